From an optimization exercise on the open Yosys and OpenROAD flow, aimed at small area and a short achievable clock period; shortcuts taken in it are not production practice. At most, simulation tests tie the RTL to the original design; equivalence was not proved. Runs are listed by start time; runs that overlapped did not see each other's results, and the first one shown may already differ from the original design. The series may have gaps, and a smaller design here may also do less where the tests do not look. Function not checked in runs 11, 12, 26 to 43 and 46: the RTL went through the layout flow alone. In runs 16 to 46 the design's own scripts or RTL, not TritonCTS, make the clock network. The clock port is modelled as an ideal driver, which makes a skipped or thinned clock tree look cheaper than it is; a real chip needs a root buffer or a tree. Power is estimated from default activity; no workload was simulated.

===== design/flow/constraint.sdc =====
create_clock -name core_clock -period 13.0 [get_ports {clk}]
set_input_delay 2.6000 -clock core_clock [delete_from_list [all_inputs] [get_ports {clk}]]
set_output_delay 2.6000 -clock core_clock [all_outputs]
set_load 0.01 [all_outputs]

===== design/flow/run.sh =====
#!/bin/bash
# synth_recipe.tcl (not shown) runs the flow's synth.tcl, then flattens the netlist and writes it again
# the make line also repeats each setting of config.mk as NAME=value (left out here)
make -C /OpenROAD-flow-scripts/flow DESIGN_CONFIG=/design/flow/config.mk WORK_HOME=/design/flow/orfs CLKGATE_MAP_FILE= SYNTH_SCRIPT=/design/flow/synth_recipe.tcl finish

===== design/flow/config.mk =====
export PLATFORM = sky130hd
export DESIGN_NAME = fpadd
export DESIGN_NICKNAME = fpadd
export VERILOG_FILES = /design/flow/design.v
export SDC_FILE = /design/flow/constraint.sdc
export NUM_CORES = 4
export LEC_CHECK = 0
export CAP_MARGIN = 20
export CORE_MARGIN = 2
export CORE_UTILIZATION = 40
export SLEW_MARGIN = 20

===== design/flow/design.v =====
module cmpshift(e1,e2,s1,s2,m1,m2,clk,ex,ey,mx,my,s,sx1,sy1);  
input [7:0]e1,e2;
input [23:0]m1,m2;
input clk,s1,s2;
output reg[7:0]ex,ey;
output reg[23:0]mx,my;
output reg s,sx1,sy1;
reg [7:0]diff;
always@(posedge clk)
begin
sx1<=s1;
sy1<=s2;
if(e1==e2)
begin
ex<=e1+8'b10000001;
ey<=e2+8'b10000001;
mx<=m1;
my<=m2;
s<=1'b1;
end
else if(e1>e2)
begin
diff=e1-e2;
ex<=e1+8'b10000001;
ey<=e1+8'b10000001;
mx<=m1;
my<=m2>>diff;
s<=1'b1;
end
else
begin
diff=e2-e1;
ex<=e2+8'b10000001;
ey<=e2+8'b10000001;
mx<=m2;
my<=m1>>diff;
s<=1'b0;
end
end
endmodule
module buffer1(ex,ey,sx1,sy1,mx,my,s,clk,ex1,ey1,mx1,my1,sn,sn1,sn2);
input [7:0]ex,ey;
input [23:0]mx,my;
input s,clk,sx1,sy1;
output reg [7:0]ex1,ey1;
output reg [23:0]mx1,my1;
output reg sn,sn1,sn2;
always@(posedge clk)
begin
sn1<=sx1;
sn2<=sy1;
ex1<=ex;
ey1<=ey;
mx1<=mx;
my1<=my;
sn<=s;
end
endmodule
module faddsub(a,b,s1,s2,sn,ex1,clk,out,ex2,sn3,sn4,s,sr1);  
input [23:0]a,b;
input[7:0]ex1;
input s1,s2,clk,sn;
output reg [7:0]ex2;
output reg[24:0]out;
output reg s,sn3,sn4,sr1;
always@(posedge clk)
begin
ex2<=ex1;
sr1<=sn;
sn3<=s1;
sn4<=s2;
s<=s1^s2;
if(s)
begin
out<=a+b;
end
else
begin
out<=a+b;
end
end
endmodule
module buffer2(mxy1,s3,sr1,ex,sn3,sn4,clk,mxy2,ex3,sn5,sn6,s4,sr2);
input [24:0]mxy1;
input s3,clk,sr1,sn3,sn4;
input [7:0]ex;
output reg[24:0]mxy2;
output reg[7:0]ex3;
output reg s4,sn5,sn6,sr2;
always@(posedge clk)
begin
sr2<=sr1;
sn5<=sn3;
sn6<=sn4;
ex3<=ex;
mxy2<=mxy1;
s4<=s3;
end
endmodule
module normalized(mxy1,s,s1,s2,s3,clk,ex,sr,exy,mxy);
input[24:0]mxy1;
input s,s1,s2,s3,clk;
input[7:0]ex;
output reg sr;
output reg[7:0]exy;
output reg[23:0]mxy;
reg [24:0]mxy2;
reg [23:0]mxyt;
reg [7:0]exyt;
always@(posedge clk)
begin
sr<=s?s1^(mxy1[24]&s3):s2^(mxy1[24]&s3);
mxy2=(mxy1[24]&s3)?~mxy1+25'b1:mxy1;
mxyt=mxy2[24:1];
exyt=ex;
repeat(24)
begin
if(mxyt[23]==1'b0)
begin
mxyt=mxyt<<1'b1;
exyt=exyt-8'b1;
end
end
mxy<=mxyt;
exy<=exyt;
end
endmodule
module fpadd(a,b,clk,out);
input[31:0]a,b;
input clk;
output [31:0]out;
wire [7:0]e1,e2,ex,ey,exy,ex1,ey1,ex2,ex3;
wire s1,s2,s,s3,sr,sn,s4,sx1,sy1,sn1,sn2,sn3,sn4,sr1,sr2,sn5,sn6;
wire [23:0]m1,m2,mx,my,mxy,mx1,my1;
wire [24:0]mxy1,mxy2;
assign s1=a[31];
assign s2=b[31];
assign e1=a[30:23];
assign e2=b[30:23];
assign m1[23]=1'b1;
assign m2[23]=1'b1;
assign m1[22:0]=a[22:0];
assign m2[22:0]=b[22:0];
cmpshift cmp1(e1[7:0],e2[7:0],s1,s2,m1[23:0],m2[23:0],clk,ex,ey,mx,my,s,sx1,sy1);
buffer1 buff1(ex,ey,sx1,sy1,mx,my,s,clk,ex1,ey1,mx1,my1,sn,sn1,sn2);
faddsub add(mx1,my1,sn1,sn2,sn,ex1,clk,mxy1,ex2,sn3,sn4,s3,sr1);
buffer2 buff2(mxy1,s3,sr1,ex2,sn3,sn4,clk,mxy2,ex3,sn5,sn6,s4,sr2);
normalized norm(mxy2,sr2,sn5,sn6,s4,clk,ex3,sr,exy,mxy);
assign out={sr,exy,mxy[22:0]};
endmodule

==> run summary, run 1 <==
The global routing usage summed across all routing layers is 23.8%. The total of max-cap violations came out at 0. The aggregate routed wire length came out at 57000 µm. The final number of setup-violating endpoints came out at 0. Setup repair after global routing left no endpoint under its margin. The antenna diode count came out at 0.

The portion of the post-synthesis area used by sequential elements is 24.8%. Routability-driven placement finished with a final weighted congestion of 1.01. The worst path arrival time came out at 12.87 ns. The cell with the most instances on the worst path is ha_1. At the pin with the least slew margin, the transition time is 1.09 ns. The routed length per placed instance is 19.5 µm. The area growth from synthesis to layout came out at 14.7%. Dividing the synthesized area by the synthesized cell count gives 7.96 µm². The synthesized netlist contains 114 unique library cells.

The number of nets in the layout came out at 2446. The initialized floorplan defines 77 standard-cell rows. In this run the clock root is driven by a clkbuf_16. On the worst path, the slowest cell contributes a delay of 0.74 ns. The height of the chip came out at 216 µm. The total area inside the core boundary comes to 44200 µm². The share of the clock period used by the worst path after layout came out at 95.4%. The total power draw came out at 3100 µW. Summed over all layers, the global routing overflow is 0. In this run the tool buffered the top-level ports with 96 buffer cells.

The synthesized net count came out at 2385. The DRC violations left came out at 0. The peak supply drop came out at 0.0955 mV. The clock tree from TritonCTS is built. Sorting the synthesized cells by area gives the leading types as dfxtp_1 25%, xnor2_1 4.8%, a21oi_1 4.6%. The worst setup path is of the flip-flop to flip-flop kind. The initial antenna violation count is 0. The clock insertion delay at the later pin of the skew report came out at 0.55 ns. The buffer levels on the longest clock path came out at 3. STA classifies the critical path endpoint as a flip-flop.

After technology mapping, the gate count stands at 2255. The die covers 46600 µm². Before antenna repair, the detailed router went through 6 iterations. The clock period minus final worst setup slack came out at 12.40 ns. The data required time at the worst endpoint came out at 13.48 ns. Timing would allow up to 80.7 MHz. The total number of clock tree sinks came out at 222. The number of DRC violations after detailed-routing iteration 0 is 1745. The clock skew came out at 0.0122 ns. Power spread over the standard cell area amounts to 150 nW/µm².

The final core utilization is 46.6%. The H-tree level count came out at 1. The synthesized design devotes to its leading area cell type 24.8% of total area. The critical path contains buffers and inverters numbering 2 combined. The final-report hold violation count came out at 0. The via total after detailed routing is 17554. The cell at the slowest stage of the critical path is or4_1. In this run, synthesis produced a sequential element count of 222. Dividing the detail-routed via count by the number of cells gives 6.00. The via count of the first global-routing pass is 16588. The kind of cell with the highest combined delay on the critical path is adder cells. The HPWL after detailed placement is 43600 µm. Summed over all instances, the cell type with the most area after synthesis is dfxtp_1. Ranked by instance count, the synthesized netlist is headed by 222 x dfxtp_1, 209 x nand2_1, 190 x nor2_1. The number of warnings reported in the yosys synthesis log is 5. After filler insertion, the fill cell instance count of the layout stands at 4355. The path class of the tightest hold or removal check is flip-flop to flip-flop. In the synthesized netlist the dominant register cell turns out to be dfxtp_1. The analysis attributes to cell leakage a power of 0.00783 µW. The first global-routing pass estimated 91200 µm of wire.

In this run the remaining antenna-violating nets after routing total 0. Summed over all failing endpoints, the final setup total negative slack is 0 ns. The maximum number of pins on one net before global-route repair came out at 61. From left edge to right edge, the die measures 216 µm. The maximum fanout along the worst path is 8. The worst max-slew margin expressed relative to the limit is 27.1%. The count of flip-flops with a built-in enable after synthesis came out at 0.

The mapped netlist covers 18000 µm². The max-slew violation count is 0. Of the cells placed in the final design, the portion with a size suffix greater than 1 is 11.9%. The flow ran to the end and the layout has no timing, DRC or antenna violations. The worst setup path is launched from a flip-flop. By instance count, the leading cell after synthesis is dfxtp_1. In this run, post-CTS hold repair placed 0 buffers.

The count of boundary I/O pins came out at 97. After clock tree synthesis, the clock-pin slew on the worst setup and hold paths is 0.07 ns. The async set or reset register ratio after synthesis came out at 0%. For this configuration, the core starts out at a cell density of 40.6%. The number of buffers created by CTS is 24.
==> cells in the final DEF, fill, tap and decap left out, types with 29 or more instances in the layout <==
master             n
a21oi_1          163
a31oi_1           34
buf_4             61
mux2i_1           80
nand4_1           29
xor2_1            46
xnor2_1           96
nand3_1           63
a211oi_1          49
nor2_1           189
nor3_1            77
ha_1              61
clkdlybuf4s50_1   96
o21ai_0          109
o21a_1            30
dfxtp_1          222
mux2_2            55
inv_1             67
nand2_1          209
==> routing by layer <==
layer / GRT usage (%) / share of wire (%) / routed length (µm)
met2: 36.6 / 44 / 24900
met5: 0 / 0 / 0
met4: 7.29 / 2.7 / 1520
met3: 2.65 / 6.9 / 3930
met1: 34.6 / 47 / 26700
==> sequential cells by signal, indices dropped and copies added (netlist names), 8 cells and up <==
name / count
add.ex2: 8
add.out: 25
buff1.ex1: 8
buff1.mx1: 23
buff1.my1: 24
buff2.ex3: 8
buff2.mxy2: 25
cmp1.ex: 8
cmp1.mx: 23
cmp1.my: 24
norm.exy: 8
norm.mxy: 23
==> repair_timing <==
item                       in CTS  in global routing
setup endpoints to repair       0                  4
buffers inserted                0                  5
gates resized for setup         0                 19
==> kinds of logic (layout without fill, tap and decap cells) <==
group / Yosys count / after routing / share of synthesized area (%)
buffers and inverters: 189 / 268 / 4.29
DFF: 222 / 222 / 24.8
AOI/OAI and AO/OA: 660 / 660 / 24.8
muxes: 143 / 143 / 8.80
adders and majority gates: 67 / 67 / 4.77
xor gates and xnor gates: 167 / 167 / 9.60
and+or+nand+nor: 807 / 807 / 23.0
==> area by class of cell <==
class | instances | area, µm² | share of cell area (%)
Clock inverter | 16 | 200 | 0.972
Sequential cell | 222 | 4440 | 21.6
Tap cell | 592 | 741 | 3.60
Timing Repair Buffer | 157 | 1420 | 6.89
Inverter | 67 | 251 | 1.22
Clock buffer | 28 | 656 | 3.18
Multi-Input combinational cell | 1844 | 12900 | 62.6
==> metrics by stage <==
stage | hold WS, ns | setup slack (ns) | instances | cell area (µm²)
CTS | 0.317 | 0.296 | 2921 | 20400
global route | 0.324 | 0.00652 | 2926 | 20600
floorplan | 0.310 | 0.847 | 2255 | 18000
finish | 0.315 | 0.603 | 2926 | 20600
detailed placement | 0.312 | 0.292 | 2877 | 19600
global placement | 0.313 | 0.550 | 2877 | 19600
==> where the power goes <==
group | leakage, µW | switching (µW) | internal, µW
combinational | 0.00556 | 913 | 584
sequential | 0.00186 | 74.4 | 814
clock | 0.000407 | 301 | 412
==> path summary, 6_finish.rpt <==
check | to | slack [ns] | cells after the start | start
max | norm.exy[7] | 0.60 | 51 | buff2.mxy2[14]
min reg2reg | buff2.mxy2[24] | 0.31 | 0 | add.out[24]
min | buff2.mxy2[24] | 0.31 | 0 | add.out[24]
max reg2reg | norm.exy[7] | 0.60 | 51 | buff2.mxy2[14]
==> run 2, diff against run 1 <==
==> design/flow/design.v (replaced) <==
module cmpshift(clk,a,b,ex,mx,my,sg,sx);
input clk;
input [31:0] a,b;
output reg [7:0] ex;
output reg [22:0] mx;
output reg [23:0] my;
output reg sg,sx;
wire [7:0] e1 = a[30:23];
wire [7:0] e2 = b[30:23];
wire [8:0] d12 = {1'b0,e1} - {1'b0,e2};
wire [7:0] d21 = e2 - e1;
wire ge = ~d12[8];
wire [7:0] diff = ge ? d12[7:0] : d21;
wire [23:0] ms = ge ? {1'b1,b[22:0]} : {1'b1,a[22:0]};
wire big = (|diff[7:5]) | (diff[4] & diff[3]);
wire [23:0] sh = ms >> diff[4:0];
always @(posedge clk) begin
  ex <= (ge ? e1 : e2) + 8'h81;
  mx <= ge ? a[22:0] : b[22:0];
  my <= big ? 24'd0 : sh;
  sg <= ge ? a[31] : b[31];
  sx <= a[31] ^ b[31];
end
endmodule
module faddsub(clk,ex,mx,my,sg,sx,t,ex_o,sg_o);
input clk;
input [7:0] ex;
input [22:0] mx;
input [23:0] my;
input sg,sx;
output reg [23:0] t;
output reg [7:0] ex_o;
output reg sg_o;
wire [24:0] sum = {2'b01,mx} + {1'b0,my};
wire neg = sum[24] & sx;
reg [24:0] low;
integer i;
always @* begin
  low[0] = 1'b0;
  for (i = 1; i < 25; i = i + 1)
    low[i] = low[i-1] | sum[i-1];
end
wire [24:0] m = sum ^ ({25{neg}} & low);
always @(posedge clk) begin
  t <= m[24:1];
  ex_o <= ex;
  sg_o <= sg ^ neg;
end
endmodule
module buffer2(clk,d,q);
input clk;
input [31:0] d;
output reg [31:0] q;
always @(posedge clk)
  q <= d;
endmodule
module normalized(clk,t,ex,sg,r);
input clk;
input [23:0] t;
input [7:0] ex;
input sg;
output reg [31:0] r;
wire z16 = ~|t[23:8];
wire [23:0] t1 = z16 ? {t[7:0],16'd0} : t;
wire z8 = ~|t1[23:16];
wire [23:0] t2 = z8 ? {t1[15:0],8'd0} : t1;
wire z4 = ~|t2[23:20];
wire [23:0] t3 = z4 ? {t2[19:0],4'd0} : t2;
wire z2 = ~|t3[23:22];
wire [23:0] t4 = z2 ? {t3[21:0],2'd0} : t3;
wire z1 = ~t4[23];
wire [23:0] t5 = z1 ? {t4[22:0],1'b0} : t4;
wire [4:0] lz = {z16,z8,z4,z2,z1};
always @(posedge clk)
  r <= {sg, ex - {3'd0,lz}, t5[22:0]};
endmodule
module fpadd(a,b,clk,out);
input [31:0] a,b;
input clk;
output [31:0] out;
reg [31:0] ra, rb;
always @(posedge clk) begin
  ra <= a;
  rb <= b;
end
wire [7:0] ex2;
wire [22:0] mx2;
wire [23:0] my2;
wire sg2, sx2;
cmpshift u_cmp(.clk(clk), .a(ra), .b(rb), .ex(ex2), .mx(mx2), .my(my2), .sg(sg2), .sx(sx2));
wire [23:0] t3;
wire [7:0] ex3;
wire sg3;
faddsub u_add(.clk(clk), .ex(ex2), .mx(mx2), .my(my2), .sg(sg2), .sx(sx2), .t(t3), .ex_o(ex3), .sg_o(sg3));
wire [31:0] r4;
normalized u_norm(.clk(clk), .t(t3), .ex(ex3), .sg(sg3), .r(r4));
buffer2 u_out(.clk(clk), .d(r4), .q(out));
endmodule
==> run 2 against run 1 <==
Area after synthesis fell by 43%. Synthesized cell count fell by 52%. Clock power rose by 4.6%. Critical path type unchanged. Cell area fell by 40%. Still clean.
==> run summary, run 2 <==
The number of buffers created by CTS came to 23 (-4.2%). The multiplexer fraction of the synthesized cell area is 10.7% (+1.9 points). The async set or reset register ratio after synthesis is 0% (unchanged). The post-cts resize count came out at 0 (unchanged). The DRC violations left is 0 (unchanged).

The clock insertion delay at the later pin of the skew report came out at 0.52 ns (-0.03 ns). The number of unique standard cell types used by synthesis came out at 74 (-35%). The highest attainable clock frequency came to 209 MHz (+160%). The clock-pin slew on the worst setup and hold paths is 0.06 ns (about the same). The cell area after synthesis is 10200 µm² (-43%). The count of hold-fix buffers inserted at cts is 0 (unchanged).

STA classifies the critical path endpoint as a flip-flop. The pre-CTS worst setup slack came to 7.92 ns (+7.63 ns). The kind of cell with the highest combined delay on the critical path is compound AO/OA/AOI/OAI gates. The remaining antenna violation count came out at 0 (unchanged). The flow ran to the end and the layout has no timing, DRC or antenna violations. Of all cell types, the one taking the most synthesized area is dfxtp_1. TritonCTS built the clock tree.

The clock period minus final worst setup slack is 4.79 ns (-7.61 ns). The delay of the slowest critical-path stage came out at 0.57 ns (-0.17 ns). The height of the chip is 164 µm (-24%). The placer's final routability congestion estimate came to 0.976 (-3.4%). The data required time at the worst endpoint came out at 13.45 ns (-0.03 ns). The aggregate routed wire length is 23000 µm (-60%).

The number of nets in the layout came to 1282 (-48%). The area growth from synthesis to layout came out at 21.2%. The post-synthesis register bit count came to 218 (-1.8%). The clock skew is 0.0110 ns (-0.00120 ns). The total power draw is 2230 µW (-28%). The via total after detailed routing is 7908 (-55%). The post-CTS repair timing setup buffer count was 0 (unchanged). The cell at the slowest stage of the critical path is inv_1. The number of placement rows was 58 (-25%). The total overflow reported by the global router came to 0 (unchanged). In the layout the commonest cells are 218 x dfxtp_1, 146 x nand2_1, 96 x clkdlybuf4s50_1. The number of buffers and inverters on the critical path came to 2 (unchanged). The sequential cell area came out at 4360 µm² (-1.8%).

The worst path arrival time was 5.24 ns (-7.63 ns). Setup repair after global routing left no endpoint under its margin. The first-pass GRT wire length is 38100 µm (-58%). The first-pass iteration count of the detailed router came out at 5 (-1). Traced cell by cell, the critical path runs through nor4_1 -> a21oi_1 -> o21a_1 -> inv_1 -> o21ai_0 -> a21oi_1 -> nand2_1 -> inv_2 -> fa_1 -> nor2b_1 -> o21ai_0 -> nand2b_1 -> a211oi_1 -> xor2_1. The buffer levels on the longest clock path came out at 3 (unchanged). The maximum fanout along the worst path came out at 28 (+20). The slew at the pin with the worst max-slew slack came out at 1.01 ns (-0.0769 ns). The power density of the placed cells is 180 nW/µm² (+20%). The routed length per placed instance is 15.2 µm (-22%).

The path class of the tightest hold or removal check is flip-flop to flip-flop. The final-report hold violation count came out at 0 (unchanged). The most common cell after layout, fill and taps aside is dfxtp_1. The most used flip-flop cell after synthesis is dfxtp_1.

The post-synthesis cell count is 1088 (-52%). The area of combinational cells with multiple inputs came out at 5510 µm² (-57%). The setup path with the least slack is of type flip-flop to flip-flop. The count of flip-flops with a built-in enable after synthesis came to 0 (unchanged). The worst setup path is launched from a flip-flop. The total of max-cap violations was 0 (unchanged). The via count of the first global-routing pass came out at 7633 (-54%). The peak supply drop is 0.113 mV (+18%). The leakage dissipation was 0.00504 µW (-36%). The final number of setup-violating endpoints came out at 0 (unchanged).

The core box area came out at 25100 µm² (-43%). The die width is 164 µm (-24%). The max-slew violation count is 0 (unchanged). Sorting the synthesized cells by area gives the leading types as dfxtp_1 43%, ha_1 5.4%, nand2_1 5.4%. The final setup slack of the worst path was 8.21 ns (+7.61 ns). After synthesis, the largest family of logic cells by area is simple AND/OR/NAND/NOR gates. The final core utilization came out at 49.3% (+2.7 points). The synthesized-area fraction occupied by and/or/nand/nor cells came out at 16.8% (-6.2 points). The count of boundary I/O pins came out at 97 (unchanged). The number of I/O port buffers is 96 (unchanged).

The share of the synthesized area in compound gates (AO/OA/AOI/OAI) came out at 15.6% (-9.2 points). The tree is rooted in a clkbuf_16. By instance count, the leading cell after synthesis is dfxtp_1.

The count of filler cells inserted in the layout was 2432 (-44%). The maximum number of pins on one net before global-route repair was 44 (-28%). The effective utilization at floorplan is 40.7% (+0.053 points). The per-instance average area after synthesis came to 9.38 µm² (+18%). The H-tree level count is 1 (unchanged). Counting instances in the post-synthesis netlist gives the leading cell types as 218 x dfxtp_1, 146 x nand2_1, 67 x a21oi_1. The global routing usage summed across all routing layers is 17.4% (-6.4 points). The estimated wirelength of the detail-placed design came out at 17500 µm (-60%). The worst max-slew margin expressed relative to the limit came out at 30.8% (+3.7 points). The total negative slack is 0 ns (unchanged).

The number of DRC violations after detailed-routing iteration 0 came out at 514 (-71%). The adder-cell area share of the yosys netlist came out at 6.18% (+1.4 points). The total number of clock tree sinks came to 218 (-1.8%).

The share of post-route cells with drive strength above 1 is 8.85% (-3.0 points). The antenna diode count came out at 0 (unchanged). The initial antenna violation count is 0 (unchanged). The share of the clock period used by the worst path after layout is 36.9% (-59 points). The average vias per placed instance came out at 5.22 (-13%). The synthesized net count came out at 1201 (-50%).

The xor and xnor area share after synthesis came out at 4.46% (-5.1 points). The number of warnings reported in the yosys synthesis log came out at 5 (unchanged). The portion of the post-synthesis area used by sequential elements came out at 42.8% (+18 points).

The fraction of post-synthesis cell area in the top cell type by area is 42.8% (+18 points). The total die area is 26800 µm² (-42%).
## run 2: changes by cell type after synthesis, moves of 37 or more
cell      delta
nand3_1     -42
a211oi_1    -37
clkbuf_1    -49
o21ai_0     -62
nand2_1     -63
nor2_1     -128
mux2_2      -47
a21oi_1     -98
xnor2_1     -59
nor3_1      -44
## run 2: path summary, 6_finish.rpt
check | from | endpoint | slack, ns | cells after the start
max | u_add.t[9] | u_norm.r[29] | 8.21 | 14
min reg2reg | u_norm.r[21] | u_out.q[21] | 0.32 | 0
max reg2reg | u_add.t[9] | u_norm.r[29] | 8.21 | 14
min | u_norm.r[21] | u_out.q[21] | 0.32 | 0
## run 2: metrics by stage
step | instances | hold WS (ns) | cell area [µm²]
after floorplan | 1088 | 0.310 | 10200
after global routing | 1516 | 0.331 | 12400
after CTS | 1515 | 0.325 | 12300
final | 1516 | 0.324 | 12400
after global placement | 1473 | 0.311 | 11500
after detailed placement | 1473 | 0.312 | 11500
## run 2: final cells by class
cell class	instances	area share [%]
well taps	330	3.34
repair buffers	103	8.36
inverters	45	1.37
clock buffers	25	4.79
multi-input cells	778	44.5
clock inverters	17	2.34
flip-flops and latches	218	35.3
## run 2: cells by family (layout without fill, tap and decap cells)
logic type | after synthesis | after routing
buffers and inverters | 92 | 190
adders and majority gates | 48 | 48
DFF | 218 | 218
xor gates and xnor gates | 52 | 52
muxes | 78 | 78
AOI/OAI and AO/OA | 242 | 242
and+or+nand+nor | 358 | 358
## run 2: power by group
group	switching (µW)	total [µW]	internal, µW
logic	326	607	281
registers	71.6	874	803
clock network	271	746	474
total	669	2230	1560
## run 2: metal layers
| layer | wire, µm | vias up | global-route usage, % |
|---|---|---|---|
| met5 | 0 | - | 0 |
| met4 | 643 | 0 | 5.98 |
| met3 | 1050 | 53 | 2.63 |
| met2 | 10800 | 204 | 29.6 |
| met1 | 10600 | 3588 | 22.5 |
| li1 | - | 4063 | - |
==> run 3, diff against run 2 <==
--- a/design/flow/config.mk
+++ b/design/flow/config.mk
@@ -7,2 +7,3 @@
 export LEC_CHECK = 0
+export ABC_AREA = 1
 export CAP_MARGIN = 20
==> run 3 against run 2 <==
Still clean. Cell count increased by 15%. Via count rose by 2.7%. Worst setup slack worse by 0.059 ns.
==> run summary, run 3 <==
The worst hold path cell count is 0 (unchanged). The origin of the worst min-delay path is u_norm.r[12]. The number of DRC violations after detailed-routing iteration 0 is 395 (-23%). Setup repair after global routing left no endpoint under its margin. The highest attainable clock frequency came out at 206 MHz (-1.2%). The flow ran to the end and the layout has no timing, DRC or antenna violations. The net switching fraction of the power came out at 31.7% (+1.6 points). The startpoint of the worst-slack reg-to-reg timing path is u_add.t[10]. The remaining antenna violation count is 0 (unchanged). The number of nets in the layout is 1517 (+18%). The total number of clock tree sinks came out at 218 (unchanged). The total negative slack came out at 0 ns (unchanged). The worst max-slew margin expressed relative to the limit came out at 33.4% (+2.6 points). The maximum number of pins on one net before global-route repair came out at 94 (+110%). The internal power summed over all cells came to 1550 µW (-0.83%).

The first-pass iteration count of the detailed router is 5 (unchanged). The tightest min-delay check is of the flip-flop to flip-flop type. The global routing stage identified its most utilized layer as met2.

The clock-pin slew on the worst setup and hold paths is 0.05 ns (about the same). The power spent charging and discharging nets came out at 716 µW (+7.0%). The area growth from synthesis to layout came out at 20.0%. The clock period minus final worst setup slack is 4.85 ns (+0.0586 ns). TritonCTS built the clock tree. The total die area came out at 26300 µm² (-2.1%). The async set or reset register ratio after synthesis is 0% (unchanged). The worst path arrival time is 5.29 ns (+0.05 ns). The slew at the pin with the worst max-slew slack came out at 0.996 ns (-0.0160 ns).

The post-cts resize count came out at 0 (unchanged). The share of the clock period used by the worst path after layout is 37.3% (+0.45 points). The total of max-cap violations is 0 (unchanged). The die width came out at 162 µm (-1.0%).

The number of cells in the design after placement was 1702 (+16%). The DRC violations left came out at 0 (unchanged). The effective utilization at floorplan came out at 41.0% (+0.31 points).

The per-instance average area after synthesis came out at 7.54 µm² (-20%). The cell at the slowest stage of the critical path is o21ai_0. STA classifies the critical path startpoint as a flip-flop.

Leaving out fill and tap cells, the most frequent cells in the layout are 365 x nand2_1, 218 x dfxtp_1, 150 x inv_1. The buffer levels on the longest clock path was 3 (unchanged). The power density of the placed cells was 189 nW/µm² (+4.7%). The met2 global-route usage is 29.4% (-0.13 points). The average vias per placed instance came out at 4.65 (-11%).

The global routing usage on met3 is 2.32% (-0.30 points). CTS placed an instance of clkbuf_16 at the clock tree root. The total power draw came out at 2260 µW (+1.5%). The number of warnings reported in the yosys synthesis log is 5 (unchanged). The aggregate routed wire length came to 20800 µm (-9.7%).

The post-CTS repair timing setup buffer count came out at 0 (unchanged). The number of I/O port buffers is 96 (unchanged). The number of placement rows came out at 57 (-1.7%). The number of unique standard cell types used by synthesis came out at 46 (-38%).

The met1 track utilization from global routing came out at 19.0% (-3.6 points). The synthesized design spends more area on one cell type than any other, namely dfxtp_1. The final-report hold violation count came out at 0 (unchanged). The synthesized net count came out at 1438 (+20%). In the post-synthesis netlist, the biggest area contributors are dfxtp_1 44%, nand2_1 14%, o21ai_0 6.9%. The kind of capture point of the worst setup path is a flip-flop.

The final number of setup-violating endpoints came out at 0 (unchanged). The number of standard cells in the layout, taps in and fillers out came out at 1745 (+15%). The data required time at the worst endpoint came out at 13.44 ns (about the same).

The post-synthesis cell count came out at 1325 (+22%). The portion of the post-synthesis area used by sequential elements is 43.7% (+0.93 points). By count the netlist is led by 365 x nand2_1, 218 x dfxtp_1, 150 x inv_1.

The estimated wirelength of the detail-placed design is 16600 µm (-5.4%). The beginning of the critical path is u_add.t[10]. The type of the worst setup path is flip-flop to flip-flop.

The clock group share of total power is 31.1% (-2.4 points). The peak supply drop is 0.108 mV (-4.5%). The combinational cell fraction of total power came to 30.2% (+2.9 points). The part of the total power dissipated in sequential elements came to 38.7% (-0.6 points).

The height of the chip is 162 µm (-1.0%). The count of flip-flops with a built-in enable after synthesis is 0 (unchanged). The first-pass GRT wire length is 34400 µm (-9.6%). The number of buffers and inverters on the critical path came out at 2 (unchanged).

The delay of the slowest critical-path stage was 0.60 ns (+0.03 ns). The placer's final routability congestion estimate came out at 0.880 (-9.9%). The share of post-route cells with drive strength above 1 is 5.70% (-3.2 points). The core box area is 24400 µm² (-2.9%).

The via count of the first global-routing pass came out at 7486 (-1.9%). The depth of the worst register-to-register path is 22 (+8). The clock insertion delay at the later pin of the skew report was 0.51 ns (about the same). The most frequent cell after synthesis is nand2_1. The antenna diode count is 0 (unchanged). The most common cell after layout, fill and taps aside is nand2_1. The number of buffers created by CTS came out at 24 (+4.3%). The cell area after synthesis came to 9990 µm² (-2.1%). The post-synthesis register bit count is 218 (unchanged). Traced cell by cell, the critical path runs through inv_1 -> nand4_1 -> nor2_1 -> nand2_4 -> inv_4 -> a21oi_1 -> nand2_1 -> nor3_1 -> nand2_1 -> o21ai_0 -> nor2_4 -> nand2_2 -> o21ai_4 -> a21oi_4 -> ha_1 -> nor2_1 -> a211oi_1 -> nor2_1 -> o21ai_0 -> nand2_1 -> nor3_1 -> xor2_1. The total overflow reported by the global router is 0 (unchanged). The clock skew came out at 0.0151 ns (+0.00411 ns). The count of hold-fix buffers inserted at cts came out at 0 (unchanged). The maximum fanout along the worst path is 32 (+14%). The initial antenna violation count is 0 (unchanged). The number of cells on the critical path came to 22 (+8). The most used flip-flop cell after synthesis is dfxtp_1. The routed length per placed instance was 11.9 µm (-22%). The via total after detailed routing came out at 8119 (+2.7%).

The count of boundary I/O pins came out at 97 (unchanged). The fraction of post-synthesis cell area in the top cell type by area came to 43.7% (+0.93 points). The max-slew violation count is 0 (unchanged). The cell family contributing the most delay on the critical path is simple AND/OR/NAND/NOR gates. The leakage dissipation is 0.00569 µW (+13%). The H-tree level count is 1 (unchanged).

The global routing usage summed across all routing layers came to 15.8% (-1.5 points).
-- run 3: changes by cell type after synthesis, sizes merged, moves of 24 or more --
cell	change
inv	+115
mux2i	-43
mux4	-24
nand2	+224
nand3	+65
nor3	-26
o21ai	+103
-- run 3: metal layers --
layer | part of all wire [%] | vias up
met2 | 49 | 169
met3 | 3.6 | 50
met4 | 2.8 | 0
met5 | 0 | -
met1 | 44 | 3516
li1 | - | 4384
-- run 3: cell type report --
cell class                 instances  area (µm²)
timing repair buffer             100         991
multi-input combinational        899        4780
sequential                       218        4360
fill                            2478       12400
clock inverter                    13         183
clock buffer                      30         664
inverter                         161         607
tap                              324         405
-- run 3: cells by family (layout without fill, tap and decap cells) --
| kind of cell | count (synthesis) | in the layout | share of synthesized area, % |
|---|---|---|---|
| fa+ha+maj | 48 | 48 | 6.31 |
| mux | 3 | 3 | 0.301 |
| xor+xnor | 57 | 57 | 5.00 |
| flops | 218 | 218 | 43.7 |
| simple gates | 555 | 555 | 23.4 |
| buf+inv | 208 | 304 | 8.50 |
| compound gates | 236 | 236 | 12.8 |
-- run 3: path summary, 6_finish.rpt --
path                                endpoint  slack, ns
worst max-delay path            u_norm.r[30]       8.15
worst min-delay path             u_out.q[12]       0.32
worst max register to register  u_norm.r[30]       8.15
worst min register to register   u_out.q[12]       0.32
-- run 3: per-stage QoR --
stage	hold slack [ns]	cell area, µm²	worst slack (ns)	util, %
2_1_floorplan	0.310	9990	9.69	-
3_3_place_gp	0.310	11100	8.25	45.7
3_5_place_dp	0.312	11100	8.14	45.7
4_1_cts	0.322	12000	8.12	49.2
5_1_grt	0.329	12000	7.36	49.2
6_report	0.322	12000	8.15	49.2
-- run 3: power by group through the flow --
stage	clock [µW]	combinational, µW	sequential [µW]
floorplan	0	440	902
global placement	0	685	890
detailed placement	0	683	893
CTS	723	686	879
global route	753	771	892
finish	703	682	876
==> run 4, diff against run 3 <==
--- a/design/flow/design.v
+++ b/design/flow/design.v
@@ -49,10 +49,3 @@
 endmodule
-module buffer2(clk,d,q);
-input clk;
-input [31:0] d;
-output reg [31:0] q;
-always @(posedge clk)
-  q <= d;
-endmodule
-module normalized(clk,t,ex,sg,r);
+module buffer2(clk,t,ex,sg,q);
 input clk;
@@ -61,3 +54,20 @@
 input sg;
-output reg [31:0] r;
+output reg [31:0] q;
+wire z4 = ~|t[23:20];
+wire [23:0] t3 = z4 ? {t[19:0],4'd0} : t;
+wire z2 = ~|t3[23:22];
+wire [23:0] t4 = z2 ? {t3[21:0],2'd0} : t3;
+wire z1 = ~t4[23];
+wire [22:0] t5 = z1 ? t4[21:0] << 1 : t4[22:0];
+always @(posedge clk)
+  q <= {sg, ex - {5'd0,z4,z2,z1}, t5};
+endmodule
+module normalized(clk,t,ex,sg,t_o,ex_o,sg_o);
+input clk;
+input [23:0] t;
+input [7:0] ex;
+input sg;
+output reg [23:0] t_o;
+output reg [7:0] ex_o;
+output reg sg_o;
 wire z16 = ~|t[23:8];
@@ -66,11 +76,7 @@
 wire [23:0] t2 = z8 ? {t1[15:0],8'd0} : t1;
-wire z4 = ~|t2[23:20];
-wire [23:0] t3 = z4 ? {t2[19:0],4'd0} : t2;
-wire z2 = ~|t3[23:22];
-wire [23:0] t4 = z2 ? {t3[21:0],2'd0} : t3;
-wire z1 = ~t4[23];
-wire [23:0] t5 = z1 ? {t4[22:0],1'b0} : t4;
-wire [4:0] lz = {z16,z8,z4,z2,z1};
-always @(posedge clk)
-  r <= {sg, ex - {3'd0,lz}, t5[22:0]};
+always @(posedge clk) begin
+  t_o <= t2;
+  ex_o <= {ex[7:3] - {3'd0,z16,z8}, ex[2:0]};
+  sg_o <= sg;
+end
 endmodule
@@ -94,5 +100,7 @@
 faddsub u_add(.clk(clk), .ex(ex2), .mx(mx2), .my(my2), .sg(sg2), .sx(sx2), .t(t3), .ex_o(ex3), .sg_o(sg3));
-wire [31:0] r4;
-normalized u_norm(.clk(clk), .t(t3), .ex(ex3), .sg(sg3), .r(r4));
-buffer2 u_out(.clk(clk), .d(r4), .q(out));
+wire [23:0] t4;
+wire [7:0] ex4;
+wire sg4;
+normalized u_norm(.clk(clk), .t(t3), .ex(ex3), .sg(sg3), .t_o(t4), .ex_o(ex4), .sg_o(sg4));
+buffer2 u_out(.clk(clk), .t(t4), .ex(ex4), .sg(sg4), .q(out));
 endmodule
==> design/flow/flow/run.sh (new file) <==
#!/bin/bash
# Standard ORFS layout, with plain buffers (not delay cells) on the ports.
set -euo pipefail
export BUFFER_PORTS_ARGS="-buffer_cell sky130_fd_sc_hd__buf_2"
bash standard.sh > standard.log 2>&1
==> design/flow/standard.sh (new file) <==
#!/bin/bash
# synth_recipe.tcl (not shown) runs the flow's synth.tcl, then flattens the netlist and writes it again
# the make line also repeats each setting of config.mk as NAME=value (left out here)
make -C /OpenROAD-flow-scripts/flow DESIGN_CONFIG=/design/flow/config.mk WORK_HOME=/design/flow/orfs CLKGATE_MAP_FILE= SYNTH_SCRIPT=/design/flow/synth_recipe.tcl "${@:-finish}"
removed: design/flow/run.sh
==> run 4 against run 3 <==
Core utilization decreased by 2.4 points. Sequential cell count increased by 1. Clock skew increased by 0.0087 ns. Largest cell class unchanged. Critical path depth decreased by 4. Clock-buffer cell count decreased by 1. Register-to-register slack improved by 0.68 ns. Critical endpoint is now u_cmp.my[0]. Critical path type unchanged. Total power decreased by 1.8%. Global-route usage decreased by 0.37 points.
==> run summary, run 4 <==
The flow ran to the end and the layout has no timing, DRC or antenna violations. The total placed instance area came out at 10800 µm² (-3.2%). The via total after detailed routing is 7817 (-3.7%). The number of nets in the layout came to 1464 (-3.5%). The die width came out at 163 µm (+0.34%). The share of the clock period used by the worst path after layout is 32.1% (-5.2 points). The portion of the post-synthesis area used by sequential elements was 43.6% (-0.11 points). The leakage dissipation was 0.00572 µW (+0.52%). The count of flip-flops with a built-in enable after synthesis came to 0 (unchanged). The share of the synthesized area in compound gates (AO/OA/AOI/OAI) is 14.6% (+1.8 points). The maximum number of pins on one net before global-route repair came out at 94 (unchanged). TritonCTS built the clock tree. The global routing usage summed across all routing layers came to 15.5% (-0.37 points). The total number of clock tree sinks was 219 (+0.46%). The share of post-route cells with drive strength above 1 was 14.8% (+9.1 points). The number of placement rows is 58 (+1.8%). The routed wire length on met2 came to 9470 µm (-7.5%). Among all flip-flop cells after synthesis, the most frequent one is dfxtp_1.

The kind of capture point of the worst setup path is a flip-flop. The per-instance average area after synthesis is 7.96 µm² (+5.6%). The first-pass iteration count of the detailed router was 5 (unchanged). Yosys instantiated no cell more often than nand2_1.

The total negative slack is 0 ns (unchanged). The antenna diode count came out at 0 (unchanged). The total of max-cap violations came out at 0 (unchanged). The largest total area in the synthesized netlist belongs to dfxtp_1. The post-CTS repair timing setup buffer count is 0 (unchanged). The type of the worst setup path is flip-flop to flip-flop.

The effective utilization at floorplan came out at 40.3% (-0.66 points). The power density of the placed cells came out at 190 nW/µm² (+0.91%). The average vias per placed instance came out at 4.60 (-1.1%).

The post-synthesis register bit count came out at 219 (+0.46%). The final-report hold violation count came to 0 (unchanged). The commonest cells after synthesis are 287 x nand2_1, 219 x dfxtp_1, 146 x inv_1.

The synthesized net count came out at 1378 (-4.2%). The async set or reset register ratio after synthesis is 0% (unchanged). The total die area is 26400 µm² (+0.69%). The cell area after synthesis is 10100 µm² (+0.70%). The synthesized-area fraction occupied by and/or/nand/nor cells came out at 19.4% (-4.0 points). The min-delay analysis places its worst path in the category flip-flop to flip-flop. The total overflow reported by the global router is 0 (unchanged).

The max-slew violation count came out at 0 (unchanged). Relative to the synthesized area, the layout overhead comes to 16.0%. The remaining antenna violation count came out at 0 (unchanged). The placer's final routability congestion estimate was 0.946 (+7.5%). In the final layout, the registers with the most flip-flops are ra: 32 flops, rb: 32 flops, u_out.q: 32 flops. The cell sitting at the root of the clock tree is a clkbuf_16. The worst hold path cell count is 0 (unchanged).

The most common cell after layout, fill and taps aside is nand2_1. The multiplexer fraction of the synthesized cell area is 2.39% (+2.1 points). Sorting the synthesized cells by area gives the leading types as dfxtp_1 44%, nand2_1 11%, o21ai_0 6.8%. The estimated wirelength of the detail-placed design came out at 15900 µm (-4.0%). In this run the critical register-to-register path is captured at u_cmp.my[0]. The count of boundary I/O pins is 97 (unchanged). The number of I/O port buffers was 96 (unchanged). The data required time at the worst endpoint is 13.42 ns (-0.02 ns). The number of DRC violations after detailed-routing iteration 0 is 398 (+0.76%).

The clock period minus final worst setup slack is 4.17 ns (-0.681 ns). In the layout the commonest cells are 286 x nand2_1, 219 x dfxtp_1, 146 x inv_1. The fraction of post-synthesis cell area in the top cell type by area came out at 43.6% (-0.11 points). The register-to-register path setup slack is 8.83 ns (+0.68 ns). The post-route cell area was 11700 µm² (-2.7%).

The height of the chip came out at 163 µm (+0.34%). The buffer levels on the longest clock path is 3 (unchanged). The slew at the pin with the worst max-slew slack is 0.811 ns (-0.185 ns).

The highest attainable clock frequency is 240 MHz (+16%). The most critical setup path has its endpoint at u_cmp.my[0]. The H-tree level count is 1 (unchanged). Routed signal wires occupy layers up through met4. The clock skew came out at 0.0238 ns (+0.00872 ns).

The clock insertion delay at the later pin of the skew report is 0.52 ns (about the same). The maximum fanout along the worst path is 93 (+190%). The post-cts resize count is 0 (unchanged). The clock-pin slew on the worst setup and hold paths is 0.06 ns (about the same). The xor and xnor area share after synthesis came out at 5.61% (+0.61 points). The initial antenna violation count came out at 0 (unchanged).

The core box area is 25000 µm² (+2.3%). The peak supply drop is 0.168 mV (+57%). By area, the combinational part of the netlist is dominated by simple AND/OR/NAND/NOR gates. The worst path arrival time is 4.59 ns (-0.70 ns). The worst max-slew margin expressed relative to the limit is 45.6% (+12 points). The number of unique standard cell types used by synthesis is 52 (+13%). The adder-cell area share of the yosys netlist is 6.47% (+0.16 points). The depth of the worst register-to-register path was 18 (-18%). The launching element type of the critical path is a flip-flop. The via count of the first global-routing pass is 7104 (-5.1%). Setup repair after global routing left no endpoint under its margin. The number of warnings reported in the yosys synthesis log was 5 (unchanged). The DRC violations left came out at 0 (unchanged). The startpoint identified for the worst register-to-register timing path is ra[23]. The post-synthesis cell count came out at 1264 (-4.6%). The met3 wire length is 835 µm (+11%). The first-pass GRT wire length came to 33700 µm (-2.1%).

The routed length per placed instance is 12.0 µm (+0.47%). The final number of setup-violating endpoints is 0 (unchanged). The met1 wire length is 9340 µm (+1.1%). The count of hold-fix buffers inserted at cts is 0 (unchanged). The beginning of the critical path is ra[23]. The aggregate routed wire length came out at 20400 µm (-2.2%).

The number of buffers created by CTS came out at 25 (+4.2%).
==> run 4: cell types whose count changed in the layout (fill, tap and decap cells not counted), moves of 4 or more <==
cell,before,now
xnor2_1,28,20
mux2i_1,3,24
o21ai_1,14,48
or2_2,1,10
clkinv_4,2,6
a21oi_1,51,46
nand2_1,365,286
buf_2,0,96
inv_1,150,146
nand3_1,83,33
nor2_1,63,59
xor2_1,29,35
o211ai_1,8,12
clkdlybuf4s50_1,96,0
==> run 4: critical path: stages (launching register included) <==
cell	delay, ns
dfxtp_1	0.35
inv_1	0.05
ha_1	0.19
inv_1	0.08
fa_1	0.19
inv_1	0.06
o21ai_2	0.18
nand4_1	0.16
nand2_4	0.28
buf_4	0.61
nand2_1	0.09
o21ai_1	0.46
inv_2	0.44
o21ai_0	0.40
mux2i_1	0.17
nand2_1	0.12
a21oi_1	0.07
o21ai_1	0.10
inv_1	0.04
==> run 4: how the worst min path moves through the flow <==
stage                              from              to  slack, ns
after floorplan             u_cmp.ex[0]   u_add.ex_o[0]       0.31
after global placement       u_add.sg_o     u_norm.sg_o       0.31
after detailed placement    u_cmp.ex[1]   u_add.ex_o[1]       0.31
after CTS                 u_add.ex_o[0]  u_norm.ex_o[0]       0.33
after global routing        u_norm.sg_o     u_out.q[31]       0.33
final                     u_add.ex_o[0]  u_norm.ex_o[0]       0.33
==> run 4: cell families after synthesis <==
| kind of cell | count (synthesis) |
|---|---|
| xor+xnor | 58 |
| buf+inv | 200 |
| fa+ha+maj | 49 |
| simple gates | 443 |
| flops | 219 |
| mux | 24 |
| compound gates | 271 |
==> run 4: final cells by class <==
class / instances / area [µm²]
clock inverter: 16 / 213
timing repair buffer: 102 / 526
clock buffer: 29 / 661
multi-input combinational: 845 / 4880
fill: 2532 / 13300
sequential: 219 / 4380
tap: 330 / 413
inverter: 157 / 591
==> run 4: power breakdown <==
group          internal, µW  leakage [µW]  switching (µW)
clock network           448      0.000432             279
logic                   229       0.00345             378
registers               819       0.00184            67.4
==> run 4: routing by layer <==
layer / global-route usage (%) / vias up
met4: 5.83 / 0
met1: 19.5 / 3360
met5: 0 / -
met3: 2.32 / 37
met2: 26.8 / 173
li1: - / 4247
==> run 4: metrics by stage <==
step / utilization (%) / power [µW] / setup WS (ns) / cells / hold WS, ns
floorplan: - / 1340 / 10.07 / 1264 / 0.310
global placement: 43.2 / 1500 / 9.08 / 1653 / 0.311
detailed placement: 43.2 / 1510 / 8.92 / 1653 / 0.312
CTS: 46.7 / 2240 / 8.91 / 1698 / 0.326
global route: 46.7 / 2370 / 8.43 / 1698 / 0.334
finish: 46.7 / 2220 / 8.83 / 1698 / 0.326
==> run 5, diff against run 4 <==
--- a/design/flow/design.v
+++ b/design/flow/design.v
@@ -1,4 +1,5 @@
-module cmpshift(clk,a,b,ex,mx,my,sg,sx);
+module cmpshift(clk,a,b,ge_m,ge_x,ex,mx,my,sg,sx);
 input clk;
 input [31:0] a,b;
+input ge_m,ge_x;
 output reg [7:0] ex;
@@ -9,7 +10,6 @@
 wire [7:0] e2 = b[30:23];
-wire [8:0] d12 = {1'b0,e1} - {1'b0,e2};
+wire [7:0] d12 = e1 - e2;
 wire [7:0] d21 = e2 - e1;
-wire ge = ~d12[8];
-wire [7:0] diff = ge ? d12[7:0] : d21;
-wire [23:0] ms = ge ? {1'b1,b[22:0]} : {1'b1,a[22:0]};
+wire [7:0] diff = ge_x ? d12 : d21;
+wire [23:0] ms = ge_m ? {1'b1,b[22:0]} : {1'b1,a[22:0]};
 wire big = (|diff[7:5]) | (diff[4] & diff[3]);
@@ -17,6 +17,6 @@
 always @(posedge clk) begin
-  ex <= (ge ? e1 : e2) + 8'h81;
-  mx <= ge ? a[22:0] : b[22:0];
+  ex <= (ge_x ? e1 : e2) + 8'h81;
+  mx <= ge_x ? a[22:0] : b[22:0];
   my <= big ? 24'd0 : sh;
-  sg <= ge ? a[31] : b[31];
+  sg <= ge_x ? a[31] : b[31];
   sx <= a[31] ^ b[31];
@@ -55,10 +55,10 @@
 output reg [31:0] q;
-wire z4 = ~|t[23:20];
-wire [23:0] t3 = z4 ? {t[19:0],4'd0} : t;
-wire z2 = ~|t3[23:22];
-wire [23:0] t4 = z2 ? {t3[21:0],2'd0} : t3;
-wire z1 = ~t4[23];
-wire [22:0] t5 = z1 ? t4[21:0] << 1 : t4[22:0];
+wire [7:0] h = t[23:16];
+wire [2:0] lz;
+assign lz[2] = ~|h[7:4];
+assign lz[1] = lz[2] ? ~|h[3:2] : ~|h[7:6];
+assign lz[0] = lz[2] ? (lz[1] ? ~h[1] : ~h[3]) : (lz[1] ? ~h[5] : ~h[7]);
+wire [23:0] tn = t << lz;
 always @(posedge clk)
-  q <= {sg, ex - {5'd0,z4,z2,z1}, t5};
+  q <= {sg, ex - {5'd0,lz}, tn[22:0]};
 endmodule
@@ -87,2 +87,3 @@
 reg [31:0] ra, rb;
+reg ge_m, ge_x;
 always @(posedge clk) begin
@@ -90,2 +91,4 @@
   rb <= b;
+  ge_m <= a[30:23] >= b[30:23];
+  ge_x <= ~(b[30:23] > a[30:23]);
 end
@@ -95,3 +98,3 @@
 wire sg2, sx2;
-cmpshift u_cmp(.clk(clk), .a(ra), .b(rb), .ex(ex2), .mx(mx2), .my(my2), .sg(sg2), .sx(sx2));
+cmpshift u_cmp(.clk(clk), .a(ra), .b(rb), .ge_m(ge_m), .ge_x(ge_x), .ex(ex2), .mx(mx2), .my(my2), .sg(sg2), .sx(sx2));
 wire [23:0] t3;
==> run 5 against run 4 <==
Cell area grew 0.75%. Register-to-register slack gained 0.71 ns. Die area grew 0.25%. Sequential cell count grew 1. Hold slack lost 0.00094 ns. Area after synthesis grew 0.26%. Via count grew 1.1%. Global-route usage shrank 0.076 points. Total power shrank 0.74%. Sequential share of layout area shrank 0.099 points. Core utilization grew 0.35 points. Clock skew grew 0.00057 ns. Critical path type is now flip-flop to output pin. Critical endpoint is now out[24].
==> run summary, run 5 <==
The run finished with no timing, DRC or antenna violations. The count of filler cells inserted in the layout was 2558 (+1.0%). The total number of clock tree sinks came out at 220 (+0.46%). The routed length per placed instance is 12.1 µm (+1.0%). The async set or reset register ratio after synthesis is 0% (unchanged).

The worst hold path begins at u_add.ex_o[0]. The average vias per placed instance was 4.67 (+1.4%). The worst path arrival time came to 0.94 ns (-3.65 ns). The height of the chip came out at 163 µm (+0.13%). The DRC violations left is 0 (unchanged). The effective utilization at floorplan is 40.4% (+0.11 points). The remaining antenna violation count is 0 (unchanged). The number of DRC violations after detailed-routing iteration 0 came out at 328 (-18%). Among cell families on the critical path, the largest total delay comes from flip-flops. In this run the critical register-to-register path is launched from u_norm.t_o[21]. The slowest stage of the critical path is the dfxtp_1 cell. The number of nets in the layout is 1465 (+0.068%). The fraction of post-synthesis cell area in the top cell type by area is 43.7% (+0.085 points). The estimated wirelength of the detail-placed design came out at 16100 µm (+1.2%).

The via total after detailed routing came to 7903 (+1.1%). Ranked by instance count, the synthesized netlist is headed by 310 x nand2_1, 220 x dfxtp_1, 134 x o21ai_0. The placer's final routability congestion estimate came out at 0.896 (-5.3%). The number of buffers and inverters on the critical path came out at 1 (-5).

The peak supply drop is 0.112 mV (-34%). Setup repair after global routing left no endpoint under its margin. The launching element type of the critical path is a flip-flop. The via count of the first global-routing pass is 7302 (+2.8%). The post-synthesis cell count is 1259 (-0.40%).

The H-tree level count came out at 1 (unchanged). The first-pass iteration count of the detailed router came out at 5 (unchanged). The total die area is 26500 µm² (+0.25%). The delay of the slowest critical-path stage is 0.31 ns (-0.30 ns). The power density of the placed cells is 187 nW/µm² (-1.5%). Yosys instantiated no cell more often than nand2_1. The die width is 163 µm (+0.13%). The endpoint of the worst register-to-register path is u_out.q[30]. The final-report hold violation count is 0 (unchanged). The library cell used most frequently in the layout, excluding fill and tap cells, is nand2_1. The clock skew is 0.0243 ns (+0.000566 ns). The max-slew violation count came to 0 (unchanged). In this run the clock root is driven by a clkbuf_16. The global routing usage summed across all routing layers came to 15.4% (-0.076 points). The number of buffers created by CTS is 25 (unchanged). The met1 track utilization from global routing is 19.0% (-0.53 points). The worst hold path cell count came out at 0 (unchanged). The total negative slack was 0 ns (unchanged). The synthesized net count is 1380 (+0.15%). The number of unique standard cell types used by synthesis came to 55 (+5.8%). The aggregate routed wire length came out at 20500 µm (+0.73%). Leaving out fill and tap cells, the most frequent cells in the layout are 310 x nand2_1, 219 x dfxtp_1, 133 x o21ai_0.

The post-cts resize count is 0 (unchanged). The clock-pin slew on the worst setup and hold paths came out at 0.06 ns (about the same). The maximum fanout along the worst path came to 1 (-99%). The post-synthesis register bit count came to 220 (+0.46%). The data required time at the worst endpoint was 10.40 ns (-3.02 ns). The share of post-route cells with drive strength above 1 came out at 14.0% (-0.75 points). The clock insertion delay at the later pin of the skew report is 0.52 ns (about the same).

The total of max-cap violations came out at 0 (unchanged). The worst setup path is captured at an output pin. The type of the worst setup path is flip-flop to output pin. Summed over all instances, the cell type with the most area after synthesis is dfxtp_1. The core box area was 25000 µm² (unchanged). The antenna diode count is 0 (unchanged).

The count of boundary I/O pins is 97 (unchanged). The buffer levels on the longest clock path is 3 (unchanged). The met2 global-route usage was 27.3% (+0.56 points).

The number of warnings reported in the yosys synthesis log was 5 (unchanged). The post-CTS repair timing setup buffer count came to 0 (unchanged). The worst max-slew margin expressed relative to the limit came out at 38.1% (-7.5 points). The leakage dissipation came to 0.00570 µW (-0.32%). The largest registers in the layout are ra: 32 flops, rb: 32 flops, u_out.q: 32 flops.

The final number of setup-violating endpoints came out at 0 (unchanged). The initial antenna violation count is 0 (unchanged). The maximum number of pins on one net before global-route repair is 69 (-27%). The count of hold-fix buffers inserted at cts came to 0 (unchanged). The portion of the post-synthesis area used by sequential elements is 43.7% (+0.085 points). The number of standard cells in the layout, taps in and fillers out is 1693 (-0.29%). The global routing usage on met3 came out at 2.32% (unchanged).

met2 is the most crowded layer. The number of I/O port buffers is 96 (unchanged). The share of the clock period used by the worst path after layout is 27.2% (-4.9 points). The hold path endpoint is u_norm.ex_o[0]. In the synthesized netlist the dominant register cell turns out to be dfxtp_1. TritonCTS built the clock tree. The class of the most critical hold timing path is flip-flop to flip-flop. The slew at the pin with the worst max-slew slack is 0.929 ns (+0.118 ns). The number of cells in the design after placement came out at 1647 (-0.36%). The cell area after synthesis came out at 10100 µm² (+0.26%). The final core utilization is 47.1% (+0.35 points). The count of flip-flops with a built-in enable after synthesis was 0 (unchanged).

The number of placement rows is 58 (unchanged). The per-instance average area after synthesis came out at 8.01 µm² (+0.66%). The depth of the worst register-to-register path came out at 14 (-4). The first-pass GRT wire length is 33800 µm (+0.53%). The register-to-register path setup slack came out at 9.54 ns (+0.71 ns). Traced cell by cell, the critical path runs through buf_2. The clock period minus final worst setup slack was 3.54 ns (-0.632 ns). The area growth from synthesis to layout is 16.5%. The highest attainable clock frequency was 283 MHz (+18%).

Yosys attributes the largest share of cell area to dfxtp_1 44%, nand2_1 12%, o21ai_0 6.6%. The total overflow reported by the global router is 0 (unchanged).
## run 5: changes by cell type after synthesis, sizes merged, moves of 10 or more
cell   change
mux2i     +10
o21ai     -45
inv       -18
nand2     +21
nand3     +16
## run 5: power by group
group / internal, µW / switching [µW]
Combinational: 220 / 367
Clock: 479 / 267
Sequential: 813 / 57.6
## run 5: worst max-delay path by stage
| stage | start | end | depth (start not counted) |
|---|---|---|---|
| 3_5_place_dp | a[24] | ge_m | 8 |
| 6_report | u_out.q[24] | out[24] | 1 |
| 4_1_cts | u_out.q[10] | out[10] | 1 |
| 5_1_grt | u_norm.t_o[21] | u_out.q[30] | 14 |
| 2_1_floorplan | a[26] | ge_m | 7 |
| 3_3_place_gp | a[24] | ge_m | 8 |
## run 5: kinds of logic (layout without fill, tap and decap cells)
logic type | after synthesis | in the layout | share of synthesized area (%)
AO/OA/AOI/OAI | 232 | 232 | 12.5
buffers and inverters | 182 | 286 | 7.00
multiplexers | 34 | 34 | 3.37
adder cells (fa/ha/maj) | 56 | 56 | 7.32
flip-flops | 220 | 220 | 43.7
AND/OR/NAND/NOR | 476 | 476 | 20.8
XOR/XNOR | 59 | 59 | 5.38
## run 5: stage by stage
step | area (µm²) | hold slack, ns | power, µW | setup slack [ns]
after global placement | 10800 | 0.311 | 1470 | 9.36
after global routing | 11800 | 0.330 | 2350 | 9.16
final | 11800 | 0.325 | 2200 | 9.46
after floorplan | 10100 | 0.310 | 1300 | 9.58
after detailed placement | 10800 | 0.312 | 1470 | 9.37
after CTS | 11800 | 0.324 | 2230 | 9.43
## run 5: area by class of cell
cell class	instances	area (µm²)	share of cell area, %
multi-input cells	857	4980	42.3
inverters	139	522	4.44
flip-flops and latches	220	4410	37.5
repair buffers	101	518	4.41
well taps	330	413	3.51
clock buffers	35	743	6.32
clock inverters	11	175	1.49
## run 5: per-layer routing
layer	routed length (µm)	share of wire, %	vias up
li1	-	-	4234
met1	9330	45	3473
met2	9800	48	160
met3	785	3.8	36
met4	590	2.9	0
met5	0	0	-
==> run 6, diff against run 5 <==
==> design/flow/flow/run.sh (replaced) <==
#!/bin/bash
# Standard ORFS layout, with plain buffers (not delay cells) on the ports,
# and timing repair asked to leave extra setup slack.
set -euo pipefail
export BUFFER_PORTS_ARGS="-buffer_cell sky130_fd_sc_hd__buf_2"
export SETUP_SLACK_MARGIN=9.5
bash standard.sh > standard.log 2>&1
==> run 6 against run 5 <==
Cell count is essentially flat. Non-clock buffer count is the same. First-iteration DRC count grew 4.9%. Clock power is essentially flat. Global-route usage is essentially flat. Die area is the same. Highest routed layer unchanged.
==> run summary, run 6 <==
The tightest min-delay check is of the flip-flop to flip-flop type. The post-CTS repair timing setup buffer count is 0 (unchanged). The final-report hold violation count came out at 0 (unchanged). The highest attainable clock frequency came to 283 MHz (+0.23%). The final setup slack of the worst path came out at 9.47 ns (+0.00796 ns). The clock tree from TritonCTS is built. The run finished with no timing, DRC or antenna violations. The routed length per placed instance came to 12.1 µm (+0.24%). The endpoint of the worst register-to-register path is u_cmp.my[1].

The via total after detailed routing came to 7931 (+0.35%). On the critical path, the stage with the largest delay is an instance of dfxtp_2. The worst setup path is launched from a flip-flop. The worst hold path begins at u_add.ex_o[0]. The largest registers in the layout are ra: 32 flops, rb: 32 flops, u_out.q: 32 flops. The total overflow reported by the global router is 0 (unchanged). The height of the chip came out at 163 µm (unchanged). The share of the clock period used by the worst path after layout is 27.1% (-0.061 points). The clock period minus final worst setup slack is 3.53 ns (-0.00796 ns).

The number of buffers created by CTS came out at 25 (unchanged). The number of unique standard cell types used by synthesis is 55 (unchanged). The number of placement rows came out at 58 (unchanged). The average vias per placed instance came out at 4.68 (+0.30%). The async set or reset register ratio after synthesis came to 0% (unchanged).

The synthesized net count is 1380 (unchanged). The placer's final routability congestion estimate is 0.896 (unchanged). The final core utilization came out at 47.4% (+0.36 points). The DRC violations left came out at 0 (unchanged). Leaving out fill and tap cells, the most frequent cells in the layout are 307 x nand2_1, 212 x dfxtp_1, 133 x o21ai_0. The total placed instance area was 10800 µm² (unchanged). The area growth from synthesis to layout is 17.4%.

The clock-pin slew on the worst setup and hold paths is 0.06 ns (about the same). The worst hold path cell count is 0 (unchanged). The total die area is 26500 µm² (unchanged). The count of boundary I/O pins came out at 97 (unchanged). The post-route cell area was 11800 µm² (+0.76%). The portion of the post-synthesis area used by sequential elements came to 43.7% (unchanged). The first-pass iteration count of the detailed router was 5 (unchanged).

The die width is 163 µm (unchanged). The count of flip-flops with a built-in enable after synthesis came out at 0 (unchanged). The clock skew came out at 0.0259 ns (+0.00155 ns). The post-synthesis register bit count came out at 220 (unchanged).

The share of post-route cells with drive strength above 1 is 15.0% (+1.0 points). The clock insertion delay at the later pin of the skew report is 0.52 ns (about the same). The maximum fanout along the worst path is 1 (unchanged). The number of nets in the layout is 1466 (+0.068%). The peak supply drop came to 0.125 mV (+12%). The delay of the slowest critical-path stage is 0.32 ns (about the same). The signal on the critical path passes through buf_6. After synthesis, the most frequently instantiated cells are 310 x nand2_1, 220 x dfxtp_1, 134 x o21ai_0.

The worst max-slew margin expressed relative to the limit is 38.3% (+0.22 points). The path with the worst hold slack has its endpoint at u_norm.ex_o[0]. The effective utilization at floorplan came out at 40.4% (unchanged).

The power density of the placed cells is 188 nW/µm² (about the same). The register-to-register path setup slack is 9.81 ns (+0.27 ns). The cell area after synthesis is 10100 µm² (unchanged). The number of buffers and inverters on the critical path came out at 1 (unchanged). The data required time at the worst endpoint was 10.40 ns (about the same).

The antenna diode count is 0 (unchanged). The worst setup path is captured at an output pin. The number of warnings reported in the yosys synthesis log came out at 5 (unchanged). The leakage dissipation is 0.00571 µW (about the same).

In the synthesized netlist the dominant register cell turns out to be dfxtp_1. The depth of the worst register-to-register path was 10 (-4). The startpoint of the worst-slack reg-to-reg timing path is ra[23]. The core box area is 25000 µm² (unchanged). The aggregate routed wire length is 20600 µm (+0.30%). The estimated wirelength of the detail-placed design came to 16100 µm (unchanged). The total of max-cap violations is 0 (unchanged). Grouping stages by cell kind, the critical path spends the most delay in flip-flops. Among all cell types in the netlist, the one instantiated most often is nand2_1. The remaining antenna violation count is 0 (unchanged).

The worst path arrival time is 0.93 ns (about the same). The maximum number of pins on one net before global-route repair came out at 69 (unchanged). The pre-CTS worst setup slack came out at 9.37 ns (unchanged). The number of DRC violations after detailed-routing iteration 0 came to 344 (+4.9%). The worst setup path is of the flip-flop to output pin kind.

The most common cell after layout, fill and taps aside is nand2_1. By area the synthesized netlist is led by dfxtp_1 44%, nand2_1 12%, o21ai_0 6.6%. The max-slew violation count came out at 0 (unchanged). Setup repair after global routing could not meet its margin everywhere. The cell chosen for the clock root is clkbuf_16. The final number of setup-violating endpoints came out at 0 (unchanged). The initial antenna violation count came to 0 (unchanged). The buffer levels on the longest clock path came out at 3 (unchanged).

The global routing usage summed across all routing layers came out at 15.4% (about the same). The fraction of post-synthesis cell area in the top cell type by area is 43.7% (unchanged). The first-pass GRT wire length came out at 33800 µm (about the same). The post-synthesis cell count came to 1259 (unchanged). The slew at the pin with the worst max-slew slack is 0.926 ns (-0.00324 ns). The total number of clock tree sinks came out at 220 (unchanged). The per-instance average area after synthesis came to 8.01 µm² (unchanged). The total negative slack came out at 0 ns (unchanged). The via count of the first global-routing pass is 7299 (-0.041%). The count of hold-fix buffers inserted at cts came out at 0 (unchanged).

The number of I/O port buffers was 96 (unchanged). The H-tree level count is 1 (unchanged). The total power draw came out at 2220 µW (+0.77%). The synthesized design spends more area on one cell type than any other, namely dfxtp_1.
-- run 6: metal layers --
metal | vias up | GRT usage, % | share of wire [%]
li1 | 4238 | - | -
met1 | 3490 | 19.0 | 45
met2 | 163 | 27.3 | 48
met3 | 40 | 2.32 | 3.8
met4 | 0 | 5.31 | 3.0
met5 | - | 0 | 0
-- run 6: worst max path at each step --
stage                      from       to  slack, ns  cells past startpoint
floorplan                 a[26]     ge_m       9.58                      7
global placement          a[24]     ge_m       9.36                      8
detailed placement        a[24]     ge_m       9.37                      8
CTS                 u_out.q[24]  out[24]       9.43                      1
global route         u_out.q[0]   out[0]       9.42                      1
finish              u_out.q[25]  out[25]       9.47                      1
-- run 6: repair_timing --
item / 4_1_cts / 5_1_grt
endpoints found under the setup margin: 32 / 69
gates resized for setup: 4 / 21
cloned: 0 / 1
-- run 6: where the power goes --
group	total (µW)	switching, µW	internal, µW
registers	874	59.8	815
clock network	747	267	479
logic	600	369	230
-- run 6: cell type report --
type                    instances  area (µm²)
fillers                      2546       13100
multi-input cells             857        4990
flip-flops and latches        220        4410
clock buffers                  35         743
repair buffers                101         566
inverters                     139         534
well taps                     330         413
clock inverters                11         175
repair inverters                1        5.00
-- run 6: stage by stage --
stage	instances	hold slack, ns
detailed placement	1647	0.312
global route	1694	0.330
CTS	1693	0.324
finish	1694	0.325
floorplan	1259	0.310
global placement	1647	0.311
-- run 6: logic make-up after synthesis --
group	synth area share (%)
DFF	43.7
muxes	3.37
adders and majority gates	7.32
buffers and inverters	7.00
and+or+nand+nor	20.8
xor gates and xnor gates	5.38
AOI/OAI and AO/OA	12.5
==> run 7, diff against run 6 <==
==> design/flow/flow/run.sh (replaced) <==
#!/bin/bash
# Standard ORFS layout, with plain buffers (not delay cells) on the ports.
set -euo pipefail
export BUFFER_PORTS_ARGS="-buffer_cell sky130_fd_sc_hd__buf_2"
bash standard.sh > standard.log 2>&1
--- a/design/flow/config.mk
+++ b/design/flow/config.mk
@@ -11,2 +11,3 @@
 export CORE_UTILIZATION = 40
+export CTS_BUF_LIST = sky130_fd_sc_hd__clkbuf_4
 export SLEW_MARGIN = 20
==> run 7 against run 6 <==
Clock-buffer cell count up 37. Sequential cell count is the same. Total power fell by 9.8%. Highest routed layer unchanged. Clock power is 27% lower. Largest power group unchanged. Critical path type unchanged.
==> run summary, run 7 <==
The depth of the worst register-to-register path is 8 (-2). The number of placement rows is 58 (unchanged). The peak supply drop came out at 0.105 mV (-16%). The maximum fanout along the worst path was 1 (unchanged). The kind of cell with the highest combined delay on the critical path is flip-flops. The count of filler cells inserted in the layout came out at 2628 (+3.2%). The fraction of post-synthesis cell area in the top cell type by area was 43.7% (unchanged).

The first-pass iteration count of the detailed router came to 5 (unchanged). The startpoint of the worst-slack reg-to-reg timing path is ge_m. The per-instance average area after synthesis came to 8.01 µm² (unchanged). The worst path arrival time came out at 1.12 ns (+0.19 ns). Ranked by total cell area, the synthesized netlist is headed by dfxtp_1 44%, nand2_1 12%, o21ai_0 6.6%.

Of all cell types, the one taking the most synthesized area is dfxtp_1. The total overflow reported by the global router is 0 (unchanged). The number of warnings reported in the yosys synthesis log is 5 (unchanged). Among all cell types in the netlist, the one instantiated most often is nand2_1.

The routed length per placed instance is 12.0 µm (-1.3%). The count of boundary I/O pins was 97 (unchanged). The async set or reset register ratio after synthesis came out at 0% (unchanged). The sequential cell area is 4410 µm² (-0.20%). The path with the worst hold slack has its endpoint at u_add.ex_o[4]. The final number of setup-violating endpoints came out at 0 (unchanged). The area of combinational cells with multiple inputs is 4980 µm² (-0.30%). The first-pass GRT wire length is 34500 µm (+1.9%).

The cell area after synthesis came to 10100 µm² (unchanged). The number of buffers created by CTS is 56 (+120%). The count of hold-fix buffers inserted at cts is 0 (unchanged). The pre-CTS worst setup slack was 9.37 ns (unchanged). The final-report hold violation count is 0 (unchanged). The number of buffers and inverters on the critical path is 1 (unchanged). The critical path is of the flip-flop to output pin type.

After synthesis, the most frequently instantiated cells are 310 x nand2_1, 220 x dfxtp_1, 134 x o21ai_0. The clock-pin slew on the worst setup and hold paths was 0.07 ns (about the same). The aggregate routed wire length is 20900 µm (+1.6%). The highest attainable clock frequency is 269 MHz (-5.2%). TritonCTS built the clock tree. The number of cells in the design after placement is 1647 (unchanged).

The global routing usage summed across all routing layers is 15.8% (+0.41 points). The core box area came to 25000 µm² (unchanged). The worst max-slew margin expressed relative to the limit was 38.8% (+0.49 points).

The via total after detailed routing is 8114 (+2.3%). The register-to-register path setup slack is 9.51 ns (-0.30 ns). The max-slew violation count is 0 (unchanged). The most used flip-flop cell after synthesis is dfxtp_1. The launching element type of the critical path is a flip-flop. The height of the chip came out at 163 µm (unchanged). The slew at the pin with the worst max-slew slack is 0.918 ns (-0.00734 ns). The effective utilization at floorplan came out at 40.4% (unchanged). The portion of the post-synthesis area used by sequential elements was 43.7% (unchanged). The via count of the first global-routing pass came out at 7581 (+3.9%). The count of flip-flops with a built-in enable after synthesis came out at 0 (unchanged). In the layout the commonest cells are 310 x nand2_1, 219 x dfxtp_1, 133 x o21ai_0.

The clock insertion delay at the later pin of the skew report came out at 0.69 ns (+0.17 ns). The average vias per placed instance came out at 4.66 (-0.57%). For this design, the slowest cell found on the critical path is dfxtp_1. The worst hold path cell count came out at 0 (unchanged). The data required time at the worst endpoint is 10.40 ns (about the same).

The most common cell after layout, fill and taps aside is nand2_1. The number of DRC violations after detailed-routing iteration 0 came out at 375 (+9.0%). The H-tree level count came out at 2 (+1). The clock period minus final worst setup slack came out at 3.72 ns (+0.193 ns). The post-CTS repair timing setup buffer count came out at 0 (unchanged). The total of max-cap violations came to 0 (unchanged). From synthesis to final layout, the design area changed by 14.1%. The post-synthesis register bit count is 220 (unchanged). The number of unique standard cell types used by synthesis was 55 (unchanged). The buffer levels on the longest clock path came out at 3 (unchanged). The number of standard cells in the layout, taps in and fillers out is 1743 (+2.9%).

The delay of the slowest critical-path stage is 0.31 ns (about the same). The remaining antenna violation count is 0 (unchanged). The worst hold slack was 0.309 ns (-0.0155 ns). The cell chosen for the clock root is clkbuf_4. The total number of clock tree sinks is 220 (unchanged). The total die area was 26500 µm² (unchanged). The largest registers in the layout are ra: 32 flops, rb: 32 flops, u_out.q: 32 flops. The maximum number of pins on one net before global-route repair is 69 (unchanged).

The synthesized net count is 1380 (unchanged). The worst setup path is captured at an output pin. The total power draw is 2000 µW (-9.8%).

The post-cts resize count came out at 0 (-4). The share of the clock period used by the worst path after layout is 28.6% (+1.5 points). The DRC violations left came out at 0 (unchanged). The estimated wirelength of the detail-placed design came out at 16100 µm (unchanged). The post-synthesis cell count is 1259 (unchanged). The number of I/O port buffers is 96 (unchanged). The leakage dissipation was 0.00565 µW (-0.97%). The placer's final routability congestion estimate came out at 0.896 (unchanged). The worst register-to-register path ends at u_cmp.my[3]. The total negative slack came out at 0 ns (unchanged). The die width was 163 µm (unchanged). The number of nets in the layout is 1496 (+2.0%). The min-delay analysis places its worst path in the category flip-flop to flip-flop. The power density of the placed cells came to 174 nW/µm² (-7.1%).

The clock skew came out at 0.0789 ns (+0.0530 ns). The final setup slack of the worst path is 9.28 ns (-0.193 ns). Traced cell by cell, the critical path runs through buf_2. The worst hold path begins at u_cmp.ex[4]. Setup repair after global routing left no endpoint under its margin. The run finished with no timing, DRC or antenna violations. The initial antenna violation count came out at 1 (+1). The share of post-route cells with drive strength above 1 came out at 16.2% (+1.1 points).
[run 7: cell count changes in the layout (fill, tap and decap cells not counted), sizes merged]
| cell | previous run | this run |
|---|---|---|
| clkinvlp | 5 | 1 |
| clkbuf | 35 | 72 |
| bufinv | 4 | 1 |
| inv | 137 | 139 |
| clkinv | 5 | 20 |
| diode | 0 | 2 |
[run 7: through the flow]
step / util (%) / area (µm²)
after floorplan: - / 10100
after global placement: 43.4 / 10800
after detailed placement: 43.4 / 10800
after CTS: 46.1 / 11500
after global routing: 46.1 / 11500
final: 46.1 / 11500
[run 7: per-layer routing]
metal	track usage [%]	vias to the layer above	wire length, µm
li1	-	4327	-
met1	18.8	3535	9270
met2	27.5	203	9940
met3	3.57	49	1100
met4	6.52	0	579
met5	0	-	0
[run 7: cell type report]
cell class / count / share of cell area (%)
multi-input combinational: 857 / 43.3
clock inverter: 22 / 1.08
timing repair buffer: 101 / 4.50
antenna: 2 / 0.0435
sequential: 220 / 38.3
clock buffer: 72 / 4.70
inverter: 139 / 4.54
tap: 330 / 3.59
[run 7: where the power goes]
group	leakage, µW	switching, µW	total [µW]	internal (µW)
Combinational	0.00341	367	587	220
Sequential	0.00185	58.0	870	812
Clock	0.000394	267	546	279
Total	0.00565	692	2000	1310
[run 7: worst max path at each step]
stage,start,end,cells past startpoint
2_1_floorplan,a[26],ge_m,7
3_3_place_gp,a[24],ge_m,8
3_5_place_dp,a[24],ge_m,8
4_1_cts,u_out.q[10],out[10],1
5_1_grt,ge_m,u_cmp.my[3],8
6_report,u_out.q[30],out[30],1
[run 7: cell families (layout without fill, tap and decap cells)]
logic type               Yosys count  count (layout)  synth area share, %
AND/OR/NAND/NOR                  476             476                 20.8
buffers and inverters            182             334                 7.00
multiplexers                      34              34                 3.37
AO/OA/AOI/OAI                    232             232                 12.5
XOR/XNOR                          59              59                 5.38
other                              0               2                    0
adder cells (fa/ha/maj)           56              56                 7.32
flip-flops                       220             220                 43.7
[run 7: worst reg2reg max path: cells and delay by family, from the launching register on]
kind | cells | cell delay [ns]
buffers and inverters | 3 | 1.40
AO/OA/AOI/OAI | 2 | 0.63
flip-flops | 1 | 0.32
XOR/XNOR | 1 | 0.60
AND/OR/NAND/NOR | 2 | 0.34
==> run 8, diff against run 7 <==
--- a/design/flow/config.mk
+++ b/design/flow/config.mk
@@ -11,3 +11,3 @@
 export CORE_UTILIZATION = 40
-export CTS_BUF_LIST = sky130_fd_sc_hd__clkbuf_4
+export CTS_BUF_LIST = sky130_fd_sc_hd__clkbuf_8
 export SLEW_MARGIN = 20
==> run 8 against run 7 <==
Via count decreased by 1.9%. Clock power grew 22%. Total power rose by 6.1%. Clock skew shrank 0.059 ns. Sequential power about the same. Largest cell class unchanged.
==> run summary, run 8 <==
The run finished with no timing, DRC or antenna violations. The count of filler cells inserted in the layout is 2595 (-1.3%). The data required time at the worst endpoint is 10.40 ns (about the same). The highest attainable clock frequency came to 283 MHz (+5.1%).

The total negative slack came out at 0 ns (unchanged). The buffer levels on the longest clock path came out at 3 (unchanged). The max-slew violation count came out at 0 (unchanged). The maximum fanout along the worst path came out at 1 (unchanged). The total die area came out at 26500 µm² (unchanged).

The initial antenna violation count came out at 0 (-1). The clock skew is 0.0203 ns (-0.0586 ns). The maximum number of pins on one net before global-route repair is 69 (unchanged). The number of cells on the critical path came to 1 (unchanged).

The number of DRC violations after detailed-routing iteration 0 came out at 390 (+4.0%). The path class of the tightest hold or removal check is flip-flop to flip-flop. The post-cts resize count came to 0 (unchanged). The global routing usage summed across all routing layers was 15.6% (-0.16 points). Ranked by instance count, the synthesized netlist is headed by 310 x nand2_1, 220 x dfxtp_1, 134 x o21ai_0. The depth of the worst register-to-register path is 13 (+5). The number of unique standard cell types used by synthesis is 55 (unchanged). The clock period minus final worst setup slack is 3.54 ns (-0.182 ns). Setup repair after global routing left no endpoint under its margin. The most frequent cell after synthesis is nand2_1. The worst setup path is captured at an output pin. The register-to-register path setup slack was 9.53 ns (+0.02 ns).

The first-pass iteration count of the detailed router is 6 (+1). The slew at the pin with the worst max-slew slack came out at 0.912 ns (-0.00656 ns). Ranked by total cell area, the synthesized netlist is headed by dfxtp_1 44%, nand2_1 12%, o21ai_0 6.6%. The routed length per placed instance is 12.1 µm (+0.64%). The critical path is of the flip-flop to output pin type.

Leaving out fill and tap cells, the most frequent cells in the layout are 310 x nand2_1, 219 x dfxtp_1, 138 x inv_1. The effective utilization at floorplan came out at 40.4% (unchanged). The total placed instance area is 10800 µm² (unchanged). The async set or reset register ratio after synthesis is 0% (unchanged). The via total after detailed routing was 7956 (-1.9%). The worst hold slack is 0.324 ns (+0.0144 ns). The die width came out at 163 µm (unchanged). The tree is rooted in a clkbuf_8. The first-pass GRT wire length is 34100 µm (-0.98%). The portion of the post-synthesis area used by sequential elements came to 43.7% (unchanged). The antenna diode count is 0 (-2). The synthesized net count came out at 1380 (unchanged).

The number of warnings reported in the yosys synthesis log came to 5 (unchanged). The estimated wirelength of the detail-placed design came out at 16100 µm (unchanged). Among all stages on the critical path, the largest delay is contributed by dfxtp_1. The post-CTS repair timing setup buffer count is 0 (unchanged). The total of max-cap violations came out at 0 (unchanged). The area growth from synthesis to layout is 15.7%. The critical path goes through buf_2.

In this run the worst setup path begins at u_out.q[30]. The delay of the slowest critical-path stage is 0.31 ns (about the same). The share of the clock period used by the worst path after layout came out at 27.2% (-1.4 points). The peak supply drop came to 0.0878 mV (-16%).

The leakage dissipation came out at 0.00571 µW (+1.0%). The startpoint identified for the worst register-to-register timing path is u_add.t[17]. The number of buffers created by CTS was 37 (-34%).

Following the worst setup path forward leads to its endpoint at out[30]. The power density of the placed cells is 182 nW/µm² (+4.6%). Leaving out fill and tap cells, the most frequent cell in the layout is nand2_1. The DRC violations left is 0 (unchanged). The average vias per placed instance came out at 4.64 (-0.23%). The area of combinational cells with multiple inputs came out at 4980 µm² (unchanged).

The number of I/O port buffers is 96 (unchanged). The endpoint of the worst register-to-register path is u_norm.ex_o[7]. The total number of clock tree sinks is 220 (unchanged). TritonCTS built the clock tree. The count of hold-fix buffers inserted at cts is 0 (unchanged). The count of flip-flops with a built-in enable after synthesis is 0 (unchanged). The sequential cell area came out at 4410 µm² (unchanged). The number of buffers and inverters on the critical path is 1 (unchanged).

The share of post-route cells with drive strength above 1 is 14.9% (-1.3 points). The fraction of post-synthesis cell area in the top cell type by area is 43.7% (unchanged). The placer's final routability congestion estimate came to 0.896 (unchanged). The count of boundary I/O pins is 97 (unchanged). The final number of setup-violating endpoints came out at 0 (unchanged). STA classifies the critical path startpoint as a flip-flop. The clock-pin slew on the worst setup and hold paths is 0.06 ns (about the same). The total overflow reported by the global router came out at 0 (unchanged). The aggregate routed wire length came out at 20700 µm (-1.1%). The worst max-slew margin expressed relative to the limit is 39.2% (+0.44 points). The most used flip-flop cell after synthesis is dfxtp_1.

Of all cell types, the one taking the most synthesized area is dfxtp_1. The height of the chip came out at 163 µm (unchanged). Grouping stages by cell kind, the critical path spends the most delay in flip-flops. The total power draw came to 2130 µW (+6.1%). The post-synthesis register bit count came out at 220 (unchanged). The remaining antenna violation count came out at 0 (unchanged). The H-tree level count came to 2 (unchanged). The largest registers in the layout are ra: 32 flops, rb: 32 flops, u_out.q: 32 flops. The cell area after synthesis came to 10100 µm² (unchanged). The number of nets in the layout came out at 1477 (-1.3%). The core box area came out at 25000 µm² (unchanged). The number of placement rows was 58 (unchanged).

The worst path arrival time is 0.94 ns (-0.18 ns). The clock insertion delay at the later pin of the skew report is 0.52 ns (-0.17 ns). The via count of the first global-routing pass is 7412 (-2.2%). The per-instance average area after synthesis is 8.01 µm² (unchanged). The post-synthesis cell count was 1259 (unchanged).

The post-route cell area came out at 11700 µm² (+1.4%). The final-report hold violation count is 0 (unchanged).
[run 8: per-stage QoR]
stage | std cells | setup slack [ns] | utilization, %
6_report | 1713 | 9.46 | 46.7
2_1_floorplan | 1259 | 9.58 | -
5_1_grt | 1713 | 9.16 | 46.7
3_5_place_dp | 1647 | 9.37 | 43.4
3_3_place_gp | 1647 | 9.36 | 43.4
4_1_cts | 1713 | 9.42 | 46.7
[run 8: kinds of logic (layout without fill, tap and decap cells)]
kind of cell / count (synthesis) / count (layout) / synth area share, %
AND/OR/NAND/NOR: 476 / 476 / 20.8
AO/OA/AOI/OAI: 232 / 232 / 12.5
flip-flops: 220 / 220 / 43.7
buffers and inverters: 182 / 306 / 7.00
XOR/XNOR: 59 / 59 / 5.38
adder cells (fa/ha/maj): 56 / 56 / 7.32
multiplexers: 34 / 34 / 3.37
[run 8: worst min-delay path by stage]
stage                endpoint  depth (start not counted)  slack (ns)          start
6_report          u_out.q[31]                          0        0.32    u_norm.sg_o
5_1_grt        u_norm.ex_o[0]                          0        0.33  u_add.ex_o[0]
4_1_cts           u_out.q[31]                          0        0.32    u_norm.sg_o
3_5_place_dp      u_out.q[31]                          0        0.31    u_norm.sg_o
3_3_place_gp   u_norm.ex_o[0]                          0        0.31  u_add.ex_o[0]
2_1_floorplan   u_add.ex_o[0]                          0        0.31    u_cmp.ex[0]
[run 8: cell type report]
class	instances	area share [%]
multi-input cells	857	42.7
flip-flops and latches	220	37.8
clock buffers	46	5.43
inverters	139	4.47
repair buffers	101	4.44
well taps	330	3.54
clock inverters	20	1.72
[run 8: where the power goes]
| group | internal (µW) | total [µW] | switching, µW |
|---|---|---|---|
| Combinational | 220 | 587 | 367 |
| Sequential | 813 | 871 | 57.9 |
| Clock | 401 | 668 | 267 |
| Total | 1430 | 2130 | 692 |
[run 8: per-layer routing]
metal  GRT usage, %  share of wire [%]  vias to the layer above
met1           19.1                 45                     3484
met2           27.5                 48                      175
met3           2.93                4.4                       35
met4           5.59                2.3                        0
li1               -                  -                     4262
met5              0                  0                        -
==> run 9, diff against run 8 <==
--- a/design/flow/config.mk
+++ b/design/flow/config.mk
@@ -11,3 +11,4 @@
 export CORE_UTILIZATION = 40
-export CTS_BUF_LIST = sky130_fd_sc_hd__clkbuf_8
+export CTS_CLUSTER_DIAMETER = 200
+export CTS_CLUSTER_SIZE = 30
 export SLEW_MARGIN = 20
==> run 9 against run 8 <==
Still clean on timing, DRC and antenna. Core utilization shrank 2.2 points. Clock power decreased by 45%. Wire length shrank 1.8%. Cell area is 4.6% lower. Area after synthesis stayed put. Worst setup slack gained 0.031 ns. Critical endpoint is now out[24].
==> run summary, run 9 <==
The sequential cell area came out at 4410 µm² (unchanged). The maximum fanout along the worst path is 1 (unchanged). The placer's final routability congestion estimate came to 0.896 (unchanged). The antenna diode count came out at 0 (unchanged). The number of cells on the critical path is 1 (unchanged).

The share of the clock period used by the worst path after layout is 27.0% (-0.24 points). The number of unique standard cell types used by synthesis came out at 55 (unchanged). The synthesized net count came out at 1380 (unchanged).

The highest attainable clock frequency came out at 285 MHz (+0.89%). The total die area is 26500 µm² (unchanged). The fraction of post-synthesis cell area in the top cell type by area came out at 43.7% (unchanged).

The DRC violations left came to 0 (unchanged). The estimated wirelength of the detail-placed design was 16100 µm (unchanged). The clock skew was 0.0186 ns (-0.00171 ns).

The max-slew violation count was 0 (unchanged). The clock insertion delay at the later pin of the skew report came out at 0.47 ns (-0.05 ns). The count of boundary I/O pins is 97 (unchanged).

The number of placement rows came out at 58 (unchanged). The number of cells in the design after placement came out at 1647 (unchanged). The number of DRC violations after detailed-routing iteration 0 came to 359 (-7.9%). The power density of the placed cells is 164 nW/µm² (-10%). The core box area was 25000 µm² (unchanged). The portion of the post-synthesis area used by sequential elements is 43.7% (unchanged). The final core utilization is 44.6% (-2.2 points). The number of I/O port buffers is 96 (unchanged). The number of standard cells in the layout, taps in and fillers out is 1659 (-3.2%). The most common cell in the synthesized netlist is nand2_1. The initial antenna violation count is 0 (unchanged). The count of hold-fix buffers inserted at cts came out at 0 (unchanged). The async set or reset register ratio after synthesis was 0% (unchanged). The total number of clock tree sinks is 220 (unchanged). The aggregate routed wire length is 20300 µm (-1.8%). The data required time at the worst endpoint came out at 10.40 ns (about the same). The post-synthesis register bit count came out at 220 (unchanged).

The biggest area contributor in the post-synthesis netlist is dfxtp_1. The height of the chip was 163 µm (unchanged). The leakage dissipation is 0.00540 µW (-5.4%). The largest registers in the layout are ra: 32 flops, rb: 32 flops, u_out.q: 32 flops. The count of filler cells inserted in the layout was 2624 (+1.1%).

The H-tree level count came out at 1 (-1). The count of flip-flops with a built-in enable after synthesis is 0 (unchanged). The final-report hold violation count was 0 (unchanged). The kind of cell with the highest combined delay on the critical path is flip-flops. Leaving out fill and tap cells, the most frequent cell in the layout is nand2_1. Walking the worst path, the cells encountered are buf_2. The die width is 163 µm (unchanged). The final number of setup-violating endpoints came out at 0 (unchanged). The peak supply drop is 0.122 mV (+39%). The number of warnings reported in the yosys synthesis log was 5 (unchanged). The per-instance average area after synthesis came to 8.01 µm² (unchanged). The cell area after synthesis came out at 10100 µm² (unchanged).

The total negative slack is 0 ns (unchanged). The buffer levels on the longest clock path is 3 (unchanged). The remaining antenna violation count was 0 (unchanged). The post-CTS repair timing setup buffer count was 0 (unchanged).

The delay of the slowest critical-path stage came out at 0.33 ns (+0.02 ns). The effective utilization at floorplan is 40.4% (unchanged). STA classifies the critical path endpoint as an output pin. The total power draw came out at 1820 µW (-14%). The worst hold path cell count came out at 0 (unchanged). The average vias per placed instance came to 4.69 (+1.1%). The number of buffers created by CTS came to 11 (-70%).

The routed length per placed instance is 12.2 µm (+1.4%). The clock period minus final worst setup slack was 3.51 ns (-0.0312 ns). The total of max-cap violations came out at 0 (unchanged).

The clock-pin slew on the worst setup and hold paths was 0.10 ns (+0.04 ns). The area of combinational cells with multiple inputs is 4980 µm² (unchanged). In the post-synthesis netlist, the biggest area contributors are dfxtp_1 44%, nand2_1 12%, o21ai_0 6.6%. The worst path arrival time is 0.91 ns (-0.03 ns). The global routing usage summed across all routing layers is 15.3% (-0.33 points). The depth of the worst register-to-register path is 14 (+1).

The share of post-route cells with drive strength above 1 was 12.0% (-2.9 points). TritonCTS built the clock tree. The via count of the first global-routing pass was 7184 (-3.1%).

The first-pass iteration count of the detailed router is 5 (-1). Setup repair after global routing left no endpoint under its margin. Leaving out fill and tap cells, the most frequent cells in the layout are 310 x nand2_1, 219 x dfxtp_1, 133 x o21ai_0.

The total overflow reported by the global router came out at 0 (unchanged). The run finished with no timing, DRC or antenna violations. The number of nets in the layout came out at 1451 (-1.8%). The post-cts resize count is 0 (unchanged). The number of buffers and inverters on the critical path is 1 (unchanged). The commonest cells after synthesis are 310 x nand2_1, 220 x dfxtp_1, 134 x o21ai_0. The maximum number of pins on one net before global-route repair is 69 (unchanged).

The class of the most critical hold timing path is flip-flop to flip-flop. The cell at the slowest stage of the critical path is dfxtp_1. The most used flip-flop cell after synthesis is dfxtp_1. The area growth from synthesis to layout is 10.3%. The post-synthesis cell count was 1259 (unchanged). The critical path is of the flip-flop to output pin type. The slew at the pin with the worst max-slew slack came out at 0.920 ns (+0.00815 ns). STA classifies the critical path startpoint as a flip-flop.

The via total after detailed routing came out at 7789 (-2.1%). The worst max-slew margin expressed relative to the limit is 38.7% (-0.54 points). The first-pass GRT wire length came to 33600 µm (-1.5%). In this run the clock root is driven by a clkbuf_16.
## run 9: path summary, 6_finish.rpt
check / startpoint / slack (ns) / endpoint
setup reg to reg: u_norm.t_o[21] / 9.53 / u_out.q[30]
setup / recovery: u_out.q[24] / 9.49 / out[24]
hold reg to reg: u_add.ex_o[0] / 0.34 / u_norm.ex_o[0]
hold / removal: u_add.ex_o[0] / 0.34 / u_norm.ex_o[0]
## run 9: cell families after synthesis
| logic type | synth area share (%) |
|---|---|
| and+or+nand+nor | 20.8 |
| AOI/OAI and AO/OA | 12.5 |
| DFF | 43.7 |
| buffers and inverters | 7.00 |
| xor gates and xnor gates | 5.38 |
| adders and majority gates | 7.32 |
| muxes | 3.37 |
## run 9: routing by layer
metal | up-vias | wire (µm) | global-route usage (%)
met2 | 162 | 9710 | 27.5
met1 | 3403 | 9340 | 19.2
li1 | 4187 | - | -
met3 | 37 | 726 | 1.81
met4 | 0 | 507 | 4.55
met5 | - | 0 | 0
## run 9: final cells by class
cell class                 count  share of cell area (%)
inverter                     139                    4.69
sequential                   220                    39.6
multi-input combinational    857                    44.7
clock inverter                 1                   0.180
clock buffer                  11                    2.47
timing repair buffer         101                    4.65
tap                          330                    3.71
## run 9: worst register-to-register path: stages, from the launching register on
cell and delay, ns:
dfxtp_1 0.36, nor2_1 0.13, o21ai_0 0.09, nand2_1 0.55, inv_2 0.36, o21ai_0 0.25
o21bai_1 0.11, a21oi_2 0.11, buf_4 0.29, ha_1 0.25, nor2_1 0.06, a211oi_1 0.32
nand3b_1 0.17, nor3_1 0.21, xor2_1 0.16
## run 9: where the power goes
group	switching [µW]	total [µW]	internal, µW	leakage, µW
combinational	368	588	220	0.00341
sequential	57.7	869	811	0.00185
clock	208	365	158	0.000145
## run 9: stage by stage
| stage | setup WS [ns] | cell area, µm² | hold WS (ns) |
|---|---|---|---|
| 2_1_floorplan | 9.58 | 10100 | 0.310 |
| 5_1_grt | 9.13 | 11100 | 0.343 |
| 6_report | 9.49 | 11100 | 0.336 |
| 3_3_place_gp | 9.36 | 10800 | 0.311 |
| 4_1_cts | 9.46 | 11100 | 0.337 |
| 3_5_place_dp | 9.37 | 10800 | 0.312 |
==> run 10, diff against run 9 <==
--- a/design/flow/config.mk
+++ b/design/flow/config.mk
@@ -11,4 +11,4 @@
 export CORE_UTILIZATION = 40
-export CTS_CLUSTER_DIAMETER = 200
-export CTS_CLUSTER_SIZE = 30
+export CTS_CLUSTER_DIAMETER = 150
+export CTS_CLUSTER_SIZE = 24
 export SLEW_MARGIN = 20
==> run 10 against run 9 <==
Still clean on timing, DRC and antenna. Hold slack worse by 0.0055 ns. Cell area up 0.45%. Worst setup slack better by 0.0019 ns. Cell count up 0.12%. Critical endpoint unchanged. Largest cell class unchanged. Largest power group unchanged.
==> run summary, run 10 <==
The flow ran to the end and the layout has no timing, DRC or antenna violations. The total overflow reported by the global router is 0 (unchanged). The most used flip-flop cell after synthesis is dfxtp_1. The number of standard cells in the layout, taps in and fillers out came out at 1661 (+0.12%). The final number of setup-violating endpoints is 0 (unchanged). The worst setup path is of the flip-flop to output pin kind. In the final layout, the registers with the most flip-flops are ra: 32 flops, rb: 32 flops, u_out.q: 32 flops. The first-pass GRT wire length came out at 33300 µm (-0.94%). The critical path goes through buf_2. The biggest area contributor in the post-synthesis netlist is dfxtp_1. The count of flip-flops with a built-in enable after synthesis is 0 (unchanged). The area of combinational cells with multiple inputs is 4980 µm² (unchanged). In this run the most critical hold path is launched from u_add.ex_o[2]. The register-to-register path setup slack came out at 9.53 ns (about the same). STA classifies the critical path endpoint as an output pin. The count of hold-fix buffers inserted at cts came out at 0 (unchanged).

The endpoint identified for the worst register-to-register timing path is u_out.q[30]. After synthesis, the cell types taking the most area are dfxtp_1 44%, nand2_1 12%, o21ai_0 6.6%. The highest attainable clock frequency is 285 MHz (about the same).

The buffer levels on the longest clock path came out at 3 (unchanged). The average vias per placed instance came to 4.68 (-0.40%). The number of cells in the design after placement came out at 1647 (unchanged). The global routing usage summed across all routing layers is 15.1% (-0.17 points). The total placed instance area is 10800 µm² (unchanged). The aggregate routed wire length is 20200 µm (-0.20%). The leakage dissipation is 0.00543 µW (+0.46%). The startpoint of the worst-slack reg-to-reg timing path is u_norm.t_o[21]. The DRC violations left came out at 0 (unchanged). In the layout the commonest cells are 310 x nand2_1, 219 x dfxtp_1, 133 x o21ai_0.

The count of boundary I/O pins was 97 (unchanged). The clock skew came out at 0.0202 ns (+0.00160 ns). The number of warnings reported in the yosys synthesis log is 5 (unchanged). The via count of the first global-routing pass is 7166 (-0.25%). The post-synthesis register bit count is 220 (unchanged). The post-CTS repair timing setup buffer count came to 0 (unchanged). The effective utilization at floorplan came to 40.4% (unchanged). The post-cts resize count is 0 (unchanged). The data required time at the worst endpoint came out at 10.40 ns (about the same). Among all stages on the critical path, the largest delay is contributed by dfxtp_1. The total die area came out at 26500 µm² (unchanged). The max-slew violation count came out at 0 (unchanged). The placer's final routability congestion estimate came out at 0.896 (unchanged). The total negative slack is 0 ns (unchanged). The worst max-slew margin expressed relative to the limit is 38.2% (-0.49 points). The synthesized net count came out at 1380 (unchanged). The via total after detailed routing came out at 7767 (-0.28%). The slew at the pin with the worst max-slew slack came to 0.927 ns (+0.00731 ns).

The peak supply drop is 0.124 mV (+1.5%). The count of filler cells inserted in the layout came out at 2614 (-0.38%). The commonest cells after synthesis are 310 x nand2_1, 220 x dfxtp_1, 134 x o21ai_0.

The final core utilization came out at 44.8% (+0.20 points). The total of max-cap violations came to 0 (unchanged). The height of the chip is 163 µm (unchanged).

The delay of the slowest critical-path stage was 0.32 ns (about the same). The core box area came out at 25000 µm² (unchanged). The routed length per placed instance is 12.2 µm (-0.32%). Setup repair after global routing left no endpoint under its margin. The share of post-route cells with drive strength above 1 came out at 12.1% (+0.13 points).

The kind of cell with the highest combined delay on the critical path is flip-flops. The antenna diode count is 0 (unchanged). The depth of the worst register-to-register path is 14 (unchanged).

The number of unique standard cell types used by synthesis came out at 55 (unchanged). The class of the most critical hold timing path is flip-flop to flip-flop. The fraction of post-synthesis cell area in the top cell type by area is 43.7% (unchanged).

The library cell used most frequently in the layout, excluding fill and tap cells, is nand2_1. The total number of clock tree sinks came to 220 (unchanged). The die width came out at 163 µm (unchanged). The post-route cell area is 11200 µm² (+0.45%). The worst hold path terminates at u_norm.ex_o[2]. The remaining antenna violation count is 0 (unchanged).

The portion of the post-synthesis area used by sequential elements is 43.7% (unchanged). The first-pass iteration count of the detailed router is 5 (unchanged). The initial antenna violation count came to 0 (unchanged).

The clock-pin slew on the worst setup and hold paths came to 0.09 ns (about the same). The number of buffers and inverters on the critical path came out at 1 (unchanged). The number of I/O port buffers came out at 96 (unchanged). The cell area after synthesis is 10100 µm² (unchanged). The power density of the placed cells is 165 nW/µm² (+1.1%). The area growth from synthesis to layout is 10.8%. The number of DRC violations after detailed-routing iteration 0 is 355 (-1.1%). The total power draw was 1850 µW (+1.5%). The clock insertion delay at the later pin of the skew report came out at 0.47 ns (about the same).

The most frequent cell after synthesis is nand2_1. The cell chosen for the clock root is clkbuf_16. The post-synthesis cell count came out at 1259 (unchanged). The async set or reset register ratio after synthesis came to 0% (unchanged). The maximum number of pins on one net before global-route repair was 69 (unchanged).

STA classifies the critical path startpoint as a flip-flop. The number of buffers created by CTS came to 13 (+2). The sequential cell area is 4410 µm² (unchanged). The final-report hold violation count came out at 0 (unchanged).

The estimated wirelength of the detail-placed design was 16100 µm (unchanged). The per-instance average area after synthesis is 8.01 µm² (unchanged). The number of placement rows is 58 (unchanged).

The clock period minus final worst setup slack is 3.51 ns (-0.00193 ns). The number of nets in the layout is 1453 (+0.14%). The worst path arrival time came out at 0.91 ns (about the same). The maximum fanout along the worst path came to 1 (unchanged). The clock tree from TritonCTS is built.

The H-tree level count came out at 1 (unchanged). The worst hold path cell count was 0 (unchanged). The share of the clock period used by the worst path after layout came out at 27.0% (about the same).
## run 10: cell counts after synthesis
No cell type changed its count.
## run 10: cell type report
class	count	share of cell area (%)
multi-input cells	857	44.5
clock buffers	13	2.91
well taps	330	3.69
repair buffers	101	4.63
inverters	139	4.67
flip-flops and latches	220	39.4
clock inverters	1	0.179
## run 10: power by group
| group | total (µW) | switching (µW) | internal (µW) |
|---|---|---|---|
| Clock | 394 | 210 | 184 |
| Combinational | 587 | 368 | 220 |
| Sequential | 869 | 57.6 | 811 |
| Total | 1850 | 635 | 1210 |
## run 10: metal layers
layer	vias up	global-route usage (%)	wire [µm]
met2	155	27.2	9660
met3	38	1.83	731
met4	0	4.63	556
li1	4184	-	-
met5	-	0	0
met1	3390	18.9	9300
## run 10: worst max-delay path by stage
stage,from,slack (ns),cells after the start,to
2_1_floorplan,a[26],9.58,7,ge_m
3_3_place_gp,a[24],9.36,8,ge_m
6_report,u_out.q[24],9.49,1,out[24]
4_1_cts,u_out.q[10],9.46,1,out[10]
3_5_place_dp,a[24],9.37,8,ge_m
5_1_grt,u_norm.t_o[21],9.14,14,u_out.q[30]
## run 10: per-stage QoR
step                      hold slack, ns  worst slack [ns]
final                              0.331              9.49
after global routing               0.336              9.14
after CTS                          0.334              9.46
after detailed placement           0.312              9.37
after global placement             0.311              9.36
after floorplan                    0.310              9.58
## run 10: logic make-up after synthesis
| kind of cell | after synthesis | synth area share, % |
|---|---|---|
| simple gates | 476 | 20.8 |
| compound gates | 232 | 12.5 |
| flops | 220 | 43.7 |
| buf+inv | 182 | 7.00 |
| xor+xnor | 59 | 5.38 |
| fa+ha+maj | 56 | 7.32 |
| mux | 34 | 3.37 |
==> run 11, diff against run 10 <==
--- a/design/flow/design.v
+++ b/design/flow/design.v
@@ -10,5 +10,5 @@
 wire [7:0] e2 = b[30:23];
-wire [7:0] d12 = e1 - e2;
-wire [7:0] d21 = e2 - e1;
-wire [7:0] diff = ge_x ? d12 : d21;
+wire [7:0] emax = ge_x ? e1 : e2;
+wire [7:0] emin = ge_x ? e2 : e1;
+wire [7:0] diff = emax - emin;
 wire [23:0] ms = ge_m ? {1'b1,b[22:0]} : {1'b1,a[22:0]};
@@ -17,3 +17,3 @@
 always @(posedge clk) begin
-  ex <= (ge_x ? e1 : e2) + 8'h81;
+  ex <= emax + 8'h81;
   mx <= ge_x ? a[22:0] : b[22:0];
--- a/design/flow/config.mk
+++ b/design/flow/config.mk
@@ -10,5 +10,6 @@
 export CORE_MARGIN = 2
-export CORE_UTILIZATION = 40
+export CORE_UTILIZATION = 60
 export CTS_CLUSTER_DIAMETER = 150
 export CTS_CLUSTER_SIZE = 24
+export PLACE_DENSITY = 0.7
 export SLEW_MARGIN = 20
==> run 11 against run 10 <==
Global-route usage is 7.6 points higher. Cell area is 3.3% lower. Combinational power is 26% higher. Largest cell class unchanged.
==> run summary, run 11 <==
The library cell used most frequently in the layout, excluding fill and tap cells, is nand2_1. The H-tree level count is 1 (unchanged). The height of the chip came out at 132 µm (-19%). By area the synthesized netlist is led by dfxtp_1 45%, nand2_1 11%, o21ai_0 7.4%. The share of post-route cells with drive strength above 1 is 12.0% (-0.15 points). The number of I/O port buffers is 96 (unchanged). The clock group share of total power is 19.6% (-1.7 points). The number of nets in the layout came out at 1409 (-3.0%). The peak supply drop is 0.129 mV (+3.8%). The leakage dissipation is 0.00531 µW (-2.1%).

The most used flip-flop cell after synthesis is dfxtp_1. The most frequent cell after synthesis is nand2_1. The post-cts resize count came out at 0 (unchanged). Leaving out fill and tap cells, the most frequent cells in the layout are 287 x nand2_1, 219 x dfxtp_1, 146 x o21ai_0. The worst hold path belongs to the class flip-flop to flip-flop.

The max-slew violation count is 0 (unchanged). The via total after detailed routing is 7656 (-1.4%). The effective utilization at floorplan is 61.8% (+21 points). The internal power summed over all cells came out at 1280 µW (+5.7%). The post-route cell area was 10800 µm² (-3.3%). The cell area after synthesis is 9860 µm² (-2.3%). The depth of the worst register-to-register path came out at 11 (-3). The commonest cells after synthesis are 287 x nand2_1, 220 x dfxtp_1, 146 x o21ai_0. The count of hold-fix buffers inserted at cts was 0 (unchanged). The number of warnings reported in the yosys synthesis log is 5 (unchanged). The number of standard cells in the layout, taps in and fillers out was 1513 (-8.9%). The highest attainable clock frequency came out at 225 MHz (-21%). The number of unique standard cell types used by synthesis came out at 47 (-15%). The initial antenna violation count was 0 (unchanged). The total placed instance area was 10500 µm² (-3.5%). The tree is rooted in a clkbuf_16. The first-pass iteration count of the detailed router came out at 5 (unchanged). The total overflow reported by the global router came to 0 (unchanged). The startpoint of the worst-slack reg-to-reg timing path is ge_m.

The number of buffers created by CTS came out at 13 (unchanged). The worst setup path is of the flip-flop to flip-flop kind. The register-to-register path setup slack was 8.55 ns (-0.98 ns). The remaining antenna violation count came to 0 (unchanged).

The per-instance average area after synthesis came out at 8.03 µm² (+0.25%). The part of the total power dissipated in sequential elements is 44.2% (-2.8 points). The clock period minus final worst setup slack came out at 4.45 ns (+0.942 ns). The data required time at the worst endpoint came out at 13.34 ns (+2.94 ns). Compared with the post-synthesis result, the final layout area differs by 9.65%. The worst max-slew margin expressed relative to the limit came to 28.8% (-9.4 points).

The number of cells in the design after placement came out at 1498 (-9.0%). The routed length per placed instance came out at 13.4 µm (+10%). The post-synthesis register bit count came out at 220 (unchanged). The kind of capture point of the worst setup path is a flip-flop. The placer's final routability congestion estimate came out at 0.891 (-0.51%). The clock-pin slew on the worst setup and hold paths came out at 0.09 ns (about the same). The worst path arrival time came out at 4.79 ns (+3.88 ns).

The post-CTS repair timing setup buffer count came to 0 (unchanged). The number of DRC violations after detailed-routing iteration 0 is 419 (+18%). The global routing usage summed across all routing layers came out at 22.7% (+7.6 points). The core box area came to 15900 µm² (-36%). The fraction of post-synthesis cell area in the top cell type by area came to 44.7% (+1.0 points). The count of flip-flops with a built-in enable after synthesis was 0 (unchanged). The estimated wirelength of the detail-placed design came to 16000 µm (-0.46%).

The maximum number of pins on one net before global-route repair came out at 74 (+7.2%). The worst register-to-register path ends at u_cmp.my[4]. Setup repair after global routing left no endpoint under its margin. The clock insertion delay at the later pin of the skew report came out at 0.48 ns (about the same). The total number of clock tree sinks was 220 (unchanged). The buffer levels on the longest clock path came out at 3 (unchanged).

The share of the clock period used by the worst path after layout is 34.2% (+7.2 points). The run finished with no timing, DRC or antenna violations. The average vias per placed instance came out at 5.06 (+8.2%). The aggregate routed wire length is 20300 µm (+0.39%).

The power density of the placed cells came out at 189 nW/µm² (+14%). The portion of the post-synthesis area used by sequential elements came out at 44.7% (+1.0 points). The antenna diode count is 0 (unchanged). The final number of setup-violating endpoints is 0 (unchanged). The pre-CTS worst setup slack is 8.59 ns (-0.785 ns).

The die width came to 132 µm (-19%). TritonCTS built the clock tree. The worst setup path is launched from a flip-flop. The net switching fraction of the power was 37.2% (+2.8 points). The count of boundary I/O pins came to 97 (unchanged). The largest registers in the layout are ra: 32 flops, rb: 32 flops, u_out.q: 32 flops.

The total die area came out at 17500 µm² (-34%). The first-pass GRT wire length came out at 32900 µm (-1.2%). The post-synthesis cell count is 1227 (-2.5%). The power spent charging and discharging nets is 760 µW (+20%). The final setup slack of the worst path is 8.55 ns (-0.942 ns). The async set or reset register ratio after synthesis came out at 0% (unchanged). The number of placement rows came out at 46 (-21%). The combinational cell fraction of total power is 36.2% (+4.5 points).

The clock skew came out at 0.0179 ns (-0.00231 ns). The maximum fanout along the worst path came to 73 (+72). dfxtp_1 takes more of the synthesized area than any other cell. The via count of the first global-routing pass is 6851 (-4.4%). The synthesized net count was 1339 (-3.0%). The total of max-cap violations came out at 0 (unchanged). The final-report hold violation count is 0 (unchanged).

The DRC violations left is 0 (unchanged). The worst hold slack came out at 0.331 ns (+0.000529 ns). The beginning of the critical path is ge_m. The total negative slack came out at 0 ns (unchanged). The slew at the pin with the worst max-slew slack is 1.07 ns (+0.141 ns). In this run the worst setup path terminates at u_cmp.my[4].
[run 11: power by group through the flow]
stage | Sequential [µW] | Clock, µW | Combinational (µW)
after floorplan | 910 | 0 | 537
after global placement | 919 | 0 | 730
after detailed placement | 920 | 0 | 735
after CTS | 906 | 412 | 738
after global routing | 918 | 430 | 837
final | 903 | 400 | 740
[run 11: kinds of logic after synthesis]
| kind of cell | synth area share [%] |
|---|---|
| multiplexers | 4.06 |
| AO/OA/AOI/OAI | 12.8 |
| adder cells (fa/ha/maj) | 6.27 |
| XOR/XNOR | 5.51 |
| AND/OR/NAND/NOR | 19.8 |
| flip-flops | 44.7 |
| buffers and inverters | 6.87 |
[run 11: how the worst min path moves through the flow]
| stage | startpoint | endpoint | cells past startpoint |
|---|---|---|---|
| floorplan | u_cmp.ex[0] | u_add.ex_o[0] | 0 |
| global placement | u_add.ex_o[2] | u_norm.ex_o[2] | 0 |
| detailed placement | u_cmp.ex[4] | u_add.ex_o[4] | 0 |
| CTS | u_cmp.ex[0] | u_add.ex_o[0] | 0 |
| global route | u_cmp.ex[4] | u_add.ex_o[4] | 0 |
| finish | u_add.ex_o[2] | u_norm.ex_o[2] | 0 |
[run 11: per-stage QoR]
step	power, µW	util, %
after floorplan	1450	-
after global placement	1650	65.6
after detailed placement	1660	65.6
after CTS	2060	67.8
after global routing	2180	67.8
final	2040	67.8
[run 11: critical path, cell delays in order (launching register included)]
cell,delay (ns)
dfxtp_2,1.03
o21ai_0,0.47
ha_1,0.41
nand2_1,0.07
nand2_1,0.05
a21oi_1,0.11
inv_1,0.06
or2_2,0.26
nand2_1,0.69
clkinv_1,0.67
o31ai_1,0.39
a21oi_1,0.09
[run 11: layer usage]
metal / global-route usage (%) / part of all wire [%]
met3: 2.42 / 4.3
met2: 38.1 / 46
met1: 32.1 / 49
met4: 4.23 / 1.2
met5: 0 / 0
[run 11: final cells by class]
cell class                 count  area [µm²]
clock buffer                  13         325
fill                        1410        5140
clock inverter                 2        28.8
multi-input combinational    831        4780
tap                          216         270
sequential                   220        4410
inverter                     132         495
timing repair buffer          99         503
==> run 12, diff against run 11 <==
--- a/design/flow/config.mk
+++ b/design/flow/config.mk
@@ -10,6 +10,6 @@
 export CORE_MARGIN = 2
-export CORE_UTILIZATION = 60
+export CORE_UTILIZATION = 70
 export CTS_CLUSTER_DIAMETER = 150
 export CTS_CLUSTER_SIZE = 24
-export PLACE_DENSITY = 0.7
+export PLACE_DENSITY = 0.8
 export SLEW_MARGIN = 20
==> run 12 against run 11 <==
Cell area is 0.35% lower. Sequential power is 0.9% lower. Cell count is 2.3% lower. Critical endpoint is now u_cmp.my[1]. Largest power group unchanged. Highest routed layer unchanged.
==> run summary, run 12 <==
The flow ran to the end and the layout has no timing, DRC or antenna violations. The DRC violations left is 0 (unchanged). By instance count, the leading cell after synthesis is nand2_1.

Leaving out fill and tap cells, the most frequent cell in the layout is nand2_1. The portion of the post-synthesis area used by sequential elements is 44.7% (unchanged). The effective utilization at floorplan is 71.3% (+9.5 points). The commonest cells after synthesis are 287 x nand2_1, 220 x dfxtp_1, 146 x o21ai_0. The remaining antenna violation count is 0 (unchanged). The async set or reset register ratio after synthesis is 0% (unchanged). The average vias per placed instance is 5.41 (+6.9%).

The final-report hold violation count is 0 (unchanged). The slew at the pin with the worst max-slew slack is 0.981 ns (-0.0874 ns). The number of warnings reported in the yosys synthesis log came out at 5 (unchanged). The first-pass iteration count of the detailed router is 5 (unchanged).

In this design, the critical path's most frequently occurring cell is nand2_1. The number of buffers created by CTS is 13 (unchanged). The endpoint identified for the worst register-to-register timing path is u_cmp.my[1]. For this design, the slowest cell found on the critical path is nand2_1.

The clock insertion delay at the later pin of the skew report was 0.48 ns (about the same). The worst register-to-register path begins at ge_m. The share of the clock period used by the worst path after layout came out at 32.1% (-2.2 points). The estimated wirelength of the detail-placed design came out at 16600 µm (+3.4%). The number of placement rows was 43 (-6.5%). The total of max-cap violations is 0 (unchanged).

The clock-pin slew on the worst setup and hold paths is 0.09 ns (about the same). The area growth from synthesis to layout came out at 9.27%. The power density of the placed cells is 191 nW/µm² (+0.82%). The number of I/O port buffers is 96 (unchanged).

The startpoint identified for the worst hold timing path is u_cmp.ex[3]. TritonCTS built the clock tree. The count of hold-fix buffers inserted at cts came out at 0 (unchanged). The sequential cell area came out at 4410 µm² (unchanged).

The via total after detailed routing is 7995 (+4.4%). The register-to-register path setup slack came out at 8.83 ns (+0.28 ns). The post-CTS repair timing setup buffer count is 0 (unchanged).

The aggregate routed wire length was 21200 µm (+4.5%). The global routing usage summed across all routing layers is 28.0% (+5.3 points). The antenna diode count is 0 (unchanged). The library cells used most frequently in the layout, excluding fill and tap cells, are 287 x nand2_1, 219 x dfxtp_1, 146 x o21ai_0. The highest attainable clock frequency is 240 MHz (+6.7%). The placer's final routability congestion estimate came to 0.889 (-0.26%).

The worst hold slack was 0.331 ns (+0.000239 ns). The maximum number of pins on one net before global-route repair came to 74 (unchanged). The worst hold path cell count came to 0 (unchanged). The via count of the first global-routing pass was 7286 (+6.3%). The total number of clock tree sinks is 220 (unchanged). The fraction of post-synthesis cell area in the top cell type by area is 44.7% (unchanged). The H-tree level count is 1 (unchanged). The critical path is of the flip-flop to flip-flop type. The area of combinational cells with multiple inputs was 4780 µm² (unchanged). By area the synthesized netlist is led by dfxtp_1 45%, nand2_1 11%, o21ai_0 7.4%. The depth of the worst register-to-register path was 13 (+2).

The post-cts resize count was 0 (unchanged). The number of nets in the layout is 1410 (+0.071%). The leakage dissipation came out at 0.00532 µW (about the same). The count of boundary I/O pins came out at 97 (unchanged). The die width came out at 123 µm (-7.2%). The worst max-slew margin expressed relative to the limit is 34.4% (+5.7 points). The share of post-route cells with drive strength above 1 came out at 12.0% (+0.068 points). In the final layout, the registers with the most flip-flops are ra: 32 flops, rb: 32 flops, u_out.q: 32 flops. The cell area after synthesis is 9860 µm² (unchanged). The path with the worst hold slack has its endpoint at u_add.ex_o[3]. The peak supply drop is 0.139 mV (+7.9%). In the synthesized netlist the dominant register cell turns out to be dfxtp_1.

The post-synthesis cell count came out at 1227 (unchanged). The max-slew violation count is 0 (unchanged). The number of unique standard cell types used by synthesis is 47 (unchanged). The initial antenna violation count came out at 0 (unchanged). The maximum fanout along the worst path came out at 73 (unchanged). STA classifies the critical path startpoint as a flip-flop. The total negative slack is 0 ns (unchanged). The biggest area contributor in the post-synthesis netlist is dfxtp_1. Walking the worst path, the cells encountered are buf_4 -> o21ai_0 -> ha_1 -> nand2_1 -> nand2_1 -> a21oi_1 -> inv_1 -> or2_2 -> nand2_1 -> clkinv_1 -> nor2_1 -> nand2_1 -> a21oi_1. The data required time at the worst endpoint came out at 13.39 ns (+0.05 ns). The synthesized net count is 1339 (unchanged). The count of flip-flops with a built-in enable after synthesis is 0 (unchanged). The delay of the slowest critical-path stage came to 0.72 ns (-0.31 ns). The count of filler cells inserted in the layout came out at 990 (-30%). The height of the chip is 123 µm (-7.2%). The routed length per placed instance was 14.4 µm (+7.0%). Setup repair after global routing left no endpoint under its margin. The total overflow reported by the global router came to 0 (unchanged).

The per-instance average area after synthesis is 8.03 µm² (unchanged). The clock skew came out at 0.0237 ns (+0.00581 ns). The final number of setup-violating endpoints is 0 (unchanged).

Clock tree synthesis selected as its root buffer the cell clkbuf_16. The first-pass GRT wire length is 33800 µm (+2.7%). The buffer levels on the longest clock path came to 3 (unchanged). The worst setup path is captured at a flip-flop. The clock period minus final worst setup slack is 4.17 ns (-0.281 ns). The total die area came out at 15000 µm² (-14%). The post-synthesis register bit count is 220 (unchanged). The core box area is 13800 µm² (-13%). The tightest min-delay check is of the flip-flop to flip-flop type. The number of DRC violations after detailed-routing iteration 0 was 645 (+54%). The worst path arrival time came out at 4.56 ns (-0.23 ns).
run 12: cell counts after synthesis:
Identical to the previous run, type by type.
run 12: how the worst max path moves through the flow:
stage                     start          end  slack [ns]  depth (start not counted)
after global placement     ge_m  u_cmp.my[4]        8.98                         12
after floorplan            ge_m  u_cmp.my[0]        9.03                         18
after detailed placement   ge_m  u_cmp.my[4]        8.91                         12
after global routing       ge_m  u_cmp.my[1]        8.44                         13
after CTS                  ge_m  u_cmp.my[1]        8.83                         13
final                      ge_m  u_cmp.my[1]        8.83                         13
run 12: report_power, final:
| part | switching, µW | internal, µW | total [µW] |
|---|---|---|---|
| clock network | 214 | 186 | 400 |
| logic | 484 | 274 | 758 |
| registers | 69.3 | 826 | 895 |
run 12: cell families (layout without fill, tap and decap cells):
family,after synthesis,in the layout,synth area share [%]
adders and majority gates,47,47,6.27
DFF,220,220,44.7
buffers and inverters,176,247,6.87
muxes,40,40,4.06
xor gates and xnor gates,59,59,5.51
AOI/OAI and AO/OA,235,235,12.8
and+or+nand+nor,450,450,19.8
run 12: critical path, delay by kind of cell, from the launching register on:
family | cells | cell delay [ns]
fa+ha+maj | 1 | 0.38
compound gates | 3 | 0.68
flops | 1 | 0.32
simple gates | 6 | 1.47
buf+inv | 3 | 1.24
run 12: area by class of cell:
type                            instances  share of cell area (%)
Tap cell                              180                    2.09
Timing Repair Buffer                  100                    4.74
Clock inverter                          2                   0.267
Inverter                              132                    4.60
Multi-Input combinational cell        831                    44.4
Clock buffer                           13                    3.02
Sequential cell                       220                    40.9
run 12: through the flow:
stage | power [µW] | instances | cell area [µm²] | worst slack (ns) | util, %
floorplan | 1450 | 1227 | 9860 | 9.03 | -
global placement | 1640 | 1463 | 10400 | 8.98 | 75.3
detailed placement | 1660 | 1463 | 10400 | 8.91 | 75.3
CTS | 2050 | 1478 | 10800 | 8.83 | 77.9
global route | 2180 | 1478 | 10800 | 8.44 | 77.9
finish | 2050 | 1478 | 10800 | 8.83 | 77.9
run 12: metal layers:
layer,GRT usage (%),share of wire [%],up-vias,routed length (µm)
met2,49.7,48,237,10200
li1,-,-,4106,-
met3,3.58,4.9,36,1040
met4,6.68,2.1,0,448
met5,0,0,-,0
met1,36.4,45,3616,9530
==> run 13, diff against run 12 <==
--- a/design/flow/design.v
+++ b/design/flow/design.v
@@ -1,5 +1,5 @@
-module cmpshift(clk,a,b,ge_m,ge_x,ex,mx,my,sg,sx);
+module cmpshift(clk,a,b,ge_m,lt_x,ex,mx,my,sg,sx);
 input clk;
 input [31:0] a,b;
-input ge_m,ge_x;
+input ge_m,lt_x;
 output reg [7:0] ex;
@@ -10,4 +10,4 @@
 wire [7:0] e2 = b[30:23];
-wire [7:0] emax = ge_x ? e1 : e2;
-wire [7:0] emin = ge_x ? e2 : e1;
+wire [7:0] emax = lt_x ? e2 : e1;
+wire [7:0] emin = lt_x ? e1 : e2;
 wire [7:0] diff = emax - emin;
@@ -18,5 +18,5 @@
   ex <= emax + 8'h81;
-  mx <= ge_x ? a[22:0] : b[22:0];
+  mx <= lt_x ? b[22:0] : a[22:0];
   my <= big ? 24'd0 : sh;
-  sg <= ge_x ? a[31] : b[31];
+  sg <= lt_x ? b[31] : a[31];
   sx <= a[31] ^ b[31];
@@ -87,3 +87,3 @@
 reg [31:0] ra, rb;
-reg ge_m, ge_x;
+reg ge_m, lt_x;
 always @(posedge clk) begin
@@ -92,3 +92,3 @@
   ge_m <= a[30:23] >= b[30:23];
-  ge_x <= ~(b[30:23] > a[30:23]);
+  lt_x <= a[30:23] < b[30:23];
 end
@@ -98,3 +98,3 @@
 wire sg2, sx2;
-cmpshift u_cmp(.clk(clk), .a(ra), .b(rb), .ge_m(ge_m), .ge_x(ge_x), .ex(ex2), .mx(mx2), .my(my2), .sg(sg2), .sx(sx2));
+cmpshift u_cmp(.clk(clk), .a(ra), .b(rb), .ge_m(ge_m), .lt_x(lt_x), .ex(ex2), .mx(mx2), .my(my2), .sg(sg2), .sx(sx2));
 wire [23:0] t3;
--- a/design/flow/config.mk
+++ b/design/flow/config.mk
@@ -10,6 +10,6 @@
 export CORE_MARGIN = 2
-export CORE_UTILIZATION = 70
+export CORE_UTILIZATION = 60
 export CTS_CLUSTER_DIAMETER = 150
 export CTS_CLUSTER_SIZE = 24
-export PLACE_DENSITY = 0.8
+export PLACE_DENSITY = 0.7
 export SLEW_MARGIN = 20
==> run 13 against run 12 <==
Cell area is 0.53% higher. Clock-buffer cell count stayed put. Hold slack improved by 0.0011 ns. Wire length down 4.1%. Cell count is 2.8% higher. Critical path depth up 2. Largest power group unchanged. Highest routed layer unchanged.
==> run summary, run 13 <==
The flow ran to the end and the layout has no timing, DRC or antenna violations. The worst hold slack was 0.332 ns (+0.00106 ns). The internal power summed over all cells is 1280 µW (-0.75%). Traced cell by cell, the critical path runs through nor2_1 -> o21ai_0 -> nand2_1 -> clkinv_1 -> nand2_1 -> nand2_1 -> nand2_1 -> nand2_1 -> inv_1 -> ha_1 -> nor2_1 -> a211oi_1 -> nand3b_1 -> nor3_1 -> xor2_1.

The maximum number of pins on one net before global-route repair is 66 (-11%). The first-pass iteration count of the detailed router came out at 6 (+1). The number of unique standard cell types used by synthesis came out at 53 (+13%). The count of hold-fix buffers inserted at cts is 0 (unchanged). The routed length per placed instance is 13.4 µm (-6.7%). The clock period minus final worst setup slack was 4.41 ns (+0.241 ns). The clock skew is 0.0156 ns (-0.00805 ns). TritonCTS built the clock tree. The buffer levels on the longest clock path came to 3 (unchanged). The number of buffers created by CTS is 13 (unchanged). The cell that appears most often on the critical path is nand2_1. The share of the clock period used by the worst path after layout is 33.9% (+1.9 points). The worst hold path cell count is 0 (unchanged). The worst register-to-register path ends at u_out.q[30].

The global routing usage summed across all routing layers was 23.3% (-4.7 points). The worst setup path is of the flip-flop to flip-flop kind. The library cell used most frequently in the layout, excluding fill and tap cells, is nand2_1. The effective utilization at floorplan is 61.7% (-9.5 points). The estimated wirelength of the detail-placed design came out at 16100 µm (-2.7%). The total die area is 17500 µm² (+16%). The number of nets in the layout is 1415 (+0.35%).

The initial antenna violation count is 0 (unchanged). The total of max-cap violations is 0 (unchanged). The slew at the pin with the worst max-slew slack is 0.967 ns (-0.0138 ns). The per-instance average area after synthesis was 8.01 µm² (-0.25%). The cell area after synthesis is 9880 µm² (+0.24%). The total placed instance area came out at 10500 µm² (+0.55%). The count of boundary I/O pins is 97 (unchanged). In this run the worst hold path is classified as flip-flop to flip-flop.

The leakage dissipation came out at 0.00527 µW (-0.87%). The startpoint identified for the worst register-to-register timing path is u_norm.t_o[21]. The clock insertion delay at the later pin of the skew report was 0.48 ns (about the same).

The power density of the placed cells is 187 nW/µm² (-2.2%). The worst setup path is launched from a flip-flop. The number of placement rows is 46 (+7.0%). The most frequent cell after synthesis is nand2_1.

The net switching fraction of the power is 36.8% (-0.57 points). The fraction of post-synthesis cell area in the top cell type by area is 44.8% (+0.095 points). The clock-pin slew on the worst setup and hold paths came out at 0.09 ns (about the same). The post-cts resize count is 0 (unchanged). The portion of the post-synthesis area used by sequential elements is 44.8% (+0.095 points). The number of I/O port buffers is 96 (unchanged).

Yosys attributes the largest share of cell area to dfxtp_1 45%, nand2_1 11%, o21ai_0 7.6%. The depth of the worst register-to-register path is 15 (+2). The area growth from synthesis to layout came out at 9.59%.

The aggregate routed wire length is 20400 µm (-4.1%). The pre-CTS worst setup slack is 8.69 ns (-0.221 ns). The worst max-slew margin expressed relative to the limit is 35.5% (+1.1 points).

The synthesized net count came to 1345 (+0.45%). The total number of clock tree sinks is 221 (+0.45%). The most used flip-flop cell after synthesis is dfxtp_1.

The share of post-route cells with drive strength above 1 came out at 11.6% (-0.43 points). The post-synthesis register bit count is 221 (+0.45%). The core box area came to 16000 µm² (+16%). Setup repair after global routing left no endpoint under its margin. The final number of setup-violating endpoints is 0 (unchanged). The H-tree level count came out at 1 (unchanged). The part of the total power dissipated in sequential elements is 44.4% (+0.8 points).

The via total after detailed routing is 7726 (-3.4%). The final-report hold violation count is 0 (unchanged). The post-route cell area came out at 10800 µm² (+0.53%). The max-slew violation count is 0 (unchanged). The data required time at the worst endpoint was 13.41 ns (+0.02 ns). The post-synthesis cell count came out at 1233 (+0.49%). The final setup slack of the worst path was 8.59 ns (-0.241 ns). The height of the chip was 132 µm (+7.9%). The register-to-register path setup slack came out at 8.59 ns (-0.24 ns).

The peak supply drop is 0.117 mV (-16%). The path with the worst hold slack has its endpoint at u_norm.sg_o. The via count of the first global-routing pass is 7179 (-1.5%). The library cell with the largest summed area after synthesis is dfxtp_1. The die width is 132 µm (+7.9%). The worst path arrival time is 4.82 ns (+0.26 ns).

The maximum fanout along the worst path is 28 (-62%). The total negative slack came to 0 ns (unchanged). The DRC violations left is 0 (unchanged). The average vias per placed instance was 5.09 (-6.0%). The count of flip-flops with a built-in enable after synthesis is 0 (unchanged). For this design, the slowest cell found on the critical path is clkinv_1. The first-pass GRT wire length came out at 33800 µm (+0.12%). The clock group share of total power is 19.9% (+0.4 points).

The power spent charging and discharging nets came out at 744 µW (-3.1%). The top cell types in the final layout, fill and taps aside, are 290 x nand2_1, 220 x dfxtp_1, 151 x o21ai_0. The number of DRC violations after detailed-routing iteration 0 is 420 (-35%).

The async set or reset register ratio after synthesis came out at 0% (unchanged). The combinational cell fraction of total power was 35.7% (-1.2 points). The number of warnings reported in the yosys synthesis log was 5 (unchanged).

The post-CTS repair timing setup buffer count came out at 0 (unchanged). In the synthesized netlist, the cells that appear most often are 290 x nand2_1, 221 x dfxtp_1, 151 x o21ai_0. The highest attainable clock frequency came out at 227 MHz (-5.5%).

The delay of the slowest critical-path stage came out at 0.76 ns (+0.04 ns). The cell chosen for the clock root is clkbuf_16. The worst setup path is captured at a flip-flop. The antenna diode count was 0 (unchanged).

The largest registers in the layout are ra: 32 flops, rb: 32 flops, u_out.q: 32 flops. The total overflow reported by the global router is 0 (unchanged). The placer's final routability congestion estimate is 0.854 (-3.9%). The startpoint identified for the worst hold timing path is u_add.sg_o. The remaining antenna violation count is 0 (unchanged).
-- run 13: cell count changes in the layout (fill, tap and decap cells not counted), moves of 2 or more --
| cell | previous run | this run |
|---|---|---|
| clkinv_1 | 3 | 5 |
| nor2_2 | 5 | 3 |
| mux2i_1 | 40 | 35 |
| a31oi_1 | 2 | 4 |
| nor2_1 | 69 | 73 |
| nand3_1 | 32 | 28 |
| inv_2 | 4 | 2 |
| nand4_1 | 10 | 8 |
| nand2_1 | 287 | 290 |
| o22ai_1 | 0 | 3 |
| o211a_1 | 0 | 2 |
| o211ai_1 | 5 | 1 |
| o21ai_0 | 146 | 151 |
-- run 13: layer usage --
metal	part of all wire (%)	GRT usage (%)
met5	0	0
met4	2.7	6.63
met2	47	39.6
met3	4.4	3.27
met1	46	31.0
-- run 13: kinds of logic after synthesis --
family	count (synthesis)	share of synthesized area (%)
XOR/XNOR	59	5.50
adder cells (fa/ha/maj)	47	6.26
buffers and inverters	177	6.90
flip-flops	221	44.8
multiplexers	35	3.55
AO/OA/AOI/OAI	243	13.4
AND/OR/NAND/NOR	451	19.7
-- run 13: worst max-delay path by stage --
| stage | slack (ns) | end | start | cells past startpoint |
|---|---|---|---|---|
| after floorplan | 9.49 | u_cmp.my[16] | lt_x | 15 |
| after global placement | 8.82 | u_cmp.my[1] | lt_x | 9 |
| after detailed placement | 8.69 | u_out.q[30] | u_norm.t_o[21] | 15 |
| after CTS | 8.65 | u_out.q[30] | u_norm.t_o[21] | 15 |
| after global routing | 7.95 | u_out.q[30] | u_norm.t_o[21] | 15 |
| final | 8.59 | u_out.q[30] | u_norm.t_o[21] | 15 |
-- run 13: area by class of cell --
class	instances	area, µm²
multi-input combinational	835	4770
timing repair buffer	99	503
clock inverter	2	28.8
tap	216	270
sequential	221	4430
clock buffer	13	325
fill	1421	5170
inverter	133	500
-- run 13: stage by stage --
stage | total power, µW | cells | util, %
floorplan | 1430 | 1233 | -
global placement | 1620 | 1504 | 65.5
detailed placement | 1630 | 1504 | 65.5
CTS | 2030 | 1519 | 67.7
global route | 2170 | 1519 | 67.7
finish | 2020 | 1519 | 67.7
-- run 13: worst max-delay path: cells and delay by family (launching register included) --
kind            cells  cell delay [ns]
buf+inv             2             1.38
compound gates      2             0.38
flops               1             0.34
fa+ha+maj           1             0.30
simple gates        9             1.79
xor+xnor            1             0.15
-- run 13: power by group through the flow --
stage               combinational [µW]  clock [µW]  sequential, µW
global route                       816         437             913
detailed placement                 714           0             914
floorplan                          520           0             907
CTS                                718         411             899
global placement                   710           0             915
finish                             721         401             897
==> run 14, diff against run 13 <==
--- a/design/flow/flow/run.sh
+++ b/design/flow/flow/run.sh
@@ -4,2 +4,3 @@
 export BUFFER_PORTS_ARGS="-buffer_cell sky130_fd_sc_hd__buf_2"
+export SETUP_SLACK_MARGIN=9.6
 bash standard.sh > standard.log 2>&1
==> run 14 against run 13 <==
Clock-buffer cell count unchanged. Global-route usage down 0.075 points. Sequential power about the same. Critical path type is now flip-flop to output pin. Largest cell class unchanged. Combinational power up 6.1%. Cell area up 2.5%. Wire length up 3.4%. Sequential share of layout area down 0.89 points. Total power up 2.1%. Non-clock buffer count up 6. Hold slack worse by 0.0019 ns. First-iteration DRC count up 25%. Register-to-register slack better by 1.2 ns.
==> run summary, run 14 <==
The flow ran to the end and the layout has no timing, DRC or antenna violations. The clock period minus final worst setup slack is 3.53 ns (-0.883 ns). The per-instance average area after synthesis is 8.01 µm² (unchanged). The kind of cell with the highest combined delay on the critical path is flip-flops.

The H-tree level count is 1 (unchanged). The core box area came out at 16000 µm² (unchanged). The data required time at the worst endpoint came out at 10.40 ns (-3.01 ns).

The remaining antenna violation count is 0 (unchanged). The effective utilization at floorplan came out at 61.7% (unchanged). The total overflow reported by the global router is 0 (unchanged). STA classifies the critical path endpoint as an output pin. Leaving out fill and tap cells, the most frequent cells in the layout are 286 x nand2_1, 213 x dfxtp_1, 147 x o21ai_0.

The clock skew was 0.0219 ns (+0.00629 ns). The delay of the slowest critical-path stage came to 0.32 ns (-0.44 ns). The clock-pin slew on the worst setup and hold paths came to 0.09 ns (about the same). The depth of the worst register-to-register path is 13 (-2). The worst hold path cell count came out at 0 (unchanged). In this run the critical register-to-register path is launched from lt_x. TritonCTS built the clock tree. The hold path endpoint is u_add.ex_o[4].

The maximum fanout along the worst path came out at 1 (-96%). The total negative slack came out at 0 ns (unchanged). The fraction of post-synthesis cell area in the top cell type by area was 44.8% (unchanged).

The height of the chip is 132 µm (unchanged). The count of flip-flops with a built-in enable after synthesis is 0 (unchanged). In the post-synthesis netlist, the cell with the most instances is nand2_1. The first-pass GRT wire length is 33800 µm (about the same). The power density of the placed cells is 186 nW/µm² (-0.40%). The cell chosen for the clock root is clkbuf_16.

The count of boundary I/O pins came out at 97 (unchanged). The endpoint identified for the worst register-to-register timing path is u_cmp.my[22]. The antenna diode count is 0 (unchanged).

The async set or reset register ratio after synthesis came out at 0% (unchanged). The clock insertion delay at the later pin of the skew report is 0.49 ns (about the same). Leaving out fill and tap cells, the most frequent cell in the layout is nand2_1. The number of buffers created by CTS came out at 13 (unchanged).

The synthesized net count is 1345 (unchanged). The buffer levels on the longest clock path came to 3 (unchanged). Sorting the synthesized cells by how often they occur yields 290 x nand2_1, 221 x dfxtp_1, 151 x o21ai_0.

The final-report hold violation count is 0 (unchanged). The startpoint identified for the worst hold timing path is u_cmp.ex[4]. The biggest area contributor in the post-synthesis netlist is dfxtp_1. The global routing usage summed across all routing layers was 23.2% (-0.075 points). The portion of the post-synthesis area used by sequential elements is 44.8% (unchanged). The share of post-route cells with drive strength above 1 came out at 14.3% (+2.8 points). The post-synthesis register bit count is 221 (unchanged). The maximum number of pins on one net before global-route repair is 42 (-36%). The number of placement rows came out at 46 (unchanged).

The share of the clock period used by the worst path after layout is 27.1% (-6.8 points). The peak supply drop came out at 0.162 mV (+39%). The worst path arrival time is 0.93 ns (-3.89 ns). The DRC violations left came to 0 (unchanged).

The total of max-cap violations came out at 0 (unchanged). The aggregate routed wire length is 21100 µm (+3.4%). The first-pass iteration count of the detailed router is 5 (-1).

The number of nets in the layout is 1423 (+0.57%). The cell area after synthesis came out at 9880 µm² (unchanged). The estimated wirelength of the detail-placed design came out at 15900 µm (-1.4%). STA classifies the critical path startpoint as a flip-flop.

The routed length per placed instance is 13.8 µm (+2.9%). The count of hold-fix buffers inserted at cts came out at 0 (unchanged). The total number of clock tree sinks came out at 221 (unchanged).

The final core utilization came out at 69.3% (+1.7 points). The number of buffers and inverters on the critical path is 1 (-1). The post-synthesis cell count came out at 1233 (unchanged). The worst hold path belongs to the class flip-flop to flip-flop. The leakage dissipation came out at 0.00537 µW (+1.8%).

Setup repair after global routing could not meet its margin everywhere. The max-slew violation count is 0 (unchanged). The critical path goes through buf_2. The largest registers in the layout are ra: 32 flops, rb: 32 flops, u_out.q: 32 flops. The total die area is 17500 µm² (unchanged). The number of warnings reported in the yosys synthesis log came out at 5 (unchanged). The via count of the first global-routing pass is 7193 (+0.20%). The worst max-slew margin expressed relative to the limit came out at 53.8% (+18 points). The via total after detailed routing is 7841 (+1.5%).

The number of unique standard cell types used by synthesis came to 53 (unchanged). The worst setup path is of the flip-flop to output pin kind. The number of DRC violations after detailed-routing iteration 0 came out at 525 (+25%). By area the synthesized netlist is led by dfxtp_1 45%, nand2_1 11%, o21ai_0 7.6%.

The placer's final routability congestion estimate came out at 0.866 (+1.4%). The die width was 132 µm (unchanged). The average vias per placed instance is 5.13 (+0.96%). The highest attainable clock frequency came out at 284 MHz (+25%). The register-to-register path setup slack came out at 9.78 ns (+1.19 ns).

Among all flip-flop cells after synthesis, the most frequent one is dfxtp_1. The area growth from synthesis to layout is 12.3%. The cell at the slowest stage of the critical path is dfxtp_1. The slew at the pin with the worst max-slew slack is 0.686 ns (-0.281 ns). The number of I/O port buffers is 96 (unchanged). The final number of setup-violating endpoints came out at 0 (unchanged). The initial antenna violation count is 0 (unchanged).
[run 14: layout make-up]
type                            count  area, µm²
Timing Repair inverter              1       5.00
Clock buffer                       13        325
Inverter                          133        522
Timing Repair Buffer              105        626
Sequential cell                   221       4440
Clock inverter                      2       28.8
Multi-Input combinational cell    836       4880
Fill cell                        1375       4900
Tap cell                          216        270
[run 14: kinds of logic after synthesis]
| family | count (synthesis) | share of synthesized area (%) |
|---|---|---|
| xor+xnor | 59 | 5.50 |
| fa+ha+maj | 47 | 6.26 |
| simple gates | 451 | 19.7 |
| buf+inv | 177 | 6.90 |
| flops | 221 | 44.8 |
| compound gates | 243 | 13.4 |
| mux | 35 | 3.55 |
[run 14: metal layers]
layer | track usage [%] | vias up | share of wire (%)
met2 | 39.8 | 188 | 47
li1 | - | 4137 | -
met3 | 3.19 | 41 | 4.0
met5 | 0 | - | 0
met4 | 6.81 | 0 | 2.7
met1 | 30.6 | 3475 | 46
[run 14: how the worst max path moves through the flow]
stage | to | cells after the start | slack (ns) | startpoint
final | out[27] | 1 | 9.47 | u_out.q[27]
after global routing | out[27] | 1 | 9.43 | u_out.q[27]
after CTS | out[30] | 1 | 9.48 | u_out.q[30]
after detailed placement | u_cmp.my[22] | 13 | 8.64 | lt_x
after global placement | u_out.q[30] | 15 | 8.80 | u_norm.t_o[21]
after floorplan | ge_m | 7 | 9.62 | b[24]
[run 14: metrics by stage]
| stage | setup WS [ns] | total power [µW] | hold slack (ns) | cell area [µm²] | instances |
|---|---|---|---|---|---|
| 2_1_floorplan | 9.62 | 1430 | 0.310 | 9910 | 1233 |
| 3_3_place_gp | 8.80 | 1620 | 0.310 | 10500 | 1504 |
| 3_5_place_dp | 8.64 | 1630 | 0.313 | 10500 | 1504 |
| 4_1_cts | 9.48 | 2040 | 0.333 | 11000 | 1521 |
| 5_1_grt | 9.43 | 2200 | 0.343 | 11100 | 1527 |
| 6_report | 9.47 | 2060 | 0.330 | 11100 | 1527 |
[run 14: timing repair]
item / in CTS / in global routing
resized for setup: 27 / 17
cloned: 1 / 1
pin swaps: 0 / 2
endpoints found under the setup margin: 93 / 70
setup buffers: 1 / 5
[run 14: where the power goes]
group	total, µW	internal (µW)	switching, µW
logic	765	288	476
clock network	399	186	213
registers	898	827	71.0
total	2060	1300	761
==> run 15, diff against run 14 <==
==> design/flow/flow/run.sh (replaced) <==
#!/bin/bash
# Standard ORFS layout, with plain buffers (not delay cells) on the ports,
# and timing repair asked to leave more setup slack than the clock needs
# so that it buffers and sizes the slowest paths.
set -euo pipefail
export BUFFER_PORTS_ARGS="-buffer_cell sky130_fd_sc_hd__buf_2"
export SETUP_SLACK_MARGIN=9.6
bash standard.sh > standard.log 2>&1
==> run 15 against run 14 <==
Still clean on timing, DRC and antenna. Cell area did not move. Cell count unchanged. Via count unchanged. Wire length stayed put. Clock skew unchanged. Critical path depth unchanged. Critical path type unchanged. Largest cell class unchanged.
==> run summary, run 15 <==
The die width came out at 132 µm (unchanged). The async set or reset register ratio after synthesis came out at 0% (unchanged). The via count of the first global-routing pass came to 7193 (unchanged).

The first-pass GRT wire length is 33800 µm (unchanged). The initial antenna violation count came to 0 (unchanged). The highest attainable clock frequency is 284 MHz (unchanged). The cell chosen for the clock root is clkbuf_16. Among cell families on the critical path, the largest total delay comes from flip-flops.

The global routing usage summed across all routing layers came to 23.2% (unchanged). The power density of the placed cells came out at 186 nW/µm² (unchanged). STA classifies the critical path endpoint as an output pin.

The run finished with no timing, DRC or antenna violations. The total overflow reported by the global router came out at 0 (unchanged). The pre-CTS worst setup slack is 8.64 ns (unchanged).

The worst setup path is launched from a flip-flop. The number of placement rows is 46 (unchanged). The share of the clock period used by the worst path after layout is 27.1% (unchanged). The slew at the pin with the worst max-slew slack is 0.686 ns (unchanged). The portion of the post-synthesis area used by sequential elements is 44.8% (unchanged). The count of hold-fix buffers inserted at cts came to 0 (unchanged). The final-report hold violation count came out at 0 (unchanged). The remaining antenna violation count came out at 0 (unchanged). The cell area after synthesis came out at 9880 µm² (unchanged). In this run the critical register-to-register path is launched from lt_x. The clock insertion delay at the later pin of the skew report is 0.49 ns (about the same). The effective utilization at floorplan was 61.7% (unchanged). The average vias per placed instance is 5.13 (unchanged). The clock skew came out at 0.0219 ns (unchanged).

The total of max-cap violations came to 0 (unchanged). The library cell used most frequently in the layout, excluding fill and tap cells, is nand2_1. The hold path endpoint is u_add.ex_o[4]. The total die area came to 17500 µm² (unchanged). The worst max-slew margin expressed relative to the limit came to 53.8% (unchanged). The worst path arrival time is 0.93 ns (about the same). The origin of the worst min-delay path is u_cmp.ex[4]. Leaving out fill and tap cells, the most frequent cells in the layout are 286 x nand2_1, 213 x dfxtp_1, 147 x o21ai_0.

The count of flip-flops with a built-in enable after synthesis is 0 (unchanged). The post-synthesis cell count is 1233 (unchanged). The count of filler cells inserted in the layout is 1375 (unchanged).

The via total after detailed routing is 7841 (unchanged). The routed length per placed instance is 13.8 µm (unchanged). The total number of clock tree sinks was 221 (unchanged). The largest registers in the layout are ra: 32 flops, rb: 32 flops, u_out.q: 32 flops. The critical path goes through buf_2. The data required time at the worst endpoint came out at 10.40 ns (about the same). The clock-pin slew on the worst setup and hold paths is 0.09 ns (about the same).

The core box area is 16000 µm² (unchanged). By count the netlist is led by 290 x nand2_1, 221 x dfxtp_1, 151 x o21ai_0. The area growth from synthesis to layout is 12.3% (unchanged).

In the synthesized netlist the dominant register cell turns out to be dfxtp_1. On the critical path, the stage with the largest delay is an instance of dfxtp_1. The post-synthesis register bit count is 221 (unchanged). The depth of the worst register-to-register path came out at 13 (unchanged). The number of nets in the layout is 1423 (unchanged). The synthesized net count came out at 1345 (unchanged).

The final setup slack of the worst path came out at 9.47 ns (unchanged). Setup repair after global routing could not meet its margin everywhere. The maximum fanout along the worst path is 1 (unchanged). The placer's final routability congestion estimate came out at 0.866 (unchanged). The total negative slack came to 0 ns (unchanged).

The buffer levels on the longest clock path was 3 (unchanged). The first-pass iteration count of the detailed router came out at 5 (unchanged). The worst hold path cell count came out at 0 (unchanged).

The number of DRC violations after detailed-routing iteration 0 was 525 (unchanged). The tightest min-delay check is of the flip-flop to flip-flop type. The worst setup path is of the flip-flop to output pin kind. The height of the chip came out at 132 µm (unchanged). The number of unique standard cell types used by synthesis came to 53 (unchanged). Sorting the synthesized cells by area gives the leading types as dfxtp_1 45%, nand2_1 11%, o21ai_0 7.6%. The peak supply drop came to 0.162 mV (unchanged). The register-to-register path setup slack was 9.78 ns (about the same). The antenna diode count is 0 (unchanged). The maximum number of pins on one net before global-route repair is 42 (unchanged). The DRC violations left came out at 0 (unchanged). The synthesized design spends more area on one cell type than any other, namely dfxtp_1. The estimated wirelength of the detail-placed design is 15900 µm (unchanged). The per-instance average area after synthesis is 8.01 µm² (unchanged). The max-slew violation count is 0 (unchanged). In this run the critical register-to-register path is captured at u_cmp.my[22]. The count of boundary I/O pins is 97 (unchanged).

The final number of setup-violating endpoints is 0 (unchanged). The share of post-route cells with drive strength above 1 came out at 14.3% (unchanged). In the post-synthesis netlist, the cell with the most instances is nand2_1. The leakage dissipation came to 0.00537 µW (unchanged). The fraction of post-synthesis cell area in the top cell type by area is 44.8% (unchanged).

TritonCTS built the clock tree. The aggregate routed wire length is 21100 µm (unchanged). The clock period minus final worst setup slack is 3.53 ns (unchanged). The H-tree level count is 1 (unchanged). The number of buffers and inverters on the critical path came out at 1 (unchanged). The number of warnings reported in the yosys synthesis log came out at 5 (unchanged). The delay of the slowest critical-path stage is 0.32 ns (about the same). The number of buffers created by CTS came to 13 (unchanged).

The number of I/O port buffers came out at 96 (unchanged).
run 15: cell counts after synthesis:
Identical to the previous run, type by type.
run 15: kinds of logic after synthesis:
family                   count (synthesis)  share of synthesized area [%]
AO/OA/AOI/OAI                          243                           13.4
XOR/XNOR                                59                           5.50
adder cells (fa/ha/maj)                 47                           6.26
buffers and inverters                  177                           6.90
flip-flops                             221                           44.8
multiplexers                            35                           3.55
AND/OR/NAND/NOR                        451                           19.7
run 15: area by class of cell:
cell class	count	area (µm²)	area share [%]
clock buffers	13	325	2.93
repair buffers	105	626	5.64
inverters	133	522	4.70
well taps	216	270	2.44
flip-flops and latches	221	4440	40.0
repair inverters	1	5.00	0.0451
clock inverters	2	28.8	0.259
multi-input cells	836	4880	44.0
run 15: how the worst max path moves through the flow:
| stage | depth (start not counted) | slack, ns | startpoint | end |
|---|---|---|---|---|
| global placement | 15 | 8.80 | u_norm.t_o[21] | u_out.q[30] |
| finish | 1 | 9.47 | u_out.q[27] | out[27] |
| floorplan | 7 | 9.62 | b[24] | ge_m |
| detailed placement | 13 | 8.64 | lt_x | u_cmp.my[22] |
| global route | 1 | 9.43 | u_out.q[27] | out[27] |
| CTS | 1 | 9.48 | u_out.q[30] | out[30] |
run 15: layer usage:
layer	GRT usage, %	up-vias	routed length, µm
li1	-	4137	-
met1	30.6	3475	9710
met2	39.8	188	9930
met3	3.19	41	853
met4	6.81	0	570
met5	0	-	0
run 15: per-stage QoR:
step / hold slack [ns] / cells / total power (µW) / util, % / instance area (µm²)
final: 0.330 / 1527 / 2060 / 69.3 / 11100
after global routing: 0.343 / 1527 / 2200 / 69.3 / 11100
after CTS: 0.333 / 1521 / 2040 / 68.6 / 11000
after detailed placement: 0.313 / 1504 / 1630 / 65.7 / 10500
after global placement: 0.310 / 1504 / 1620 / 65.7 / 10500
after floorplan: 0.310 / 1233 / 1430 / - / 9910
run 15: worst reg2reg max path, stage by stage, from the launching register on:
cell and delay [ns]:
dfxtp_4 0.45, inv_1 0.24, or2_2 0.34, o21ai_0 0.17, inv_1 0.11, ha_1 0.41
a21oi_1 0.27, nor2_1 0.07, nor2_1 0.08, o21ai_0 0.10, xnor2_1 0.19, nor3_4 0.26
nand2_4 0.17, nor4_1 0.26
run 15: what timing repair did:
action | 4_1_cts | 5_1_grt
endpoints found under the setup margin | 93 | 70
gates resized for setup | 27 | 17
pin swaps | 0 | 2
setup buffers | 1 | 5
cloned | 1 | 1
run 15: report_power, final:
part           leakage, µW  switching, µW  total [µW]  internal (µW)
Combinational      0.00334            476         765            288
Clock             0.000175            213         399            186
Sequential         0.00185           71.0         898            827
Total              0.00537            761        2060           1300
==> run 16, diff against run 15 <==
==> design/flow/flow/run.sh (replaced) <==
#!/bin/bash
# Standard ORFS layout with three changes: plain buffers (not delay cells)
# on the ports; a two-level inverter clock tree in place of TritonCTS
# (flow/cts_hook.tcl); and timing repair asked to leave more setup slack
# than the clock needs, so that it buffers and sizes the slowest paths.
set -euo pipefail
here=$(pwd)
export BUFFER_PORTS_ARGS="-buffer_cell sky130_fd_sc_hd__buf_2"
export SETUP_SLACK_MARGIN=9.65
export PRE_CTS_TCL=$here/flow/cts_hook.tcl
export MANTREE_LEAVES=10
bash standard.sh > standard.log 2>&1
==> design/flow/flow/cts_hook.tcl (new file) <==
# Sourced by ORFS's cts.tcl before it builds the clock tree: replaces
# TritonCTS with a two-level inverter tree (mantree.tcl), which has less
# insertion delay on a design this small.
source [file join [file dirname [info script]] mantree.tcl]
rename clock_tree_synthesis _tritoncts
proc clock_tree_synthesis {args} {
  mantree_build $::env(MANTREE_LEAVES) sky130_fd_sc_hd__clkinv_8 sky130_fd_sc_hd__clkinv_16
  global_connect
  set_propagated_clock [all_clocks]
}
==> design/flow/flow/mantree.tcl (new file) <==
# Build a two-level clock tree: one root buffer driving K leaf buffers,
# each leaf driving the flip-flops of one k-means cluster.
proc mantree_build {K leafcell rootcell} {
  set db [ord::get_db]
  set block [ord::get_db_block]
  set clknet [$block findNet clk]
  set sinks {}
  set xs {}; set ys {}
  foreach it [$clknet getITerms] {
    set inst [$it getInst]
    set bb [$inst getBBox]
    lappend sinks $it
    lappend xs [expr {([$bb xMin] + [$bb xMax]) / 2.0}]
    lappend ys [expr {([$bb yMin] + [$bb yMax]) / 2.0}]
  }
  set n [llength $sinks]
  # k-means, seeded by sorting along x then y in strips
  set idx [lsort -integer -command [list apply {{xs a b} {expr {[lindex $xs $a] < [lindex $xs $b] ? -1 : 1}}} $xs] [lrange [list_range $n] 0 end]]
  set cx {}; set cy {}
  for {set k 0} {$k < $K} {incr k} {
    set i [lindex $idx [expr {int(($k + 0.5) * $n / $K)}]]
    lappend cx [lindex $xs $i]; lappend cy [lindex $ys $i]
  }
  set cap [expr {int(ceil(1.0 * $n / $K)) + 2}]
  for {set iter 0} {$iter < 30} {incr iter} {
    # balanced assignment: greedy by distance with capacity
    set pairs {}
    for {set i 0} {$i < $n} {incr i} {
      for {set k 0} {$k < $K} {incr k} {
        set d [expr {abs([lindex $xs $i] - [lindex $cx $k]) + abs([lindex $ys $i] - [lindex $cy $k])}]
        lappend pairs [list $d $i $k]
      }
    }
    set pairs [lsort -real -index 0 $pairs]
    set asg [lrepeat $n -1]
    set cnt [lrepeat $K 0]
    foreach p $pairs {
      lassign $p d i k
      if {[lindex $asg $i] >= 0} continue
      if {[lindex $cnt $k] >= $cap} continue
      lset asg $i $k
      lset cnt $k [expr {[lindex $cnt $k] + 1}]
    }
    set sx [lrepeat $K 0.0]; set sy [lrepeat $K 0.0]
    for {set i 0} {$i < $n} {incr i} {
      set k [lindex $asg $i]
      lset sx $k [expr {[lindex $sx $k] + [lindex $xs $i]}]
      lset sy $k [expr {[lindex $sy $k] + [lindex $ys $i]}]
    }
    for {set k 0} {$k < $K} {incr k} {
      if {[lindex $cnt $k] > 0} {
        lset cx $k [expr {[lindex $sx $k] / [lindex $cnt $k]}]
        lset cy $k [expr {[lindex $sy $k] / [lindex $cnt $k]}]
      }
    }
  }
  set leafm [$db findMaster $leafcell]
  set rootm [$db findMaster $rootcell]
  # root at the centroid of the leaves
  set rx 0.0; set ry 0.0
  for {set k 0} {$k < $K} {incr k} { set rx [expr {$rx + [lindex $cx $k]}]; set ry [expr {$ry + [lindex $cy $k]}] }
  set rx [expr {int($rx / $K)}]; set ry [expr {int($ry / $K)}]
  set root [odb::dbInst_create $block $rootm "clkroot"]
  $root setLocation $rx $ry
  $root setPlacementStatus PLACED
  set rnet [odb::dbNet_create $block "clknet_root"]
  $rnet setSigType CLOCK
  set leafnets {}
  for {set k 0} {$k < $K} {incr k} {
    set b [odb::dbInst_create $block $leafm "clkleaf_$k"]
    $b setLocation [expr {int([lindex $cx $k])}] [expr {int([lindex $cy $k])}]
    $b setPlacementStatus PLACED
    set ln [odb::dbNet_create $block "clknet_leaf_$k"]
    $ln setSigType CLOCK
    [$b findITerm A] connect $rnet
    [mantree_out $b] connect $ln
    lappend leafnets $ln
  }
  for {set i 0} {$i < $n} {incr i} {
    set it [lindex $sinks $i]
    $it disconnect
    $it connect [lindex $leafnets [lindex $asg $i]]
  }
  [$root findITerm A] connect $clknet
  [mantree_out $root] connect $rnet
  puts "mantree: $n sinks, $K leaves, counts $cnt"
}
proc list_range {n} { set l {}; for {set i 0} {$i < $n} {incr i} { lappend l $i }; return $l }
proc mantree_out {inst} {
  set it [$inst findITerm X]
  if {$it eq "NULL" || $it eq ""} { set it [$inst findITerm Y] }
  return $it
}
==> run 16 against run 15 <==
Wire length down 2.0%. Total power down 6.4%. Clock skew about the same. Clock power decreased by 34%. Area after synthesis is the same. Die area unchanged. Cell count shrank 0.20%. Register-to-register slack is essentially flat. Hold slack got worse by 0.0054 ns. Global-route usage shrank 0.69 points. Largest cell class unchanged.
==> run summary, run 16 <==
The run finished with no timing, DRC or antenna violations. The via count of the first global-routing pass came to 7097 (-1.3%). The count of filler cells inserted in the layout came to 1383 (+0.58%). The total overflow reported by the global router is 0 (unchanged). The number of cells on the critical path came out at 1 (unchanged). The first-pass iteration count of the detailed router is 5 (unchanged). The slew at the pin with the worst max-slew slack is 0.655 ns (-0.0315 ns). The share of post-route cells with drive strength above 1 is 15.2% (+0.87 points). Setup repair after global routing could not meet its margin everywhere. The total of max-cap violations is 0 (unchanged). The die width came out at 132 µm (unchanged). The worst max-slew margin expressed relative to the limit is 55.9% (+2.1 points).

The first-pass GRT wire length came out at 33400 µm (-1.1%). The worst path arrival time is 0.73 ns (-0.20 ns). The register-to-register path setup slack came out at 9.77 ns (about the same). The number of nets in the layout was 1422 (-0.070%). The share of the clock period used by the worst path after layout came out at 25.6% (-1.5 points). The count of flip-flops with a built-in enable after synthesis is 0 (unchanged). The total negative slack was 0 ns (unchanged). The remaining antenna violation count came out at 0 (unchanged). The post-synthesis cell count came out at 1233 (unchanged). The critical path goes through buf_2.

The per-instance average area after synthesis came out at 8.01 µm² (unchanged). The top cell types in the final layout, fill and taps aside, are 283 x nand2_1, 209 x dfxtp_1, 148 x o21ai_0. The height of the chip came to 132 µm (unchanged). By startpoint and endpoint, the worst setup path is classified as flip-flop to output pin. The via total after detailed routing is 7802 (-0.50%). Counting instances in the post-synthesis netlist gives the leading cell types as 290 x nand2_1, 221 x dfxtp_1, 151 x o21ai_0. The core box area is 16000 µm² (unchanged). The number of DRC violations after detailed-routing iteration 0 came to 481 (-8.4%). The DRC violations left came out at 0 (unchanged). The origin of the worst min-delay path is u_norm.sg_o. The maximum number of pins on one net before global-route repair is 42 (unchanged). The async set or reset register ratio after synthesis came out at 0% (unchanged). The synthesized net count came out at 1345 (unchanged). The clock period minus final worst setup slack is 3.33 ns (-0.197 ns). The total die area is 17500 µm² (unchanged). For this run, the leading register cell type out of synthesis is dfxtp_1. The effective utilization at floorplan is 61.7% (unchanged). The power density of the placed cells was 175 nW/µm² (-5.7%). The number of warnings reported in the yosys synthesis log is 5 (unchanged).

The number of buffers and inverters on the critical path is 1 (unchanged). The portion of the post-synthesis area used by sequential elements is 44.8% (unchanged). The max-slew violation count came out at 0 (unchanged).

The min-delay analysis places its worst path in the category flip-flop to flip-flop. The largest registers in the layout are ra: 32 flops, rb: 32 flops, u_out.q: 32 flops. The fraction of post-synthesis cell area in the top cell type by area came out at 44.8% (unchanged). The startpoint identified for the worst register-to-register timing path is lt_x.

The placer's final routability congestion estimate is 0.883 (+1.9%). The clock skew came out at 0.0218 ns (-0.0000718 ns). The antenna diode count is 0 (unchanged). The number of unique standard cell types used by synthesis is 53 (unchanged). The estimated wirelength of the detail-placed design came out at 15900 µm (about the same). The number of placement rows came out at 46 (unchanged). The worst hold path cell count is 0 (unchanged). The delay of the slowest critical-path stage is 0.33 ns (about the same). Of all cell types, the one taking the most synthesized area is dfxtp_1. In this run the critical register-to-register path is captured at u_cmp.my[1]. The maximum fanout along the worst path came to 1 (unchanged).

The routed length per placed instance came to 13.6 µm (-1.8%). The cell at the slowest stage of the critical path is dfxtp_1. The highest attainable clock frequency is 300 MHz (+5.9%).

The final-report hold violation count is 0 (unchanged). The count of hold-fix buffers inserted at cts is 0 (unchanged). The launching element type of the critical path is a flip-flop. The leakage dissipation is 0.00525 µW (-2.2%).

The peak supply drop was 0.141 mV (-13%). The kind of cell with the highest combined delay on the critical path is flip-flops. The average vias per placed instance is 5.12 (-0.30%).

The post-synthesis register bit count is 221 (unchanged). The final number of setup-violating endpoints is 0 (unchanged). Ranked by total cell area, the synthesized netlist is headed by dfxtp_1 45%, nand2_1 11%, o21ai_0 7.6%. The kind of capture point of the worst setup path is an output pin. The global routing usage summed across all routing layers is 22.5% (-0.69 points).

The data required time at the worst endpoint is 10.40 ns (about the same). The most common cell after layout, fill and taps aside is nand2_1. The clock-pin slew on the worst setup and hold paths came out at 0.10 ns (about the same).

The cell area after synthesis came out at 9880 µm² (unchanged). The area growth from synthesis to layout is 11.4%. The initial antenna violation count is 0 (unchanged). The count of boundary I/O pins was 97 (unchanged). The hold path endpoint is u_out.q[31].

The most common cell in the synthesized netlist is nand2_1. The aggregate routed wire length is 20700 µm (-2.0%). The worst hold slack came out at 0.325 ns (-0.00541 ns). The depth of the worst register-to-register path is 11 (-2). The clock insertion delay at the later pin of the skew report is 0.28 ns (-0.21 ns). The number of I/O port buffers is 96 (unchanged).
-- run 16: changes by cell type in the layout (fill, tap and decap cells not counted), sizes merged --
cell	previous run	this run
clkbuf	14	0
clkinv	2	15
clkinvlp	4	7
buf	104	106
nand2	297	296
inv	130	124
-- run 16: cell type report --
type | count | area [µm²] | share of cell area, %
Timing Repair Buffer | 106 | 629 | 5.72
Multi-Input combinational cell | 835 | 4910 | 44.7
Inverter | 144 | 741 | 6.73
Timing Repair inverter | 2 | 10.0 | 0.0909
Tap cell | 216 | 270 | 2.46
Sequential cell | 221 | 4440 | 40.4
-- run 16: cells by family (layout without fill, tap and decap cells) --
| kind of cell | after synthesis | in the layout | synth area share (%) |
|---|---|---|---|
| adder cells (fa/ha/maj) | 47 | 47 | 6.26 |
| flip-flops | 221 | 221 | 44.8 |
| multiplexers | 35 | 35 | 3.55 |
| buffers and inverters | 177 | 252 | 6.90 |
| AO/OA/AOI/OAI | 243 | 243 | 13.4 |
| AND/OR/NAND/NOR | 451 | 451 | 19.7 |
| XOR/XNOR | 59 | 59 | 5.50 |
-- run 16: report_power, final --
group	total (µW)	switching (µW)	internal, µW
sequential	899	70.7	828
combinational	768	478	290
clock	263	226	36.4
-- run 16: worst max path at each step --
stage / start / endpoint / slack [ns]
6_report: u_out.q[29] / out[29] / 9.67
5_1_grt: u_norm.t_o[19] / u_out.q[29] / 9.55
4_1_cts: u_out.q[0] / out[0] / 9.65
3_5_place_dp: u_norm.t_o[21] / u_out.q[30] / 8.69
3_3_place_gp: u_norm.t_o[21] / u_out.q[30] / 8.80
2_1_floorplan: b[24] / ge_m / 9.64
-- run 16: layer usage --
metal / up-vias / global-route usage, % / wire [µm]
li1: 4150 / - / -
met1: 3482 / 30.2 / 9770
met2: 138 / 38.9 / 9710
met3: 32 / 2.19 / 649
met4: 0 / 6.21 / 525
met5: - / 0 / 0
-- run 16: what timing repair did --
item                                    in CTS  in global routing
cloned                                       1                  1
pin swaps                                    0                  5
endpoints found under the setup margin      64                 56
buffers inserted                             2                  5
gates resized for setup                     26                 28
-- run 16: worst register-to-register path, stage by stage, from the launching register on --
cell	delay (ns)
dfxtp_4	0.42
o21ai_0	0.40
ha_2	0.26
inv_1	0.07
fa_2	0.41
xor2_1	0.20
buf_4	0.32
clkinvlp_2	0.43
mux2i_1	0.39
nor2_1	0.07
nand2_1	0.07
a21oi_1	0.06
-- run 16: per-stage QoR --
stage	instance area [µm²]	utilization, %	setup slack, ns	total power (µW)	std cells
global placement	10500	65.9	8.80	1630	1504
floorplan	9950	-	9.64	1430	1233
global route	11000	68.8	9.55	2070	1524
finish	11000	68.8	9.67	1930	1524
detailed placement	10500	65.9	8.69	1630	1504
CTS	10900	67.9	9.65	1910	1518
==> run 17, diff against run 16 <==
--- a/design/flow/config.mk
+++ b/design/flow/config.mk
@@ -7,3 +7,3 @@
 export LEC_CHECK = 0
-export ABC_AREA = 1
+export ABC_AREA = 0
 export CAP_MARGIN = 20
==> run 17 against run 16 <==
Still clean on timing, DRC and antenna. Global-route usage shrank 0.88 points. Area after synthesis grew 2.0%. Clock skew grew 0.0030 ns. Cell area grew 3.6%. Total power grew 6.6%. Sequential power grew 3.9%. Clock power shrank 3%. Maximum frequency shrank 6.4%. Wire length shrank 4.5%. Critical path depth grew 9. Critical path type is now input pin to flip-flop. Highest routed layer unchanged.
==> run summary, run 17 <==
The flow ran to the end and the layout has no timing, DRC or antenna violations. The post-synthesis cell count is 1025 (-17%). The count of hold-fix buffers inserted at cts is 0 (unchanged). The total of max-cap violations came out at 0 (unchanged). The height of the chip came out at 134 µm (+0.97%). The clock skew came out at 0.0248 ns (+0.00296 ns). The largest registers in the layout are ra: 32 flops, rb: 32 flops, u_out.q: 32 flops. The share of post-route cells with drive strength above 1 came out at 21.4% (+6.2 points). The effective utilization at floorplan came to 61.0% (-0.75 points). The average vias per placed instance came out at 5.50 (+7.5%). Setup repair after global routing could not meet its margin everywhere. The worst hold path belongs to the class flip-flop to flip-flop.

The DRC violations left came out at 0 (unchanged). The initial antenna violation count came out at 0 (unchanged). The remaining antenna violation count came to 0 (unchanged). Yosys instantiated no cell more often than dfxtp_1. The maximum fanout along the worst path is 2 (+1). The highest attainable clock frequency came out at 281 MHz (-6.4%).

The number of unique standard cell types used by synthesis is 70 (+32%). The clock insertion delay at the later pin of the skew report came out at 0.27 ns (about the same). The peak supply drop was 0.134 mV (-4.3%). The worst register-to-register path begins at u_cmp.mx[0]. Relative to the synthesized area, the layout overhead comes to 13.1%. The per-instance average area after synthesis came out at 9.83 µm² (+23%). The number of DRC violations after detailed-routing iteration 0 came out at 271 (-44%). The fraction of post-synthesis cell area in the top cell type by area was 43.9% (-0.88 points). The kind of capture point of the worst setup path is a flip-flop.

The via count of the first global-routing pass was 6974 (-1.7%). The aggregate routed wire length is 19700 µm (-4.5%). The synthesized net count was 1137 (-15%).

The total negative slack came out at 0 ns (unchanged). The max-slew violation count came out at 0 (unchanged). The estimated wirelength of the detail-placed design came out at 15200 µm (-4.3%). The power density of the placed cells came out at 180 nW/µm² (+2.9%). The worst max-slew margin expressed relative to the limit came out at 53.3% (-2.6 points). The biggest area contributor in the post-synthesis netlist is dfxtp_1. The data required time at the worst endpoint came to 13.16 ns (+2.76 ns).

The maximum number of pins on one net before global-route repair came out at 30 (-29%). The worst path arrival time was 3.71 ns (+2.98 ns). The core box area came to 16500 µm² (+3.3%). The slew at the pin with the worst max-slew slack came out at 0.695 ns (+0.0401 ns). The number of placement rows is 47 (+2.2%).

The count of boundary I/O pins came out at 97 (unchanged). In this run the most critical hold path is launched from u_norm.sg_o. The pre-CTS worst setup slack came out at 8.98 ns (+0.297 ns). The portion of the post-synthesis area used by sequential elements came to 43.9% (-0.88 points). The total die area is 17900 µm² (+2.0%). The clock period minus final worst setup slack is 3.55 ns (+0.226 ns). The most critical setup path has its startpoint at b[24].

The die width came out at 134 µm (+0.97%). The count of flip-flops with a built-in enable after synthesis was 0 (unchanged). The leakage dissipation was 0.00498 µW (-5.1%). The number of warnings reported in the yosys synthesis log came to 5 (unchanged). The final core utilization is 69.0% (+0.21 points).

The cell area after synthesis is 10100 µm² (+2.0%). Sorting the synthesized cells by how often they occur yields 221 x dfxtp_1, 116 x nand2_1, 72 x mux2i_1. The number of cells in the design after placement is 1311 (-13%). The placer's final routability congestion estimate was 0.952 (+7.8%).

The number of nets in the layout was 1225 (-14%). The routed length per placed instance came out at 14.8 µm (+9.3%). Ranked by total cell area, the synthesized netlist is headed by dfxtp_1 44%, mux2i_1 7.2%, ha_1 5.3%. The global routing usage summed across all routing layers was 21.6% (-0.88 points). In the synthesized netlist the dominant register cell turns out to be dfxtp_1. The worst setup path is launched from an input pin. The library cell used most frequently in the layout, excluding fill and tap cells, is dfxtp_1.

The first-pass GRT wire length came to 32400 µm (-3.2%). The total overflow reported by the global router came out at 0 (unchanged). The top cell types in the final layout, fill and taps aside, are 214 x dfxtp_1, 116 x nand2_1, 91 x buf_2. The number of standard cells in the layout, taps in and fillers out is 1331 (-13%). The final setup slack of the worst path came out at 9.45 ns (-0.226 ns). The first-pass iteration count of the detailed router is 5 (unchanged). The count of filler cells inserted in the layout was 1392 (+0.65%). The clock-pin slew on the worst setup and hold paths was 0.10 ns (about the same). The worst setup path is of the input pin to flip-flop kind. The post-synthesis register bit count came out at 221 (unchanged). The async set or reset register ratio after synthesis is 0% (unchanged).

The via total after detailed routing is 7323 (-6.1%). The final-report hold violation count came to 0 (unchanged). The antenna diode count is 0 (unchanged). The share of the clock period used by the worst path after layout came out at 27.3% (+1.7 points). The final number of setup-violating endpoints is 0 (unchanged). The number of I/O port buffers came out at 96 (unchanged).
run 17: kinds of logic after synthesis:
family	Yosys count	synth area share [%]
AOI/OAI and AO/OA	188	12.6
DFF	221	43.9
muxes	125	14.6
and+or+nand+nor	302	14.3
adders and majority gates	47	6.13
xor gates and xnor gates	63	5.47
buffers and inverters	79	2.95
run 17: routing by layer:
metal | vias to the layer above | wire, µm | track usage, %
met5 | - | 0 | 0
met4 | 0 | 557 | 6.15
met3 | 38 | 718 | 1.29
met2 | 147 | 9950 | 40.9
met1 | 3342 | 8490 | 26.6
li1 | 3796 | - | -
run 17: worst max-delay path, stage by stage:
cell      delay (ns)
buf_12          0.11
inv_12          0.04
ha_4            0.18
nor2b_4         0.12
o21ai_1         0.12
nand2b_1        0.10
a21oi_2         0.13
nor2_1          0.06
a211oi_2        0.16
o21ai_1         0.10
run 17: final timing paths:
kind	endpoint	slack [ns]	cells after the start
max	ge_m	9.45	10
min	u_out.q[31]	0.33	0
max reg2reg	u_add.t[22]	9.71	11
min reg2reg	u_out.q[31]	0.33	0
run 17: through the flow:
step | hold slack (ns) | power (µW) | cell area (µm²)
floorplan | 0.310 | 1540 | 10100
global placement | 0.310 | 1750 | 10800
detailed placement | 0.312 | 1760 | 10800
CTS | 0.335 | 2020 | 11100
global route | 0.339 | 2210 | 11400
finish | 0.334 | 2060 | 11400
run 17: final cells by class:
type / instances / area [µm²] / area share (%)
inverter: 49 / 348 / 3.05
multi-input combinational: 725 / 5630 / 49.4
sequential: 221 / 4440 / 38.9
tap: 220 / 275 / 2.41
timing repair buffer: 116 / 709 / 6.22
run 17: repair_timing:
action                     in CTS  in global routing
pin swaps                      10                 13
gates cloned                    0                  0
gates resized for setup        16                 52
setup buffers                   3                  6
setup endpoints to repair      50                 37
run 17: where the power goes:
group / internal [µW] / switching (µW) / total [µW]
registers: 840 / 93.7 / 934
clock network: 36.4 / 219 / 255
logic: 380 / 487 / 867
==> run 18, diff against run 17 <==
==> design/flow/flow/run.sh (replaced) <==
#!/bin/bash
# Standard ORFS layout with three changes: plain buffers (not delay cells)
# on the ports (flow/place_hook.tcl); a two-level inverter clock tree in
# place of TritonCTS (flow/cts_hook.tcl); and timing repair asked to leave
# more setup slack than the clock needs, so that it buffers and sizes the
# slowest paths.
set -euo pipefail
here=$(pwd)
export PRE_GLOBAL_PLACE_TCL=$here/flow/place_hook.tcl
export SETUP_SLACK_MARGIN=9.65
export PRE_CTS_TCL=$here/flow/cts_hook.tcl
export MANTREE_LEAVES=10
bash standard.sh > standard.log 2>&1
==> design/flow/flow/place_hook.tcl (new file) <==
# Sourced by ORFS's global_place.tcl before it buffers the ports: inputs
# get the smallest buffer, outputs a buffer that drives the port load well.
rename buffer_ports _orfs_buffer_ports
proc buffer_ports {args} {
  _orfs_buffer_ports -inputs -buffer_cell sky130_fd_sc_hd__buf_1
  _orfs_buffer_ports -outputs -buffer_cell sky130_fd_sc_hd__buf_2
}
==> design/flow/config.mk (replaced) <==
export PLATFORM = sky130hd
export DESIGN_NAME = fpadd
export DESIGN_NICKNAME = fpadd
export VERILOG_FILES = /design/flow/design.v
export SDC_FILE = /design/flow/constraint.sdc
export NUM_CORES = 4
export LEC_CHECK = 0
export ABC_AREA = 1
export CAP_MARGIN = 20
export CORE_MARGIN = 2
export CORE_UTILIZATION = 70
export PLACE_DENSITY = 0.8
export SLEW_MARGIN = 20
==> run 18 against run 17 <==
Sequential power down 3.4%. Cell area is 4.1% lower. First-iteration DRC count increased to 2.6 times the previous value. Critical endpoint is now out[31]. Total power decreased by 5.5%. Hold slack got worse by 0.0014 ns. Wire length grew 9.9%.
==> run summary, run 18 <==
The first-pass iteration count of the detailed router came out at 5 (unchanged). By count the netlist is led by 290 x nand2_1, 221 x dfxtp_1, 151 x o21ai_0. The number of DRC violations after detailed-routing iteration 0 is 692 (+160%). Sorting the synthesized cells by area gives the leading types as dfxtp_1 45%, nand2_1 11%, o21ai_0 7.6%. Leaving out fill and tap cells, the most frequent cell in the layout is nand2_1. The number of I/O port buffers is 96 (unchanged). The number of buffers and inverters on the critical path came to 1 (-1). dfxtp_1 takes more of the synthesized area than any other cell. The post-synthesis register bit count is 221 (unchanged). The placer's final routability congestion estimate was 0.927 (-2.6%).

The number of nets in the layout came out at 1422 (+16%). The flow ran to the end and the layout has no timing, DRC or antenna violations. The clock period minus final worst setup slack came out at 3.34 ns (-0.217 ns). The total negative slack is 0 ns (unchanged). The total of max-cap violations is 0 (unchanged). The number of cells on the critical path is 1 (-9). The remaining antenna violation count is 0 (unchanged). The synthesized net count came out at 1345 (+18%).

The die width came out at 123 µm (-8.1%). The worst setup path is captured at an output pin. The slew at the pin with the worst max-slew slack is 0.659 ns (-0.0357 ns). The number of warnings reported in the yosys synthesis log was 5 (unchanged). The area growth from synthesis to layout is 10.7%. The async set or reset register ratio after synthesis is 0% (unchanged). The aggregate routed wire length was 21700 µm (+9.9%). In the layout the commonest cells are 283 x nand2_1, 211 x dfxtp_1, 145 x o21ai_0. The via count of the first global-routing pass is 7246 (+3.9%).

The area of combinational cells with multiple inputs is 4950 µm² (-12%). The total placed instance area is 10400 µm² (-3.8%). The post-synthesis cell count came out at 1233 (+20%). The count of filler cells inserted in the layout came out at 985 (-29%). The global routing usage summed across all routing layers was 27.1% (+5.5 points).

The count of boundary I/O pins was 97 (unchanged). The estimated wirelength of the detail-placed design is 16000 µm (+5.3%). The highest attainable clock frequency is 300 MHz (+6.5%).

For hold timing, the worst endpoint is u_norm.ex_o[0]. The share of the clock period used by the worst path after layout is 25.7% (-1.7 points). The path class of the tightest hold or removal check is flip-flop to flip-flop.

The worst hold path cell count was 0 (unchanged). The first-pass GRT wire length came out at 33300 µm (+2.8%). The origin of the worst min-delay path is u_add.ex_o[0]. The met1 track utilization from global routing is 34.4% (+7.8 points). The leakage dissipation is 0.00512 µW (+2.8%). The routed length per placed instance is 14.6 µm (-1.7%). The worst setup path is launched from a flip-flop.

The via total after detailed routing came to 8054 (+10%). The clock insertion delay at the later pin of the skew report came out at 0.28 ns (about the same). Tracing the worst setup path back leads to its startpoint at u_out.q[31]. The count of flip-flops with a built-in enable after synthesis came out at 0 (unchanged). The most common cell in the synthesized netlist is nand2_1. The cell at the slowest stage of the critical path is dfxtp_2. The total die area was 15100 µm² (-16%). The sequential cell area came out at 4440 µm² (about the same). The max-slew violation count was 0 (unchanged). The portion of the post-synthesis area used by sequential elements is 44.8% (+0.88 points).

The clock-pin slew on the worst setup and hold paths is 0.10 ns (about the same). The worst path arrival time came out at 0.74 ns (-2.97 ns). The effective utilization at floorplan came to 71.5% (+10 points). The worst register-to-register path ends at u_add.t[23]. The number of placement rows came out at 43 (-8.5%).

The post-route cell area is 10900 µm² (-4.1%). The final number of setup-violating endpoints came out at 0 (unchanged). The share of post-route cells with drive strength above 1 is 11.0% (-10 points). The final-report hold violation count came out at 0 (unchanged). The startpoint identified for the worst register-to-register timing path is u_cmp.mx[0]. The global routing usage on met3 was 2.28% (+0.98 points). Setup repair after global routing could not meet its margin everywhere. The maximum number of pins on one net before global-route repair came to 42 (+40%). The per-instance average area after synthesis is 8.01 µm² (-19%). Broken down by cell family, the worst path's largest delay share belongs to flip-flops. The most heavily used metal layer in global routing is met2. The total overflow reported by the global router came out at 0 (unchanged).

The depth of the worst register-to-register path came out at 18 (+7). The delay of the slowest critical-path stage is 0.34 ns (+0.16 ns). The largest registers in the layout are ra: 32 flops, rb: 32 flops, u_out.q: 32 flops.

The core box area is 13800 µm² (-16%). The antenna diode count is 0 (unchanged). The number of unique standard cell types used by synthesis came out at 53 (-24%). The DRC violations left came to 0 (unchanged). The number of cells in the design after placement is 1468 (+12%).

The average vias per placed instance came to 5.41 (-1.6%). The met2 global-route usage was 49.8% (+8.9 points). The fraction of post-synthesis cell area in the top cell type by area was 44.8% (+0.88 points). The register-to-register path setup slack came to 9.87 ns (+0.16 ns).

The worst max-slew margin expressed relative to the limit is 55.6% (+2.3 points). The signal on the critical path passes through buf_6. The initial antenna violation count is 0 (unchanged). The height of the chip came out at 123 µm (-8.1%).

The clock skew came out at 0.0268 ns (+0.00202 ns). The power density of the placed cells came out at 178 nW/µm² (-1.5%). The peak supply drop was 0.139 mV (+3.1%). The maximum fanout along the worst path came out at 1 (-1). The most used flip-flop cell after synthesis is dfxtp_1. The number of standard cells in the layout, taps in and fillers out is 1488 (+12%). By startpoint and endpoint, the worst setup path is classified as flip-flop to output pin.

The data required time at the worst endpoint is 10.40 ns (-2.76 ns). The cell area after synthesis was 9880 µm² (-2.0%).
## run 18: per-stage QoR
step	setup slack, ns	util, %	hold slack, ns	total power [µW]
2_1_floorplan	9.64	-	0.310	1430
3_3_place_gp	8.76	75.3	0.310	1620
3_5_place_dp	8.51	75.3	0.313	1630
4_1_cts	9.65	77.5	0.332	1890
5_1_grt	9.59	79.1	0.336	2070
6_report	9.66	79.1	0.333	1940
## run 18: what timing repair did
action	4_1_cts	5_1_grt
hold endpoints to repair	0	0
resized for setup	23	49
pin swaps	0	8
setup buffers	3	5
hold buffers	0	0
endpoints found under the setup margin	62	50
gates cloned	1	0
## run 18: kinds of logic (layout without fill, tap and decap cells)
| group | Yosys count | after routing | synth area share [%] |
|---|---|---|---|
| compound gates | 243 | 243 | 13.4 |
| xor+xnor | 59 | 59 | 5.50 |
| fa+ha+maj | 47 | 47 | 6.26 |
| buf+inv | 177 | 252 | 6.90 |
| flops | 221 | 221 | 44.8 |
| mux | 35 | 35 | 3.55 |
| simple gates | 451 | 451 | 19.7 |
## run 18: layer usage
| layer | part of all wire [%] | routed length [µm] | vias up |
|---|---|---|---|
| met4 | 2.9 | 632 | 0 |
| met2 | 50 | 10800 | 213 |
| met3 | 4.2 | 915 | 43 |
| met5 | 0 | 0 | - |
| li1 | - | - | 4136 |
| met1 | 43 | 9330 | 3662 |
## run 18: cell type report
type	instances	share of cell area, %
inverter	144	6.75
multi-input combinational	835	45.3
sequential	221	40.6
tap	180	2.06
timing repair buffer	107	5.31
timing repair inverter	1	0.0458
## run 18: worst max-delay path by stage
stage	to	slack, ns
floorplan	ge_m	9.64
global placement	u_out.q[30]	8.76
detailed placement	u_out.q[30]	8.51
CTS	out[4]	9.65
global route	ge_m	9.59
finish	out[31]	9.66
## run 18: where the power goes
part	internal, µW	switching [µW]
logic	293	485
registers	828	74.2
clock network	36.4	226
total	1160	785
==> run 19, diff against run 18 <==
--- a/design/flow/config.mk
+++ b/design/flow/config.mk
@@ -10,4 +10,4 @@
 export CORE_MARGIN = 2
-export CORE_UTILIZATION = 70
-export PLACE_DENSITY = 0.8
+export CORE_UTILIZATION = 60
+export PLACE_DENSITY = 0.7
 export SLEW_MARGIN = 20
==> run 19 against run 18 <==
Sequential cell count stayed put. Sequential power is 0.6% lower. Clock skew is 0.010 ns lower. Core utilization is 11 points lower. Register-to-register slack worse by 0.02 ns. Worst setup slack better by 0.017 ns.
==> run summary, run 19 <==
The die width is 132 µm (+7.8%). The worst path arrival time came to 0.72 ns (-0.02 ns). The clock insertion delay at the later pin of the skew report came out at 0.28 ns (about the same). The portion of the post-synthesis area used by sequential elements came out at 44.8% (unchanged).

The most frequent cell after synthesis is nand2_1. The flow ran to the end and the layout has no timing, DRC or antenna violations. The post-route cell area is 10900 µm² (-0.55%). The type of the worst setup path is flip-flop to output pin.

The met2 global-route usage came out at 39.5% (-10 points). The total placed instance area is 10500 µm² (+0.43%). After global routing, the most crowded layer is met2. The highest attainable clock frequency is 301 MHz (+0.51%). The share of the clock period used by the worst path after layout came out at 25.5% (-0.13 points). The placer's final routability congestion estimate was 0.861 (-7.1%).

The clock skew is 0.0167 ns (-0.0101 ns). The worst max-slew margin expressed relative to the limit came out at 54.3% (-1.3 points). The count of boundary I/O pins came to 97 (unchanged).

The via total after detailed routing is 7748 (-3.8%). The antenna diode count was 0 (unchanged). The average vias per placed instance came out at 5.10 (-5.8%).

The global routing usage on met3 came out at 2.50% (+0.22 points). The number of buffers and inverters on the critical path came out at 1 (unchanged). The leakage dissipation came out at 0.00508 µW (-0.77%).

Broken down by cell family, the worst path's largest delay share belongs to flip-flops. The number of warnings reported in the yosys synthesis log came to 5 (unchanged). The first-pass GRT wire length is 32800 µm (-1.3%). In the layout the commonest cells are 284 x nand2_1, 212 x dfxtp_1, 146 x o21ai_0.

The total die area was 17500 µm² (+16%). The sequential cell area was 4440 µm² (about the same). The maximum fanout along the worst path is 1 (unchanged). The met1 track utilization from global routing was 29.2% (-5.1 points). The cell area after synthesis came out at 9880 µm² (unchanged).

The maximum number of pins on one net before global-route repair came out at 42 (unchanged). The estimated wirelength of the detail-placed design is 16100 µm (+0.20%). The count of hold-fix buffers inserted at cts is 0 (unchanged). The aggregate routed wire length is 20500 µm (-5.3%). The number of nets in the layout is 1418 (-0.28%). The via count of the first global-routing pass came out at 7016 (-3.2%). The core box area came out at 16000 µm² (+16%).

The final number of setup-violating endpoints came out at 0 (unchanged). The worst hold slack is 0.328 ns (-0.00465 ns). The clock period minus final worst setup slack came to 3.32 ns (-0.0170 ns). STA classifies the critical path endpoint as an output pin. The largest total area in the synthesized netlist belongs to dfxtp_1. The DRC violations left was 0 (unchanged).

Setup repair after global routing could not meet its margin everywhere. The signal on the critical path passes through buf_6. The worst hold path cell count is 0 (unchanged).

The routed length per placed instance is 13.5 µm (-7.3%). The data required time at the worst endpoint came out at 10.40 ns (about the same). The peak supply drop is 0.127 mV (-8.1%). The remaining antenna violation count is 0 (unchanged). The total overflow reported by the global router was 0 (unchanged). The per-instance average area after synthesis is 8.01 µm² (unchanged). The number of I/O port buffers came to 96 (unchanged).

The fraction of post-synthesis cell area in the top cell type by area came out at 44.8% (unchanged). The async set or reset register ratio after synthesis was 0% (unchanged). The library cell used most frequently in the layout, excluding fill and tap cells, is nand2_1. The area of combinational cells with multiple inputs came to 4910 µm² (-0.88%). The slew at the pin with the worst max-slew slack is 0.679 ns (+0.0196 ns). The count of flip-flops with a built-in enable after synthesis was 0 (unchanged). The area growth from synthesis to layout came out at 10.1%.

The height of the chip was 132 µm (+7.8%). The depth of the worst register-to-register path is 13 (-5). The final-report hold violation count is 0 (unchanged). For this run, the leading register cell type out of synthesis is dfxtp_1.

On the critical path, the stage with the largest delay is an instance of dfxtp_2. The effective utilization at floorplan was 61.7% (-9.7 points). The register-to-register path setup slack came to 9.85 ns (-0.02 ns). The delay of the slowest critical-path stage came to 0.34 ns (about the same). The count of filler cells inserted in the layout is 1430 (+45%). The synthesized net count is 1345 (unchanged). The class of the most critical hold timing path is flip-flop to flip-flop. The share of post-route cells with drive strength above 1 came out at 9.89% (-1.1 points). The number of unique standard cell types used by synthesis came out at 53 (unchanged). The post-synthesis cell count came to 1233 (unchanged). The global routing usage summed across all routing layers came to 22.3% (-4.9 points). The power density of the placed cells is 176 nW/µm² (-1.1%). The largest registers in the layout are ra: 32 flops, rb: 32 flops, u_out.q: 32 flops.

The number of DRC violations after detailed-routing iteration 0 came to 483 (-30%). Yosys attributes the largest share of cell area to dfxtp_1 45%, nand2_1 11%, o21ai_0 7.6%. The first-pass iteration count of the detailed router came out at 5 (unchanged). The max-slew violation count came out at 0 (unchanged). The final core utilization was 68.0% (-11 points). Ranked by instance count, the synthesized netlist is headed by 290 x nand2_1, 221 x dfxtp_1, 151 x o21ai_0.

The number of cells on the critical path is 1 (unchanged). The post-synthesis register bit count is 221 (unchanged). The clock-pin slew on the worst setup and hold paths came to 0.09 ns (about the same). The initial antenna violation count came out at 0 (unchanged).

STA classifies the critical path startpoint as a flip-flop. The total negative slack came out at 0 ns (unchanged). The total of max-cap violations came to 0 (unchanged). The number of placement rows is 46 (+7.0%).
==> run 19: cell counts after synthesis <==
No cell type changed its count.
==> run 19: timing repair <==
item,in CTS,in global routing
buffers inserted,1,3
cloned,1,0
pin swaps,0,5
gates resized for setup,22,31
setup endpoints to repair,61,52
==> run 19: worst paths after layout <==
path,from,end
max,u_out.q[23],out[23]
min,u_add.ex_o[0],u_norm.ex_o[0]
max reg2reg,u_norm.t_o[19],u_out.q[29]
min reg2reg,u_add.ex_o[0],u_norm.ex_o[0]
==> run 19: area by class of cell <==
type / count / area share (%)
sequential: 221 / 40.8
multi-input combinational: 835 / 45.1
inverter: 144 / 6.69
timing repair inverter: 1 / 0.0460
tap: 216 / 2.48
timing repair buffer: 103 / 4.88
==> run 19: where the power goes <==
part / total (µW) / switching, µW / internal (µW)
clock: 261 / 225 / 36.4
sequential: 897 / 70.4 / 827
combinational: 753 / 471 / 282
total: 1910 / 767 / 1140
==> run 19: through the flow <==
| step | cells | total power (µW) | worst slack [ns] |
|---|---|---|---|
| floorplan | 1233 | 1430 | 9.64 |
| global placement | 1504 | 1620 | 8.79 |
| detailed placement | 1504 | 1630 | 8.59 |
| CTS | 1517 | 1900 | 9.62 |
| global route | 1520 | 2050 | 9.54 |
| finish | 1520 | 1910 | 9.68 |
==> run 19: worst reg2reg max path, cell delays in order (launching register included) <==
cell        delay (ns)
dfxtp_1           0.34
o21ai_0           0.29
nand2_4           0.22
clkinv_4          0.23
nand2_1           0.08
nand2_1           0.06
nand2_1           0.08
nand2_4           0.23
clkinvlp_4        0.27
ha_1              0.28
fa_1              0.40
o21ai_0           0.31
nor3_1            0.10
xor2_1            0.15
==> run 19: routing by layer <==
metal	wire, µm	vias to the layer above
met3	891	25
met2	9740	166
met4	460	0
met5	0	-
met1	9430	3425
li1	-	4132
==> run 19: cells by family after synthesis <==
logic type               Yosys count  share of synthesized area, %
AO/OA/AOI/OAI                    243                          13.4
XOR/XNOR                          59                          5.50
adder cells (fa/ha/maj)           47                          6.26
buffers and inverters            177                          6.90
flip-flops                       221                          44.8
multiplexers                      35                          3.55
AND/OR/NAND/NOR                  451                          19.7
==> run 20, diff against run 19 <==
--- a/design/flow/flow/run.sh
+++ b/design/flow/flow/run.sh
@@ -9,3 +9,3 @@
 export PRE_GLOBAL_PLACE_TCL=$here/flow/place_hook.tcl
-export SETUP_SLACK_MARGIN=9.65
+export SETUP_SLACK_MARGIN=9.7
 export PRE_CTS_TCL=$here/flow/cts_hook.tcl
==> run 20 against run 19 <==
Still clean on timing, DRC and antenna. First-iteration DRC count down 2.5%. Critical path depth unchanged. Clock skew up 0.0049 ns. Global-route usage up 0.25 points. Worst setup slack worse by 0.017 ns. Register-to-register slack better by 0.03 ns. Sequential power about the same. Clock power up 2%. Maximum frequency down 0.51%. Cell area up 3.1%. Die area unchanged. Critical path type unchanged. Largest cell class unchanged. Largest power group unchanged. Highest routed layer unchanged.
==> run summary, run 20 <==
The per-instance average area after synthesis is 8.01 µm² (unchanged). The estimated wirelength of the detail-placed design came out at 15700 µm (-2.5%). The register-to-register path setup slack is 9.88 ns (+0.03 ns). The total of max-cap violations was 0 (unchanged). The post-synthesis register bit count came out at 221 (unchanged). Among cell families on the critical path, the largest total delay comes from flip-flops. The fraction of post-synthesis cell area in the top cell type by area is 44.8% (unchanged). The worst path arrival time is 0.74 ns (+0.02 ns). The worst setup path is launched from a flip-flop.

The cell area after synthesis came out at 9880 µm² (unchanged). The post-synthesis cell count is 1233 (unchanged). The via total after detailed routing is 7906 (+2.0%). The average vias per placed instance was 5.17 (+1.4%). The slowest stage of the critical path belongs to the cell dfxtp_1. Yosys instantiated no cell more often than nand2_1. The critical path goes through buf_2.

The share of post-route cells with drive strength above 1 is 13.1% (+3.2 points). The delay of the slowest critical-path stage is 0.33 ns (about the same). The max-slew violation count came to 0 (unchanged).

The clock insertion delay at the later pin of the skew report was 0.28 ns (about the same). The worst max-slew margin expressed relative to the limit was 51.6% (-2.7 points). The remaining antenna violation count was 0 (unchanged). The placer's final routability congestion estimate is 0.915 (+6.2%).

The core box area was 16000 µm² (unchanged). The initial antenna violation count is 0 (unchanged). Ranked by instance count, the synthesized netlist is headed by 290 x nand2_1, 221 x dfxtp_1, 151 x o21ai_0. The final number of setup-violating endpoints is 0 (unchanged). The type of the worst setup path is flip-flop to output pin. The clock skew was 0.0216 ns (+0.00489 ns). The number of buffers and inverters on the critical path is 1 (unchanged).

In the final layout, the registers with the most flip-flops are ra: 32 flops, rb: 32 flops, u_out.q: 32 flops. The total negative slack came out at 0 ns (unchanged). The final core utilization is 70.1% (+2.1 points). The total overflow reported by the global router came to 0 (unchanged).

The height of the chip is 132 µm (unchanged). The number of warnings reported in the yosys synthesis log came to 5 (unchanged). The total die area is 17500 µm² (unchanged).

The power density of the placed cells was 176 nW/µm² (about the same). The total power draw is 1970 µW (+3.2%). The number of nets in the layout is 1428 (+0.71%). The library cells used most frequently in the layout, excluding fill and tap cells, are 281 x nand2_1, 207 x dfxtp_1, 142 x o21ai_0. The run finished with no timing, DRC or antenna violations.

The clock period minus final worst setup slack came out at 3.34 ns (+0.0170 ns). In the synthesized netlist the dominant register cell turns out to be dfxtp_1. The maximum number of pins on one net before global-route repair came out at 66 (+57%). Setup repair after global routing could not meet its margin everywhere. The count of flip-flops with a built-in enable after synthesis is 0 (unchanged).

The synthesized net count was 1345 (unchanged). The number of DRC violations after detailed-routing iteration 0 is 471 (-2.5%). The async set or reset register ratio after synthesis came out at 0% (unchanged). The antenna diode count is 0 (unchanged). The library cell with the largest summed area after synthesis is dfxtp_1. The first-pass iteration count of the detailed router is 6 (+1). The number of placement rows came out at 46 (unchanged). The data required time at the worst endpoint was 10.40 ns (about the same). Leaving out fill and tap cells, the most frequent cell in the layout is nand2_1. The class of the most critical hold timing path is flip-flop to flip-flop. The number of unique standard cell types used by synthesis came out at 53 (unchanged).

The DRC violations left is 0 (unchanged). The area growth from synthesis to layout came out at 13.6%. The portion of the post-synthesis area used by sequential elements came out at 44.8% (unchanged).

The kind of capture point of the worst setup path is an output pin. Sorting the synthesized cells by area gives the leading types as dfxtp_1 45%, nand2_1 11%, o21ai_0 7.6%. The first-pass GRT wire length came out at 33400 µm (+1.6%).

The maximum fanout along the worst path is 1 (unchanged). The count of boundary I/O pins came out at 97 (unchanged). The slew at the pin with the worst max-slew slack was 0.718 ns (+0.0394 ns). The final-report hold violation count is 0 (unchanged). The die width is 132 µm (unchanged). The share of the clock period used by the worst path after layout came out at 25.7% (+0.13 points). The leakage dissipation came out at 0.00518 µW (+2.0%). The via count of the first global-routing pass is 7129 (+1.6%). The peak supply drop is 0.138 mV (+8.1%). The aggregate routed wire length came to 20700 µm (+1.1%). The number of I/O port buffers is 96 (unchanged). The effective utilization at floorplan came out at 61.7% (unchanged). The global routing usage summed across all routing layers is 22.5% (+0.25 points). The clock-pin slew on the worst setup and hold paths came to 0.10 ns (about the same).

The routed length per placed instance was 13.6 µm (+0.40%). The highest attainable clock frequency is 300 MHz (-0.51%).
==> run 20: cell counts after synthesis <==
No cell type changed its count.
==> run 20: what timing repair did <==
item                       in CTS  in global routing
resized for setup              40                 69
hold buffers                    0                  0
setup endpoints to repair      91                 81
buffers inserted                3                  8
gates cloned                    2                  1
pin swaps                       1                 19
==> run 20: cell families (layout without fill, tap and decap cells) <==
logic type / after synthesis / count (layout) / synth area share [%]
fa+ha+maj: 47 / 47 / 6.26
mux: 35 / 35 / 3.55
buf+inv: 177 / 258 / 6.90
xor+xnor: 59 / 59 / 5.50
flops: 221 / 221 / 44.8
simple gates: 451 / 451 / 19.7
compound gates: 243 / 243 / 13.4
==> run 20: layout make-up <==
type / instances / area (µm²)
inverters: 144 / 741
fillers: 1361 / 4780
multi-input cells: 835 / 5060
well taps: 216 / 270
flip-flops and latches: 221 / 4440
repair buffers: 112 / 697
repair inverters: 2 / 10.0
==> run 20: worst paths after layout <==
path	start	endpoint	depth (start not counted)
hold reg to reg	u_cmp.ex[7]	u_add.ex_o[7]	0
setup reg to reg	u_norm.t_o[19]	u_out.q[29]	13
hold / removal	u_cmp.ex[7]	u_add.ex_o[7]	0
setup / recovery	u_out.q[25]	out[25]	1
==> run 20: through the flow <==
step | hold WS, ns | setup slack [ns] | instance area, µm² | instances
floorplan | 0.310 | 9.64 | 9980 | 1233
global placement | 0.310 | 8.75 | 10500 | 1505
detailed placement | 0.312 | 8.68 | 10500 | 1505
CTS | 0.315 | 9.65 | 10800 | 1521
global route | 0.318 | 9.61 | 11200 | 1530
finish | 0.311 | 9.66 | 11200 | 1530
==> run 20: layer usage <==
metal,GRT usage [%],routed length [µm],vias to the layer above
met2,39.1,9890,193
met1,30.8,9380,3521
met3,2.08,973,37
li1,-,-,4155
met4,4.42,493,0
met5,0,0,-
==> run 20: where the power goes <==
group	switching (µW)	total (µW)	internal [µW]
sequential	68.4	896	828
clock	229	266	36.5
combinational	497	811	314
total	795	1970	1180
==> run 21, diff against run 20 <==
--- a/design/flow/flow/run.sh
+++ b/design/flow/flow/run.sh
@@ -9,3 +9,3 @@
 export PRE_GLOBAL_PLACE_TCL=$here/flow/place_hook.tcl
-export SETUP_SLACK_MARGIN=9.7
+export SETUP_SLACK_MARGIN=9.55
 export PRE_CTS_TCL=$here/flow/cts_hook.tcl
==> run 21 against run 20 <==
Cell count decreased by 0.59%. Clock skew increased by 0.014 ns. Sequential share of layout area increased by 1.6 points. Via count decreased by 1.9%. Clock power about the same. Global-route usage increased by 0.30 points. Synthesized cell count unchanged. Die area unchanged. Sequential power about the same. Cell area decreased by 4.1%. Worst setup slack got worse by 0.028 ns. Still clean on timing, DRC and antenna. Critical path depth unchanged. Critical path type unchanged.
==> run summary, run 21 <==
The share of post-route cells with drive strength above 1 came to 8.20% (-4.9 points). The fraction of post-synthesis cell area in the top cell type by area came out at 44.8% (unchanged). The number of standard cells in the layout, taps in and fillers out is 1521 (-0.59%). The data required time at the worst endpoint came out at 10.40 ns (about the same). The clock period minus final worst setup slack is 3.37 ns (+0.0284 ns). Counting instances in the post-synthesis netlist gives the leading cell types as 290 x nand2_1, 221 x dfxtp_1, 151 x o21ai_0. The estimated wirelength of the detail-placed design came out at 16200 µm (+3.3%). The kind of cell with the highest combined delay on the critical path is flip-flops. The initial antenna violation count came out at 0 (unchanged). The number of DRC violations after detailed-routing iteration 0 came out at 441 (-6.4%).

The placer's final routability congestion estimate came out at 0.881 (-3.7%). The cell area after synthesis is 9880 µm² (unchanged). The count of flip-flops with a built-in enable after synthesis came out at 0 (unchanged). The cell at the slowest stage of the critical path is dfxtp_1. The count of filler cells inserted in the layout is 1458 (+7.1%). The number of cells in the design after placement is 1506 (+0.066%). The clock-pin slew on the worst setup and hold paths was 0.10 ns (about the same). STA classifies the critical path startpoint as a flip-flop. The first-pass GRT wire length is 33600 µm (+0.76%). The count of boundary I/O pins was 97 (unchanged). The type of the worst setup path is flip-flop to output pin. The total negative slack is 0 ns (unchanged).

The effective utilization at floorplan was 61.7% (unchanged). The clock insertion delay at the later pin of the skew report came out at 0.28 ns (about the same). The routed length per placed instance is 13.5 µm (-0.38%). STA classifies the critical path endpoint as an output pin. The flow ran to the end and the layout has no timing, DRC or antenna violations.

The top cell types in the final layout, fill and taps aside, are 286 x nand2_1, 220 x dfxtp_1, 147 x o21ai_0. The worst path arrival time came out at 0.77 ns (+0.03 ns). The max-slew violation count came out at 0 (unchanged).

The antenna diode count was 0 (unchanged). The clock skew was 0.0360 ns (+0.0145 ns). The leakage dissipation came to 0.00505 µW (-2.6%).

The async set or reset register ratio after synthesis came to 0% (unchanged). The number of placement rows came to 46 (unchanged). Setup repair after global routing left no endpoint under its margin. The worst max-slew margin expressed relative to the limit is 51.3% (-0.28 points). By area the synthesized netlist is led by dfxtp_1 45%, nand2_1 11%, o21ai_0 7.6%. Yosys instantiated no cell more often than nand2_1. The remaining antenna violation count came out at 0 (unchanged). The critical path goes through buf_2. The total placed instance area came out at 10400 µm² (-0.83%). The maximum fanout along the worst path came out at 1 (unchanged). The core box area is 16000 µm² (unchanged). The area growth from synthesis to layout is 8.87%. The number of warnings reported in the yosys synthesis log was 5 (unchanged). The number of I/O port buffers came out at 96 (unchanged).

The aggregate routed wire length was 20500 µm (-0.96%). The class of the most critical hold timing path is flip-flop to flip-flop. The synthesized net count came out at 1345 (unchanged). The first-pass iteration count of the detailed router came out at 5 (-1).

The die width came out at 132 µm (unchanged). The peak supply drop was 0.108 mV (-22%). The final-report hold violation count came out at 0 (unchanged). The delay of the slowest critical-path stage came to 0.35 ns (+0.02 ns). The number of unique standard cell types used by synthesis is 53 (unchanged).

The via count of the first global-routing pass is 7133 (+0.056%). The portion of the post-synthesis area used by sequential elements came to 44.8% (unchanged). The worst hold slack is 0.334 ns (+0.0226 ns). The slew at the pin with the worst max-slew slack came out at 0.722 ns (+0.00414 ns).

The highest attainable clock frequency is 297 MHz (-0.84%). The number of buffers and inverters on the critical path is 1 (unchanged). The library cell used most frequently in the layout, excluding fill and tap cells, is nand2_1.

The height of the chip was 132 µm (unchanged). The post-synthesis register bit count is 221 (unchanged). The total die area came to 17500 µm² (unchanged). In the final layout, the registers with the most flip-flops are ra: 32 flops, rb: 32 flops, u_out.q: 32 flops. The total overflow reported by the global router came out at 0 (unchanged). The maximum number of pins on one net before global-route repair is 42 (-36%).

The final number of setup-violating endpoints was 0 (unchanged). The average vias per placed instance came out at 5.10 (-1.3%). Among all flip-flop cells after synthesis, the most frequent one is dfxtp_1. The post-synthesis cell count came out at 1233 (unchanged). The global routing usage summed across all routing layers was 22.8% (+0.30 points). The per-instance average area after synthesis was 8.01 µm² (unchanged). The DRC violations left is 0 (unchanged). The via total after detailed routing came out at 7758 (-1.9%).

The total of max-cap violations came out at 0 (unchanged). The post-route cell area was 10800 µm² (-4.1%). The library cell with the largest summed area after synthesis is dfxtp_1. The final core utilization came out at 67.2% (-2.9 points). The number of nets in the layout came out at 1419 (-0.63%). The share of the clock period used by the worst path after layout came to 25.9% (+0.22 points).

The power density of the placed cells is 176 nW/µm² (+0.28%).
## run 21: cell counts after synthesis
No cell type changed its count.
## run 21: layout make-up
| type | count | area (µm²) | area share, % |
|---|---|---|---|
| Tap cell | 216 | 270 | 2.51 |
| Inverter | 144 | 716 | 6.65 |
| Multi-Input combinational cell | 835 | 4850 | 45.1 |
| Timing Repair Buffer | 104 | 488 | 4.54 |
| Timing Repair inverter | 1 | 5.00 | 0.0465 |
| Sequential cell | 221 | 4430 | 41.2 |
## run 21: layer usage
metal / vias up / global-route usage, % / wire, µm
met5: - / 0 / 0
met4: 0 / 4.60 / 358
met3: 21 / 2.54 / 715
met2: 121 / 39.8 / 9830
met1: 3473 / 30.7 / 9630
li1: 4143 / - / -
## run 21: repair_timing
| item | in CTS | in global routing |
|---|---|---|
| endpoints found under the hold margin | 0 | 0 |
| pin swaps | 0 | 1 |
| resized for setup | 12 | 15 |
| setup endpoints to repair | 56 | 32 |
| hold buffers | 0 | 0 |
| setup buffers | 1 | 2 |
| cloned | 1 | 0 |
## run 21: path summary, 6_finish.rpt
check	from	endpoint	slack, ns	cells after the start
max	u_out.q[3]	out[3]	9.63	1
min	u_cmp.ex[4]	u_add.ex_o[4]	0.33	0
max reg2reg	u_add.t[17]	u_norm.ex_o[5]	9.83	12
min reg2reg	u_cmp.ex[4]	u_add.ex_o[4]	0.33	0
## run 21: kinds of logic after synthesis
group | synth area share (%)
AO/OA/AOI/OAI | 13.4
adder cells (fa/ha/maj) | 6.26
AND/OR/NAND/NOR | 19.7
buffers and inverters | 6.90
flip-flops | 44.8
XOR/XNOR | 5.50
multiplexers | 3.55
## run 21: where the power goes
part	internal [µW]	leakage [µW]	total, µW	switching, µW
logic	272	0.00312	740	468
clock network	36.4	0.0000803	263	227
registers	825	0.00185	894	69.0
## run 21: through the flow
stage	worst slack [ns]	power (µW)
finish	9.63	1900
global route	9.55	2040
detailed placement	8.58	1630
global placement	8.77	1620
floorplan	9.55	1430
CTS	9.57	1900
==> run 22, diff against run 21 <==
--- a/design/flow/flow/run.sh
+++ b/design/flow/flow/run.sh
@@ -9,3 +9,3 @@
 export PRE_GLOBAL_PLACE_TCL=$here/flow/place_hook.tcl
-export SETUP_SLACK_MARGIN=9.55
+export SETUP_SLACK_MARGIN=9.5
 export PRE_CTS_TCL=$here/flow/cts_hook.tcl
==> run 22 against run 21 <==
Hold slack better by 0.0013 ns. Sequential cell count did not move. Sequential power about the same. Area after synthesis stayed put. Wire length decreased by 0.12%. Sequential share of layout area grew 0.072 points. Critical path type is now input pin to flip-flop. Largest cell class unchanged.
==> run summary, run 22 <==
The flow ran to the end and the layout has no timing, DRC or antenna violations. The DRC violations left came to 0 (unchanged). The post-synthesis register bit count came to 221 (unchanged). The count of flip-flops with a built-in enable after synthesis is 0 (unchanged).

STA classifies the critical path startpoint as an input pin. The number of warnings reported in the yosys synthesis log is 5 (unchanged). The number of placement rows came out at 46 (unchanged). The count of boundary I/O pins came out at 97 (unchanged). The aggregate routed wire length came out at 20500 µm (-0.12%). In the layout the commonest cells are 286 x nand2_1, 220 x dfxtp_1, 150 x o21ai_0. The maximum number of pins on one net before global-route repair came out at 42 (unchanged). The final number of setup-violating endpoints is 0 (unchanged). The leakage dissipation came out at 0.00503 µW (-0.37%).

The die width is 132 µm (unchanged). The placer's final routability congestion estimate is 0.870 (-1.2%). The clock group share of total power is 14.0% (about the same). The library cell with the largest summed area after synthesis is dfxtp_1. Setup repair after global routing left no endpoint under its margin. The async set or reset register ratio after synthesis came out at 0% (unchanged).

The total of max-cap violations came out at 0 (unchanged). In the final layout, the registers with the most flip-flops are ra: 32 flops, rb: 32 flops, u_out.q: 32 flops. The via count of the first global-routing pass is 7106 (-0.38%). The slew at the pin with the worst max-slew slack is 0.740 ns (+0.0175 ns). The number of nets in the layout is 1418 (-0.070%). The per-instance average area after synthesis came to 8.01 µm² (unchanged). The worst path arrival time came to 3.54 ns (+2.77 ns). The total overflow reported by the global router came out at 0 (unchanged).

The data required time at the worst endpoint is 13.19 ns (+2.79 ns). STA classifies the critical path endpoint as a flip-flop. The final core utilization came out at 67.1% (-0.12 points). The internal power summed over all cells came out at 1130 µW (about the same). The combinational cell fraction of total power was 38.9% (about the same). The part of the total power dissipated in sequential elements is 47.1% (about the same). The total negative slack came out at 0 ns (unchanged).

The net switching fraction of the power is 40.3% (about the same). The effective utilization at floorplan is 61.7% (unchanged). The height of the chip is 132 µm (unchanged). The first-pass iteration count of the detailed router is 5 (unchanged). The most frequent cell after synthesis is nand2_1. The remaining antenna violation count is 0 (unchanged). The core box area is 16000 µm² (unchanged). The maximum fanout along the worst path was 2 (+1). The area growth from synthesis to layout is 8.67%. The worst setup path is of the input pin to flip-flop kind. The initial antenna violation count is 0 (unchanged). The total die area came out at 17500 µm² (unchanged). The highest attainable clock frequency came out at 298 MHz (+0.33%).

The cell area after synthesis was 9880 µm² (unchanged). The post-synthesis cell count came out at 1233 (unchanged). The commonest cells after synthesis are 290 x nand2_1, 221 x dfxtp_1, 151 x o21ai_0. The path class of the tightest hold or removal check is flip-flop to flip-flop. The max-slew violation count is 0 (unchanged). The clock skew was 0.0391 ns (+0.00305 ns).

The peak supply drop came out at 0.142 mV (+31%). The power density of the placed cells is 177 nW/µm² (+0.16%). The count of hold-fix buffers inserted at cts came out at 0 (unchanged).

The final-report hold violation count is 0 (unchanged). The share of the clock period used by the worst path after layout came to 25.8% (-0.086 points). The antenna diode count is 0 (unchanged).

The fraction of post-synthesis cell area in the top cell type by area came out at 44.8% (unchanged). The routed length per placed instance came to 13.5 µm (about the same). The worst max-slew margin expressed relative to the limit came out at 50.2% (-1.2 points). The clock-pin slew on the worst setup and hold paths is 0.10 ns (about the same).

The clock period minus final worst setup slack came to 3.35 ns (-0.0112 ns). Sorting the synthesized cells by area gives the leading types as dfxtp_1 45%, nand2_1 11%, o21ai_0 7.6%. The power spent charging and discharging nets came to 765 µW (about the same). The most used flip-flop cell after synthesis is dfxtp_1. The estimated wirelength of the detail-placed design came out at 16100 µm (-0.14%). The number of I/O port buffers came out at 96 (unchanged). The global routing usage summed across all routing layers came out at 22.6% (-0.18 points). The first-pass GRT wire length is 33300 µm (-0.90%). The share of post-route cells with drive strength above 1 is 8.13% (-0.070 points). The number of unique standard cell types used by synthesis is 53 (unchanged). The via total after detailed routing is 7743 (-0.19%). The clock insertion delay at the later pin of the skew report is 0.29 ns (about the same). The synthesized net count came to 1345 (unchanged). The average vias per placed instance was 5.09 (-0.13%). The portion of the post-synthesis area used by sequential elements is 44.8% (unchanged).

The number of DRC violations after detailed-routing iteration 0 is 418 (-5.2%). Leaving out fill and tap cells, the most frequent cell in the layout is nand2_1.
run 22: cell counts after synthesis:
No cell type changed its count.
run 22: final timing paths:
kind               start     endpoint  slack (ns)  depth (start not counted)
min          u_norm.sg_o  u_out.q[31]        0.34                          0
min reg2reg  u_norm.sg_o  u_out.q[31]        0.34                          0
max reg2reg         lt_x  u_cmp.my[3]        9.77                         13
max                b[24]         ge_m        9.65                          8
run 22: timing repair:
| item | in CTS | in global routing |
|---|---|---|
| endpoints found under the setup margin | 56 | 31 |
| gates resized for setup | 11 | 12 |
| cloned | 0 | 1 |
| setup buffers | 1 | 2 |
run 22: cell families after synthesis:
group,share of synthesized area (%)
and+or+nand+nor,19.7
xor gates and xnor gates,5.50
adders and majority gates,6.26
buffers and inverters,6.90
AOI/OAI and AO/OA,13.4
muxes,3.55
DFF,44.8
run 22: layout make-up:
type / count / area (µm²)
well taps: 216 / 270
repair buffers: 103 / 480
inverters: 144 / 726
flip-flops and latches: 221 / 4430
fillers: 1479 / 5260
repair inverters: 1 / 5.00
multi-input cells: 835 / 4830
run 22: power by group through the flow:
stage | Clock, µW | Sequential [µW] | Combinational [µW]
5_1_grt | 295 | 907 | 830
3_5_place_dp | 0 | 914 | 714
4_1_cts | 275 | 896 | 725
6_report | 265 | 894 | 737
3_3_place_gp | 0 | 914 | 710
2_1_floorplan | 0 | 907 | 521
run 22: critical path, cell delays in order:
cell and delay (ns):
buf_1 0.09, inv_1 0.04, ha_1 0.30, a21oi_2 0.14, o21ai_0 0.08, nand2_1 0.07
o211a_1 0.15, o21ai_0 0.07
run 22: metal layers:
layer | part of all wire [%] | vias up | GRT usage (%)
met5 | 0 | - | 0
met4 | 2.4 | 0 | 5.14
met3 | 3.7 | 29 | 1.96
met2 | 48 | 160 | 40.2
met1 | 46 | 3423 | 30.0
li1 | - | 4131 | -
run 22: through the flow:
step	hold slack [ns]	setup slack, ns	std cells	instance area (µm²)	total power (µW)
after floorplan	0.310	9.54	1233	9890	1430
after global placement	0.310	8.77	1505	10400	1620
after detailed placement	0.312	8.61	1505	10400	1630
after CTS	0.333	9.54	1517	10700	1900
after global routing	0.347	9.50	1520	10700	2030
final	0.335	9.65	1520	10700	1900
==> run 23, diff against run 22 <==
--- a/design/flow/flow/run.sh
+++ b/design/flow/flow/run.sh
@@ -9,3 +9,3 @@
 export PRE_GLOBAL_PLACE_TCL=$here/flow/place_hook.tcl
-export SETUP_SLACK_MARGIN=9.5
+export SETUP_SLACK_MARGIN=9.6
 export PRE_CTS_TCL=$here/flow/cts_hook.tcl
==> run 23 against run 22 <==
Still clean on timing, DRC and antenna. Worst setup slack improved by 0.016 ns. Cell area rose by 0.38%. Die area stayed put. Largest cell class unchanged. Largest power group unchanged.
==> run summary, run 23 <==
The flow ran to the end and the layout has no timing, DRC or antenna violations. The most used flip-flop cell after synthesis is dfxtp_1. The initial antenna violation count is 0 (unchanged).

The number of warnings reported in the yosys synthesis log came out at 5 (unchanged). The maximum number of pins on one net before global-route repair was 42 (unchanged). After synthesis, the cell types taking the most area are dfxtp_1 45%, nand2_1 11%, o21ai_0 7.6%. The met1 wire length is 9590 µm (+1.0%). The slew at the pin with the worst max-slew slack is 0.731 ns (-0.00845 ns). The worst path arrival time was 0.74 ns (-2.80 ns).

The placer's final routability congestion estimate came out at 0.880 (+1.1%). Traced cell by cell, the critical path runs through buf_2. The total of max-cap violations is 0 (unchanged). The maximum fanout along the worst path came out at 1 (-1). The power density of the placed cells came out at 176 nW/µm² (-0.26%).

The via count of the first global-routing pass was 7057 (-0.69%). The final core utilization came out at 67.4% (+0.26 points). The per-instance average area after synthesis came out at 8.01 µm² (unchanged). The share of the clock period used by the worst path after layout was 25.7% (-0.12 points).

The critical path in this run is classified as flip-flop to output pin. Grouping stages by cell kind, the critical path spends the most delay in flip-flops. The data required time at the worst endpoint came out at 10.40 ns (-2.79 ns).

The final number of setup-violating endpoints came out at 0 (unchanged). The average vias per placed instance is 5.09 (about the same). The cell area after synthesis came to 9880 µm² (unchanged). The aggregate routed wire length was 20700 µm (+0.80%).

The post-synthesis cell count was 1233 (unchanged). The die width is 132 µm (unchanged). The clock insertion delay at the later pin of the skew report came out at 0.28 ns (about the same). Summed over all instances, the cell type with the most area after synthesis is dfxtp_1. The number of I/O port buffers was 96 (unchanged). The number of unique standard cell types used by synthesis came out at 53 (unchanged). The area growth from synthesis to layout came out at 9.09%. The remaining antenna violation count came out at 0 (unchanged). The number of DRC violations after detailed-routing iteration 0 came to 424 (+1.4%). The number of placement rows is 46 (unchanged). The clock period minus final worst setup slack is 3.34 ns (-0.0159 ns). The depth of the worst register-to-register path is 11 (-2). The leakage dissipation is 0.00506 µW (+0.55%). The post-synthesis register bit count was 221 (unchanged). The total overflow reported by the global router is 0 (unchanged). Setup repair after global routing left no endpoint under its margin. The share of post-route cells with drive strength above 1 came out at 8.96% (+0.83 points). The async set or reset register ratio after synthesis came out at 0% (unchanged). The antenna diode count came out at 0 (unchanged). The total die area came out at 17500 µm² (unchanged). The total placed instance area was 10400 µm² (+0.17%).

The post-route cell area came out at 10800 µm² (+0.38%). The core box area came out at 16000 µm² (unchanged). Counting instances in the post-synthesis netlist gives the leading cell types as 290 x nand2_1, 221 x dfxtp_1, 151 x o21ai_0.

The height of the chip came out at 132 µm (unchanged). The DRC violations left came to 0 (unchanged). The count of flip-flops with a built-in enable after synthesis is 0 (unchanged). The portion of the post-synthesis area used by sequential elements was 44.8% (unchanged). Leaving out fill and tap cells, the most frequent cell in the layout is nand2_1. The routed wire length on met2 is 9610 µm (-1.5%). The tightest min-delay check is of the flip-flop to flip-flop type. The first-pass GRT wire length is 33400 µm (+0.14%). The synthesized net count is 1345 (unchanged). The final-report hold violation count came out at 0 (unchanged). The total negative slack is 0 ns (unchanged). The delay of the slowest critical-path stage is 0.33 ns (+0.03 ns). The count of boundary I/O pins is 97 (unchanged). The worst max-slew margin expressed relative to the limit was 50.7% (+0.57 points). The number of buffers and inverters on the critical path is 1 (-1). The top cell types in the final layout, fill and taps aside, are 284 x nand2_1, 219 x dfxtp_1, 145 x o21ai_0. The estimated wirelength of the detail-placed design is 16000 µm (-1.1%). The number of nets in the layout is 1420 (+0.14%). The fraction of post-synthesis cell area in the top cell type by area is 44.8% (unchanged). The highest attainable clock frequency is 300 MHz (+0.48%). The met3 wire length came out at 878 µm (+14%). The count of hold-fix buffers inserted at cts is 0 (unchanged). On the critical path, the stage with the largest delay is an instance of dfxtp_2. In the final layout, the registers with the most flip-flops are ra: 32 flops, rb: 32 flops, u_out.q: 32 flops. The clock-pin slew on the worst setup and hold paths is 0.10 ns (about the same). STA classifies the critical path endpoint as an output pin.

Routed signal wires occupy layers up through met4. The peak supply drop is 0.134 mV (-5.8%). The launching element type of the critical path is a flip-flop. The first-pass iteration count of the detailed router was 5 (unchanged). The effective utilization at floorplan came out at 61.7% (unchanged).

The global routing usage summed across all routing layers came out at 22.6% (-0.038 points). The routed length per placed instance came to 13.6 µm (+0.67%). The max-slew violation count is 0 (unchanged). Yosys instantiated no cell more often than nand2_1. The number of cells on the critical path came out at 1 (-7). The worst hold path cell count came out at 0 (unchanged).

The clock skew came out at 0.0256 ns (-0.0135 ns). The via total after detailed routing came to 7751 (+0.10%).
run 23: cells by family (layout without fill, tap and decap cells):
family                   after synthesis  count (layout)  synth area share, %
AO/OA/AOI/OAI                        243             243                 13.4
AND/OR/NAND/NOR                      451             451                 19.7
flip-flops                           221             221                 44.8
adder cells (fa/ha/maj)               47              47                 6.26
multiplexers                          35              35                 3.55
XOR/XNOR                              59              59                 5.50
buffers and inverters                177             250                 6.90
run 23: routing by layer:
metal | up-vias | global-route usage [%]
li1 | 4131 | -
met5 | - | 0
met1 | 3430 | 30.2
met2 | 153 | 38.7
met3 | 37 | 2.73
met4 | 0 | 6.27
run 23: per-stage QoR:
step / worst slack [ns] / total power [µW] / std cells / hold WS [ns]
2_1_floorplan: 9.62 / 1430 / 1233 / 0.310
3_3_place_gp: 8.77 / 1620 / 1504 / 0.311
3_5_place_dp: 8.61 / 1630 / 1504 / 0.312
4_1_cts: 9.62 / 1900 / 1519 / 0.328
5_1_grt: 9.61 / 2040 / 1522 / 0.331
6_report: 9.66 / 1900 / 1522 / 0.329
run 23: power breakdown:
group / switching (µW) / internal (µW)
logic: 468 / 272
registers: 69.7 / 825
clock network: 227 / 36.4
run 23: path summary, 6_finish.rpt:
check | startpoint | to | slack [ns]
setup / recovery | u_out.q[25] | out[25] | 9.66
hold / removal | u_add.ex_o[2] | u_norm.ex_o[2] | 0.33
setup reg to reg | lt_x | u_cmp.my[3] | 9.84
hold reg to reg | u_add.ex_o[2] | u_norm.ex_o[2] | 0.33
run 23: layout make-up:
cell class,count,area [µm²]
Multi-Input combinational cell,835,4860
Timing Repair Buffer,105,498
Fill cell,1439,5220
Timing Repair inverter,1,5.00
Inverter,144,717
Sequential cell,221,4430
Tap cell,216,270
run 23: what timing repair did:
item | 4_1_cts | 5_1_grt
cloned | 1 | 0
setup endpoints to repair | 56 | 50
setup buffers | 3 | 3
resized for setup | 19 | 13
pin swaps | 0 | 2
==> run 24, diff against run 23 <==
--- a/design/flow/config.mk
+++ b/design/flow/config.mk
@@ -11,3 +11,3 @@
 export CORE_UTILIZATION = 60
-export PLACE_DENSITY = 0.7
+export PLACE_DENSITY = 0.8
 export SLEW_MARGIN = 20
==> run 24 against run 23 <==
Sequential cell count did not move. Critical path depth up 7. Hold slack got worse by 0.0014 ns. Clock power barely moved. Sequential share of layout area shrank 0.19 points. First-iteration DRC count up 5.4%. Wire length decreased by 7.7%.
==> run summary, run 24 <==
The DRC violations left is 0 (unchanged). The initial antenna violation count was 0 (unchanged). The core box area is 16000 µm² (unchanged). The power density of the placed cells was 174 nW/µm² (-1.1%). The maximum fanout along the worst path is 2 (+1). The worst path arrival time is 3.55 ns (+2.81 ns). The height of the chip is 132 µm (unchanged). The share of the clock period used by the worst path after layout came out at 26.0% (+0.27 points). The total power draw came to 1890 µW (-0.69%). The area growth from synthesis to layout came out at 9.59%. The number of warnings reported in the yosys synthesis log came out at 5 (unchanged). The estimated wirelength of the detail-placed design is 14700 µm (-7.8%). The synthesized design spends more area on one cell type than any other, namely dfxtp_1. The total of max-cap violations is 0 (unchanged). The number of I/O port buffers was 96 (unchanged).

The synthesized net count came out at 1345 (unchanged). The part of the total power dissipated in sequential elements came out at 47.2% (about the same). The tightest min-delay check is of the flip-flop to flip-flop type.

The most used flip-flop cell after synthesis is dfxtp_1. The worst max-slew margin expressed relative to the limit was 57.8% (+7.0 points). The clock period minus final worst setup slack came out at 3.37 ns (+0.0349 ns).

The clock skew is 0.0270 ns (+0.00140 ns). The total placed instance area came out at 10400 µm² (+0.14%). The aggregate routed wire length is 19100 µm (-7.7%).

The effective utilization at floorplan came out at 61.7% (unchanged). The post-route cell area is 10800 µm² (+0.45%). The kind of capture point of the worst setup path is a flip-flop. The maximum number of pins on one net before global-route repair is 42 (unchanged). The leakage dissipation came out at 0.00505 µW (-0.21%). Walking the worst path, the cells encountered are clkbuf_2 -> inv_2 -> ha_4 -> a21oi_2 -> o21ai_2 -> nand2_1 -> o211a_1 -> o21ai_1. The final number of setup-violating endpoints came out at 0 (unchanged). The clock insertion delay at the later pin of the skew report came out at 0.28 ns (about the same). The async set or reset register ratio after synthesis is 0% (unchanged). The share of the synthesized area in compound gates (AO/OA/AOI/OAI) came out at 13.4% (unchanged).

The total die area is 17500 µm² (unchanged). The worst setup path is launched from an input pin. The internal power summed over all cells is 1140 µW (+0.22%). The clock group share of total power came to 13.9% (about the same). The placer's final routability congestion estimate came out at 0.955 (+8.5%).

The peak supply drop is 0.129 mV (-3.1%). The number of DRC violations after detailed-routing iteration 0 is 447 (+5.4%). The total negative slack is 0 ns (unchanged). The xor and xnor area share after synthesis was 5.50% (unchanged). The remaining antenna violation count came out at 0 (unchanged). After synthesis, the largest family of logic cells by area is simple AND/OR/NAND/NOR gates. The portion of the post-synthesis area used by sequential elements is 44.8% (unchanged). The count of hold-fix buffers inserted at cts is 0 (unchanged). The delay of the slowest critical-path stage is 0.24 ns (-0.09 ns). The per-instance average area after synthesis came out at 8.01 µm² (unchanged).

The number of unique standard cell types used by synthesis came out at 53 (unchanged). The share of post-route cells with drive strength above 1 came out at 9.41% (+0.45 points). The antenna diode count is 0 (unchanged). The count of filler cells inserted in the layout is 1388 (-3.5%). The total overflow reported by the global router is 0 (unchanged). In the layout the commonest cells are 283 x nand2_1, 219 x dfxtp_1, 146 x o21ai_0.

The cell area after synthesis was 9880 µm² (unchanged). The area of combinational cells with multiple inputs came to 4910 µm² (+1.0%). The final-report hold violation count came out at 0 (unchanged). The power spent charging and discharging nets came out at 750 µW (-2.0%). The net switching fraction of the power came out at 39.8% (-0.54 points). The sequential cell area came out at 4430 µm² (unchanged). The die width is 132 µm (unchanged). Yosys instantiated no cell more often than nand2_1. Leaving out fill and tap cells, the most frequent cell in the layout is nand2_1. The fraction of post-synthesis cell area in the top cell type by area came out at 44.8% (unchanged).

The final core utilization came out at 67.7% (+0.30 points). The post-synthesis register bit count is 221 (unchanged). The routed length per placed instance was 12.5 µm (-7.7%). The number of placement rows came out at 46 (unchanged). The number of nets in the layout came out at 1421 (+0.070%). The combinational cell fraction of total power was 39.0% (about the same). The post-synthesis cell count came out at 1233 (unchanged). The highest attainable clock frequency is 296 MHz (-1.0%).

The global routing usage summed across all routing layers came out at 21.2% (-1.4 points). By startpoint and endpoint, the worst setup path is classified as input pin to flip-flop. The run finished with no timing, DRC or antenna violations.

The via count of the first global-routing pass came out at 7384 (+4.6%). Setup repair after global routing left no endpoint under its margin. The clock-pin slew on the worst setup and hold paths is 0.10 ns (about the same). The count of flip-flops with a built-in enable after synthesis came out at 0 (unchanged).

By area the synthesized netlist is led by dfxtp_1 45%, nand2_1 11%, o21ai_0 7.6%. The data required time at the worst endpoint came to 13.18 ns (+2.78 ns). The slew at the pin with the worst max-slew slack came out at 0.627 ns (-0.104 ns).

The cell at the slowest stage of the critical path is ha_4. The max-slew violation count came out at 0 (unchanged). The count of boundary I/O pins came out at 97 (unchanged). The largest registers in the layout are ra: 32 flops, rb: 32 flops, u_out.q: 32 flops. The commonest cells after synthesis are 290 x nand2_1, 221 x dfxtp_1, 151 x o21ai_0.

The multiplexer fraction of the synthesized cell area is 3.55% (unchanged). The first-pass iteration count of the detailed router is 6 (+1). The synthesized-area fraction occupied by and/or/nand/nor cells is 19.7% (unchanged). The first-pass GRT wire length came to 31900 µm (-4.4%). The via total after detailed routing is 7758 (+0.090%). The average vias per placed instance was 5.09 (about the same).

The worst hold slack was 0.327 ns (-0.00142 ns). The adder-cell area share of the yosys netlist came out at 6.26% (unchanged).
==> run 24: cell counts after synthesis <==
No cell type changed its count.
==> run 24: kinds of logic (layout without fill, tap and decap cells) <==
| logic type | after synthesis | count (layout) |
|---|---|---|
| and+or+nand+nor | 451 | 451 |
| DFF | 221 | 221 |
| muxes | 35 | 35 |
| buffers and inverters | 177 | 251 |
| xor gates and xnor gates | 59 | 59 |
| AOI/OAI and AO/OA | 243 | 243 |
| adders and majority gates | 47 | 47 |
==> run 24: metal layers <==
layer / up-vias / share of wire [%] / GRT usage (%)
li1: 4134 / - / -
met1: 3379 / 42 / 24.6
met2: 207 / 50 / 40.4
met3: 38 / 4.7 / 2.11
met4: 0 / 3.0 / 6.87
met5: - / 0 / 0
==> run 24: critical path: cells and delay by family <==
kind                     cells  cell delay [ns]
AO/OA/AOI/OAI                4             0.47
adder cells (fa/ha/maj)      1             0.24
buffers and inverters        2             0.15
AND/OR/NAND/NOR              1             0.10
==> run 24: final timing paths <==
check                              startpoint             end  slack (ns)  cells past startpoint
worst max-delay path                    b[26]            ge_m        9.63                      8
worst max register to register           lt_x    u_cmp.my[22]        9.86                     13
worst min register to register  u_add.ex_o[1]  u_norm.ex_o[1]        0.33                      0
worst min-delay path            u_add.ex_o[1]  u_norm.ex_o[1]        0.33                      0
==> run 24: layout make-up <==
type / instances / share of cell area [%]
repair inverters: 1 / 0.0462
multi-input cells: 835 / 45.3
well taps: 216 / 2.50
inverters: 144 / 6.55
repair buffers: 106 / 4.67
flip-flops and latches: 221 / 40.9
==> run 24: timing repair <==
| item | 4_1_cts | 5_1_grt |
|---|---|---|
| resized for setup | 9 | 28 |
| pin swaps | 0 | 7 |
| buffers inserted | 1 | 4 |
| gates cloned | 1 | 0 |
| setup endpoints to repair | 32 | 50 |
==> run 24: per-stage QoR <==
| step | worst slack (ns) | instances |
|---|---|---|
| 2_1_floorplan | 9.62 | 1233 |
| 3_3_place_gp | 8.98 | 1506 |
| 3_5_place_dp | 8.77 | 1506 |
| 4_1_cts | 9.61 | 1519 |
| 5_1_grt | 9.56 | 1523 |
| 6_report | 9.63 | 1523 |
==> run 24: power groups by stage <==
stage | Sequential, µW | Clock, µW | Combinational, µW
2_1_floorplan | 907 | 0 | 522
3_3_place_gp | 906 | 0 | 690
3_5_place_dp | 909 | 0 | 700
4_1_cts | 891 | 269 | 714
5_1_grt | 903 | 293 | 830
6_report | 890 | 261 | 735
==> run 25, diff against run 24 <==
--- a/design/flow/config.mk
+++ b/design/flow/config.mk
@@ -10,4 +10,4 @@
 export CORE_MARGIN = 2
-export CORE_UTILIZATION = 60
-export PLACE_DENSITY = 0.8
+export CORE_UTILIZATION = 50
+export PLACE_DENSITY = 0.6
 export SLEW_MARGIN = 20
==> run 25 against run 24 <==
Synthesized cell count unchanged. Sequential power about the same. Clock power increased by 2%. Combinational power about the same. Critical path depth decreased by 7. Critical endpoint is now out[21]. Hold slack got worse by 0.014 ns. Sequential cell count unchanged. Cell count increased by 3.2%. Worst setup slack improved by 0.027 ns. Still clean on timing, DRC and antenna.
==> run summary, run 25 <==
The aggregate routed wire length is 20700 µm (+8.6%). The first-pass iteration count of the detailed router is 4 (-2). The portion of the post-synthesis area used by sequential elements is 44.8% (unchanged).

The endpoint of the worst register-to-register path is u_cmp.my[1]. The worst hold path cell count came out at 0 (unchanged). The height of the chip is 145 µm (+9.3%).

The delay of the slowest critical-path stage came out at 0.34 ns (+0.10 ns). The total die area came out at 20900 µm² (+19%). The clock skew came out at 0.0232 ns (-0.00382 ns). The average vias per placed instance is 4.87 (-4.5%). The max-slew violation count is 0 (unchanged). The async set or reset register ratio after synthesis is 0% (unchanged).

The count of boundary I/O pins came out at 97 (unchanged). The tightest min-delay check is of the flip-flop to flip-flop type. The per-instance average area after synthesis came out at 8.01 µm² (unchanged).

The DRC violations left was 0 (unchanged). The clock period minus final worst setup slack is 3.35 ns (-0.0270 ns). Among all flip-flop cells after synthesis, the most frequent one is dfxtp_1.

The total overflow reported by the global router came out at 0 (unchanged). The leakage dissipation is 0.00504 µW (-0.13%). The core box area is 19400 µm² (+21%).

The number of unique standard cell types used by synthesis was 53 (unchanged). Traced cell by cell, the critical path runs through buf_2. The final number of setup-violating endpoints came out at 0 (unchanged).

Leaving out fill and tap cells, the most frequent cells in the layout are 285 x nand2_1, 220 x dfxtp_1, 148 x o21ai_0. The via total after detailed routing came out at 7646 (-1.4%). The die width came out at 145 µm (+9.3%). The estimated wirelength of the detail-placed design came out at 16300 µm (+11%). The global routing usage summed across all routing layers came out at 19.7% (-1.4 points). The number of warnings reported in the yosys synthesis log came out at 5 (unchanged). By startpoint and endpoint, the worst setup path is classified as flip-flop to output pin. The placer's final routability congestion estimate is 0.870 (-8.9%).

The number of cells on the critical path was 1 (-7). In the final layout, the registers with the most flip-flops are ra: 32 flops, rb: 32 flops, u_out.q: 32 flops. The remaining antenna violation count was 0 (unchanged). The startpoint identified for the worst hold timing path is u_cmp.ex[7]. The number of placement rows came to 51 (+11%). The cell area after synthesis was 9880 µm² (unchanged). The total placed instance area is 10500 µm² (+0.59%). The run finished with no timing, DRC or antenna violations. The synthesized design spends more area on one cell type than any other, namely dfxtp_1. The routed length per placed instance came out at 13.2 µm (+5.3%).

The number of DRC violations after detailed-routing iteration 0 was 330 (-26%). The initial antenna violation count came out at 0 (unchanged). The maximum number of pins on one net before global-route repair is 42 (unchanged).

The worst max-slew margin expressed relative to the limit is 52.5% (-5.3 points). The worst path arrival time was 0.75 ns (-2.80 ns). The power density of the placed cells is 175 nW/µm² (+0.43%). The synthesized net count is 1345 (unchanged). The data required time at the worst endpoint was 10.40 ns (-2.78 ns).

Yosys attributes the largest share of cell area to dfxtp_1 45%, nand2_1 11%, o21ai_0 7.6%. The highest attainable clock frequency is 299 MHz (+0.81%). The post-synthesis register bit count came to 221 (unchanged). The post-route cell area is 10800 µm² (-0.13%).

The first-pass GRT wire length came out at 33700 µm (+5.6%). The share of post-route cells with drive strength above 1 is 8.50% (-0.91 points). By count the netlist is led by 290 x nand2_1, 221 x dfxtp_1, 151 x o21ai_0. For hold timing, the worst endpoint is u_add.ex_o[7]. From synthesis to final layout, the design area changed by 9.45%. The number of buffers and inverters on the critical path came to 1 (-1). The launching element type of the critical path is a flip-flop. The final-report hold violation count came to 0 (unchanged).

The clock-pin slew on the worst setup and hold paths came to 0.10 ns (about the same). The total of max-cap violations came out at 0 (unchanged). The number of I/O port buffers came to 96 (unchanged). The maximum fanout along the worst path came out at 1 (-1). The depth of the worst register-to-register path is 10 (-3). The slew at the pin with the worst max-slew slack came out at 0.705 ns (+0.0783 ns). The total negative slack came out at 0 ns (unchanged). The antenna diode count came to 0 (unchanged). Setup repair after global routing left no endpoint under its margin.

The number of nets in the layout was 1420 (-0.070%). The cell family contributing the most delay on the critical path is flip-flops. The effective utilization at floorplan was 50.9% (-11 points).

The most frequent cell after synthesis is nand2_1. The startpoint of the worst-slack reg-to-reg timing path is lt_x. The fraction of post-synthesis cell area in the top cell type by area is 44.8% (unchanged). The peak supply drop came to 0.123 mV (-4.9%).

The worst setup path is captured at an output pin. The count of flip-flops with a built-in enable after synthesis is 0 (unchanged). The register-to-register path setup slack came out at 9.84 ns (-0.02 ns). The share of the clock period used by the worst path after layout came out at 25.7% (-0.21 points).

Leaving out fill and tap cells, the most frequent cell in the layout is nand2_1. The post-synthesis cell count is 1233 (unchanged). The largest individual stage delay along the critical path comes from the cell dfxtp_1. The via count of the first global-routing pass came to 7053 (-4.5%). The clock insertion delay at the later pin of the skew report is 0.29 ns (about the same).
run 25: what timing repair did:
item / in CTS / in global routing
setup buffers: 1 / 1
hold buffers: 0 / 0
gates resized for setup: 12 / 10
pin swaps: 0 / 1
setup endpoints to repair: 55 / 37
gates cloned: 1 / 2
run 25: final cells by class:
class                           count  area, µm²
Fill cell                        1922       8590
Multi-Input combinational cell    836       4850
Sequential cell                   221       4430
Inverter                          144        711
Timing Repair Buffer              103        480
Tap cell                          265        332
Timing Repair inverter              2       10.0
run 25: logic make-up (layout without fill, tap and decap cells):
logic type | Yosys count | in the layout | share of synthesized area (%)
simple gates | 451 | 452 | 19.7
fa+ha+maj | 47 | 47 | 6.26
mux | 35 | 35 | 3.55
compound gates | 243 | 243 | 13.4
buf+inv | 177 | 249 | 6.90
xor+xnor | 59 | 59 | 5.50
flops | 221 | 221 | 44.8
run 25: stage by stage:
step	setup slack [ns]	hold WS [ns]	utilization (%)	std cells	total power, µW
finish	9.65	0.313	55.7	1571	1890
global route	9.60	0.320	55.7	1571	2050
CTS	9.60	0.308	55.5	1568	1910
detailed placement	8.80	0.312	54.1	1555	1630
global placement	8.89	0.310	54.1	1555	1630
floorplan	9.62	0.310	-	1233	1430
run 25: worst max-delay path by stage:
stage	from	end	slack, ns
after floorplan	b[24]	ge_m	9.62
after global placement	lt_x	u_cmp.my[22]	8.89
after detailed placement	lt_x	u_cmp.my[14]	8.80
after CTS	u_add.t[17]	u_norm.ex_o[5]	9.60
after global routing	u_out.q[21]	out[21]	9.60
final	u_out.q[21]	out[21]	9.65
run 25: routing by layer:
metal / up-vias / GRT usage, % / routed length [µm]
met3: 20 / 1.59 / 591
met4: 0 / 3.12 / 366
li1: 4124 / - / -
met2: 104 / 35.5 / 9980
met1: 3398 / 26.4 / 9800
met5: - / 0 / 0
run 25: power by group:
part	total [µW]	switching (µW)	internal (µW)
Combinational	735	465	270
Clock	266	230	36.4
Sequential	890	65.7	825
==> run 26, diff against run 25 <==
--- a/design/flow/design.v
+++ b/design/flow/design.v
@@ -15,3 +15,9 @@
 wire big = (|diff[7:5]) | (diff[4] & diff[3]);
-wire [23:0] sh = ms >> diff[4:0];
+wire [23:0] s1 = diff[0] ? {1'd0, ms[23:1]} : ms;
+wire [23:0] s2 = diff[1] ? {2'd0, s1[23:2]} : s1;
+wire [23:0] s4 = diff[2] ? {4'd0, s2[23:4]} : s2;
+wire k0 = ~big & ~diff[4] & ~diff[3];
+wire k8 = ~big & diff[3];
+wire k16 = ~big & diff[4];
+wire [23:0] sh = ({24{k0}} & s4) | ({24{k8}} & {8'd0, s4[23:8]}) | ({24{k16}} & {16'd0, s4[23:16]});
 always @(posedge clk) begin
@@ -19,3 +25,3 @@
   mx <= lt_x ? b[22:0] : a[22:0];
-  my <= big ? 24'd0 : sh;
+  my <= sh;
   sg <= lt_x ? b[31] : a[31];
@@ -60,5 +66,7 @@
 assign lz[0] = lz[2] ? (lz[1] ? ~h[1] : ~h[3]) : (lz[1] ? ~h[5] : ~h[7]);
-wire [23:0] tn = t << lz;
+wire [22:0] t4 = lz[2] ? {t[18:0],4'd0} : t[22:0];
+wire [22:0] t6 = lz[1] ? {t4[20:0],2'd0} : t4;
+wire [22:0] t7 = lz[0] ? {t6[21:0],1'd0} : t6;
 always @(posedge clk)
-  q <= {sg, ex - {5'd0,lz}, tn[22:0]};
+  q <= {sg, ex - {5'd0,lz}, t7};
 endmodule
@@ -72,9 +80,9 @@
 output reg sg_o;
-wire z16 = ~|t[23:8];
-wire [23:0] t1 = z16 ? {t[7:0],16'd0} : t;
-wire z8 = ~|t1[23:16];
-wire [23:0] t2 = z8 ? {t1[15:0],8'd0} : t1;
+wire k16 = ~|t[23:8];
+wire k0 = |t[23:16];
+wire k8 = ~k0 & ~k16;
+wire [23:0] t2 = ({24{k0}} & t) | ({24{k8}} & {t[15:0],8'd0}) | ({24{k16}} & {t[7:0],16'd0});
 always @(posedge clk) begin
   t_o <= t2;
-  ex_o <= {ex[7:3] - {3'd0,z16,z8}, ex[2:0]};
+  ex_o <= {ex[7:3] - {3'd0,k16,k8}, ex[2:0]};
   sg_o <= sg;
--- a/design/flow/config.mk
+++ b/design/flow/config.mk
@@ -10,4 +10,4 @@
 export CORE_MARGIN = 2
-export CORE_UTILIZATION = 50
-export PLACE_DENSITY = 0.6
+export CORE_UTILIZATION = 60
+export PLACE_DENSITY = 0.7
 export SLEW_MARGIN = 20
==> run 26 against run 25 <==
Clock power barely moved. Worst setup slack improved by 0.013 ns. Via count rose by 0.67%. First-iteration DRC count rose by 58%. Cell count fell by 2.4%. Sequential share of layout area barely moved.
==> run summary, run 26 <==
The total die area came out at 17300 µm² (-17%). The number of placement rows came out at 46 (-9.8%). The library cell with the largest summed area after synthesis is dfxtp_1. The routed length per placed instance is 13.4 µm (+1.4%). The most common cell in the synthesized netlist is nand2_1. The count of filler cells inserted in the layout is 1393 (-28%). STA classifies the critical path endpoint as a flip-flop.

The total negative slack was 0 ns (unchanged). The initial antenna violation count was 1 (+1). The final core utilization is 68.2% (+12 points). The worst max-slew margin expressed relative to the limit is 39.8% (-13 points).

The highest attainable clock frequency is 300 MHz (+0.38%). The synthesized net count was 1336 (-0.67%). The post-synthesis cell count came out at 1224 (-0.73%).

The global routing usage summed across all routing layers is 23.0% (+3.3 points). The first-pass iteration count of the detailed router came out at 6 (+2). The commonest cells after synthesis are 286 x nand2_1, 221 x dfxtp_1, 157 x inv_1. The maximum number of pins on one net before global-route repair is 43 (+2.4%). The max-slew violation count is 0 (unchanged).

After synthesis, the cell types taking the most area are dfxtp_1 45%, nand2_1 11%, o21ai_0 7.8%. The share of post-route cells with drive strength above 1 is 10.3% (+1.8 points). The peak supply drop is 0.119 mV (-3.6%). Setup repair after global routing left no endpoint under its margin. The clock skew came out at 0.0202 ns (-0.00300 ns). The area growth from synthesis to layout is 10.8%. Leaving out fill and tap cells, the most frequent cell in the layout is nand2_1.

The number of unique standard cell types used by synthesis is 46 (-13%). The estimated wirelength of the detail-placed design is 15900 µm (-2.2%). The share of the clock period used by the worst path after layout came out at 25.6% (-0.098 points). The critical path starts at b[24]. The via count of the first global-routing pass came out at 7054 (+0.014%). The count of flip-flops with a built-in enable after synthesis is 0 (unchanged). The worst hold path begins at u_cmp.ex[7]. The fraction of post-synthesis cell area in the top cell type by area came out at 45.3% (+0.49 points). The maximum fanout along the worst path is 2 (+1). In the final layout, the registers with the most flip-flops are ra: 32 flops, rb: 32 flops, u_out.q: 32 flops. The first-pass GRT wire length came to 33400 µm (-0.80%). The number of I/O port buffers is 96 (unchanged). The effective utilization at floorplan was 61.5% (+11 points).

The remaining antenna violation count is 0 (unchanged). The startpoint identified for the worst register-to-register timing path is lt_x. The pre-CTS worst setup slack is 8.24 ns (-0.556 ns). The worst path arrival time came out at 3.50 ns (+2.75 ns). The data required time at the worst endpoint is 13.16 ns (+2.76 ns). The async set or reset register ratio after synthesis is 0% (unchanged). The area of combinational cells with multiple inputs came out at 4720 µm² (-2.7%). The placer's final routability congestion estimate came out at 0.940 (+8.0%). The total overflow reported by the global router was 0 (unchanged). The aggregate routed wire length came out at 20500 µm (-1.0%). The portion of the post-synthesis area used by sequential elements is 45.3% (+0.49 points). The average vias per placed instance was 5.02 (+3.2%). The number of warnings reported in the yosys synthesis log came to 5 (unchanged). The number of nets in the layout was 1431 (+0.77%). In this run the worst hold path is classified as flip-flop to flip-flop. The clock insertion delay at the later pin of the skew report is 0.28 ns (about the same). The die width is 132 µm (-9.0%). The library cells used most frequently in the layout, excluding fill and tap cells, are 286 x nand2_1, 219 x dfxtp_1, 149 x inv_1.

The type of the worst setup path is input pin to flip-flop. The total of max-cap violations came to 0 (unchanged). The number of DRC violations after detailed-routing iteration 0 came to 520 (+58%). The DRC violations left is 0 (unchanged). The clock-pin slew on the worst setup and hold paths is 0.09 ns (about the same).

The run finished with no timing, DRC or antenna violations. The power density of the placed cells is 178 nW/µm² (+1.8%). The final setup slack of the worst path came out at 9.67 ns (+0.0127 ns). The leakage dissipation is 0.00510 µW (+1.2%). The antenna diode count came out at 0 (unchanged). The count of boundary I/O pins is 97 (unchanged). The count of hold-fix buffers inserted at cts came to 0 (unchanged). The via total after detailed routing is 7697 (+0.67%). The slew at the pin with the worst max-slew slack is 0.903 ns (+0.198 ns). The cell area after synthesis was 9770 µm² (-1.1%). The sequential cell area came out at 4430 µm² (about the same).

The final-report hold violation count came out at 0 (unchanged). The launching element type of the critical path is an input pin. The post-synthesis register bit count came to 221 (unchanged).

The clock period minus final worst setup slack is 3.33 ns (-0.0127 ns). The height of the chip is 132 µm (-9.0%). In the synthesized netlist the dominant register cell turns out to be dfxtp_1. The per-instance average area after synthesis came to 7.98 µm² (-0.35%).

The core box area came out at 15900 µm² (-18%). The final number of setup-violating endpoints is 0 (unchanged).
run 26: per-layer routing:
layer | track usage (%) | vias to the layer above | wire length [µm]
met4 | 4.11 | 0 | 405
li1 | - | 4098 | -
met2 | 39.6 | 167 | 9390
met3 | 1.81 | 28 | 879
met5 | 0 | - | 0
met1 | 32.1 | 3404 | 9850
run 26: kinds of logic after synthesis:
logic type	Yosys count	share of synthesized area, %
simple gates	448	19.8
compound gates	221	12.2
flops	221	45.3
buf+inv	198	7.73
xor+xnor	57	5.38
fa+ha+maj	47	6.32
mux	32	3.28
run 26: critical path: stages:
cell and delay, ns:
buf_1 0.13, inv_2 0.06, ha_4 0.24, a21oi_2 0.11
o21ai_1 0.08, nand2_1 0.06, o211a_1 0.15, o21ai_1 0.07
run 26: final timing paths:
kind | to | slack, ns | depth (start not counted)
worst max-delay path | ge_m | 9.67 | 8
worst min register to register | u_add.ex_o[7] | 0.32 | 0
worst max register to register | u_cmp.my[6] | 9.73 | 21
worst min-delay path | u_add.ex_o[7] | 0.32 | 0
run 26: final cells by class:
class	instances	area share, %
inverter	172	7.61
multi-input combinational	806	43.6
sequential	221	40.9
tap	216	2.50
timing repair buffer	115	5.23
timing repair inverter	3	0.162
run 26: timing repair:
action | in CTS | in global routing
buffers inserted | 8 | 10
gates resized for setup | 17 | 23
cloned | 3 | 1
setup endpoints to repair | 45 | 34
pin swaps | 2 | 4
run 26: where the power goes:
| part | switching (µW) | total, µW | internal [µW] |
|---|---|---|---|
| registers | 72.3 | 912 | 839 |
| logic | 475 | 754 | 279 |
| clock network | 226 | 263 | 36.4 |
run 26: through the flow:
step | hold WS (ns) | total power, µW | instance area [µm²] | std cells
CTS | 0.325 | 1920 | 10700 | 1522
global placement | 0.310 | 1640 | 10300 | 1500
detailed placement | 0.312 | 1640 | 10300 | 1500
floorplan | 0.310 | 1440 | 9790 | 1224
global route | 0.326 | 2070 | 10800 | 1533
finish | 0.325 | 1930 | 10800 | 1533
==> run 27, diff against run 26 <==
--- a/design/flow/flow/run.sh
+++ b/design/flow/flow/run.sh
@@ -9,3 +9,3 @@
 export PRE_GLOBAL_PLACE_TCL=$here/flow/place_hook.tcl
-export SETUP_SLACK_MARGIN=9.6
+export SETUP_SLACK_MARGIN=9.65
 export PRE_CTS_TCL=$here/flow/cts_hook.tcl
==> run 27 against run 26 <==
Sequential cell count did not move. Wire length rose by 0.15%. Clock skew is 0.011 ns higher. Via count increased by 1.9%. Worst setup slack better by 0.012 ns. First-iteration DRC count decreased by 7.9%. Critical path depth decreased by 7. Synthesized cell count unchanged. Critical endpoint is now out[5].
==> run summary, run 27 <==
The flow ran to the end and the layout has no timing, DRC or antenna violations. The per-instance average area after synthesis is 7.98 µm² (unchanged). The maximum number of pins on one net before global-route repair came to 43 (unchanged). The core box area is 15900 µm² (unchanged). The post-synthesis cell count is 1224 (unchanged). The final setup slack of the worst path came out at 9.68 ns (+0.0124 ns).

The area growth from synthesis to layout is 12.8%. The number of I/O port buffers is 96 (unchanged). The die width came out at 132 µm (unchanged). The power density of the placed cells is 176 nW/µm² (-1.4%). The count of flip-flops with a built-in enable after synthesis came out at 0 (unchanged).

The power spent charging and discharging nets came out at 769 µW (-0.57%). The number of buffers and inverters on the critical path is 1 (-1). The maximum fanout along the worst path is 1 (-1). The leakage dissipation came out at 0.00516 µW (+1.2%).

The slew at the pin with the worst max-slew slack came out at 0.882 ns (-0.0207 ns). The max-slew violation count is 0 (unchanged). The clock-pin slew on the worst setup and hold paths came to 0.09 ns (about the same). The peak supply drop is 0.133 mV (+12%). The pre-CTS worst setup slack was 8.21 ns (-0.0330 ns). After synthesis, the most frequently instantiated cells are 286 x nand2_1, 221 x dfxtp_1, 157 x inv_1. The count of filler cells inserted in the layout came to 1380 (-0.93%). The count of boundary I/O pins is 97 (unchanged). The total overflow reported by the global router came out at 0 (unchanged). The routed length per placed instance came to 13.4 µm (-0.24%). Traced cell by cell, the critical path runs through buf_6.

The adder-cell area share of the yosys netlist came out at 6.32% (unchanged). The via total after detailed routing came to 7847 (+1.9%). The internal power summed over all cells was 1170 µW (+1.0%).

The total of max-cap violations is 0 (unchanged). The placer's final routability congestion estimate is 0.938 (-0.26%). The kind of capture point of the worst setup path is an output pin. The cell area after synthesis came to 9770 µm² (unchanged). The dominant combinational cell family by area after synthesis is simple AND/OR/NAND/NOR gates.

The post-route cell area is 11000 µm² (+1.8%). The worst path arrival time is 0.72 ns (-2.78 ns). The share of the synthesized area in compound gates (AO/OA/AOI/OAI) is 12.2% (unchanged). The worst setup path is of the flip-flop to output pin kind. The number of placement rows came to 46 (unchanged). The global routing usage summed across all routing layers is 23.2% (+0.16 points). The top cell types in the final layout, fill and taps aside, are 283 x nand2_1, 217 x dfxtp_1, 144 x inv_1. The total placed instance area came out at 10400 µm² (+0.53%).

The number of DRC violations after detailed-routing iteration 0 was 479 (-7.9%). The clock period minus final worst setup slack is 3.32 ns (-0.0124 ns). The via count of the first global-routing pass came out at 7321 (+3.8%). The DRC violations left is 0 (unchanged).

The fraction of post-synthesis cell area in the top cell type by area came out at 45.3% (unchanged). The height of the chip was 132 µm (unchanged). The most common cell after layout, fill and taps aside is nand2_1. The portion of the post-synthesis area used by sequential elements is 45.3% (unchanged). The remaining antenna violation count is 0 (unchanged). The effective utilization at floorplan came out at 61.5% (unchanged). The async set or reset register ratio after synthesis came out at 0% (unchanged). The net switching fraction of the power is 39.7% (-0.38 points).

The synthesized net count is 1336 (unchanged). The share of post-route cells with drive strength above 1 is 13.1% (+2.7 points). The clock group share of total power came out at 13.4% (-0.2 points). For this design, the slowest cell found on the critical path is dfxtp_2. The xor and xnor area share after synthesis was 5.38% (unchanged).

The estimated wirelength of the detail-placed design is 15900 µm (-0.48%). The library cell with the largest summed area after synthesis is dfxtp_1. The clock skew is 0.0314 ns (+0.0113 ns).

The multiplexer fraction of the synthesized cell area is 3.28% (unchanged). Yosys attributes the largest share of cell area to dfxtp_1 45%, nand2_1 11%, o21ai_0 7.8%. The synthesized-area fraction occupied by and/or/nand/nor cells is 19.8% (unchanged). The total negative slack is 0 ns (unchanged).

The aggregate routed wire length is 20600 µm (+0.15%). The most used flip-flop cell after synthesis is dfxtp_1. The class of the most critical hold timing path is flip-flop to flip-flop. The launching element type of the critical path is a flip-flop. Setup repair after global routing could not meet its margin everywhere. The number of warnings reported in the yosys synthesis log is 5 (unchanged). The first-pass iteration count of the detailed router came out at 5 (-1). The first-pass GRT wire length is 33900 µm (+1.4%). The number of nets in the layout is 1437 (+0.42%).

The combinational cell fraction of total power is 39.7% (+0.6 points). The post-synthesis register bit count is 221 (unchanged). The average vias per placed instance is 5.10 (+1.6%).

The initial antenna violation count is 0 (-1). The kind of cell with the highest combined delay along the critical path is flip-flops. The share of the clock period used by the worst path after layout is 25.6% (-0.096 points). The data required time at the worst endpoint came out at 10.40 ns (-2.76 ns). The largest registers in the layout are ra: 32 flops, rb: 32 flops, u_out.q: 32 flops. The final number of setup-violating endpoints is 0 (unchanged). The final-report hold violation count came out at 0 (unchanged).

The final core utilization came to 69.4% (+1.2 points). The total die area came out at 17300 µm² (unchanged). The most frequent cell after synthesis is nand2_1.

The highest attainable clock frequency came out at 301 MHz (+0.37%). The part of the total power dissipated in sequential elements is 46.9% (-0.4 points). The worst max-slew margin expressed relative to the limit came out at 41.2% (+1.4 points). The delay of the slowest critical-path stage is 0.34 ns (+0.10 ns). The clock insertion delay at the later pin of the skew report is 0.28 ns (about the same).

The number of unique standard cell types used by synthesis came out at 46 (unchanged). The antenna diode count came out at 0 (unchanged).
[run 27: changes by cell type in the layout (fill, tap and decap cells not counted), moves of 3 or more]
cell	before	now
o21ai_0	147	139
buf_4	17	24
buf_1	64	58
ha_1	40	35
inv_1	149	144
clkbuf_2	0	4
o21ai_2	2	6
buf_6	1	4
ha_2	0	3
inv_2	5	8
nand2_1	286	283
nand2_2	6	9
o21ai_1	9	12
[run 27: power groups by stage]
stage | clock, µW | sequential (µW) | combinational (µW)
2_1_floorplan | 0 | 923 | 517
5_1_grt | 295 | 922 | 867
4_1_cts | 274 | 907 | 734
3_3_place_gp | 0 | 927 | 704
3_5_place_dp | 0 | 928 | 711
6_report | 259 | 907 | 769
[run 27: final timing paths]
check / start / endpoint / slack, ns / cells after the start
max reg2reg: u_cmp.my[0] / u_add.t[23] / 9.87 / 18
min: u_cmp.ex[3] / u_add.ex_o[3] / 0.33 / 0
min reg2reg: u_cmp.ex[3] / u_add.ex_o[3] / 0.33 / 0
max: u_out.q[5] / out[5] / 9.68 / 1
[run 27: cell families (layout without fill, tap and decap cells)]
group,count (synthesis),in the layout
AOI/OAI and AO/OA,221,221
muxes,32,32
and+or+nand+nor,448,449
xor gates and xnor gates,57,57
DFF,221,221
buffers and inverters,198,296
adders and majority gates,47,47
[run 27: layer usage]
metal / GRT usage [%] / routed length (µm)
met4: 4.95 / 462
met1: 31.3 / 9550
met2: 40.3 / 9760
met3: 2.28 / 783
met5: 0 / 0
[run 27: area by class of cell]
cell class	count	area, µm²	share of cell area [%]
repair buffers	122	656	5.95
well taps	216	270	2.45
inverters	172	836	7.58
multi-input cells	806	4820	43.7
repair inverters	2	10.0	0.0908
flip-flops and latches	221	4430	40.2
[run 27: per-stage QoR]
step / hold slack (ns) / instances / total power, µW
6_report: 0.327 / 1539 / 1940
5_1_grt: 0.339 / 1539 / 2080
4_1_cts: 0.335 / 1521 / 1920
3_5_place_dp: 0.312 / 1501 / 1640
3_3_place_gp: 0.310 / 1501 / 1630
2_1_floorplan: 0.310 / 1224 / 1440
[run 27: what timing repair did]
item | 4_1_cts | 5_1_grt
gates resized for setup | 23 | 59
setup endpoints to repair | 49 | 41
buffers inserted | 6 | 18
hold buffers | 0 | 0
gates cloned | 3 | 0
pin swaps | 2 | 14
==> run 28, diff against run 27 <==
--- a/design/flow/flow/run.sh
+++ b/design/flow/flow/run.sh
@@ -9,3 +9,3 @@
 export PRE_GLOBAL_PLACE_TCL=$here/flow/place_hook.tcl
-export SETUP_SLACK_MARGIN=9.65
+export SETUP_SLACK_MARGIN=9.55
 export PRE_CTS_TCL=$here/flow/cts_hook.tcl
==> run 28 against run 27 <==
Clock skew is 0.0077 ns lower. Via count is 0.29% lower. Clock power hardly changed. Global-route usage hardly changed. Core utilization is 0.76 points lower. Die area stayed put. Critical path type is now input pin to flip-flop. Largest cell class unchanged. Highest routed layer unchanged.
==> run summary, run 28 <==
The library cells used most frequently in the layout, excluding fill and tap cells, are 285 x nand2_1, 220 x dfxtp_1, 148 x inv_1. The library cell with the largest summed area after synthesis is dfxtp_1. The clock insertion delay at the later pin of the skew report is 0.28 ns (about the same). The post-synthesis cell count is 1224 (unchanged).

Setup repair after global routing could not meet its margin everywhere. The average vias per placed instance is 5.09 (-0.16%). The share of the clock period used by the worst path after layout was 25.9% (+0.37 points).

The leakage dissipation came out at 0.00515 µW (-0.18%). By count the netlist is led by 286 x nand2_1, 221 x dfxtp_1, 157 x inv_1. The async set or reset register ratio after synthesis was 0% (unchanged). The number of unique standard cell types used by synthesis is 46 (unchanged).

The worst max-slew margin expressed relative to the limit came to 55.5% (+14 points). The total overflow reported by the global router came out at 0 (unchanged). The per-instance average area after synthesis is 7.98 µm² (unchanged). The maximum number of pins on one net before global-route repair was 43 (unchanged). The via count of the first global-routing pass is 7259 (-0.85%). The post-synthesis register bit count is 221 (unchanged). The data required time at the worst endpoint came to 13.17 ns (+2.77 ns). The total die area came out at 17300 µm² (unchanged). The initial antenna violation count came out at 0 (unchanged). The most used flip-flop cell after synthesis is dfxtp_1. The share of post-route cells with drive strength above 1 was 11.1% (-2.0 points).

The die width came out at 132 µm (unchanged). The pre-CTS worst setup slack is 8.55 ns (+0.343 ns). The kind of capture point of the worst setup path is a flip-flop. The number of warnings reported in the yosys synthesis log is 5 (unchanged). The total placed instance area is 10300 µm² (-0.46%). The placer's final routability congestion estimate is 0.859 (-8.4%).

The highest attainable clock frequency is 297 MHz (-1.4%). The worst path arrival time came out at 3.54 ns (+2.82 ns). The largest registers in the layout are ra: 32 flops, rb: 32 flops, u_out.q: 32 flops.

The height of the chip came out at 132 µm (unchanged). The maximum fanout along the worst path was 2 (+1). The count of hold-fix buffers inserted at cts came out at 0 (unchanged).

The DRC violations left was 0 (unchanged). The clock period minus final worst setup slack came out at 3.37 ns (+0.0477 ns). The synthesized net count was 1336 (unchanged). The estimated wirelength of the detail-placed design came out at 15800 µm (-0.41%).

The number of placement rows is 46 (unchanged). The effective utilization at floorplan is 61.5% (unchanged). The total negative slack was 0 ns (unchanged). The count of flip-flops with a built-in enable after synthesis is 0 (unchanged). The worst setup path is launched from an input pin. nand2_1 is the most common cell in the netlist. The portion of the post-synthesis area used by sequential elements is 45.3% (unchanged). The number of nets in the layout came to 1435 (-0.14%). The setup path with the least slack is of type input pin to flip-flop. The total of max-cap violations is 0 (unchanged). By area the synthesized netlist is led by dfxtp_1 45%, nand2_1 11%, o21ai_0 7.8%. The core box area is 15900 µm² (unchanged). The number of DRC violations after detailed-routing iteration 0 came out at 361 (-25%). The fraction of post-synthesis cell area in the top cell type by area came out at 45.3% (unchanged).

The final core utilization is 68.6% (-0.76 points). The via total after detailed routing is 7824 (-0.29%). The final number of setup-violating endpoints is 0 (unchanged). The routed length per placed instance came out at 13.4 µm (+0.47%).

The aggregate routed wire length came out at 20600 µm (+0.34%). The first-pass iteration count of the detailed router is 6 (+1). The antenna diode count was 0 (unchanged). The count of filler cells inserted in the layout was 1428 (+3.5%). The final setup slack of the worst path came to 9.63 ns (-0.0477 ns).

The run finished with no timing, DRC or antenna violations. The final-report hold violation count came to 0 (unchanged). The global routing usage summed across all routing layers came to 23.2% (about the same). The max-slew violation count is 0 (unchanged). The post-route cell area is 10900 µm² (-1.1%). The slew at the pin with the worst max-slew slack came to 0.666 ns (-0.216 ns). The cell area after synthesis came out at 9770 µm² (unchanged). The peak supply drop came out at 0.144 mV (+7.6%). The clock-pin slew on the worst setup and hold paths is 0.10 ns (about the same). Leaving out fill and tap cells, the most frequent cell in the layout is nand2_1. The power density of the placed cells came to 177 nW/µm² (+1.0%).

The min-delay analysis places its worst path in the category flip-flop to flip-flop. The first-pass GRT wire length came out at 33600 µm (-0.79%). The number of I/O port buffers came out at 96 (unchanged). The remaining antenna violation count is 0 (unchanged). The clock skew came out at 0.0237 ns (-0.00769 ns).

Relative to the synthesized area, the layout overhead comes to 11.5%. The count of boundary I/O pins came out at 97 (unchanged).
-- run 28: per-layer routing --
layer	wire, µm	up-vias	track usage [%]
met3	825	35	2.58
met4	586	0	6.10
met1	9360	3529	30.3
met2	9850	155	40.7
li1	-	4105	-
met5	0	-	0
-- run 28: critical path: stages --
cell	delay, ns
buf_1	0.09
inv_1	0.05
ha_1	0.30
a21oi_2	0.13
o21ai_1	0.07
nand2_1	0.06
o211a_1	0.16
o21ai_0	0.09
-- run 28: logic make-up (layout without fill, tap and decap cells) --
family	after synthesis	count (layout)	synth area share [%]
multiplexers	32	32	3.28
flip-flops	221	221	45.3
adder cells (fa/ha/maj)	47	47	6.32
AO/OA/AOI/OAI	221	221	12.2
AND/OR/NAND/NOR	448	450	19.8
buffers and inverters	198	293	7.73
XOR/XNOR	57	57	5.38
-- run 28: area by class of cell --
| class | instances | area, µm² | area share, % |
|---|---|---|---|
| Multi-Input combinational cell | 807 | 4730 | 43.4 |
| Timing Repair Buffer | 118 | 628 | 5.76 |
| Inverter | 172 | 822 | 7.54 |
| Tap cell | 216 | 270 | 2.48 |
| Timing Repair inverter | 3 | 16.3 | 0.149 |
| Sequential cell | 221 | 4430 | 40.6 |
-- run 28: power breakdown --
group          total (µW)  internal [µW]  switching [µW]
sequential            901            839            61.9
clock                 262           36.3             225
combinational         771            288             483
total                1930           1160             771
-- run 28: repair_timing --
action | CTS | global route
setup endpoints to repair | 37 | 30
cloned | 7 | 0
setup buffers | 10 | 6
hold endpoints to repair | 0 | 0
pin swaps | 6 | 3
resized for setup | 26 | 31
-- run 28: worst paths after layout --
path,from,endpoint,slack [ns],depth (start not counted)
max,b[24],ge_m,9.63,8
max reg2reg,lt_x,u_cmp.my[21],9.73,21
min reg2reg,u_add.ex_o[0],u_norm.ex_o[0],0.31,0
min,u_add.ex_o[0],u_norm.ex_o[0],0.31,0
-- run 28: per-stage QoR --
stage               instances  power [µW]  hold WS (ns)
floorplan                1224        1440         0.310
global placement         1503        1630         0.310
detailed placement       1503        1640         0.312
CTS                      1531        1930         0.312
global route             1537        2080         0.315
finish                   1537        1930         0.310
==> run 29, diff against run 28 <==
--- a/design/flow/design.v
+++ b/design/flow/design.v
@@ -13,7 +13,9 @@
 wire [7:0] diff = emax - emin;
+wire [2:0] d12 = e1[2:0] - e2[2:0];
+wire [2:0] dl = lt_x ? 3'd0 - d12 : d12;
 wire [23:0] ms = ge_m ? {1'b1,b[22:0]} : {1'b1,a[22:0]};
 wire big = (|diff[7:5]) | (diff[4] & diff[3]);
-wire [23:0] s1 = diff[0] ? {1'd0, ms[23:1]} : ms;
-wire [23:0] s2 = diff[1] ? {2'd0, s1[23:2]} : s1;
-wire [23:0] s4 = diff[2] ? {4'd0, s2[23:4]} : s2;
+wire [23:0] s1 = dl[0] ? {1'd0, ms[23:1]} : ms;
+wire [23:0] s2 = dl[1] ? {2'd0, s1[23:2]} : s1;
+wire [23:0] s4 = dl[2] ? {4'd0, s2[23:4]} : s2;
 wire k0 = ~big & ~diff[4] & ~diff[3];
--- a/design/flow/flow/run.sh
+++ b/design/flow/flow/run.sh
@@ -9,3 +9,3 @@
 export PRE_GLOBAL_PLACE_TCL=$here/flow/place_hook.tcl
-export SETUP_SLACK_MARGIN=9.55
+export SETUP_SLACK_MARGIN=9.6
 export PRE_CTS_TCL=$here/flow/cts_hook.tcl
==> run 29 against run 28 <==
Maximum frequency increased by 0.77%. Combinational power decreased by 13%. Highest routed layer unchanged. Synthesized cell count increased by 0.16%. Still clean on timing, DRC and antenna.
==> run summary, run 29 <==
The count of flip-flops with a built-in enable after synthesis came out at 0 (unchanged). Setup repair after global routing could not meet its margin everywhere. The power density of the placed cells is 170 nW/µm² (-4.0%). The worst max-slew margin expressed relative to the limit came out at 59.1% (+3.6 points). The height of the chip came out at 132 µm (+0.24%). The leakage dissipation came out at 0.00514 µW (-0.23%). The final number of setup-violating endpoints was 0 (unchanged). The clock insertion delay at the later pin of the skew report came out at 0.28 ns (about the same). The average vias per placed instance came to 4.99 (-2.0%).

The tightest min-delay check is of the flip-flop to flip-flop type. The async set or reset register ratio after synthesis is 0% (unchanged). The placer's final routability congestion estimate was 0.901 (+4.9%).

The share of the clock period used by the worst path after layout came out at 25.7% (-0.20 points). The first-pass GRT wire length came to 32100 µm (-4.5%). The number of warnings reported in the yosys synthesis log is 5 (unchanged).

The count of hold-fix buffers inserted at cts is 0 (unchanged). The aggregate routed wire length is 20000 µm (-3.2%). The clock-pin slew on the worst setup and hold paths came out at 0.09 ns (about the same). STA classifies the critical path endpoint as an output pin.

The number of I/O port buffers is 96 (unchanged). The cell at the slowest stage of the critical path is dfxtp_2. The DRC violations left was 0 (unchanged). The via count of the first global-routing pass came out at 6785 (-6.5%). The count of filler cells inserted in the layout is 1418 (-0.70%). The area growth from synthesis to layout is 9.70%.

The clock skew was 0.0175 ns (-0.00624 ns). The maximum fanout along the worst path is 1 (-1). The run finished with no timing, DRC or antenna violations.

The slew at the pin with the worst max-slew slack is 0.610 ns (-0.0557 ns). The initial antenna violation count is 0 (unchanged). The commonest cells after synthesis are 300 x nand2_1, 221 x dfxtp_1, 153 x inv_1. The total overflow reported by the global router came out at 0 (unchanged).

The synthesized net count is 1339 (+0.22%). The estimated wirelength of the detail-placed design was 15500 µm (-1.9%). The clock period minus final worst setup slack was 3.34 ns (-0.0258 ns). STA classifies the critical path startpoint as a flip-flop. The post-synthesis cell count came out at 1226 (+0.16%).

The total negative slack came out at 0 ns (unchanged). The global routing usage summed across all routing layers came out at 21.8% (-1.3 points). The library cell used most frequently in the layout, excluding fill and tap cells, is nand2_1. The remaining antenna violation count came to 0 (unchanged).

The critical path is of the flip-flop to output pin type. The portion of the post-synthesis area used by sequential elements came out at 45.1% (-0.22 points). The count of boundary I/O pins was 97 (unchanged). The routed length per placed instance came out at 13.1 µm (-2.6%).

The final-report hold violation count is 0 (unchanged). The most used flip-flop cell after synthesis is dfxtp_1. The data required time at the worst endpoint came out at 10.40 ns (-2.77 ns). Traced cell by cell, the critical path runs through buf_2. The post-synthesis register bit count was 221 (unchanged). The antenna diode count is 0 (unchanged). The delay of the slowest critical-path stage is 0.34 ns (+0.04 ns).

The per-instance average area after synthesis came out at 8.01 µm² (+0.32%). The library cell with the largest summed area after synthesis is dfxtp_1. The maximum number of pins on one net before global-route repair came out at 68 (+58%). In the final layout, the registers with the most flip-flops are ra: 32 flops, rb: 32 flops, u_out.q: 32 flops. The worst hold slack came to 0.334 ns (+0.0239 ns). The via total after detailed routing is 7625 (-2.5%). The die width is 132 µm (+0.24%).

The fraction of post-synthesis cell area in the top cell type by area came out at 45.1% (-0.22 points). The kind of cell with the highest combined delay on the critical path is flip-flops. The highest attainable clock frequency is 299 MHz (+0.77%). The effective utilization at floorplan came out at 61.6% (+0.076 points). Sorting the synthesized cells by area gives the leading types as dfxtp_1 45%, nand2_1 11%, o21ai_0 7.7%. The total of max-cap violations came out at 0 (unchanged). The cell area after synthesis was 9820 µm² (+0.49%).

The share of post-route cells with drive strength above 1 is 9.30% (-1.8 points). The worst path arrival time is 0.74 ns (-2.80 ns). The total die area came to 17400 µm² (+0.47%). The number of nets in the layout was 1427 (-0.56%). The first-pass iteration count of the detailed router came out at 5 (-1). The most common cell in the synthesized netlist is nand2_1. The max-slew violation count came out at 0 (unchanged). The core box area came out at 15900 µm² (+0.36%).

The number of placement rows is 46 (unchanged). The number of buffers and inverters on the critical path is 1 (-1). The number of unique standard cell types used by synthesis was 47 (+2.2%). The peak supply drop is 0.138 mV (-4.1%).

The number of DRC violations after detailed-routing iteration 0 was 542 (+50%). The top cell types in the final layout, fill and taps aside, are 298 x nand2_1, 218 x dfxtp_1, 149 x o21ai_0.
==> run 29: changes by cell type after synthesis, moves of 3 or more <==
| cell | before | now |
|---|---|---|
| o21ai_1 | 5 | 8 |
| nor2_1 | 75 | 62 |
| nand3_1 | 31 | 25 |
| nand2_1 | 286 | 300 |
| o211ai_1 | 9 | 17 |
| inv_1 | 157 | 153 |
| buf_1 | 6 | 0 |
| o221ai_1 | 6 | 1 |
| clkinv_1 | 1 | 4 |
==> run 29: report_power, final <==
group / switching [µW] / internal (µW) / leakage [µW]
Sequential: 70.0 / 836 / 0.00185
Combinational: 422 / 247 / 0.00321
Clock: 225 / 36.4 / 0.0000803
Total: 717 / 1120 / 0.00514
==> run 29: cell families after synthesis <==
group | share of synthesized area (%)
AOI/OAI and AO/OA | 12.7
xor gates and xnor gates | 5.44
adders and majority gates | 6.42
buffers and inverters | 7.75
DFF | 45.1
muxes | 3.36
and+or+nand+nor | 19.3
==> run 29: through the flow <==
step	setup WS [ns]	power (µW)	utilization (%)	cells	cell area, µm²
5_1_grt	9.57	1970	67.6	1528	10800
2_1_floorplan	9.61	1380	-	1226	9860
4_1_cts	9.62	1830	66.8	1522	10700
3_3_place_gp	8.77	1560	65.3	1507	10400
6_report	9.66	1840	67.6	1528	10800
3_5_place_dp	8.60	1570	65.3	1507	10400
==> run 29: final cells by class <==
| type | count | area (µm²) | share of cell area, % |
|---|---|---|---|
| multi-input cells | 809 | 4720 | 43.8 |
| flip-flops and latches | 221 | 4430 | 41.1 |
| inverters | 173 | 813 | 7.55 |
| repair buffers | 106 | 523 | 4.85 |
| well taps | 216 | 270 | 2.51 |
| repair inverters | 3 | 17.5 | 0.163 |
==> run 29: worst paths after layout <==
path,from,end,slack [ns],cells after the start
worst min register to register,u_cmp.ex[6],u_add.ex_o[6],0.33,0
worst min-delay path,u_cmp.ex[6],u_add.ex_o[6],0.33,0
worst max register to register,lt_x,u_cmp.my[5],9.78,16
worst max-delay path,u_out.q[24],out[24],9.66,1
==> run 29: what timing repair did <==
action	CTS	global route
gates resized for setup	9	15
endpoints found under the hold margin	0	0
pin swaps	2	0
buffers inserted	1	3
gates cloned	3	3
setup endpoints to repair	33	27
==> run 29: routing by layer <==
metal	vias up	GRT usage, %	part of all wire (%)
met5	-	0	0
li1	4091	-	-
met2	160	36.7	46
met3	22	1.69	3.9
met4	0	2.72	1.3
met1	3352	31.7	49
==> run 30, diff against run 29 <==
--- a/design/flow/flow/run.sh
+++ b/design/flow/flow/run.sh
@@ -9,5 +9,6 @@
 export PRE_GLOBAL_PLACE_TCL=$here/flow/place_hook.tcl
-export SETUP_SLACK_MARGIN=9.6
+export SETUP_SLACK_MARGIN=9.8
 export PRE_CTS_TCL=$here/flow/cts_hook.tcl
-export MANTREE_LEAVES=10
+export MANTREE_LEAVES=12
+export MANTREE_ROOTS=4
 bash standard.sh > standard.log 2>&1
--- a/design/flow/flow/mantree.tcl
+++ b/design/flow/flow/mantree.tcl
@@ -62,7 +62,21 @@
   set rx [expr {int($rx / $K)}]; set ry [expr {int($ry / $K)}]
-  set root [odb::dbInst_create $block $rootm "clkroot"]
-  $root setLocation $rx $ry
-  $root setPlacementStatus PLACED
-  set rnet [odb::dbNet_create $block "clknet_root"]
-  $rnet setSigType CLOCK
+  # R roots, each driving the leaves nearest to it (leaves split by k-means
+  # on their own positions); the clock port drives the R roots
+  set R $::env(MANTREE_ROOTS)
+  set lasg [mantree_kmeans $cx $cy $R]
+  set roots {}
+  set rnets {}
+  for {set r 0} {$r < $R} {incr r} {
+    set sx 0.0; set sy 0.0; set c 0
+    for {set k 0} {$k < $K} {incr k} {
+      if {[lindex $lasg $k] == $r} { set sx [expr {$sx + [lindex $cx $k]}]; set sy [expr {$sy + [lindex $cy $k]}]; incr c }
+    }
+    set root [odb::dbInst_create $block $rootm "clkroot_$r"]
+    $root setLocation [expr {int($sx / max($c,1))}] [expr {int($sy / max($c,1))}]
+    $root setPlacementStatus PLACED
+    set rnet [odb::dbNet_create $block "clknet_root_$r"]
+    $rnet setSigType CLOCK
+    lappend roots $root
+    lappend rnets $rnet
+  }
   set leafnets {}
@@ -74,3 +88,3 @@
     $ln setSigType CLOCK
-    [$b findITerm A] connect $rnet
+    [$b findITerm A] connect [lindex $rnets [lindex $lasg $k]]
     [mantree_out $b] connect $ln
@@ -83,4 +97,6 @@
   }
-  [$root findITerm A] connect $clknet
-  [mantree_out $root] connect $rnet
+  foreach root $roots rnet $rnets {
+    [$root findITerm A] connect $clknet
+    [mantree_out $root] connect $rnet
+  }
   puts "mantree: $n sinks, $K leaves, counts $cnt"
@@ -93 +109,30 @@
 }
+# k-means of points (xs, ys) into K groups, seeded along x; returns the group of each point
+proc mantree_kmeans {xs ys K} {
+  set n [llength $xs]
+  set idx [lsort -integer -command [list apply {{xs a b} {expr {[lindex $xs $a] < [lindex $xs $b] ? -1 : 1}}} $xs] [list_range $n]]
+  set cx {}; set cy {}
+  for {set k 0} {$k < $K} {incr k} {
+    set i [lindex $idx [expr {int(($k + 0.5) * $n / $K)}]]
+    lappend cx [lindex $xs $i]; lappend cy [lindex $ys $i]
+  }
+  set asg [lrepeat $n 0]
+  for {set iter 0} {$iter < 20} {incr iter} {
+    for {set i 0} {$i < $n} {incr i} {
+      set best 0; set bd 1e30
+      for {set k 0} {$k < $K} {incr k} {
+        set d [expr {abs([lindex $xs $i] - [lindex $cx $k]) + abs([lindex $ys $i] - [lindex $cy $k])}]
+        if {$d < $bd} { set bd $d; set best $k }
+      }
+      lset asg $i $best
+    }
+    for {set k 0} {$k < $K} {incr k} {
+      set sx 0.0; set sy 0.0; set c 0
+      for {set i 0} {$i < $n} {incr i} {
+        if {[lindex $asg $i] == $k} { set sx [expr {$sx + [lindex $xs $i]}]; set sy [expr {$sy + [lindex $ys $i]}]; incr c }
+      }
+      if {$c > 0} { lset cx $k [expr {$sx / $c}]; lset cy $k [expr {$sy / $c}] }
+    }
+  }
+  return $asg
+}
==> run 30 against run 29 <==
Register-to-register slack gained 0.09 ns. Core utilization grew 2.6 points. First-iteration DRC count shrank 18%. Hold slack lost 0.0063 ns. Via count grew 2.4%. Wire length grew 1.3%. Synthesized cell count is the same. Cell area grew 3.9%. Clock skew grew 0.033 ns. Sequential share of layout area shrank 1.5 points. Still clean on timing, DRC and antenna. Sequential power is essentially flat. Largest power group unchanged.
==> run summary, run 30 <==
The commonest cells after synthesis are 300 x nand2_1, 221 x dfxtp_1, 153 x inv_1. The portion of the post-synthesis area used by sequential elements is 45.1% (unchanged). The number of cells in the design after placement came to 1507 (unchanged).

The post-synthesis register bit count came out at 221 (unchanged). The worst path arrival time is 3.36 ns (+2.62 ns). The average vias per placed instance is 5.07 (+1.5%). The largest total area in the synthesized netlist belongs to dfxtp_1. The routed length per placed instance came out at 13.1 µm (+0.35%). The DRC violations left came out at 0 (unchanged). The worst setup path is captured at a flip-flop. The share of the synthesized area in compound gates (AO/OA/AOI/OAI) came out at 12.7% (unchanged).

The final number of setup-violating endpoints came out at 0 (unchanged). The total overflow reported by the global router was 0 (unchanged). The die width is 132 µm (unchanged). The critical path in this run is classified as input pin to flip-flop. The clock period minus final worst setup slack came out at 3.30 ns (-0.0414 ns).

In this design, the critical path's most frequently occurring cell is a21oi_2. On the critical path the largest part of the delay comes from compound AO/OA/AOI/OAI gates. The highest attainable clock frequency came out at 303 MHz (+1.3%). The core box area came to 15900 µm² (unchanged). The count of flip-flops with a built-in enable after synthesis is 0 (unchanged). The placer's final routability congestion estimate is 0.894 (-0.79%). The xor and xnor area share after synthesis is 5.44% (unchanged). The worst max-slew margin expressed relative to the limit came to 57.1% (-2.1 points).

The count of boundary I/O pins came out at 97 (unchanged). The number of DRC violations after detailed-routing iteration 0 is 442 (-18%). The total die area is 17400 µm² (unchanged). The final-report hold violation count came out at 0 (unchanged).

The clock insertion delay at the later pin of the skew report is 0.17 ns (-0.11 ns). The area growth from synthesis to layout is 13.9%. The count of filler cells inserted in the layout came out at 1340 (-5.5%). The fraction of post-synthesis cell area in the top cell type by area came to 45.1% (unchanged). The first-pass GRT wire length is 32700 µm (+1.9%). The largest registers in the layout are ra: 32 flops, rb: 32 flops, u_out.q: 32 flops. The data required time at the worst endpoint is 13.05 ns (+2.65 ns). The class of the most critical hold timing path is flip-flop to flip-flop. The via total after detailed routing came out at 7811 (+2.4%). The via count of the first global-routing pass is 6991 (+3.0%).

Sorting the synthesized cells by area gives the leading types as dfxtp_1 45%, nand2_1 11%, o21ai_0 7.7%. The number of placement rows came out at 46 (unchanged). The total of max-cap violations was 0 (unchanged). The worst hold slack came out at 0.328 ns (-0.00634 ns). The adder-cell area share of the yosys netlist came out at 6.42% (unchanged).

The post-synthesis cell count is 1226 (unchanged). The number of standard cells in the layout, taps in and fillers out came out at 1542 (+0.92%). The peak supply drop came out at 0.113 mV (-18%). The initial antenna violation count came out at 0 (unchanged).

The number of I/O port buffers is 96 (unchanged). The post-route cell area came out at 11200 µm² (+3.9%). The library cell used most frequently in the layout, excluding fill and tap cells, is nand2_1.

The aggregate routed wire length was 20200 µm (+1.3%). The slew at the pin with the worst max-slew slack is 0.642 ns (+0.0311 ns). The flow ran to the end and the layout has no timing, DRC or antenna violations. The first-pass iteration count of the detailed router is 5 (unchanged). The remaining antenna violation count came to 0 (unchanged). The total negative slack came out at 0 ns (unchanged). The dominant combinational cell family by area after synthesis is simple AND/OR/NAND/NOR gates. The total power draw is 1900 µW (+3.7%). For this run, the leading register cell type out of synthesis is dfxtp_1.

Traced cell by cell, the critical path runs through buf_6 -> ha_4 -> a21oi_2 -> o21ai_2 -> a21oi_2 -> o21ai_1. The clock-pin slew on the worst setup and hold paths came out at 0.07 ns (-0.02 ns). The share of the clock period used by the worst path after layout is 25.4% (-0.32 points). The number of warnings reported in the yosys synthesis log came to 5 (unchanged). The async set or reset register ratio after synthesis is 0% (unchanged). The most frequent cell after synthesis is nand2_1. The share of post-route cells with drive strength above 1 came out at 13.3% (+4.0 points). The synthesized net count came out at 1339 (unchanged).

The number of unique standard cell types used by synthesis is 47 (unchanged). The number of buffers and inverters on the critical path is 1 (unchanged). The global routing usage summed across all routing layers came out at 22.2% (+0.38 points). The maximum number of pins on one net before global-route repair came out at 44 (-35%). The top cell types in the final layout, fill and taps aside, are 295 x nand2_1, 213 x dfxtp_1, 145 x o21ai_0. The estimated wirelength of the detail-placed design is 15600 µm (+0.76%). The clock skew is 0.0503 ns (+0.0328 ns). Among all stages on the critical path, the largest delay is contributed by ha_4. The antenna diode count is 0 (unchanged). The cell area after synthesis came out at 9820 µm² (unchanged). The leakage dissipation is 0.00529 µW (+2.9%). The power density of the placed cells is 170 nW/µm² (-0.10%). The total placed instance area came out at 10500 µm² (+0.54%). The launching element type of the critical path is an input pin.

The number of nets in the layout came out at 1441 (+0.98%). The max-slew violation count came out at 0 (unchanged). The multiplexer fraction of the synthesized cell area was 3.36% (unchanged).

The effective utilization at floorplan came out at 61.6% (unchanged). The height of the chip is 132 µm (unchanged). The synthesized-area fraction occupied by and/or/nand/nor cells is 19.3% (unchanged). The delay of the slowest critical-path stage came out at 0.23 ns (-0.11 ns). The maximum fanout along the worst path came to 2 (+1). Setup repair after global routing could not meet its margin everywhere. The per-instance average area after synthesis came out at 8.01 µm² (unchanged).
==> run 30: cell types whose count changed in the layout (fill, tap and decap cells not counted), moves of 5 or more <==
cell,before,now
buf_1,64,54
buf_2,32,37
buf_4,7,18
dfxtp_1,218,213
dfxtp_2,2,7
inv_1,148,141
inv_4,0,5
==> run 30: cells by family after synthesis <==
| group | count (synthesis) |
|---|---|
| AND/OR/NAND/NOR | 440 |
| AO/OA/AOI/OAI | 229 |
| flip-flops | 221 |
| buffers and inverters | 197 |
| XOR/XNOR | 58 |
| adder cells (fa/ha/maj) | 48 |
| multiplexers | 33 |
==> run 30: per-stage QoR <==
stage               utilization (%)  setup WS [ns]
finish                         70.2           9.70
floorplan                         -           9.66
detailed placement             65.6           8.55
global placement               65.6           8.74
global route                   70.2           9.67
CTS                            68.9           9.71
==> run 30: worst paths after layout <==
| path | start | end | slack (ns) | depth (start not counted) |
|---|---|---|---|---|
| max | a[26] | ge_m | 9.70 | 6 |
| min | u_cmp.ex[3] | u_add.ex_o[3] | 0.33 | 0 |
| max reg2reg | u_cmp.my[0] | u_add.t[22] | 9.87 | 18 |
| min reg2reg | u_cmp.ex[3] | u_add.ex_o[3] | 0.33 | 0 |
==> run 30: what timing repair did <==
item	CTS	global route
pin swaps	11	18
gates cloned	4	2
resized for setup	43	37
setup endpoints to repair	49	50
buffers inserted	3	10
hold buffers	0	0
==> run 30: routing by layer <==
metal  GRT usage [%]  wire length (µm)  up-vias
li1                -                 -     4133
met1            31.8              9770     3460
met2            37.6              9300      193
met3            1.50               774       25
met4            3.68               369        0
met5               0                 0        -
==> run 30: layout make-up <==
class,count,area [µm²],share of cell area (%)
Tap cell,216,270,2.42
Sequential cell,221,4440,39.7
Inverter,178,965,8.62
Timing Repair inverter,3,17.5,0.157
Timing Repair Buffer,115,634,5.67
Multi-Input combinational cell,809,4860,43.5
==> run 30: power breakdown <==
part           internal, µW  leakage, µW  switching, µW
combinational           261      0.00331            437
clock                  67.2     0.000128            232
sequential              837      0.00186           70.2
==> run 30: worst register-to-register path, stage by stage (launching register included) <==
cell,delay (ns)
dfxtp_2,0.33
ha_4,0.16
fa_1,0.49
or2_4,0.26
nor2_4,0.09
nand3_2,0.10
nor2_4,0.15
nand3_4,0.10
nor2_4,0.15
nand4_4,0.12
nor2_4,0.16
nand4_4,0.11
nor2_4,0.18
nand4_4,0.11
nor2_4,0.19
nand4_2,0.11
nand2_2,0.12
nand2_1,0.05
nand2_1,0.06
==> run 31, diff against run 30 <==
--- a/design/flow/flow/run.sh
+++ b/design/flow/flow/run.sh
@@ -9,6 +9,6 @@
 export PRE_GLOBAL_PLACE_TCL=$here/flow/place_hook.tcl
-export SETUP_SLACK_MARGIN=9.8
+export SETUP_SLACK_MARGIN=9.7
 export PRE_CTS_TCL=$here/flow/cts_hook.tcl
 export MANTREE_LEAVES=12
-export MANTREE_ROOTS=4
+export MANTREE_ROOTS=2
 bash standard.sh > standard.log 2>&1
==> run 31 against run 30 <==
Synthesized cell count unchanged. First-iteration DRC count increased by 14%. Sequential power increased by 0.6%. Sequential cell count unchanged. Cell area decreased by 0.82%. Maximum frequency decreased by 0.76%. Die area unchanged. Via count decreased by 0.23%. Critical endpoint unchanged.
==> run summary, run 31 <==
The slew at the pin with the worst max-slew slack is 0.658 ns (+0.0164 ns). Setup repair after global routing could not meet its margin everywhere. By area the synthesized netlist is led by dfxtp_1 45%, nand2_1 11%, o21ai_0 7.7%. The fraction of post-synthesis cell area in the top cell type by area came out at 45.1% (unchanged). The height of the chip was 132 µm (unchanged).

The part of the total power dissipated in sequential elements came out at 48.1% (+0.5 points). The total negative slack came out at 0 ns (unchanged). The die width came out at 132 µm (unchanged).

In the synthesized netlist the dominant register cell turns out to be dfxtp_1. The power spent charging and discharging nets is 747 µW (+1.1%). The post-synthesis cell count came to 1226 (unchanged). The aggregate routed wire length came out at 20600 µm (+2.1%).

The worst max-slew margin expressed relative to the limit came out at 56.1% (-0.93 points). The maximum number of pins on one net before global-route repair came out at 44 (unchanged). The first-pass iteration count of the detailed router came out at 5 (unchanged). The cell area after synthesis is 9820 µm² (unchanged). The placer's final routability congestion estimate came out at 0.936 (+4.7%). The global routing usage summed across all routing layers is 22.5% (+0.30 points). The count of hold-fix buffers inserted at cts came out at 0 (unchanged).

The min-delay analysis places its worst path in the category flip-flop to flip-flop. The remaining antenna violation count is 0 (unchanged). The number of standard cells in the layout, taps in and fillers out came out at 1543 (+0.065%). The max-slew violation count came out at 0 (unchanged). The data required time at the worst endpoint is 13.05 ns (about the same). The leakage dissipation came out at 0.00526 µW (-0.66%).

The number of unique standard cell types used by synthesis is 47 (unchanged). The power density of the placed cells is 171 nW/µm² (+0.35%). The beginning of the critical path is b[24]. The origin of the worst min-delay path is u_add.sg_o. The clock group share of total power is 15.2% (-0.5 points). The internal power summed over all cells came to 1150 µW (-1.4%). The number of warnings reported in the yosys synthesis log came out at 5 (unchanged).

The final number of setup-violating endpoints was 0 (unchanged). The core box area is 15900 µm² (unchanged). The count of flip-flops with a built-in enable after synthesis came out at 0 (unchanged). The met2 global-route usage is 37.2% (-0.41 points). The maximum fanout along the worst path is 2 (unchanged). The number of DRC violations after detailed-routing iteration 0 is 505 (+14%). The number of buffers and inverters on the critical path was 2 (+1).

The post-synthesis register bit count is 221 (unchanged). The worst path arrival time came out at 3.38 ns (+0.02 ns). The via count of the first global-routing pass is 6850 (-2.0%). The DRC violations left is 0 (unchanged). The initial antenna violation count is 0 (unchanged). The first-pass GRT wire length was 32800 µm (+0.19%). The total overflow reported by the global router came out at 0 (unchanged). The share of post-route cells with drive strength above 1 is 12.5% (-0.76 points). The clock skew is 0.0590 ns (+0.00873 ns). The kind of capture point of the worst setup path is a flip-flop. The async set or reset register ratio after synthesis is 0% (unchanged). The routed length per placed instance is 13.4 µm (+2.1%). The largest registers in the layout are ra: 32 flops, rb: 32 flops, u_out.q: 32 flops. The run finished with no timing, DRC or antenna violations. The total die area is 17400 µm² (unchanged).

Yosys instantiated no cell more often than nand2_1. Leaving out fill and tap cells, the most frequent cell in the layout is nand2_1. The count of boundary I/O pins is 97 (unchanged).

The net switching fraction of the power came out at 39.4% (+0.60 points). The combinational cell fraction of total power is 36.6% (about the same). The per-instance average area after synthesis is 8.01 µm² (unchanged). The effective utilization at floorplan is 61.6% (unchanged). The worst register-to-register path begins at u_cmp.mx[0]. The final-report hold violation count came out at 0 (unchanged). The via total after detailed routing is 7793 (-0.23%).

The estimated wirelength of the detail-placed design came out at 15600 µm (+0.30%). The antenna diode count came out at 0 (unchanged). The share of the clock period used by the worst path after layout is 25.6% (+0.20 points). The clock period minus final worst setup slack came out at 3.33 ns (+0.0254 ns). The highest attainable clock frequency came to 301 MHz (-0.76%). STA classifies the critical path startpoint as an input pin. In the layout the commonest cells are 297 x nand2_1, 218 x dfxtp_1, 147 x o21ai_0. The synthesized design spends more area on one cell type than any other, namely dfxtp_1. The signal on the critical path passes through buf_12 -> inv_12 -> ha_4 -> a21oi_2 -> o21ai_1 -> a21oi_2 -> o21ai_1.

The clock insertion delay at the later pin of the skew report is 0.22 ns (+0.05 ns). The number of nets in the layout was 1442 (+0.069%). Relative to the synthesized area, the layout overhead comes to 13.0%.

The count of filler cells inserted in the layout came out at 1339 (-0.075%). The met1 track utilization from global routing is 32.6% (+0.78 points). The total of max-cap violations is 0 (unchanged). The portion of the post-synthesis area used by sequential elements came out at 45.1% (unchanged). The global routing usage on met3 is 1.92% (+0.42 points).

The number of cells in the design after placement is 1505 (-0.13%). The clock-pin slew on the worst setup and hold paths is 0.06 ns (about the same). The synthesized net count came out at 1339 (unchanged). The layer flagged by global routing as most heavily used is met2. The delay of the slowest critical-path stage came out at 0.19 ns (-0.04 ns). The number of placement rows came to 46 (unchanged). The total power draw came out at 1900 µW (-0.47%). The cell family contributing the most delay on the critical path is compound AO/OA/AOI/OAI gates. The average vias per placed instance came out at 5.05 (-0.30%). The peak supply drop is 0.0969 mV (-14%). The type of the worst setup path is input pin to flip-flop. The number of I/O port buffers is 96 (unchanged).

The commonest cells after synthesis are 300 x nand2_1, 221 x dfxtp_1, 153 x inv_1. The cell at the slowest stage of the critical path is ha_4.
-- run 31: cell counts after synthesis --
Identical to the previous run, type by type.
-- run 31: repair_timing --
item / 4_1_cts / 5_1_grt
buffers inserted: 5 / 15
gates resized for setup: 26 / 39
pin swaps: 8 / 19
endpoints found under the setup margin: 45 / 34
cloned: 3 / 1
-- run 31: worst paths after layout --
path,to,slack (ns),depth (start not counted)
max reg2reg,u_add.t[23],9.90,18
min reg2reg,u_norm.sg_o,0.33,0
max,ge_m,9.67,7
min,u_norm.sg_o,0.33,0
-- run 31: layout make-up --
class	instances	area, µm²	share of cell area [%]
Sequential cell	221	4430	39.9
Multi-Input combinational cell	809	4830	43.5
Timing Repair Buffer	118	653	5.89
Tap cell	216	270	2.44
Inverter	176	897	8.08
Timing Repair inverter	3	15.0	0.135
-- run 31: stage by stage --
stage	hold slack, ns	worst slack [ns]	utilization (%)	instance area (µm²)
2_1_floorplan	0.310	9.66	-	9900
3_3_place_gp	0.310	8.74	65.4	10400
3_5_place_dp	0.312	8.57	65.5	10400
4_1_cts	0.328	9.70	68.1	10900
5_1_grt	0.336	9.66	69.6	11100
6_report	0.327	9.67	69.6	11100
-- run 31: worst register-to-register path: cells and delay by family (launching register included) --
kind	cells	cell delay [ns]
flops	1	0.34
fa+ha+maj	2	0.63
simple gates	15	2.00
buf+inv	1	0.06
-- run 31: kinds of logic after synthesis --
| family | after synthesis | share of synthesized area (%) |
|---|---|---|
| DFF | 221 | 45.1 |
| muxes | 33 | 3.36 |
| xor gates and xnor gates | 58 | 5.44 |
| AOI/OAI and AO/OA | 229 | 12.7 |
| buffers and inverters | 197 | 7.75 |
| and+or+nand+nor | 440 | 19.3 |
| adders and majority gates | 48 | 6.42 |
-- run 31: routing by layer --
| layer | wire (µm) | vias to the layer above |
|---|---|---|
| met5 | 0 | - |
| met4 | 425 | 0 |
| met3 | 955 | 37 |
| met2 | 9500 | 208 |
| met1 | 9760 | 3420 |
| li1 | - | 4128 |
-- run 31: power groups by stage --
stage | Sequential (µW) | Clock (µW) | Combinational [µW]
after CTS | 914 | 297 | 658
final | 913 | 289 | 695
after detailed placement | 934 | 0 | 639
after global placement | 933 | 0 | 636
after floorplan | 920 | 0 | 462
after global routing | 928 | 322 | 774
==> run 32, diff against run 31 <==
--- a/design/flow/flow/run.sh
+++ b/design/flow/flow/run.sh
@@ -9,3 +9,3 @@
 export PRE_GLOBAL_PLACE_TCL=$here/flow/place_hook.tcl
-export SETUP_SLACK_MARGIN=9.7
+export SETUP_SLACK_MARGIN=9.65
 export PRE_CTS_TCL=$here/flow/cts_hook.tcl
==> run 32 against run 31 <==
First-iteration DRC count decreased by 17%. Wire length decreased by 1.7%. Global-route usage decreased by 0.33 points. Critical path type unchanged. Critical endpoint unchanged. Total power decreased by 1.2%.
==> run summary, run 32 <==
The max-slew violation count came to 0 (unchanged). The type of the worst setup path is input pin to flip-flop. The number of cells in the design after placement came out at 1507 (+0.13%). The global routing usage summed across all routing layers is 22.2% (-0.33 points). The average vias per placed instance is 5.02 (-0.65%). The per-instance average area after synthesis came out at 8.01 µm² (unchanged). The die width is 132 µm (unchanged).

The share of the clock period used by the worst path after layout is 25.6% (+0.044 points). The clock period minus final worst setup slack came out at 3.33 ns (+0.00574 ns). The share of post-route cells with drive strength above 1 is 11.2% (-1.3 points). The total negative slack came out at 0 ns (unchanged). The placer's final routability congestion estimate came out at 0.890 (-4.9%).

The number of unique standard cell types used by synthesis was 47 (unchanged). The antenna diode count came out at 0 (unchanged). Yosys instantiated no cell more often than nand2_1. The core box area is 15900 µm² (unchanged).

The DRC violations left is 0 (unchanged). The sequential cell area is 4430 µm² (about the same). The post-route cell area is 11000 µm² (-1.3%). The estimated wirelength of the detail-placed design was 15900 µm (+1.4%). The first-pass iteration count of the detailed router came out at 5 (unchanged). The total overflow reported by the global router came out at 0 (unchanged). By count the netlist is led by 300 x nand2_1, 221 x dfxtp_1, 153 x inv_1. The peak supply drop came out at 0.0877 mV (-9.5%). The maximum number of pins on one net before global-route repair came out at 68 (+55%). The effective utilization at floorplan came out at 61.6% (unchanged). Leaving out fill and tap cells, the most frequent cells in the layout are 297 x nand2_1, 219 x dfxtp_1, 147 x o21ai_0. STA classifies the critical path endpoint as a flip-flop.

The worst max-slew margin expressed relative to the limit is 57.1% (+0.96 points). The total of max-cap violations came out at 0 (unchanged). The height of the chip is 132 µm (unchanged). The clock insertion delay at the later pin of the skew report is 0.20 ns (-0.02 ns). The area of combinational cells with multiple inputs is 4800 µm² (-0.70%). The highest attainable clock frequency is 300 MHz (-0.17%). The aggregate routed wire length came to 20300 µm (-1.7%).

The total die area is 17400 µm² (unchanged). The final number of setup-violating endpoints is 0 (unchanged). The count of flip-flops with a built-in enable after synthesis came to 0 (unchanged). The slew at the pin with the worst max-slew slack came out at 0.641 ns (-0.0168 ns). The number of standard cells in the layout, taps in and fillers out is 1533 (-0.65%). The portion of the post-synthesis area used by sequential elements came out at 45.1% (unchanged). The synthesized net count is 1339 (unchanged). The worst path arrival time was 3.41 ns (+0.03 ns).

The data required time at the worst endpoint came out at 13.08 ns (+0.03 ns). The first-pass GRT wire length came out at 32600 µm (-0.59%). In the final layout, the registers with the most flip-flops are ra: 32 flops, rb: 32 flops, u_out.q: 32 flops. The power density of the placed cells came to 171 nW/µm² (about the same).

The number of DRC violations after detailed-routing iteration 0 is 420 (-17%). In the post-synthesis netlist, the biggest area contributors are dfxtp_1 45%, nand2_1 11%, o21ai_0 7.7%. The routed length per placed instance is 13.2 µm (-1.1%). The post-synthesis register bit count is 221 (unchanged).

The clock-pin slew on the worst setup and hold paths is 0.07 ns (about the same). The pre-CTS worst setup slack is 8.50 ns (-0.0730 ns). The via total after detailed routing is 7692 (-1.3%).

The cell area after synthesis is 9820 µm² (unchanged). The count of filler cells inserted in the layout came out at 1378 (+2.9%). The clock skew came out at 0.0184 ns (-0.0406 ns). The via count of the first global-routing pass is 7026 (+2.6%).

The number of placement rows is 46 (unchanged). The leakage dissipation came out at 0.00521 µW (-0.86%). The number of nets in the layout is 1432 (-0.69%). Setup repair after global routing left no endpoint under its margin. The maximum fanout along the worst path came out at 2 (unchanged). The initial antenna violation count came out at 0 (unchanged). The area growth from synthesis to layout is 11.6%. In the synthesized netlist the dominant register cell turns out to be dfxtp_1.

Summed over all instances, the cell type with the most area after synthesis is dfxtp_1. The count of boundary I/O pins came out at 97 (unchanged). The total placed instance area came out at 10400 µm² (about the same). The number of I/O port buffers is 96 (unchanged). The async set or reset register ratio after synthesis came out at 0% (unchanged).

The launching element type of the critical path is an input pin. The class of the most critical hold timing path is flip-flop to flip-flop. The final setup slack of the worst path is 9.67 ns (-0.00574 ns).

The flow ran to the end and the layout has no timing, DRC or antenna violations. The final-report hold violation count is 0 (unchanged). The number of warnings reported in the yosys synthesis log is 5 (unchanged).

The post-synthesis cell count is 1226 (unchanged). The library cell used most frequently in the layout, excluding fill and tap cells, is nand2_1. The remaining antenna violation count came out at 0 (unchanged). The fraction of post-synthesis cell area in the top cell type by area is 45.1% (unchanged).
[run 32: cell types whose count changed in the layout (fill, tap and decap cells not counted), moves of 2 or more]
cell,previous run,this run
clkbuf_2,3,7
buf_4,20,9
a21oi_2,6,4
buf_6,5,2
ha_1,36,38
nand4_4,4,1
inv_1,142,145
clkbuf_16,0,2
nand4_2,0,3
[run 32: logic make-up after synthesis]
kind of cell,count (synthesis),share of synthesized area (%)
AOI/OAI and AO/OA,229,12.7
buffers and inverters,197,7.75
muxes,33,3.36
xor gates and xnor gates,58,5.44
DFF,221,45.1
and+or+nand+nor,440,19.3
adders and majority gates,48,6.42
[run 32: critical path: stages]
cell and delay [ns]:
buf_2 0.11, inv_2 0.06, ha_4 0.20, a21oi_2 0.12, o21ai_2 0.08, a21oi_2 0.16
o21ai_1 0.07
[run 32: cell type report]
cell class	instances	share of cell area [%]
tap	216	2.47
inverter	176	8.05
timing repair inverter	3	0.137
sequential	221	40.4
multi-input combinational	809	43.8
timing repair buffer	108	5.14
[run 32: layer usage]
| metal | share of wire (%) | wire (µm) | GRT usage (%) | vias to the layer above |
|---|---|---|---|---|
| met3 | 4.2 | 856 | 2.04 | 29 |
| met4 | 1.7 | 340 | 3.68 | 0 |
| met1 | 48 | 9670 | 31.1 | 3394 |
| li1 | - | - | - | 4107 |
| met2 | 46 | 9420 | 37.9 | 162 |
| met5 | 0 | 0 | 0 | - |
[run 32: final timing paths]
check,startpoint,endpoint,slack [ns],cells after the start
min,u_cmp.ex[1],u_add.ex_o[1],0.33,0
max,b[26],ge_m,9.67,7
min reg2reg,u_cmp.ex[1],u_add.ex_o[1],0.33,0
max reg2reg,lt_x,u_cmp.my[2],9.87,16
[run 32: where the power goes]
part / total [µW] / internal [µW] / switching, µW
combinational: 676 / 252 / 423
sequential: 906 / 836 / 70.7
clock: 290 / 50.8 / 239
total: 1870 / 1140 / 733
[run 32: timing repair]
action / 4_1_cts / 5_1_grt
resized for setup: 13 / 36
hold buffers: 0 / 0
endpoints found under the setup margin: 40 / 29
pin swaps: 5 / 9
setup buffers: 1 / 5
cloned: 3 / 3
[run 32: through the flow]
step           hold WS (ns)  power, µW  utilization, %
6_report              0.327       1870            68.7
5_1_grt               0.335       2010            68.7
4_1_cts               0.328       1860            67.5
3_5_place_dp          0.312       1570            65.4
3_3_place_gp          0.310       1570            65.4
2_1_floorplan         0.310       1380               -
==> run 33, diff against run 32 <==
--- a/design/flow/design.v
+++ b/design/flow/design.v
@@ -1,5 +1,5 @@
-module cmpshift(clk,a,b,ge_m,lt_x,ex,mx,my,sg,sx);
+module cmpshift(clk,a,b,lt,ex,mx,my,sg,sx);
 input clk;
 input [31:0] a,b;
-input ge_m,lt_x;
+input lt;
 output reg [7:0] ex;
@@ -10,8 +10,8 @@
 wire [7:0] e2 = b[30:23];
-wire [7:0] emax = lt_x ? e2 : e1;
-wire [7:0] emin = lt_x ? e1 : e2;
+wire [7:0] emax = lt ? e2 : e1;
+wire [7:0] emin = lt ? e1 : e2;
 wire [7:0] diff = emax - emin;
 wire [2:0] d12 = e1[2:0] - e2[2:0];
-wire [2:0] dl = lt_x ? 3'd0 - d12 : d12;
-wire [23:0] ms = ge_m ? {1'b1,b[22:0]} : {1'b1,a[22:0]};
+wire [2:0] dl = lt ? 3'd0 - d12 : d12;
+wire [23:0] ms = lt ? {1'b1,a[22:0]} : {1'b1,b[22:0]};
 wire big = (|diff[7:5]) | (diff[4] & diff[3]);
@@ -26,5 +26,5 @@
   ex <= emax + 8'h81;
-  mx <= lt_x ? b[22:0] : a[22:0];
+  mx <= lt ? b[22:0] : a[22:0];
   my <= sh;
-  sg <= lt_x ? b[31] : a[31];
+  sg <= lt ? b[31] : a[31];
   sx <= a[31] ^ b[31];
@@ -97,3 +97,3 @@
 reg [31:0] ra, rb;
-reg ge_m, lt_x;
+reg lt;
 always @(posedge clk) begin
@@ -101,4 +101,3 @@
   rb <= b;
-  ge_m <= a[30:23] >= b[30:23];
-  lt_x <= a[30:23] < b[30:23];
+  lt <= a[30:23] < b[30:23];
 end
@@ -108,3 +107,3 @@
 wire sg2, sx2;
-cmpshift u_cmp(.clk(clk), .a(ra), .b(rb), .ge_m(ge_m), .lt_x(lt_x), .ex(ex2), .mx(mx2), .my(my2), .sg(sg2), .sx(sx2));
+cmpshift u_cmp(.clk(clk), .a(ra), .b(rb), .lt(lt), .ex(ex2), .mx(mx2), .my(my2), .sg(sg2), .sx(sx2));
 wire [23:0] t3;
--- a/design/flow/flow/run.sh
+++ b/design/flow/flow/run.sh
@@ -9,6 +9,5 @@
 export PRE_GLOBAL_PLACE_TCL=$here/flow/place_hook.tcl
-export SETUP_SLACK_MARGIN=9.65
+export SETUP_SLACK_MARGIN=9.6
 export PRE_CTS_TCL=$here/flow/cts_hook.tcl
-export MANTREE_LEAVES=12
-export MANTREE_ROOTS=2
+export MANTREE_LEAVES=10
 bash standard.sh > standard.log 2>&1
==> design/flow/flow/mantree.tcl: back to that of run 16 <==
==> run 33 against run 32 <==
Still clean. Core utilization shrank 1.7 points. Combinational power fell by 5.9%. Largest cell class unchanged. Register-to-register slack got worse by 0.06 ns. Worst setup slack got worse by 0.31 ns. Largest power group unchanged. Synthesized cell count rose by 0.24%. Cell count shrank 0.72%. Critical path type unchanged. Sequential power down 2.2%. Clock power is about 10% lower.
==> run summary, run 33 <==
The flow ran to the end and the layout has no timing, DRC or antenna violations. The final number of setup-violating endpoints is 0 (unchanged). The number of standard cells in the layout, taps in and fillers out came to 1522 (-0.72%). The internal power summed over all cells came to 1100 µW (-3.6%).

The kind of capture point of the worst setup path is a flip-flop. The number of cells in the design after placement came out at 1509 (+0.13%). The via total after detailed routing came out at 7569 (-1.6%). The aggregate routed wire length is 19200 µm (-5.3%). The combinational cell fraction of total power is 35.7% (-0.4 points). The async set or reset register ratio after synthesis came out at 0% (unchanged). The part of the total power dissipated in sequential elements was 49.7% (+1.3 points). The total overflow reported by the global router was 0 (unchanged). In the layout the commonest cells are 307 x nand2_1, 219 x dfxtp_1, 145 x inv_1. The via count of the first global-routing pass came out at 6852 (-2.5%). The placer's final routability congestion estimate came out at 0.869 (-2.4%). The clock insertion delay at the later pin of the skew report is 0.28 ns (+0.08 ns). The clock-pin slew on the worst setup and hold paths came out at 0.09 ns (+0.02 ns). The total of max-cap violations is 0 (unchanged). Ranked by instance count, the synthesized netlist is headed by 308 x nand2_1, 220 x dfxtp_1, 146 x inv_1. The fraction of post-synthesis cell area in the top cell type by area is 44.8% (-0.28 points). The routed length per placed instance came out at 12.6 µm (-4.6%). The path class of the tightest hold or removal check is flip-flop to flip-flop. The peak supply drop came out at 0.134 mV (+53%).

The total power draw came to 1780 µW (-4.8%). The post-synthesis cell count came out at 1229 (+0.24%). The power spent charging and discharging nets is 685 µW (-6.6%). The post-synthesis register bit count came out at 220 (-0.45%). The slew at the pin with the worst max-slew slack is 0.539 ns (-0.102 ns). The final setup slack of the worst path came to 9.36 ns (-0.307 ns). The area growth from synthesis to layout is 8.65%.

The largest total area in the synthesized netlist belongs to dfxtp_1. The maximum number of pins on one net before global-route repair came out at 72 (+5.9%). The remaining antenna violation count is 0 (unchanged). The highest attainable clock frequency came out at 275 MHz (-8.4%).

The library cell used most frequently in the layout, excluding fill and tap cells, is nand2_1. The share of post-route cells with drive strength above 1 was 8.65% (-2.6 points). The estimated wirelength of the detail-placed design came to 15100 µm (-4.8%). The synthesized net count came out at 1341 (+0.15%). The origin of the worst min-delay path is u_cmp.ex[3]. The power density of the placed cells was 167 nW/µm² (-2.4%). The critical path is of the input pin to flip-flop type. The share of the clock period used by the worst path after layout is 28.0% (+2.4 points).

The final-report hold violation count was 0 (unchanged). The clock skew is 0.0179 ns (-0.000533 ns). The number of DRC violations after detailed-routing iteration 0 is 496 (+18%). The total negative slack came out at 0 ns (unchanged). The cell area after synthesis was 9840 µm² (+0.18%). The antenna diode count is 0 (unchanged). After synthesis, the cell types taking the most area are dfxtp_1 45%, nand2_1 12%, o21ai_0 6.9%. The clock group share of total power is 14.6% (-0.9 points). The per-instance average area after synthesis was 8.01 µm² (about the same). The pre-CTS worst setup slack came to 9.01 ns (+0.512 ns). The DRC violations left came out at 0 (unchanged).

The most used flip-flop cell after synthesis is dfxtp_1. The number of unique standard cell types used by synthesis was 53 (+13%). The height of the chip came to 132 µm (about the same).

The count of flip-flops with a built-in enable after synthesis is 0 (unchanged). The maximum fanout along the worst path is 2 (unchanged). The total die area came out at 17400 µm² (+0.17%). The number of placement rows came out at 46 (unchanged). The effective utilization at floorplan is 61.7% (+0.11 points). The number of nets in the layout came to 1420 (-0.84%). The initial antenna violation count is 0 (unchanged). The leakage dissipation is 0.00512 µW (-1.8%).

The net switching fraction of the power came out at 38.4% (-0.74 points). The count of hold-fix buffers inserted at cts was 0 (unchanged). The clock period minus final worst setup slack came out at 3.64 ns (+0.307 ns). The core box area is 15900 µm² (unchanged). The number of warnings reported in the yosys synthesis log came to 5 (unchanged). The global routing usage summed across all routing layers came out at 21.3% (-0.90 points). The worst path arrival time is 3.84 ns (+0.43 ns). In the post-synthesis netlist, the cell with the most instances is nand2_1. The worst register-to-register path begins at lt. The average vias per placed instance is 4.97 (-0.89%). The post-route cell area came out at 10700 µm² (-2.4%).

The largest registers in the layout are ra: 32 flops, rb: 32 flops, u_out.q: 32 flops. The first-pass iteration count of the detailed router came out at 5 (unchanged). The die width is 132 µm (about the same). The worst setup path is launched from an input pin. The data required time at the worst endpoint came to 13.21 ns (+0.13 ns). The first-pass GRT wire length came to 31700 µm (-2.7%). The count of boundary I/O pins is 97 (unchanged). The portion of the post-synthesis area used by sequential elements is 44.8% (-0.28 points).

The worst max-slew margin expressed relative to the limit came out at 63.7% (+6.6 points). The total placed instance area is 10400 µm² (-0.41%). The most critical setup path has its startpoint at b[24].

The max-slew violation count came out at 0 (unchanged). Setup repair after global routing could not meet its margin everywhere. The number of I/O port buffers is 96 (unchanged).
-- run 33: cells by family after synthesis --
| kind of cell | count (synthesis) | synth area share [%] |
|---|---|---|
| mux | 26 | 2.65 |
| fa+ha+maj | 47 | 6.28 |
| xor+xnor | 58 | 5.43 |
| buf+inv | 194 | 7.61 |
| compound gates | 222 | 12.7 |
| flops | 220 | 44.8 |
| simple gates | 462 | 20.6 |
-- run 33: final cells by class --
cell class / count / area [µm²]
fillers: 1381 / 5250
multi-input cells: 815 / 4720
flip-flops and latches: 220 / 4410
inverters: 168 / 797
repair buffers: 103 / 500
well taps: 216 / 270
-- run 33: worst max-delay path: stages --
cell      delay [ns]
buf_1           0.09
inv_1           0.05
ha_1            0.26
a21boi_1        0.13
o211ai_1        0.16
nand2_1         0.10
a21oi_2         0.12
nor2_1          0.04
o21ai_1         0.12
nand2_1         0.08
a21oi_2         0.10
-- run 33: worst paths after layout --
kind                    to  slack, ns  depth (start not counted)
max                     lt       9.36                         11
min          u_add.ex_o[3]       0.33                          0
max reg2reg    u_cmp.my[6]       9.81                         15
min reg2reg  u_add.ex_o[3]       0.33                          0
-- run 33: routing by layer --
layer / GRT usage, % / part of all wire (%)
met4: 3.44 / 1.7
met1: 29.6 / 47
met3: 2.23 / 4.1
met5: 0 / 0
met2: 36.5 / 47
-- run 33: power groups by stage --
stage / Clock [µW] / Sequential [µW] / Combinational (µW)
2_1_floorplan: 0 / 908 / 449
3_3_place_gp: 0 / 902 / 618
3_5_place_dp: 0 / 903 / 626
4_1_cts: 273 / 887 / 631
5_1_grt: 294 / 902 / 720
6_report: 260 / 886 / 636
-- run 33: timing repair --
action                     4_1_cts  5_1_grt
gates resized for setup         10       12
pin swaps                        0        2
setup endpoints to repair       29       26
gates cloned                     0        2
buffers inserted                 0        0
-- run 33: through the flow --
stage	utilization, %	hold WS [ns]
finish	67.0	0.333
global route	67.0	0.340
CTS	66.6	0.335
detailed placement	65.2	0.312
global placement	65.2	0.310
floorplan	-	0.310
==> run 34, diff against run 33 <==
--- a/design/flow/design.v
+++ b/design/flow/design.v
@@ -1,5 +1,5 @@
-module cmpshift(clk,a,b,lt,ex,mx,my,sg,sx);
+module cmpshift(clk,a,b,ge_m,lt_x,ex,mx,my,sg,sx);
 input clk;
 input [31:0] a,b;
-input lt;
+input ge_m,lt_x;
 output reg [7:0] ex;
@@ -10,8 +10,8 @@
 wire [7:0] e2 = b[30:23];
-wire [7:0] emax = lt ? e2 : e1;
-wire [7:0] emin = lt ? e1 : e2;
+wire [7:0] emax = lt_x ? e2 : e1;
+wire [7:0] emin = lt_x ? e1 : e2;
 wire [7:0] diff = emax - emin;
 wire [2:0] d12 = e1[2:0] - e2[2:0];
-wire [2:0] dl = lt ? 3'd0 - d12 : d12;
-wire [23:0] ms = lt ? {1'b1,a[22:0]} : {1'b1,b[22:0]};
+wire [2:0] dl = lt_x ? 3'd0 - d12 : d12;
+wire [23:0] ms = ge_m ? {1'b1,b[22:0]} : {1'b1,a[22:0]};
 wire big = (|diff[7:5]) | (diff[4] & diff[3]);
@@ -26,5 +26,5 @@
   ex <= emax + 8'h81;
-  mx <= lt ? b[22:0] : a[22:0];
+  mx <= lt_x ? b[22:0] : a[22:0];
   my <= sh;
-  sg <= lt ? b[31] : a[31];
+  sg <= lt_x ? b[31] : a[31];
   sx <= a[31] ^ b[31];
@@ -96,4 +96,12 @@
 output [31:0] out;
+wire [7:0] ea = a[30:23];
+wire [7:0] eb = b[30:23];
+wire [7:0] l = ~ea & eb;
+wire [7:0] e = ~(ea ^ eb);
+wire l_hi = l[7] | (e[7] & l[6]) | (e[7] & e[6] & l[5]) | (e[7] & e[6] & e[5] & l[4]);
+wire l_lo = l[3] | (e[3] & l[2]) | (e[3] & e[2] & l[1]) | (e[3] & e[2] & e[1] & l[0]);
+wire e_hi = &e[7:4];
+wire lt = l_hi | (e_hi & l_lo);
 reg [31:0] ra, rb;
-reg lt;
+reg ge_m, lt_x;
 always @(posedge clk) begin
@@ -101,3 +109,4 @@
   rb <= b;
-  lt <= a[30:23] < b[30:23];
+  ge_m <= ~lt;
+  lt_x <= lt;
 end
@@ -107,3 +116,3 @@
 wire sg2, sx2;
-cmpshift u_cmp(.clk(clk), .a(ra), .b(rb), .lt(lt), .ex(ex2), .mx(mx2), .my(my2), .sg(sg2), .sx(sx2));
+cmpshift u_cmp(.clk(clk), .a(ra), .b(rb), .ge_m(ge_m), .lt_x(lt_x), .ex(ex2), .mx(mx2), .my(my2), .sg(sg2), .sx(sx2));
 wire [23:0] t3;
--- a/design/flow/flow/run.sh
+++ b/design/flow/flow/run.sh
@@ -9,5 +9,6 @@
 export PRE_GLOBAL_PLACE_TCL=$here/flow/place_hook.tcl
-export SETUP_SLACK_MARGIN=9.6
+export SETUP_SLACK_MARGIN=9.7
 export PRE_CTS_TCL=$here/flow/cts_hook.tcl
-export MANTREE_LEAVES=10
+export MANTREE_LEAVES=12
+export MANTREE_ROOTS=2
 bash standard.sh > standard.log 2>&1
==> design/flow/flow/mantree.tcl: back to that of run 30 <==
==> run 34 against run 33 <==
Clock power up 11%. Total power up 6.1%. Critical path depth down 2. Via count up 2.8%. Register-to-register slack better by 0.05 ns. Combinational power up 9.7%. Global-route usage up 0.84 points. First-iteration DRC count up 6.3%. Clock skew up 0.010 ns. Worst setup slack better by 0.20 ns. Cell area up 3.6%. Largest power group unchanged.
==> run summary, run 34 <==
The portion of the post-synthesis area used by sequential elements is 45.2% (+0.42 points). The met1 track utilization from global routing came out at 31.0% (+1.4 points). The placer's final routability congestion estimate is 0.904 (+4.0%). The final core utilization is 69.5% (+2.4 points).

The total overflow reported by the global router came to 0 (unchanged). The worst path arrival time is 3.52 ns (-0.32 ns). The number of warnings reported in the yosys synthesis log came out at 5 (unchanged). The leakage dissipation came out at 0.00526 µW (+2.9%). The count of hold-fix buffers inserted at cts was 0 (unchanged). The routed length per placed instance is 13.1 µm (+3.9%). The number of buffers and inverters on the critical path came out at 4 (+2). The tightest min-delay check is of the flip-flop to flip-flop type. Compared with the post-synthesis result, the final layout area differs by 13.1%.

The flow ran to the end and the layout has no timing, DRC or antenna violations. The clock-pin slew on the worst setup and hold paths came out at 0.07 ns (-0.02 ns). The final-report hold violation count came out at 0 (unchanged).

The synthesized net count came out at 1333 (-0.60%). The peak supply drop is 0.108 mV (-20%). The maximum fanout along the worst path came out at 2 (unchanged). The highest attainable clock frequency was 291 MHz (+5.9%). The initial antenna violation count is 1 (+1).

The total die area is 17400 µm² (-0.47%). The cell at the slowest stage of the critical path is a221oi_2. The global routing usage summed across all routing layers is 22.1% (+0.84 points). The count of boundary I/O pins is 97 (unchanged). The remaining antenna violation count came to 0 (unchanged). The kind of capture point of the worst setup path is a flip-flop. The via total after detailed routing came to 7784 (+2.8%). The per-instance average area after synthesis is 8.02 µm² (+0.17%). The most common cell after layout, fill and taps aside is nand2_1. The async set or reset register ratio after synthesis is 0% (unchanged). The worst setup path is launched from an input pin. The top cell types in the final layout, fill and taps aside, are 292 x nand2_1, 219 x dfxtp_1, 146 x o21ai_0. Sorting the synthesized cells by area gives the leading types as dfxtp_1 45%, nand2_1 11%, o21ai_0 7.6%. The via count of the first global-routing pass is 7008 (+2.3%). The number of DRC violations after detailed-routing iteration 0 is 527 (+6.3%). The height of the chip came to 132 µm (-0.23%). The total negative slack came to 0 ns (unchanged). The fraction of post-synthesis cell area in the top cell type by area is 45.2% (+0.42 points).

The share of post-route cells with drive strength above 1 came out at 12.1% (+3.4 points). The number of nets in the layout is 1440 (+1.4%). The first-pass GRT wire length is 32500 µm (+2.3%). The number of unique standard cell types used by synthesis came out at 49 (-7.5%). The most used flip-flop cell after synthesis is dfxtp_1. The delay of the slowest critical-path stage came out at 0.22 ns (-0.04 ns).

The most heavily used metal layer in global routing is met2. The post-synthesis register bit count came to 221 (+0.45%). The clock insertion delay at the later pin of the skew report is 0.20 ns (-0.08 ns). The count of flip-flops with a built-in enable after synthesis was 0 (unchanged). The clock period minus final worst setup slack came out at 3.44 ns (-0.202 ns).

The kind of cell with the highest combined delay on the critical path is compound AO/OA/AOI/OAI gates. The data required time at the worst endpoint came out at 13.09 ns (-0.12 ns). The clock skew was 0.0282 ns (+0.0103 ns). The largest total area in the synthesized netlist belongs to dfxtp_1. The cell area after synthesis came to 9790 µm² (-0.48%). The largest registers in the layout are ra: 32 flops, rb: 32 flops, u_out.q: 32 flops. The estimated wirelength of the detail-placed design was 15500 µm (+2.8%). The die width came to 132 µm (-0.23%).

Sorting the synthesized cells by how often they occur yields 297 x nand2_1, 221 x dfxtp_1, 153 x inv_1. The DRC violations left was 0 (unchanged). The first-pass iteration count of the detailed router came to 5 (unchanged). The share of the clock period used by the worst path after layout came out at 26.4% (-1.6 points). The number of cells in the design after placement came out at 1501 (-0.53%). The worst max-slew margin expressed relative to the limit came out at 54.8% (-8.8 points).

The number of standard cells in the layout, taps in and fillers out is 1542 (+1.3%). The aggregate routed wire length is 20200 µm (+5.3%). The effective utilization at floorplan is 61.4% (-0.30 points). The final number of setup-violating endpoints came out at 0 (unchanged). The core box area is 15900 µm² (unchanged).

The met2 global-route usage came out at 38.5% (+2.0 points). The global routing usage on met3 came out at 1.27% (-0.96 points). Walking the worst path, the cells encountered are buf_8 -> inv_4 -> ha_4 -> nand2_4 -> inv_2 -> a221oi_2 -> nand2_1 -> a21oi_2 -> inv_1. The antenna diode count came out at 0 (unchanged).

The max-slew violation count is 0 (unchanged). The number of I/O port buffers came to 96 (unchanged). The total of max-cap violations came out at 0 (unchanged). The maximum number of pins on one net before global-route repair came out at 68 (-5.6%). The worst hold slack is 0.321 ns (-0.0116 ns). Among all cell types in the netlist, the one instantiated most often is nand2_1.

The slew at the pin with the worst max-slew slack came out at 0.670 ns (+0.131 ns). The type of the worst setup path is input pin to flip-flop. The average vias per placed instance is 5.05 (+1.5%). The power density of the placed cells came out at 171 nW/µm² (+2.5%). The number of placement rows came out at 46 (unchanged). The post-synthesis cell count is 1221 (-0.65%).

Setup repair after global routing could not meet its margin everywhere. The total power draw is 1890 µW (+6.1%).
==> run 34: cell types whose count changed in the layout (fill, tap and decap cells not counted), moves of 5 or more <==
cell,before,now
nand3_1,34,25
buf_1,64,58
mux2i_1,26,33
o21ai_1,20,10
o21ai_0,130,146
buf_2,32,37
buf_4,4,24
nand2_1,307,292
clkinvlp_4,1,6
nand2_4,1,6
==> run 34: worst paths after layout <==
kind / from / endpoint / slack [ns] / cells past startpoint
min reg2reg: u_norm.sg_o / u_out.q[31] / 0.32 / 0
min: u_norm.sg_o / u_out.q[31] / 0.32 / 0
max: a[30] / lt_x / 9.56 / 9
max reg2reg: u_cmp.mx[0] / u_add.t[20] / 9.86 / 17
==> run 34: metrics by stage <==
stage,setup slack (ns),area (µm²)
floorplan,9.50,9840
global placement,8.62,10400
detailed placement,8.44,10400
CTS,9.56,10700
global route,9.50,11100
finish,9.56,11100
==> run 34: layout make-up <==
type | count | area (µm²)
Tap cell | 216 | 270
Timing Repair Buffer | 123 | 668
Sequential cell | 221 | 4430
Inverter | 176 | 893
Fill cell | 1358 | 4870
Multi-Input combinational cell | 803 | 4800
Timing Repair inverter | 3 | 17.5
==> run 34: worst reg2reg max path, stage by stage, from the launching register on <==
cell     delay (ns)
dfxtp_2        0.34
ha_4           0.17
fa_1           0.49
or2_4          0.26
nor2_4         0.11
nand3_4        0.09
nor2_4         0.14
nand3_4        0.09
nor2_4         0.16
nand4_4        0.11
nor2_4         0.17
nand4_4        0.11
nor2_4         0.19
nand4_4        0.11
nor2_4         0.20
nand2_1        0.08
nand2_1        0.10
xor2_1         0.15
==> run 34: logic make-up after synthesis <==
kind of cell / after synthesis / share of synthesized area [%]
and+or+nand+nor: 438 / 19.4
AOI/OAI and AO/OA: 226 / 12.7
buffers and inverters: 198 / 7.77
DFF: 221 / 45.2
xor gates and xnor gates: 58 / 5.27
adders and majority gates: 47 / 6.31
muxes: 33 / 3.37
==> run 34: repair_timing <==
action                     CTS  global route
pin swaps                    6            13
gates cloned                 3             3
resized for setup           18            36
setup endpoints to repair   47            50
setup buffers                2            19
==> run 34: power breakdown <==
group	internal, µW	switching (µW)
registers	838	67.7
clock network	50.8	237
logic	264	434
==> run 34: metal layers <==
| metal | vias to the layer above | part of all wire [%] |
|---|---|---|
| met5 | - | 0 |
| met4 | 0 | 2.1 |
| met3 | 35 | 4.4 |
| met2 | 192 | 48 |
| met1 | 3444 | 46 |
| li1 | 4113 | - |
==> run 35, diff against run 34 <==
--- a/design/flow/flow/run.sh
+++ b/design/flow/flow/run.sh
@@ -9,6 +9,5 @@
 export PRE_GLOBAL_PLACE_TCL=$here/flow/place_hook.tcl
-export SETUP_SLACK_MARGIN=9.7
+export SETUP_SLACK_MARGIN=9.6
 export PRE_CTS_TCL=$here/flow/cts_hook.tcl
-export MANTREE_LEAVES=12
-export MANTREE_ROOTS=2
+export MANTREE_LEAVES=10
 bash standard.sh > standard.log 2>&1
==> design/flow/flow/mantree.tcl: back to that of run 16 <==
==> run 35 against run 34 <==
Global-route usage barely moved. Area after synthesis did not move. Still clean on timing, DRC and antenna. Via count fell by 1.1%. Critical path depth did not move. Critical path type unchanged. Sequential share of layout area rose by 0.62 points. Clock power fell by 9.0%. Maximum frequency rose by 2.6%. Sequential cell count did not move. Hold slack improved by 0.013 ns. Sequential power barely moved. First-iteration DRC count fell by 6.1%.
==> run summary, run 35 <==
The delay of the slowest critical-path stage was 0.20 ns (-0.02 ns). The fraction of post-synthesis cell area in the top cell type by area came to 45.2% (unchanged). The total die area came out at 17400 µm² (unchanged). Leaving out fill and tap cells, the most frequent cell in the layout is nand2_1. The area of combinational cells with multiple inputs came out at 4750 µm² (-0.89%). The total overflow reported by the global router came out at 0 (unchanged). The count of hold-fix buffers inserted at cts is 0 (unchanged).

The worst hold slack is 0.334 ns (+0.0128 ns). The share of post-route cells with drive strength above 1 came out at 11.0% (-1.0 points). The DRC violations left came out at 0 (unchanged).

In the synthesized netlist, the cells that appear most often are 297 x nand2_1, 221 x dfxtp_1, 153 x inv_1. The slew at the pin with the worst max-slew slack came to 0.654 ns (-0.0159 ns). The portion of the post-synthesis area used by sequential elements came out at 45.2% (unchanged). The peak supply drop came out at 0.137 mV (+27%). The effective utilization at floorplan is 61.4% (unchanged). Tracing the worst setup path back leads to its startpoint at a[30]. The worst setup path is launched from an input pin. The sequential cell area is 4430 µm² (about the same).

The maximum number of pins on one net before global-route repair is 68 (unchanged). The power spent charging and discharging nets came out at 721 µW (-2.4%). The post-synthesis cell count came out at 1221 (unchanged). The cell area after synthesis came out at 9790 µm² (unchanged). The flow ran to the end and the layout has no timing, DRC or antenna violations.

The count of boundary I/O pins came out at 97 (unchanged). The routed length per placed instance is 13.1 µm (about the same). The worst setup path is of the input pin to flip-flop kind. The first-pass GRT wire length is 32500 µm (+0.13%). The number of DRC violations after detailed-routing iteration 0 came out at 495 (-6.1%). The aggregate routed wire length is 20100 µm (-0.65%). The number of I/O port buffers came out at 96 (unchanged). The data required time at the worst endpoint is 13.16 ns (+0.07 ns).

The number of placement rows is 46 (unchanged). The per-instance average area after synthesis is 8.02 µm² (unchanged). The core box area came out at 15900 µm² (unchanged). The largest registers in the layout are ra: 32 flops, rb: 32 flops, u_out.q: 32 flops. The final-report hold violation count is 0 (unchanged).

For this run, the leading register cell type out of synthesis is dfxtp_1. The final number of setup-violating endpoints was 0 (unchanged). In this run the critical register-to-register path is launched from lt_x.

The number of warnings reported in the yosys synthesis log came to 5 (unchanged). The clock group share of total power came out at 14.1% (-1.1 points). The synthesized net count came out at 1333 (unchanged).

The leakage dissipation came out at 0.00519 µW (-1.5%). Among all cell types in the netlist, the one instantiated most often is nand2_1. The total of max-cap violations is 0 (unchanged). The clock-pin slew on the worst setup and hold paths is 0.09 ns (+0.02 ns). The number of standard cells in the layout, taps in and fillers out is 1532 (-0.65%). The height of the chip came to 132 µm (unchanged).

The worst setup path is captured at a flip-flop. The average vias per placed instance is 5.03 (-0.43%). The count of flip-flops with a built-in enable after synthesis is 0 (unchanged). The part of the total power dissipated in sequential elements was 48.9% (+1.0 points).

The total negative slack came out at 0 ns (unchanged). The worst path arrival time came to 3.51 ns (about the same). The first-pass iteration count of the detailed router came to 7 (+2).

The net switching fraction of the power is 39.0% (-0.11 points). The max-slew violation count is 0 (unchanged). The highest attainable clock frequency came out at 299 MHz (+2.6%). The clock skew came out at 0.0215 ns (-0.00670 ns).

The register-to-register path setup slack is 9.85 ns (about the same). The clock insertion delay at the later pin of the skew report is 0.28 ns (+0.08 ns). The count of filler cells inserted in the layout is 1378 (+1.5%). The via count of the first global-routing pass is 6992 (-0.23%). The die width is 132 µm (unchanged). In the layout the commonest cells are 294 x nand2_1, 220 x dfxtp_1, 147 x o21ai_0. The combinational cell fraction of total power came to 37.0% (about the same). The maximum fanout along the worst path is 2 (unchanged). The library cell with the largest summed area after synthesis is dfxtp_1. The number of nets in the layout came out at 1430 (-0.69%). The post-synthesis register bit count was 221 (unchanged). Setup repair after global routing could not meet its margin everywhere. By area the synthesized netlist is led by dfxtp_1 45%, nand2_1 11%, o21ai_0 7.6%. Walking the worst path, the cells encountered are buf_8 -> inv_4 -> ha_4 -> nand2_4 -> inv_2 -> a221oi_2 -> nand2_1 -> a21oi_2 -> inv_1. The remaining antenna violation count is 0 (unchanged). The number of unique standard cell types used by synthesis came out at 49 (unchanged). The initial antenna violation count is 1 (unchanged). In this run the most critical hold path is launched from u_cmp.ex[5]. The number of cells in the design after placement is 1501 (unchanged). The internal power summed over all cells is 1130 µW (-1.9%). The slowest stage of the critical path is the ha_4 cell.

The worst max-slew margin expressed relative to the limit is 56.2% (+1.4 points). The path class of the tightest hold or removal check is flip-flop to flip-flop. The estimated wirelength of the detail-placed design came out at 15500 µm (unchanged). The power density of the placed cells came out at 170 nW/µm² (-0.50%). The share of the clock period used by the worst path after layout is 25.8% (-0.68 points). The via total after detailed routing came out at 7700 (-1.1%).

Compared with the post-synthesis result, the final layout area differs by 11.3%. The global routing usage summed across all routing layers came out at 22.1% (about the same). The placer's final routability congestion estimate was 0.904 (unchanged). The antenna diode count is 0 (unchanged). The clock period minus final worst setup slack came out at 3.35 ns (-0.0880 ns). The async set or reset register ratio after synthesis is 0% (unchanged).
## run 35: cell counts after synthesis
No cell type changed its count.
## run 35: timing repair
action	4_1_cts	5_1_grt
resized for setup	12	31
setup buffers	1	14
setup endpoints to repair	41	46
pin swaps	2	12
gates cloned	3	2
## run 35: power groups by stage
stage / Sequential (µW) / Combinational [µW] / Clock, µW
after floorplan: 923 / 464 / 0
after global placement: 918 / 642 / 0
after detailed placement: 921 / 649 / 0
after CTS: 904 / 656 / 274
after global routing: 919 / 773 / 298
final: 905 / 685 / 262
## run 35: logic make-up (layout without fill, tap and decap cells)
kind of cell	Yosys count	count (layout)	synth area share, %
xor gates and xnor gates	58	58	5.27
and+or+nand+nor	438	439	19.4
buffers and inverters	198	292	7.77
muxes	33	33	3.37
adders and majority gates	47	47	6.31
DFF	221	221	45.2
AOI/OAI and AO/OA	226	226	12.7
## run 35: cell type report
type,count,share of cell area [%]
inverter,173,7.63
multi-input combinational,803,43.6
timing repair buffer,116,5.49
tap,216,2.48
timing repair inverter,3,0.161
sequential,221,40.6
## run 35: routing by layer
metal / routed length (µm) / share of wire [%] / GRT usage [%]
met4: 347 / 1.7 / 3.08
met1: 9310 / 46 / 30.8
met3: 888 / 4.4 / 1.69
met2: 9550 / 48 / 38.7
met5: 0 / 0 / 0
## run 35: critical path, delay by kind of cell
family	cells	cell delay (ns)
AOI/OAI and AO/OA	2	0.32
adders and majority gates	1	0.20
and+or+nand+nor	2	0.16
buffers and inverters	4	0.22
## run 35: worst paths after layout
path,endpoint,cells after the start
max,lt_x,9
min,u_add.ex_o[5],0
max reg2reg,u_cmp.my[21],13
min reg2reg,u_add.ex_o[5],0
## run 35: metrics by stage
step           setup WS [ns]  cell area [µm²]  utilization [%]  total power (µW)
2_1_floorplan           9.50             9840                -              1390
3_3_place_gp            8.62            10400             65.2              1560
3_5_place_dp            8.44            10400             65.2              1570
4_1_cts                 9.60            10600             66.8              1830
5_1_grt                 9.59            10900             68.3              1990
6_report                9.65            10900             68.3              1850
==> run 36, diff against run 35 <==
--- a/design/flow/design.v
+++ b/design/flow/design.v
@@ -96,10 +96,2 @@
 output [31:0] out;
-wire [7:0] ea = a[30:23];
-wire [7:0] eb = b[30:23];
-wire [7:0] l = ~ea & eb;
-wire [7:0] e = ~(ea ^ eb);
-wire l_hi = l[7] | (e[7] & l[6]) | (e[7] & e[6] & l[5]) | (e[7] & e[6] & e[5] & l[4]);
-wire l_lo = l[3] | (e[3] & l[2]) | (e[3] & e[2] & l[1]) | (e[3] & e[2] & e[1] & l[0]);
-wire e_hi = &e[7:4];
-wire lt = l_hi | (e_hi & l_lo);
 reg [31:0] ra, rb;
@@ -109,4 +101,4 @@
   rb <= b;
-  ge_m <= ~lt;
-  lt_x <= lt;
+  ge_m <= a[30:23] >= b[30:23];
+  lt_x <= a[30:23] < b[30:23];
 end
--- a/design/flow/flow/run.sh
+++ b/design/flow/flow/run.sh
@@ -11,3 +11,3 @@
 export PRE_CTS_TCL=$here/flow/cts_hook.tcl
-export MANTREE_LEAVES=10
+export MANTREE_LEAVES=12
 bash standard.sh > standard.log 2>&1
==> run 36 against run 35 <==
Via count decreased by 1.1%. Critical endpoint is now out[25]. Core utilization decreased by 0.55 points. Critical path depth decreased by 8. Clock power increased by 7%. Still clean on timing, DRC and antenna.
==> run summary, run 36 <==
The largest registers in the layout are ra: 32 flops, rb: 32 flops, u_out.q: 32 flops. The clock insertion delay at the later pin of the skew report is 0.31 ns (+0.03 ns). The post-synthesis register bit count is 221 (unchanged). The count of flip-flops with a built-in enable after synthesis was 0 (unchanged). Relative to the synthesized area, the layout overhead comes to 10.1%. The count of hold-fix buffers inserted at cts came out at 0 (unchanged). The cell area after synthesis came to 9820 µm² (+0.31%). On the critical path, the stage with the largest delay is an instance of dfxtp_2. The leakage dissipation is 0.00516 µW (-0.45%). The antenna diode count was 0 (unchanged). The post-route cell area came out at 10800 µm² (-0.80%). The library cell used most frequently in the layout, excluding fill and tap cells, is nand2_1.

The flow ran to the end and the layout has no timing, DRC or antenna violations. The effective utilization at floorplan is 61.6% (+0.19 points). The share of the clock period used by the worst path after layout came out at 25.8% (+0.039 points).

The final core utilization is 67.8% (-0.55 points). The initial antenna violation count came to 0 (-1). The routed length per placed instance is 13.1 µm (-0.10%). The remaining antenna violation count came out at 0 (unchanged). The final number of setup-violating endpoints was 0 (unchanged). The worst setup path is captured at an output pin. The power density of the placed cells came out at 172 nW/µm² (+1.1%). The number of nets in the layout came out at 1428 (-0.14%). The portion of the post-synthesis area used by sequential elements is 45.1% (-0.14 points).

The top cell types in the final layout, fill and taps aside, are 298 x nand2_1, 217 x dfxtp_1, 150 x o21ai_0. The most used flip-flop cell after synthesis is dfxtp_1. The average vias per placed instance is 4.98 (-0.86%). The aggregate routed wire length is 20000 µm (-0.30%). The number of buffers and inverters on the critical path came out at 1 (-3). The core box area came to 15900 µm² (unchanged).

The critical path is of the flip-flop to output pin type. The number of unique standard cell types used by synthesis is 47 (-4.1%). STA classifies the critical path startpoint as a flip-flop. The worst hold path begins at u_cmp.ex[5]. The internal power summed over all cells is 1130 µW (-0.42%). The number of warnings reported in the yosys synthesis log is 5 (unchanged). Ranked by total cell area, the synthesized netlist is headed by dfxtp_1 45%, nand2_1 11%, o21ai_0 7.7%. The clock group share of total power came out at 15.2% (+1.1 points). The startpoint of the worst-slack reg-to-reg timing path is lt_x. The maximum number of pins on one net before global-route repair is 68 (unchanged). The power spent charging and discharging nets was 731 µW (+1.3%). The DRC violations left was 0 (unchanged). The fraction of post-synthesis cell area in the top cell type by area is 45.1% (-0.14 points). The clock-pin slew on the worst setup and hold paths came to 0.09 ns (about the same). The net switching fraction of the power is 39.4% (+0.42 points).

The count of boundary I/O pins is 97 (unchanged). The critical path goes through buf_2. The total placed instance area came out at 10400 µm² (+0.14%). The register-to-register path setup slack came out at 9.80 ns (-0.05 ns). The count of filler cells inserted in the layout is 1418 (+2.9%). The clock period minus final worst setup slack came out at 3.35 ns (+0.00511 ns). The peak supply drop came out at 0.140 mV (+1.8%). The die width came out at 132 µm (+0.15%). The placer's final routability congestion estimate is 0.901 (-0.37%). The part of the total power dissipated in sequential elements came out at 48.9% (about the same). The total negative slack was 0 ns (unchanged). The first-pass GRT wire length is 32400 µm (-0.28%).

The data required time at the worst endpoint came to 10.40 ns (-2.76 ns). The estimated wirelength of the detail-placed design was 15500 µm (-0.25%). The total overflow reported by the global router is 0 (unchanged). The maximum fanout along the worst path is 1 (-1). The class of the most critical hold timing path is flip-flop to flip-flop. The total die area came to 17400 µm² (+0.30%). The library cell with the largest summed area after synthesis is dfxtp_1.

The delay of the slowest critical-path stage is 0.33 ns (+0.13 ns). The max-slew violation count is 0 (unchanged). The number of DRC violations after detailed-routing iteration 0 is 580 (+17%). The final-report hold violation count is 0 (unchanged). The kind of cell with the highest combined delay along the critical path is flip-flops. The synthesized net count came out at 1339 (+0.45%). The commonest cells after synthesis are 300 x nand2_1, 221 x dfxtp_1, 153 x inv_1. The via count of the first global-routing pass is 6842 (-2.1%).

The slew at the pin with the worst max-slew slack is 0.610 ns (-0.0445 ns). The total of max-cap violations came out at 0 (unchanged). The height of the chip is 132 µm (+0.15%). The clock skew came out at 0.0315 ns (+0.0100 ns). The number of I/O port buffers is 96 (unchanged). The via total after detailed routing came out at 7619 (-1.1%). The worst path arrival time is 0.75 ns (-2.76 ns). The highest attainable clock frequency came to 298 MHz (-0.15%). The worst max-slew margin expressed relative to the limit is 59.2% (+3.0 points).

The per-instance average area after synthesis came out at 8.01 µm² (-0.10%). The share of post-route cells with drive strength above 1 came out at 9.37% (-1.7 points). The combinational cell fraction of total power is 35.9% (-1.1 points). The async set or reset register ratio after synthesis is 0% (unchanged).

The first-pass iteration count of the detailed router came out at 5 (-2). The most common cell in the synthesized netlist is nand2_1. Setup repair after global routing left no endpoint under its margin. The number of placement rows came out at 46 (unchanged).

The global routing usage summed across all routing layers came to 22.0% (-0.083 points). The most critical setup path has its startpoint at u_out.q[25]. The post-synthesis cell count came out at 1226 (+0.41%).
run 36: cell families (layout without fill, tap and decap cells):
logic type	count (synthesis)	after routing	synth area share [%]
compound gates	229	229	12.7
xor+xnor	58	58	5.44
fa+ha+maj	48	48	6.42
buf+inv	197	283	7.75
flops	221	221	45.1
mux	33	33	3.36
simple gates	440	441	19.3
run 36: path summary, 6_finish.rpt:
path | end | depth (start not counted)
worst max-delay path | out[25] | 1
worst min-delay path | u_add.ex_o[5] | 0
worst max register to register | u_cmp.my[5] | 16
worst min register to register | u_add.ex_o[5] | 0
run 36: metrics by stage:
stage | setup slack [ns] | cells | hold slack [ns] | power, µW
after floorplan | 9.61 | 1226 | 0.310 | 1380
after global placement | 8.77 | 1507 | 0.310 | 1560
after detailed placement | 8.60 | 1507 | 0.312 | 1570
after CTS | 9.60 | 1524 | 0.321 | 1850
after global routing | 9.60 | 1529 | 0.329 | 1990
final | 9.65 | 1529 | 0.319 | 1860
run 36: area by class of cell:
| class | count | area, µm² | area share (%) |
|---|---|---|---|
| timing repair buffer | 106 | 529 | 4.90 |
| tap | 216 | 270 | 2.50 |
| inverter | 175 | 843 | 7.80 |
| sequential | 221 | 4430 | 41.0 |
| timing repair inverter | 2 | 10.0 | 0.0926 |
| multi-input combinational | 809 | 4720 | 43.7 |
run 36: metal layers:
layer  GRT usage, %  wire (µm)  up-vias
met1           31.8       9710     3344
met2           37.2       9180      161
met4           3.32        334        0
li1               -          -     4088
met5              0          0        -
met3           1.58        815       26
run 36: timing repair:
| item | CTS | global route |
|---|---|---|
| pin swaps | 2 | 0 |
| setup endpoints to repair | 33 | 30 |
| gates resized for setup | 10 | 15 |
| setup buffers | 1 | 3 |
| gates cloned | 3 | 2 |
run 36: power groups by stage:
stage / combinational (µW) / clock (µW) / sequential [µW]
after detailed placement: 649 / 0 / 920
final: 667 / 281 / 908
after global routing: 751 / 317 / 923
after global placement: 644 / 0 / 920
after floorplan: 460 / 0 / 920
after CTS: 654 / 292 / 907
==> run 37, diff against run 36 <==
--- a/design/flow/flow/run.sh
+++ b/design/flow/flow/run.sh
@@ -11,3 +11,3 @@
 export PRE_CTS_TCL=$here/flow/cts_hook.tcl
-export MANTREE_LEAVES=12
+export MANTREE_LEAVES=9
 bash standard.sh > standard.log 2>&1
==> run 37 against run 36 <==
Combinational power is essentially flat. Via count grew 0.17%. Still clean on timing, DRC and antenna. Core utilization shrank 0.27 points. Area after synthesis is the same. Clock power shrank 8.2%. Wire length grew 0.33%. Global-route usage shrank 0.14 points.
==> run summary, run 37 <==
The data required time at the worst endpoint was 10.40 ns (about the same). The via total after detailed routing came to 7632 (+0.17%). The post-synthesis register bit count was 221 (unchanged). The library cell with the largest summed area after synthesis is dfxtp_1. The maximum number of pins on one net before global-route repair is 68 (unchanged). The number of DRC violations after detailed-routing iteration 0 was 563 (-2.9%).

Among all cell types in the netlist, the one instantiated most often is nand2_1. The clock skew came out at 0.0284 ns (-0.00314 ns). The worst max-slew margin expressed relative to the limit came out at 59.1% (-0.090 points). The final core utilization is 67.5% (-0.27 points). The antenna diode count came to 0 (unchanged). The maximum fanout along the worst path is 1 (unchanged). The number of unique standard cell types used by synthesis is 47 (unchanged).

The flow ran to the end and the layout has no timing, DRC or antenna violations. The fraction of post-synthesis cell area in the top cell type by area came out at 45.1% (unchanged). The power density of the placed cells is 170 nW/µm² (-0.85%). The share of post-route cells with drive strength above 1 was 9.23% (-0.14 points). The count of flip-flops with a built-in enable after synthesis is 0 (unchanged).

The DRC violations left is 0 (unchanged). The peak supply drop is 0.131 mV (-5.9%). The most used flip-flop cell after synthesis is dfxtp_1. The share of the clock period used by the worst path after layout came to 25.9% (+0.046 points). By startpoint and endpoint, the worst setup path is classified as flip-flop to output pin. The worst setup path is captured at an output pin.

The clock insertion delay at the later pin of the skew report came out at 0.28 ns (-0.03 ns). The slew at the pin with the worst max-slew slack is 0.611 ns (+0.00134 ns). Ranked by total cell area, the synthesized netlist is headed by dfxtp_1 45%, nand2_1 11%, o21ai_0 7.7%. The cell area after synthesis is 9820 µm² (unchanged). The kind of cell with the highest combined delay along the critical path is flip-flops. The routed length per placed instance came to 13.2 µm (+0.46%). The number of warnings reported in the yosys synthesis log came to 5 (unchanged). The max-slew violation count is 0 (unchanged).

The average vias per placed instance came to 5.00 (+0.30%). The async set or reset register ratio after synthesis came out at 0% (unchanged). The initial antenna violation count came out at 0 (unchanged). Leaving out fill and tap cells, the most frequent cells in the layout are 298 x nand2_1, 219 x dfxtp_1, 150 x o21ai_0. The register-to-register path setup slack is 9.81 ns (about the same). The clock period minus final worst setup slack came out at 3.36 ns (+0.00594 ns). The number of nets in the layout was 1426 (-0.14%). The count of hold-fix buffers inserted at cts was 0 (unchanged). The via count of the first global-routing pass is 6739 (-1.5%). The number of placement rows was 46 (unchanged). The height of the chip came to 132 µm (unchanged). The path class of the tightest hold or removal check is flip-flop to flip-flop. The count of boundary I/O pins came out at 97 (unchanged). Relative to the synthesized area, the layout overhead comes to 9.61%.

The delay of the slowest critical-path stage is 0.36 ns (+0.03 ns). The post-synthesis cell count came to 1226 (unchanged). Ranked by instance count, the synthesized netlist is headed by 300 x nand2_1, 221 x dfxtp_1, 153 x inv_1. The worst path arrival time came to 0.76 ns (about the same).

The first-pass iteration count of the detailed router is 5 (unchanged). The total overflow reported by the global router came out at 0 (unchanged). The portion of the post-synthesis area used by sequential elements came out at 45.1% (unchanged). The number of I/O port buffers came out at 96 (unchanged). The leakage dissipation was 0.00513 µW (-0.54%). Walking the worst path, the cells encountered are buf_2. The aggregate routed wire length was 20100 µm (+0.33%). The core box area is 15900 µm² (unchanged). The library cell used most frequently in the layout, excluding fill and tap cells, is nand2_1.

The number of buffers and inverters on the critical path was 1 (unchanged). On the critical path, the stage with the largest delay is an instance of dfxtp_1. The total negative slack was 0 ns (unchanged). The highest attainable clock frequency came out at 298 MHz (-0.18%). The synthesized net count is 1339 (unchanged).

The clock-pin slew on the worst setup and hold paths came to 0.10 ns (about the same). The placer's final routability congestion estimate is 0.901 (unchanged). The remaining antenna violation count is 0 (unchanged). The total of max-cap violations came out at 0 (unchanged). The per-instance average area after synthesis is 8.01 µm² (unchanged). In the final layout, the registers with the most flip-flops are ra: 32 flops, rb: 32 flops, u_out.q: 32 flops. The estimated wirelength of the detail-placed design came out at 15500 µm (unchanged).

Setup repair after global routing left no endpoint under its margin. STA classifies the critical path startpoint as a flip-flop. The first-pass GRT wire length is 32200 µm (-0.73%). The final number of setup-violating endpoints came out at 0 (unchanged). The die width is 132 µm (unchanged).

The total die area is 17400 µm² (unchanged). The final-report hold violation count is 0 (unchanged). The global routing usage summed across all routing layers came out at 21.9% (-0.14 points).

The effective utilization at floorplan came to 61.6% (unchanged).
[run 37: cell count changes in the layout (fill, tap and decap cells not counted), sizes merged]
cell and delta:
inv -1, clkinv -3, clkinvlp +2
[run 37: worst paths after layout]
check                   start  cells after the start             to
setup / recovery  u_out.q[24]                      1        out[24]
hold / removal    u_cmp.ex[7]                      0  u_add.ex_o[7]
setup reg to reg         lt_x                     16    u_cmp.my[5]
hold reg to reg   u_cmp.ex[7]                      0  u_add.ex_o[7]
[run 37: cells by family after synthesis]
| logic type | share of synthesized area (%) |
|---|---|
| XOR/XNOR | 5.44 |
| AND/OR/NAND/NOR | 19.3 |
| flip-flops | 45.1 |
| buffers and inverters | 7.75 |
| AO/OA/AOI/OAI | 12.7 |
| multiplexers | 3.36 |
| adder cells (fa/ha/maj) | 6.42 |
[run 37: power breakdown]
group          switching [µW]  internal, µW  total, µW
registers                70.8           836        907
clock network             224          33.9        258
logic                     422           247        669
[run 37: routing by layer]
layer	track usage (%)	routed length [µm]
met4	2.11	220
met2	37.0	9220
met3	1.85	946
met1	31.9	9720
met5	0	0
[run 37: through the flow]
stage / setup slack [ns] / hold WS [ns] / instances / instance area (µm²) / total power, µW
finish: 9.64 / 0.335 / 1527 / 10800 / 1830
global route: 9.60 / 0.346 / 1527 / 10800 / 1970
CTS: 9.62 / 0.337 / 1521 / 10600 / 1830
detailed placement: 8.60 / 0.312 / 1507 / 10400 / 1570
global placement: 8.77 / 0.310 / 1507 / 10400 / 1560
floorplan: 9.61 / 0.310 / 1226 / 9860 / 1380
[run 37: layout make-up]
class	count	area [µm²]
Timing Repair Buffer	106	523
Inverter	172	798
Fill cell	1419	5180
Multi-Input combinational cell	809	4730
Tap cell	216	270
Sequential cell	221	4430
Timing Repair inverter	3	15.0
[run 37: repair_timing]
item                                    CTS  global route
gates resized for setup                   9            16
endpoints found under the setup margin   33            28
gates cloned                              3             3
buffers inserted                          1             3
pin swaps                                 2             0
==> run 38, diff against run 37 <==
--- a/design/flow/design.v
+++ b/design/flow/design.v
@@ -1,5 +1,4 @@
-module cmpshift(clk,a,b,ge_m,lt_x,ex,mx,my,sg,sx);
+module cmpshift(clk,a,b,ex,mx,my,sg,sx);
 input clk;
 input [31:0] a,b;
-input ge_m,lt_x;
 output reg [7:0] ex;
@@ -10,8 +9,9 @@
 wire [7:0] e2 = b[30:23];
-wire [7:0] emax = lt_x ? e2 : e1;
-wire [7:0] emin = lt_x ? e1 : e2;
-wire [7:0] diff = emax - emin;
-wire [2:0] d12 = e1[2:0] - e2[2:0];
-wire [2:0] dl = lt_x ? 3'd0 - d12 : d12;
-wire [23:0] ms = ge_m ? {1'b1,b[22:0]} : {1'b1,a[22:0]};
+wire [8:0] d12 = {1'b0,e1} - {1'b0,e2};
+wire [7:0] d21 = e2 - e1;
+wire lt = d12[8];
+wire [7:0] emax = lt ? e2 : e1;
+wire [7:0] diff = lt ? d21 : d12[7:0];
+wire [2:0] dl = diff[2:0];
+wire [23:0] ms = lt ? {1'b1,a[22:0]} : {1'b1,b[22:0]};
 wire big = (|diff[7:5]) | (diff[4] & diff[3]);
@@ -26,5 +26,5 @@
   ex <= emax + 8'h81;
-  mx <= lt_x ? b[22:0] : a[22:0];
+  mx <= lt ? b[22:0] : a[22:0];
   my <= sh;
-  sg <= lt_x ? b[31] : a[31];
+  sg <= lt ? b[31] : a[31];
   sx <= a[31] ^ b[31];
@@ -97,3 +97,2 @@
 reg [31:0] ra, rb;
-reg ge_m, lt_x;
 always @(posedge clk) begin
@@ -101,4 +100,2 @@
   rb <= b;
-  ge_m <= a[30:23] >= b[30:23];
-  lt_x <= a[30:23] < b[30:23];
 end
@@ -108,3 +105,3 @@
 wire sg2, sx2;
-cmpshift u_cmp(.clk(clk), .a(ra), .b(rb), .ge_m(ge_m), .lt_x(lt_x), .ex(ex2), .mx(mx2), .my(my2), .sg(sg2), .sx(sx2));
+cmpshift u_cmp(.clk(clk), .a(ra), .b(rb), .ex(ex2), .mx(mx2), .my(my2), .sg(sg2), .sx(sx2));
 wire [23:0] t3;
--- a/design/flow/flow/run.sh
+++ b/design/flow/flow/run.sh
@@ -9,5 +9,6 @@
 export PRE_GLOBAL_PLACE_TCL=$here/flow/place_hook.tcl
-export SETUP_SLACK_MARGIN=9.6
+export SETUP_SLACK_MARGIN=9.75
 export PRE_CTS_TCL=$here/flow/cts_hook.tcl
-export MANTREE_LEAVES=9
+export MANTREE_LEAVES=12
+export MANTREE_ROOTS=4
 bash standard.sh > standard.log 2>&1
==> design/flow/flow/mantree.tcl: back to that of run 30 <==
==> run 38 against run 37 <==
Cell area up 6.8%. Highest routed layer unchanged. Sequential power down 3.6%. Core utilization up 4.3 points. Largest power group unchanged. Register-to-register slack better by 0.04 ns. Via count up 7.5%. Combinational power down 2%. Wire length up 8.8%.
==> run summary, run 38 <==
The signal on the critical path passes through buf_2. The placer's final routability congestion estimate came out at 0.937 (+4.0%). The worst path arrival time came out at 0.63 ns (-0.13 ns). The number of DRC violations after detailed-routing iteration 0 came out at 484 (-14%). The average vias per placed instance came out at 5.15 (+3.1%). The first-pass GRT wire length came out at 33200 µm (+3.2%). Setup repair after global routing could not meet its margin everywhere. The final-report hold violation count came out at 0 (unchanged). The share of post-route cells with drive strength above 1 was 12.9% (+3.7 points). The aggregate routed wire length is 21900 µm (+8.8%). The worst max-slew margin expressed relative to the limit is 55.3% (-3.8 points). The library cells used most frequently in the layout, excluding fill and tap cells, are 311 x nand2_1, 211 x dfxtp_1, 146 x inv_1. The final setup slack of the worst path is 9.77 ns (+0.130 ns). The xor and xnor area share after synthesis came out at 5.33% (-0.11 points).

The number of I/O port buffers was 96 (unchanged). The internal power summed over all cells is 1140 µW (+2.2%). The number of unique standard cell types used by synthesis is 49 (+4.3%). The remaining antenna violation count came out at 0 (unchanged). The initial antenna violation count came out at 0 (unchanged). The pre-CTS worst setup slack is 8.86 ns (+0.254 ns). The total overflow reported by the global router is 0 (unchanged). The worst setup path is of the flip-flop to output pin kind. The async set or reset register ratio after synthesis came out at 0% (unchanged). The portion of the post-synthesis area used by sequential elements is 44.5% (-0.59 points). The tightest min-delay check is of the flip-flop to flip-flop type. The combinational cell fraction of total power came out at 35.8% (-0.7 points). The total power draw was 1830 µW (-0.43%). The library cell used most frequently in the layout, excluding fill and tap cells, is nand2_1. The via total after detailed routing came to 8207 (+7.5%).

The number of warnings reported in the yosys synthesis log was 5 (unchanged). The global routing usage summed across all routing layers is 22.4% (+0.51 points). The maximum fanout along the worst path came out at 1 (unchanged).

The height of the chip is 132 µm (+0.20%). The power density of the placed cells is 159 nW/µm² (-6.7%). The clock skew came out at 0.0662 ns (+0.0378 ns).

The library cell with the largest summed area after synthesis is dfxtp_1. The dominant combinational cell family by area after synthesis is simple AND/OR/NAND/NOR gates. The post-synthesis register bit count came out at 219 (-0.90%). The net switching fraction of the power is 37.5% (-1.6 points).

The total of max-cap violations is 0 (unchanged). The delay of the slowest critical-path stage is 0.32 ns (-0.04 ns). The largest registers in the layout are ra: 32 flops, rb: 32 flops, u_out.q: 32 flops. The share of the clock period used by the worst path after layout is 24.9% (-1.0 points). The cell area after synthesis came out at 9860 µm² (+0.42%). The worst setup path is captured at an output pin. The estimated wirelength of the detail-placed design is 15700 µm (+1.1%).

The cell at the slowest stage of the critical path is dfxtp_2. The via count of the first global-routing pass is 7022 (+4.2%). The multiplexer fraction of the synthesized cell area is 1.83% (-1.5 points). The leakage dissipation is 0.00540 µW (+5.1%). The clock insertion delay at the later pin of the skew report was 0.18 ns (-0.10 ns). The adder-cell area share of the yosys netlist came out at 6.60% (+0.18 points).

STA classifies the critical path startpoint as a flip-flop. The first-pass iteration count of the detailed router is 5 (unchanged). The fraction of post-synthesis cell area in the top cell type by area is 44.5% (-0.59 points). From synthesis to final layout, the design area changed by 16.5%.

The total placed instance area is 10400 µm² (-0.12%). The maximum number of pins on one net before global-route repair was 39 (-43%). The highest attainable clock frequency was 310 MHz (+4.0%). The number of placement rows is 46 (unchanged). The total negative slack is 0 ns (unchanged). The effective utilization at floorplan is 61.6% (about the same). The die width was 132 µm (+0.20%). The cell family contributing the most delay on the critical path is flip-flops. The peak supply drop is 0.0942 mV (-28%).

The total die area came out at 17500 µm² (+0.41%). The part of the total power dissipated in sequential elements came out at 47.9% (-1.5 points). The per-instance average area after synthesis is 7.91 µm² (-1.2%). The power spent charging and discharging nets is 685 µW (-4.5%).

The synthesized net count is 1360 (+1.6%). The clock group share of total power came to 16.3% (+2.2 points). The post-route cell area came to 11500 µm² (+6.8%). The post-synthesis cell count came out at 1246 (+1.6%). Yosys instantiated no cell more often than nand2_1. The number of nets in the layout came to 1493 (+4.7%).

The antenna diode count came out at 0 (unchanged). The routed length per placed instance is 13.7 µm (+4.3%). Among all flip-flop cells after synthesis, the most frequent one is dfxtp_1. The share of the synthesized area in compound gates (AO/OA/AOI/OAI) came out at 13.1% (+0.42 points). The final number of setup-violating endpoints is 0 (unchanged).

The clock period minus final worst setup slack is 3.23 ns (-0.130 ns). The slew at the pin with the worst max-slew slack came out at 0.671 ns (+0.0599 ns). The clock-pin slew on the worst setup and hold paths is 0.08 ns (-0.02 ns). The data required time at the worst endpoint is 10.40 ns (about the same).

The run finished with no timing, DRC or antenna violations. The final core utilization was 71.8% (+4.3 points). By area the synthesized netlist is led by dfxtp_1 44%, nand2_1 12%, o21ai_0 6.7%. In the synthesized netlist, the cells that appear most often are 313 x nand2_1, 219 x dfxtp_1, 150 x inv_1. The DRC violations left came out at 0 (unchanged). The synthesized-area fraction occupied by and/or/nand/nor cells is 20.9% (+1.6 points). The number of buffers and inverters on the critical path came out at 1 (unchanged). The count of hold-fix buffers inserted at cts came out at 0 (unchanged). The max-slew violation count was 0 (unchanged). The count of flip-flops with a built-in enable after synthesis is 0 (unchanged). The count of boundary I/O pins came to 97 (unchanged). The core box area came out at 16000 µm² (+0.36%).
run 38: changes by cell type after synthesis, moves of 5 or more:
cell and change:
and2_1 +5, buf_2 +9, clkbuf_1 -9, mux2i_1 -15, nand2_1 +13, nand3_1 +19
o211ai_1 -10, o21a_1 +11, o21ai_0 -19, o21ai_1 +11, or2_2 -8, xnor2_1 +5
xor2_1 -6
run 38: worst paths after layout:
path / start / endpoint / cells past startpoint / slack [ns]
max: u_out.q[7] / out[7] / 1 / 9.77
min: u_add.ex_o[1] / u_norm.ex_o[1] / 0 / 0.32
max reg2reg: ra[23] / u_cmp.my[3] / 19 / 9.85
min reg2reg: u_add.ex_o[1] / u_norm.ex_o[1] / 0 / 0.32
run 38: final cells by class:
| type | instances | area [µm²] |
|---|---|---|
| timing repair inverter | 4 | 31.3 |
| multi-input combinational | 834 | 4900 |
| timing repair buffer | 145 | 946 |
| fill | 1356 | 4510 |
| tap | 216 | 270 |
| inverter | 175 | 953 |
| sequential | 219 | 4390 |
run 38: repair_timing:
action | CTS | global route
gates resized for setup | 29 | 53
endpoints found under the setup margin | 61 | 51
pin swaps | 5 | 22
setup buffers | 4 | 33
cloned | 6 | 9
run 38: per-stage QoR:
| stage | hold WS [ns] | cells |
|---|---|---|
| after floorplan | 0.310 | 1246 |
| after global placement | 0.310 | 1525 |
| after detailed placement | 0.312 | 1525 |
| after CTS | 0.320 | 1551 |
| after global routing | 0.332 | 1593 |
| final | 0.321 | 1593 |
run 38: metal layers:
layer / up-vias / GRT usage (%) / share of wire, %
met5: - / 0 / 0
met4: 0 / 3.35 / 2.6
met3: 38 / 1.73 / 4.8
met2: 251 / 39.1 / 48
met1: 3659 / 31.2 / 45
li1: 4259 / - / -
run 38: kinds of logic after synthesis:
group	Yosys count
buf+inv	196
simple gates	474
flops	219
fa+ha+maj	49
xor+xnor	57
compound gates	233
mux	18
run 38: power by group through the flow:
| stage | Combinational [µW] | Clock (µW) | Sequential [µW] |
|---|---|---|---|
| 3_3_place_gp | 557 | 0 | 885 |
| 4_1_cts | 585 | 308 | 871 |
| 3_5_place_dp | 561 | 0 | 886 |
| 5_1_grt | 722 | 336 | 886 |
| 6_report | 654 | 298 | 874 |
| 2_1_floorplan | 392 | 0 | 889 |
==> run 39, diff against run 38 <==
--- a/design/flow/flow/run.sh
+++ b/design/flow/flow/run.sh
@@ -9,6 +9,6 @@
 export PRE_GLOBAL_PLACE_TCL=$here/flow/place_hook.tcl
-export SETUP_SLACK_MARGIN=9.75
+export SETUP_SLACK_MARGIN=9.7
 export PRE_CTS_TCL=$here/flow/cts_hook.tcl
 export MANTREE_LEAVES=12
-export MANTREE_ROOTS=4
+export MANTREE_ROOTS=2
 bash standard.sh > standard.log 2>&1
==> run 39 against run 38 <==
Still clean. Maximum frequency decreased by 1.3%. Die area unchanged. Hold slack about the same. Sequential share of layout area increased by 1.1 points. Register-to-register slack got worse by 0.06 ns. Wire length decreased by 3.0%. Critical path depth unchanged. Worst setup slack got worse by 0.044 ns. Via count decreased by 1.8%. Area after synthesis unchanged. Critical endpoint is now out[24]. Largest power group unchanged. Highest routed layer unchanged.
==> run summary, run 39 <==
The cell at the slowest stage of the critical path is dfxtp_2. The number of warnings reported in the yosys synthesis log is 5 (unchanged). The worst max-slew margin expressed relative to the limit came out at 56.4% (+1.2 points). The total overflow reported by the global router is 0 (unchanged). The final-report hold violation count came out at 0 (unchanged). The register-to-register path setup slack came out at 9.79 ns (-0.06 ns). The data required time at the worst endpoint came out at 10.40 ns (about the same). The largest registers in the layout are ra: 32 flops, rb: 32 flops, u_out.q: 32 flops. The count of boundary I/O pins is 97 (unchanged). The share of the clock period used by the worst path after layout is 25.2% (+0.34 points). The global routing usage summed across all routing layers came out at 22.1% (-0.32 points). The first-pass GRT wire length was 32700 µm (-1.5%). The placer's final routability congestion estimate came out at 0.937 (unchanged). The average vias per placed instance is 5.11 (-0.73%). The depth of the worst register-to-register path came out at 18 (-1).

The number of unique standard cell types used by synthesis is 49 (unchanged). The number of buffers and inverters on the critical path came out at 1 (unchanged). The synthesized-area fraction occupied by and/or/nand/nor cells came out at 20.9% (unchanged). The total negative slack is 0 ns (unchanged). The flow ran to the end and the layout has no timing, DRC or antenna violations. The synthesized net count is 1360 (unchanged).

The cell area after synthesis is 9860 µm² (unchanged). The highest attainable clock frequency is 305 MHz (-1.3%). The via count of the first global-routing pass is 6918 (-1.5%). The startpoint identified for the worst register-to-register timing path is u_cmp.my[0]. The maximum number of pins on one net before global-route repair is 77 (+97%). The total power draw came out at 1780 µW (-2.7%).

The hold path endpoint is u_norm.ex_o[1]. From synthesis to final layout, the design area changed by 13.2%. The tightest min-delay check is of the flip-flop to flip-flop type. The antenna diode count is 0 (unchanged).

The clock period minus final worst setup slack came out at 3.27 ns (+0.0441 ns). The xor and xnor area share after synthesis came out at 5.33% (unchanged). The number of I/O port buffers came out at 96 (unchanged). The async set or reset register ratio after synthesis is 0% (unchanged). In the layout the commonest cells are 311 x nand2_1, 215 x dfxtp_1, 147 x inv_1. The remaining antenna violation count is 0 (unchanged).

The number of nets in the layout is 1476 (-1.1%). The most used flip-flop cell after synthesis is dfxtp_1. The adder-cell area share of the yosys netlist came out at 6.60% (unchanged). The cell family contributing the most delay on the critical path is flip-flops. The post-synthesis register bit count is 219 (unchanged). By area, the combinational part of the netlist is dominated by simple AND/OR/NAND/NOR gates. The slew at the pin with the worst max-slew slack is 0.653 ns (-0.0182 ns). The effective utilization at floorplan came out at 61.6% (unchanged).

By area the synthesized netlist is led by dfxtp_1 44%, nand2_1 12%, o21ai_0 6.7%. The clock insertion delay at the later pin of the skew report is 0.23 ns (+0.05 ns). The number of placement rows is 46 (unchanged).

The post-synthesis cell count came out at 1246 (unchanged). The total of max-cap violations is 0 (unchanged). The maximum fanout along the worst path came out at 1 (unchanged).

The fraction of post-synthesis cell area in the top cell type by area is 44.5% (unchanged). The DRC violations left is 0 (unchanged). By instance count, the leading cell after synthesis is nand2_1. The height of the chip was 132 µm (unchanged). The share of the synthesized area in compound gates (AO/OA/AOI/OAI) came out at 13.1% (unchanged). The multiplexer fraction of the synthesized cell area is 1.83% (unchanged).

In this run the critical register-to-register path is captured at u_add.t[23]. The max-slew violation count came out at 0 (unchanged). Setup repair after global routing could not meet its margin everywhere. The first-pass iteration count of the detailed router came out at 5 (unchanged). The biggest area contributor in the post-synthesis netlist is dfxtp_1. The worst setup path is launched from a flip-flop. The critical path is of the flip-flop to output pin type. The worst hold path cell count came out at 0 (unchanged). The leakage dissipation is 0.00525 µW (-2.8%). The worst setup path is captured at an output pin. The count of hold-fix buffers inserted at cts came out at 0 (unchanged). The via total after detailed routing is 8060 (-1.8%).

The portion of the post-synthesis area used by sequential elements is 44.5% (unchanged). The die width is 132 µm (unchanged). The signal on the critical path passes through buf_6. The share of post-route cells with drive strength above 1 came out at 11.1% (-1.8 points). The routed length per placed instance came out at 13.5 µm (-2.0%). The startpoint identified for the worst hold timing path is u_add.ex_o[1]. The peak supply drop is 0.0993 mV (+5.4%). The library cell used most frequently in the layout, excluding fill and tap cells, is nand2_1. The initial antenna violation count came out at 0 (unchanged). The clock-pin slew on the worst setup and hold paths was 0.08 ns (about the same). The delay of the slowest critical-path stage came to 0.33 ns (about the same). The aggregate routed wire length is 21200 µm (-3.0%). The number of DRC violations after detailed-routing iteration 0 came to 509 (+5.2%).

The final number of setup-violating endpoints came out at 0 (unchanged). The clock skew is 0.0842 ns (+0.0181 ns). The total die area is 17500 µm² (unchanged). The count of flip-flops with a built-in enable after synthesis came out at 0 (unchanged). The core box area came out at 16000 µm² (unchanged). The estimated wirelength of the detail-placed design came out at 15700 µm (unchanged).

The per-instance average area after synthesis came out at 7.91 µm² (unchanged). The worst path arrival time is 0.67 ns (+0.04 ns). The commonest cells after synthesis are 313 x nand2_1, 219 x dfxtp_1, 150 x inv_1. The power density of the placed cells came to 159 nW/µm² (+0.18%).
[run 39: cell types whose count changed in the layout (fill, tap and decap cells not counted), moves of 2 or more]
cell       previous run  this run
buf_6                 6         4
buf_2                31        33
dfxtp_1             211       215
buf_4                35        25
o21ai_0             122       126
dfxtp_2               8         4
o21ai_4               2         0
clkinv_16             5         2
clkbuf_16             4         2
o21ai_1              22        20
[run 39: cell families after synthesis]
logic type | Yosys count
and+or+nand+nor | 474
AOI/OAI and AO/OA | 233
DFF | 219
buffers and inverters | 196
xor gates and xnor gates | 57
adders and majority gates | 49
muxes | 18
[run 39: layout make-up]
type,instances,area (µm²)
timing repair inverter,3,20.0
fill,1425,4840
sequential,219,4390
tap,216,270
multi-input combinational,834,4850
timing repair buffer,131,756
inverter,173,881
[run 39: what timing repair did]
action | 4_1_cts | 5_1_grt
cloned | 3 | 8
buffers inserted | 4 | 22
setup endpoints to repair | 56 | 48
resized for setup | 20 | 38
pin swaps | 4 | 17
[run 39: stage by stage]
step / hold WS (ns) / std cells / setup slack [ns] / utilization, % / instance area [µm²]
4_1_cts: 0.321 / 1546 / 9.70 / 67.4 / 10800
3_5_place_dp: 0.312 / 1525 / 8.86 / 65.0 / 10400
5_1_grt: 0.333 / 1576 / 9.57 / 69.8 / 11200
3_3_place_gp: 0.310 / 1525 / 9.02 / 65.0 / 10400
6_report: 0.321 / 1576 / 9.73 / 69.8 / 11200
2_1_floorplan: 0.310 / 1246 / 10.07 / - / 9860
[run 39: worst max-delay path by stage]
stage                         from     endpoint  slack [ns]  depth (start not counted)
finish                 u_out.q[24]      out[24]        9.73                          1
global route           u_cmp.my[0]  u_add.t[23]        9.57                         18
CTS                    u_out.q[26]      out[26]        9.70                          1
detailed placement  u_norm.t_o[22]  u_out.q[30]        8.86                         15
global placement    u_norm.t_o[22]  u_out.q[30]        9.02                         15
floorplan               u_out.q[0]       out[0]       10.07                          0
[run 39: routing by layer]
metal	global-route usage [%]	vias up	wire, µm	share of wire, %
met1	30.8	3600	9780	46
met3	1.61	29	936	4.4
met5	0	-	0	0
li1	-	4219	-	-
met2	38.3	212	10000	47
met4	3.82	0	443	2.1
[run 39: worst register-to-register path: stages (launching register included)]
cell and delay, ns:
dfxtp_2 0.34, ha_4 0.17, fa_1 0.50, or2_4 0.29, nor2_4 0.09, nand3_2 0.10, nor2_4 0.16, nand3_4 0.09
nor2_4 0.14, nand4_4 0.10, nor2_4 0.19, nand4_4 0.11, nor2_4 0.18, nand4_4 0.11, nor2_4 0.17, nand4_1 0.12
nand2_1 0.11, inv_1 0.05, nor2_2 0.06
[run 39: power by group]
part           total (µW)  internal, µW  switching (µW)  leakage (µW)
Combinational         623           237             387       0.00330
Sequential            871           813            58.3       0.00184
Clock                 282          50.5             232      0.000106
Total                1780          1100             677       0.00525
==> run 40, diff against run 39 <==
--- a/design/flow/flow/run.sh
+++ b/design/flow/flow/run.sh
@@ -9,6 +9,4 @@
 export PRE_GLOBAL_PLACE_TCL=$here/flow/place_hook.tcl
-export SETUP_SLACK_MARGIN=9.7
 export PRE_CTS_TCL=$here/flow/cts_hook.tcl
-export MANTREE_LEAVES=12
-export MANTREE_ROOTS=2
+export MANTREE_LEAVES=10
 bash standard.sh > standard.log 2>&1
==> design/flow/flow/mantree.tcl: back to that of run 16 <==
==> run 40 against run 39 <==
Global-route usage fell by 0.33 points. Sequential share of layout area rose by 2.1 points. Critical path depth rose by 14. Via count fell by 4.2%. Die area did not move. Critical path type is now flip-flop to flip-flop. Highest routed layer unchanged.
==> run summary, run 40 <==
The run finished with no timing, DRC or antenna violations. The total die area is 17500 µm² (unchanged). The type of the worst setup path is flip-flop to flip-flop. The clock-pin slew on the worst setup and hold paths is 0.10 ns (+0.02 ns).

The library cell used most frequently in the layout, excluding fill and tap cells, is nand2_1. The sequential cell area is 4380 µm² (-0.11%). The part of the total power dissipated in sequential elements came out at 51.4% (+2.4 points).

The peak supply drop came to 0.130 mV (+31%). The worst hold path cell count was 0 (unchanged). The fraction of post-synthesis cell area in the top cell type by area is 44.5% (unchanged). The post-synthesis cell count is 1246 (unchanged).

The count of flip-flops with a built-in enable after synthesis is 0 (unchanged). The cell area after synthesis was 9860 µm² (unchanged). The total negative slack is 0 ns (unchanged).

Yosys instantiated no cell more often than nand2_1. In the synthesized netlist the dominant register cell turns out to be dfxtp_1. The library cells used most frequently in the layout, excluding fill and tap cells, are 313 x nand2_1, 219 x dfxtp_1, 150 x inv_1. The met1 wire length came out at 9440 µm (-3.5%). The count of boundary I/O pins is 97 (unchanged). The number of placement rows is 46 (unchanged).

The post-cts resize count was 0 (-100%). The share of post-route cells with drive strength above 1 is 6.52% (-4.6 points). The power spent charging and discharging nets is 638 µW (-5.6%). The depth of the worst register-to-register path is 15 (-3).

In this run the worst hold path is classified as flip-flop to flip-flop. The routed wire length on met2 came out at 9060 µm (-9.7%). The slew at the pin with the worst max-slew slack came out at 0.942 ns (+0.289 ns).

By area the synthesized netlist is led by dfxtp_1 44%, nand2_1 12%, o21ai_0 6.7%. The clock insertion delay at the later pin of the skew report came out at 0.27 ns (+0.04 ns). The highest attainable clock frequency came out at 236 MHz (-23%). The core box area is 16000 µm² (unchanged). The first-pass iteration count of the detailed router is 5 (unchanged). The area growth from synthesis to layout came out at 7.36%. dfxtp_1 takes more of the synthesized area than any other cell. The post-CTS repair timing setup buffer count came to 0 (-4). The initial antenna violation count came out at 0 (unchanged). The max-slew violation count came out at 0 (unchanged).

The worst path arrival time came out at 4.45 ns (+3.78 ns). The async set or reset register ratio after synthesis came out at 0% (unchanged). Setup repair after global routing left no endpoint under its margin. The per-instance average area after synthesis came out at 7.91 µm² (unchanged).

The number of unique standard cell types used by synthesis was 49 (unchanged). The placer's final routability congestion estimate is 0.937 (unchanged). The maximum number of pins on one net before global-route repair came out at 77 (unchanged). The worst max-slew margin expressed relative to the limit is 37.1% (-19 points).

The number of DRC violations after detailed-routing iteration 0 is 444 (-13%). The estimated wirelength of the detail-placed design came to 15700 µm (unchanged). The total of max-cap violations came out at 0 (unchanged).

The kind of cell with the highest combined delay on the critical path is simple AND/OR/NAND/NOR gates. The total power draw is 1690 µW (-4.8%). The commonest cells after synthesis are 313 x nand2_1, 219 x dfxtp_1, 150 x inv_1. The clock skew is 0.0190 ns (-0.0652 ns). The count of filler cells inserted in the layout came out at 1488 (+4.4%). The DRC violations left is 0 (unchanged). The area of combinational cells with multiple inputs was 4710 µm² (-2.7%). The critical path goes through nor2_1 -> nand2_1 -> inv_1 -> a31oi_1 -> buf_4 -> inv_1 -> nand2_1 -> inv_1 -> nor2_2 -> ha_1 -> nor2_1 -> a211oi_1 -> nand2_1 -> nor3_1 -> xor2_1. The share of the clock period used by the worst path after layout is 32.6% (+7.4 points).

The via count of the first global-routing pass is 6844 (-1.1%). The clock period minus final worst setup slack came to 4.24 ns (+0.966 ns). The synthesized net count is 1360 (unchanged).

The number of nets in the layout is 1436 (-2.7%). The maximum fanout along the worst path is 25 (+24). The data required time at the worst endpoint was 13.21 ns (+2.81 ns). The slowest stage of the critical path is the nor2_2 cell.

The height of the chip came out at 132 µm (unchanged). The portion of the post-synthesis area used by sequential elements came to 44.5% (unchanged). The total overflow reported by the global router is 0 (unchanged).

The number of cells on the critical path came out at 15 (+14). The net switching fraction of the power is 37.7% (-0.33 points). The combinational cell fraction of total power is 33.4% (-1.7 points). The remaining antenna violation count came out at 0 (unchanged). The die width is 132 µm (unchanged). The antenna diode count was 0 (unchanged). The aggregate routed wire length came out at 19700 µm (-7.1%). The global routing usage summed across all routing layers came out at 21.8% (-0.33 points). The final-report hold violation count is 0 (unchanged). The number of buffers and inverters on the critical path is 4 (+3). In the final layout, the registers with the most flip-flops are ra: 32 flops, rb: 32 flops, u_out.q: 32 flops.

The routed length per placed instance is 12.8 µm (-4.7%). The post-synthesis register bit count is 219 (unchanged). The power density of the placed cells came out at 160 nW/µm² (+0.37%). The first-pass GRT wire length is 32200 µm (-1.5%).

The number of I/O port buffers was 96 (unchanged). The met3 wire length is 884 µm (-5.6%). The average vias per placed instance came out at 5.03 (-1.7%). STA classifies the critical path endpoint as a flip-flop. The clock group share of total power came to 15.2% (-0.7 points). The worst hold slack is 0.327 ns (+0.00619 ns). The count of hold-fix buffers inserted at cts came to 0 (unchanged). STA classifies the critical path startpoint as a flip-flop.

The final number of setup-violating endpoints came to 0 (unchanged). The internal power summed over all cells is 1050 µW (-4.3%). The delay of the slowest critical-path stage was 0.71 ns (+0.38 ns). Routed signal wires occupy layers up through met4.

The number of warnings reported in the yosys synthesis log is 5 (unchanged). The effective utilization at floorplan is 61.6% (unchanged). The leakage dissipation is 0.00502 µW (-4.4%). The via total after detailed routing is 7721 (-4.2%).
==> run 40: cell types whose count changed in the layout (fill, tap and decap cells not counted), moves of 3 or more <==
cell / previous run / this run
xor2_2: 3 / 0
buf_6: 4 / 0
clkinvlp_4: 5 / 0
nor2_1: 61 / 64
inv_2: 4 / 7
buf_4: 25 / 4
dfxtp_1: 215 / 219
nand2_4: 3 / 0
o21ai_2: 6 / 0
o21ai_0: 126 / 133
inv_1: 147 / 150
dfxtp_2: 4 / 0
xor2_1: 26 / 29
==> run 40: through the flow <==
step	cell area, µm²	worst slack (ns)	util, %	std cells
after floorplan	9860	10.07	-	1246
after global placement	10400	9.02	65.0	1525
after detailed placement	10400	8.86	65.0	1525
after CTS	10600	8.80	66.2	1536
after global routing	10600	8.30	66.2	1536
final	10600	8.76	66.2	1536
==> run 40: routing by layer <==
metal / up-vias / track usage (%)
met4: 0 / 2.87
met1: 3403 / 30.5
met3: 22 / 1.69
met5: - / 0
met2: 172 / 37.8
li1: 4124 / -
==> run 40: worst paths after layout <==
| kind | from | endpoint | slack, ns |
|---|---|---|---|
| worst max-delay path | u_norm.t_o[22] | u_out.q[30] | 8.76 |
| worst min-delay path | u_add.ex_o[1] | u_norm.ex_o[1] | 0.33 |
| worst max register to register | u_norm.t_o[22] | u_out.q[30] | 8.76 |
| worst min register to register | u_add.ex_o[1] | u_norm.ex_o[1] | 0.33 |
==> run 40: cell families (layout without fill, tap and decap cells) <==
| family | after synthesis | in the layout | synth area share [%] |
|---|---|---|---|
| AOI/OAI and AO/OA | 233 | 233 | 13.1 |
| xor gates and xnor gates | 57 | 57 | 5.33 |
| adders and majority gates | 49 | 49 | 6.60 |
| buffers and inverters | 196 | 270 | 7.75 |
| DFF | 219 | 219 | 44.5 |
| muxes | 18 | 18 | 1.83 |
| and+or+nand+nor | 474 | 474 | 20.9 |
==> run 40: power by group through the flow <==
| stage | Combinational, µW | Sequential [µW] | Clock [µW] |
|---|---|---|---|
| 3_5_place_dp | 561 | 886 | 0 |
| 3_3_place_gp | 557 | 885 | 0 |
| 6_report | 565 | 869 | 257 |
| 5_1_grt | 635 | 882 | 292 |
| 2_1_floorplan | 392 | 889 | 0 |
| 4_1_cts | 564 | 870 | 270 |
==> run 40: layout make-up <==
class / instances / area share (%)
tap: 216 / 2.55
inverter: 170 / 7.46
multi-input combinational: 831 / 44.5
timing repair buffer: 100 / 4.07
sequential: 219 / 41.4
==> run 41, diff against run 40 <==
--- a/design/flow/flow/run.sh
+++ b/design/flow/flow/run.sh
@@ -9,2 +9,3 @@
 export PRE_GLOBAL_PLACE_TCL=$here/flow/place_hook.tcl
+export SETUP_SLACK_MARGIN=9.6
 export PRE_CTS_TCL=$here/flow/cts_hook.tcl
==> run 41 against run 40 <==
Cell count up 1.7%. Die area is the same. Sequential share of layout area down 1.3 points. Maximum frequency is 27% higher. Register-to-register slack better by 1.1 ns. Hold slack is essentially flat. Global-route usage rose by 0.20 points. Total power up 2.1%. Clock skew up 0.00051 ns.
==> run summary, run 41 <==
The flow ran to the end and the layout has no timing, DRC or antenna violations. The die width came out at 132 µm (unchanged). The combinational cell fraction of total power is 34.7% (+1.3 points).

The met1 wire length came out at 9700 µm (+2.7%). The first-pass GRT wire length came to 32500 µm (+0.94%). The cell area after synthesis is 9860 µm² (unchanged).

The core box area came out at 16000 µm² (unchanged). The placer's final routability congestion estimate is 0.937 (unchanged). The post-synthesis cell count is 1246 (unchanged). The max-slew violation count came to 0 (unchanged).

The final setup slack of the worst path came out at 9.66 ns (+0.902 ns). The total overflow reported by the global router is 0 (unchanged). The routed wire length on met2 is 9630 µm (+6.2%).

The worst max-slew margin expressed relative to the limit is 56.3% (+19 points). The number of unique standard cell types used by synthesis came to 49 (unchanged). The initial antenna violation count came out at 0 (unchanged). The post-synthesis register bit count is 219 (unchanged). The async set or reset register ratio after synthesis is 0% (unchanged). The average vias per placed instance is 5.07 (+0.88%). Leaving out fill and tap cells, the most frequent cell in the layout is nand2_1. The effective utilization at floorplan was 61.6% (unchanged). The count of filler cells inserted in the layout came out at 1443 (-3.0%). The highest attainable clock frequency came to 300 MHz (+27%). The delay of the slowest critical-path stage is 0.34 ns (-0.37 ns). The maximum number of pins on one net before global-route repair came out at 77 (unchanged). The share of post-route cells with drive strength above 1 came out at 9.44% (+2.9 points).

The cell at the slowest stage of the critical path is dfxtp_1. The per-instance average area after synthesis came out at 7.91 µm² (unchanged). The antenna diode count came out at 0 (unchanged). The number of warnings reported in the yosys synthesis log is 5 (unchanged). The final-report hold violation count was 0 (unchanged). The fraction of post-synthesis cell area in the top cell type by area came to 44.5% (unchanged). The global routing usage summed across all routing layers is 22.0% (+0.20 points). The startpoint of the worst-slack reg-to-reg timing path is ra[23].

The number of cells in the design after placement is 1525 (unchanged). The count of boundary I/O pins came out at 97 (unchanged). The clock-pin slew on the worst setup and hold paths is 0.10 ns (about the same). The clock period minus final worst setup slack is 3.34 ns (-0.902 ns).

In the final layout, the registers with the most flip-flops are ra: 32 flops, rb: 32 flops, u_out.q: 32 flops. The pre-CTS worst setup slack came out at 8.86 ns (unchanged). The part of the total power dissipated in sequential elements is 50.4% (-1.0 points). In the synthesized netlist the dominant register cell turns out to be dfxtp_1. The number of I/O port buffers is 96 (unchanged). The via total after detailed routing is 7921 (+2.6%).

In this run the most critical hold path is launched from u_add.ex_o[1]. The data required time at the worst endpoint is 10.40 ns (-2.81 ns). The portion of the post-synthesis area used by sequential elements is 44.5% (unchanged).

The clock insertion delay at the later pin of the skew report came to 0.27 ns (about the same). The library cells used most frequently in the layout, excluding fill and tap cells, are 311 x nand2_1, 219 x dfxtp_1, 147 x inv_1. The maximum fanout along the worst path is 1 (-96%).

The total die area came out at 17500 µm² (unchanged). The clock group share of total power is 14.9% (-0.3 points). The area of combinational cells with multiple inputs is 4800 µm² (+1.9%).

The number of placement rows is 46 (unchanged). The net switching fraction of the power is 37.9% (+0.17 points). The clock skew is 0.0195 ns (+0.000512 ns). The number of buffers and inverters on the critical path is 1 (-3).

The height of the chip came out at 132 µm (unchanged). The via count of the first global-routing pass is 6901 (+0.83%). Setup repair after global routing left no endpoint under its margin.

The count of flip-flops with a built-in enable after synthesis is 0 (unchanged). Relative to the synthesized area, the layout overhead comes to 10.9%. The signal on the critical path passes through buf_2.

The leakage dissipation was 0.00515 µW (+2.7%). The estimated wirelength of the detail-placed design came out at 15700 µm (unchanged). The aggregate routed wire length came to 20700 µm (+4.9%). The slew at the pin with the worst max-slew slack came out at 0.655 ns (-0.287 ns).

The DRC violations left is 0 (unchanged). The register-to-register path setup slack was 9.84 ns (+1.08 ns). The share of the clock period used by the worst path after layout was 25.7% (-6.9 points). The number of nets in the layout came out at 1462 (+1.8%).

The internal power summed over all cells is 1070 µW (+1.8%). The routed length per placed instance was 13.2 µm (+3.2%). The sequential cell area was 4380 µm² (unchanged). The worst path arrival time is 0.74 ns (-3.71 ns).

The power density of the placed cells is 158 nW/µm² (-1.2%). The met3 wire length is 926 µm (+4.8%). The largest total area in the synthesized netlist belongs to dfxtp_1. The topmost layer with routed signal wires is met4. The number of standard cells in the layout, taps in and fillers out was 1562 (+1.7%). The first-pass iteration count of the detailed router is 5 (unchanged).

The synthesized net count came to 1360 (unchanged). Ranked by instance count, the synthesized netlist is headed by 313 x nand2_1, 219 x dfxtp_1, 150 x inv_1. The final core utilization is 68.4% (+2.2 points).

The number of DRC violations after detailed-routing iteration 0 came out at 528 (+19%). The worst hold path belongs to the class flip-flop to flip-flop. The remaining antenna violation count came out at 0 (unchanged).

nand2_1 is the most common cell in the netlist. The total of max-cap violations came to 0 (unchanged). The total negative slack was 0 ns (unchanged). The power spent charging and discharging nets was 655 µW (+2.5%). STA classifies the critical path startpoint as a flip-flop. The peak supply drop came out at 0.131 mV (+0.44%). The type of the worst setup path is flip-flop to output pin. Yosys attributes the largest share of cell area to dfxtp_1 44%, nand2_1 12%, o21ai_0 6.7%. The beginning of the critical path is u_out.q[24].

STA classifies the critical path endpoint as an output pin. The final number of setup-violating endpoints is 0 (unchanged). The cell family contributing the most delay on the critical path is flip-flops.
-- run 41: cell count changes in the layout (fill, tap and decap cells not counted), sizes merged --
cell | previous run | this run
buf | 100 | 118
clkbuf | 0 | 2
clkinv | 13 | 14
clkinvlp | 0 | 6
inv | 157 | 153
nand2 | 318 | 320
nor2 | 75 | 76
-- run 41: kinds of logic after synthesis --
| group | synth area share [%] |
|---|---|
| simple gates | 20.9 |
| compound gates | 13.1 |
| flops | 44.5 |
| buf+inv | 7.75 |
| xor+xnor | 5.33 |
| fa+ha+maj | 6.60 |
| mux | 1.83 |
-- run 41: per-layer routing --
layer / vias to the layer above / GRT usage [%]
li1: 4187 / -
met3: 32 / 1.69
met2: 195 / 38.1
met1: 3507 / 30.8
met4: 0 / 3.05
met5: - / 0
-- run 41: power groups by stage --
stage / Sequential [µW] / Clock, µW / Combinational (µW)
global placement: 885 / 0 / 557
floorplan: 889 / 0 / 392
CTS: 870 / 270 / 571
finish: 869 / 258 / 599
global route: 882 / 292 / 669
detailed placement: 886 / 0 / 561
-- run 41: layout make-up --
cell class	instances	area share [%]
multi-input cells	834	43.9
flip-flops and latches	219	40.1
inverters	170	7.46
repair buffers	120	5.97
well taps	216	2.47
repair inverters	3	0.160
-- run 41: through the flow --
stage	power (µW)	area [µm²]	hold slack [ns]
floorplan	1280	9860	0.310
global placement	1440	10400	0.310
detailed placement	1450	10400	0.312
CTS	1710	10700	0.326
global route	1840	10900	0.334
finish	1730	10900	0.327
-- run 41: what timing repair did --
item	in CTS	in global routing
cloned	3	6
setup endpoints to repair	41	44
buffers inserted	1	16
pin swaps	2	5
hold buffers	0	0
gates resized for setup	15	21
-- run 41: final timing paths --
check	end	depth (start not counted)
min	u_norm.ex_o[1]	0
max	out[24]	1
max reg2reg	u_cmp.my[8]	17
min reg2reg	u_norm.ex_o[1]	0
==> run 42, diff against run 41 <==
--- a/design/flow/design.v
+++ b/design/flow/design.v
@@ -1,4 +1,5 @@
-module cmpshift(clk,a,b,ex,mx,my,sg,sx);
+module cmpshift(clk,a,b,ge_m,lt_x,ex,mx,my,sg,sx);
 input clk;
 input [31:0] a,b;
+input ge_m,lt_x;
 output reg [7:0] ex;
@@ -9,9 +10,8 @@
 wire [7:0] e2 = b[30:23];
-wire [8:0] d12 = {1'b0,e1} - {1'b0,e2};
-wire [7:0] d21 = e2 - e1;
-wire lt = d12[8];
-wire [7:0] emax = lt ? e2 : e1;
-wire [7:0] diff = lt ? d21 : d12[7:0];
-wire [2:0] dl = diff[2:0];
-wire [23:0] ms = lt ? {1'b1,a[22:0]} : {1'b1,b[22:0]};
+wire [7:0] emax = lt_x ? e2 : e1;
+wire [7:0] emin = lt_x ? e1 : e2;
+wire [7:0] diff = emax - emin;
+wire [2:0] d12 = e1[2:0] - e2[2:0];
+wire [2:0] dl = lt_x ? 3'd0 - d12 : d12;
+wire [23:0] ms = ge_m ? {1'b1,b[22:0]} : {1'b1,a[22:0]};
 wire big = (|diff[7:5]) | (diff[4] & diff[3]);
@@ -26,5 +26,5 @@
   ex <= emax + 8'h81;
-  mx <= lt ? b[22:0] : a[22:0];
+  mx <= lt_x ? b[22:0] : a[22:0];
   my <= sh;
-  sg <= lt ? b[31] : a[31];
+  sg <= lt_x ? b[31] : a[31];
   sx <= a[31] ^ b[31];
@@ -57,5 +57,6 @@
 endmodule
-module buffer2(clk,t,ex,sg,q);
+module buffer2(clk,t,lz,ex,sg,q);
 input clk;
 input [23:0] t;
+input [2:0] lz;
 input [7:0] ex;
@@ -63,7 +64,2 @@
 output reg [31:0] q;
-wire [7:0] h = t[23:16];
-wire [2:0] lz;
-assign lz[2] = ~|h[7:4];
-assign lz[1] = lz[2] ? ~|h[3:2] : ~|h[7:6];
-assign lz[0] = lz[2] ? (lz[1] ? ~h[1] : ~h[3]) : (lz[1] ? ~h[5] : ~h[7]);
 wire [22:0] t4 = lz[2] ? {t[18:0],4'd0} : t[22:0];
@@ -74,3 +70,3 @@
 endmodule
-module normalized(clk,t,ex,sg,t_o,ex_o,sg_o);
+module normalized(clk,t,ex,sg,t_o,lz_o,ex_o,sg_o);
 input clk;
@@ -80,2 +76,3 @@
 output reg [23:0] t_o;
+output reg [2:0] lz_o;
 output reg [7:0] ex_o;
@@ -86,4 +83,10 @@
 wire [23:0] t2 = ({24{k0}} & t) | ({24{k8}} & {t[15:0],8'd0}) | ({24{k16}} & {t[7:0],16'd0});
+wire [2:0] lz_a, lz_b, lz_c;
+lz8 u_a(.h(t[23:16]), .lz(lz_a));
+lz8 u_b(.h(t[15:8]), .lz(lz_b));
+lz8 u_c(.h(t[7:0]), .lz(lz_c));
+wire [2:0] lz = ({3{k0}} & lz_a) | ({3{k8}} & lz_b) | ({3{k16}} & lz_c);
 always @(posedge clk) begin
   t_o <= t2;
+  lz_o <= lz;
   ex_o <= {ex[7:3] - {3'd0,k16,k8}, ex[2:0]};
@@ -91,2 +94,9 @@
 end
+endmodule
+module lz8(h,lz);
+input [7:0] h;
+output [2:0] lz;
+assign lz[2] = ~|h[7:4];
+assign lz[1] = lz[2] ? ~|h[3:2] : ~|h[7:6];
+assign lz[0] = lz[2] ? (lz[1] ? ~h[1] : ~h[3]) : (lz[1] ? ~h[5] : ~h[7]);
 endmodule
@@ -97,2 +107,3 @@
 reg [31:0] ra, rb;
+reg ge_m, lt_x;
 always @(posedge clk) begin
@@ -100,2 +111,4 @@
   rb <= b;
+  ge_m <= a[30:23] >= b[30:23];
+  lt_x <= a[30:23] < b[30:23];
 end
@@ -105,3 +118,3 @@
 wire sg2, sx2;
-cmpshift u_cmp(.clk(clk), .a(ra), .b(rb), .ex(ex2), .mx(mx2), .my(my2), .sg(sg2), .sx(sx2));
+cmpshift u_cmp(.clk(clk), .a(ra), .b(rb), .ge_m(ge_m), .lt_x(lt_x), .ex(ex2), .mx(mx2), .my(my2), .sg(sg2), .sx(sx2));
 wire [23:0] t3;
@@ -111,6 +124,7 @@
 wire [23:0] t4;
+wire [2:0] lz4;
 wire [7:0] ex4;
 wire sg4;
-normalized u_norm(.clk(clk), .t(t3), .ex(ex3), .sg(sg3), .t_o(t4), .ex_o(ex4), .sg_o(sg4));
-buffer2 u_out(.clk(clk), .t(t4), .ex(ex4), .sg(sg4), .q(out));
+normalized u_norm(.clk(clk), .t(t3), .ex(ex3), .sg(sg3), .t_o(t4), .lz_o(lz4), .ex_o(ex4), .sg_o(sg4));
+buffer2 u_out(.clk(clk), .t(t4), .lz(lz4), .ex(ex4), .sg(sg4), .q(out));
 endmodule
==> run 42 against run 41 <==
Total power up 7.1%. Critical path depth stayed put. Combinational power rose by about 10%. Sequential power rose by 6.7%. Maximum frequency about the same. Via count down 2.7%. Wire length fell by 9.3%. Cell area decreased by 0.78%. Largest cell class unchanged. Sequential share of layout area grew 1.1 points. Worst setup slack improved by 0.00097 ns. Hold slack is essentially flat.
==> run summary, run 42 <==
The cell area after synthesis is 9920 µm² (+0.58%). The number of unique standard cell types used by synthesis came out at 52 (+6.1%). The die width came out at 133 µm (+0.28%). The per-instance average area after synthesis came out at 8.06 µm² (+1.8%).

The first-pass iteration count of the detailed router came out at 5 (unchanged). The max-slew violation count was 0 (unchanged). Summed over all instances, the cell type with the most area after synthesis is dfxtp_1. The total negative slack came out at 0 ns (unchanged). The initial antenna violation count was 0 (unchanged). The count of hold-fix buffers inserted at cts came out at 0 (unchanged). The power density of the placed cells is 170 nW/µm² (+7.9%).

The effective utilization at floorplan is 60.7% (-0.96 points). The average vias per placed instance is 5.02 (-0.94%). The total die area came out at 17600 µm² (+0.57%). The remaining antenna violation count came out at 0 (unchanged). The first-pass GRT wire length came to 32100 µm (-1.5%).

Sorting the synthesized cells by area gives the leading types as dfxtp_1 45%, nand2_1 11%, o21ai_0 6.2%. Setup repair after global routing left no endpoint under its margin. The total of max-cap violations is 0 (unchanged).

The leakage dissipation came out at 0.00506 µW (-1.7%). Leaving out fill and tap cells, the most frequent cell in the layout is nand2_1. The area of combinational cells with multiple inputs came out at 4820 µm² (+0.50%).

The maximum fanout along the worst path came out at 1 (unchanged). The placer's final routability congestion estimate is 0.978 (+4.4%). The count of boundary I/O pins is 97 (unchanged). The number of DRC violations after detailed-routing iteration 0 is 462 (-13%). The peak supply drop is 0.133 mV (+1.7%). The number of warnings reported in the yosys synthesis log is 5 (unchanged).

The post-route cell area came out at 10900 µm² (-0.78%). The routed length per placed instance came to 12.2 µm (-7.6%). The sequential cell area is 4470 µm² (+2.0%). In the final layout, the registers with the most flip-flops are ra: 32 flops, rb: 32 flops, u_out.q: 32 flops. The number of I/O port buffers came out at 96 (unchanged). The clock period minus final worst setup slack is 3.34 ns (-0.000970 ns). The count of filler cells inserted in the layout was 1472 (+2.0%). The share of the clock period used by the worst path after layout was 25.7% (about the same). The aggregate routed wire length is 18700 µm (-9.3%).

The post-synthesis cell count came out at 1231 (-1.2%). The DRC violations left came out at 0 (unchanged). The fraction of post-synthesis cell area in the top cell type by area came out at 45.0% (+0.55 points).

STA classifies the critical path endpoint as an output pin. The library cells used most frequently in the layout, excluding fill and tap cells, are 293 x nand2_1, 220 x dfxtp_1, 130 x inv_1. The internal power summed over all cells came out at 1140 µW (+5.9%). The portion of the post-synthesis area used by sequential elements is 45.0% (+0.55 points). The share of post-route cells with drive strength above 1 came out at 8.83% (-0.61 points).

The count of flip-flops with a built-in enable after synthesis came out at 0 (unchanged). The via total after detailed routing is 7706 (-2.7%). The global routing usage summed across all routing layers is 21.3% (-0.62 points). The highest attainable clock frequency is 300 MHz (about the same). The class of the most critical hold timing path is flip-flop to flip-flop. The clock insertion delay at the later pin of the skew report came out at 0.29 ns (+0.02 ns). The part of the total power dissipated in sequential elements is 50.1% (-0.3 points). Ranked by instance count, the synthesized netlist is headed by 297 x nand2_1, 223 x dfxtp_1, 134 x inv_1.

The total overflow reported by the global router was 0 (unchanged). The maximum number of pins on one net before global-route repair came to 44 (-43%). The final-report hold violation count came out at 0 (unchanged). The data required time at the worst endpoint came out at 10.40 ns (about the same).

The flow ran to the end and the layout has no timing, DRC or antenna violations. The critical path in this run is classified as flip-flop to output pin. The synthesized net count came to 1344 (-1.2%). The worst max-slew margin expressed relative to the limit was 47.0% (-9.3 points). The clock skew is 0.0223 ns (+0.00277 ns). The final number of setup-violating endpoints came out at 0 (unchanged).

The total placed instance area came out at 10500 µm² (+1.1%). The critical path goes through buf_2. The post-synthesis register bit count is 223 (+1.8%). The clock-pin slew on the worst setup and hold paths is 0.09 ns (about the same). The core box area is 16300 µm² (+2.2%). The height of the chip came out at 133 µm (+0.28%). The area growth from synthesis to layout came out at 9.45%.

The power spent charging and discharging nets came out at 713 µW (+8.9%). The most used flip-flop cell after synthesis is dfxtp_1. The via count of the first global-routing pass came out at 7077 (+2.6%). The async set or reset register ratio after synthesis was 0% (unchanged). The combinational cell fraction of total power came to 35.7% (+1.0 points). The net switching fraction of the power was 38.6% (+0.66 points). STA classifies the critical path startpoint as a flip-flop. The delay of the slowest critical-path stage came to 0.33 ns (about the same).

The kind of cell with the highest combined delay along the critical path is flip-flops. The antenna diode count was 0 (unchanged). The number of nets in the layout came to 1429 (-2.3%). The most frequent cell after synthesis is nand2_1. The slew at the pin with the worst max-slew slack is 0.787 ns (+0.133 ns). The number of placement rows came to 47 (+2.2%). The estimated wirelength of the detail-placed design was 14800 µm (-5.5%). The worst path arrival time is 0.74 ns (about the same). The number of buffers and inverters on the critical path is 1 (unchanged). The clock group share of total power came to 14.2% (-0.7 points). Among all stages on the critical path, the largest delay is contributed by dfxtp_1.
==> run 42: path summary, 6_finish.rpt <==
check | start | to | slack [ns] | cells past startpoint
setup / recovery | u_out.q[31] | out[31] | 9.66 | 1
hold / removal | u_norm.sg_o | u_out.q[31] | 0.33 | 0
setup reg to reg | lt_x | u_cmp.my[1] | 9.88 | 14
hold reg to reg | u_norm.sg_o | u_out.q[31] | 0.33 | 0
==> run 42: repair_timing <==
item,4_1_cts,5_1_grt
buffers inserted,2,7
endpoints found under the setup margin,24,49
pin swaps,0,2
resized for setup,3,19
==> run 42: layout make-up <==
class                           instances  area share, %
Timing Repair Buffer                  110           4.92
Sequential cell                       223           41.2
Inverter                              156           6.93
Tap cell                              220           2.54
Multi-Input combinational cell        825           44.4
==> run 42: stage by stage <==
step                      util (%)  std cells  power [µW]  setup slack, ns  hold slack (ns)
after floorplan                  -       1231        1410             9.62            0.310
after global placement        64.3       1514        1570             8.91            0.311
after detailed placement      64.3       1514        1580             8.75            0.313
after CTS                     65.7       1527        1850             9.62            0.330
after global routing          66.4       1534        1990             9.60            0.337
final                         66.4       1534        1850             9.66            0.327
==> run 42: cell families after synthesis <==
group	Yosys count	synth area share, %
adders and majority gates	48	6.36
muxes	34	3.43
buffers and inverters	183	7.03
DFF	223	45.0
xor gates and xnor gates	57	5.30
and+or+nand+nor	479	21.0
AOI/OAI and AO/OA	207	11.9
==> run 42: metal layers <==
metal  routed length, µm  GRT usage, %  up-vias  share of wire, %
met5                   0             0        -                 0
met4                 725          7.23        0               3.9
met3                 730          1.76       44               3.9
met2                9030          39.2      182                48
met1                8260          26.3     3319                44
li1                    -             -     4161                 -
==> run 42: power groups by stage <==
| stage | combinational (µW) | sequential [µW] | clock, µW |
|---|---|---|---|
| after floorplan | 469 | 941 | 0 |
| after global placement | 628 | 945 | 0 |
| after detailed placement | 637 | 946 | 0 |
| after CTS | 649 | 926 | 274 |
| after global routing | 751 | 942 | 297 |
| final | 659 | 927 | 262 |
==> run 43, diff against run 42 <==
--- a/design/flow/design.v
+++ b/design/flow/design.v
@@ -32,3 +32,3 @@
 endmodule
-module faddsub(clk,ex,mx,my,sg,sx,t,ex_o,sg_o);
+module faddsub(clk,ex,mx,my,sg,sx,sum,ex_o,sg_o,sx_o);
 input clk;
@@ -38,19 +38,10 @@
 input sg,sx;
-output reg [23:0] t;
+output reg [24:0] sum;
 output reg [7:0] ex_o;
-output reg sg_o;
-wire [24:0] sum = {2'b01,mx} + {1'b0,my};
-wire neg = sum[24] & sx;
-reg [24:0] low;
-integer i;
-always @* begin
-  low[0] = 1'b0;
-  for (i = 1; i < 25; i = i + 1)
-    low[i] = low[i-1] | sum[i-1];
-end
-wire [24:0] m = sum ^ ({25{neg}} & low);
+output reg sg_o,sx_o;
 always @(posedge clk) begin
-  t <= m[24:1];
+  sum <= {2'b01,mx} + {1'b0,my};
   ex_o <= ex;
-  sg_o <= sg ^ neg;
+  sg_o <= sg;
+  sx_o <= sx;
 end
@@ -70,5 +61,6 @@
 endmodule
-module normalized(clk,t,ex,sg,t_o,lz_o,ex_o,sg_o);
+module normalized(clk,sum,sx,ex,sg,t_o,lz_o,ex_o,sg_o);
 input clk;
-input [23:0] t;
+input [24:0] sum;
+input sx;
 input [7:0] ex;
@@ -79,2 +71,12 @@
 output reg sg_o;
+wire neg = sum[24] & sx;
+reg [24:0] low;
+integer i;
+always @* begin
+  low[0] = 1'b0;
+  for (i = 1; i < 25; i = i + 1)
+    low[i] = low[i-1] | sum[i-1];
+end
+wire [24:0] m = sum ^ ({25{neg}} & low);
+wire [23:0] t = m[24:1];
 wire k16 = ~|t[23:8];
@@ -92,3 +94,3 @@
   ex_o <= {ex[7:3] - {3'd0,k16,k8}, ex[2:0]};
-  sg_o <= sg;
+  sg_o <= sg ^ neg;
 end
@@ -119,6 +121,6 @@
 cmpshift u_cmp(.clk(clk), .a(ra), .b(rb), .ge_m(ge_m), .lt_x(lt_x), .ex(ex2), .mx(mx2), .my(my2), .sg(sg2), .sx(sx2));
-wire [23:0] t3;
+wire [24:0] sum3;
 wire [7:0] ex3;
-wire sg3;
-faddsub u_add(.clk(clk), .ex(ex2), .mx(mx2), .my(my2), .sg(sg2), .sx(sx2), .t(t3), .ex_o(ex3), .sg_o(sg3));
+wire sg3, sx3;
+faddsub u_add(.clk(clk), .ex(ex2), .mx(mx2), .my(my2), .sg(sg2), .sx(sx2), .sum(sum3), .ex_o(ex3), .sg_o(sg3), .sx_o(sx3));
 wire [23:0] t4;
@@ -127,3 +129,3 @@
 wire sg4;
-normalized u_norm(.clk(clk), .t(t3), .ex(ex3), .sg(sg3), .t_o(t4), .lz_o(lz4), .ex_o(ex4), .sg_o(sg4));
+normalized u_norm(.clk(clk), .sum(sum3), .sx(sx3), .ex(ex3), .sg(sg3), .t_o(t4), .lz_o(lz4), .ex_o(ex4), .sg_o(sg4));
 buffer2 u_out(.clk(clk), .t(t4), .lz(lz4), .ex(ex4), .sg(sg4), .q(out));
==> run 43 against run 42 <==
Register-to-register slack worse by 0.11 ns. Area after synthesis is 0.20% lower. Wire length grew 13%. First-iteration DRC count grew 3.2%. Via count increased by 3.5%. Synthesized cell count down 0.89%. Sequential share of layout area fell by 0.48 points. Cell count barely moved.
==> run summary, run 43 <==
The run finished with no timing, DRC or antenna violations. The number of warnings reported in the yosys synthesis log came out at 5 (unchanged). The library cell with the largest summed area after synthesis is dfxtp_1. The portion of the post-synthesis area used by sequential elements came to 45.5% (+0.50 points).

The average vias per placed instance is 5.20 (+3.4%). The most common cell after layout, fill and taps aside is nand2_1. The most used flip-flop cell after synthesis is dfxtp_1. The number of nets in the layout came out at 1434 (+0.35%). The estimated wirelength of the detail-placed design is 16300 µm (+10%). The combinational cell fraction of total power is 36.9% (+1.2 points). The largest registers in the layout are ra: 32 flops, rb: 32 flops, u_out.q: 32 flops. The max-slew violation count came out at 0 (unchanged). The maximum fanout along the worst path is 1 (unchanged). The clock period minus final worst setup slack came out at 3.35 ns (+0.00796 ns).

The effective utilization at floorplan came out at 61.9% (+1.2 points). The global routing usage summed across all routing layers came out at 23.0% (+1.6 points). The share of post-route cells with drive strength above 1 is 11.2% (+2.4 points). Ranked by total cell area, the synthesized netlist is headed by dfxtp_1 46%, nand2_1 11%, o21ai_0 6.8%. The routed length per placed instance came to 13.8 µm (+13%). The first-pass iteration count of the detailed router is 6 (+1). The count of boundary I/O pins is 97 (unchanged). The most common cell in the synthesized netlist is nand2_1. The met3 wire length is 1070 µm (+46%).

The number of unique standard cell types used by synthesis is 48 (-7.7%). The total overflow reported by the global router came out at 0 (unchanged). The internal power summed over all cells was 1150 µW (+1.4%).

The commonest cells after synthesis are 289 x nand2_1, 225 x dfxtp_1, 134 x o21ai_0. In the layout the commonest cells are 283 x nand2_1, 222 x dfxtp_1, 130 x o21ai_0. The clock insertion delay at the later pin of the skew report is 0.28 ns (about the same).

The data required time at the worst endpoint is 10.40 ns (about the same). The maximum number of pins on one net before global-route repair is 44 (unchanged). Setup repair after global routing could not meet its margin everywhere. The worst max-slew margin expressed relative to the limit is 44.6% (-2.4 points). The cell at the slowest stage of the critical path is dfxtp_1.

The placer's final routability congestion estimate is 0.933 (-4.6%). The via count of the first global-routing pass came out at 7266 (+2.7%). The clock skew came out at 0.0248 ns (+0.00248 ns). The routed wire length on met2 came out at 10100 µm (+12%). The number of buffers and inverters on the critical path is 1 (unchanged). The number of placement rows is 46 (-2.1%). The peak supply drop came out at 0.125 mV (-5.7%). Compared with the post-synthesis result, the final layout area differs by 11.9%. The number of I/O port buffers is 96 (unchanged). The post-synthesis cell count came out at 1220 (-0.89%). In this run the worst hold path is classified as flip-flop to flip-flop. STA classifies the critical path startpoint as a flip-flop. By startpoint and endpoint, the worst setup path is classified as flip-flop to output pin. The topmost layer with routed signal wires is met4.

The power density of the placed cells came out at 171 nW/µm² (+0.57%). The remaining antenna violation count came to 0 (unchanged). The count of flip-flops with a built-in enable after synthesis came out at 0 (unchanged). The antenna diode count came out at 0 (unchanged). The count of hold-fix buffers inserted at cts came out at 0 (unchanged). STA classifies the critical path endpoint as an output pin. The fraction of post-synthesis cell area in the top cell type by area is 45.5% (+0.50 points). The aggregate routed wire length is 21200 µm (+13%). The leakage dissipation is 0.00521 µW (+2.8%). The critical path goes through buf_2. The final-report hold violation count came out at 0 (unchanged).

The async set or reset register ratio after synthesis is 0% (unchanged). The total of max-cap violations is 0 (unchanged). The number of standard cells in the layout, taps in and fillers out came to 1535 (+0.065%). The share of the clock period used by the worst path after layout came to 25.7% (+0.061 points).

The total die area came to 17500 µm² (-0.20%). In this design, the largest share of critical-path delay is due to flip-flops. The cell area after synthesis came to 9900 µm² (-0.20%). The die width is 132 µm (about the same).

The initial antenna violation count is 0 (unchanged). The synthesized net count came to 1333 (-0.82%). The post-synthesis register bit count came out at 225 (+0.90%). The net switching fraction of the power is 39.4% (+0.77 points). The final core utilization is 69.3% (+2.9 points).

The core box area came out at 16000 µm² (-2.1%). The first-pass GRT wire length was 33900 µm (+5.9%). The delay of the slowest critical-path stage is 0.34 ns (about the same). The met1 wire length is 9500 µm (+15%).

The height of the chip came to 132 µm (about the same). The per-instance average area after synthesis is 8.11 µm² (+0.70%). The number of cells in the design after placement came out at 1496 (-1.2%). The power spent charging and discharging nets came to 747 µW (+4.7%). The final number of setup-violating endpoints came out at 0 (unchanged). The slew at the pin with the worst max-slew slack came to 0.830 ns (+0.0429 ns).

The clock-pin slew on the worst setup and hold paths came out at 0.10 ns (about the same). The highest attainable clock frequency is 299 MHz (-0.24%). The worst path arrival time is 0.75 ns (about the same). The clock group share of total power came out at 13.9% (-0.3 points). The DRC violations left came out at 0 (unchanged).

The total negative slack is 0 ns (unchanged). The number of DRC violations after detailed-routing iteration 0 came to 477 (+3.2%). The part of the total power dissipated in sequential elements came to 49.2% (-0.9 points). The via total after detailed routing is 7977 (+3.5%).
-- run 43: changes by cell type in the layout (fill, tap and decap cells not counted), moves of 10 or more --
cell,previous run,this run
o21ai_0,120,130
buf_4,12,27
nand2_1,293,283
xnor2_1,24,14
nor2_1,62,47
xor2_1,31,44
-- run 43: final timing paths --
| path | slack, ns | depth (start not counted) | startpoint | end |
|---|---|---|---|---|
| worst max-delay path | 9.65 | 1 | u_out.q[4] | out[4] |
| worst min-delay path | 0.32 | 0 | u_add.ex_o[2] | u_norm.ex_o[2] |
| worst max register to register | 9.77 | 20 | u_add.sum[1] | u_norm.ex_o[4] |
| worst min register to register | 0.32 | 0 | u_add.ex_o[2] | u_norm.ex_o[2] |
-- run 43: through the flow --
step           instance area [µm²]  hold slack [ns]  power (µW)  setup WS [ns]
2_1_floorplan                 9920            0.310        1400           9.62
3_3_place_gp                 10500            0.310        1580           8.72
3_5_place_dp                 10500            0.312        1590           8.61
4_1_cts                      10800            0.325        1870           9.61
5_1_grt                      11100            0.329        2030           9.52
6_report                     11100            0.324        1900           9.65
-- run 43: logic make-up (layout without fill, tap and decap cells) --
logic type | Yosys count | in the layout | share of synthesized area [%]
flip-flops | 225 | 225 | 45.5
adder cells (fa/ha/maj) | 48 | 48 | 6.37
multiplexers | 35 | 35 | 3.54
XOR/XNOR | 62 | 62 | 5.49
buffers and inverters | 179 | 278 | 6.96
AO/OA/AOI/OAI | 208 | 208 | 11.5
AND/OR/NAND/NOR | 463 | 463 | 20.7
-- run 43: what timing repair did --
item                                    in CTS  in global routing
gates cloned                                 0                  2
buffers inserted                            11                 15
gates resized for setup                     16                 33
pin swaps                                    7                 20
endpoints found under the setup margin      28                 30
-- run 43: layout make-up --
cell class              count  area, µm²
repair inverters            2       12.5
repair buffers            125        642
fillers                  1335       4920
inverters                 151        742
multi-input cells         816       4900
well taps                 216        270
flip-flops and latches    225       4510
-- run 43: layer usage --
metal  vias up  global-route usage (%)
li1       4154                       -
met5         -                       0
met4         0                    5.32
met2       229                    40.2
met3        43                    2.34
met1      3551                    30.8
-- run 43: power groups by stage --
stage | Sequential (µW) | Clock [µW] | Combinational, µW
floorplan | 949 | 0 | 449
global placement | 948 | 0 | 633
detailed placement | 951 | 0 | 640
CTS | 932 | 274 | 663
global route | 950 | 296 | 785
finish | 934 | 263 | 700
==> run 44, diff against run 43 <==
==> design/flow/design.v: back to that of run 13 <==
--- a/design/flow/flow/run.sh
+++ b/design/flow/flow/run.sh
@@ -12,2 +12,3 @@
 export MANTREE_LEAVES=10
+export SKIP_GATE_CLONING=1
 bash standard.sh > standard.log 2>&1
==> run 44 against run 43 <==
Sequential share of layout area increased by 0.39 points. Die area is 0.20% lower. Largest power group unchanged. Combinational power increased by 5.9%. Area after synthesis down 0.20%. Cell area is 2.7% lower. Via count is 2.8% lower. Global-route usage fell by 0.39 points. First-iteration DRC count decreased by 9.6%. Maximum frequency increased by 0.21%. Sequential cell count decreased by 4.
==> run summary, run 44 <==
The xor and xnor area share after synthesis is 5.50% (+0.011 points). The async set or reset register ratio after synthesis is 0% (unchanged). The post-synthesis cell count is 1233 (+1.1%). The final core utilization is 67.4% (-1.9 points). The delay of the slowest critical-path stage is 0.33 ns (about the same). The average vias per placed instance is 5.09 (-2.0%). The number of cells on the critical path came out at 1 (unchanged). The remaining antenna violation count is 0 (unchanged). The class of the most critical hold timing path is flip-flop to flip-flop. The first-pass GRT wire length is 33400 µm (-1.5%). The total die area is 17500 µm² (-0.20%). The portion of the post-synthesis area used by sequential elements came out at 44.8% (-0.72 points). The final number of setup-violating endpoints was 0 (unchanged). The maximum number of pins on one net before global-route repair is 42 (-4.5%). The depth of the worst register-to-register path is 11 (-45%).

The total placed instance area is 10400 µm² (-0.35%). The worst max-slew margin expressed relative to the limit is 51.2% (+6.6 points). The area growth from synthesis to layout is 9.09%. The cell area after synthesis is 9880 µm² (-0.20%).

The total overflow reported by the global router is 0 (unchanged). The share of the synthesized area in compound gates (AO/OA/AOI/OAI) came out at 13.4% (+1.9 points). STA classifies the critical path startpoint as a flip-flop.

The via total after detailed routing came out at 7750 (-2.8%). The aggregate routed wire length is 20600 µm (-2.5%). The number of unique standard cell types used by synthesis came out at 53 (+10%). The most used flip-flop cell after synthesis is dfxtp_1.

The first-pass iteration count of the detailed router came out at 5 (-1). The count of flip-flops with a built-in enable after synthesis was 0 (unchanged). The adder-cell area share of the yosys netlist came to 6.26% (-0.11 points).

The worst hold path cell count is 0 (unchanged). Traced cell by cell, the critical path runs through buf_2. The type of the worst setup path is flip-flop to output pin. The routed length per placed instance was 13.6 µm (-1.7%). The slowest stage of the critical path belongs to the cell dfxtp_2. The worst setup path is captured at an output pin. The synthesized net count came out at 1345 (+0.90%). The maximum fanout along the worst path came out at 1 (unchanged). The initial antenna violation count came out at 0 (unchanged). The post-synthesis register bit count is 221 (-1.8%). The total negative slack came out at 0 ns (unchanged).

The flow ran to the end and the layout has no timing, DRC or antenna violations. The number of nets in the layout came out at 1420 (-0.98%). The number of buffers and inverters on the critical path is 1 (unchanged). In this run the critical register-to-register path is launched from lt_x.

The total of max-cap violations is 0 (unchanged). The die width is 132 µm (about the same). The final-report hold violation count came out at 0 (unchanged). The number of placement rows is 46 (unchanged). The pre-CTS worst setup slack came out at 8.61 ns (-0.00658 ns). Leaving out fill and tap cells, the most frequent cell in the layout is nand2_1. The total power draw came out at 1900 µW (about the same). The DRC violations left came out at 0 (unchanged). The number of I/O port buffers came out at 96 (unchanged). The power density of the placed cells came out at 176 nW/µm² (+2.9%). The synthesized-area fraction occupied by and/or/nand/nor cells came out at 19.7% (-1.0 points).

The number of DRC violations after detailed-routing iteration 0 was 431 (-9.6%). The clock insertion delay at the later pin of the skew report came to 0.28 ns (about the same). The count of boundary I/O pins is 97 (unchanged). After synthesis, the largest family of logic cells by area is simple AND/OR/NAND/NOR gates. The biggest area contributor in the post-synthesis netlist is dfxtp_1. The number of warnings reported in the yosys synthesis log is 5 (unchanged). The per-instance average area after synthesis came to 8.01 µm² (-1.3%). The antenna diode count is 0 (unchanged). The height of the chip is 132 µm (about the same). In this run the most critical hold path is launched from u_add.ex_o[1].

The endpoint identified for the worst register-to-register timing path is u_cmp.my[3]. The share of post-route cells with drive strength above 1 came out at 8.96% (-2.3 points). The top cell types in the final layout, fill and taps aside, are 284 x nand2_1, 219 x dfxtp_1, 145 x o21ai_0.

The core box area is 16000 µm² (unchanged). The highest attainable clock frequency is 300 MHz (+0.21%). The estimated wirelength of the detail-placed design is 16000 µm (-2.0%). The share of the clock period used by the worst path after layout came to 25.7% (-0.054 points). The most common cell in the synthesized netlist is nand2_1.

The final setup slack of the worst path is 9.66 ns (+0.00699 ns). The clock skew is 0.0264 ns (+0.00164 ns). The clock-pin slew on the worst setup and hold paths came out at 0.10 ns (about the same). In the synthesized netlist, the cells that appear most often are 290 x nand2_1, 221 x dfxtp_1, 151 x o21ai_0. The via count of the first global-routing pass came to 7067 (-2.7%).

The slew at the pin with the worst max-slew slack is 0.724 ns (-0.106 ns). The hold path endpoint is u_norm.ex_o[1]. The data required time at the worst endpoint is 10.40 ns (about the same).

Setup repair after global routing left no endpoint under its margin. The count of hold-fix buffers inserted at cts is 0 (unchanged). The fraction of post-synthesis cell area in the top cell type by area is 44.8% (-0.72 points). The worst path arrival time came out at 0.74 ns (about the same). In the final layout, the registers with the most flip-flops are ra: 32 flops, rb: 32 flops, u_out.q: 32 flops.

The placer's final routability congestion estimate was 0.880 (-5.7%). The effective utilization at floorplan came out at 61.7% (-0.13 points). The multiplexer fraction of the synthesized cell area is 3.55% (+0.0072 points). The leakage dissipation came out at 0.00506 µW (-2.8%). The post-route cell area is 10800 µm² (-2.7%). Among cell families on the critical path, the largest total delay comes from flip-flops. Sorting the synthesized cells by area gives the leading types as dfxtp_1 45%, nand2_1 11%, o21ai_0 7.6%. The max-slew violation count came out at 0 (unchanged). The peak supply drop is 0.134 mV (+6.8%). The register-to-register path setup slack is 9.85 ns (+0.08 ns). The clock period minus final worst setup slack is 3.34 ns (-0.00699 ns).

The global routing usage summed across all routing layers is 22.6% (-0.39 points).
-- run 44: per-stage QoR --
step / hold slack [ns] / cells
detailed placement: 0.312 / 1504
CTS: 0.328 / 1519
global placement: 0.311 / 1504
finish: 0.328 / 1522
global route: 0.331 / 1522
floorplan: 0.310 / 1233
-- run 44: routing by layer --
metal / GRT usage, % / routed length (µm)
met1: 30.2 / 9510
met3: 2.73 / 936
met4: 6.27 / 586
met2: 38.7 / 9620
met5: 0 / 0
-- run 44: report_power, final --
group          internal [µW]  total (µW)  switching, µW  leakage [µW]
Sequential               825         895           69.5       0.00185
Clock                   36.4         263            226     0.0000803
Combinational            272         741            469       0.00313
-- run 44: kinds of logic after synthesis --
group | after synthesis
compound gates | 243
fa+ha+maj | 47
mux | 35
simple gates | 451
xor+xnor | 59
buf+inv | 177
flops | 221
-- run 44: what timing repair did --
item	in CTS	in global routing
setup buffers	4	3
setup endpoints to repair	56	52
resized for setup	19	13
pin swaps	0	2
-- run 44: cell type report --
cell class / count / area (µm²)
fill: 1436 / 5220
inverter: 144 / 717
multi-input combinational: 835 / 4860
sequential: 221 / 4430
tap: 216 / 270
timing repair buffer: 106 / 503
-- run 44: worst max-delay path by stage --
stage / startpoint / endpoint
2_1_floorplan: b[24] / ge_m
3_3_place_gp: u_norm.t_o[21] / u_out.q[30]
3_5_place_dp: u_norm.t_o[21] / u_out.q[30]
4_1_cts: u_out.q[25] / out[25]
5_1_grt: u_cmp.mx[0] / u_add.t[23]
6_report: u_out.q[25] / out[25]
==> run 45, diff against run 44 <==
--- a/design/flow/flow/run.sh
+++ b/design/flow/flow/run.sh
@@ -12,3 +12,3 @@
 export MANTREE_LEAVES=10
-export SKIP_GATE_CLONING=1
+export SKIP_LAST_GASP=1
 bash standard.sh > standard.log 2>&1
==> run 45 against run 44 <==
Sequential share of layout area unchanged. Combinational power barely moved. Total power about the same. Global-route usage about the same. Clock power barely moved.
==> run summary, run 45 <==
The flow ran to the end and the layout has no timing, DRC or antenna violations. The number of standard cells in the layout, taps in and fillers out came out at 1522 (unchanged). The number of placement rows came out at 46 (unchanged). The total of max-cap violations came out at 0 (unchanged). The number of buffers and inverters on the critical path came out at 1 (unchanged). The number of DRC violations after detailed-routing iteration 0 is 424 (-1.6%). The initial antenna violation count is 0 (unchanged). The share of post-route cells with drive strength above 1 came out at 8.96% (unchanged). The worst max-slew margin expressed relative to the limit came out at 50.7% (-0.46 points).

The slew at the pin with the worst max-slew slack is 0.731 ns (+0.00684 ns). The die width came out at 132 µm (unchanged). In the final layout, the registers with the most flip-flops are ra: 32 flops, rb: 32 flops, u_out.q: 32 flops. The effective utilization at floorplan is 61.7% (unchanged). The post-synthesis register bit count is 221 (unchanged).

The multiplexer fraction of the synthesized cell area is 3.55% (unchanged). The clock-pin slew on the worst setup and hold paths came out at 0.10 ns (about the same). The core box area is 16000 µm² (unchanged). The per-instance average area after synthesis was 8.01 µm² (unchanged). The share of the clock period used by the worst path after layout is 25.7% (about the same). The count of hold-fix buffers inserted at cts came out at 0 (unchanged). The final number of setup-violating endpoints was 0 (unchanged).

The DRC violations left came out at 0 (unchanged). The async set or reset register ratio after synthesis came to 0% (unchanged). The total die area came out at 17500 µm² (unchanged). The maximum number of pins on one net before global-route repair came to 42 (unchanged). The data required time at the worst endpoint is 10.40 ns (about the same). The final core utilization was 67.4% (unchanged).

The fraction of post-synthesis cell area in the top cell type by area is 44.8% (unchanged). The portion of the post-synthesis area used by sequential elements was 44.8% (unchanged). The peak supply drop came out at 0.134 mV (about the same).

In the synthesized netlist the dominant register cell turns out to be dfxtp_1. The antenna diode count is 0 (unchanged). The average vias per placed instance is 5.09 (about the same).

The critical path goes through buf_2. Setup repair after global routing left no endpoint under its margin. The clock period minus final worst setup slack is 3.34 ns (+0.000150 ns).

The first-pass GRT wire length came out at 33400 µm (about the same). The number of warnings reported in the yosys synthesis log was 5 (unchanged). On the critical path the largest part of the delay comes from flip-flops. The final-report hold violation count is 0 (unchanged). The worst hold slack came out at 0.329 ns (+0.000933 ns). The tightest min-delay check is of the flip-flop to flip-flop type. The global routing usage summed across all routing layers came out at 22.6% (about the same). The library cells used most frequently in the layout, excluding fill and tap cells, are 284 x nand2_1, 219 x dfxtp_1, 145 x o21ai_0.

The worst setup path is captured at an output pin. The aggregate routed wire length came out at 20700 µm (+0.13%). The first-pass iteration count of the detailed router is 5 (unchanged). The total negative slack came to 0 ns (unchanged). The worst path arrival time is 0.74 ns (about the same).

The placer's final routability congestion estimate is 0.880 (unchanged). The number of I/O port buffers came to 96 (unchanged). The clock insertion delay at the later pin of the skew report is 0.28 ns (about the same).

The cell area after synthesis came to 9880 µm² (unchanged). The adder-cell area share of the yosys netlist is 6.26% (unchanged). The number of nets in the layout came to 1420 (unchanged).

The number of unique standard cell types used by synthesis came out at 53 (unchanged). The remaining antenna violation count came out at 0 (unchanged). The total overflow reported by the global router is 0 (unchanged).

The library cell used most frequently in the layout, excluding fill and tap cells, is nand2_1. STA classifies the critical path startpoint as a flip-flop. The xor and xnor area share after synthesis came out at 5.50% (unchanged). The share of the synthesized area in compound gates (AO/OA/AOI/OAI) is 13.4% (unchanged).

The synthesized design spends more area on one cell type than any other, namely dfxtp_1. The total power draw came out at 1900 µW (about the same). The post-synthesis cell count came out at 1233 (unchanged). The max-slew violation count came to 0 (unchanged).

After synthesis, the most frequently instantiated cells are 290 x nand2_1, 221 x dfxtp_1, 151 x o21ai_0. The leakage dissipation is 0.00506 µW (about the same). The delay of the slowest critical-path stage is 0.33 ns (about the same). The maximum fanout along the worst path is 1 (unchanged).

The area growth from synthesis to layout is 9.09% (unchanged). The synthesized net count is 1345 (unchanged). The dominant combinational cell family by area after synthesis is simple AND/OR/NAND/NOR gates. The count of flip-flops with a built-in enable after synthesis came out at 0 (unchanged). Yosys instantiated no cell more often than nand2_1.

The count of boundary I/O pins was 97 (unchanged). The clock skew came out at 0.0256 ns (-0.000834 ns). The critical path is of the flip-flop to output pin type. The highest attainable clock frequency came out at 300 MHz (about the same). The cell at the slowest stage of the critical path is dfxtp_2. In the post-synthesis netlist, the biggest area contributors are dfxtp_1 45%, nand2_1 11%, o21ai_0 7.6%. The power density of the placed cells is 176 nW/µm² (about the same).

The via count of the first global-routing pass came to 7057 (-0.14%). The routed length per placed instance is 13.6 µm (+0.13%). The number of cells in the design after placement came out at 1504 (unchanged). The synthesized-area fraction occupied by and/or/nand/nor cells is 19.7% (unchanged). The height of the chip is 132 µm (unchanged). The estimated wirelength of the detail-placed design was 16000 µm (unchanged).

The via total after detailed routing was 7751 (+0.013%).
[run 45: cell counts after synthesis]
Identical to the previous run, type by type.
[run 45: logic make-up (layout without fill, tap and decap cells)]
| logic type | after synthesis | after routing |
|---|---|---|
| AO/OA/AOI/OAI | 243 | 243 |
| adder cells (fa/ha/maj) | 47 | 47 |
| flip-flops | 221 | 221 |
| AND/OR/NAND/NOR | 451 | 451 |
| buffers and inverters | 177 | 250 |
| multiplexers | 35 | 35 |
| XOR/XNOR | 59 | 59 |
[run 45: area by class of cell]
cell class                 count  area (µm²)
fill                        1439        5220
sequential                   221        4430
inverter                     144         717
timing repair inverter         1        5.00
tap                          216         270
timing repair buffer         105         498
multi-input combinational    835        4860
[run 45: path summary, 6_finish.rpt]
check,from,end,slack (ns),cells after the start
min reg2reg,u_add.ex_o[2],u_norm.ex_o[2],0.33,0
max reg2reg,lt_x,u_cmp.my[3],9.84,11
min,u_add.ex_o[2],u_norm.ex_o[2],0.33,0
max,u_out.q[25],out[25],9.66,1
[run 45: stage by stage]
stage                     worst slack (ns)  instance area, µm²
after floorplan                       9.62                9910
final                                 9.66               10800
after CTS                             9.62               10700
after detailed placement              8.61               10400
after global placement                8.77               10400
after global routing                  9.61               10800
[run 45: what timing repair did]
item | in CTS | in global routing
endpoints found under the hold margin | 0 | 0
cloned | 1 | 0
setup endpoints to repair | 56 | 50
gates resized for setup | 19 | 13
pin swaps | 0 | 2
setup buffers | 3 | 3
[run 45: metal layers]
layer / up-vias / GRT usage [%] / share of wire, %
met5: - / 0 / 0
met4: 0 / 6.27 / 2.9
met3: 37 / 2.73 / 4.2
met2: 153 / 38.7 / 46
met1: 3430 / 30.2 / 46
li1: 4131 / - / -
[run 45: power by group]
part	internal, µW	switching (µW)
combinational	272	468
clock	36.4	227
sequential	825	69.7
total	1130	765
==> run 46, diff against run 45 <==
==> design/flow/design.v: back to that of run 42 <==
--- a/design/flow/flow/run.sh
+++ b/design/flow/flow/run.sh
@@ -9,6 +9,4 @@
 export PRE_GLOBAL_PLACE_TCL=$here/flow/place_hook.tcl
-export SETUP_SLACK_MARGIN=9.6
 export PRE_CTS_TCL=$here/flow/cts_hook.tcl
 export MANTREE_LEAVES=10
-export SKIP_LAST_GASP=1
 bash standard.sh > standard.log 2>&1
==> run 46 against run 45 <==
Synthesized cell count shrank 0.16%. Via count is 1.1% lower. Largest cell class unchanged. Hold slack better by 0.0054 ns. Cell area down 0.94%. Register-to-register slack got worse by 0.69 ns.
==> run summary, run 46 <==
The run finished with no timing, DRC or antenna violations. The aggregate routed wire length came out at 18900 µm (-8.6%). The synthesized net count is 1344 (-0.074%). The routed length per placed instance is 12.4 µm (-8.8%). The largest registers in the layout are ra: 32 flops, rb: 32 flops, u_out.q: 32 flops. The worst max-slew margin expressed relative to the limit came out at 36.1% (-15 points). The cell that appears most often on the critical path is o21ai_0.

The worst path arrival time is 3.99 ns (+3.25 ns). The count of flip-flops with a built-in enable after synthesis is 0 (unchanged). The number of unique standard cell types used by synthesis came out at 52 (-1.9%). The count of boundary I/O pins is 97 (unchanged).

The net switching fraction of the power came to 38.6% (-1.7 points). The library cells used most frequently in the layout, excluding fill and tap cells, are 297 x nand2_1, 222 x dfxtp_1, 134 x inv_1. The post-synthesis register bit count is 223 (+0.90%).

The initial antenna violation count is 0 (unchanged). The highest attainable clock frequency came to 260 MHz (-13%). The total overflow reported by the global router is 0 (unchanged). The via count of the first global-routing pass is 7057 (unchanged).

The part of the total power dissipated in sequential elements is 50.9% (+3.8 points). The max-slew violation count came out at 0 (unchanged). The post-synthesis cell count is 1231 (-0.16%). The internal power summed over all cells is 1130 µW (-0.77%). The share of the clock period used by the worst path after layout is 29.6% (+3.9 points). The async set or reset register ratio after synthesis was 0% (unchanged). The number of warnings reported in the yosys synthesis log came to 5 (unchanged).

The clock period minus final worst setup slack came to 3.85 ns (+0.507 ns). The average vias per placed instance came out at 5.03 (-1.3%). The number of DRC violations after detailed-routing iteration 0 is 463 (+9.2%). The worst hold slack came out at 0.334 ns (+0.00541 ns). Compared with the post-synthesis result, the final layout area differs by 7.63%. The antenna diode count came out at 0 (unchanged).

The placer's final routability congestion estimate came to 0.951 (+8.1%). The portion of the post-synthesis area used by sequential elements came out at 45.0% (+0.22 points). The share of post-route cells with drive strength above 1 was 6.67% (-2.3 points). The fraction of post-synthesis cell area in the top cell type by area is 45.0% (+0.22 points). The setup path with the least slack is of type flip-flop to flip-flop. The combinational cell fraction of total power came out at 34.9% (-4.1 points). The final core utilization came to 65.3% (-2.1 points). By instance count, the leading cell after synthesis is nand2_1. The number of I/O port buffers is 96 (unchanged). The post-cts resize count was 0 (-19).

Sorting the synthesized cells by area gives the leading types as dfxtp_1 45%, nand2_1 11%, o21ai_0 6.2%. The power density of the placed cells was 172 nW/µm² (-2.6%). The maximum fanout along the worst path is 69 (+68). The final number of setup-violating endpoints came out at 0 (unchanged).

The kind of cell with the highest combined delay on the critical path is simple AND/OR/NAND/NOR gates. The total of max-cap violations came out at 0 (unchanged). The via total after detailed routing is 7666 (-1.1%). The estimated wirelength of the detail-placed design was 15300 µm (-4.3%). The effective utilization at floorplan was 60.7% (-1.1 points).

The leakage dissipation is 0.00500 µW (-1.1%). The most used flip-flop cell after synthesis is dfxtp_1. The power spent charging and discharging nets was 707 µW (-7.6%).

The data required time at the worst endpoint is 13.14 ns (+2.74 ns). The final-report hold violation count is 0 (unchanged). The path class of the tightest hold or removal check is flip-flop to flip-flop. The first-pass GRT wire length is 31900 µm (-4.5%).

Setup repair after global routing left no endpoint under its margin. The clock-pin slew on the worst setup and hold paths is 0.10 ns (about the same). The height of the chip was 133 µm (+0.20%). The clock group share of total power came to 14.2% (+0.3 points). The die width was 133 µm (+0.20%). The library cell with the largest summed area after synthesis is dfxtp_1. The cell at the slowest stage of the critical path is dfxtp_4.

The count of hold-fix buffers inserted at cts is 0 (unchanged). The delay of the slowest critical-path stage was 0.73 ns (+0.40 ns). The first-pass iteration count of the detailed router is 5 (unchanged). The maximum number of pins on one net before global-route repair is 70 (+67%). Traced cell by cell, the critical path runs through inv_1 -> or2_2 -> o21ai_0 -> inv_1 -> ha_1 -> or4_1 -> o211ai_1 -> a21oi_1 -> o21ai_0 -> a221oi_2 -> nand2_1 -> inv_2 -> o21ai_0 -> o211ai_1.

The DRC violations left came out at 0 (unchanged). The remaining antenna violation count is 0 (unchanged). The number of nets in the layout is 1420 (unchanged).

By count the netlist is led by 297 x nand2_1, 223 x dfxtp_1, 134 x inv_1. The total negative slack is 0 ns (unchanged). The clock insertion delay at the later pin of the skew report came out at 0.28 ns (about the same).

The most common cell after layout, fill and taps aside is nand2_1. The kind of capture point of the worst setup path is a flip-flop. The total die area is 17600 µm² (+0.39%).

The slew at the pin with the worst max-slew slack came to 0.955 ns (+0.224 ns). The peak supply drop is 0.133 mV (-0.48%). The core box area came out at 16300 µm² (+2.2%). The post-CTS repair timing setup buffer count came to 0 (-3). The cell area after synthesis came out at 9920 µm² (+0.41%). The number of buffers and inverters on the critical path came out at 3 (+2). The per-instance average area after synthesis came out at 8.06 µm² (+0.57%). The launching element type of the critical path is a flip-flop.

The clock skew came out at 0.0197 ns (-0.00590 ns). The number of placement rows is 47 (+2.2%). The global routing usage summed across all routing layers came out at 21.4% (-1.2 points).
==> run 46: per-stage QoR <==
stage          total power (µW)  instance area [µm²]  worst slack (ns)  cells
6_report                   1830                10700              9.15   1525
5_1_grt                    1970                10700              8.75   1525
4_1_cts                    1850                10700              8.77   1525
3_5_place_dp               1590                10500              8.79   1514
3_3_place_gp               1570                10500              8.92   1514
2_1_floorplan              1410                 9920              9.54   1231
==> run 46: kinds of logic after synthesis <==
group                    count (synthesis)  synth area share (%)
adder cells (fa/ha/maj)                 48                  6.36
XOR/XNOR                                57                  5.30
AO/OA/AOI/OAI                          207                  11.9
multiplexers                            34                  3.43
AND/OR/NAND/NOR                        479                  21.0
buffers and inverters                  183                  7.03
flip-flops                             223                  45.0
==> run 46: layout make-up <==
cell class	instances	area, µm²
Sequential cell	223	4470
Inverter	156	737
Multi-Input combinational cell	825	4760
Timing Repair Buffer	101	438
Fill cell	1554	5670
Tap cell	220	275
==> run 46: power by group through the flow <==
stage	combinational, µW	clock, µW	sequential [µW]
after floorplan	468	0	941
after global placement	628	0	946
after detailed placement	639	0	948
after CTS	641	273	932
after global routing	727	295	947
final	639	261	932
==> run 46: per-layer routing <==
layer,up-vias,global-route usage (%),wire length (µm)
met2,165,39.6,9330
met3,39,1.11,600
met5,-,0,0
met4,0,6.93,686
li1,4132,-,-
met1,3330,26.5,8270
==> run 46: worst paths after layout <==
check	slack, ns	from	depth (start not counted)	to
hold / removal	0.33	u_add.ex_o[0]	0	u_norm.ex_o[0]
setup reg to reg	9.15	lt_x	14	u_cmp.my[1]
hold reg to reg	0.33	u_add.ex_o[0]	0	u_norm.ex_o[0]
setup / recovery	9.15	lt_x	14	u_cmp.my[1]
==> run 46: worst reg2reg max path, cell delays in order (launching register included) <==
cell and delay [ns]:
dfxtp_4 0.73, inv_1 0.34, or2_2 0.35, o21ai_0 0.18, inv_1 0.09, ha_1 0.33, or4_1 0.53, o211ai_1 0.10
a21oi_1 0.06, o21ai_0 0.11, a221oi_2 0.08, nand2_1 0.40, inv_2 0.19, o21ai_0 0.13, o211ai_1 0.11

-- static timing again, ports no longer ideal --
No port has a modelled driver above. Below, the same layouts with a new extraction and two added sets of constraints. Step 1 (the two cells are an assumption about what drives the block):
set clk [get_ports {clk}]
set_driving_cell -lib_cell sky130_fd_sc_hd__clkbuf_16 $clk
set_driving_cell -lib_cell sky130_fd_sc_hd__buf_2 [delete_from_list [all_inputs] $clk]
Step 2 also shifts input and output timing later by t, the mid clock arrival at the registers, as if the neighbouring blocks saw the same clock. a / b / c = ideal / step 1 / step 2; a / b = the first two.
run | t, ns | slack for setup (ns) | pins driven straight from the clock port
run 1 | 0.589 | 0.603 / 0.603 / 0.603 | 1
run 2 | 0.559 | 8.209 / 8.209 / 8.209 | 1
run 3 | 0.554 | 8.150 / 8.150 / 8.150 | 1
run 4 | 0.558 | 8.831 / 8.831 / 8.831 | 1
run 5 | 0.555 | 9.463 / 9.418 / 9.370 | 1
run 6 | 0.555 | 9.471 / 9.425 / 9.371 | 1
run 7 | 0.690 | 9.278 / 9.236 / 9.388 | 1
run 8 | 0.550 | 9.460 / 9.417 / 9.368 | 1
run 9 | 0.510 | 9.492 / 9.442 / 9.387 | 1
run 10 | 0.506 | 9.493 / 9.447 / 9.376 | 1
run 11 | 0.514 | 8.551 / 8.551 / 8.551 | 1
run 12 | 0.506 | 8.832 / 8.832 / 8.832 | 1
run 13 | 0.510 | 8.591 / 8.591 / 8.591 | 1
run 14 | 0.515 | 9.474 / 9.433 / 9.405 | 1
run 15 | 0.515 | 9.474 / 9.433 / 9.405 | 1
run 16 | 0.347 | 9.671 / 9.595 / 9.404 | 1
run 17 | 0.338 | 9.446 / 9.475 / 9.138 | 1
run 18 | 0.343 | 9.663 / 9.588 / 9.368 | 1
run 19 | 0.347 | 9.680 / 9.604 / 9.389 | 1
run 20 | 0.348 | 9.663 / 9.585 / 9.435 | 1
run 21 | 0.338 | 9.634 / 9.561 / 9.347 | 1
run 22 | 0.345 | 9.645 / 9.571 / 9.354 | 1
run 23 | 0.347 | 9.661 / 9.584 / 9.395 | 1
run 24 | 0.347 | 9.626 / 9.610 / 9.335 | 1
run 25 | 0.353 | 9.653 / 9.577 / 9.387 | 1
run 26 | 0.347 | 9.666 / 9.592 / 9.374 | 1
run 27 | 0.342 | 9.678 / 9.601 / 9.399 | 1
run 28 | 0.347 | 9.631 / 9.578 / 9.330 | 1
run 29 | 0.345 | 9.657 / 9.582 / 9.427 | 1
run 30 | 0.353 | 9.698 / 9.614 / 9.525 | 4
run 31 | 0.317 | 9.673 / 9.615 / 9.428 | 2
run 32 | 0.322 | 9.667 / 9.615 / 9.444 | 2
run 33 | 0.345 | 9.360 / 9.416 / 9.071 | 1
run 34 | 0.314 | 9.563 / 9.613 / 9.332 | 2
run 35 | 0.345 | 9.651 / 9.578 / 9.337 | 1
run 36 | 0.369 | 9.645 / 9.568 / 9.415 | 1
run 37 | 0.338 | 9.639 / 9.564 / 9.435 | 1
run 38 | 0.362 | 9.769 / 9.547 / 9.840 | 4
run 39 | 0.312 | 9.725 / 9.598 / 9.791 | 2
run 40 | 0.338 | 8.759 / 8.759 / 8.759 | 1
run 41 | 0.339 | 9.661 / 9.586 / 9.838 | 1
run 42 | 0.354 | 9.662 / 9.583 / 9.403 | 1
run 43 | 0.344 | 9.654 / 9.580 / 9.382 | 1
run 44 | 0.347 | 9.661 / 9.584 / 9.396 | 1
run 45 | 0.347 | 9.661 / 9.584 / 9.395 | 1
run 46 | 0.345 | 9.154 / 9.154 / 9.154 | 1
After both steps every run listed still meets setup and hold. The setup slack of run 35, which loses most, moves by -0.073 ns with the drivers and by -0.314 ns with both steps.
